What follows belongs to an exercise in optimizing a design on an open flow for small area, a short achievable clock period and few clock cycles; a production flow would make more cautious choices.
At most, simulation tests tie the RTL to the original design; equivalence was not proved.
Order is by start time. A run may have started before the one above it ended, and the first run may already hold edits.
The series may have gaps, and a smaller design here may also do less where the tests do not look.
No functional check of the RTL was part of runs 4, 5, 12, 13, 17, 24, 25, 30 to 32, 35, 37 and 39 to 42.
Power figures rest on the tool's default switching activity, not on a simulated workload.

## design/flow/constraint.sdc

```tcl
create_clock -name core_clock -period 12.0 [get_ports {clk}]
set_input_delay 2.4000 -clock core_clock [delete_from_list [all_inputs] [get_ports {clk}]]
set_output_delay 2.4000 -clock core_clock [all_outputs]
set_load 0.01 [all_outputs]
```

## design/flow/run.sh

```bash
#!/bin/bash
# synth_recipe.tcl (not shown) runs the flow's synth.tcl, then flattens the netlist and writes it again
# the make line also repeats each setting of config.mk as NAME=value (left out here)
make -C /OpenROAD-flow-scripts/flow DESIGN_CONFIG=/design/flow/config.mk WORK_HOME=/design/flow/orfs CLKGATE_MAP_FILE= SYNTH_SCRIPT=/design/flow/synth_recipe.tcl finish
```

## design/flow/design.v

```verilog
module LCD_CTRL (
  input              clk,
  input              reset,
  input        [3:0] cmd,
  input              cmd_valid,
  input        [7:0] IROM_Q,
  output logic       IROM_rd,
  output logic [5:0] IROM_A,
  output logic       IRAM_valid,
  output logic [7:0] IRAM_D,
  output logic [5:0] IRAM_A,
  output logic       busy,
  output             done
);
  typedef enum logic [3:0] {
    IDLE,
    ROM_RD,
    CMD_SU,
    CMD_SD,
    CMD_SL,
    CMD_SR,
    CMD_MAX,
    CMD_MIN,
    CMD_AVG,
    CMD_CCW,
    CMD_CW,
    CMD_MX,
    CMD_MY,
    CMD_WR,
    DONE
  } state_t;
  state_t cs, ns;
  parameter int BIT_WIDTH = 8;
  logic [BIT_WIDTH-1:0] map[8][8];
  logic [6:0] rom_rd_cnt, rom_rd_cnt_r;
  logic [6:0] cmd_cnt;
  logic [3:0] op_x, op_y;   
  logic [2*BIT_WIDTH-1:0] calc_res, calc_res_tmp1, calc_res_tmp2;
  logic [2:0] rom_rd_x, rom_rd_y, ram_wr_x, ram_wr_y;
  always_ff @(posedge clk or posedge reset) begin
    if (reset) rom_rd_cnt <= '0;
    else if (cs == ROM_RD) rom_rd_cnt <= rom_rd_cnt + 1'b1;
    else if (cs == CMD_WR) rom_rd_cnt <= rom_rd_cnt + 1'b1;
    else rom_rd_cnt <= '0;
  end
  always_ff @(posedge clk or posedge reset) begin
    if (reset) rom_rd_cnt_r <= '0;
    else rom_rd_cnt_r <= rom_rd_cnt;
  end
  assign rom_rd_x = rom_rd_cnt_r[2:0];
  assign rom_rd_y = rom_rd_cnt_r[5:3];
  assign ram_wr_x = rom_rd_cnt[2:0];
  assign ram_wr_y = rom_rd_cnt[5:3];
  always_ff @(posedge clk or posedge reset) begin
    if (reset) IROM_A <= '0;
    else if (cs == ROM_RD) IROM_A <= rom_rd_cnt;
  end
  always_ff @(posedge clk or posedge reset) begin
    if (reset) IROM_rd <= 1'b0;
    else if (cs == ROM_RD) IROM_rd <= 1'b1;
    else IROM_rd <= 1'b0;
  end
  always_ff @(posedge clk) begin
    if (IROM_rd == 1'b1) map[rom_rd_y][rom_rd_x] <= IROM_Q;   
    else if (cs == CMD_MAX || cs == CMD_MIN || cs == CMD_AVG) begin   
      map[op_y][op_x]      <= calc_res;
      map[op_y-1'b1][op_x] <= calc_res;
      map[op_y][op_x-1'b1] <= calc_res;
      map[op_y-1][op_x-1]  <= calc_res;
    end else if (cs == CMD_CCW) begin   
      map[op_y-1][op_x-1] <= map[op_y-1][op_x];
      map[op_y][op_x-1]   <= map[op_y-1][op_x-1];
      map[op_y][op_x]     <= map[op_y][op_x-1];
      map[op_y-1][op_x]   <= map[op_y][op_x];
    end else if (cs == CMD_CW) begin   
      map[op_y-1][op_x-1] <= map[op_y][op_x-1];
      map[op_y-1][op_x]   <= map[op_y-1][op_x-1];
      map[op_y][op_x]     <= map[op_y-1][op_x];
      map[op_y][op_x-1]   <= map[op_y][op_x];
    end else if (cs == CMD_MX) begin   
      map[op_y-1][op_x-1] <= map[op_y][op_x-1];
      map[op_y-1][op_x]   <= map[op_y][op_x];
      map[op_y][op_x]     <= map[op_y-1][op_x];
      map[op_y][op_x-1]   <= map[op_y-1][op_x-1];
    end else if (cs == CMD_MY) begin   
      map[op_y-1][op_x-1] <= map[op_y-1][op_x];
      map[op_y-1][op_x]   <= map[op_y-1][op_x-1];
      map[op_y][op_x]     <= map[op_y][op_x-1];
      map[op_y][op_x-1]   <= map[op_y][op_x];
    end
  end
  always_ff @(posedge clk or posedge reset) begin
    if (reset) IRAM_valid <= 1'b0;
    else if (cs == CMD_WR) IRAM_valid <= 1'b1;
    else IRAM_valid <= 1'b0;
  end
  assign IRAM_A = rom_rd_cnt_r;
  always_ff @(posedge clk or posedge reset) begin
    if (reset) IRAM_D <= '0;
    else if (cs == CMD_WR) IRAM_D <= map[ram_wr_y][ram_wr_x];
  end
  always_ff @(posedge clk or posedge reset) begin
    if (reset) begin
      op_x <= 4'd4;
      op_y <= 4'd4;
    end else begin
      case (cs)
        CMD_SU: begin
          op_x <= op_x;
          op_y <= (op_y != 4'd1) ? op_y - 1'd1 : op_y;
        end
        CMD_SD: begin
          op_x <= op_x;
          op_y <= (op_y != 4'd7) ? op_y + 1'd1 : op_y;
        end
        CMD_SL: begin
          op_x <= (op_x != 4'd1) ? op_x - 1'd1 : op_x;
          op_y <= op_y;
        end
        CMD_SR: begin
          op_x <= (op_x != 4'd7) ? op_x + 1'd1 : op_x;
          op_y <= op_y;
        end
        default: begin
          op_x <= op_x;
          op_y <= op_y;
        end
      endcase
    end
  end
  always_comb begin
    calc_res_tmp1 = '0;
    calc_res_tmp2 = '0;
    case (cs)
      CMD_MAX: begin
        if (map[op_y][op_x] > map[op_y][op_x-1]) calc_res_tmp1 = map[op_y][op_x];
        else calc_res_tmp1 = map[op_y][op_x-1];
        if (map[op_y-1][op_x] > map[op_y-1][op_x-1]) calc_res_tmp2 = map[op_y-1][op_x];
        else calc_res_tmp2 = map[op_y-1][op_x-1];
        if (calc_res_tmp1 > calc_res_tmp2) calc_res = calc_res_tmp1;
        else calc_res = calc_res_tmp2;
      end
      CMD_MIN: begin
        if (map[op_y][op_x] < map[op_y][op_x-1]) calc_res_tmp1 = map[op_y][op_x];
        else calc_res_tmp1 = map[op_y][op_x-1];
        if (map[op_y-1][op_x] < map[op_y-1][op_x-1]) calc_res_tmp2 = map[op_y-1][op_x];
        else calc_res_tmp2 = map[op_y-1][op_x-1];
        if (calc_res_tmp1 < calc_res_tmp2) calc_res = calc_res_tmp1;
        else calc_res = calc_res_tmp2;
      end
      CMD_AVG: begin
        calc_res_tmp1 = map[op_y][op_x] + map[op_y][op_x-1] + map[op_y-1][op_x] + map[op_y-1][op_x-1];
        calc_res_tmp2 = calc_res_tmp1 >> 2;
        calc_res = calc_res_tmp2;
      end
      default: calc_res = '0;
    endcase
  end
  always_ff @(posedge clk or posedge reset) begin
    if (reset) cs <= ROM_RD;
    else cs <= ns;
  end
  always_comb begin
    case (cs)
      IDLE: begin
        case (cmd)
          4'b0000: ns = (cmd_valid == 1) ? CMD_WR : IDLE;   
          4'b0001: ns = (cmd_valid == 1) ? CMD_SU : IDLE;   
          4'b0010: ns = (cmd_valid == 1) ? CMD_SD : IDLE;   
          4'b0011: ns = (cmd_valid == 1) ? CMD_SL : IDLE;   
          4'b0100: ns = (cmd_valid == 1) ? CMD_SR : IDLE;   
          4'b0101: ns = (cmd_valid == 1) ? CMD_MAX : IDLE;   
          4'b0110: ns = (cmd_valid == 1) ? CMD_MIN : IDLE;   
          4'b0111: ns = (cmd_valid == 1) ? CMD_AVG : IDLE;   
          4'b1000: ns = (cmd_valid == 1) ? CMD_CCW : IDLE;   
          4'b1001: ns = (cmd_valid == 1) ? CMD_CW : IDLE;   
          4'b1010: ns = (cmd_valid == 1) ? CMD_MX : IDLE;   
          4'b1011: ns = (cmd_valid == 1) ? CMD_MY : IDLE;   
          default: ns = (cmd_valid == 1) ? CMD_WR : IDLE;   
        endcase
      end
      ROM_RD:  ns = (rom_rd_cnt_r == 63) ? IDLE : ROM_RD;
      CMD_SU:  ns = IDLE;
      CMD_SD:  ns = IDLE;
      CMD_SL:  ns = IDLE;
      CMD_SR:  ns = IDLE;
      CMD_MAX: ns = IDLE;
      CMD_MIN: ns = IDLE;
      CMD_AVG: ns = IDLE;
      CMD_CW:  ns = IDLE;
      CMD_CCW: ns = IDLE;
      CMD_MX:  ns = IDLE;
      CMD_MY:  ns = IDLE;
      CMD_WR:  ns = (rom_rd_cnt_r == 63) ? DONE : CMD_WR;
      DONE:    ns = IDLE;
      default: ns = cs;   
    endcase
  end
  assign done = (cs == DONE);
  assign busy = (cs != IDLE);
endmodule
```

## design/flow/config.mk

```make
export PLATFORM = sky130hd
export DESIGN_NAME = LCD_CTRL
export DESIGN_NICKNAME = LCD_CTRL
export VERILOG_FILES = /design/flow/design.v
export SDC_FILE = /design/flow/constraint.sdc
export NUM_CORES = 8
export LEC_CHECK = 0
export CAP_MARGIN = 20
export CORE_MARGIN = 2
export CORE_UTILIZATION = 25
export SLEW_MARGIN = 20
```

==> impl_metrics.py, run 1 <==
metrics = {
    "run_status": {
        "status": "finished clean",
    },
    "timing": {
        "fin_crit_sh_pct": 91.0,
        "slew_headroom_pct": 6.62,
        "min_period_ns": 10.92,
        "setup_tns_ns": 0,
        "hold_viol": 0,
        "fmax_ghz": 0.0916,
        "rsz0062_at_grt": "no",
        "drv_slew": 0,
        "worst_pin_slew_ns": 1.40,
        "setup_viol": 0,
        "finClkSkew_ns": 0.0515,
    },
    "logic_synthesis": {
        "synth_fa_ha_area_share_pct": 2.38,
        "async_flop_share_pct": 7.58,
        "avgSynthCellArea_sq_um": 9.75,
        "ys_types": 106,
        "synth_flop_cell": "edfxtp_1",
        "synth_compound_area_share_pct": 25.6,
        "synthXorXnorAreaFrac_pct": 0.709,
        "syn-num-nets": 5130,
        "synth.area.mux_share_pct": 18.8,
        "synth_seq_cells": 554,
        "synth-edff-count": 512,
        "yosys.area_share.simple_pct": 13.8,
        "ys_seq_area_share_pct": 33.5,
        "synth_top_family_by_area": "compound AO/OA/AOI/OAI gates",
        "syn_inst": 5033,
        "yosys_warnings": 1,
        "syn_area_sq_um": 49100,
    },
    "setup_path": {
        "critical_path_depth": 29,
        "cp.arrival_ns": 11.26,
        "critical_path_class": "reg2reg",
        "r2r-start": "op_x[2]",
        "cp_top_family": "compound AO/OA/AOI/OAI gates",
        "start_kind": "flip-flop",
        "critPathSlowestCell": "a2111oi_0",
        "cp_max_fo": 24,
        "reg2reg_to": "map[11][7]",
        "rrSetupSlack_ns": 1.08,
        "cpMostUsedCell": "buf_4",
        "cp_num_buf_inv": 4,
        "critPathMaxStageDelay_ns": 1.09,
        "critPathCaptureType": "flip-flop",
        "cp_data_required_time_ns": 12.35,
        "reg2reg_depth": 29,
    },
    "min_path": {
        "whs_path_depth": 0,
        "hold_end": "rom_rd_cnt_r[6]",
        "hp-start": "rom_rd_cnt[6]",
        "hp-class": "reg2reg",
    },
    "cells_and_area": {
        "area_growth_pct": 14.2,
        "drive_gt1_share_pct": 17.5,
        "nFillCells": 20500,
        "layout.nets": 5033,
        "multi_input_comb_area_sq_um": 30700,
        "regArea_sq_um": 16500,
    },
    "grt": {
        "grt_pass1_vias": 49300,
        "grt_antenna_before_repair": 38,
        "grt_max_degree": 78,
        "grt_overflow_total": 0,
        "grt_pass1_wl_mm": 440,
        "grt_use_total_pct": 31.9,
    },
    "floorplanning": {
        "die_area_sq_um": 200000,
        "die_x_microns": 447,
        "die_h_microns": 447,
        "start_util_pct": 25.2,
        "num_rows": 162,
        "fp.coreArea_sq_um": 195000,
        "ioPinCount": 39,
    },
    "drt": {
        "wl_met2_mm": 129,
        "drtIter0Drc": 12000,
        "viasPerCell": 7.24,
        "highest_layer": "met5",
        "wl_per_cell_microns": 43.1,
        "drtPass1Iterations": 13,
        "wl_met1_mm": 112,
        "routed_wirelength_mm": 331,
        "vias": 55600,
        "drcViolationCount": 0,
        "met3_length_mm": 56.1,
        "drtAntennaViolNets": 0,
    },
    "place": {
        "place_hpwl_mm": 227,
        "portBuffers": 38,
        "gp_congestion": 1.13,
    },
    "clock_tree": {
        "cts_buffer_depth": 3,
        "clock_sinks": 554,
        "cts_tree": "yes",
        "cts.hold.buffers_added": 0,
        "cts-root-buf": "clkbuf_16",
        "numCtsBuffers": 71,
        "htreeDepth": 3,
        "clk_pin_slew_ns": 0.06,
        "cts_setup_buffers": 0,
        "insertion_delay_ns": 0.75,
        "cts.repair.resized": 0,
    },
    "run": {
        "maxCapViolations": 0,
    },
}
==> cell usage after synthesis (all sizes together), types with 10 or more instances <==
master / n / area share (%)
nand2b: 58 / 0.74
nor4: 20 / 0.29
o22ai: 84 / 1.1
o21ai: 187 / 1.9
a22o: 16 / 0.29
and2: 13 / 0.17
and3: 16 / 0.20
buf: 216 / 2.6
a31oi: 26 / 0.36
edfxtp: 512 / 31
xor2: 16 / 0.30
mux2i: 177 / 3.6
nor2: 499 / 3.8
o221ai: 307 / 5.5
o22a: 12 / 0.21
a222oi: 19 / 0.39
a221oi: 151 / 2.8
a22oi: 431 / 6.7
o21bai: 10 / 0.15
o21a: 16 / 0.24
dfrtp: 39 / 2.0
ha: 63 / 1.6
xnor2: 15 / 0.27
a21oi: 262 / 2.7
clkbuf: 257 / 2.0
nor2b: 22 / 0.28
a21o: 19 / 0.29
a221o: 14 / 0.29
o211ai: 53 / 0.82
nand2: 578 / 4.4
mux4: 285 / 13
inv: 69 / 0.53
nand3b: 14 / 0.21
mux2: 93 / 2.1
or3: 15 / 0.19
nand4: 10 / 0.13
fa: 19 / 0.78
nor3: 122 / 1.2
nand3: 160 / 1.7
a211oi: 14 / 0.22
==> cell type report <==
cell class	instances	area share [%]
Multi-Input combinational cell	3936	54.7
Sequential cell	554	29.4
Tap cell	2624	5.86
Timing Repair Buffer	303	5.30
Clock buffer	88	3.45
Clock inverter	40	0.529
Inverter	70	0.478
Antenna cell	62	0.277
==> cells in the final DEF (no fill, tap or decap), types with 52 or more instances in the layout <==
cell type	instances
nand2b_1	54
nand2_1	571
ha_1	62
diode_2	62
buf_4	215
o22ai_1	84
o21ai_0	140
a221oi_1	146
o221ai_1	304
edfxtp_1	512
mux2i_1	177
nand3_1	147
mux4_2	285
o211ai_1	52
a21oi_1	254
a22oi_1	427
inv_1	65
clkbuf_16	74
mux2_2	91
nor3_1	114
nor2_1	486
==> routing by layer <==
| metal | global-route usage, % | up-vias |
|---|---|---|
| li1 | - | 20300 |
| met1 | 37.9 | 26900 |
| met2 | 43.5 | 6497 |
| met3 | 15.9 | 1870 |
| met4 | 24.2 | 32 |
| met5 | 0.635 | - |
==> worst max-delay path by stage <==
stage	from	end	slack, ns
6_report	op_x[2]	map[11][7]	1.08
3_3_place_gp	op_x[2]	map[11][7]	1.34
2_1_floorplan	op_x[0]	map[38][1]	2.55
3_5_place_dp	op_x[2]	map[11][7]	1.51
5_1_grt	op_x[2]	map[63][1]	1.06
4_1_cts	op_x[2]	map[11][7]	1.47
==> per-stage QoR <==
step | util [%] | setup WS, ns | instance area, sq um | std cells | hold slack (ns)
floorplan | - | 2.55 | 49100 | 5033 | 0.352
finish | 28.7 | 1.08 | 56000 | 7677 | 0.395
detailed placement | 27.5 | 1.51 | 53500 | 7483 | 0.384
global placement | 27.4 | 1.34 | 53500 | 7476 | 0.385
global route | 28.7 | 1.06 | 55900 | 7620 | 0.406
CTS | 28.6 | 1.47 | 55800 | 7611 | 0.398
==> flip-flops by register name (all words and copies together), names as in the netlist <==
signal and cells:
IRAM_D 8, IROM_rd 1, rom_rd_cnt_r 7, op_y 4, IROM_A 6, map 512
cs 4, rom_rd_cnt 7, IRAM_valid 1, op_x 4
==> cells by family (layout without fill, tap and decap cells) <==
| kind of cell | Yosys count | count (layout) |
|---|---|---|
| other | 0 | 62 |
| AO/OA/AOI/OAI | 1709 | 1709 |
| XOR/XNOR | 34 | 34 |
| multiplexers | 555 | 555 |
| adder cells (fa/ha/maj) | 82 | 82 |
| buffers and inverters | 543 | 501 |
| flip-flops | 554 | 554 |
| AND/OR/NAND/NOR | 1556 | 1556 |
Testbench counts, summed over its fixed seeds: cycles 10,176.
Power of run 1 is not shown: the default activity estimate is doubtful for this run.
==> run 2: changes to the inputs <==
==> design/flow/design.v (replaced) <==
module LCD_CTRL (
  input              clk,
  input              reset,
  input        [3:0] cmd,
  input              cmd_valid,
  input        [7:0] IROM_Q,
  output logic       IROM_rd,
  output logic [5:0] IROM_A,
  output logic       IRAM_valid,
  output logic [7:0] IRAM_D,
  output logic [5:0] IRAM_A,
  output logic       busy,
  output logic       done
);
  logic [7:0] img [64];
  logic [63:0] vld;
  logic [2:0] x, y;           
  logic       pend;           
  logic [2:0] op;             
  logic       wr_act;         
  logic [5:0] wptr;
  logic [1:0] ya, yb, xa, xb;
  assign ya = y[2:1];
  assign yb = 2'(3'(y - 3'd1) >> 1);
  assign xa = x[2:1];
  assign xb = 2'(3'(x - 3'd1) >> 1);
  logic [1:0] sr [4], sc [4];   
  logic [7:0] K  [4];
  logic [3:0] vk;
  always_comb
    for (int k = 0; k < 4; k++) begin
      if (wr_act) begin
        sr[k] = wptr[5:4];
        sc[k] = wptr[2:1];
      end else begin
        sr[k] = k[1] ? yb : ya;
        sc[k] = k[0] ? xb : xa;
      end
      K[k]  = img[{sr[k], k[1], sc[k], k[0]}];
      vk[k] = vld[{sr[k], k[1], sc[k], k[0]}];
    end
  logic ready, exec;
  assign ready = &vk;
  assign exec  = pend & ready;
  logic [7:0] mx01, mx23, mn01, mn23, vmax, vmin, vavg, alu;
  logic [9:0] sum;
  assign mx01 = (K[0] > K[1]) ? K[0] : K[1];
  assign mx23 = (K[2] > K[3]) ? K[2] : K[3];
  assign vmax = (mx01 > mx23) ? mx01 : mx23;
  assign mn01 = (K[0] < K[1]) ? K[0] : K[1];
  assign mn23 = (K[2] < K[3]) ? K[2] : K[3];
  assign vmin = (mn01 < mn23) ? mn01 : mn23;
  assign sum  = 10'(K[0]) + 10'(K[1]) + 10'(K[2]) + 10'(K[3]);
  assign vavg = sum[9:2];
  always_comb
    case (op)
      3'd0:    alu = vmax;
      3'd1:    alu = vmin;
      default: alu = vavg;
    endcase
  logic       cw_cls;
  logic [3:0] from1;        
  assign cw_cls = (op == 3'd4) ^ x[0] ^ y[0];
  always_comb
    for (int k = 0; k < 4; k++)
      from1[k] = (op == 3'd6) | ((op == 3'd3 || op == 3'd4) & ((k[1] == k[0]) ^ cw_cls));
  logic [7:0] wb [4];
  always_comb
    for (int k = 0; k < 4; k++)
      if (IROM_rd & !wr_act) wb[k] = IROM_Q;
      else if (op <= 3'd2)   wb[k] = alu;
      else if (from1[k])     wb[k] = K[k ^ 1];
      else                   wb[k] = K[k ^ 2];
  logic ldst;
  assign ldst = IROM_rd & !wr_act;
  for (genvar p = 0; p < 64; p++) begin : g_pix
    localparam int R = p / 8, C = p % 8, KC = (R % 2) * 2 + (C % 2);
    logic inwin, ld;
    assign inwin = (R / 2 == sr[KC]) && (C / 2 == sc[KC]);
    assign ld    = ldst && (IROM_A == 6'(p)) && !vld[p];
    always_ff @(posedge clk)
      if ((exec && inwin) || ld) img[p] <= wb[KC];
    always_ff @(posedge clk or posedge reset)
      if (reset) vld[p] <= 1'b0;
      else if (ld) vld[p] <= 1'b1;
  end
  logic       acc, is_wr, is_data;
  logic [2:0] nx, ny;
  assign acc     = cmd_valid & !busy;
  assign is_wr   = (cmd == 4'd0) || (cmd >= 4'd12);
  assign is_data = (cmd >= 4'd5) && (cmd <= 4'd11);
  always_comb begin
    nx = x;
    ny = y;
    if (acc)
      case (cmd)
        4'd1: if (y != 3'd1) ny = y - 3'd1;
        4'd2: if (y != 3'd7) ny = y + 3'd1;
        4'd3: if (x != 3'd1) nx = x - 3'd1;
        4'd4: if (x != 3'd7) nx = x + 3'd1;
        default: ;
      endcase
  end
  always_ff @(posedge clk or posedge reset)
    if (reset) begin
      x    <= 3'd4;
      y    <= 3'd4;
      pend <= 1'b0;
      op   <= 3'd0;
    end else begin
      x <= nx;
      y <= ny;
      if (acc) begin
        pend <= is_data;
        op   <= 3'(cmd - 4'd5);
      end else if (exec) pend <= 1'b0;
    end
  logic [1:0] nya, nyb, nxa, nxb;
  assign nya = ny[2:1];
  assign nyb = 2'(3'(ny - 3'd1) >> 1);
  assign nxa = nx[2:1];
  assign nxb = 2'(3'(nx - 3'd1) >> 1);
  logic [5:0] na [4];
  logic [3:0] need;
  always_comb
    for (int k = 0; k < 4; k++) begin
      na[k]   = {k[1] ? nyb : nya, k[1], k[0] ? nxb : nxa, k[0]};
      need[k] = !vld[na[k]] && !(ldst && IROM_A == na[k]);
    end
  logic       wr_start;
  assign wr_start = acc & is_wr;
  always_ff @(posedge clk or posedge reset)
    if (reset) begin
      IROM_rd <= 1'b0;
      IROM_A  <= 6'd0;
    end else if (wr_start) begin
      IROM_rd <= 1'b1;
      IROM_A  <= 6'd0;
    end else if (wr_act) begin
      IROM_rd <= (wptr != 6'd63);
      IROM_A  <= wptr + 6'd1;
    end else begin
      IROM_rd <= |need;
      if (need[0])      IROM_A <= na[0];
      else if (need[1]) IROM_A <= na[1];
      else if (need[2]) IROM_A <= na[2];
      else              IROM_A <= na[3];
    end
  logic [1:0] wk;
  assign wk = {wptr[3], wptr[0]};
  always_ff @(posedge clk or posedge reset)
    if (reset) begin
      wr_act     <= 1'b0;
      wptr       <= 6'd0;
      IRAM_valid <= 1'b0;
      done       <= 1'b0;
    end else begin
      IRAM_valid <= wr_act;
      done       <= IRAM_valid && !wr_act;
      if (wr_start) begin
        wr_act <= 1'b1;
        wptr   <= 6'd0;
      end else if (wr_act) begin
        wptr <= wptr + 6'd1;
        if (wptr == 6'd63) wr_act <= 1'b0;
      end
    end
  always_ff @(posedge clk)
    if (wr_act) begin
      IRAM_A <= wptr;
      IRAM_D <= vk[wk] ? K[wk] : IROM_Q;
    end
  assign busy = wr_act | IRAM_valid | done | (pend & !ready);
endmodule
==> impl_metrics.py, run 2 <==
metrics = {
    "run_status": {
        "status": "finished clean",
    },
    "floorplanning": {
        "die_area_sq_um": 118000,
        "start_util_pct": 25.2,
        "ioPinCount": 39,
        "die_h_microns": 343,
        "die_x_microns": 343,
        "num_rows": 124,
        "fp.coreArea_sq_um": 114000,
    },
    "cells_and_area": {
        "multi_input_comb_area_sq_um": 10100,
        "largest_register": "img",
        "drive_gt1_share_pct": 14.7,
        "largestRegisters": "img (512), vld (64), IRAM_D (8)",
        "antenna_cells": 0,
        "layout.nets": 2421,
        "area_growth_pct": 17.1,
        "regArea_sq_um": 18100,
        "largest_reg_flops": 512,
        "instances_no_fill": 3897,
        "final_common_cell": "edfxtp_1",
        "final_cell_mix": "edfxtp_1 (526), nor2_1 (165), nand2_1 (160)",
        "nFillCells": 11600,
    },
    "logic_synthesis": {
        "syn_inst": 2214,
        "ys_seq_area_share_pct": 62.8,
        "ys_types": 96,
        "synth_flop_cell": "edfxtp_1",
        "synth-edff-count": 526,
        "async_flop_share_pct": 14.6,
        "post-synth-top-count-cell": "edfxtp_1",
        "synth_common_cells": "edfxtp_1 (526), nor2_1 (167), nand2_1 (160)",
        "avgSynthCellArea_sq_um": 13.0,
        "syn_area_sq_um": 28700,
        "syn-num-nets": 2303,
        "synth_top_area_share_pct": 55.0,
        "synth_area_leaders": "edfxtp_1 (55%), dfrtp_1 (7.7%), ha_1 (2.6%), a22oi_1 (2.4%), a21oi_1 (2.3%)",
        "yosys_warnings": 7,
        "synth_top_cell_by_area": "edfxtp_1",
        "synth_seq_cells": 616,
    },
    "timing": {
        "fin_crit_sh_pct": 81.5,
        "finClkSkew_ns": 0.0460,
        "slew_headroom_pct": 22.0,
        "setup_viol": 0,
        "worst_pin_slew_ns": 1.16,
        "setup_tns_ns": 0,
        "rsz0062_at_grt": "no",
        "drv_slew": 0,
        "min_period_ns": 9.78,
        "fmax_ghz": 0.102,
        "holdWs_ns": 0.522,
        "hold_viol": 0,
    },
    "setup_path": {
        "cp.arrival_ns": 10.06,
        "cp_data_required_time_ns": 12.28,
        "critPathCaptureType": "flip-flop",
        "rrSetupSlack_ns": 2.22,
        "critical_path_class": "reg2reg",
        "critPathMaxStageDelay_ns": 0.90,
        "critPathSlowestCell": "o21ai_0",
        "cp_max_fo": 29,
        "cpMostUsedCell": "o21ai_0",
        "start_kind": "flip-flop",
    },
    "grt": {
        "grt_antenna_before_repair": 0,
        "grt_pass1_vias": 19800,
        "grt_overflow_total": 0,
        "grt_max_degree": 53,
        "grt_use_total_pct": 15.9,
        "grt_pass1_wl_mm": 139,
    },
    "clock_tree": {
        "numCtsBuffers": 61,
        "cts.hold.buffers_added": 0,
        "cts_setup_buffers": 0,
        "cts.repair.resized": 0,
        "htreeDepth": 2,
        "insertion_delay_ns": 0.66,
        "cts-root-buf": "clkbuf_16",
        "clock_sinks": 616,
        "cts_tree": "yes",
        "cts_buffer_depth": 3,
        "clk_pin_slew_ns": 0.07,
    },
    "drt": {
        "drtAntennaViolNets": 0,
        "drcViolationCount": 0,
        "routed_wirelength_mm": 95.9,
        "viasPerCell": 5.33,
        "wl_per_cell_microns": 24.6,
        "vias": 20800,
        "drtPass1Iterations": 7,
        "drtIter0Drc": 2915,
    },
    "place": {
        "portBuffers": 38,
        "dpl.cell_count": 3781,
        "place_hpwl_mm": 64.1,
        "gp_congestion": 0.961,
    },
    "min_path": {
        "hp-class": "reg2reg",
    },
    "run": {
        "maxCapViolations": 0,
    },
}
-- run 2: cell count changes after synthesis, moves of 130 or more --
cell,previous run,this run
clkbuf_1,257,92
a22oi_1,427,93
a221oi_1,148,18
nor2_1,499,167
nand2_1,575,160
o221ai_1,306,6
mux4_2,285,21
-- run 2: path summary, 6_finish.rpt --
kind,start,endpoint,cells after the start
min reg2reg,vld[41],vld[41],1
max in group asynchronous,reset,vld[57],3
min,vld[41],vld[41],1
min in group asynchronous,reset,IROM_A[4],2
max,wr_act,img[22][7],28
max reg2reg,wr_act,img[22][7],28
-- run 2: worst max-delay path, delay by kind of cell, from the launching register on --
| family | cells | cell delay (ns) |
|---|---|---|
| compound gates | 15 | 3.96 |
| fa+ha+maj | 2 | 0.63 |
| buf+inv | 3 | 1.01 |
| flops | 1 | 0.73 |
| mux | 1 | 0.45 |
| simple gates | 7 | 2.60 |
-- run 2: cell type report --
class,instances,share of cell area (%)
Multi-Input combinational cell,1409,29.9
Sequential cell,616,53.6
Clock inverter,40,1.18
Inverter,71,0.799
Timing Repair Buffer,173,4.14
Tap cell,1512,5.62
Clock buffer,76,4.77
-- run 2: per-layer routing --
metal  vias up  GRT usage [%]  part of all wire (%)
met3       185           2.96                    10
met2      1217           24.9                    45
li1       8912              -                     -
met1     10500           21.9                    41
met5         -              0                     0
met4         0           5.73                   3.6
-- run 2: cells by family (layout without fill, tap and decap cells) --
logic type                 after synthesis  count (layout)  share of synthesized area [%]
AOI/OAI and AO/OA                      636             636                           15.6
muxes                                  110             110                           4.93
DFF                                    616             616                           62.8
and+or+nand+nor                        559             559                           9.29
buffers and inverters                  189             360                           2.70
xor gates and xnor gates                30              30                           1.08
adders and majority gates               74              74                           3.61
-- run 2: per-stage QoR --
| stage | area, sq um | util [%] | setup slack (ns) |
|---|---|---|---|
| after floorplan | 28700 | - | 4.01 |
| after global placement | 31600 | 27.7 | 2.63 |
| after detailed placement | 31600 | 27.7 | 2.55 |
| after CTS | 33600 | 29.4 | 2.51 |
| after global routing | 33700 | 29.5 | 1.89 |
| final | 33700 | 29.5 | 2.22 |
Testbench counts for the RTL of run 2, summed over its fixed seeds: cycles 5,556.
Power of run 2 is not shown: default switching activity piles up to over one toggle a cycle in this logic, so the estimate is an artifact.
==> run 3: changes to the inputs <==
==> design/flow/design.v (replaced) <==
module LCD_CTRL (
  input              clk,
  input              reset,
  input        [3:0] cmd,
  input              cmd_valid,
  input        [7:0] IROM_Q,
  output logic       IROM_rd,
  output logic [5:0] IROM_A,
  output logic       IRAM_valid,
  output logic [7:0] IRAM_D,
  output logic [5:0] IRAM_A,
  output logic       busy,
  output logic       done
);
  logic [7:0]  img [64];
  logic [63:0] vld;
  logic [2:0] x, y;           
  logic [1:0] ra, rb, ca, cb;
  logic [7:0] W [4];          
  logic [3:0] Wv;             
  logic       pend;           
  logic       is_alu;         
  logic [1:0] alu_op;         
  logic [3:0] from1;          
  logic       wr_act;         
  logic [5:0] wptr;
  logic [5:0] la [4];
  logic [7:0] L  [4];
  logic [3:0] LV;
  always_comb
    for (int k = 0; k < 4; k++) begin
      la[k] = {k[1] ? rb : ra, k[1], k[0] ? cb : ca, k[0]};
      L[k]  = img[la[k]];
      LV[k] = vld[la[k]];
    end
  logic ready, exec, ldst;
  assign ready = &Wv;
  assign exec  = pend & ready;
  assign ldst  = IROM_rd & !wr_act;
  logic [3:0] ldhit;
  always_comb
    for (int k = 0; k < 4; k++) ldhit[k] = ldst && (IROM_A == la[k]);
  logic c01, c02, c03, c12, c13, c23;   
  assign c01 = W[0] >= W[1];
  assign c02 = W[0] >= W[2];
  assign c03 = W[0] >= W[3];
  assign c12 = W[1] >= W[2];
  assign c13 = W[1] >= W[3];
  assign c23 = W[2] >= W[3];
  logic [3:0] mx, mn, s;
  assign mx[0] =  c01 &  c02 &  c03;
  assign mx[1] = !c01 &  c12 &  c13;
  assign mx[2] = !c02 & !c12 &  c23;
  assign mx[3] = !c03 & !c13 & !c23;
  assign mn[0] = !c01 & !c02 & !c03;
  assign mn[1] =  c01 & !c12 & !c13;
  assign mn[2] =  c02 &  c12 & !c23;
  assign mn[3] =  c03 &  c13 &  c23;
  always_comb
    for (int i = 0; i < 4; i++)
      s[i] = (alu_op == 2'd0) ? mx[i] : (alu_op == 2'd1) ? mn[i] : 1'b0;
  logic [9:0] sum;
  logic [7:0] avg;
  assign sum = 10'(W[0]) + 10'(W[1]) + 10'(W[2]) + 10'(W[3]);
  assign avg = sum[9:2];
  logic [7:0] wb [4];
  always_comb
    for (int k = 0; k < 4; k++) begin
      wb[k] = (is_alu && alu_op == 2'd2) ? avg : 8'd0;
      for (int i = 0; i < 4; i++)
        if ((is_alu && s[i]) ||
            (!is_alu && i == (k ^ 1) && from1[k]) ||
            (!is_alu && i == (k ^ 2) && !from1[k]))
          wb[k] = wb[k] | W[i];
    end
  logic [7:0] bus [4];
  always_comb
    for (int k = 0; k < 4; k++) bus[k] = ldst ? IROM_Q : wb[k];
  for (genvar p = 0; p < 64; p++) begin : g_pix
    localparam int R = p / 8, C = p % 8, KC = (R % 2) * 2 + (C % 2);
    logic inwin, ld;
    assign inwin = (6'(p) == la[KC]);
    assign ld    = ldst && (IROM_A == 6'(p)) && !vld[p];
    always_ff @(posedge clk)
      if ((exec && inwin) || ld) img[p] <= bus[KC];
    always_ff @(posedge clk or posedge reset)
      if (reset) vld[p] <= 1'b0;
      else if (ld) vld[p] <= 1'b1;
  end
  always_ff @(posedge clk)
    for (int k = 0; k < 4; k++)
      W[k] <= (exec || ldhit[k]) ? bus[k] : L[k];
  always_ff @(posedge clk or posedge reset)
    if (reset) Wv <= 4'd0;
    else Wv <= LV | ldhit;
  logic       acc, is_wr, is_data, wr_start;
  logic [2:0] nx, ny;
  assign acc      = cmd_valid & !busy;
  assign is_wr    = (cmd == 4'd0) || (cmd >= 4'd12);
  assign is_data  = (cmd >= 4'd5) && (cmd <= 4'd11);
  assign wr_start = acc & is_wr;
  always_comb begin
    nx = x;
    ny = y;
    if (acc)
      case (cmd)
        4'd1: if (y != 3'd1) ny = y - 3'd1;
        4'd2: if (y != 3'd7) ny = y + 3'd1;
        4'd3: if (x != 3'd1) nx = x - 3'd1;
        4'd4: if (x != 3'd7) nx = x + 3'd1;
        default: ;
      endcase
  end
  logic       cw_cls;
  logic [3:0] nfrom1;
  assign cw_cls = (cmd == 4'd9) ^ x[0] ^ y[0];
  always_comb
    for (int k = 0; k < 4; k++)
      nfrom1[k] = (cmd == 4'd11) | ((cmd == 4'd8 || cmd == 4'd9) & ((k[1] == k[0]) ^ cw_cls));
  logic [5:0] nwptr;
  logic       nwr;
  always_comb begin
    nwr   = wr_act;
    nwptr = wptr;
    if (wr_start) begin
      nwr   = 1'b1;
      nwptr = 6'd0;
    end else if (wr_act) begin
      nwptr = wptr + 6'd1;
      if (wptr == 6'd63) nwr = 1'b0;
    end
  end
  always_ff @(posedge clk or posedge reset)
    if (reset) begin
      x      <= 3'd4;
      y      <= 3'd4;
      ra     <= 2'd2;
      rb     <= 2'd1;
      ca     <= 2'd2;
      cb     <= 2'd1;
      pend   <= 1'b0;
      is_alu <= 1'b0;
      alu_op <= 2'd0;
      from1  <= 4'd0;
      wr_act <= 1'b0;
      wptr   <= 6'd0;
    end else begin
      x      <= nx;
      y      <= ny;
      wr_act <= nwr;
      wptr   <= nwptr;
      if (nwr) begin
        ra <= nwptr[5:4];
        rb <= nwptr[5:4];
        ca <= nwptr[2:1];
        cb <= nwptr[2:1];
      end else begin
        ra <= ny[2:1];
        rb <= 2'(3'(ny - 3'd1) >> 1);
        ca <= nx[2:1];
        cb <= 2'(3'(nx - 3'd1) >> 1);
      end
      if (acc) begin
        pend   <= is_data;
        is_alu <= cmd <= 4'd7;
        alu_op <= 2'(cmd - 4'd5);
        from1  <= nfrom1;
      end else if (exec) pend <= 1'b0;
    end
  logic [3:0] need;
  assign need = ~(LV | ldhit);
  always_ff @(posedge clk or posedge reset)
    if (reset) begin
      IROM_rd <= 1'b0;
      IROM_A  <= 6'd27;
    end else if (wr_start) begin
      IROM_rd <= 1'b1;
      IROM_A  <= 6'd0;
    end else if (wr_act) begin
      IROM_rd <= (wptr != 6'd63);
      IROM_A  <= nwptr;
    end else begin
      IROM_rd <= |need;
      if (need[0])      IROM_A <= la[0];
      else if (need[1]) IROM_A <= la[1];
      else if (need[2]) IROM_A <= la[2];
      else              IROM_A <= la[3];
    end
  logic [1:0] wk;
  assign wk = {wptr[3], wptr[0]};
  always_ff @(posedge clk or posedge reset)
    if (reset) begin
      IRAM_valid <= 1'b0;
      done       <= 1'b0;
      busy       <= 1'b0;
    end else begin
      IRAM_valid <= wr_act;
      done       <= IRAM_valid && !wr_act;
      busy       <= nwr | IRAM_valid |
                    (((acc & is_data) | (pend & !exec)) & !(&(LV | ldhit)));
    end
  always_ff @(posedge clk)
    if (wr_act) begin
      IRAM_A <= wptr;
      IRAM_D <= LV[wk] ? L[wk] : IROM_Q;
    end
endmodule
==> impl_metrics.py, run 3 <==
metrics = {
    "clock_tree": {
        "cts_setup_buffers": 0,
        "cts.repair.resized": 0,
        "numCtsBuffers": 69,
        "clk_pin_slew_ns": 0.06,
        "htreeDepth": 3,
        "cts-root-buf": "clkbuf_16",
        "clock_sinks": 663,
        "cts.hold.buffers_added": 0,
        "insertion_delay_ns": 0.65,
        "cts_buffer_depth": 3,
        "cts_tree": "yes",
    },
    "drt": {
        "viasPerCell": 5.12,
        "drtPass1Iterations": 6,
        "drtAntennaViolNets": 0,
        "drcViolationCount": 0,
        "vias": 21300,
        "routed_wirelength_mm": 96.1,
        "drtIter0Drc": 2542,
        "wl_per_cell_microns": 23.1,
    },
    "logic_synthesis": {
        "post-synth-top-count-cell": "edfxtp_1",
        "syn_inst": 2393,
        "synth_common_cells": "edfxtp_1 (526), nand2_1 (200), nor2_1 (167)",
        "synth_top_cell_by_area": "edfxtp_1",
        "synth_top_area_share_pct": 51.6,
        "avgSynthCellArea_sq_um": 12.8,
        "synth-edff-count": 526,
        "syn-num-nets": 2492,
        "syn_area_sq_um": 30600,
        "async_flop_share_pct": 15.8,
        "ys_seq_area_share_pct": 62.3,
        "ys_types": 84,
        "synth_area_leaders": "edfxtp_1 (52%), dfrtp_1 (7.8%), ha_1 (2.8%), mux2i_1 (2.6%), nand2_1 (2.5%)",
        "yosys_warnings": 7,
        "synth_flop_cell": "edfxtp_1",
        "synth_seq_cells": 663,
    },
    "run": {
        "maxCapViolations": 0,
    },
    "setup_path": {
        "cp_max_fo": 16,
        "start_kind": "flip-flop",
        "cp_num_buf_inv": 2,
        "critPathSlowestCell": "nor3_2",
        "critPathCaptureType": "flip-flop",
        "cp_top_family": "compound AO/OA/AOI/OAI gates",
        "critPathMaxStageDelay_ns": 0.65,
        "cp_data_required_time_ns": 12.26,
        "path_cells": "inv_1 -> fa_1 -> inv_1 -> fa_1 -> nand2_1 -> nor2_1 -> fa_1 -> a21o_1 -> a21oi_1 -> o21ai_0 -> a21o_1 -> a21oi_1 -> o21ai_0 -> nor3_2 -> a21oi_1",
        "cp.arrival_ns": 5.07,
        "critical_path_class": "reg2reg",
    },
    "floorplanning": {
        "die_h_microns": 354,
        "start_util_pct": 25.2,
        "die_area_sq_um": 125000,
        "fp.coreArea_sq_um": 122000,
        "ioPinCount": 39,
        "die_x_microns": 354,
        "num_rows": 128,
    },
    "timing": {
        "rsz0062_at_grt": "no",
        "fin_crit_sh_pct": 40.1,
        "fmax_ghz": 0.208,
        "slew_headroom_pct": 28.6,
        "hold_viol": 0,
        "finClkSkew_ns": 0.0412,
        "finalWorstSetupSlack_ns": 7.19,
        "setup_viol": 0,
        "worst_pin_slew_ns": 1.07,
        "drv_slew": 0,
        "min_period_ns": 4.81,
        "setup_tns_ns": 0,
    },
    "place": {
        "portBuffers": 38,
        "gp_congestion": 0.936,
        "place_ws_ns": 6.87,
        "place_hpwl_mm": 64.6,
        "place_area_sq_um": 33400,
    },
    "cells_and_area": {
        "nFillCells": 12400,
        "multi_input_comb_area_sq_um": 10800,
        "final_cell_mix": "edfxtp_1 (526), nand2_1 (200), nor2_1 (160)",
        "layout.nets": 2582,
        "drive_gt1_share_pct": 14.1,
        "largest_register": "img",
        "final_common_cell": "edfxtp_1",
        "final_area_sq_um": 35700,
        "regArea_sq_um": 19100,
        "largest_reg_flops": 512,
        "area_growth_pct": 16.7,
        "antenna_cells": 0,
        "largestRegisters": "img (512), vld (64), W (32)",
    },
    "min_path": {
        "hp-class": "reg2reg",
    },
    "grt": {
        "grt_overflow_total": 0,
        "grt_pass1_wl_mm": 141,
        "grt_use_total_pct": 15.0,
        "grt_max_degree": 64,
        "grt_pass1_vias": 20900,
        "grt_antenna_before_repair": 2,
    },
    "run_status": {
        "status": "finished clean",
    },
}
-- run 3: cell count changes after synthesis, moves of 25 or more --
cell / before / now
a222oi_1: 48 / 5
a22oi_1: 93 / 37
buf_2: 9 / 44
dfxtp_1: 0 / 32
mux2i_1: 56 / 81
nand2_1: 160 / 200
o21ai_0: 75 / 110
-- run 3: stage by stage --
step	instances	util [%]	hold slack (ns)
after floorplan	2393	-	0.452
after global placement	4034	27.4	0.469
after detailed placement	4036	27.4	0.475
after CTS	4163	29.3	0.492
after global routing	4164	29.4	0.511
final	4164	29.4	0.492
-- run 3: final timing paths --
check / slack [ns] / start / cells after the start / to
max in group asynchronous: 8.49 / reset / 3 / vld[63]
min in group asynchronous: 2.19 / reset / 2 / vld[8]
min reg2reg: 0.49 / vld[13] / 1 / vld[13]
max reg2reg: 7.19 / W[0][1] / 15 / img[16][7]
max: 7.19 / W[0][1] / 15 / img[16][7]
min: 0.49 / vld[13] / 1 / vld[13]
-- run 3: routing by layer --
metal / vias up / global-route usage, % / share of wire (%)
li1: 9362 / - / -
met1: 10800 / 20.0 / 42
met2: 952 / 24.1 / 47
met3: 168 / 2.64 / 7.8
met4: 0 / 5.75 / 3.7
met5: - / 0 / 0
-- run 3: cell type report --
type                            instances  area share [%]
Timing Repair Buffer                  153            3.48
Tap cell                             1625            5.69
Sequential cell                       663            53.4
Multi-Input combinational cell       1520            30.1
Clock inverter                         30            1.13
Clock buffer                           97            5.35
Inverter                               76           0.809
-- run 3: cell families (layout without fill, tap and decap cells) --
kind of cell	count (synthesis)	after routing	synth area share (%)
fa+ha+maj	84	84	3.82
compound gates	606	606	13.4
flops	663	663	62.3
buf+inv	210	356	2.89
mux	155	155	6.59
simple gates	655	655	10.4
xor+xnor	20	20	0.572
Testbench counts for the RTL of run 3, summed over its fixed seeds: cycles 5,820.
Power of run 3 is not shown: the default activity estimate is doubtful for this run.
==> run 4: changes to the inputs <==
==> design/flow/design.v (replaced) <==
module LCD_CTRL (
  input              clk,
  input              reset,
  input        [3:0] cmd,
  input              cmd_valid,
  input        [7:0] IROM_Q,
  output logic       IROM_rd,
  output logic [5:0] IROM_A,
  output logic       IRAM_valid,
  output logic [7:0] IRAM_D,
  output logic [5:0] IRAM_A,
  output logic       busy,
  output logic       done
);
  logic [7:0]  img [64];
  logic [63:0] vld;
  logic [2:0] x, y;           
  logic [1:0] ra, rb, ca, cb;
  logic [1:0] dra, drb, dca, dcb;   
  logic       dirty;                
  logic [7:0] W [4];          
  logic [3:0] Wv;             
  logic [3:0] rl;             
  logic       pend;           
  logic       is_alu;         
  logic [1:0] alu_op;         
  logic [3:0] from1;          
  logic       wr_act;         
  logic [5:0] wptr;
  logic [5:0] wa [4];
  always_comb
    for (int k = 0; k < 4; k++)
      wa[k] = {k[1] ? rb : ra, k[1], k[0] ? cb : ca, k[0]};
  logic [5:0] la [4];
  logic [7:0] L  [4];
  logic [3:0] LV;
  always_comb
    for (int k = 0; k < 4; k++) begin
      la[k] = wr_act ? {wptr[5:4], k[1], wptr[2:1], k[0]} : wa[k];
      L[k]  = img[la[k]];
      LV[k] = vld[la[k]];
    end
  logic ready, exec, ldst, hit;
  assign ready = &Wv;
  assign exec  = pend & ready;
  assign ldst  = IROM_rd & !wr_act;
  assign hit   = ldst && (IROM_A[5:4] == (IROM_A[3] ? rb : ra)) &&
                         (IROM_A[2:1] == (IROM_A[0] ? cb : ca));
  logic [3:0] ldhit;
  always_comb
    for (int k = 0; k < 4; k++) ldhit[k] = hit && ({IROM_A[3], IROM_A[0]} == 2'(k));
  function automatic logic ge8(input logic [7:0] a, input logic [7:0] b);
    logic [7:0] g, p;
    logic [3:0] g2, p2;
    logic [1:0] g4, p4;
    for (int i = 0; i < 8; i++) begin
      g[i] = a[i] & ~b[i];
      p[i] = a[i] | ~b[i];
    end
    for (int i = 0; i < 4; i++) begin
      g2[i] = g[2*i+1] | (p[2*i+1] & g[2*i]);
      p2[i] = p[2*i+1] & p[2*i];
    end
    for (int i = 0; i < 2; i++) begin
      g4[i] = g2[2*i+1] | (p2[2*i+1] & g2[2*i]);
      p4[i] = p2[2*i+1] & p2[2*i];
    end
    ge8 = g4[1] | (p4[1] & (g4[0] | p4[0]));
  endfunction
  logic c01, c02, c03, c12, c13, c23;   
  assign c01 = ge8(W[0], W[1]);
  assign c02 = ge8(W[0], W[2]);
  assign c03 = ge8(W[0], W[3]);
  assign c12 = ge8(W[1], W[2]);
  assign c13 = ge8(W[1], W[3]);
  assign c23 = ge8(W[2], W[3]);
  logic [3:0] mx, mn, s;
  assign mx[0] =  c01 &  c02 &  c03;
  assign mx[1] = !c01 &  c12 &  c13;
  assign mx[2] = !c02 & !c12 &  c23;
  assign mx[3] = !c03 & !c13 & !c23;
  assign mn[0] = !c01 & !c02 & !c03;
  assign mn[1] =  c01 & !c12 & !c13;
  assign mn[2] =  c02 &  c12 & !c23;
  assign mn[3] =  c03 &  c13 &  c23;
  always_comb
    for (int i = 0; i < 4; i++)
      s[i] = (alu_op == 2'd0) ? mx[i] : (alu_op == 2'd1) ? mn[i] : 1'b0;
  logic [9:0] sum;
  logic [7:0] avg;
  assign sum = 10'(W[0]) + 10'(W[1]) + 10'(W[2]) + 10'(W[3]);
  assign avg = sum[9:2];
  logic [7:0] wb [4];
  always_comb
    for (int k = 0; k < 4; k++) begin
      wb[k] = (is_alu && alu_op == 2'd2) ? avg : 8'd0;
      for (int i = 0; i < 4; i++)
        if ((is_alu && s[i]) ||
            (!is_alu && i == (k ^ 1) && from1[k]) ||
            (!is_alu && i == (k ^ 2) && !from1[k]))
          wb[k] = wb[k] | W[i];
    end
  always_ff @(posedge clk)
    for (int k = 0; k < 4; k++)
      if (exec)          W[k] <= wb[k];
      else if (ldhit[k]) W[k] <= IROM_Q;
      else if (rl[k])    W[k] <= L[k];
  logic [3:0] nWv;
  always_comb
    for (int k = 0; k < 4; k++)
      nWv[k] = ldhit[k] | (rl[k] ? LV[k] : Wv[k]);
  always_ff @(posedge clk or posedge reset)
    if (reset) Wv <= 4'd0;
    else Wv <= nWv;
  for (genvar p = 0; p < 64; p++) begin : g_pix
    localparam int R = p / 8, C = p % 8, KC = (R % 2) * 2 + (C % 2);
    logic wen;
    assign wen = dirty && ((R % 2) ? (R / 2 == drb) : (R / 2 == dra)) &&
                          ((C % 2) ? (C / 2 == dcb) : (C / 2 == dca));
    always_ff @(posedge clk)
      if (wen) img[p] <= W[KC];
    always_ff @(posedge clk or posedge reset)
      if (reset) vld[p] <= 1'b0;
      else if (hit && IROM_A == 6'(p)) vld[p] <= 1'b1;
  end
  logic       acc, is_wr, is_data, wr_start;
  logic [2:0] nx, ny;
  logic [3:0] nrl;
  assign acc      = cmd_valid & !busy;
  assign is_wr    = (cmd == 4'd0) || (cmd >= 4'd12);
  assign is_data  = (cmd >= 4'd5) && (cmd <= 4'd11);
  assign wr_start = acc & is_wr;
  always_comb begin
    nx  = x;
    ny  = y;
    nrl = 4'd0;
    if (acc)
      case (cmd)
        4'd1: if (y != 3'd1) begin ny = y - 3'd1; nrl = y[0] ? 4'b1100 : 4'b0011; end
        4'd2: if (y != 3'd7) begin ny = y + 3'd1; nrl = y[0] ? 4'b0011 : 4'b1100; end
        4'd3: if (x != 3'd1) begin nx = x - 3'd1; nrl = x[0] ? 4'b1010 : 4'b0101; end
        4'd4: if (x != 3'd7) begin nx = x + 3'd1; nrl = x[0] ? 4'b0101 : 4'b1010; end
        default: ;
      endcase
  end
  logic       cw_cls;
  logic [3:0] nfrom1;
  assign cw_cls = (cmd == 4'd9) ^ x[0] ^ y[0];
  always_comb
    for (int k = 0; k < 4; k++)
      nfrom1[k] = (cmd == 4'd11) | ((cmd == 4'd8 || cmd == 4'd9) & ((k[1] == k[0]) ^ cw_cls));
  logic [5:0] nwptr;
  logic       nwr;
  always_comb begin
    nwr   = wr_act;
    nwptr = wptr;
    if (wr_start) begin
      nwr   = 1'b1;
      nwptr = 6'd0;
    end else if (wr_act) begin
      nwptr = wptr + 6'd1;
      if (wptr == 6'd63) nwr = 1'b0;
    end
  end
  logic npend;
  assign npend = acc ? is_data : (pend & !exec);
  always_ff @(posedge clk or posedge reset)
    if (reset) begin
      x      <= 3'd4;
      y      <= 3'd4;
      ra     <= 2'd2;
      rb     <= 2'd1;
      ca     <= 2'd2;
      cb     <= 2'd1;
      dra    <= 2'd2;
      drb    <= 2'd1;
      dca    <= 2'd2;
      dcb    <= 2'd1;
      dirty  <= 1'b0;
      rl     <= 4'd0;
      pend   <= 1'b0;
      is_alu <= 1'b0;
      alu_op <= 2'd0;
      from1  <= 4'd0;
      wr_act <= 1'b0;
      wptr   <= 6'd0;
    end else begin
      x      <= nx;
      y      <= ny;
      ra     <= ny[2:1];
      rb     <= 2'(3'(ny - 3'd1) >> 1);
      ca     <= nx[2:1];
      cb     <= 2'(3'(nx - 3'd1) >> 1);
      dra    <= ra;
      drb    <= rb;
      dca    <= ca;
      dcb    <= cb;
      dirty  <= exec | hit;
      rl     <= nrl;
      wr_act <= nwr;
      wptr   <= nwptr;
      pend   <= npend;
      if (acc) begin
        is_alu <= cmd <= 4'd7;
        alu_op <= 2'(cmd - 4'd5);
        from1  <= nfrom1;
      end
    end
  logic [3:0] need;
  assign need = ~nWv;
  always_ff @(posedge clk or posedge reset)
    if (reset) begin
      IROM_rd <= 1'b0;
      IROM_A  <= 6'd27;
    end else if (wr_start) begin
      IROM_rd <= 1'b1;
      IROM_A  <= 6'd0;
    end else if (wr_act) begin
      IROM_rd <= (wptr != 6'd63);
      IROM_A  <= nwptr;
    end else begin
      IROM_rd <= |need;
      if (need[0])      IROM_A <= wa[0];
      else if (need[1]) IROM_A <= wa[1];
      else if (need[2]) IROM_A <= wa[2];
      else              IROM_A <= wa[3];
    end
  logic [1:0] wk;
  logic       inwin, pv;
  logic [7:0] pd;
  assign wk    = {wptr[3], wptr[0]};
  assign inwin = (wptr == wa[wk]);
  assign pv    = inwin ? Wv[wk] : LV[wk];
  assign pd    = inwin ? W[wk] : L[wk];
  always_ff @(posedge clk or posedge reset)
    if (reset) begin
      IRAM_valid <= 1'b0;
      done       <= 1'b0;
      busy       <= 1'b0;
    end else begin
      IRAM_valid <= wr_act;
      done       <= IRAM_valid && !wr_act;
      busy       <= nwr | IRAM_valid | (npend & !(&nWv));
    end
  always_ff @(posedge clk)
    if (wr_act) begin
      IRAM_A <= wptr;
      IRAM_D <= pv ? pd : IROM_Q;
    end
endmodule
--- a/design/flow/config.mk
+++ b/design/flow/config.mk
@@ -7,5 +7,5 @@
 export LEC_CHECK = 0
 export CAP_MARGIN = 20
 export CORE_MARGIN = 2
-export CORE_UTILIZATION = 25
+export CORE_UTILIZATION = 60
 export SLEW_MARGIN = 20
==> impl_metrics.py, run 4 <==
metrics = {
    "logic_synthesis": {
        "syn_area_sq_um": 30200,
        "syn_inst": 2216,
        "synth_flop_cell": "edfxtp_1",
        "synth_top_area_share_pct": 55.5,
        "synth_top_cell_by_area": "edfxtp_1",
        "syn-num-nets": 2291,
        "synth_seq_cells": 672,
        "synth-edff-count": 558,
        "synth_area_leaders": "edfxtp_1 (56%), dfrtp_1 (8.5%), a22oi_1 (3.9%), mux2i_1 (3.0%), nor2_1 (2.0%)",
        "ys_seq_area_share_pct": 65.0,
        "avgSynthCellArea_sq_um": 13.6,
        "synth_common_cells": "edfxtp_1 (558), nor2_1 (163), a22oi_1 (157)",
        "ys_types": 86,
        "yosys_warnings": 7,
        "post-synth-top-count-cell": "edfxtp_1",
        "async_flop_share_pct": 17.0,
    },
    "cells_and_area": {
        "area_growth_pct": 10.9,
        "drive_gt1_share_pct": 11.3,
        "layout.nets": 2301,
        "final_common_cell": "edfxtp_1",
        "largest_reg_flops": 512,
        "largest_register": "img",
        "largestRegisters": "img (512), vld (64), W (32)",
        "final_cell_mix": "edfxtp_1 (558), a22oi_1 (157), nor2_1 (151)",
    },
    "pwr": {
        "power_leakage_nw": 11.9,
        "finalPower_mw": 8.70,
        "ir_drop_mv": 0.159,
        "power_density_nw_per_um2": 260,
    },
    "timing": {
        "worst_pin_slew_ns": 1.18,
        "setup_tns_ns": 0,
        "drv_slew": 0,
        "finClkSkew_ns": 0.0158,
        "min_period_ns": 4.87,
        "hold_viol": 0,
        "finalWorstSetupSlack_ns": 7.13,
        "setup_viol": 0,
        "rsz0062_at_grt": "no",
        "fin_crit_sh_pct": 40.6,
        "slew_headroom_pct": 21.4,
        "fmax_ghz": 0.205,
    },
    "grt": {
        "grt_pass1_vias": 19900,
        "grt_use_total_pct": 34.8,
        "grt_antenna_before_repair": 1,
        "grt_overflow_total": 0,
        "grt_pass1_wl_mm": 133,
        "grt_max_degree": 80,
    },
    "run": {
        "maxCapViolations": 0,
    },
    "drt": {
        "wl_per_cell_microns": 30.6,
        "routed_wirelength_mm": 90.5,
        "drtIter0Drc": 2978,
        "drcViolationCount": 0,
        "viasPerCell": 6.94,
        "vias": 20500,
        "drtAntennaViolNets": 0,
        "drtPass1Iterations": 8,
    },
    "setup_path": {
        "start_kind": "flip-flop",
        "cp.arrival_ns": 5.20,
        "cp_data_required_time_ns": 12.33,
        "critPathMaxStageDelay_ns": 0.83,
        "critical_path_class": "reg2reg",
        "cp_max_fo": 24,
        "path_cells": "inv_1 -> fa_1 -> inv_1 -> fa_1 -> nand2_1 -> nor2_1 -> fa_1 -> a21o_1 -> a21oi_1 -> o21bai_1 -> a21oi_1 -> o21bai_1 -> a21oi_1 -> o21ai_0 -> a211oi_1 -> a32oi_1",
        "cp_num_buf_inv": 2,
        "critPathCaptureType": "flip-flop",
        "critPathSlowestCell": "edfxtp_1",
        "cp_top_family": "compound AO/OA/AOI/OAI gates",
    },
    "clock_tree": {
        "cts_tree": "yes",
        "insertion_delay_ns": 0.62,
        "cts_setup_buffers": 0,
        "cts_buffer_depth": 3,
        "numCtsBuffers": 70,
        "clk_pin_slew_ns": 0.06,
        "cts.hold.buffers_added": 0,
        "clock_sinks": 672,
        "cts.repair.resized": 0,
        "cts-root-buf": "clkbuf_16",
        "htreeDepth": 3,
    },
    "floorplanning": {
        "die_x_microns": 228,
        "fp.coreArea_sq_um": 49900,
        "ioPinCount": 39,
        "start_util_pct": 60.5,
        "die_h_microns": 228,
        "num_rows": 82,
        "die_area_sq_um": 52100,
    },
    "place": {
        "place_hpwl_mm": 59.2,
        "gp_congestion": 0.952,
        "portBuffers": 38,
        "place_ws_ns": 7.24,
    },
    "min_path": {
        "hp-class": "reg2reg",
    },
    "run_status": {
        "status": "finished clean",
    },
}
[run 4: kinds of logic (layout without fill, tap and decap cells)]
group | after synthesis | in the layout | share of synthesized area [%]
DFF | 672 | 672 | 65.0
AOI/OAI and AO/OA | 624 | 624 | 15.1
buffers and inverters | 225 | 290 | 3.13
other | 0 | 1 | 0
muxes | 119 | 119 | 5.02
and+or+nand+nor | 488 | 488 | 8.02
xor gates and xnor gates | 22 | 22 | 0.638
adders and majority gates | 66 | 66 | 3.08
[run 4: layer usage]
metal | track usage, % | vias up | wire [microns]
met5 | 0 | - | 0
met4 | 11.7 | 0 | 3130
met3 | 7.24 | 187 | 9490
met2 | 55.1 | 1208 | 42300
met1 | 48.7 | 10400 | 35700
li1 | - | 8689 | -
[run 4: cell type report]
type,count,area [sq um]
diodes,1,2.50
clock buffers,89,1850
clock inverters,38,437
fillers,3638,16400
inverters,76,288
multi-input cells,1319,9670
flip-flops and latches,672,19600
well taps,672,841
repair buffers,87,752
[run 4: power by group]
group          internal [mW]  switching (mW)
Clock                   1.29           0.898
Combinational           1.18            2.13
Sequential              2.85           0.350
[run 4: worst reg2reg max path, cell delays in order, from the launching register on]
cell and delay (ns):
edfxtp_1 0.83, inv_1 0.23, fa_1 0.59, inv_1 0.05, fa_1 0.45, nand2_1 0.11, nor2_1 0.08, fa_1 0.45
a21o_1 0.18, a21oi_1 0.23, o21bai_1 0.11, a21oi_1 0.24, o21bai_1 0.09, a21oi_1 0.14, o21ai_0 0.09, a211oi_1 0.55
a32oi_1 0.18
[run 4: final timing paths]
check	start	end	slack (ns)	cells past startpoint
worst max-delay path	W[0][1]	W[1][7]	7.13	16
worst min-delay path	vld[11]	vld[11]	0.45	1
worst max register to register	W[0][1]	W[1][7]	7.13	16
worst min register to register	vld[11]	vld[11]	0.45	1
max in group asynchronous	reset	wptr[0]	8.40	3
min in group asynchronous	reset	vld[44]	2.15	2
[run 4: through the flow]
stage          cells  util, %  hold WS, ns  area (sq um)
2_1_floorplan   2216        -        0.349         30200
3_3_place_gp    2823     62.4        0.431         31100
3_5_place_dp    2823     62.4        0.442         31100
4_1_cts         2950     67.0        0.455         33400
5_1_grt         2953     67.1        0.469         33500
6_report        2954     67.1        0.450         33500
==> run 5: changes to the inputs <==
--- a/design/flow/config.mk
+++ b/design/flow/config.mk
@@ -7,5 +7,5 @@
 export LEC_CHECK = 0
 export CAP_MARGIN = 20
 export CORE_MARGIN = 2
-export CORE_UTILIZATION = 60
+export CORE_UTILIZATION = 25
 export SLEW_MARGIN = 20
==> impl_metrics.py, run 5 <==
metrics = {
    "run_status": {
        "status": "finished clean",
    },
    "clock_tree": {
        "cts_tree": "yes",
        "clock_sinks": 672,
        "cts_setup_buffers": 0,
        "cts-root-buf": "clkbuf_16",
        "htreeDepth": 3,
        "cts_buffer_depth": 3,
        "cts.hold.buffers_added": 0,
        "clk_pin_slew_ns": 0.06,
        "numCtsBuffers": 71,
        "cts.repair.resized": 0,
        "insertion_delay_ns": 0.62,
    },
    "timing": {
        "min_period_ns": 4.99,
        "fin_crit_sh_pct": 41.5,
        "finalWorstSetupSlack_ns": 7.01,
        "hold_viol": 0,
        "fmax_ghz": 0.201,
        "worst_pin_slew_ns": 1.19,
        "rsz0062_at_grt": "no",
        "drv_slew": 0,
        "setup_viol": 0,
        "slew_headroom_pct": 20.1,
        "setup_tns_ns": 0,
        "finClkSkew_ns": 0.0416,
    },
    "logic_synthesis": {
        "synth_common_cells": "edfxtp_1 (558), nor2_1 (163), a22oi_1 (157)",
        "async_flop_share_pct": 17.0,
        "syn_area_sq_um": 30200,
        "syn-num-nets": 2291,
        "synth_seq_cells": 672,
        "yosys_warnings": 7,
        "avgSynthCellArea_sq_um": 13.6,
        "synth_top_cell_by_area": "edfxtp_1",
        "synth_area_leaders": "edfxtp_1 (56%), dfrtp_1 (8.5%), a22oi_1 (3.9%), mux2i_1 (3.0%), nor2_1 (2.0%)",
        "ys_types": 86,
        "synth-edff-count": 558,
        "post-synth-top-count-cell": "edfxtp_1",
        "syn_inst": 2216,
        "synth_flop_cell": "edfxtp_1",
        "synth_top_area_share_pct": 55.5,
        "ys_seq_area_share_pct": 65.0,
    },
    "pwr": {
        "p_clk_share_pct": 24.8,
        "power_density_nw_per_um2": 252,
        "finalPower_mw": 8.72,
        "switchingPower_mw": 3.43,
        "power_leakage_nw": 11.9,
        "pwr-share-seq_pct": 36.2,
        "ir_drop_mv": 0.202,
        "internal-power_mw": 5.29,
        "comb_power_share_pct": 39.0,
        "sw_frac_of_total_pct": 39.3,
    },
    "setup_path": {
        "rrSetupSlack_ns": 7.01,
        "cp_max_fo": 24,
        "cp.arrival_ns": 5.30,
        "start_kind": "flip-flop",
        "cp_data_required_time_ns": 12.31,
        "critPathCaptureType": "flip-flop",
        "critical_path_class": "reg2reg",
    },
    "cells_and_area": {
        "drive_gt1_share_pct": 11.4,
        "largest_register": "img",
        "nFillCells": 12100,
        "final_common_cell": "edfxtp_1",
        "final_cell_mix": "edfxtp_1 (558), nor2_1 (157), a22oi_1 (157)",
        "area_growth_pct": 14.8,
        "multi_input_comb_area_sq_um": 9650,
        "regArea_sq_um": 19600,
        "largestRegisters": "img (512), vld (64), W (32)",
        "layout.nets": 2310,
        "fin_util_pct": 28.9,
        "largest_reg_flops": 512,
    },
    "drt": {
        "viasPerCell": 5.23,
        "drcViolationCount": 0,
        "drtIter0Drc": 2710,
        "routed_wirelength_mm": 94.0,
        "wl_per_cell_microns": 24.1,
        "vias": 20400,
        "drtPass1Iterations": 6,
        "drtAntennaViolNets": 0,
    },
    "floorplanning": {
        "ioPinCount": 39,
        "num_rows": 127,
        "die_area_sq_um": 124000,
        "die_h_microns": 352,
        "die_x_microns": 352,
        "fp.coreArea_sq_um": 120000,
        "start_util_pct": 25.2,
    },
    "grt": {
        "grt_pass1_vias": 19900,
        "grt_overflow_total": 0,
        "grt_max_degree": 69,
        "grt_use_total_pct": 15.0,
        "grt_pass1_wl_mm": 137,
        "grt_antenna_before_repair": 6,
    },
    "min_path": {
        "hp-class": "reg2reg",
    },
    "run": {
        "maxCapViolations": 0,
    },
    "place": {
        "gp_congestion": 0.903,
        "place_hpwl_mm": 61.4,
        "place_ws_ns": 7.03,
        "portBuffers": 38,
    },
}
==> run 5: worst max-delay path: stages (launching register included) <==
cell and delay, ns:
edfxtp_1 0.89, inv_1 0.20, fa_1 0.55, inv_1 0.05, fa_1 0.43, nand2_1 0.10, nor2_1 0.07, fa_1 0.45
a21o_1 0.18, a21oi_1 0.22, o21bai_1 0.10, a21oi_1 0.22, o21bai_1 0.09, a21oi_1 0.14, o21ai_0 0.08, a211oi_1 0.70
a32oi_1 0.23
==> run 5: power groups by stage <==
| stage | Clock [mW] | Sequential, mW | Combinational [mW] |
|---|---|---|---|
| global placement | 0 | 3.20 | 3.29 |
| global route | 2.28 | 3.19 | 3.61 |
| floorplan | 0 | 3.04 | 2.16 |
| finish | 2.16 | 3.16 | 3.40 |
| CTS | 2.18 | 3.16 | 3.33 |
| detailed placement | 0 | 3.20 | 3.31 |
==> run 5: per-stage QoR <==
stage                     hold slack (ns)  std cells  instance area [sq um]
after floorplan                     0.349       2216                  30200
after global placement              0.429       3771                  32400
after detailed placement            0.431       3772                  32400
after CTS                           0.428       3898                  34600
after global routing                0.438       3900                  34600
final                               0.423       3901                  34600
==> run 5: cell families (layout without fill, tap and decap cells) <==
| kind of cell | after synthesis | in the layout | synth area share (%) |
|---|---|---|---|
| adder cells (fa/ha/maj) | 66 | 66 | 3.08 |
| AO/OA/AOI/OAI | 624 | 624 | 15.1 |
| multiplexers | 119 | 119 | 5.02 |
| other | 0 | 1 | 0 |
| flip-flops | 672 | 672 | 65.0 |
| XOR/XNOR | 22 | 22 | 0.638 |
| buffers and inverters | 225 | 297 | 3.13 |
| AND/OR/NAND/NOR | 488 | 488 | 8.02 |
==> run 5: worst paths after layout <==
check                              from       to  cells after the start
min in group asynchronous         reset     y[0]                      2
worst min register to register    rb[0]   drb[0]                      0
max in group asynchronous         reset  vld[48]                      3
worst max-delay path            W[1][1]  W[1][7]                     16
worst max register to register  W[1][1]  W[1][7]                     16
worst min-delay path              rb[0]   drb[0]                      0
==> run 5: per-layer routing <==
metal,part of all wire [%],routed length [microns],track usage [%],vias up
li1,-,-,-,8706
met1,42,39200,20.6,10300
met2,45,42400,23.3,1178
met3,9.6,9000,3.03,211
met4,3.6,3360,5.71,8
met5,0.053,50,0,-
==> run 5: area by class of cell <==
| type | count | area share, % |
|---|---|---|
| multi-input cells | 1319 | 27.8 |
| inverters | 76 | 0.831 |
| well taps | 1612 | 5.82 |
| flip-flops and latches | 672 | 56.6 |
| clock inverters | 30 | 0.943 |
| repair buffers | 95 | 2.37 |
| diodes | 1 | 0.00722 |
| clock buffers | 96 | 5.55 |
==> run 6: changes to the inputs <==
--- a/design/flow/design.v
+++ b/design/flow/design.v
@@ -40,15 +40,19 @@
       L[k]  = img[la[k]];
       LV[k] = vld[la[k]];
     end
-  logic ready, exec, ldst, hit;
-  assign ready = &Wv;
+  logic ready, exec, ldst, hit, is_avg;
+  assign is_avg = is_alu && alu_op == 2'd2;
+  assign ready = &Wv && (!is_avg || uni || avgok);
   assign exec  = pend & ready;
   assign ldst  = IROM_rd & !wr_act;
-  assign hit   = ldst && (IROM_A[5:4] == (IROM_A[3] ? rb : ra)) &&
-                         (IROM_A[2:1] == (IROM_A[0] ? cb : ca));
+  logic [1:0] ik;
+  assign ik  = {IROM_A[3], IROM_A[0]};
+  assign hit = ldst && (IROM_A[5:4] == (IROM_A[3] ? rb : ra)) &&
+                       (IROM_A[2:1] == (IROM_A[0] ? cb : ca)) &&
+                       !(rl[ik] && LV[ik]);
   logic [3:0] ldhit;
   always_comb
-    for (int k = 0; k < 4; k++) ldhit[k] = hit && ({IROM_A[3], IROM_A[0]} == 2'(k));
+    for (int k = 0; k < 4; k++) ldhit[k] = hit && (ik == 2'(k));
   function automatic logic ge8(input logic [7:0] a, input logic [7:0] b);
     logic [7:0] g, p;
     logic [3:0] g2, p2;
@@ -87,13 +91,15 @@
     for (int i = 0; i < 4; i++)
       s[i] = (alu_op == 2'd0) ? mx[i] : (alu_op == 2'd1) ? mn[i] : 1'b0;
   logic [9:0] sum;
-  logic [7:0] avg;
+  logic [7:0] AVGR, avg;
+  logic       avgok, uni;
   assign sum = 10'(W[0]) + 10'(W[1]) + 10'(W[2]) + 10'(W[3]);
-  assign avg = sum[9:2];
+  assign avg = uni ? W[0] : AVGR;
+  always_ff @(posedge clk) AVGR <= sum[9:2];
   logic [7:0] wb [4];
   always_comb
     for (int k = 0; k < 4; k++) begin
-      wb[k] = (is_alu && alu_op == 2'd2) ? avg : 8'd0;
+      wb[k] = is_avg ? avg : 8'd0;
       for (int i = 0; i < 4; i++)
         if ((is_alu && s[i]) ||
             (!is_alu && i == (k ^ 1) && from1[k]) ||
@@ -124,24 +130,63 @@
       else if (hit && IROM_A == 6'(p)) vld[p] <= 1'b1;
   end
   logic       acc, is_wr, is_data, wr_start;
-  logic [2:0] nx, ny;
-  logic [3:0] nrl;
   assign acc      = cmd_valid & !busy;
   assign is_wr    = (cmd == 4'd0) || (cmd >= 4'd12);
   assign is_data  = (cmd >= 4'd5) && (cmd <= 4'd11);
   assign wr_start = acc & is_wr;
+  logic       mu, md, ml, mr;       
+  assign mu = acc && cmd == 4'd1 && y != 3'd1;
+  assign md = acc && cmd == 4'd2 && y != 3'd7;
+  assign ml = acc && cmd == 4'd3 && x != 3'd1;
+  assign mr = acc && cmd == 4'd4 && x != 3'd7;
+  logic [2:0] ym1, yp1, xm1, xp1, ym2, xm2;
+  assign ym1 = y - 3'd1;
+  assign yp1 = y + 3'd1;
+  assign ym2 = y - 3'd2;
+  assign xm1 = x - 3'd1;
+  assign xp1 = x + 3'd1;
+  assign xm2 = x - 3'd2;
+  logic [2:0] nx, ny;
+  logic [1:0] nra, nrb, nca, ncb;
+  logic [3:0] nrl;
+  logic [5:0] na;
   always_comb begin
     nx  = x;
     ny  = y;
+    nra = ra;
+    nrb = rb;
+    nca = ca;
+    ncb = cb;
     nrl = 4'd0;
-    if (acc)
-      case (cmd)
-        4'd1: if (y != 3'd1) begin ny = y - 3'd1; nrl = y[0] ? 4'b1100 : 4'b0011; end
-        4'd2: if (y != 3'd7) begin ny = y + 3'd1; nrl = y[0] ? 4'b0011 : 4'b1100; end
-        4'd3: if (x != 3'd1) begin nx = x - 3'd1; nrl = x[0] ? 4'b1010 : 4'b0101; end
-        4'd4: if (x != 3'd7) begin nx = x + 3'd1; nrl = x[0] ? 4'b0101 : 4'b1010; end
-        default: ;
-      endcase
+    na  = 6'd0;
+    if (mu) begin
+      ny  = ym1;
+      nra = ym1[2:1];
+      nrb = ym2[2:1];
+      nrl = y[0] ? 4'b1100 : 4'b0011;
+      na  = {ym2, ca, 1'b0};
+    end
+    if (md) begin
+      ny  = yp1;
+      nra = yp1[2:1];
+      nrb = y[2:1];
+      nrl = y[0] ? 4'b0011 : 4'b1100;
+      na  = {yp1, ca, 1'b0};
+    end
+    if (ml) begin
+      nx  = xm1;
+      nca = xm1[2:1];
+      ncb = xm2[2:1];
+      nrl = x[0] ? 4'b1010 : 4'b0101;
+      na  = {ra, 1'b0, xm2};
+    end
+    if (mr) begin
+      nx  = xp1;
+      nca = xp1[2:1];
+      ncb = x[2:1];
+      nrl = x[0] ? 4'b0101 : 4'b1010;
+      na  = {ra, 1'b0, xp1};
+    end
   end
   logic       cw_cls;
   logic [3:0] nfrom1;
@@ -162,8 +207,11 @@
       if (wptr == 6'd63) nwr = 1'b0;
     end
   end
-  logic npend;
-  assign npend = acc ? is_data : (pend & !exec);
+  logic npend, nis_avg, navgok, nuni;
+  assign npend   = acc ? is_data : (pend & !exec);
+  assign nis_avg = acc ? (cmd == 4'd7) : is_avg;
+  assign navgok  = !(hit | (|rl));
+  assign nuni    = (exec & is_alu) | (uni & !(hit | (|rl)));
   always_ff @(posedge clk or posedge reset)
     if (reset) begin
       x      <= 3'd4;
@@ -178,6 +226,8 @@
       dcb    <= 2'd1;
       dirty  <= 1'b0;
       rl     <= 4'd0;
+      avgok  <= 1'b0;
+      uni    <= 1'b0;
       pend   <= 1'b0;
       is_alu <= 1'b0;
       alu_op <= 2'd0;
@@ -187,16 +237,18 @@
     end else begin
       x      <= nx;
       y      <= ny;
-      ra     <= ny[2:1];
-      rb     <= 2'(3'(ny - 3'd1) >> 1);
-      ca     <= nx[2:1];
-      cb     <= 2'(3'(nx - 3'd1) >> 1);
+      ra     <= nra;
+      rb     <= nrb;
+      ca     <= nca;
+      cb     <= ncb;
       dra    <= ra;
       drb    <= rb;
       dca    <= ca;
       dcb    <= cb;
       dirty  <= exec | hit;
       rl     <= nrl;
+      avgok  <= navgok;
+      uni    <= nuni;
       wr_act <= nwr;
       wptr   <= nwptr;
       pend   <= npend;
@@ -218,6 +270,9 @@
     end else if (wr_act) begin
       IROM_rd <= (wptr != 6'd63);
       IROM_A  <= nwptr;
+    end else if (mu | md | ml | mr) begin
+      IROM_rd <= 1'b1;
+      IROM_A  <= na;
     end else begin
       IROM_rd <= |need;
       if (need[0])      IROM_A <= wa[0];
@@ -240,7 +295,7 @@
     end else begin
       IRAM_valid <= wr_act;
       done       <= IRAM_valid && !wr_act;
-      busy       <= nwr | IRAM_valid | (npend & !(&nWv));
+      busy       <= nwr | IRAM_valid | (npend & !(&nWv && (!nis_avg || nuni || navgok)));
     end
   always_ff @(posedge clk)
     if (wr_act) begin
==> impl_metrics.py, run 6 <==
metrics = {
    "drt": {
        "met3_length_mm": 11.3,
        "wl_met2_mm": 43.3,
        "drtAntennaViolNets": 0,
        "drtPass1Iterations": 6,
        "drcViolationCount": 0,
        "vias": 21700,
        "wl_met1_mm": 42.9,
        "highest_layer": "met4",
        "routed_wirelength_mm": 100,
        "viasPerCell": 5.35,
        "drtIter0Drc": 2846,
        "wl_per_cell_microns": 24.7,
    },
    "cells_and_area": {
        "largest_reg_flops": 512,
        "layout.nets": 2426,
        "final_common_cell": "edfxtp_1",
        "largestRegisters": "img (512), vld (64), W (32)",
        "final_cell_mix": "edfxtp_1 (558), nor2_1 (164), nand2_1 (124)",
        "largest_register": "img",
        "instances_no_fill": 4050,
        "area_growth_pct": 15.6,
        "final_area_sq_um": 35900,
        "drive_gt1_share_pct": 12.1,
        "antenna_cells": 0,
    },
    "logic_synthesis": {
        "synth_seq_cells": 682,
        "synth_common_cells": "edfxtp_1 (558), nor2_1 (167), clkbuf_1 (130)",
        "post-synth-top-count-cell": "edfxtp_1",
        "avgSynthCellArea_sq_um": 13.3,
        "synth_top_area_share_pct": 54.0,
        "yosys_warnings": 7,
        "syn_area_sq_um": 31100,
        "syn-num-nets": 2398,
        "syn_inst": 2331,
        "synth-edff-count": 558,
        "async_flop_share_pct": 17.0,
        "ys_types": 78,
        "synth_top_cell_by_area": "edfxtp_1",
        "synth_flop_cell": "edfxtp_1",
        "ys_seq_area_share_pct": 63.9,
        "synth_area_leaders": "edfxtp_1 (54%), dfrtp_1 (8.4%), mux2i_1 (4.0%), a22oi_1 (2.7%), nor2_1 (2.0%)",
    },
    "clock_tree": {
        "cts_buffer_depth": 3,
        "clk_pin_slew_ns": 0.07,
        "insertion_delay_ns": 0.64,
        "htreeDepth": 3,
        "cts_setup_buffers": 0,
        "cts_tree": "yes",
        "numCtsBuffers": 71,
        "cts.repair.resized": 0,
        "cts-root-buf": "clkbuf_16",
        "cts.hold.buffers_added": 0,
        "clock_sinks": 682,
    },
    "place": {
        "place_area_sq_um": 33500,
        "place_hpwl_mm": 65.7,
        "portBuffers": 38,
        "gp_congestion": 0.862,
        "dpl.cell_count": 3922,
    },
    "setup_path": {
        "critPathMaxStageDelay_ns": 0.98,
        "cpMostUsedCell": "o21ai_0",
        "critPathCaptureType": "flip-flop",
        "r2r-start": "wr_act",
        "critPathSlowestCell": "dfrtp_2",
        "cp-startpoint": "wr_act",
        "cp.arrival_ns": 5.15,
        "path_cells": "or3b_2 -> nand2_1 -> buf_4 -> a222oi_1 -> o22ai_1 -> nor3_1 -> o21ai_0 -> mux4_2 -> mux2i_1 -> o21ai_0",
        "cp_top_family": "simple AND/OR/NAND/NOR gates",
        "reg2reg_depth": 10,
        "cp_max_fo": 47,
        "rrSetupSlack_ns": 7.24,
        "cp_data_required_time_ns": 12.39,
        "critical_path_class": "reg2reg",
        "start_kind": "flip-flop",
        "reg2reg_to": "IRAM_D[6]",
        "cp_num_buf_inv": 1,
    },
    "timing": {
        "worst_pin_slew_ns": 1.18,
        "min_period_ns": 4.76,
        "fin_crit_sh_pct": 39.7,
        "drv_slew": 0,
        "rsz0062_at_grt": "no",
        "slew_headroom_pct": 21.0,
        "setup_viol": 0,
        "finClkSkew_ns": 0.0348,
        "fmax_ghz": 0.210,
        "hold_viol": 0,
        "setup_tns_ns": 0,
    },
    "floorplanning": {
        "fp.coreArea_sq_um": 123000,
        "die_h_microns": 356,
        "die_x_microns": 356,
        "ioPinCount": 39,
        "num_rows": 129,
        "die_area_sq_um": 127000,
        "start_util_pct": 25.1,
    },
    "pwr": {
        "power_density_nw_per_um2": 276,
        "sw_frac_of_total_pct": 40.7,
        "p_clk_share_pct": 23.5,
        "switchingPower_mw": 4.03,
        "pwr-share-seq_pct": 34.3,
        "comb_power_share_pct": 42.3,
        "internal-power_mw": 5.88,
        "ir_drop_mv": 0.181,
        "power_leakage_nw": 12.6,
    },
    "min_path": {
        "hp-start": "vld[13]",
        "whs_path_depth": 1,
        "hp-class": "reg2reg",
        "hold_end": "vld[13]",
    },
    "grt": {
        "grt_overflow_total": 0,
        "grt_max_degree": 64,
        "grt_pass1_wl_mm": 146,
        "grt_antenna_before_repair": 0,
        "grt_use_total_pct": 15.4,
        "grt_pass1_vias": 20600,
    },
    "run_status": {
        "status": "finished clean",
    },
    "run": {
        "maxCapViolations": 0,
    },
}
## run 6: metrics by stage
step           power [mW]  hold WS (ns)  utilization [%]  setup WS (ns)
3_3_place_gp         7.52         0.434             27.1           7.02
6_report             9.91         0.456             29.1           7.24
3_5_place_dp         7.54         0.441             27.1           6.99
2_1_floorplan        5.89         0.358                -           6.55
5_1_grt              10.4         0.462             29.1           7.18
4_1_cts              9.88         0.458             29.1           7.38
## run 6: logic make-up after synthesis
family,Yosys count,share of synthesized area (%)
simple gates,575,9.30
buf+inv,208,2.60
flops,682,63.9
mux,155,5.88
fa+ha+maj,62,2.80
xor+xnor,22,0.621
compound gates,627,14.9
## run 6: how the worst max path moves through the flow
stage	to	cells after the start
final	IRAM_D[6]	10
after global routing	IRAM_D[6]	10
after CTS	IROM_A[5]	1
after detailed placement	IROM_A[2]	9
after global placement	IROM_A[2]	9
after floorplan	IRAM_valid	1
## run 6: cell type report
class / instances / area [sq um]
fill: 12500 / 87600
sequential: 682 / 19800
multi-input combinational: 1441 / 10400
tap: 1637 / 2050
clock buffer: 84 / 1860
timing repair buffer: 117 / 975
clock inverter: 43 / 577
inverter: 46 / 175
## run 6: worst register-to-register path: cells and delay by family, from the launching register on
kind / cells / cell delay, ns
compound gates: 4 / 1.02
buf+inv: 1 / 0.50
flops: 1 / 0.98
mux: 2 / 0.69
simple gates: 3 / 1.35
## run 6: per-layer routing
layer	track usage, %	vias to the layer above
met2	22.6	1276
met4	4.36	0
met5	0	-
met3	3.77	151
li1	-	9229
met1	22.3	11000
## run 6: power groups by stage
| stage | combinational, mW | sequential (mW) | clock [mW] |
|---|---|---|---|
| after floorplan | 2.64 | 3.25 | 0 |
| after global placement | 4.09 | 3.43 | 0 |
| after detailed placement | 4.12 | 3.42 | 0 |
| after CTS | 4.15 | 3.38 | 2.36 |
| after global routing | 4.48 | 3.42 | 2.46 |
| final | 4.19 | 3.40 | 2.33 |
Testbench counts for the RTL of run 6, summed over its fixed seeds: cycles 5,676.
==> run 7: changes to the inputs <==
==> design/flow/flow/run.sh (new file) <==
#!/bin/bash
# Standard layout, with timing repair aiming past the clock period.
set -euo pipefail
bash standard.sh SETUP_SLACK_MARGIN=8.5 finish > make.log 2>&1
==> design/flow/standard.sh (new file) <==
#!/bin/bash
# synth_recipe.tcl (not shown) runs the flow's synth.tcl, then flattens the netlist and writes it again
# the make line also repeats each setting of config.mk as NAME=value (left out here)
make -C /OpenROAD-flow-scripts/flow DESIGN_CONFIG=/design/flow/config.mk WORK_HOME=/design/flow/orfs CLKGATE_MAP_FILE= SYNTH_SCRIPT=/design/flow/synth_recipe.tcl "${@:-finish}"
--- a/design/flow/config.mk
+++ b/design/flow/config.mk
@@ -7,5 +7,5 @@
 export LEC_CHECK = 0
 export CAP_MARGIN = 20
 export CORE_MARGIN = 2
-export CORE_UTILIZATION = 25
+export CORE_UTILIZATION = 50
 export SLEW_MARGIN = 20
removed: design/flow/run.sh
==> impl_metrics.py, run 7 <==
metrics = {
    "floorplanning": {
        "die_area_sq_um": 64100,
        "ioPinCount": 39,
        "start_util_pct": 50.4,
        "num_rows": 91,
        "die_x_microns": 253,
        "die_h_microns": 253,
        "fp.coreArea_sq_um": 61600,
    },
    "place": {
        "portBuffers": 38,
        "place_area_sq_um": 32500,
        "place_ws_ns": 7.50,
        "gp_congestion": 0.940,
        "place_hpwl_mm": 65.5,
    },
    "setup_path": {
        "path_cells": "buf_6",
        "cp_top_family": "flip-flops",
        "cp_data_required_time_ns": 9.60,
        "start_kind": "flip-flop",
        "critical_path_class": "reg2out",
        "critPathSlowestCell": "dfstp_4",
        "cp_max_fo": 2,
        "cp.arrival_ns": 1.36,
        "critPathMaxStageDelay_ns": 0.63,
        "cp_num_buf_inv": 1,
        "critPathCaptureType": "output port",
    },
    "logic_synthesis": {
        "synth_top_cell_by_area": "edfxtp_1",
        "yosys_warnings": 7,
        "syn_area_sq_um": 31100,
        "async_flop_share_pct": 17.0,
        "synth-edff-count": 558,
        "ys_types": 78,
        "synth_seq_cells": 682,
        "post-synth-top-count-cell": "edfxtp_1",
        "synth_common_cells": "edfxtp_1 (558), nor2_1 (167), clkbuf_1 (130)",
        "syn-num-nets": 2398,
        "ys_seq_area_share_pct": 63.9,
        "syn_inst": 2331,
        "synth_flop_cell": "edfxtp_1",
        "synth_area_leaders": "edfxtp_1 (54%), dfrtp_1 (8.4%), mux2i_1 (4.0%), a22oi_1 (2.7%), nor2_1 (2.0%)",
        "synth_top_area_share_pct": 54.0,
        "avgSynthCellArea_sq_um": 13.3,
    },
    "grt": {
        "grt_max_degree": 75,
        "grt_overflow_total": 0,
        "grt_pass1_vias": 21800,
        "grt_pass1_wl_mm": 155,
        "grt_use_total_pct": 33.8,
        "grt_antenna_before_repair": 1,
    },
    "drt": {
        "drcViolationCount": 0,
        "wl_met2_mm": 47.1,
        "highest_layer": "met4",
        "viasPerCell": 6.77,
        "drtAntennaViolNets": 0,
        "routed_wirelength_mm": 110,
        "vias": 23000,
        "met3_length_mm": 13.6,
        "wl_met1_mm": 44.0,
        "drtPass1Iterations": 9,
        "drtIter0Drc": 3575,
        "wl_per_cell_microns": 32.3,
    },
    "timing": {
        "hold_viol": 0,
        "setup_viol": 0,
        "fin_crit_sh_pct": 31.3,
        "finalWorstSetupSlack_ns": 8.24,
        "slew_headroom_pct": 22.4,
        "rsz0062_at_grt": "yes",
        "min_period_ns": 3.76,
        "drv_slew": 0,
        "fmax_ghz": 0.266,
        "worst_pin_slew_ns": 1.16,
        "setup_tns_ns": 0,
        "finClkSkew_ns": 0.0264,
    },
    "run": {
        "maxCapViolations": 0,
    },
    "cells_and_area": {
        "final_cell_mix": "edfxtp_1 (558), buf_4 (161), nor2_1 (152)",
        "drive_gt1_share_pct": 23.9,
        "nFillCells": 4679,
        "largestRegisters": "img (512), vld (64), W (32)",
        "final_common_cell": "edfxtp_1",
        "final_area_sq_um": 37500,
        "largest_register": "img",
        "layout.nets": 2572,
        "area_growth_pct": 20.6,
        "largest_reg_flops": 512,
    },
    "min_path": {
        "hp-class": "reg2reg",
    },
    "clock_tree": {
        "clk_pin_slew_ns": 0.06,
        "htreeDepth": 3,
        "insertion_delay_ns": 0.64,
        "cts_tree": "yes",
        "clock_sinks": 682,
        "cts.hold.buffers_added": 0,
        "numCtsBuffers": 73,
        "cts-root-buf": "clkbuf_16",
        "cts_buffer_depth": 3,
    },
    "pwr": {
        "power_density_nw_per_um2": 296,
        "ir_drop_mv": 0.150,
        "finalPower_mw": 11.1,
        "power_leakage_nw": 13.7,
    },
    "run_status": {
        "status": "finished clean",
    },
}
==> run 7: changes by cell type in the layout (fill, tap and decap cells not counted), sizes merged, moves of 2 or more <==
cell / previous run / this run
buf: 79 / 236
clkinv: 28 / 33
dlygate4sd2: 0 / 2
clkbuf: 84 / 90
clkdlybuf4s50: 38 / 9
clkinvlp: 0 / 6
bufbuf: 0 / 4
bufinv: 12 / 9
==> run 7: final cells by class <==
cell class,count,area (sq um),share of cell area [%]
clock inverters,51,523,1.40
multi-input cells,1443,11300,30.1
repair buffers,259,2660,7.10
clock buffers,82,1900,5.08
inverters,46,176,0.471
flip-flops and latches,682,19900,53.1
well taps,837,1050,2.80
diodes,1,2.50,0.00668
==> run 7: final timing paths <==
kind | startpoint | to | slack, ns | depth (start not counted)
min | vld[12] | vld[12] | 0.46 | 1
max | IROM_A[4] | IROM_A[4] | 8.24 | 1
max in group asynchronous | reset | vld[43] | 8.85 | 4
max reg2reg | wr_act | IRAM_D[7] | 8.33 | 12
min in group asynchronous | reset | alu_op[0] | 2.31 | 3
min reg2reg | vld[12] | vld[12] | 0.46 | 1
==> run 7: timing repair <==
item | 4_1_cts | 5_1_grt
gates resized for setup | 273 | 116
endpoints found under the hold margin | 0 | 0
gates cloned | 12 | 6
buffers inserted | 81 | 55
setup endpoints to repair | 256 | 138
pin swaps | 40 | 62
==> run 7: cell families after synthesis <==
logic type               synth area share [%]
adder cells (fa/ha/maj)                  2.80
AO/OA/AOI/OAI                            14.9
XOR/XNOR                                0.621
AND/OR/NAND/NOR                          9.30
buffers and inverters                    2.60
flip-flops                               63.9
multiplexers                             5.88
==> run 7: metal layers <==
metal	up-vias	GRT usage, %
met1	11600	49.0
li1	9543	-
met4	0	14.4
met2	1645	48.7
met5	-	0
met3	251	8.13
==> run 7: metrics by stage <==
step,cells,hold slack (ns),utilization [%]
5_1_grt,3400,0.474,60.8
2_1_floorplan,2331,0.358,-
3_3_place_gp,3111,0.435,52.7
4_1_cts,3337,0.458,59.2
6_report,3401,0.463,60.8
3_5_place_dp,3111,0.444,52.7
==> run 7: power breakdown <==
part / switching (mW) / internal, mW / leakage (nW)
combinational: 3.26 / 2.19 / 5.90
clock: 0.962 / 1.34 / 1.18
sequential: 0.335 / 3.01 / 6.61
total: 4.55 / 6.54 / 13.7
==> run 8: changes to the inputs <==
==> design/flow/flow/run.sh (replaced) <==
#!/bin/bash
# Standard layout, with plain port buffers and timing repair aiming past the clock period.
set -euo pipefail
bash standard.sh SETUP_SLACK_MARGIN=8.7 "BUFFER_PORTS_ARGS=-buffer_cell sky130_fd_sc_hd__buf_4" finish > make.log 2>&1
--- a/design/flow/config.mk
+++ b/design/flow/config.mk
@@ -8,4 +8,5 @@
 export CAP_MARGIN = 20
 export CORE_MARGIN = 2
 export CORE_UTILIZATION = 50
+export CTS_CLUSTER_SIZE = 30
 export SLEW_MARGIN = 20
==> impl_metrics.py, run 8 <==
metrics = {
    "clock_tree": {
        "cts.hold.buffers_added": 0,
        "numCtsBuffers": 75,
        "clock_sinks": 682,
        "clk_pin_slew_ns": 0.06,
        "htreeDepth": 3,
        "insertion_delay_ns": 0.63,
        "cts-root-buf": "clkbuf_16",
        "cts_tree": "yes",
        "cts_buffer_depth": 3,
    },
    "logic_synthesis": {
        "synth_seq_cells": 682,
        "avgSynthCellArea_sq_um": 13.3,
        "synth-edff-count": 558,
        "synth_area_leaders": "edfxtp_1 (54%), dfrtp_1 (8.4%), mux2i_1 (4.0%), a22oi_1 (2.7%), nor2_1 (2.0%)",
        "synth_top_area_share_pct": 54.0,
        "syn_area_sq_um": 31100,
        "yosys_warnings": 7,
        "ys_seq_area_share_pct": 63.9,
        "syn_inst": 2331,
        "synth_common_cells": "edfxtp_1 (558), nor2_1 (167), clkbuf_1 (130)",
        "syn-num-nets": 2398,
        "post-synth-top-count-cell": "edfxtp_1",
        "synth_top_cell_by_area": "edfxtp_1",
        "ys_types": 78,
        "async_flop_share_pct": 17.0,
        "synth_flop_cell": "edfxtp_1",
    },
    "setup_path": {
        "cp.arrival_ns": 1.35,
        "cp_top_family": "flip-flops",
        "critPathCaptureType": "output port",
        "start_kind": "flip-flop",
        "critPathSlowestCell": "dfstp_4",
        "cp_num_buf_inv": 1,
        "reg2reg_to": "IRAM_D[7]",
        "critical_path_class": "reg2out",
        "path_cells": "buf_6",
        "critPathMaxStageDelay_ns": 0.63,
        "cp_max_fo": 2,
        "r2r-start": "wr_act",
        "cp_data_required_time_ns": 9.60,
        "critical_path_depth": 1,
        "rrSetupSlack_ns": 8.31,
        "cp-startpoint": "IROM_A[0]",
        "reg2reg_depth": 11,
    },
    "cells_and_area": {
        "drive_gt1_share_pct": 27.4,
        "final_common_cell": "edfxtp_1",
        "largestRegisters": "img (512), vld (64), W (32)",
        "area_growth_pct": 24.1,
        "final_area_sq_um": 38500,
        "final_cell_mix": "edfxtp_1 (558), buf_4 (203), nor2_1 (142)",
        "layout.nets": 2626,
        "largest_reg_flops": 512,
        "largest_register": "img",
    },
    "grt": {
        "grt_pass1_wl_mm": 157,
        "grt_use_total_pct": 34.2,
        "grt_antenna_before_repair": 1,
        "grt_overflow_total": 0,
        "grt_pass1_vias": 22300,
        "grt_max_degree": 83,
    },
    "timing": {
        "hold_viol": 0,
        "worst_pin_slew_ns": 1.24,
        "setup_tns_ns": 0,
        "setup_viol": 0,
        "min_period_ns": 3.75,
        "rsz0062_at_grt": "yes",
        "drv_slew": 0,
        "fin_crit_sh_pct": 31.3,
        "finClkSkew_ns": 0.0176,
        "finalWorstSetupSlack_ns": 8.25,
        "slew_headroom_pct": 17.2,
        "fmax_ghz": 0.267,
    },
    "place": {
        "place_ws_ns": 7.19,
        "place_area_sq_um": 32500,
        "portBuffers": 38,
        "place_hpwl_mm": 66.2,
        "gp_congestion": 0.951,
    },
    "drt": {
        "routed_wirelength_mm": 112,
        "drcViolationCount": 0,
        "vias": 23500,
        "drtPass1Iterations": 8,
        "drtIter0Drc": 3445,
        "drtAntennaViolNets": 0,
        "wl_per_cell_microns": 32.6,
        "viasPerCell": 6.80,
    },
    "run_status": {
        "status": "finished clean",
    },
    "run": {
        "maxCapViolations": 0,
    },
    "floorplanning": {
        "start_util_pct": 50.4,
        "die_x_microns": 253,
        "fp.coreArea_sq_um": 61600,
        "num_rows": 91,
        "die_h_microns": 253,
        "die_area_sq_um": 64100,
        "ioPinCount": 39,
    },
    "pwr": {
        "power_density_nw_per_um2": 299,
        "power_leakage_nw": 14.2,
        "ir_drop_mv": 0.169,
    },
    "min_path": {
        "hp-class": "reg2reg",
        "hold_end": "vld[12]",
        "hp-start": "vld[12]",
        "whs_path_depth": 1,
    },
}
## run 8: kinds of logic (layout without fill, tap and decap cells)
| kind of cell | count (synthesis) | count (layout) | share of synthesized area, % |
|---|---|---|---|
| multiplexers | 155 | 155 | 5.88 |
| adder cells (fa/ha/maj) | 62 | 62 | 2.80 |
| buffers and inverters | 208 | 490 | 2.60 |
| flip-flops | 682 | 682 | 63.9 |
| AND/OR/NAND/NOR | 575 | 578 | 9.30 |
| XOR/XNOR | 22 | 22 | 0.621 |
| other | 0 | 1 | 0 |
| AO/OA/AOI/OAI | 627 | 627 | 14.9 |
## run 8: worst max-delay path by stage
stage / to / slack [ns]
after floorplan: IRAM_valid / 8.20
after global placement: IRAM_D[2] / 7.03
after detailed placement: IRAM_D[3] / 7.19
after CTS: IROM_A[0] / 8.23
after global routing: IRAM_D[7] / 8.20
final: IROM_A[0] / 8.25
## run 8: layer usage
layer / track usage [%] / vias up / share of wire [%]
met5: 0 / - / 0
met4: 13.5 / 0 / 4.2
met3: 8.42 / 308 / 13
li1: - / 9653 / -
met2: 51.0 / 1713 / 44
met1: 48.4 / 11800 / 39
## run 8: report_power, final
group          total (mW)  switching [mW]  internal (mW)
logic                5.76            3.35           2.40
registers            3.35           0.341           3.01
clock network        2.40           0.965           1.43
total                11.5            4.66           6.85
## run 8: cell type report
cell class                      instances  area [sq um]
Timing Repair Buffer                  310          3310
Inverter                               46           194
Fill cell                            4597         23100
Antenna cell                            1          2.50
Multi-Input combinational cell       1444         11600
Sequential cell                       682         19900
Tap cell                              837          1050
Clock buffer                          100          2070
Clock inverter                         34           468
## run 8: timing repair
| action | 4_1_cts | 5_1_grt |
|---|---|---|
| buffers inserted | 111 | 76 |
| gates cloned | 15 | 7 |
| pin swaps | 58 | 53 |
| gates resized for setup | 223 | 131 |
| setup endpoints to repair | 254 | 217 |
| endpoints found under the hold margin | 0 | 0 |
## run 8: through the flow
step                hold slack (ns)  instances  utilization [%]  power [mW]
finish                        0.455       3454             62.6        11.5
global route                  0.470       3454             62.6        11.9
CTS                           0.456       3369             60.4        10.8
detailed placement            0.442       3109             52.7        7.52
global placement              0.434       3107             52.7        7.44
floorplan                     0.358       2331                -        5.90
==> run 9: changes to the inputs <==
==> design/flow/flow/run.sh (replaced) <==
#!/bin/bash
# Standard layout, with plain port buffers and timing repair aiming past the clock period.
set -euo pipefail
bash standard.sh SETUP_SLACK_MARGIN=8.2 "BUFFER_PORTS_ARGS=-buffer_cell sky130_fd_sc_hd__buf_4" finish > make.log 2>&1
--- a/design/flow/config.mk
+++ b/design/flow/config.mk
@@ -8,5 +8,4 @@
 export CAP_MARGIN = 20
 export CORE_MARGIN = 2
 export CORE_UTILIZATION = 50
-export CTS_CLUSTER_SIZE = 30
 export SLEW_MARGIN = 20
==> impl_metrics.py, run 9 <==
metrics = {
    "run_status": {
        "status": "finished clean",
    },
    "floorplanning": {
        "fp.coreArea_sq_um": 61600,
        "die_area_sq_um": 64100,
        "num_rows": 91,
        "start_util_pct": 50.4,
        "die_x_microns": 253,
        "ioPinCount": 39,
        "die_h_microns": 253,
    },
    "timing": {
        "fin_crit_sh_pct": 31.5,
        "hold_viol": 0,
        "rsz0062_at_grt": "no",
        "finClkSkew_ns": 0.0302,
        "drv_slew": 0,
        "setup_tns_ns": 0,
        "min_period_ns": 3.78,
        "finalWorstSetupSlack_ns": 8.22,
        "slew_headroom_pct": 22.5,
        "worst_pin_slew_ns": 1.16,
        "setup_viol": 0,
        "fmax_ghz": 0.265,
    },
    "pwr": {
        "ir_drop_mv": 0.163,
        "p_clk_share_pct": 22.7,
        "finalPower_mw": 10.0,
        "power_leakage_nw": 12.8,
        "comb_power_share_pct": 44.2,
        "power_density_nw_per_um2": 284,
        "internal-power_mw": 5.92,
        "sw_frac_of_total_pct": 41.1,
        "switchingPower_mw": 4.13,
        "pwr-share-seq_pct": 33.1,
    },
    "grt": {
        "grt_pass1_vias": 21100,
        "grt_overflow_total": 0,
        "grt_pass1_wl_mm": 148,
        "grt_use_total_pct": 31.8,
        "grt_max_degree": 80,
        "grt_antenna_before_repair": 0,
    },
    "cells_and_area": {
        "antenna_cells": 0,
        "largest_register": "img",
        "final_cell_mix": "edfxtp_1 (558), nor2_1 (154), buf_4 (128)",
        "final_area_sq_um": 35400,
        "drive_gt1_share_pct": 16.5,
        "final_common_cell": "edfxtp_1",
        "largest_reg_flops": 512,
        "area_growth_pct": 14.0,
        "layout.nets": 2454,
        "largestRegisters": "img (512), vld (64), W (32)",
        "instances_no_fill": 3282,
    },
    "min_path": {
        "hold_end": "vld[11]",
        "hp-start": "vld[11]",
        "hp-class": "reg2reg",
        "whs_path_depth": 1,
    },
    "place": {
        "place_area_sq_um": 32300,
        "place_hpwl_mm": 66.3,
        "place_ws_ns": 7.35,
        "dpl.cell_count": 3114,
        "gp_congestion": 0.914,
        "portBuffers": 38,
    },
    "clock_tree": {
        "numCtsBuffers": 75,
        "cts_buffer_depth": 3,
        "cts-root-buf": "clkbuf_16",
        "cts_tree": "yes",
        "insertion_delay_ns": 0.64,
        "clock_sinks": 682,
        "clk_pin_slew_ns": 0.06,
        "htreeDepth": 3,
    },
    "drt": {
        "wl_per_cell_microns": 31.0,
        "drcViolationCount": 0,
        "routed_wirelength_mm": 102,
        "drtPass1Iterations": 8,
        "drtAntennaViolNets": 0,
        "vias": 22100,
        "drtIter0Drc": 2812,
        "viasPerCell": 6.72,
    },
    "logic_synthesis": {
        "async_flop_share_pct": 17.0,
        "ys_types": 78,
        "synth_common_cells": "edfxtp_1 (558), nor2_1 (167), clkbuf_1 (130)",
        "syn-num-nets": 2398,
        "synth-edff-count": 558,
        "synth_flop_cell": "edfxtp_1",
        "synth_area_leaders": "edfxtp_1 (54%), dfrtp_1 (8.4%), mux2i_1 (4.0%), a22oi_1 (2.7%), nor2_1 (2.0%)",
        "yosys_warnings": 7,
        "synth_seq_cells": 682,
        "syn_area_sq_um": 31100,
        "synth_top_cell_by_area": "edfxtp_1",
        "post-synth-top-count-cell": "edfxtp_1",
        "synth_top_area_share_pct": 54.0,
        "avgSynthCellArea_sq_um": 13.3,
        "syn_inst": 2331,
        "ys_seq_area_share_pct": 63.9,
    },
    "setup_path": {
        "critical_path_class": "reg2out",
        "cp.arrival_ns": 1.38,
        "path_cells": "buf_4",
        "cp_num_buf_inv": 1,
        "start_kind": "flip-flop",
        "reg2reg_depth": 10,
        "critPathCaptureType": "output port",
        "cp_data_required_time_ns": 9.60,
        "critPathSlowestCell": "dfrtp_4",
        "r2r-start": "rb[0]",
        "cp_top_family": "flip-flops",
        "reg2reg_to": "IRAM_D[1]",
        "rrSetupSlack_ns": 8.30,
        "critPathMaxStageDelay_ns": 0.57,
        "cp_max_fo": 12,
    },
    "run": {
        "maxCapViolations": 0,
    },
}
==> run 9: layout make-up <==
type | instances | area [sq um]
well taps | 837 | 1050
clock inverters | 45 | 447
flip-flops and latches | 682 | 19900
inverters | 46 | 176
clock buffers | 90 | 1960
multi-input cells | 1441 | 10700
fillers | 4966 | 26200
repair buffers | 141 | 1170
==> run 9: how the worst max path moves through the flow <==
stage / slack (ns) / start / to / cells after the start
2_1_floorplan: 8.20 / reset / IRAM_valid / 1
3_3_place_gp: 7.26 / wr_act / IRAM_D[2] / 8
4_1_cts: 8.20 / W[3][0] / W[0][4] / 8
3_5_place_dp: 7.35 / wr_act / IRAM_D[3] / 8
6_report: 8.22 / IROM_A[5] / IROM_A[5] / 1
5_1_grt: 8.18 / wr_act / IRAM_D[0] / 11
==> run 9: kinds of logic after synthesis <==
family                   count (synthesis)  synth area share, %
AO/OA/AOI/OAI                          627                 14.9
XOR/XNOR                                22                0.621
adder cells (fa/ha/maj)                 62                 2.80
buffers and inverters                  208                 2.60
flip-flops                             682                 63.9
multiplexers                           155                 5.88
AND/OR/NAND/NOR                        575                 9.30
==> run 9: per-stage QoR <==
stage / hold slack (ns) / utilization, %
3_5_place_dp: 0.447 / 52.5
2_1_floorplan: 0.358 / -
5_1_grt: 0.466 / 57.5
6_report: 0.456 / 57.5
3_3_place_gp: 0.441 / 52.4
4_1_cts: 0.462 / 56.8
==> run 9: routing by layer <==
metal / global-route usage, % / routed length [microns] / up-vias
li1: - / - / 9310
met1: 46.2 / 42100 / 11200
met2: 48.6 / 45900 / 1379
met3: 6.09 / 10700 / 178
met4: 9.97 / 3100 / 0
met5: 0 / 0 / -
==> run 9: what timing repair did <==
action	4_1_cts	5_1_grt
pin swaps	3	10
endpoints found under the setup margin	145	115
cloned	1	0
setup buffers	12	19
endpoints found under the hold margin	0	0
gates resized for setup	31	39
hold buffers	0	0
==> run 9: power groups by stage <==
stage          clock [mW]  sequential (mW)  combinational, mW
2_1_floorplan           0             3.25               2.64
3_3_place_gp            0             3.39               4.05
3_5_place_dp            0             3.40               4.10
4_1_cts              2.30             3.32               4.28
5_1_grt              2.40             3.35               4.71
6_report             2.28             3.33               4.44
==> run 10: changes to the inputs <==
--- a/design/flow/config.mk
+++ b/design/flow/config.mk
@@ -8,4 +8,5 @@
 export CAP_MARGIN = 20
 export CORE_MARGIN = 2
 export CORE_UTILIZATION = 50
+export CTS_BUF_LIST = sky130_fd_sc_hd__clkbuf_8
 export SLEW_MARGIN = 20
==> impl_metrics.py, run 10 <==
metrics = {
    "run_status": {
        "status": "finished clean",
    },
    "grt": {
        "grt_use_total_pct": 31.8,
        "grt_pass1_vias": 21300,
        "grt_pass1_wl_mm": 147,
        "grt_max_degree": 80,
        "grt_overflow_total": 0,
        "grt_antenna_before_repair": 2,
    },
    "cells_and_area": {
        "final_common_cell": "edfxtp_1",
        "multi_input_comb_area_sq_um": 10700,
        "largest_register": "img",
        "instances_no_fill": 3345,
        "layout.nets": 2487,
        "largest_reg_flops": 512,
        "final_area_sq_um": 35100,
        "nFillCells": 5042,
        "area_growth_pct": 13.1,
        "final_cell_mix": "edfxtp_1 (558), nor2_1 (154), nand2_1 (121), mux2i_1 (121), clkbuf_8 (115)",
        "largestRegisters": "img (512), vld (64), W (32)",
        "drive_gt1_share_pct": 17.5,
        "fin_util_pct": 57.0,
        "regArea_sq_um": 19900,
    },
    "drt": {
        "wl_per_cell_microns": 30.5,
        "drtIter0Drc": 3157,
        "drtPass1Iterations": 10,
        "viasPerCell": 6.63,
        "drtAntennaViolNets": 0,
        "routed_wirelength_mm": 102,
        "vias": 22200,
        "drcViolationCount": 0,
    },
    "logic_synthesis": {
        "synth_flop_cell": "edfxtp_1",
        "ys_seq_area_share_pct": 63.9,
        "synth_top_area_share_pct": 54.0,
        "synth_top_cell_by_area": "edfxtp_1",
        "synth-edff-count": 558,
        "yosys_warnings": 7,
        "synth_seq_cells": 682,
        "syn-num-nets": 2398,
        "syn_area_sq_um": 31100,
        "syn_inst": 2331,
        "async_flop_share_pct": 17.0,
        "ys_types": 78,
        "synth_area_leaders": "edfxtp_1 (54%), dfrtp_1 (8.4%), mux2i_1 (4.0%), a22oi_1 (2.7%), nor2_1 (2.0%)",
        "synth_common_cells": "edfxtp_1 (558), nor2_1 (167), clkbuf_1 (130)",
        "avgSynthCellArea_sq_um": 13.3,
        "post-synth-top-count-cell": "edfxtp_1",
    },
    "setup_path": {
        "critPathMaxStageDelay_ns": 0.63,
        "reg2reg_depth": 8,
        "rrSetupSlack_ns": 8.29,
        "cp_max_fo": 2,
        "critical_path_class": "reg2out",
        "cp.arrival_ns": 1.43,
        "path_cells": "buf_6",
        "cp_num_buf_inv": 1,
        "start_kind": "flip-flop",
        "cp_top_family": "flip-flops",
        "r2r-start": "ca[0]",
        "reg2reg_to": "W[2][6]",
        "critPathCaptureType": "output port",
        "critPathSlowestCell": "dfstp_4",
        "cp_data_required_time_ns": 9.60,
    },
    "clock_tree": {
        "cts.hold.buffers_added": 0,
        "cts_tree": "yes",
        "cts_buffer_depth": 3,
        "numCtsBuffers": 110,
        "cts-root-buf": "clkbuf_8",
        "htreeDepth": 3,
        "clock_sinks": 682,
        "insertion_delay_ns": 0.73,
        "clk_pin_slew_ns": 0.06,
    },
    "pwr": {
        "finalPower_mw": 9.77,
        "power_density_nw_per_um2": 278,
        "ir_drop_mv": 0.173,
        "power_leakage_nw": 12.8,
    },
    "run": {
        "maxCapViolations": 0,
    },
    "place": {
        "dpl.cell_count": 3114,
        "place_hpwl_mm": 66.3,
        "place_area_sq_um": 32300,
        "gp_congestion": 0.914,
        "portBuffers": 38,
        "place_ws_ns": 7.35,
    },
    "min_path": {
        "hp-class": "reg2reg",
        "hold_end": "vld[11]",
        "hp-start": "vld[11]",
        "whs_path_depth": 1,
    },
    "timing": {
        "holdWs_ns": 0.459,
        "setup_tns_ns": 0,
        "worst_pin_slew_ns": 1.24,
        "rsz0062_at_grt": "yes",
        "finClkSkew_ns": 0.0511,
        "finalWorstSetupSlack_ns": 8.17,
        "setup_viol": 0,
        "fin_crit_sh_pct": 31.9,
        "fmax_ghz": 0.261,
        "drv_slew": 0,
        "hold_viol": 0,
        "min_period_ns": 3.83,
        "slew_headroom_pct": 17.6,
    },
    "floorplanning": {
        "start_util_pct": 50.4,
        "ioPinCount": 39,
        "die_h_microns": 253,
        "fp.coreArea_sq_um": 61600,
        "die_x_microns": 253,
        "num_rows": 91,
        "die_area_sq_um": 64100,
    },
}
[run 10: cell type report]
cell class | instances | share of cell area, %
diodes | 2 | 0.0142
clock buffers | 114 | 4.47
clock inverters | 84 | 1.62
multi-input cells | 1441 | 30.5
inverters | 46 | 0.502
flip-flops and latches | 682 | 56.5
well taps | 837 | 2.98
repair buffers | 139 | 3.40
[run 10: what timing repair did]
| action | CTS | global route |
|---|---|---|
| setup endpoints to repair | 152 | 123 |
| pin swaps | 3 | 6 |
| gates resized for setup | 39 | 36 |
| buffers inserted | 17 | 12 |
| gates cloned | 1 | 0 |
[run 10: how the worst max path moves through the flow]
| stage | from | slack [ns] | cells after the start | end |
|---|---|---|---|---|
| finish | IROM_A[0] | 8.17 | 1 | IROM_A[0] |
| global route | IROM_A[0] | 8.11 | 1 | IROM_A[0] |
| CTS | IROM_A[0] | 8.12 | 1 | IROM_A[0] |
| detailed placement | wr_act | 7.35 | 8 | IRAM_D[3] |
| global placement | wr_act | 7.26 | 8 | IRAM_D[2] |
| floorplan | reset | 8.20 | 1 | IRAM_valid |
[run 10: cells by family (layout without fill, tap and decap cells)]
| group | after synthesis | in the layout | synth area share (%) |
|---|---|---|---|
| AO/OA/AOI/OAI | 627 | 627 | 14.9 |
| XOR/XNOR | 22 | 22 | 0.621 |
| adder cells (fa/ha/maj) | 62 | 62 | 2.80 |
| buffers and inverters | 208 | 383 | 2.60 |
| flip-flops | 682 | 682 | 63.9 |
| multiplexers | 155 | 155 | 5.88 |
| other | 0 | 2 | 0 |
| AND/OR/NAND/NOR | 575 | 575 | 9.30 |
[run 10: layer usage]
metal / part of all wire, % / track usage (%)
met5: 0.013 / 0
met4: 3.3 / 10.4
met3: 10 / 6.81
met2: 45 / 48.0
met1: 42 / 45.9
[run 10: power by group]
| group | internal [mW] | leakage, nW | switching, mW |
|---|---|---|---|
| clock network | 1.04 | 1.21 | 0.944 |
| registers | 3.00 | 6.61 | 0.315 |
| logic | 1.60 | 5.01 | 2.87 |
| total | 5.65 | 12.8 | 4.13 |
==> run 11: changes to the inputs <==
==> design/flow/flow/run.sh (replaced) <==
#!/bin/bash
# Standard layout, with plain port buffers and timing repair aiming past the clock period.
set -euo pipefail
bash standard.sh SETUP_SLACK_MARGIN=7.9 "BUFFER_PORTS_ARGS=-buffer_cell sky130_fd_sc_hd__buf_4" finish > make.log 2>&1
--- a/design/flow/config.mk
+++ b/design/flow/config.mk
@@ -8,5 +8,4 @@
 export CAP_MARGIN = 20
 export CORE_MARGIN = 2
 export CORE_UTILIZATION = 50
-export CTS_BUF_LIST = sky130_fd_sc_hd__clkbuf_8
 export SLEW_MARGIN = 20
==> impl_metrics.py, run 11 <==
metrics = {
    "cells_and_area": {
        "final_common_cell": "edfxtp_1",
        "area_growth_pct": 12.7,
        "layout.nets": 2431,
        "largestRegisters": "img (512), vld (64), W (32)",
        "largest_reg_flops": 512,
        "largest_register": "img",
        "drive_gt1_share_pct": 15.0,
        "final_cell_mix": "edfxtp_1 (558), nor2_1 (155), nand2_1 (123)",
        "antenna_cells": 0,
    },
    "clock_tree": {
        "cts_tree": "yes",
        "cts-root-buf": "clkbuf_16",
        "cts_buffer_depth": 3,
        "htreeDepth": 3,
        "numCtsBuffers": 75,
        "insertion_delay_ns": 0.63,
        "clock_sinks": 682,
        "clk_pin_slew_ns": 0.06,
    },
    "logic_synthesis": {
        "synth_common_cells": "edfxtp_1 (558), nor2_1 (167), clkbuf_1 (130)",
        "yosys.area_share.simple_pct": 9.30,
        "synth_seq_cells": 682,
        "synth-edff-count": 558,
        "syn_inst": 2331,
        "ys_types": 78,
        "synth.area.mux_share_pct": 5.88,
        "avgSynthCellArea_sq_um": 13.3,
        "ys_seq_area_share_pct": 63.9,
        "synth_flop_cell": "edfxtp_1",
        "synth_top_family_by_area": "compound AO/OA/AOI/OAI gates",
        "post-synth-top-count-cell": "edfxtp_1",
        "synth_area_leaders": "edfxtp_1 (54%), dfrtp_1 (8.4%), mux2i_1 (4.0%), a22oi_1 (2.7%), nor2_1 (2.0%)",
        "synth_fa_ha_area_share_pct": 2.80,
        "synth_top_area_share_pct": 54.0,
        "synthXorXnorAreaFrac_pct": 0.621,
        "syn_area_sq_um": 31100,
        "yosys_warnings": 7,
        "synth_compound_area_share_pct": 14.9,
        "synth_top_cell_by_area": "edfxtp_1",
        "async_flop_share_pct": 17.0,
        "syn-num-nets": 2398,
    },
    "timing": {
        "drv_slew": 0,
        "setup_viol": 0,
        "finClkSkew_ns": 0.0272,
        "min_period_ns": 4.09,
        "fin_crit_sh_pct": 34.1,
        "rsz0062_at_grt": "yes",
        "fmax_ghz": 0.245,
        "hold_viol": 0,
        "slew_headroom_pct": 18.5,
        "worst_pin_slew_ns": 1.22,
        "setup_tns_ns": 0,
    },
    "pwr": {
        "pwr-share-seq_pct": 33.8,
        "power_density_nw_per_um2": 285,
        "sw_frac_of_total_pct": 41.1,
        "finalPower_mw": 9.99,
        "power_leakage_nw": 12.6,
        "comb_power_share_pct": 42.9,
        "p_clk_share_pct": 23.3,
        "internal-power_mw": 5.88,
        "ir_drop_mv": 0.181,
        "switchingPower_mw": 4.11,
    },
    "setup_path": {
        "cp.arrival_ns": 4.45,
        "start_kind": "flip-flop",
        "cp_max_fo": 55,
        "cp-startpoint": "wr_act",
        "critPathCaptureType": "flip-flop",
        "r2r-start": "wr_act",
        "cp_data_required_time_ns": 12.36,
        "critical_path_class": "reg2reg",
    },
    "floorplanning": {
        "die_h_microns": 253,
        "die_x_microns": 253,
        "start_util_pct": 50.4,
        "ioPinCount": 39,
        "num_rows": 91,
        "fp.coreArea_sq_um": 61600,
        "die_area_sq_um": 64100,
    },
    "min_path": {
        "hp-class": "reg2reg",
        "hp-start": "vld[12]",
    },
    "drt": {
        "drcViolationCount": 0,
        "wl_met1_mm": 41.9,
        "vias": 21900,
        "drtAntennaViolNets": 0,
        "highest_layer": "met5",
        "routed_wirelength_mm": 102,
        "viasPerCell": 6.72,
        "wl_met2_mm": 45.6,
        "drtPass1Iterations": 9,
        "drtIter0Drc": 3152,
        "wl_per_cell_microns": 31.3,
        "met3_length_mm": 10.9,
    },
    "grt": {
        "grt_antenna_before_repair": 1,
        "grt_use_total_pct": 31.9,
        "grt_pass1_wl_mm": 147,
        "grt_overflow_total": 0,
        "grt_pass1_vias": 20900,
        "grt_max_degree": 78,
    },
    "run": {
        "maxCapViolations": 0,
    },
    "place": {
        "gp_congestion": 0.911,
        "portBuffers": 38,
        "place_hpwl_mm": 66.7,
    },
    "run_status": {
        "status": "finished clean",
    },
}
## run 11: cell count changes in the layout (fill, tap and decap cells not counted), sizes merged
| cell | delta |
|---|---|
| inv | -27 |
| clkinv | -26 |
| buf | -21 |
| clkbuf | -17 |
| clkinvlp | +5 |
| diode | -2 |
| bufbuf | -1 |
| bufinv | +1 |
## run 11: metal layers
layer / global-route usage [%] / vias up
met5: 0 / -
met3: 5.98 / 199
met2: 48.3 / 1356
li1: - / 9236
met4: 11.0 / 2
met1: 46.3 / 11100
## run 11: power by group through the flow
stage          registers [mW]  clock network (mW)  logic (mW)
6_report                 3.38                2.33        4.29
5_1_grt                  3.40                2.44        4.54
4_1_cts                  3.37                2.35        4.18
3_5_place_dp             3.40                   0        4.13
3_3_place_gp             3.40                   0        4.08
2_1_floorplan            3.25                   0        2.64
## run 11: cell families (layout without fill, tap and decap cells)
logic type                 count (synthesis)  after routing
DFF                                      682            682
AOI/OAI and AO/OA                        627            627
and+or+nand+nor                          575            575
buffers and inverters                    208            297
muxes                                    155            155
adders and majority gates                 62             62
xor gates and xnor gates                  22             22
## run 11: worst max-delay path, stage by stage (launching register included)
cell	delay (ns)
dfrtp_4	0.57
buf_12	0.22
and3b_1	0.34
or2_1	0.41
buf_4	0.34
a222oi_1	0.53
nor2_1	0.14
nor4_2	0.37
a21oi_1	0.29
mux2i_1	0.20
o221ai_1	0.13
mux2_2	0.27
## run 11: what timing repair did
action                                  4_1_cts  5_1_grt
pin swaps                                     1        0
resized for setup                            14       15
endpoints found under the setup margin      106       74
buffers inserted                              1        2
endpoints found under the hold margin         0        0
hold buffers                                  0        0
## run 11: stage by stage
stage / util [%] / hold slack, ns / instances / setup slack (ns) / cell area, sq um
2_1_floorplan: - / 0.358 / 2331 / 8.08 / 31100
3_3_place_gp: 52.5 / 0.434 / 3116 / 6.92 / 32300
4_1_cts: 56.6 / 0.455 / 3252 / 7.82 / 34900
6_report: 56.8 / 0.460 / 3257 / 7.91 / 35000
5_1_grt: 56.8 / 0.475 / 3257 / 7.90 / 35000
3_5_place_dp: 52.5 / 0.443 / 3118 / 7.22 / 32400
## run 11: final cells by class
cell class / instances / area (sq um)
fillers: 5019 / 26600
flip-flops and latches: 682 / 19800
multi-input cells: 1441 / 10600
clock buffers: 96 / 2020
well taps: 837 / 1050
repair buffers: 118 / 907
clock inverters: 37 / 434
inverters: 46 / 176
## run 11: path summary, 6_finish.rpt
check / slack (ns) / cells past startpoint / to
worst min register to register: 0.46 / 1 / vld[12]
worst max-delay path: 7.91 / 11 / IRAM_D[2]
worst min-delay path: 0.46 / 1 / vld[12]
min in group asynchronous: 1.96 / 2 / x[0]
max in group asynchronous: 8.48 / 3 / wr_act
worst max register to register: 7.91 / 11 / IRAM_D[2]
==> run 12: changes to the inputs <==
--- a/design/flow/design.v
+++ b/design/flow/design.v
@@ -26,19 +26,23 @@
   logic [1:0] alu_op;         
   logic [3:0] from1;          
   logic       wr_act;         
-  logic [5:0] wptr;
+  logic       avgok, uni;     
+  logic [3:0] rs [2], cs [2];
   logic [5:0] wa [4];
   always_comb
     for (int k = 0; k < 4; k++)
       wa[k] = {k[1] ? rb : ra, k[1], k[0] ? cb : ca, k[0]};
-  logic [5:0] la [4];
   logic [7:0] L  [4];
   logic [3:0] LV;
   always_comb
     for (int k = 0; k < 4; k++) begin
-      la[k] = wr_act ? {wptr[5:4], k[1], wptr[2:1], k[0]} : wa[k];
-      L[k]  = img[la[k]];
-      LV[k] = vld[la[k]];
+      L[k]  = 8'd0;
+      LV[k] = 1'b0;
+      for (int q = 0; q < 16; q++)
+        if (rs[k / 2][q / 4] && cs[k % 2][q % 4]) begin
+          L[k]  = L[k]  | img[(q / 4) * 16 + (k / 2) * 8 + (q % 4) * 2 + k % 2];
+          LV[k] = LV[k] | vld[(q / 4) * 16 + (k / 2) * 8 + (q % 4) * 2 + k % 2];
+        end
     end
   logic ready, exec, ldst, hit, is_avg;
   assign is_avg = is_alu && alu_op == 2'd2;
@@ -71,41 +75,29 @@
     end
     ge8 = g4[1] | (p4[1] & (g4[0] | p4[0]));
   endfunction
-  logic c01, c02, c03, c12, c13, c23;   
-  assign c01 = ge8(W[0], W[1]);
-  assign c02 = ge8(W[0], W[2]);
-  assign c03 = ge8(W[0], W[3]);
-  assign c12 = ge8(W[1], W[2]);
-  assign c13 = ge8(W[1], W[3]);
-  assign c23 = ge8(W[2], W[3]);
-  logic [3:0] mx, mn, s;
-  assign mx[0] =  c01 &  c02 &  c03;
-  assign mx[1] = !c01 &  c12 &  c13;
-  assign mx[2] = !c02 & !c12 &  c23;
-  assign mx[3] = !c03 & !c13 & !c23;
-  assign mn[0] = !c01 & !c02 & !c03;
-  assign mn[1] =  c01 & !c12 & !c13;
-  assign mn[2] =  c02 &  c12 & !c23;
-  assign mn[3] =  c03 &  c13 &  c23;
-  always_comb
-    for (int i = 0; i < 4; i++)
-      s[i] = (alu_op == 2'd0) ? mx[i] : (alu_op == 2'd1) ? mn[i] : 1'b0;
+  logic       g01, g23, gmx, gmn;
+  logic [7:0] hi01, lo01, hi23, lo23, vmax, vmin;
+  assign g01  = ge8(W[0], W[1]);
+  assign g23  = ge8(W[2], W[3]);
+  assign hi01 = g01 ? W[0] : W[1];
+  assign lo01 = g01 ? W[1] : W[0];
+  assign hi23 = g23 ? W[2] : W[3];
+  assign lo23 = g23 ? W[3] : W[2];
+  assign gmx  = ge8(hi01, hi23);
+  assign gmn  = ge8(lo23, lo01);
+  assign vmax = gmx ? hi01 : hi23;
+  assign vmin = gmn ? lo01 : lo23;
   logic [9:0] sum;
   logic [7:0] AVGR, avg;
-  logic       avgok, uni;
   assign sum = 10'(W[0]) + 10'(W[1]) + 10'(W[2]) + 10'(W[3]);
   assign avg = uni ? W[0] : AVGR;
   always_ff @(posedge clk) AVGR <= sum[9:2];
+  logic [7:0] alu;
+  assign alu = (alu_op == 2'd0) ? vmax : (alu_op == 2'd1) ? vmin : avg;
   logic [7:0] wb [4];
   always_comb
-    for (int k = 0; k < 4; k++) begin
-      wb[k] = is_avg ? avg : 8'd0;
-      for (int i = 0; i < 4; i++)
-        if ((is_alu && s[i]) ||
-            (!is_alu && i == (k ^ 1) && from1[k]) ||
-            (!is_alu && i == (k ^ 2) && !from1[k]))
-          wb[k] = wb[k] | W[i];
-    end
+    for (int k = 0; k < 4; k++)
+      wb[k] = is_alu ? alu : from1[k] ? W[k ^ 1] : W[k ^ 2];
   always_ff @(posedge clk)
     for (int k = 0; k < 4; k++)
       if (exec)          W[k] <= wb[k];
@@ -194,18 +186,28 @@
   always_comb
     for (int k = 0; k < 4; k++)
       nfrom1[k] = (cmd == 4'd11) | ((cmd == 4'd8 || cmd == 4'd9) & ((k[1] == k[0]) ^ cw_cls));
-  logic [5:0] nwptr;
-  logic       nwr;
-  always_comb begin
-    nwr   = wr_act;
-    nwptr = wptr;
-    if (wr_start) begin
-      nwr   = 1'b1;
-      nwptr = 6'd0;
-    end else if (wr_act) begin
-      nwptr = wptr + 6'd1;
-      if (wptr == 6'd63) nwr = 1'b0;
-    end
+  logic nwr;
+  assign nwr = wr_start | (wr_act & (IROM_A != 6'd63));
+  logic [5:0] nrd;
+  logic [1:0] nr0, nr1, nc0, nc1;
+  assign nrd = wr_start ? 6'd0 : IROM_A + 6'd1;
+  always_comb
+    if (nwr) begin
+      nr0 = nrd[5:4];
+      nr1 = nrd[5:4];
+      nc0 = nrd[2:1];
+      nc1 = nrd[2:1];
+    end else begin
+      nr0 = nra;
+      nr1 = nrb;
+      nc0 = nca;
+      nc1 = ncb;
+    end
+  always_ff @(posedge clk) begin
+    rs[0] <= 4'b1 << nr0;
+    rs[1] <= 4'b1 << nr1;
+    cs[0] <= 4'b1 << nc0;
+    cs[1] <= 4'b1 << nc1;
   end
   logic npend, nis_avg, navgok, nuni;
   assign npend   = acc ? is_data : (pend & !exec);
@@ -220,20 +222,11 @@
       rb     <= 2'd1;
       ca     <= 2'd2;
       cb     <= 2'd1;
-      dra    <= 2'd2;
-      drb    <= 2'd1;
-      dca    <= 2'd2;
-      dcb    <= 2'd1;
       dirty  <= 1'b0;
       rl     <= 4'd0;
-      avgok  <= 1'b0;
       uni    <= 1'b0;
       pend   <= 1'b0;
-      is_alu <= 1'b0;
-      alu_op <= 2'd0;
-      from1  <= 4'd0;
       wr_act <= 1'b0;
-      wptr   <= 6'd0;
     end else begin
       x      <= nx;
       y      <= ny;
@@ -241,23 +234,24 @@
       rb     <= nrb;
       ca     <= nca;
       cb     <= ncb;
-      dra    <= ra;
-      drb    <= rb;
-      dca    <= ca;
-      dcb    <= cb;
       dirty  <= exec | hit;
       rl     <= nrl;
-      avgok  <= navgok;
       uni    <= nuni;
       wr_act <= nwr;
-      wptr   <= nwptr;
       pend   <= npend;
-      if (acc) begin
-        is_alu <= cmd <= 4'd7;
-        alu_op <= 2'(cmd - 4'd5);
-        from1  <= nfrom1;
-      end
     end
+  always_ff @(posedge clk) begin
+    dra   <= ra;
+    drb   <= rb;
+    dca   <= ca;
+    dcb   <= cb;
+    avgok <= navgok;
+    if (acc) begin
+      is_alu <= cmd <= 4'd7;
+      alu_op <= 2'(cmd - 4'd5);
+      from1  <= nfrom1;
+    end
+  end
   logic [3:0] need;
   assign need = ~nWv;
   always_ff @(posedge clk or posedge reset)
@@ -268,8 +262,8 @@
       IROM_rd <= 1'b1;
       IROM_A  <= 6'd0;
     end else if (wr_act) begin
-      IROM_rd <= (wptr != 6'd63);
-      IROM_A  <= nwptr;
+      IROM_rd <= (IROM_A != 6'd63);
+      IROM_A  <= nrd;
     end else if (mu | md | ml | mr) begin
       IROM_rd <= 1'b1;
       IROM_A  <= na;
@@ -283,8 +277,8 @@
   logic [1:0] wk;
   logic       inwin, pv;
   logic [7:0] pd;
-  assign wk    = {wptr[3], wptr[0]};
-  assign inwin = (wptr == wa[wk]);
+  assign wk    = {IROM_A[3], IROM_A[0]};
+  assign inwin = (IROM_A == wa[wk]);
   assign pv    = inwin ? Wv[wk] : LV[wk];
   assign pd    = inwin ? W[wk] : L[wk];
   always_ff @(posedge clk or posedge reset)
@@ -297,9 +291,8 @@
       done       <= IRAM_valid && !wr_act;
       busy       <= nwr | IRAM_valid | (npend & !(&nWv && (!nis_avg || nuni || navgok)));
     end
-  always_ff @(posedge clk)
-    if (wr_act) begin
-      IRAM_A <= wptr;
-      IRAM_D <= pv ? pd : IROM_Q;
-    end
+  always_ff @(posedge clk) begin
+    IRAM_A <= IROM_A;
+    IRAM_D <= pv ? pd : IROM_Q;
+  end
 endmodule
==> design/flow/flow/run.sh (replaced) <==
#!/bin/bash
# Standard layout, with plain port buffers and timing repair aiming past the clock period.
set -euo pipefail
bash standard.sh SETUP_SLACK_MARGIN=8.2 "BUFFER_PORTS_ARGS=-buffer_cell sky130_fd_sc_hd__buf_4" finish > make.log 2>&1
==> impl_metrics.py, run 12 <==
metrics = {
    "run_status": {
        "status": "finished clean",
    },
    "drt": {
        "wl_met2_mm": 45.1,
        "routed_wirelength_mm": 99.2,
        "drtAntennaViolNets": 0,
        "drcViolationCount": 0,
        "wl_met1_mm": 39.8,
        "met3_length_mm": 9.82,
        "highest_layer": "met4",
        "drtPass1Iterations": 6,
        "drtIter0Drc": 2835,
        "viasPerCell": 6.67,
        "wl_per_cell_microns": 31.1,
        "vias": 21300,
    },
    "clock_tree": {
        "clk_pin_slew_ns": 0.06,
        "cts-root-buf": "clkbuf_16",
        "clock_sinks": 696,
        "numCtsBuffers": 73,
        "cts.hold.buffers_added": 0,
        "htreeDepth": 3,
        "cts_tree": "yes",
        "cts_buffer_depth": 3,
        "insertion_delay_ns": 0.62,
    },
    "pwr": {
        "ir_drop_mv": 0.148,
        "power_leakage_nw": 12.7,
        "power_density_nw_per_um2": 216,
    },
    "setup_path": {
        "cp_max_fo": 2,
        "critPathSlowestCell": "dfstp_4",
        "cp_num_buf_inv": 1,
        "cp_top_family": "flip-flops",
        "cp.arrival_ns": 1.35,
        "reg2reg_depth": 15,
        "critPathCaptureType": "output port",
        "path_cells": "buf_4",
        "r2r-start": "W[1][5]",
        "start_kind": "flip-flop",
        "reg2reg_to": "W[0][4]",
        "critPathMaxStageDelay_ns": 0.62,
        "cp_data_required_time_ns": 9.60,
        "critical_path_class": "reg2out",
        "rrSetupSlack_ns": 8.26,
        "cp-startpoint": "IROM_A[0]",
    },
    "logic_synthesis": {
        "synth_seq_cells": 696,
        "avgSynthCellArea_sq_um": 13.6,
        "synth.area.mux_share_pct": 4.97,
        "async_flop_share_pct": 14.4,
        "synth_top_area_share_pct": 54.4,
        "yosys_warnings": 8,
        "synth_fa_ha_area_share_pct": 2.73,
        "ys_types": 84,
        "synth_compound_area_share_pct": 16.1,
        "synth-edff-count": 549,
        "synth_top_cell_by_area": "edfxtp_1",
        "synth_flop_cell": "edfxtp_1",
        "synth_top_family_by_area": "compound AO/OA/AOI/OAI gates",
        "syn_area_sq_um": 30300,
        "synth_common_cells": "edfxtp_1 (549), nor2_1 (170), nand2_1 (127)",
        "ys_seq_area_share_pct": 65.8,
        "yosys.area_share.simple_pct": 7.24,
        "synthXorXnorAreaFrac_pct": 0.636,
        "post-synth-top-count-cell": "edfxtp_1",
        "synth_area_leaders": "edfxtp_1 (54%), dfrtp_1 (7.4%), dfxtp_1 (3.1%), a222oi_1 (3.0%), mux2i_1 (2.7%)",
        "syn-num-nets": 2299,
        "syn_inst": 2229,
    },
    "cells_and_area": {
        "final_common_cell": "edfxtp_1",
        "final_area_sq_um": 35200,
        "final_cell_mix": "edfxtp_1 (549), nor2_1 (165), buf_4 (154)",
        "area_growth_pct": 16.1,
        "largest_register": "img",
        "instances_no_fill": 3188,
        "fin_util_pct": 58.5,
        "layout.nets": 2416,
        "largest_reg_flops": 512,
        "drive_gt1_share_pct": 19.0,
        "largestRegisters": "img (512), vld (64), W (32)",
    },
    "floorplanning": {
        "num_rows": 90,
        "ioPinCount": 39,
        "fp.coreArea_sq_um": 60100,
        "die_area_sq_um": 62600,
        "die_x_microns": 250,
        "die_h_microns": 250,
        "start_util_pct": 50.4,
    },
    "timing": {
        "fmax_ghz": 0.266,
        "drv_slew": 0,
        "hold_viol": 0,
        "holdWs_ns": 0.467,
        "rsz0062_at_grt": "yes",
        "setup_tns_ns": 0,
        "worst_pin_slew_ns": 1.16,
        "finClkSkew_ns": 0.0225,
        "slew_headroom_pct": 22.7,
        "min_period_ns": 3.75,
        "setup_viol": 0,
        "fin_crit_sh_pct": 31.3,
    },
    "min_path": {
        "whs_path_depth": 1,
        "hp-class": "reg2reg",
        "hold_end": "vld[31]",
        "hp-start": "vld[31]",
    },
    "grt": {
        "grt_use_total_pct": 31.3,
        "grt_pass1_wl_mm": 142,
        "grt_overflow_total": 0,
        "grt_pass1_vias": 20500,
        "grt_antenna_before_repair": 0,
        "grt_max_degree": 85,
    },
    "place": {
        "place_hpwl_mm": 61.9,
        "gp_congestion": 0.936,
        "place_area_sq_um": 31500,
        "dpl.cell_count": 2959,
        "portBuffers": 38,
    },
    "run": {
        "maxCapViolations": 0,
    },
}
## run 12: cell count changes after synthesis, moves of 16 or more
cell,previous run,this run
a21o_1,54,12
a21oi_1,105,70
mux2i_1,124,83
a22o_1,8,41
a222oi_1,55,91
or2_2,36,7
dfxtp_1,8,47
buf_2,20,2
o22ai_1,38,54
o21bai_1,8,63
a32oi_1,41,3
mux2_2,10,28
inv_1,46,65
clkbuf_1,130,112
## run 12: cell type report
cell class / instances / area, sq um
well taps: 782 / 978
multi-input cells: 1328 / 10100
flip-flops and latches: 696 / 20000
diodes: 1 / 2.50
inverters: 71 / 295
repair buffers: 176 / 1510
clock buffers: 94 / 2010
fillers: 4793 / 25000
clock inverters: 40 / 359
## run 12: worst max path at each step
stage	endpoint	cells past startpoint	slack (ns)
2_1_floorplan	IROM_A[5]	8	8.21
3_3_place_gp	W[0][0]	13	7.22
3_5_place_dp	W[3][4]	13	7.15
4_1_cts	W[3][5]	12	8.12
5_1_grt	W[0][4]	16	8.10
6_report	IROM_A[0]	1	8.25
## run 12: through the flow
stage	total power, mW	setup slack (ns)
global placement	5.17	7.22
detailed placement	5.19	7.15
CTS	7.51	8.12
floorplan	4.29	8.21
finish	7.59	8.25
global route	7.84	8.10
## run 12: kinds of logic (layout without fill, tap and decap cells)
| kind of cell | count (synthesis) | in the layout |
|---|---|---|
| XOR/XNOR | 22 | 22 |
| AO/OA/AOI/OAI | 643 | 643 |
| adder cells (fa/ha/maj) | 57 | 57 |
| buffers and inverters | 206 | 381 |
| multiplexers | 127 | 127 |
| flip-flops | 696 | 696 |
| other | 0 | 1 |
| AND/OR/NAND/NOR | 478 | 479 |
## run 12: what timing repair did
item / 4_1_cts / 5_1_grt
endpoints found under the setup margin: 146 / 84
buffers inserted: 51 / 35
resized for setup: 49 / 75
cloned: 1 / 4
pin swaps: 8 / 23
## run 12: routing by layer
metal	global-route usage, %	up-vias
met2	48.1	1229
met3	6.98	209
met4	13.4	0
met1	43.0	10800
li1	-	9031
met5	0	-
## run 12: where the power goes
part	internal (mW)	switching (mW)
sequential	2.79	0.115
combinational	0.835	1.58
clock	1.30	0.962
total	4.93	2.66
==> run 13: changes to the inputs <==
--- a/design/flow/design.v
+++ b/design/flow/design.v
@@ -27,7 +27,7 @@
   logic [3:0] from1;          
   logic       wr_act;         
   logic       avgok, uni;     
-  logic [3:0] rs [2], cs [2];
+  logic [1:0] rs [2], cs [2];
   logic [5:0] wa [4];
   always_comb
     for (int k = 0; k < 4; k++)
@@ -36,13 +36,8 @@
   logic [3:0] LV;
   always_comb
     for (int k = 0; k < 4; k++) begin
-      L[k]  = 8'd0;
-      LV[k] = 1'b0;
-      for (int q = 0; q < 16; q++)
-        if (rs[k / 2][q / 4] && cs[k % 2][q % 4]) begin
-          L[k]  = L[k]  | img[(q / 4) * 16 + (k / 2) * 8 + (q % 4) * 2 + k % 2];
-          LV[k] = LV[k] | vld[(q / 4) * 16 + (k / 2) * 8 + (q % 4) * 2 + k % 2];
-        end
+      L[k]  = img[{rs[k / 2], 1'(k / 2), cs[k % 2], 1'(k % 2)}];
+      LV[k] = vld[{rs[k / 2], 1'(k / 2), cs[k % 2], 1'(k % 2)}];
     end
   logic ready, exec, ldst, hit, is_avg;
   assign is_avg = is_alu && alu_op == 2'd2;
@@ -53,7 +48,7 @@
   assign ik  = {IROM_A[3], IROM_A[0]};
   assign hit = ldst && (IROM_A[5:4] == (IROM_A[3] ? rb : ra)) &&
                        (IROM_A[2:1] == (IROM_A[0] ? cb : ca)) &&
-                       !(rl[ik] && LV[ik]);
+                       !(rl[ik] ? LV[ik] : Wv[ik]);
   logic [3:0] ldhit;
   always_comb
     for (int k = 0; k < 4; k++) ldhit[k] = hit && (ik == 2'(k));
@@ -186,11 +181,12 @@
   always_comb
     for (int k = 0; k < 4; k++)
       nfrom1[k] = (cmd == 4'd11) | ((cmd == 4'd8 || cmd == 4'd9) & ((k[1] == k[0]) ^ cw_cls));
-  logic nwr;
-  assign nwr = wr_start | (wr_act & (IROM_A != 6'd63));
+  logic spec, fast, nwr;
+  assign fast = wr_start & spec & !vld[0];
+  assign nwr  = wr_start | (wr_act & (IROM_A != 6'd63));
   logic [5:0] nrd;
   logic [1:0] nr0, nr1, nc0, nc1;
-  assign nrd = wr_start ? 6'd0 : IROM_A + 6'd1;
+  assign nrd = (wr_start & !fast) ? 6'd0 : IROM_A + 6'd1;
   always_comb
     if (nwr) begin
       nr0 = nrd[5:4];
@@ -204,10 +200,10 @@
       nc1 = ncb;
     end
   always_ff @(posedge clk) begin
-    rs[0] <= 4'b1 << nr0;
-    rs[1] <= 4'b1 << nr1;
-    cs[0] <= 4'b1 << nc0;
-    cs[1] <= 4'b1 << nc1;
+    rs[0] <= nr0;
+    rs[1] <= nr1;
+    cs[0] <= nc0;
+    cs[1] <= nc1;
   end
   logic npend, nis_avg, navgok, nuni;
   assign npend   = acc ? is_data : (pend & !exec);
@@ -258,21 +254,26 @@
     if (reset) begin
       IROM_rd <= 1'b0;
       IROM_A  <= 6'd27;
-    end else if (wr_start) begin
-      IROM_rd <= 1'b1;
-      IROM_A  <= 6'd0;
-    end else if (wr_act) begin
-      IROM_rd <= (IROM_A != 6'd63);
-      IROM_A  <= nrd;
-    end else if (mu | md | ml | mr) begin
-      IROM_rd <= 1'b1;
-      IROM_A  <= na;
-    end else begin
-      IROM_rd <= |need;
-      if (need[0])      IROM_A <= wa[0];
-      else if (need[1]) IROM_A <= wa[1];
-      else if (need[2]) IROM_A <= wa[2];
-      else              IROM_A <= wa[3];
+      spec    <= 1'b0;
+    end else begin
+      spec <= 1'b0;
+      if (wr_start | wr_act) begin
+        IROM_rd <= nwr;
+        IROM_A  <= nrd;
+      end else if (mu | md | ml | mr) begin
+        IROM_rd <= 1'b1;
+        IROM_A  <= na;
+      end else begin
+        IROM_rd <= 1'b1;
+        if (need[0])      IROM_A <= wa[0];
+        else if (need[1]) IROM_A <= wa[1];
+        else if (need[2]) IROM_A <= wa[2];
+        else if (need[3]) IROM_A <= wa[3];
+        else begin
+          IROM_A <= 6'd0;
+          spec   <= 1'b1;
+        end
+      end
     end
   logic [1:0] wk;
   logic       inwin, pv;
@@ -287,12 +288,12 @@
       done       <= 1'b0;
       busy       <= 1'b0;
     end else begin
-      IRAM_valid <= wr_act;
+      IRAM_valid <= wr_act | fast;
       done       <= IRAM_valid && !wr_act;
       busy       <= nwr | IRAM_valid | (npend & !(&nWv && (!nis_avg || nuni || navgok)));
     end
   always_ff @(posedge clk) begin
     IRAM_A <= IROM_A;
-    IRAM_D <= pv ? pd : IROM_Q;
+    IRAM_D <= (pv & !fast) ? pd : IROM_Q;
   end
 endmodule
==> impl_metrics.py, run 13 <==
metrics = {
    "run_status": {
        "status": "finished clean",
    },
    "drt": {
        "vias": 22300,
        "drtAntennaViolNets": 0,
        "wl_per_cell_microns": 30.0,
        "drtIter0Drc": 2782,
        "viasPerCell": 6.49,
        "routed_wirelength_mm": 103,
        "drtPass1Iterations": 6,
        "drcViolationCount": 0,
    },
    "run": {
        "maxCapViolations": 0,
    },
    "clock_tree": {
        "cts_tree": "yes",
        "clock_sinks": 689,
        "numCtsBuffers": 74,
        "clk_pin_slew_ns": 0.06,
        "htreeDepth": 3,
        "insertion_delay_ns": 0.64,
        "cts-root-buf": "clkbuf_16",
        "cts_buffer_depth": 3,
    },
    "logic_synthesis": {
        "avgSynthCellArea_sq_um": 13.1,
        "yosys_warnings": 8,
        "synth_top_cell_by_area": "edfxtp_1",
        "async_flop_share_pct": 14.7,
        "synth_flop_cell": "edfxtp_1",
        "synth_seq_cells": 689,
        "syn-num-nets": 2482,
        "post-synth-top-count-cell": "edfxtp_1",
        "synth_common_cells": "edfxtp_1 (549), nor2_1 (229), nand2_1 (159)",
        "synth_top_area_share_pct": 52.1,
        "ys_seq_area_share_pct": 62.5,
        "syn_inst": 2412,
        "ys_types": 90,
        "synth_area_leaders": "edfxtp_1 (52%), dfrtp_1 (7.2%), mux2i_1 (4.0%), mux4_2 (3.8%), nor2_1 (2.7%)",
        "synth-edff-count": 549,
        "syn_area_sq_um": 31700,
    },
    "timing": {
        "drv_slew": 0,
        "min_period_ns": 3.77,
        "worst_pin_slew_ns": 1.18,
        "setup_tns_ns": 0,
        "hold_viol": 0,
        "rsz0062_at_grt": "yes",
        "fmax_ghz": 0.265,
        "fin_crit_sh_pct": 31.5,
        "setup_viol": 0,
        "holdWs_ns": 0.449,
        "finClkSkew_ns": 0.0346,
        "slew_headroom_pct": 21.0,
    },
    "pwr": {
        "internal-power_mw": 5.43,
        "power_density_nw_per_um2": 240,
        "ir_drop_mv": 0.256,
        "sw_frac_of_total_pct": 38.0,
        "switchingPower_mw": 3.33,
        "power_leakage_nw": 13.2,
        "p_clk_share_pct": 25.1,
        "pwr-share-seq_pct": 35.1,
        "comb_power_share_pct": 39.8,
    },
    "floorplanning": {
        "die_h_microns": 256,
        "ioPinCount": 39,
        "die_x_microns": 256,
        "num_rows": 92,
        "die_area_sq_um": 65400,
        "fp.coreArea_sq_um": 62900,
        "start_util_pct": 50.4,
    },
    "place": {
        "dpl.cell_count": 3213,
        "portBuffers": 38,
        "place_hpwl_mm": 66.0,
        "place_area_sq_um": 33000,
        "gp_congestion": 0.966,
    },
    "cells_and_area": {
        "antenna_cells": 0,
        "instances_no_fill": 3437,
        "drive_gt1_share_pct": 20.2,
        "final_cell_mix": "edfxtp_1 (549), nor2_1 (215), buf_4 (159)",
        "layout.nets": 2604,
        "largest_register": "img",
        "largest_reg_flops": 512,
        "final_common_cell": "edfxtp_1",
        "area_growth_pct": 15.4,
        "final_area_sq_um": 36500,
        "largestRegisters": "img (512), vld (64), W (32)",
    },
    "grt": {
        "grt_use_total_pct": 31.2,
        "grt_pass1_wl_mm": 149,
        "grt_antenna_before_repair": 1,
        "grt_overflow_total": 0,
        "grt_max_degree": 70,
        "grt_pass1_vias": 21500,
    },
    "setup_path": {
        "rrSetupSlack_ns": 8.23,
        "critical_path_class": "reg2reg",
        "cp.arrival_ns": 4.20,
        "cp_data_required_time_ns": 12.43,
        "r2r-start": "W[0][1]",
        "critPathCaptureType": "flip-flop",
        "reg2reg_depth": 12,
        "start_kind": "flip-flop",
        "reg2reg_to": "W[3][1]",
        "cp_max_fo": 6,
    },
    "min_path": {
        "hold_end": "dcb[0]",
        "whs_path_depth": 0,
        "hp-class": "reg2reg",
        "hp-start": "cb[0]",
    },
}
[run 13: kinds of logic after synthesis]
family	synth area share, %
multiplexers	9.21
flip-flops	62.5
AO/OA/AOI/OAI	14.0
AND/OR/NAND/NOR	8.31
adder cells (fa/ha/maj)	2.65
XOR/XNOR	0.608
buffers and inverters	2.73
[run 13: worst max-delay path by stage]
stage | startpoint | endpoint | slack (ns) | cells past startpoint
2_1_floorplan | cmd[0] | IROM_A[5] | 8.21 | 8
3_3_place_gp | W[0][1] | W[2][3] | 6.92 | 12
3_5_place_dp | W[0][1] | W[1][3] | 6.81 | 12
4_1_cts | cmd[0] | rs[1][1] | 8.19 | 10
5_1_grt | W[2][1] | W[0][3] | 8.13 | 12
6_report | W[0][1] | W[3][1] | 8.23 | 12
[run 13: through the flow]
| stage | setup WS [ns] | util (%) | power, mW |
|---|---|---|---|
| floorplan | 8.21 | - | 5.05 |
| global placement | 6.92 | 52.5 | 6.19 |
| detailed placement | 6.81 | 52.6 | 6.22 |
| CTS | 8.19 | 57.5 | 8.59 |
| global route | 8.13 | 58.2 | 9.08 |
| finish | 8.23 | 58.2 | 8.76 |
[run 13: final cells by class]
type / instances / area (sq um)
fill: 5121 / 26300
sequential: 689 / 19800
multi-input combinational: 1506 / 11400
clock buffer: 90 / 1970
timing repair buffer: 190 / 1640
tap: 846 / 1060
clock inverter: 43 / 357
inverter: 73 / 285
[run 13: routing by layer]
metal	vias up	wire (microns)	track usage, %
li1	9533	-	-
met1	11300	42100	44.8
met2	1312	46100	46.9
met3	222	10800	6.10
met4	0	4210	12.5
met5	-	0	0
[run 13: critical path, stage by stage (launching register included)]
cell	delay, ns
edfxtp_1	0.44
ha_2	0.22
or3b_4	0.40
a311oi_4	0.38
o31ai_4	0.13
buf_6	0.17
mux2_2	0.29
o211a_1	0.20
a211o_1	0.34
o211ai_4	0.27
a211o_1	0.23
o221ai_2	0.18
o31ai_1	0.32
[run 13: repair_timing]
item / CTS / global route
setup endpoints to repair: 129 / 80
buffers inserted: 63 / 23
pin swaps: 12 / 16
hold buffers: 0 / 0
gates cloned: 2 / 3
gates resized for setup: 57 / 44
[run 13: power by group through the flow]
| stage | registers, mW | clock network (mW) | logic (mW) |
|---|---|---|---|
| 2_1_floorplan | 3.03 | 0 | 2.03 |
| 3_3_place_gp | 3.16 | 0 | 3.02 |
| 3_5_place_dp | 3.17 | 0 | 3.05 |
| 4_1_cts | 3.08 | 2.23 | 3.27 |
| 5_1_grt | 3.09 | 2.33 | 3.66 |
| 6_report | 3.07 | 2.20 | 3.48 |
==> run 14: changes to the inputs <==
--- a/design/flow/design.v
+++ b/design/flow/design.v
@@ -27,7 +27,7 @@
   logic [3:0] from1;          
   logic       wr_act;         
   logic       avgok, uni;     
-  logic [1:0] rs [2], cs [2];
+  logic [3:0] rs [2], cs [2];
   logic [5:0] wa [4];
   always_comb
     for (int k = 0; k < 4; k++)
@@ -36,8 +36,13 @@
   logic [3:0] LV;
   always_comb
     for (int k = 0; k < 4; k++) begin
-      L[k]  = img[{rs[k / 2], 1'(k / 2), cs[k % 2], 1'(k % 2)}];
-      LV[k] = vld[{rs[k / 2], 1'(k / 2), cs[k % 2], 1'(k % 2)}];
+      L[k]  = 8'd0;
+      LV[k] = 1'b0;
+      for (int q = 0; q < 16; q++)
+        if (rs[k / 2][q / 4] && cs[k % 2][q % 4]) begin
+          L[k]  = L[k]  | img[(q / 4) * 16 + (k / 2) * 8 + (q % 4) * 2 + k % 2];
+          LV[k] = LV[k] | vld[(q / 4) * 16 + (k / 2) * 8 + (q % 4) * 2 + k % 2];
+        end
     end
   logic ready, exec, ldst, hit, is_avg;
   assign is_avg = is_alu && alu_op == 2'd2;
@@ -200,10 +205,10 @@
       nc1 = ncb;
     end
   always_ff @(posedge clk) begin
-    rs[0] <= nr0;
-    rs[1] <= nr1;
-    cs[0] <= nc0;
-    cs[1] <= nc1;
+    rs[0] <= 4'b1 << nr0;
+    rs[1] <= 4'b1 << nr1;
+    cs[0] <= 4'b1 << nc0;
+    cs[1] <= 4'b1 << nc1;
   end
   logic npend, nis_avg, navgok, nuni;
   assign npend   = acc ? is_data : (pend & !exec);
==> impl_metrics.py, run 14 <==
metrics = {
    "setup_path": {
        "cp_data_required_time_ns": 9.60,
        "critical_path_class": "reg2out",
        "critPathCaptureType": "output port",
        "rrSetupSlack_ns": 8.24,
        "cp_max_fo": 2,
        "cp.arrival_ns": 1.38,
        "start_kind": "flip-flop",
    },
    "logic_synthesis": {
        "synth_common_cells": "edfxtp_1 (549), nor2_1 (154), a22oi_1 (132)",
        "synth_top_area_share_pct": 54.7,
        "post-synth-top-count-cell": "edfxtp_1",
        "synth.area.mux_share_pct": 5.51,
        "yosys.area_share.simple_pct": 6.68,
        "ys_types": 73,
        "ys_seq_area_share_pct": 66.2,
        "yosys_warnings": 8,
        "avgSynthCellArea_sq_um": 13.7,
        "synth_top_cell_by_area": "edfxtp_1",
        "synthXorXnorAreaFrac_pct": 0.639,
        "syn_area_sq_um": 30100,
        "synth_flop_cell": "edfxtp_1",
        "synth_seq_cells": 697,
        "async_flop_share_pct": 14.5,
        "synth_compound_area_share_pct": 15.6,
        "synth_area_leaders": "edfxtp_1 (55%), dfrtp_1 (7.6%), a22oi_1 (3.3%), dfxtp_1 (3.1%), a222oi_1 (2.8%)",
        "synth_top_family_by_area": "compound AO/OA/AOI/OAI gates",
        "syn_inst": 2207,
        "synth_fa_ha_area_share_pct": 2.68,
        "synth-edff-count": 549,
        "syn-num-nets": 2277,
    },
    "cells_and_area": {
        "largestRegisters": "img (512), vld (64), W (32)",
        "largest_reg_flops": 512,
        "largest_register": "img",
        "fin_util_pct": 57.9,
        "drive_gt1_share_pct": 18.6,
        "layout.nets": 2384,
        "area_growth_pct": 15.3,
        "nFillCells": 4785,
        "final_cell_mix": "edfxtp_1 (549), buf_4 (145), nor2_1 (144)",
        "final_common_cell": "edfxtp_1",
        "antenna_cells": 0,
    },
    "timing": {
        "setup_viol": 0,
        "finClkSkew_ns": 0.0196,
        "fin_crit_sh_pct": 31.5,
        "drv_slew": 0,
        "finalWorstSetupSlack_ns": 8.22,
        "hold_viol": 0,
        "rsz0062_at_grt": "yes",
        "worst_pin_slew_ns": 1.17,
        "setup_tns_ns": 0,
        "slew_headroom_pct": 21.8,
        "fmax_ghz": 0.265,
        "min_period_ns": 3.78,
    },
    "run": {
        "maxCapViolations": 0,
    },
    "pwr": {
        "ir_drop_mv": 0.174,
        "power_leakage_nw": 12.3,
        "power_density_nw_per_um2": 227,
    },
    "grt": {
        "grt_max_degree": 72,
        "grt_overflow_total": 0,
        "grt_use_total_pct": 31.8,
        "met1_usage_pct": 45.5,
        "use_met2_pct": 47.5,
        "grt_pass1_vias": 20400,
        "grtUsageMet3_pct": 6.72,
        "grt_pass1_wl_mm": 143,
        "grt_antenna_before_repair": 5,
        "top_usage_layer": "met2",
    },
    "clock_tree": {
        "cts.hold.buffers_added": 0,
        "cts_tree": "yes",
        "cts-root-buf": "clkbuf_16",
        "htreeDepth": 3,
        "cts_buffer_depth": 3,
        "clk_pin_slew_ns": 0.06,
        "insertion_delay_ns": 0.63,
        "clock_sinks": 697,
        "numCtsBuffers": 75,
    },
    "drt": {
        "drtPass1Iterations": 7,
        "wl_per_cell_microns": 31.5,
        "routed_wirelength_mm": 99.4,
        "vias": 21100,
        "drtAntennaViolNets": 0,
        "viasPerCell": 6.68,
        "drcViolationCount": 0,
        "drtIter0Drc": 3010,
    },
    "floorplanning": {
        "num_rows": 90,
        "start_util_pct": 50.2,
        "fp.coreArea_sq_um": 60000,
        "die_x_microns": 250,
        "ioPinCount": 39,
        "die_area_sq_um": 62300,
        "die_h_microns": 250,
    },
    "run_status": {
        "status": "finished clean",
    },
    "place": {
        "portBuffers": 38,
        "gp_congestion": 0.983,
        "place_ws_ns": 7.31,
        "place_hpwl_mm": 61.7,
    },
    "min_path": {
        "hp-class": "reg2reg",
    },
}
==> run 14: cell count changes after synthesis, sizes merged, moves of 36 or more <==
| cell | before | now |
|---|---|---|
| a22oi | 37 | 132 |
| a222oi | 4 | 85 |
| nor2 | 229 | 154 |
| nand2 | 159 | 100 |
| mux2i | 125 | 76 |
| a31oi | 49 | 13 |
| mux4 | 53 | 17 |
==> run 14: where the power goes <==
part / switching, mW / internal (mW) / leakage (nW)
logic: 1.65 / 0.976 / 4.54
clock network: 0.946 / 1.24 / 1.12
registers: 0.200 / 2.87 / 6.66
==> run 14: layout make-up <==
type	count	area (sq um)	area share [%]
clock buffers	93	1970	5.68
clock inverters	40	322	0.925
inverters	71	288	0.828
multi-input cells	1304	9790	28.2
flip-flops and latches	697	20000	57.5
well taps	782	978	2.82
repair buffers	165	1410	4.06
==> run 14: logic make-up after synthesis <==
logic type | Yosys count
DFF | 697
AOI/OAI and AO/OA | 662
and+or+nand+nor | 425
buffers and inverters | 207
muxes | 139
adders and majority gates | 55
xor gates and xnor gates | 22
==> run 14: per-layer routing <==
layer | part of all wire [%] | vias up
met3 | 10 | 237
met2 | 45 | 1233
met1 | 41 | 10700
li1 | - | 8863
met4 | 4.2 | 4
met5 | 0.029 | -
==> run 14: repair_timing <==
action / CTS / global route
endpoints found under the setup margin: 102 / 65
gates resized for setup: 31 / 62
pin swaps: 7 / 7
buffers inserted: 54 / 15
gates cloned: 2 / 0
==> run 14: final timing paths <==
path,cells after the start,start,end
hold reg to reg,0,cb[0],dcb[0]
min in group asynchronous,2,reset,vld[7]
hold / removal,0,cb[0],dcb[0]
max in group asynchronous,3,reset,IROM_A[2]
setup / recovery,2,IROM_A[0],IROM_A[0]
setup reg to reg,10,rs[0][1],W[1][5]
==> run 14: stage by stage <==
| step | hold WS [ns] | instance area (sq um) | instances | power [mW] |
|---|---|---|---|---|
| after global placement | 0.441 | 31400 | 2944 | 5.46 |
| after CTS | 0.449 | 34300 | 3136 | 7.78 |
| final | 0.450 | 34700 | 3152 | 7.88 |
| after detailed placement | 0.439 | 31400 | 2947 | 5.49 |
| after global routing | 0.457 | 34700 | 3152 | 8.15 |
| after floorplan | 0.381 | 30200 | 2207 | 4.54 |
==> run 14: worst max-delay path: stages, from the launching register on <==
cell	delay, ns
dfstp_2	0.56
buf_12	0.11
buf_6	0.09
Testbench counts for the RTL of run 14, summed over its fixed seeds: cycles 5,646.
==> run 15: changes to the inputs <==
--- a/design/flow/config.mk
+++ b/design/flow/config.mk
@@ -8,4 +8,6 @@
 export CAP_MARGIN = 20
 export CORE_MARGIN = 2
 export CORE_UTILIZATION = 50
+export CTS_CLUSTER_DIAMETER = 120
+export CTS_CLUSTER_SIZE = 25
 export SLEW_MARGIN = 20
==> impl_metrics.py, run 15 <==
metrics = {
    "run_status": {
        "status": "finished clean",
    },
    "drt": {
        "drtPass1Iterations": 9,
        "vias": 20900,
        "drtIter0Drc": 2701,
        "routed_wirelength_mm": 98.0,
        "drcViolationCount": 0,
        "drtAntennaViolNets": 0,
        "wl_per_cell_microns": 31.8,
        "viasPerCell": 6.77,
    },
    "logic_synthesis": {
        "synth_compound_area_share_pct": 15.6,
        "synth_top_area_share_pct": 54.7,
        "synth.area.mux_share_pct": 5.51,
        "avgSynthCellArea_sq_um": 13.7,
        "synth_common_cells": "edfxtp_1 (549), nor2_1 (154), a22oi_1 (132)",
        "yosys.area_share.simple_pct": 6.68,
        "synth_seq_cells": 697,
        "synth_top_cell_by_area": "edfxtp_1",
        "yosys_warnings": 8,
        "synth-edff-count": 549,
        "synth_top_family_by_area": "compound AO/OA/AOI/OAI gates",
        "ys_types": 73,
        "syn-num-nets": 2277,
        "post-synth-top-count-cell": "edfxtp_1",
        "synth_area_leaders": "edfxtp_1 (55%), dfrtp_1 (7.6%), a22oi_1 (3.3%), dfxtp_1 (3.1%), a222oi_1 (2.8%)",
        "async_flop_share_pct": 14.5,
        "synth_flop_cell": "edfxtp_1",
        "synthXorXnorAreaFrac_pct": 0.639,
        "syn_area_sq_um": 30100,
        "syn_inst": 2207,
        "synth_fa_ha_area_share_pct": 2.68,
        "ys_seq_area_share_pct": 66.2,
    },
    "clock_tree": {
        "cts_tree": "yes",
        "insertion_delay_ns": 0.64,
        "clk_pin_slew_ns": 0.11,
        "numCtsBuffers": 31,
        "cts_buffer_depth": 3,
        "cts-root-buf": "clkbuf_16",
        "clock_sinks": 697,
        "htreeDepth": 1,
    },
    "setup_path": {
        "cp_data_required_time_ns": 12.37,
        "critical_path_depth": 16,
        "path_cells": "ha_1 -> nand2b_1 -> a21oi_2 -> o31ai_2 -> a211oi_4 -> buf_6 -> mux2i_4 -> o211ai_1 -> buf_4 -> a41oi_2 -> o41ai_4 -> buf_4 -> o21bai_4 -> buf_12 -> mux2i_4 -> nand3_1",
        "cp_max_fo": 7,
        "cp-startpoint": "W[0][0]",
        "reg2reg_depth": 16,
        "start_kind": "flip-flop",
        "cp.arrival_ns": 4.20,
        "cp_top_family": "compound AO/OA/AOI/OAI gates",
        "critical_path_class": "reg2reg",
        "cp_num_buf_inv": 4,
        "r2r-start": "W[0][0]",
        "critPathMaxStageDelay_ns": 0.52,
        "critPathSlowestCell": "edfxtp_1",
        "critPathCaptureType": "flip-flop",
    },
    "pwr": {
        "power_leakage_nw": 11.7,
        "ir_drop_mv": 0.159,
        "power_density_nw_per_um2": 207,
        "finalPower_mw": 6.91,
    },
    "min_path": {
        "hp-class": "reg2reg",
        "hp-start": "ca[1]",
        "whs_path_depth": 0,
    },
    "timing": {
        "hold_viol": 0,
        "finClkSkew_ns": 0.0218,
        "fin_crit_sh_pct": 31.9,
        "setup_tns_ns": 0,
        "holdWs_ns": 0.446,
        "rsz0062_at_grt": "yes",
        "setup_viol": 0,
        "min_period_ns": 3.83,
        "worst_pin_slew_ns": 1.17,
        "slew_headroom_pct": 21.9,
        "fmax_ghz": 0.261,
        "finalWorstSetupSlack_ns": 8.17,
        "drv_slew": 0,
    },
    "place": {
        "gp_congestion": 0.983,
        "place_hpwl_mm": 61.7,
        "dpl.cell_count": 2947,
        "place_area_sq_um": 31400,
        "place_ws_ns": 7.31,
        "portBuffers": 38,
    },
    "cells_and_area": {
        "largestRegisters": "img (512), vld (64), W (32)",
        "final_cell_mix": "edfxtp_1 (549), buf_4 (150), nor2_1 (143)",
        "area_growth_pct": 11.0,
        "fin_util_pct": 55.8,
        "instances_no_fill": 3086,
        "layout.nets": 2350,
        "regArea_sq_um": 20000,
        "largest_register": "img",
        "nFillCells": 4912,
        "largest_reg_flops": 512,
        "multi_input_comb_area_sq_um": 9810,
        "drive_gt1_share_pct": 16.3,
        "final_area_sq_um": 33500,
        "final_common_cell": "edfxtp_1",
    },
    "floorplanning": {
        "ioPinCount": 39,
        "die_x_microns": 250,
        "start_util_pct": 50.2,
        "die_h_microns": 250,
        "die_area_sq_um": 62300,
        "fp.coreArea_sq_um": 60000,
        "num_rows": 90,
    },
    "grt": {
        "grt_antenna_before_repair": 3,
        "grt_max_degree": 72,
        "grt_use_total_pct": 31.0,
        "grt_pass1_vias": 19900,
        "grt_overflow_total": 0,
        "grt_pass1_wl_mm": 141,
    },
    "run": {
        "maxCapViolations": 0,
    },
}
run 15: cell counts after synthesis:
Identical to the previous run, type by type.
run 15: layout make-up:
| cell class | instances | area share, % |
|---|---|---|
| multi-input combinational | 1304 | 29.3 |
| clock inverter | 1 | 0.0150 |
| timing repair buffer | 175 | 4.58 |
| sequential | 697 | 59.7 |
| clock buffer | 55 | 2.59 |
| antenna | 1 | 0.00748 |
| tap | 782 | 2.92 |
| inverter | 71 | 0.860 |
run 15: path summary, 6_finish.rpt:
path / to / slack, ns
max: W[0][3] / 8.17
min: dca[1] / 0.45
max reg2reg: W[0][3] / 8.17
min reg2reg: dca[1] / 0.45
max in group asynchronous: IROM_A[2] / 8.72
min in group asynchronous: vld[7] / 1.86
run 15: what timing repair did:
| item | CTS | global route |
|---|---|---|
| endpoints found under the setup margin | 91 | 61 |
| pin swaps | 6 | 11 |
| hold buffers | 0 | 0 |
| resized for setup | 34 | 64 |
| cloned | 2 | 2 |
| buffers inserted | 54 | 23 |
run 15: cell families after synthesis:
family	Yosys count
AO/OA/AOI/OAI	662
XOR/XNOR	22
adder cells (fa/ha/maj)	55
buffers and inverters	207
flip-flops	697
multiplexers	139
AND/OR/NAND/NOR	425
run 15: metal layers:
layer,vias up,GRT usage [%],part of all wire [%]
li1,8777,-,-
met4,2,11.1,4.3
met3,229,5.36,10
met1,10700,45.3,41
met2,1214,46.9,44
met5,-,0,0.013
run 15: report_power, final:
group	internal (mW)	total, mW	switching (mW)
Combinational	0.986	2.63	1.65
Sequential	2.86	3.06	0.199
Clock	0.492	1.22	0.727
==> run 16: changes to the inputs <==
--- a/design/flow/config.mk
+++ b/design/flow/config.mk
@@ -7,7 +7,7 @@
 export LEC_CHECK = 0
 export CAP_MARGIN = 20
 export CORE_MARGIN = 2
-export CORE_UTILIZATION = 50
+export CORE_UTILIZATION = 65
 export CTS_CLUSTER_DIAMETER = 120
 export CTS_CLUSTER_SIZE = 25
 export SLEW_MARGIN = 20
==> impl_metrics.py, run 16 <==
metrics = {
    "run_status": {
        "status": "finished clean",
    },
    "setup_path": {
        "critical_path_class": "reg2reg",
        "cp_top_family": "compound AO/OA/AOI/OAI gates",
        "cp_num_buf_inv": 4,
        "critPathSlowestCell": "edfxtp_1",
        "start_kind": "flip-flop",
        "critPathMaxStageDelay_ns": 0.57,
        "cp_data_required_time_ns": 12.41,
        "path_cells": "inv_2 -> ha_4 -> inv_2 -> a211oi_4 -> o31ai_4 -> a211oi_4 -> buf_6 -> mux2i_4 -> o211ai_1 -> buf_4 -> a41oi_2 -> o41ai_4 -> o21bai_4 -> mux2i_4 -> nand3_1",
        "cp.arrival_ns": 4.39,
        "cp_max_fo": 5,
        "critPathCaptureType": "flip-flop",
    },
    "timing": {
        "hold_viol": 0,
        "setup_viol": 0,
        "fmax_ghz": 0.251,
        "worst_pin_slew_ns": 1.25,
        "slew_headroom_pct": 16.9,
        "fin_crit_sh_pct": 33.2,
        "finClkSkew_ns": 0.0329,
        "rsz0062_at_grt": "yes",
        "min_period_ns": 3.98,
        "setup_tns_ns": 0,
        "drv_slew": 0,
    },
    "floorplanning": {
        "start_util_pct": 66.1,
        "die_h_microns": 219,
        "die_area_sq_um": 48100,
        "num_rows": 78,
        "die_x_microns": 219,
        "ioPinCount": 39,
        "fp.coreArea_sq_um": 45600,
    },
    "pwr": {
        "power_density_nw_per_um2": 209,
        "ir_drop_mv": 0.194,
        "power_leakage_nw": 11.7,
    },
    "cells_and_area": {
        "area_growth_pct": 10.5,
        "drive_gt1_share_pct": 17.0,
        "nFillCells": 2905,
        "final_cell_mix": "edfxtp_1 (549), buf_4 (149), nor2_1 (143)",
        "fin_util_pct": 73.1,
        "instances_no_fill": 2910,
        "layout.nets": 2351,
        "final_common_cell": "edfxtp_1",
        "largest_register": "img",
        "largest_reg_flops": 512,
        "largestRegisters": "img (512), vld (64), W (32)",
    },
    "drt": {
        "vias": 21400,
        "viasPerCell": 7.35,
        "drtPass1Iterations": 9,
        "drcViolationCount": 0,
        "drtIter0Drc": 3992,
        "drtAntennaViolNets": 0,
        "wl_per_cell_microns": 32.4,
        "routed_wirelength_mm": 94.4,
    },
    "place": {
        "portBuffers": 38,
        "dpl.cell_count": 2757,
        "gp_congestion": 0.989,
        "place_hpwl_mm": 59.0,
    },
    "clock_tree": {
        "cts-root-buf": "clkbuf_16",
        "numCtsBuffers": 31,
        "clk_pin_slew_ns": 0.12,
        "cts_tree": "yes",
        "htreeDepth": 1,
        "insertion_delay_ns": 0.67,
        "cts.hold.buffers_added": 0,
        "clock_sinks": 697,
        "cts_buffer_depth": 3,
    },
    "logic_synthesis": {
        "synth_top_area_share_pct": 54.7,
        "ys_types": 73,
        "synth_seq_cells": 697,
        "synth_flop_cell": "edfxtp_1",
        "post-synth-top-count-cell": "edfxtp_1",
        "ys_seq_area_share_pct": 66.2,
        "synth_common_cells": "edfxtp_1 (549), nor2_1 (154), a22oi_1 (132)",
        "async_flop_share_pct": 14.5,
        "yosys_warnings": 8,
        "syn_area_sq_um": 30100,
        "syn-num-nets": 2277,
        "synth_top_cell_by_area": "edfxtp_1",
        "synth-edff-count": 549,
        "avgSynthCellArea_sq_um": 13.7,
        "syn_inst": 2207,
        "synth_area_leaders": "edfxtp_1 (55%), dfrtp_1 (7.6%), a22oi_1 (3.3%), dfxtp_1 (3.1%), a222oi_1 (2.8%)",
    },
    "grt": {
        "grt_pass1_wl_mm": 136,
        "grt_antenna_before_repair": 3,
        "grt_overflow_total": 0,
        "grt_pass1_vias": 20100,
        "grt_max_degree": 73,
        "grt_use_total_pct": 39.6,
    },
    "run": {
        "maxCapViolations": 0,
    },
    "min_path": {
        "hp-class": "reg2reg",
    },
}
## run 16: cell counts after synthesis
Identical to the previous run, type by type.
## run 16: report_power, final
| group | internal, mW | switching, mW |
|---|---|---|
| clock | 0.497 | 0.734 |
| sequential | 2.86 | 0.187 |
| combinational | 1.01 | 1.67 |
## run 16: final timing paths
path                          from        end  slack (ns)  cells past startpoint
setup / recovery           W[0][3]    W[1][3]        8.02                     15
hold / removal               ra[1]     dra[1]        0.46                      0
setup reg to reg           W[0][3]    W[1][3]        8.02                     15
hold reg to reg              ra[1]     dra[1]        0.46                      0
max in group asynchronous    reset  IROM_A[5]        8.73                      3
min in group asynchronous    reset    vld[14]        1.81                      2
## run 16: cell families after synthesis
logic type | after synthesis | synth area share, %
AOI/OAI and AO/OA | 662 | 15.6
xor gates and xnor gates | 22 | 0.639
adders and majority gates | 55 | 2.68
buffers and inverters | 207 | 2.64
DFF | 697 | 66.2
muxes | 139 | 5.51
and+or+nand+nor | 425 | 6.68
## run 16: layer usage
metal	vias up	part of all wire [%]	global-route usage [%]
met2	1844	43	56.7
li1	8771	-	-
met5	-	0	0
met1	10500	37	58.1
met3	281	15	11.2
met4	0	4.6	14.8
## run 16: final cells by class
class	count	area [sq um]	share of cell area, %
clock buffer	56	870	2.61
antenna	4	10.0	0.0301
sequential	697	20000	60.0
inverter	71	302	0.905
timing repair buffer	176	1510	4.55
tap	600	751	2.25
multi-input combinational	1304	9860	29.6
clock inverter	2	25.0	0.0751
## run 16: timing repair
action,CTS,global route
hold endpoints to repair,0,0
pin swaps,4,20
gates resized for setup,45,77
gates cloned,3,0
endpoints found under the setup margin,99,92
setup buffers,47,39
## run 16: stage by stage
stage          hold WS [ns]  instance area, sq um  power, mW  setup WS [ns]
2_1_floorplan         0.381                 30200       4.54           8.17
3_3_place_gp          0.433                 31100       5.40           7.32
3_5_place_dp          0.434                 31100       5.44           7.21
4_1_cts               0.452                 32600       6.75           8.03
5_1_grt               0.455                 33300       7.15           7.91
6_report              0.455                 33300       6.96           8.02
==> run 17: changes to the inputs <==
--- a/design/flow/design.v
+++ b/design/flow/design.v
@@ -122,15 +122,18 @@
       else if (hit && IROM_A == 6'(p)) vld[p] <= 1'b1;
   end
   logic       acc, is_wr, is_data, wr_start;
+  logic [15:0] c;            
+  always_comb
+    for (int i = 0; i < 16; i++) c[i] = (cmd == 4'(i));
   assign acc      = cmd_valid & !busy;
-  assign is_wr    = (cmd == 4'd0) || (cmd >= 4'd12);
-  assign is_data  = (cmd >= 4'd5) && (cmd <= 4'd11);
+  assign is_wr    = c[0] | c[12] | c[13] | c[14] | c[15];
+  assign is_data  = |c[11:5];
   assign wr_start = acc & is_wr;
   logic       mu, md, ml, mr;       
-  assign mu = acc && cmd == 4'd1 && y != 3'd1;
-  assign md = acc && cmd == 4'd2 && y != 3'd7;
-  assign ml = acc && cmd == 4'd3 && x != 3'd1;
-  assign mr = acc && cmd == 4'd4 && x != 3'd7;
+  assign mu = acc && c[1] && y != 3'd1;
+  assign md = acc && c[2] && y != 3'd7;
+  assign ml = acc && c[3] && x != 3'd1;
+  assign mr = acc && c[4] && x != 3'd7;
   logic [2:0] ym1, yp1, xm1, xp1, ym2, xm2;
   assign ym1 = y - 3'd1;
   assign yp1 = y + 3'd1;
@@ -182,37 +185,28 @@
   end
   logic       cw_cls;
   logic [3:0] nfrom1;
-  assign cw_cls = (cmd == 4'd9) ^ x[0] ^ y[0];
+  assign cw_cls = c[9] ^ x[0] ^ y[0];
   always_comb
     for (int k = 0; k < 4; k++)
-      nfrom1[k] = (cmd == 4'd11) | ((cmd == 4'd8 || cmd == 4'd9) & ((k[1] == k[0]) ^ cw_cls));
+      nfrom1[k] = c[11] | ((c[8] | c[9]) & ((k[1] == k[0]) ^ cw_cls));
   logic spec, fast, nwr;
   assign fast = wr_start & spec & !vld[0];
   assign nwr  = wr_start | (wr_act & (IROM_A != 6'd63));
-  logic [5:0] nrd;
-  logic [1:0] nr0, nr1, nc0, nc1;
-  assign nrd = (wr_start & !fast) ? 6'd0 : IROM_A + 6'd1;
-  always_comb
-    if (nwr) begin
-      nr0 = nrd[5:4];
-      nr1 = nrd[5:4];
-      nc0 = nrd[2:1];
-      nc1 = nrd[2:1];
-    end else begin
-      nr0 = nra;
-      nr1 = nrb;
-      nc0 = nca;
-      nc1 = ncb;
-    end
+  logic [5:0] nrd, wpix;
+  assign nrd  = (wr_start & !fast) ? 6'd0 : IROM_A + 6'd1;
+  assign wpix = wr_act ? IROM_A + 6'd1 : {5'd0, spec & !vld[0]};
+  function automatic logic [3:0] oh(input logic [1:0] v);
+    oh = 4'b1 << v;
+  endfunction
   always_ff @(posedge clk) begin
-    rs[0] <= 4'b1 << nr0;
-    rs[1] <= 4'b1 << nr1;
-    cs[0] <= 4'b1 << nc0;
-    cs[1] <= 4'b1 << nc1;
+    rs[0] <= mu ? oh(ym1[2:1]) : md ? oh(yp1[2:1]) : (ml | mr) ? oh(ra) : oh(wpix[5:4]);
+    rs[1] <= mu ? oh(ym2[2:1]) : md ? oh(y[2:1])   : (ml | mr) ? oh(rb) : oh(wpix[5:4]);
+    cs[0] <= ml ? oh(xm1[2:1]) : mr ? oh(xp1[2:1]) : (mu | md) ? oh(ca) : oh(wpix[2:1]);
+    cs[1] <= ml ? oh(xm2[2:1]) : mr ? oh(x[2:1])   : (mu | md) ? oh(cb) : oh(wpix[2:1]);
   end
   logic npend, nis_avg, navgok, nuni;
   assign npend   = acc ? is_data : (pend & !exec);
-  assign nis_avg = acc ? (cmd == 4'd7) : is_avg;
+  assign nis_avg = acc ? c[7] : is_avg;
   assign navgok  = !(hit | (|rl));
   assign nuni    = (exec & is_alu) | (uni & !(hit | (|rl)));
   always_ff @(posedge clk or posedge reset)
@@ -248,8 +242,8 @@
     dcb   <= cb;
     avgok <= navgok;
     if (acc) begin
-      is_alu <= cmd <= 4'd7;
-      alu_op <= 2'(cmd - 4'd5);
+      is_alu <= c[5] | c[6] | c[7];
+      alu_op <= {c[7], c[6]};
       from1  <= nfrom1;
     end
   end
--- a/design/flow/config.mk
+++ b/design/flow/config.mk
@@ -7,7 +7,7 @@
 export LEC_CHECK = 0
 export CAP_MARGIN = 20
 export CORE_MARGIN = 2
-export CORE_UTILIZATION = 65
+export CORE_UTILIZATION = 50
 export CTS_CLUSTER_DIAMETER = 120
 export CTS_CLUSTER_SIZE = 25
 export SLEW_MARGIN = 20
==> impl_metrics.py, run 17 <==
metrics = {
    "run_status": {
        "status": "finished clean",
    },
    "place": {
        "portBuffers": 38,
        "place_hpwl_mm": 61.0,
        "gp_congestion": 0.984,
    },
    "logic_synthesis": {
        "syn-num-nets": 2301,
        "synth_top_cell_by_area": "edfxtp_1",
        "synth_common_cells": "edfxtp_1 (549), nor2_1 (157), a22oi_1 (120)",
        "synth_flop_cell": "edfxtp_1",
        "yosys_warnings": 8,
        "ys_seq_area_share_pct": 65.2,
        "avgSynthCellArea_sq_um": 13.7,
        "synth-edff-count": 549,
        "syn_inst": 2227,
        "syn_area_sq_um": 30400,
        "ys_types": 94,
        "synth_area_leaders": "edfxtp_1 (54%), dfrtp_1 (7.3%), dfxtp_1 (3.1%), a22oi_1 (3.0%), a222oi_1 (2.9%)",
        "synth_seq_cells": 693,
        "post-synth-top-count-cell": "edfxtp_1",
        "async_flop_share_pct": 14.0,
        "synth_top_area_share_pct": 54.1,
    },
    "drt": {
        "viasPerCell": 6.83,
        "routed_wirelength_mm": 99.4,
        "drtIter0Drc": 3222,
        "wl_per_cell_microns": 32.0,
        "drtAntennaViolNets": 0,
        "vias": 21200,
        "drcViolationCount": 0,
        "drtPass1Iterations": 9,
    },
    "pwr": {
        "power_leakage_nw": 11.7,
        "ir_drop_mv": 0.146,
        "power_density_nw_per_um2": 188,
    },
    "grt": {
        "grt_pass1_vias": 20400,
        "grt_pass1_wl_mm": 143,
        "grt_antenna_before_repair": 5,
        "grt_use_total_pct": 31.2,
        "grt_max_degree": 81,
        "grt_overflow_total": 0,
    },
    "floorplanning": {
        "fp.coreArea_sq_um": 60200,
        "die_area_sq_um": 62900,
        "ioPinCount": 39,
        "die_h_microns": 251,
        "die_x_microns": 251,
        "start_util_pct": 50.5,
        "num_rows": 90,
    },
    "timing": {
        "finClkSkew_ns": 0.0434,
        "hold_viol": 0,
        "rsz0062_at_grt": "yes",
        "fmax_ghz": 0.253,
        "slew_headroom_pct": 20.1,
        "setup_viol": 0,
        "worst_pin_slew_ns": 1.19,
        "min_period_ns": 3.96,
        "fin_crit_sh_pct": 33.0,
        "setup_tns_ns": 0,
        "drv_slew": 0,
    },
    "setup_path": {
        "endpoint": "W[1][3]",
        "cp-startpoint": "W[0][1]",
        "rrSetupSlack_ns": 8.04,
        "critPathMaxStageDelay_ns": 0.50,
        "start_kind": "flip-flop",
        "reg2reg_to": "W[1][3]",
        "reg2reg_depth": 15,
        "critPathCaptureType": "flip-flop",
        "path_cells": "ha_2 -> or3b_4 -> a311oi_4 -> o31ai_4 -> buf_6 -> buf_12 -> mux2i_1 -> a21boi_2 -> a311oi_2 -> a2bb2oi_4 -> a221oi_4 -> buf_6 -> o21ai_2 -> a31oi_4 -> a211oi_2",
        "cp_max_fo": 8,
        "cp_data_required_time_ns": 12.37,
        "cpMostUsedCell": "buf_6",
        "cp.arrival_ns": 4.33,
        "r2r-start": "W[0][1]",
        "critPathSlowestCell": "edfxtp_1",
        "critical_path_class": "reg2reg",
    },
    "clock_tree": {
        "cts_tree": "yes",
        "insertion_delay_ns": 0.66,
        "clk_pin_slew_ns": 0.11,
        "numCtsBuffers": 31,
        "clock_sinks": 693,
        "htreeDepth": 1,
        "cts-root-buf": "clkbuf_16",
        "cts_buffer_depth": 3,
    },
    "cells_and_area": {
        "final_cell_mix": "edfxtp_1 (549), buf_4 (172), nor2_1 (145)",
        "largest_reg_flops": 512,
        "fin_util_pct": 56.3,
        "layout.nets": 2372,
        "final_common_cell": "edfxtp_1",
        "largest_register": "img",
        "largestRegisters": "img (512), vld (64), W (32)",
        "area_growth_pct": 11.4,
        "drive_gt1_share_pct": 18.7,
    },
    "min_path": {
        "hp-class": "reg2reg",
    },
    "run": {
        "maxCapViolations": 0,
    },
}
-- run 17: worst min path at each step --
stage / from / endpoint / slack [ns] / cells past startpoint
CTS: vld[63] / vld[63] / 0.48 / 1
global route: vld[31] / vld[31] / 0.50 / 1
detailed placement: vld[63] / vld[63] / 0.45 / 1
global placement: vld[63] / vld[63] / 0.44 / 1
floorplan: ra[1] / dra[1] / 0.42 / 0
finish: vld[6] / vld[6] / 0.48 / 1
-- run 17: timing repair --
action                                  in CTS  in global routing
setup buffers                               84                 19
endpoints found under the setup margin     159                 76
endpoints found under the hold margin        0                  0
resized for setup                           70                 35
gates cloned                                 5                  0
pin swaps                                   26                 18
hold buffers                                 0                  0
-- run 17: layout make-up --
cell class,instances,area [sq um]
fill,4827,26300
sequential,693,19900
multi-input combinational,1315,10300
timing repair buffer,194,1660
tap,782,978
clock buffer,56,870
inverter,63,251
clock inverter,1,8.76
antenna,3,7.51
-- run 17: report_power, final --
group          switching (mW)  total, mW  internal [mW]  leakage (nW)
registers               0.118       2.89           2.77          6.62
logic                    1.40       2.26          0.856          4.65
clock network           0.736       1.23          0.494         0.416
-- run 17: critical path: cells and delay by family, from the launching register on --
kind | cells | cell delay, ns
AO/OA/AOI/OAI | 9 | 1.93
multiplexers | 1 | 0.15
buffers and inverters | 3 | 0.45
adder cells (fa/ha/maj) | 1 | 0.23
AND/OR/NAND/NOR | 1 | 0.41
flip-flops | 1 | 0.50
-- run 17: cells by family (layout without fill, tap and decap cells) --
family / count (synthesis) / in the layout / share of synthesized area (%)
buffers and inverters: 220 / 314 / 2.84
other: 0 / 3 / 0
DFF: 693 / 693 / 65.2
AOI/OAI and AO/OA: 685 / 686 / 17.2
xor gates and xnor gates: 21 / 21 / 0.604
and+or+nand+nor: 443 / 443 / 6.89
muxes: 104 / 104 / 4.33
adders and majority gates: 61 / 61 / 2.89
-- run 17: layer usage --
metal / vias up / wire, microns / share of wire [%] / global-route usage, %
li1: 8974 / - / - / -
met1: 10800 / 40000 / 40 / 45.2
met2: 1285 / 44900 / 45 / 48.0
met3: 165 / 10700 / 11 / 5.67
met4: 2 / 3820 / 3.8 / 10.0
met5: - / 13 / 0.013 / 0
-- run 17: through the flow --
stage               setup WS [ns]  std cells  cell area [sq um]  power [mW]  hold slack [ns]
floorplan                    8.03       2227              30700        4.17            0.423
global placement             7.14       2935              31600        4.93            0.442
detailed placement           7.08       2937              31600        4.95            0.449
CTS                          8.14       3083              33600        6.29            0.476
global route                 7.94       3105              33900        6.58            0.499
finish                       8.04       3107              33900        6.38            0.476
==> run 18: changes to the inputs <==
--- a/design/flow/design.v
+++ b/design/flow/design.v
@@ -75,29 +75,41 @@
     end
     ge8 = g4[1] | (p4[1] & (g4[0] | p4[0]));
   endfunction
-  logic       g01, g23, gmx, gmn;
-  logic [7:0] hi01, lo01, hi23, lo23, vmax, vmin;
-  assign g01  = ge8(W[0], W[1]);
-  assign g23  = ge8(W[2], W[3]);
-  assign hi01 = g01 ? W[0] : W[1];
-  assign lo01 = g01 ? W[1] : W[0];
-  assign hi23 = g23 ? W[2] : W[3];
-  assign lo23 = g23 ? W[3] : W[2];
-  assign gmx  = ge8(hi01, hi23);
-  assign gmn  = ge8(lo23, lo01);
-  assign vmax = gmx ? hi01 : hi23;
-  assign vmin = gmn ? lo01 : lo23;
+  logic c01, c02, c03, c12, c13, c23;   
+  assign c01 = ge8(W[0], W[1]);
+  assign c02 = ge8(W[0], W[2]);
+  assign c03 = ge8(W[0], W[3]);
+  assign c12 = ge8(W[1], W[2]);
+  assign c13 = ge8(W[1], W[3]);
+  assign c23 = ge8(W[2], W[3]);
+  logic [3:0] mx, mn;
+  assign mx[0] =  c01 &  c02 &  c03;
+  assign mx[1] = !c01 &  c12 &  c13;
+  assign mx[2] = !c02 & !c12 &  c23;
+  assign mx[3] = !c03 & !c13 & !c23;
+  assign mn[0] = !c01 & !c02 & !c03;
+  assign mn[1] =  c01 & !c12 & !c13;
+  assign mn[2] =  c02 &  c12 & !c23;
+  assign mn[3] =  c03 &  c13 &  c23;
   logic [9:0] sum;
   logic [7:0] AVGR, avg;
   assign sum = 10'(W[0]) + 10'(W[1]) + 10'(W[2]) + 10'(W[3]);
   assign avg = uni ? W[0] : AVGR;
   always_ff @(posedge clk) AVGR <= sum[9:2];
-  logic [7:0] alu;
-  assign alu = (alu_op == 2'd0) ? vmax : (alu_op == 2'd1) ? vmin : avg;
+  logic [3:0] s;
+  always_comb
+    for (int i = 0; i < 4; i++)
+      s[i] = (alu_op == 2'd0) ? mx[i] : (alu_op == 2'd1) ? mn[i] : 1'b0;
   logic [7:0] wb [4];
   always_comb
-    for (int k = 0; k < 4; k++)
-      wb[k] = is_alu ? alu : from1[k] ? W[k ^ 1] : W[k ^ 2];
+    for (int k = 0; k < 4; k++) begin
+      wb[k] = is_avg ? avg : 8'd0;
+      for (int i = 0; i < 4; i++)
+        if ((is_alu && s[i]) ||
+            (!is_alu && i == (k ^ 1) && from1[k]) ||
+            (!is_alu && i == (k ^ 2) && !from1[k]))
+          wb[k] = wb[k] | W[i];
+    end
   always_ff @(posedge clk)
     for (int k = 0; k < 4; k++)
       if (exec)          W[k] <= wb[k];
@@ -249,31 +261,24 @@
   end
   logic [3:0] need;
   assign need = ~nWv;
+  logic mv;
+  assign mv = mu | md | ml | mr;
   always_ff @(posedge clk or posedge reset)
     if (reset) begin
       IROM_rd <= 1'b0;
-      IROM_A  <= 6'd27;
       spec    <= 1'b0;
     end else begin
-      spec <= 1'b0;
-      if (wr_start | wr_act) begin
-        IROM_rd <= nwr;
-        IROM_A  <= nrd;
-      end else if (mu | md | ml | mr) begin
-        IROM_rd <= 1'b1;
-        IROM_A  <= na;
-      end else begin
-        IROM_rd <= 1'b1;
-        if (need[0])      IROM_A <= wa[0];
-        else if (need[1]) IROM_A <= wa[1];
-        else if (need[2]) IROM_A <= wa[2];
-        else if (need[3]) IROM_A <= wa[3];
-        else begin
-          IROM_A <= 6'd0;
-          spec   <= 1'b1;
-        end
-      end
+      IROM_rd <= (wr_start | wr_act) ? nwr : 1'b1;
+      spec    <= !(wr_start | wr_act | mv) & !(|need);
     end
+  always_ff @(posedge clk)
+    if (wr_start | wr_act) IROM_A <= nrd;
+    else if (mv)           IROM_A <= na;
+    else if (need[0])      IROM_A <= wa[0];
+    else if (need[1])      IROM_A <= wa[1];
+    else if (need[2])      IROM_A <= wa[2];
+    else if (need[3])      IROM_A <= wa[3];
+    else                   IROM_A <= 6'd0;
   logic [1:0] wk;
   logic       inwin, pv;
   logic [7:0] pd;
==> impl_metrics.py, run 18 <==
metrics = {
    "setup_path": {
        "r2r-start": "W[0][0]",
        "cpMostUsedCell": "buf_4",
        "critical_path_class": "in2reg",
        "cp_max_fo": 10,
        "cp-startpoint": "cmd[3]",
        "critPathSlowestCell": "o21ai_1",
        "critPathMaxStageDelay_ns": 0.41,
        "path_cells": "buf_4 -> nor2_4 -> nand3_2 -> nor3_4 -> nor2_1 -> buf_4 -> o311ai_0 -> o21ai_0 -> o21ai_1",
        "cp.arrival_ns": 4.33,
        "critPathCaptureType": "flip-flop",
        "start_kind": "primary input",
        "cp_data_required_time_ns": 12.50,
    },
    "clock_tree": {
        "clk_pin_slew_ns": 0.10,
        "insertion_delay_ns": 0.65,
        "clock_sinks": 693,
        "numCtsBuffers": 31,
        "cts_buffer_depth": 3,
        "cts_tree": "yes",
        "htreeDepth": 1,
        "cts-root-buf": "clkbuf_16",
    },
    "pwr": {
        "p_clk_share_pct": 20.0,
        "switchingPower_mw": 2.23,
        "power_density_nw_per_um2": 187,
        "power_leakage_nw": 11.6,
        "comb_power_share_pct": 33.9,
        "sw_frac_of_total_pct": 36.2,
        "internal-power_mw": 3.93,
        "ir_drop_mv": 0.131,
        "pwr-share-seq_pct": 46.0,
    },
    "timing": {
        "drv_slew": 0,
        "holdWs_ns": 0.399,
        "slew_headroom_pct": 25.7,
        "rsz0062_at_grt": "yes",
        "finClkSkew_ns": 0.0316,
        "min_period_ns": 3.83,
        "fin_crit_sh_pct": 32.0,
        "setup_tns_ns": 0,
        "fmax_ghz": 0.261,
        "worst_pin_slew_ns": 1.11,
        "hold_viol": 0,
        "setup_viol": 0,
    },
    "grt": {
        "grt_pass1_wl_mm": 137,
        "grt_use_total_pct": 29.1,
        "grt_pass1_vias": 20000,
        "grt_antenna_before_repair": 2,
        "grt_max_degree": 67,
        "grt_overflow_total": 0,
    },
    "place": {
        "place_hpwl_mm": 60.2,
        "portBuffers": 38,
        "gp_congestion": 0.898,
    },
    "cells_and_area": {
        "antenna_cells": 0,
        "largest_register": "img",
        "drive_gt1_share_pct": 11.6,
        "largest_reg_flops": 512,
        "layout.nets": 2319,
        "area_growth_pct": 7.46,
        "nFillCells": 4971,
        "final_common_cell": "edfxtp_1",
        "largestRegisters": "img (512), vld (64), W (32)",
        "final_cell_mix": "edfxtp_1 (549), nor2_1 (159), a22oi_1 (116)",
    },
    "logic_synthesis": {
        "synth-edff-count": 549,
        "synth_area_leaders": "edfxtp_1 (54%), dfrtp_1 (7.1%), dfxtp_1 (3.5%), a22oi_1 (2.8%), a222oi_1 (2.8%)",
        "synth_top_area_share_pct": 53.8,
        "yosys_warnings": 8,
        "synth_top_cell_by_area": "edfxtp_1",
        "avgSynthCellArea_sq_um": 13.5,
        "syn-num-nets": 2340,
        "post-synth-top-count-cell": "edfxtp_1",
        "synth_flop_cell": "edfxtp_1",
        "synth_common_cells": "edfxtp_1 (549), nor2_1 (163), clkbuf_1 (137)",
        "syn_inst": 2266,
        "ys_seq_area_share_pct": 64.7,
        "syn_area_sq_um": 30600,
        "async_flop_share_pct": 13.1,
        "ys_types": 80,
        "synth_seq_cells": 693,
    },
    "drt": {
        "drtPass1Iterations": 7,
        "routed_wirelength_mm": 93.1,
        "wl_per_cell_microns": 30.5,
        "drcViolationCount": 0,
        "drtAntennaViolNets": 0,
        "drtIter0Drc": 2722,
        "viasPerCell": 6.78,
        "vias": 20700,
    },
    "run_status": {
        "status": "finished clean",
    },
    "floorplanning": {
        "ioPinCount": 39,
        "die_x_microns": 252,
        "die_h_microns": 252,
        "start_util_pct": 50.7,
        "num_rows": 90,
        "fp.coreArea_sq_um": 60500,
        "die_area_sq_um": 63300,
    },
    "min_path": {
        "hp-start": "IROM_A[3]",
        "hp-class": "reg2reg",
    },
    "run": {
        "maxCapViolations": 0,
    },
}
## run 18: cell count changes in the layout (fill, tap and decap cells not counted), moves of 16 or more
cell,before,now
a2111oi_0,19,1
a22o_1,39,62
a2bb2oi_1,0,34
buf_4,172,110
inv_1,47,63
mux2i_1,55,71
nand3_1,38,58
o211ai_1,27,5
o21bai_1,50,34
## run 18: what timing repair did
action	CTS	global route
pin swaps	1	4
hold buffers	0	0
gates resized for setup	10	10
buffers inserted	9	13
endpoints found under the setup margin	95	76
cloned	0	0
## run 18: stage by stage
| step | cell area, sq um | power [mW] | std cells | setup slack, ns | utilization [%] |
|---|---|---|---|---|---|
| 6_report | 32900 | 6.16 | 3051 | 8.17 | 54.5 |
| 4_1_cts | 32800 | 6.13 | 3034 | 8.02 | 54.2 |
| 2_1_floorplan | 30700 | 4.10 | 2266 | 8.20 | - |
| 3_3_place_gp | 31700 | 4.89 | 2968 | 7.33 | 52.5 |
| 3_5_place_dp | 31700 | 4.90 | 2968 | 7.30 | 52.5 |
| 5_1_grt | 32900 | 6.38 | 3051 | 8.08 | 54.5 |
## run 18: cells by family after synthesis
logic type / after synthesis / synth area share (%)
flops: 693 / 64.7
xor+xnor: 21 / 0.600
simple gates: 500 / 8.21
fa+ha+maj: 69 / 3.13
mux: 105 / 4.27
compound gates: 633 / 16.0
buf+inv: 245 / 3.04
## run 18: path summary, 6_finish.rpt
| kind | endpoint | slack (ns) | cells past startpoint |
|---|---|---|---|
| min in group asynchronous | rb[1] | 1.84 | 2 |
| max reg2reg | W[3][4] | 8.30 | 10 |
| max | cs[1][0] | 8.17 | 9 |
| min | IRAM_A[3] | 0.40 | 0 |
| max in group asynchronous | vld[37] | 8.85 | 3 |
| min reg2reg | IRAM_A[3] | 0.40 | 0 |
## run 18: final cells by class
type	count	area, sq um	share of cell area [%]
repair buffers	118	945	2.87
clock inverters	1	8.76	0.0266
inverters	73	294	0.893
clock buffers	56	870	2.64
flip-flops and latches	693	19800	60.3
well taps	782	978	2.97
multi-input cells	1328	9990	30.3
## run 18: layer usage
| layer | routed length [microns] | GRT usage [%] |
|---|---|---|
| met4 | 3020 | 8.52 |
| met1 | 39400 | 43.2 |
| met5 | 0 | 0 |
| met2 | 42200 | 44.7 |
| met3 | 8460 | 4.46 |
## run 18: worst max-delay path: cells and delay by family
kind	cells	cell delay, ns
simple gates	4	0.79
compound gates	3	0.81
buf+inv	2	0.34
## run 18: power by group through the flow
stage / Combinational, mW / Sequential [mW] / Clock [mW]
4_1_cts: 2.05 / 2.83 / 1.25
5_1_grt: 2.21 / 2.85 / 1.33
3_5_place_dp: 1.99 / 2.91 / 0
3_3_place_gp: 1.99 / 2.91 / 0
2_1_floorplan: 1.25 / 2.85 / 0
6_report: 2.09 / 2.84 / 1.23
Testbench counts for the RTL of run 18, summed over its fixed seeds: cycles 5,646.
==> run 19: changes to the inputs <==
==> design/flow/flow/run.sh (replaced) <==
#!/bin/bash
# Standard layout, with plain port buffers and timing repair aiming past the clock period.
set -euo pipefail
bash standard.sh SETUP_SLACK_MARGIN=8.8 "BUFFER_PORTS_ARGS=-buffer_cell sky130_fd_sc_hd__buf_4" finish > make.log 2>&1
==> impl_metrics.py, run 19 <==
metrics = {
    "run_status": {
        "status": "finished clean",
    },
    "setup_path": {
        "cp.arrival_ns": 1.22,
        "critPathCaptureType": "output port",
        "cp-startpoint": "IROM_A[3]",
        "start_kind": "flip-flop",
        "rrSetupSlack_ns": 8.66,
        "cp_data_required_time_ns": 9.60,
        "critPathSlowestCell": "dfxtp_4",
        "critical_path_class": "reg2out",
        "critical_path_depth": 2,
        "reg2reg_to": "W[1][6]",
        "cp_top_family": "flip-flops",
        "critPathMaxStageDelay_ns": 0.36,
        "r2r-start": "rs[0][0]",
        "cp_max_fo": 2,
        "path_cells": "buf_12 -> buf_6",
        "reg2reg_depth": 10,
        "endpoint": "IROM_A[3]",
        "cp_num_buf_inv": 2,
    },
    "logic_synthesis": {
        "avgSynthCellArea_sq_um": 13.5,
        "synth_common_cells": "edfxtp_1 (549), nor2_1 (163), clkbuf_1 (137)",
        "synth_top_cell_by_area": "edfxtp_1",
        "ys_types": 80,
        "yosys_warnings": 8,
        "syn-num-nets": 2340,
        "synth-edff-count": 549,
        "syn_area_sq_um": 30600,
        "synth_seq_cells": 693,
        "synth_top_area_share_pct": 53.8,
        "synth_area_leaders": "edfxtp_1 (54%), dfrtp_1 (7.1%), dfxtp_1 (3.5%), a22oi_1 (2.8%), a222oi_1 (2.8%)",
        "syn_inst": 2266,
        "synth_flop_cell": "edfxtp_1",
        "ys_seq_area_share_pct": 64.7,
        "async_flop_share_pct": 13.1,
        "post-synth-top-count-cell": "edfxtp_1",
    },
    "drt": {
        "drtIter0Drc": 2827,
        "viasPerCell": 6.82,
        "drtPass1Iterations": 6,
        "drtAntennaViolNets": 0,
        "routed_wirelength_mm": 103,
        "wl_per_cell_microns": 31.9,
        "vias": 22000,
        "drcViolationCount": 0,
    },
    "cells_and_area": {
        "final_common_cell": "edfxtp_1",
        "largest_register": "img",
        "layout.nets": 2492,
        "area_growth_pct": 18.1,
        "nFillCells": 4702,
        "final_area_sq_um": 36200,
        "final_cell_mix": "edfxtp_1 (549), buf_4 (171), nor2_1 (148)",
        "regArea_sq_um": 19900,
        "drive_gt1_share_pct": 24.5,
        "largest_reg_flops": 512,
        "multi_input_comb_area_sq_um": 10800,
        "largestRegisters": "img (512), vld (64), W (32)",
    },
    "grt": {
        "grt_overflow_total": 0,
        "grt_use_total_pct": 31.4,
        "grt_max_degree": 68,
        "grt_antenna_before_repair": 3,
        "grt_pass1_wl_mm": 146,
        "grt_pass1_vias": 20900,
    },
    "clock_tree": {
        "cts_buffer_depth": 3,
        "numCtsBuffers": 31,
        "clk_pin_slew_ns": 0.11,
        "cts-root-buf": "clkbuf_16",
        "cts.hold.buffers_added": 0,
        "cts_tree": "yes",
        "htreeDepth": 1,
        "clock_sinks": 693,
        "insertion_delay_ns": 0.64,
    },
    "pwr": {
        "finalPower_mw": 6.63,
        "ir_drop_mv": 0.124,
        "power_leakage_nw": 13.0,
        "power_density_nw_per_um2": 183,
    },
    "floorplanning": {
        "start_util_pct": 50.7,
        "die_area_sq_um": 63300,
        "fp.coreArea_sq_um": 60500,
        "die_x_microns": 252,
        "ioPinCount": 39,
        "die_h_microns": 252,
        "num_rows": 90,
    },
    "timing": {
        "hold_viol": 0,
        "setup_viol": 0,
        "finClkSkew_ns": 0.0297,
        "drv_slew": 0,
        "fmax_ghz": 0.276,
        "worst_pin_slew_ns": 1.17,
        "fin_crit_sh_pct": 30.2,
        "rsz0062_at_grt": "yes",
        "slew_headroom_pct": 21.7,
        "min_period_ns": 3.62,
        "finalWorstSetupSlack_ns": 8.38,
        "setup_tns_ns": 0,
    },
    "place": {
        "gp_congestion": 0.926,
        "place_area_sq_um": 31800,
        "portBuffers": 38,
        "place_hpwl_mm": 60.2,
        "place_ws_ns": 7.44,
    },
    "min_path": {
        "hp-class": "reg2reg",
        "hp-start": "vld[63]",
    },
    "run": {
        "maxCapViolations": 0,
    },
}
run 19: cell counts after synthesis:
Identical to the previous run, type by type.
run 19: cells by family after synthesis:
kind of cell             Yosys count  share of synthesized area [%]
AO/OA/AOI/OAI                    633                           16.0
XOR/XNOR                          21                          0.600
adder cells (fa/ha/maj)           69                           3.13
buffers and inverters            245                           3.04
flip-flops                       693                           64.7
multiplexers                     105                           4.27
AND/OR/NAND/NOR                  500                           8.21
run 19: layer usage:
metal,track usage (%),vias to the layer above,wire (microns)
met5,0,-,27
li1,-,9257,-
met1,45.0,11200,41700
met3,5.79,198,10500
met2,48.3,1318,46200
met4,11.0,4,4480
run 19: layout make-up:
class	count	area share, %
Clock buffer	56	2.40
Timing Repair Buffer	290	8.97
Sequential cell	693	55.0
Antenna cell	2	0.0138
Multi-Input combinational cell	1329	30.0
Inverter	73	0.920
Tap cell	782	2.70
Clock inverter	1	0.0242
run 19: worst min path at each step:
stage	end	slack (ns)	cells past startpoint
finish	vld[63]	0.47	1
global route	vld[31]	0.49	1
CTS	vld[63]	0.47	1
detailed placement	IRAM_A[1]	0.44	0
global placement	vld[63]	0.44	1
floorplan	IRAM_A[2]	0.39	0
run 19: worst register-to-register path: cells and delay by family, from the launching register on:
kind            cells  cell delay, ns
buf+inv             4            0.80
flops               1            0.33
simple gates        1            0.58
compound gates      3            0.60
mux                 2            0.78
run 19: power by group:
group	leakage, nW	internal [mW]	total (mW)	switching [mW]
clock network	0.416	0.495	1.23	0.731
logic	5.99	0.995	2.55	1.56
registers	6.61	2.73	2.85	0.113
run 19: stage by stage:
stage | util, % | std cells | hold WS, ns
global route | 59.8 | 3224 | 0.488
global placement | 52.7 | 2970 | 0.439
CTS | 57.8 | 3159 | 0.468
detailed placement | 52.7 | 2970 | 0.440
floorplan | - | 2266 | 0.392
finish | 59.8 | 3226 | 0.475
run 19: timing repair:
item | in CTS | in global routing
pin swaps | 64 | 91
setup buffers | 115 | 59
endpoints found under the setup margin | 191 | 188
cloned | 17 | 6
resized for setup | 230 | 139
==> run 20: changes to the inputs <==
==> design/flow/flow/run.sh (replaced) <==
#!/bin/bash
# Standard layout, with plain port buffers and timing repair aiming past the clock period.
set -euo pipefail
bash standard.sh SETUP_SLACK_MARGIN=8.6 "BUFFER_PORTS_ARGS=-buffer_cell sky130_fd_sc_hd__buf_4" finish > make.log 2>&1
==> impl_metrics.py, run 20 <==
metrics = {
    "min_path": {
        "hp-start": "vld[31]",
        "hp-class": "reg2reg",
        "whs_path_depth": 1,
        "hold_end": "vld[31]",
    },
    "timing": {
        "min_period_ns": 3.59,
        "rsz0062_at_grt": "yes",
        "fin_crit_sh_pct": 29.9,
        "drv_slew": 0,
        "worst_pin_slew_ns": 1.17,
        "holdWs_ns": 0.477,
        "setup_tns_ns": 0,
        "hold_viol": 0,
        "finClkSkew_ns": 0.0326,
        "setup_viol": 0,
        "slew_headroom_pct": 22.0,
        "fmax_ghz": 0.279,
    },
    "run": {
        "maxCapViolations": 0,
    },
    "logic_synthesis": {
        "post-synth-top-count-cell": "edfxtp_1",
        "synth_top_family_by_area": "compound AO/OA/AOI/OAI gates",
        "synth_top_area_share_pct": 53.8,
        "synth.area.mux_share_pct": 4.27,
        "yosys.area_share.simple_pct": 8.21,
        "async_flop_share_pct": 13.1,
        "synth_area_leaders": "edfxtp_1 (54%), dfrtp_1 (7.1%), dfxtp_1 (3.5%), a22oi_1 (2.8%), a222oi_1 (2.8%)",
        "yosys_warnings": 8,
        "syn_inst": 2266,
        "syn-num-nets": 2340,
        "synth_flop_cell": "edfxtp_1",
        "synth_fa_ha_area_share_pct": 3.13,
        "synth_compound_area_share_pct": 16.0,
        "ys_seq_area_share_pct": 64.7,
        "synth_seq_cells": 693,
        "ys_types": 80,
        "synth-edff-count": 549,
        "synth_common_cells": "edfxtp_1 (549), nor2_1 (163), clkbuf_1 (137)",
        "synth_top_cell_by_area": "edfxtp_1",
        "synthXorXnorAreaFrac_pct": 0.600,
        "syn_area_sq_um": 30600,
        "avgSynthCellArea_sq_um": 13.5,
    },
    "setup_path": {
        "reg2reg_depth": 9,
        "path_cells": "buf_6",
        "cp_num_buf_inv": 1,
        "cp.arrival_ns": 1.19,
        "reg2reg_to": "W[1][7]",
        "critical_path_class": "reg2out",
        "r2r-start": "rs[0][3]",
        "cp_max_fo": 2,
        "critPathCaptureType": "output port",
        "cp_top_family": "flip-flops",
        "critPathMaxStageDelay_ns": 0.44,
        "start_kind": "flip-flop",
        "critPathSlowestCell": "dfrtp_2",
        "cp_data_required_time_ns": 9.60,
        "rrSetupSlack_ns": 8.55,
    },
    "floorplanning": {
        "die_h_microns": 252,
        "start_util_pct": 50.7,
        "fp.coreArea_sq_um": 60500,
        "num_rows": 90,
        "die_area_sq_um": 63300,
        "die_x_microns": 252,
        "ioPinCount": 39,
    },
    "place": {
        "place_area_sq_um": 31800,
        "portBuffers": 38,
        "gp_congestion": 0.919,
        "place_hpwl_mm": 60.2,
    },
    "cells_and_area": {
        "fin_util_pct": 56.6,
        "layout.nets": 2392,
        "largest_register": "img",
        "area_growth_pct": 11.8,
        "largest_reg_flops": 512,
        "antenna_cells": 0,
        "final_common_cell": "edfxtp_1",
        "nFillCells": 4880,
        "largestRegisters": "img (512), vld (64), W (32)",
        "final_area_sq_um": 34300,
        "final_cell_mix": "edfxtp_1 (549), nor2_1 (152), buf_4 (126)",
        "drive_gt1_share_pct": 17.2,
    },
    "grt": {
        "grt_use_total_pct": 29.4,
        "grt_antenna_before_repair": 2,
        "grt_max_degree": 68,
        "grt_pass1_wl_mm": 138,
        "use_met2_pct": 45.5,
        "grt_pass1_vias": 20200,
        "grt_overflow_total": 0,
        "grtUsageMet3_pct": 4.52,
        "met1_usage_pct": 43.4,
        "top_usage_layer": "met2",
    },
    "pwr": {
        "ir_drop_mv": 0.130,
        "finalPower_mw": 6.43,
        "power_density_nw_per_um2": 188,
        "power_leakage_nw": 12.1,
    },
    "drt": {
        "drcViolationCount": 0,
        "drtAntennaViolNets": 0,
        "drtIter0Drc": 2881,
        "viasPerCell": 6.82,
        "routed_wirelength_mm": 97.5,
        "vias": 21300,
        "drtPass1Iterations": 8,
        "wl_per_cell_microns": 31.2,
    },
    "clock_tree": {
        "htreeDepth": 1,
        "cts_tree": "yes",
        "cts-root-buf": "clkbuf_16",
        "cts_buffer_depth": 3,
        "insertion_delay_ns": 0.64,
        "numCtsBuffers": 31,
        "clock_sinks": 693,
        "cts.hold.buffers_added": 0,
        "clk_pin_slew_ns": 0.10,
    },
    "run_status": {
        "status": "finished clean",
    },
}
-- run 20: changes by cell type in the layout (fill, tap and decap cells not counted), moves of 8 or more --
cell | previous run | this run
o21ai_0 | 18 | 29
a21oi_1 | 69 | 79
buf_4 | 171 | 126
buf_6 | 63 | 40
a2bb2oi_1 | 22 | 33
a2bb2oi_2 | 12 | 1
buf_12 | 27 | 13
o21ai_1 | 17 | 9
bufbuf_16 | 14 | 0
ha_1 | 35 | 43
a21oi_2 | 16 | 6
nand2_1 | 79 | 88
-- run 20: layer usage --
layer  share of wire (%)  vias up  wire length [microns]
met5                   0        -                      0
met2                  45     1278                  44000
li1                    -     9020                      -
met3                  10      170                   9810
met4                 3.3        0                   3250
met1                  42    10800                  40500
-- run 20: repair_timing --
| action | CTS | global route |
|---|---|---|
| endpoints found under the hold margin | 0 | 0 |
| gates resized for setup | 101 | 74 |
| setup endpoints to repair | 184 | 80 |
| gates cloned | 0 | 7 |
| setup buffers | 46 | 46 |
| pin swaps | 23 | 31 |
-- run 20: cell families after synthesis --
logic type | count (synthesis)
flip-flops | 693
multiplexers | 105
XOR/XNOR | 21
AO/OA/AOI/OAI | 633
buffers and inverters | 245
adder cells (fa/ha/maj) | 69
AND/OR/NAND/NOR | 500
-- run 20: how the worst max path moves through the flow --
| stage | from | depth (start not counted) | slack [ns] | endpoint |
|---|---|---|---|---|
| 2_1_floorplan | cmd_valid | 9 | 8.23 | IROM_A[1] |
| 3_3_place_gp | cmd_valid | 8 | 7.55 | IROM_A[4] |
| 3_5_place_dp | cmd_valid | 8 | 7.49 | IROM_A[4] |
| 4_1_cts | IROM_A[3] | 1 | 8.16 | IROM_A[3] |
| 5_1_grt | IRAM_valid | 1 | 8.38 | IRAM_valid |
| 6_report | IRAM_valid | 1 | 8.41 | IRAM_valid |
-- run 20: layout make-up --
type                    instances  area (sq um)  share of cell area (%)
well taps                     782           978                    2.86
repair buffers                191          1920                    5.60
inverters                      73           312                   0.910
flip-flops and latches        693         19900                    58.1
multi-input cells            1328         10300                    30.0
clock buffers                  56           870                    2.54
clock inverters                 1          8.76                  0.0256
-- run 20: through the flow --
stage	worst slack (ns)	cells
final	8.41	3124
after global routing	8.38	3124
after CTS	8.16	3071
after detailed placement	7.49	2968
after global placement	7.55	2968
after floorplan	8.23	2266
-- run 20: worst reg2reg max path, stage by stage, from the launching register on --
cell,delay [ns]
dfxtp_2,0.35
buf_6,0.20
clkinv_2,0.42
a21oi_1,0.10
or4_4,0.55
mux4_2,0.53
a2111oi_4,0.50
buf_4,0.25
mux2i_1,0.20
a2bb2oi_1,0.09
-- run 20: report_power, final --
group          total (mW)  switching, mW  internal [mW]
registers            2.84          0.104           2.73
clock network        1.24          0.741          0.495
logic                2.36           1.50          0.862
==> run 21: changes to the inputs <==
==> design/flow/flow/run.sh (replaced) <==
#!/bin/bash
# Standard layout, with plain port buffers and timing repair aiming past the clock period.
set -euo pipefail
bash standard.sh SETUP_SLACK_MARGIN=8.4 "BUFFER_PORTS_ARGS=-buffer_cell sky130_fd_sc_hd__buf_4" finish > make.log 2>&1
==> impl_metrics.py, run 21 <==
metrics = {
    "clock_tree": {
        "cts.hold.buffers_added": 0,
        "clock_sinks": 693,
        "htreeDepth": 1,
        "numCtsBuffers": 31,
        "cts_buffer_depth": 3,
        "insertion_delay_ns": 0.66,
        "cts-root-buf": "clkbuf_16",
        "cts_tree": "yes",
        "clk_pin_slew_ns": 0.11,
    },
    "cells_and_area": {
        "final_common_cell": "edfxtp_1",
        "largestRegisters": "img (512), vld (64), W (32)",
        "final_area_sq_um": 33500,
        "largest_register": "img",
        "final_cell_mix": "edfxtp_1 (549), nor2_1 (155), buf_4 (136)",
        "layout.nets": 2359,
        "area_growth_pct": 9.19,
        "drive_gt1_share_pct": 13.9,
        "largest_reg_flops": 512,
    },
    "pwr": {
        "comb_power_share_pct": 34.8,
        "power_leakage_nw": 11.8,
        "pwr-share-seq_pct": 45.3,
        "ir_drop_mv": 0.160,
        "sw_frac_of_total_pct": 36.0,
        "p_clk_share_pct": 20.0,
        "internal-power_mw": 3.98,
        "switchingPower_mw": 2.25,
        "finalPower_mw": 6.23,
        "power_density_nw_per_um2": 186,
    },
    "logic_synthesis": {
        "ys_types": 80,
        "synth_seq_cells": 693,
        "syn-num-nets": 2340,
        "synth-edff-count": 549,
        "avgSynthCellArea_sq_um": 13.5,
        "syn_area_sq_um": 30600,
        "post-synth-top-count-cell": "edfxtp_1",
        "ys_seq_area_share_pct": 64.7,
        "yosys_warnings": 8,
        "async_flop_share_pct": 13.1,
        "syn_inst": 2266,
        "synth_area_leaders": "edfxtp_1 (54%), dfrtp_1 (7.1%), dfxtp_1 (3.5%), a22oi_1 (2.8%), a222oi_1 (2.8%)",
        "synth_top_cell_by_area": "edfxtp_1",
        "synth_common_cells": "edfxtp_1 (549), nor2_1 (163), clkbuf_1 (137)",
        "synth_top_area_share_pct": 53.8,
        "synth_flop_cell": "edfxtp_1",
    },
    "drt": {
        "drtAntennaViolNets": 0,
        "met3_length_mm": 8.69,
        "routed_wirelength_mm": 93.7,
        "wl_per_cell_microns": 30.3,
        "wl_met2_mm": 42.6,
        "drcViolationCount": 0,
        "highest_layer": "met4",
        "vias": 21000,
        "wl_met1_mm": 39.0,
        "viasPerCell": 6.78,
        "drtIter0Drc": 3024,
        "drtPass1Iterations": 7,
    },
    "timing": {
        "rsz0062_at_grt": "yes",
        "finClkSkew_ns": 0.0252,
        "hold_viol": 0,
        "setup_tns_ns": 0,
        "slew_headroom_pct": 19.6,
        "worst_pin_slew_ns": 1.20,
        "drv_slew": 0,
        "setup_viol": 0,
        "min_period_ns": 3.63,
        "fmax_ghz": 0.275,
        "fin_crit_sh_pct": 30.3,
    },
    "grt": {
        "grt_use_total_pct": 29.1,
        "grt_overflow_total": 0,
        "grt_max_degree": 73,
        "grt_antenna_before_repair": 0,
        "grt_pass1_wl_mm": 136,
        "grt_pass1_vias": 19900,
    },
    "place": {
        "gp_congestion": 0.923,
        "place_hpwl_mm": 59.3,
        "portBuffers": 38,
        "place_area_sq_um": 31800,
    },
    "setup_path": {
        "path_cells": "buf_6",
        "rrSetupSlack_ns": 8.49,
        "critPathSlowestCell": "dfrtp_1",
        "cp_max_fo": 2,
        "cp_num_buf_inv": 1,
        "cp_top_family": "flip-flops",
        "r2r-start": "W[1][0]",
        "cp.arrival_ns": 1.23,
        "critPathCaptureType": "output port",
        "reg2reg_depth": 12,
        "start_kind": "flip-flop",
        "cp_data_required_time_ns": 9.60,
        "critical_path_class": "reg2out",
        "critPathMaxStageDelay_ns": 0.43,
        "reg2reg_to": "W[3][6]",
    },
    "run_status": {
        "status": "finished clean",
    },
    "floorplanning": {
        "die_x_microns": 252,
        "die_h_microns": 252,
        "num_rows": 90,
        "ioPinCount": 39,
        "start_util_pct": 50.7,
        "fp.coreArea_sq_um": 60500,
        "die_area_sq_um": 63300,
    },
    "min_path": {
        "hp-class": "reg2reg",
        "hp-start": "vld[63]",
        "hold_end": "vld[63]",
        "whs_path_depth": 1,
    },
    "run": {
        "maxCapViolations": 0,
    },
}
==> run 21: metrics by stage <==
stage          util [%]  instances  hold slack [ns]  setup WS (ns)
6_report           55.3       3093            0.466           8.37
5_1_grt            55.3       3092            0.491           8.34
4_1_cts            54.8       3067            0.468           7.97
3_5_place_dp       52.6       2964            0.448           7.63
3_3_place_gp       52.6       2964            0.439           7.64
2_1_floorplan         -       2266            0.392           8.25
==> run 21: area by class of cell <==
type                    instances  area, sq um
diodes                          1         2.50
clock buffers                  56          870
clock inverters                 2         28.8
fillers                      4970        27000
inverters                      73          305
multi-input cells            1328        10100
flip-flops and latches        693        19900
well taps                     782          978
repair buffers                158         1320
==> run 21: how the worst max path moves through the flow <==
stage	cells after the start	start	slack, ns	endpoint
2_1_floorplan	8	cmd[3]	8.25	IROM_A[1]
3_3_place_gp	8	cmd[3]	7.64	IROM_A[1]
3_5_place_dp	8	cmd[3]	7.63	IROM_A[1]
4_1_cts	1	IROM_A[3]	7.97	IROM_A[3]
5_1_grt	1	IRAM_valid	8.34	IRAM_valid
6_report	1	IRAM_valid	8.37	IRAM_valid
==> run 21: cells by family after synthesis <==
kind of cell | share of synthesized area (%)
flip-flops | 64.7
AO/OA/AOI/OAI | 16.0
AND/OR/NAND/NOR | 8.21
buffers and inverters | 3.04
multiplexers | 4.27
adder cells (fa/ha/maj) | 3.13
XOR/XNOR | 0.600
==> run 21: per-layer routing <==
layer / vias up / global-route usage, %
met4: 0 / 8.08
met2: 1184 / 44.9
met5: - / 0
met1: 10700 / 42.8
met3: 172 / 4.89
li1: 8962 / -
==> run 21: power groups by stage <==
stage	Clock, mW	Combinational, mW	Sequential (mW)
2_1_floorplan	0	1.26	2.85
3_3_place_gp	0	1.97	2.92
3_5_place_dp	0	1.98	2.92
4_1_cts	1.26	2.07	2.84
5_1_grt	1.33	2.29	2.83
6_report	1.24	2.17	2.82
==> run 21: timing repair <==
item                                    4_1_cts  5_1_grt
buffers inserted                             45       25
gates resized for setup                      23       17
gates cloned                                  0        0
pin swaps                                     8        6
endpoints found under the setup margin      119       93
==> run 22: changes to the inputs <==
--- a/design/flow/config.mk
+++ b/design/flow/config.mk
@@ -10,4 +10,5 @@
 export CORE_UTILIZATION = 50
 export CTS_CLUSTER_DIAMETER = 120
 export CTS_CLUSTER_SIZE = 25
+export PLACE_DENSITY = 0.75
 export SLEW_MARGIN = 20
==> impl_metrics.py, run 22 <==
metrics = {
    "drt": {
        "drtPass1Iterations": 10,
        "vias": 21600,
        "viasPerCell": 7.00,
        "drtAntennaViolNets": 0,
        "wl_per_cell_microns": 29.3,
        "drcViolationCount": 0,
        "drtIter0Drc": 3548,
        "routed_wirelength_mm": 90.5,
    },
    "grt": {
        "grt_pass1_vias": 20500,
        "grt_use_total_pct": 28.0,
        "grt_pass1_wl_mm": 133,
        "grt_antenna_before_repair": 1,
        "grt_max_degree": 69,
        "grt_overflow_total": 0,
    },
    "setup_path": {
        "cp.arrival_ns": 1.27,
        "critical_path_class": "reg2out",
        "path_cells": "buf_6",
        "critPathSlowestCell": "dfrtp_1",
        "cp_data_required_time_ns": 9.60,
        "start_kind": "flip-flop",
        "cp_num_buf_inv": 1,
        "cp_top_family": "flip-flops",
        "cp_max_fo": 3,
        "critPathCaptureType": "output port",
        "cp-startpoint": "IRAM_valid",
        "critPathMaxStageDelay_ns": 0.46,
        "r2r-start": "W[0][1]",
    },
    "cells_and_area": {
        "final_common_cell": "edfxtp_1",
        "final_area_sq_um": 33400,
        "nFillCells": 4698,
        "area_growth_pct": 8.94,
        "final_cell_mix": "edfxtp_1 (549), nor2_1 (154), buf_4 (128)",
        "largest_register": "img",
        "layout.nets": 2347,
        "drive_gt1_share_pct": 13.6,
        "largest_reg_flops": 512,
        "largestRegisters": "img (512), vld (64), W (32)",
    },
    "logic_synthesis": {
        "async_flop_share_pct": 13.1,
        "ys_types": 80,
        "synth_area_leaders": "edfxtp_1 (54%), dfrtp_1 (7.1%), dfxtp_1 (3.5%), a22oi_1 (2.8%), a222oi_1 (2.8%)",
        "syn_inst": 2266,
        "synth_top_cell_by_area": "edfxtp_1",
        "avgSynthCellArea_sq_um": 13.5,
        "synth-edff-count": 549,
        "syn-num-nets": 2340,
        "yosys_warnings": 8,
        "ys_seq_area_share_pct": 64.7,
        "synth_common_cells": "edfxtp_1 (549), nor2_1 (163), clkbuf_1 (137)",
        "synth_top_area_share_pct": 53.8,
        "synth_seq_cells": 693,
        "syn_area_sq_um": 30600,
        "synth_flop_cell": "edfxtp_1",
        "post-synth-top-count-cell": "edfxtp_1",
    },
    "pwr": {
        "pwr-share-seq_pct": 45.8,
        "ir_drop_mv": 0.151,
        "comb_power_share_pct": 34.3,
        "sw_frac_of_total_pct": 35.2,
        "switchingPower_mw": 2.17,
        "power_leakage_nw": 11.8,
        "power_density_nw_per_um2": 184,
        "p_clk_share_pct": 19.9,
        "internal-power_mw": 3.98,
    },
    "clock_tree": {
        "cts_buffer_depth": 3,
        "clk_pin_slew_ns": 0.11,
        "htreeDepth": 1,
        "cts-root-buf": "clkbuf_16",
        "cts.hold.buffers_added": 0,
        "cts_tree": "yes",
        "insertion_delay_ns": 0.66,
        "numCtsBuffers": 31,
        "clock_sinks": 693,
    },
    "timing": {
        "slew_headroom_pct": 20.9,
        "finClkSkew_ns": 0.0293,
        "fin_crit_sh_pct": 30.6,
        "setup_viol": 0,
        "min_period_ns": 3.67,
        "fmax_ghz": 0.272,
        "hold_viol": 0,
        "drv_slew": 0,
        "rsz0062_at_grt": "yes",
        "worst_pin_slew_ns": 1.19,
        "setup_tns_ns": 0,
    },
    "floorplanning": {
        "start_util_pct": 50.7,
        "die_area_sq_um": 63300,
        "die_h_microns": 252,
        "num_rows": 90,
        "fp.coreArea_sq_um": 60500,
        "die_x_microns": 252,
        "ioPinCount": 39,
    },
    "place": {
        "gp_congestion": 0.942,
        "portBuffers": 38,
        "place_area_sq_um": 31800,
        "place_hpwl_mm": 55.3,
    },
    "run": {
        "maxCapViolations": 0,
    },
    "min_path": {
        "hp-start": "IROM_A[1]",
        "hp-class": "reg2reg",
    },
    "run_status": {
        "status": "finished clean",
    },
}
## run 22: cell types whose count changed in the layout (fill, tap and decap cells not counted), sizes merged
cell      change
diode         +1
clkinv        +2
clkinvlp      -1
inv           -1
buf          -14
bufbuf        +2
## run 22: final cells by class
type | instances | area, sq um | share of cell area [%]
flip-flops and latches | 693 | 19900 | 59.5
multi-input cells | 1328 | 10100 | 30.3
repair buffers | 146 | 1240 | 3.71
well taps | 782 | 978 | 2.93
clock buffers | 56 | 870 | 2.60
inverters | 73 | 302 | 0.903
clock inverters | 2 | 17.5 | 0.0525
diodes | 2 | 5.00 | 0.0150
## run 22: worst reg2reg max path: stages, from the launching register on
cell,delay (ns)
edfxtp_1,0.50
buf_4,0.21
or3b_1,0.37
a41oi_1,0.21
maj3_1,0.26
o2111ai_1,0.11
o2111ai_1,0.34
o41a_1,0.40
a21oi_1,0.14
a2111o_1,0.53
a2bb2oi_1,0.18
## run 22: path summary, 6_finish.rpt
path,to,cells past startpoint,slack [ns]
max,IRAM_valid,1,8.33
min,IRAM_A[1],0,0.44
max reg2reg,W[0][2],10,8.46
min reg2reg,IRAM_A[1],0,0.44
max in group asynchronous,vld[4],3,8.94
min in group asynchronous,IRAM_valid,2,1.82
## run 22: per-layer routing
layer / vias to the layer above / share of wire (%) / routed length [microns] / track usage [%]
li1: 8932 / - / - / -
met1: 10700 / 37 / 33700 / 39.5
met2: 1701 / 45 / 40600 / 42.2
met3: 258 / 13 / 12000 / 5.51
met4: 0 / 4.6 / 4170 / 12.5
met5: - / 0 / 0 / 0
## run 22: stage by stage
step / setup slack, ns / hold slack [ns] / total power [mW] / instances / utilization, %
finish: 8.33 / 0.440 / 6.15 / 3082 / 55.2
detailed placement: 7.56 / 0.456 / 4.79 / 2961 / 52.5
global route: 8.33 / 0.449 / 6.33 / 3081 / 55.2
CTS: 8.14 / 0.437 / 6.06 / 3054 / 54.7
global placement: 7.54 / 0.443 / 4.76 / 2961 / 52.5
floorplan: 8.25 / 0.392 / 4.11 / 2266 / -
## run 22: logic make-up after synthesis
| kind of cell | count (synthesis) | synth area share [%] |
|---|---|---|
| flops | 693 | 64.7 |
| compound gates | 633 | 16.0 |
| simple gates | 500 | 8.21 |
| buf+inv | 245 | 3.04 |
| mux | 105 | 4.27 |
| fa+ha+maj | 69 | 3.13 |
| xor+xnor | 21 | 0.600 |
## run 22: what timing repair did
item	CTS	global route
endpoints found under the setup margin	142	114
buffers inserted	33	26
cloned	2	0
gates resized for setup	31	20
pin swaps	4	10
## run 22: power by group through the flow
stage	clock network, mW	registers, mW	logic (mW)
final	1.22	2.82	2.11
after global routing	1.29	2.83	2.21
after CTS	1.22	2.81	2.03
after detailed placement	0	2.90	1.89
after global placement	0	2.90	1.86
after floorplan	0	2.85	1.26
==> run 23: changes to the inputs <==
--- a/design/flow/config.mk
+++ b/design/flow/config.mk
@@ -7,8 +7,7 @@
 export LEC_CHECK = 0
 export CAP_MARGIN = 20
 export CORE_MARGIN = 2
-export CORE_UTILIZATION = 50
+export CORE_UTILIZATION = 40
 export CTS_CLUSTER_DIAMETER = 120
 export CTS_CLUSTER_SIZE = 25
-export PLACE_DENSITY = 0.75
 export SLEW_MARGIN = 20
==> impl_metrics.py, run 23 <==
metrics = {
    "timing": {
        "setup_viol": 0,
        "fmax_ghz": 0.276,
        "rsz0062_at_grt": "yes",
        "min_period_ns": 3.63,
        "finalWorstSetupSlack_ns": 8.37,
        "setup_tns_ns": 0,
        "fin_crit_sh_pct": 30.2,
        "finClkSkew_ns": 0.0242,
        "slew_headroom_pct": 21.7,
        "hold_viol": 0,
        "worst_pin_slew_ns": 1.16,
        "holdWs_ns": 0.432,
        "drv_slew": 0,
    },
    "grt": {
        "grt_overflow_total": 0,
        "grt_antenna_before_repair": 1,
        "grt_pass1_wl_mm": 139,
        "grt_max_degree": 66,
        "grt_use_total_pct": 23.7,
        "grt_pass1_vias": 20300,
    },
    "clock_tree": {
        "clk_pin_slew_ns": 0.12,
        "cts.hold.buffers_added": 0,
        "cts-root-buf": "clkbuf_16",
        "cts_tree": "yes",
        "htreeDepth": 1,
        "clock_sinks": 693,
        "numCtsBuffers": 31,
        "cts_buffer_depth": 3,
        "insertion_delay_ns": 0.64,
    },
    "cells_and_area": {
        "fin_util_pct": 44.5,
        "largest_register": "img",
        "largestRegisters": "img (512), vld (64), W (32)",
        "antenna_cells": 0,
        "final_area_sq_um": 33800,
        "instances_no_fill": 3329,
        "final_cell_mix": "edfxtp_1 (549), nor2_1 (151), buf_4 (120)",
        "drive_gt1_share_pct": 13.9,
        "layout.nets": 2349,
        "area_growth_pct": 10.2,
        "final_common_cell": "edfxtp_1",
        "largest_reg_flops": 512,
    },
    "floorplanning": {
        "num_rows": 101,
        "start_util_pct": 40.4,
        "fp.coreArea_sq_um": 75900,
        "die_area_sq_um": 78800,
        "die_h_microns": 281,
        "ioPinCount": 39,
        "die_x_microns": 281,
    },
    "drt": {
        "vias": 21100,
        "drcViolationCount": 0,
        "viasPerCell": 6.35,
        "drtPass1Iterations": 9,
        "routed_wirelength_mm": 95.0,
        "drtIter0Drc": 3070,
        "drtAntennaViolNets": 0,
        "wl_per_cell_microns": 28.5,
    },
    "setup_path": {
        "cp-startpoint": "IROM_rd",
        "cp_num_buf_inv": 1,
        "cp_data_required_time_ns": 9.60,
        "cp_max_fo": 2,
        "path_cells": "buf_6",
        "start_kind": "flip-flop",
        "reg2reg_to": "W[3][2]",
        "cp.arrival_ns": 1.23,
        "critPathMaxStageDelay_ns": 0.47,
        "endpoint": "IROM_rd",
        "critical_path_depth": 1,
        "critPathCaptureType": "output port",
        "critPathSlowestCell": "dfrtp_2",
        "reg2reg_depth": 12,
        "r2r-start": "W[1][0]",
        "critical_path_class": "reg2out",
        "cp_top_family": "flip-flops",
        "rrSetupSlack_ns": 8.43,
    },
    "logic_synthesis": {
        "ys_seq_area_share_pct": 64.7,
        "synth_top_cell_by_area": "edfxtp_1",
        "syn_inst": 2266,
        "syn_area_sq_um": 30600,
        "post-synth-top-count-cell": "edfxtp_1",
        "avgSynthCellArea_sq_um": 13.5,
        "async_flop_share_pct": 13.1,
        "synth_area_leaders": "edfxtp_1 (54%), dfrtp_1 (7.1%), dfxtp_1 (3.5%), a22oi_1 (2.8%), a222oi_1 (2.8%)",
        "yosys_warnings": 8,
        "synth_seq_cells": 693,
        "synth_common_cells": "edfxtp_1 (549), nor2_1 (163), clkbuf_1 (137)",
        "synth_flop_cell": "edfxtp_1",
        "ys_types": 80,
        "synth_top_area_share_pct": 53.8,
        "syn-num-nets": 2340,
        "synth-edff-count": 549,
    },
    "run": {
        "maxCapViolations": 0,
    },
    "place": {
        "portBuffers": 38,
        "place_ws_ns": 7.57,
        "dpl.cell_count": 3217,
        "gp_congestion": 0.939,
        "place_area_sq_um": 32100,
        "place_hpwl_mm": 60.4,
    },
    "pwr": {
        "finalPower_mw": 6.25,
        "power_leakage_nw": 11.8,
        "ir_drop_mv": 0.109,
        "power_density_nw_per_um2": 185,
    },
    "run_status": {
        "status": "finished clean",
    },
    "min_path": {
        "hp-class": "reg2reg",
    },
}
[run 23: final cells by class]
cell class              count  area [sq um]
inverters                  73           302
repair buffers            148          1280
well taps                1030          1290
clock inverters             1          8.76
clock buffers              56           870
flip-flops and latches    693         19900
fillers                  6803         42200
multi-input cells        1328         10200
[run 23: worst min-delay path by stage]
stage	from	endpoint	slack, ns	cells after the start
floorplan	IROM_A[2]	IRAM_A[2]	0.39	0
global placement	vld[63]	vld[63]	0.44	1
CTS	IROM_A[1]	IRAM_A[1]	0.45	0
global route	IROM_A[1]	IRAM_A[1]	0.45	0
detailed placement	vld[63]	vld[63]	0.45	1
finish	IROM_A[1]	IRAM_A[1]	0.43	0
[run 23: power breakdown]
part | internal, mW | switching [mW] | total (mW)
registers | 2.73 | 0.116 | 2.84
logic | 0.772 | 1.40 | 2.17
clock network | 0.495 | 0.740 | 1.23
total | 3.99 | 2.26 | 6.25
[run 23: timing repair]
action | in CTS | in global routing
endpoints found under the setup margin | 153 | 71
setup buffers | 41 | 13
gates resized for setup | 36 | 32
pin swaps | 10 | 15
gates cloned | 0 | 0
[run 23: kinds of logic (layout without fill, tap and decap cells)]
| family | Yosys count | in the layout | synth area share, % |
|---|---|---|---|
| AOI/OAI and AO/OA | 633 | 633 | 16.0 |
| xor gates and xnor gates | 21 | 21 | 0.600 |
| adders and majority gates | 69 | 69 | 3.13 |
| buffers and inverters | 245 | 278 | 3.04 |
| DFF | 693 | 693 | 64.7 |
| muxes | 105 | 105 | 4.27 |
| and+or+nand+nor | 500 | 500 | 8.21 |
[run 23: routing by layer]
layer  up-vias  GRT usage [%]  wire length (microns)
met5         -              0                      0
met4         0           6.64                   2910
met3       171           3.33                   9010
met2      1195           37.1                  43400
met1     10800           34.4                  39700
li1       8956              -                      -
==> run 24: changes to the inputs <==
--- a/design/flow/design.v
+++ b/design/flow/design.v
@@ -20,13 +20,18 @@
   logic       dirty;                
   logic [7:0] W [4];          
   logic [3:0] Wv;             
+  logic [1:0] src [4];        
   logic [3:0] rl;             
   logic       pend;           
   logic       is_alu;         
   logic [1:0] alu_op;         
   logic [3:0] from1;          
+  logic       psh, pwr;       
+  logic [1:0] pdir;           
   logic       wr_act;         
   logic       avgok, uni;     
+  logic       spec;           
+  logic       last;           
   logic [3:0] rs [2], cs [2];
   logic [5:0] wa [4];
   always_comb
@@ -44,19 +49,23 @@
           LV[k] = LV[k] | vld[(q / 4) * 16 + (k / 2) * 8 + (q % 4) * 2 + k % 2];
         end
     end
-  logic ready, exec, ldst, hit, is_avg;
-  assign is_avg = is_alu && alu_op == 2'd2;
-  assign ready = &Wv && (!is_avg || uni || avgok);
-  assign exec  = pend & ready;
-  assign ldst  = IROM_rd & !wr_act;
+  logic       ldst, inw;
   logic [1:0] ik;
-  assign ik  = {IROM_A[3], IROM_A[0]};
-  assign hit = ldst && (IROM_A[5:4] == (IROM_A[3] ? rb : ra)) &&
-                       (IROM_A[2:1] == (IROM_A[0] ? cb : ca)) &&
-                       !(rl[ik] ? LV[ik] : Wv[ik]);
-  logic [3:0] ldhit;
+  logic [3:0] hit;
+  assign ldst = IROM_rd & !wr_act;
+  assign ik   = {IROM_A[3], IROM_A[0]};
+  assign inw  = ldst && (IROM_A[5:4] == (IROM_A[3] ? rb : ra)) &&
+                        (IROM_A[2:1] == (IROM_A[0] ? cb : ca));
+  always_comb
+    for (int k = 0; k < 4; k++)
+      hit[k] = inw && (rl[k] ? (ik == 2'(k) && !LV[k]) : (!Wv[k] && src[k] == ik));
+  logic [7:0] Wh [4];
+  logic [3:0] Wvh;
   always_comb
-    for (int k = 0; k < 4; k++) ldhit[k] = hit && (ik == 2'(k));
+    for (int k = 0; k < 4; k++) begin
+      Wh[k]  = hit[k] ? IROM_Q : W[k];
+      Wvh[k] = Wv[k] | hit[k];
+    end
   function automatic logic ge8(input logic [7:0] a, input logic [7:0] b);
     logic [7:0] g, p;
     logic [3:0] g2, p2;
@@ -96,32 +105,58 @@
   assign sum = 10'(W[0]) + 10'(W[1]) + 10'(W[2]) + 10'(W[3]);
   assign avg = uni ? W[0] : AVGR;
   always_ff @(posedge clk) AVGR <= sum[9:2];
+  logic is_avg, ready, exec;
+  assign is_avg = is_alu && alu_op == 2'd2;
+  assign ready  = !is_alu || (&Wv && (!is_avg || uni || avgok));
+  assign exec   = pend & ready;
   logic [3:0] s;
   always_comb
     for (int i = 0; i < 4; i++)
       s[i] = (alu_op == 2'd0) ? mx[i] : (alu_op == 2'd1) ? mn[i] : 1'b0;
-  logic [7:0] wb [4];
-  always_comb
-    for (int k = 0; k < 4; k++) begin
-      wb[k] = is_avg ? avg : 8'd0;
-      for (int i = 0; i < 4; i++)
-        if ((is_alu && s[i]) ||
-            (!is_alu && i == (k ^ 1) && from1[k]) ||
-            (!is_alu && i == (k ^ 2) && !from1[k]))
-          wb[k] = wb[k] | W[i];
-    end
-  always_ff @(posedge clk)
-    for (int k = 0; k < 4; k++)
-      if (exec)          W[k] <= wb[k];
-      else if (ldhit[k]) W[k] <= IROM_Q;
-      else if (rl[k])    W[k] <= L[k];
+  logic [7:0] va;             
+  always_comb begin
+    va = is_avg ? avg : 8'd0;
+    for (int i = 0; i < 4; i++)
+      if (s[i]) va = va | W[i];
+  end
+  logic [7:0] nW [4];
   logic [3:0] nWv;
+  logic [1:0] nsrc [4];
   always_comb
     for (int k = 0; k < 4; k++)
-      nWv[k] = ldhit[k] | (rl[k] ? LV[k] : Wv[k]);
+      if (exec && is_alu) begin
+        nW[k]   = va;
+        nWv[k]  = 1'b1;
+        nsrc[k] = src[k];
+      end else if (exec) begin    
+        nW[k]   = from1[k] ? Wh[k ^ 1]  : Wh[k ^ 2];
+        nWv[k]  = from1[k] ? Wvh[k ^ 1] : Wvh[k ^ 2];
+        nsrc[k] = from1[k] ? src[k ^ 1] : src[k ^ 2];
+      end else if (rl[k]) begin
+        nW[k]   = hit[k] ? IROM_Q : L[k];
+        nWv[k]  = hit[k] | LV[k];
+        nsrc[k] = 2'(k);
+      end else begin
+        nW[k]   = Wh[k];
+        nWv[k]  = Wvh[k];
+        nsrc[k] = src[k];
+      end
+  logic ppn;
+  always_comb begin
+    ppn = 1'b0;
+    for (int k = 0; k < 4; k++)
+      if (!nWv[k] && nsrc[k] != 2'(k)) ppn = 1'b1;
+  end
+  always_ff @(posedge clk)
+    for (int k = 0; k < 4; k++) W[k] <= nW[k];
   always_ff @(posedge clk or posedge reset)
-    if (reset) Wv <= 4'd0;
-    else Wv <= nWv;
+    if (reset) begin
+      Wv <= 4'd0;
+      for (int k = 0; k < 4; k++) src[k] <= 2'(k);
+    end else begin
+      Wv <= nWv;
+      for (int k = 0; k < 4; k++) src[k] <= nsrc[k];
+    end
   for (genvar p = 0; p < 64; p++) begin : g_pix
     localparam int R = p / 8, C = p % 8, KC = (R % 2) * 2 + (C % 2);
     logic wen;
@@ -131,21 +166,26 @@
       if (wen) img[p] <= W[KC];
     always_ff @(posedge clk or posedge reset)
       if (reset) vld[p] <= 1'b0;
-      else if (hit && IROM_A == 6'(p)) vld[p] <= 1'b1;
+      else if (wen) vld[p] <= Wv[KC];
   end
-  logic       acc, is_wr, is_data, wr_start;
-  logic [15:0] c;            
+  logic [15:0] c;             
   always_comb
     for (int i = 0; i < 16; i++) c[i] = (cmd == 4'(i));
-  assign acc      = cmd_valid & !busy;
-  assign is_wr    = c[0] | c[12] | c[13] | c[14] | c[15];
-  assign is_data  = |c[11:5];
-  assign wr_start = acc & is_wr;
+  logic acc, is_wr, is_sh, is_data;
+  assign acc     = cmd_valid & !busy;
+  assign is_wr   = c[0] | c[12] | c[13] | c[14] | c[15];
+  assign is_sh   = |c[4:1];
+  assign is_data = |c[11:5];
+  logic       go_sh, wr_start;
+  logic [1:0] dir;
+  assign go_sh    = !ppn & ((acc & is_sh) | psh);
+  assign dir      = psh ? pdir : {c[3] | c[4], c[2] | c[4]};
+  assign wr_start = !ppn & ((acc & is_wr) | pwr);
   logic       mu, md, ml, mr;       
-  assign mu = acc && c[1] && y != 3'd1;
-  assign md = acc && c[2] && y != 3'd7;
-  assign ml = acc && c[3] && x != 3'd1;
-  assign mr = acc && c[4] && x != 3'd7;
+  assign mu = go_sh && dir == 2'd0 && y != 3'd1;
+  assign md = go_sh && dir == 2'd1 && y != 3'd7;
+  assign ml = go_sh && dir == 2'd2 && x != 3'd1;
+  assign mr = go_sh && dir == 2'd3 && x != 3'd7;
   logic [2:0] ym1, yp1, xm1, xp1, ym2, xm2;
   assign ym1 = y - 3'd1;
   assign yp1 = y + 3'd1;
@@ -201,8 +241,8 @@
   always_comb
     for (int k = 0; k < 4; k++)
       nfrom1[k] = c[11] | ((c[8] | c[9]) & ((k[1] == k[0]) ^ cw_cls));
-  logic spec, fast, nwr;
-  assign fast = wr_start & spec & !vld[0];
+  logic fast, nwr;
+  assign fast = wr_start & spec & !vld[0] & !(ra == 2'd0 && ca == 2'd0);
   assign nwr  = wr_start | (wr_act & (IROM_A != 6'd63));
   logic [5:0] nrd, wpix;
   assign nrd  = (wr_start & !fast) ? 6'd0 : IROM_A + 6'd1;
@@ -216,11 +256,14 @@
     cs[0] <= ml ? oh(xm1[2:1]) : mr ? oh(xp1[2:1]) : (mu | md) ? oh(ca) : oh(wpix[2:1]);
     cs[1] <= ml ? oh(xm2[2:1]) : mr ? oh(x[2:1])   : (mu | md) ? oh(cb) : oh(wpix[2:1]);
   end
-  logic npend, nis_avg, navgok, nuni;
-  assign npend   = acc ? is_data : (pend & !exec);
+  logic npend, nis_alu, nis_avg, navgok, nuni, npsh, npwr;
+  assign npend   = (acc & is_data) | (pend & !exec);
+  assign nis_alu = acc ? (c[5] | c[6] | c[7]) : is_alu;
   assign nis_avg = acc ? c[7] : is_avg;
-  assign navgok  = !(hit | (|rl));
-  assign nuni    = (exec & is_alu) | (uni & !(hit | (|rl)));
+  assign navgok  = !((|hit) | (|rl));
+  assign nuni    = (exec & is_alu) | (uni & !((|hit) | (|rl)));
+  assign npsh    = ppn & ((acc & is_sh) | psh);
+  assign npwr    = ppn & ((acc & is_wr) | pwr);
   always_ff @(posedge clk or posedge reset)
     if (reset) begin
       x      <= 3'd4;
@@ -233,6 +276,8 @@
       rl     <= 4'd0;
       uni    <= 1'b0;
       pend   <= 1'b0;
+      psh    <= 1'b0;
+      pwr    <= 1'b0;
       wr_act <= 1'b0;
     end else begin
       x      <= nx;
@@ -241,11 +286,13 @@
       rb     <= nrb;
       ca     <= nca;
       cb     <= ncb;
-      dirty  <= exec | hit;
+      dirty  <= exec | (|hit);
       rl     <= nrl;
       uni    <= nuni;
-      wr_act <= nwr;
       pend   <= npend;
+      psh    <= npsh;
+      pwr    <= npwr;
+      wr_act <= nwr;
     end
   always_ff @(posedge clk) begin
     dra   <= ra;
@@ -257,12 +304,20 @@
       is_alu <= c[5] | c[6] | c[7];
       alu_op <= {c[7], c[6]};
       from1  <= nfrom1;
+      pdir   <= dir;
     end
   end
   logic [3:0] need;
   assign need = ~nWv;
   logic mv;
   assign mv = mu | md | ml | mr;
+  logic [5:0] dem;            
+  always_comb
+    if (need[0])      dem = wa[nsrc[0]];
+    else if (need[1]) dem = wa[nsrc[1]];
+    else if (need[2]) dem = wa[nsrc[2]];
+    else if (need[3]) dem = wa[nsrc[3]];
+    else              dem = 6'd0;
   always_ff @(posedge clk or posedge reset)
     if (reset) begin
       IROM_rd <= 1'b0;
@@ -274,11 +329,7 @@
   always_ff @(posedge clk)
     if (wr_start | wr_act) IROM_A <= nrd;
     else if (mv)           IROM_A <= na;
-    else if (need[0])      IROM_A <= wa[0];
-    else if (need[1])      IROM_A <= wa[1];
-    else if (need[2])      IROM_A <= wa[2];
-    else if (need[3])      IROM_A <= wa[3];
-    else                   IROM_A <= 6'd0;
+    else                   IROM_A <= dem;
   logic [1:0] wk;
   logic       inwin, pv;
   logic [7:0] pd;
@@ -289,12 +340,15 @@
   always_ff @(posedge clk or posedge reset)
     if (reset) begin
       IRAM_valid <= 1'b0;
+      last       <= 1'b0;
       done       <= 1'b0;
       busy       <= 1'b0;
     end else begin
       IRAM_valid <= wr_act | fast;
-      done       <= IRAM_valid && !wr_act;
-      busy       <= nwr | IRAM_valid | (npend & !(&nWv && (!nis_avg || nuni || navgok)));
+      last       <= wr_act && IROM_A == 6'd63;
+      done       <= last;
+      busy       <= nwr | wr_act | last | npsh | npwr |
+                    (npend & nis_alu & !(&nWv && (!nis_avg || nuni || navgok)));
     end
   always_ff @(posedge clk) begin
     IRAM_A <= IROM_A;
--- a/design/flow/config.mk
+++ b/design/flow/config.mk
@@ -7,7 +7,7 @@
 export LEC_CHECK = 0
 export CAP_MARGIN = 20
 export CORE_MARGIN = 2
-export CORE_UTILIZATION = 40
+export CORE_UTILIZATION = 50
 export CTS_CLUSTER_DIAMETER = 120
 export CTS_CLUSTER_SIZE = 25
 export SLEW_MARGIN = 20
==> impl_metrics.py, run 24 <==
metrics = {
    "timing": {
        "rsz0062_at_grt": "yes",
        "drv_slew": 0,
        "worst_pin_slew_ns": 1.21,
        "slew_headroom_pct": 18.8,
        "setup_tns_ns": 0,
        "setup_viol": 0,
        "fin_crit_sh_pct": 33.0,
        "hold_viol": 0,
        "fmax_ghz": 0.253,
        "min_period_ns": 3.95,
        "finClkSkew_ns": 0.0336,
    },
    "logic_synthesis": {
        "synth_top_area_share_pct": 48.1,
        "synth_top_cell_by_area": "edfxtp_1",
        "avgSynthCellArea_sq_um": 12.7,
        "synth_common_cells": "edfxtp_1 (518), nor2_1 (202), a21oi_1 (154)",
        "syn_area_sq_um": 32400,
        "ys_seq_area_share_pct": 61.3,
        "synth_seq_cells": 706,
        "post-synth-top-count-cell": "edfxtp_1",
        "ys_types": 94,
        "yosys_warnings": 11,
        "syn-num-nets": 2627,
        "async_flop_share_pct": 14.4,
        "synth-edff-count": 518,
        "syn_inst": 2556,
        "synth_area_leaders": "edfxtp_1 (48%), dfrtp_1 (7.3%), dfxtp_1 (5.3%), a22oi_1 (3.3%), mux2_2 (3.1%)",
        "synth_flop_cell": "edfxtp_1",
    },
    "cells_and_area": {
        "multi_input_comb_area_sq_um": 12300,
        "nFillCells": 5379,
        "drive_gt1_share_pct": 22.0,
        "regArea_sq_um": 19900,
        "final_area_sq_um": 36800,
        "final_cell_mix": "edfxtp_1 (518), buf_4 (179), nor2_1 (178)",
        "largest_register": "img",
        "final_common_cell": "edfxtp_1",
        "layout.nets": 2706,
        "largestRegisters": "img (512), vld (64), W (32)",
        "area_growth_pct": 13.6,
        "largest_reg_flops": 512,
    },
    "clock_tree": {
        "insertion_delay_ns": 0.60,
        "clock_sinks": 706,
        "clk_pin_slew_ns": 0.12,
        "numCtsBuffers": 34,
        "htreeDepth": 2,
        "cts_buffer_depth": 3,
        "cts-root-buf": "clkbuf_16",
        "cts_tree": "yes",
        "cts.hold.buffers_added": 0,
    },
    "setup_path": {
        "rrSetupSlack_ns": 8.33,
        "critical_path_class": "in2reg",
        "critPathSlowestCell": "o41a_1",
        "path_cells": "buf_4 -> o41a_1 -> inv_2 -> a21oi_4 -> o21ai_4 -> nor3_4 -> buf_6 -> a22o_1 -> o31ai_4",
        "cp.arrival_ns": 4.40,
        "reg2reg_to": "y[2]",
        "r2r-start": "rs[1][3]",
        "start_kind": "primary input",
        "cp_data_required_time_ns": 12.45,
        "cp_top_family": "compound AO/OA/AOI/OAI gates",
        "cp_max_fo": 7,
        "reg2reg_depth": 17,
        "critPathCaptureType": "flip-flop",
        "critPathMaxStageDelay_ns": 0.55,
        "cp_num_buf_inv": 3,
    },
    "pwr": {
        "ir_drop_mv": 0.294,
        "power_leakage_nw": 12.9,
        "power_density_nw_per_um2": 274,
        "finalPower_mw": 10.1,
    },
    "place": {
        "portBuffers": 38,
        "place_area_sq_um": 33600,
        "gp_congestion": 0.917,
        "place_hpwl_mm": 70.6,
    },
    "floorplanning": {
        "die_x_microns": 258,
        "die_area_sq_um": 66800,
        "ioPinCount": 39,
        "num_rows": 93,
        "die_h_microns": 258,
        "fp.coreArea_sq_um": 64200,
        "start_util_pct": 50.4,
    },
    "grt": {
        "grt_pass1_vias": 22400,
        "grt_overflow_total": 0,
        "grt_antenna_before_repair": 5,
        "grt_pass1_wl_mm": 156,
        "grt_use_total_pct": 31.6,
        "grt_max_degree": 70,
    },
    "drt": {
        "drtAntennaViolNets": 0,
        "drtIter0Drc": 3251,
        "viasPerCell": 6.73,
        "drtPass1Iterations": 8,
        "drcViolationCount": 0,
        "vias": 23700,
        "wl_per_cell_microns": 30.7,
        "routed_wirelength_mm": 108,
    },
    "run": {
        "maxCapViolations": 0,
    },
    "run_status": {
        "status": "finished clean",
    },
    "min_path": {
        "hold_end": "IRAM_A[0]",
        "whs_path_depth": 0,
        "hp-class": "reg2reg",
        "hp-start": "IROM_A[0]",
    },
}
run 24: changes by cell type in the layout (fill, tap and decap cells not counted), moves of 27 or more:
cell,previous run,this run
buf_4,120,179
o21bai_1,34,3
a21oi_1,85,143
a2bb2oi_1,34,0
nor2_1,151,178
edfxtp_1,549,518
mux2_2,15,81
dfxtp_1,35,65
a22o_1,62,31
nand2_1,87,141
run 24: per-layer routing:
layer | wire length (microns) | share of wire, % | track usage (%)
met5 | 21 | 0.019 | 0
met1 | 44200 | 41 | 45.6
met4 | 3710 | 3.4 | 8.85
met2 | 49100 | 45 | 49.2
met3 | 10900 | 10 | 5.92
run 24: cell families (layout without fill, tap and decap cells):
group	Yosys count	after routing	synth area share, %
xor gates and xnor gates	33	33	0.893
DFF	706	706	61.3
buffers and inverters	275	376	3.50
adders and majority gates	64	64	2.78
muxes	175	175	6.49
other	0	2	0
AOI/OAI and AO/OA	729	730	16.4
and+or+nand+nor	574	576	8.63
run 24: through the flow:
stage	hold slack (ns)	util, %	setup slack, ns	instances
after floorplan	0.345	-	7.62	2556
after global placement	0.380	52.2	6.60	3322
after detailed placement	0.373	52.3	6.68	3323
after CTS	0.403	56.0	8.01	3462
after global routing	0.419	57.2	8.01	3516
final	0.409	57.2	8.05	3517
run 24: area by class of cell:
cell class              instances  area share [%]
multi-input cells            1578            33.5
flip-flops and latches        706            54.2
clock buffers                  57            2.61
well taps                     855            2.91
diodes                          2          0.0136
clock inverters                 4          0.0953
inverters                      90            1.03
repair buffers                225            5.66
run 24: how the worst max path moves through the flow:
stage | from | to | slack, ns | depth (start not counted)
after floorplan | cmd[2] | IROM_A[1] | 7.62 | 10
after global placement | Wv[0] | cs[1][3] | 6.60 | 10
after detailed placement | cs[1][1] | cs[1][3] | 6.68 | 12
after CTS | cmd[2] | cs[1][3] | 8.01 | 10
after global routing | cmd[1] | rs[0][2] | 8.01 | 10
final | cmd[3] | cs[1][3] | 8.05 | 9
run 24: power breakdown:
part | switching, mW | leakage, nW | internal, mW
combinational | 3.20 | 5.71 | 1.91
clock | 0.775 | 0.477 | 0.560
sequential | 0.412 | 6.74 | 3.22
total | 4.39 | 12.9 | 5.69
run 24: what timing repair did:
action                     CTS  global route
gates resized for setup    161            69
pin swaps                   44            34
setup endpoints to repair   94           131
setup buffers               74            43
cloned                       4             3
run 24: worst reg2reg max path, stage by stage, from the launching register on:
cell      delay, ns
dfxtp_1        0.33
buf_12         0.17
a22o_1         0.33
a222oi_1       0.34
buf_4          0.19
a41oi_2        0.14
nor4_4         0.27
buf_12         0.21
nor3_2         0.10
o21ai_4        0.20
buf_4          0.16
nand2_8        0.10
buf_4          0.17
nor3_4         0.28
buf_4          0.17
buf_6          0.12
a211oi_1       0.08
a211oi_2       0.22
==> run 25: changes to the inputs <==
--- a/design/flow/design.v
+++ b/design/flow/design.v
@@ -22,6 +22,7 @@
   logic [3:0] Wv;             
   logic [1:0] src [4];        
   logic [3:0] rl;             
+  logic [3:0] pvld;           
   logic       pend;           
   logic       is_alu;         
   logic [1:0] alu_op;         
@@ -141,20 +142,26 @@
         nWv[k]  = Wvh[k];
         nsrc[k] = src[k];
       end
+  logic [3:0] npvld;
+  always_comb
+    for (int k = 0; k < 4; k++)
+      npvld[k] = rl[k] ? (LV[k] | hit[k]) : (pvld[k] | nWv[k]);
   logic ppn;
   always_comb begin
     ppn = 1'b0;
     for (int k = 0; k < 4; k++)
-      if (!nWv[k] && nsrc[k] != 2'(k)) ppn = 1'b1;
+      if (!nWv[k] && (nsrc[k] != 2'(k) || npvld[k])) ppn = 1'b1;
   end
   always_ff @(posedge clk)
     for (int k = 0; k < 4; k++) W[k] <= nW[k];
   always_ff @(posedge clk or posedge reset)
     if (reset) begin
-      Wv <= 4'd0;
+      Wv   <= 4'd0;
+      pvld <= 4'd0;
       for (int k = 0; k < 4; k++) src[k] <= 2'(k);
     end else begin
-      Wv <= nWv;
+      Wv   <= nWv;
+      pvld <= npvld;
       for (int k = 0; k < 4; k++) src[k] <= nsrc[k];
     end
   for (genvar p = 0; p < 64; p++) begin : g_pix
@@ -166,7 +173,7 @@
       if (wen) img[p] <= W[KC];
     always_ff @(posedge clk or posedge reset)
       if (reset) vld[p] <= 1'b0;
-      else if (wen) vld[p] <= Wv[KC];
+      else if (wen && Wv[KC]) vld[p] <= 1'b1;
   end
   logic [15:0] c;             
   always_comb
@@ -311,13 +318,15 @@
   assign need = ~nWv;
   logic mv;
   assign mv = mu | md | ml | mr;
+  logic [1:0] dc;             
   logic [5:0] dem;            
-  always_comb
-    if (need[0])      dem = wa[nsrc[0]];
-    else if (need[1]) dem = wa[nsrc[1]];
-    else if (need[2]) dem = wa[nsrc[2]];
-    else if (need[3]) dem = wa[nsrc[3]];
-    else              dem = 6'd0;
+  always_comb begin
+    if (need[0])      dc = nsrc[0];
+    else if (need[1]) dc = nsrc[1];
+    else if (need[2]) dc = nsrc[2];
+    else              dc = nsrc[3];
+    dem = (|need) ? {dc[1] ? rb : ra, dc[1], dc[0] ? cb : ca, dc[0]} : 6'd0;
+  end
   always_ff @(posedge clk or posedge reset)
     if (reset) begin
       IROM_rd <= 1'b0;
==> impl_metrics.py, run 25 <==
metrics = {
    "run_status": {
        "status": "finished clean",
    },
    "setup_path": {
        "critPathMaxStageDelay_ns": 0.41,
        "path_cells": "buf_12 -> xnor2_4 -> nor4_4 -> a21oi_2 -> buf_6 -> or3_4 -> nand2_4 -> nand3_4 -> buf_6 -> o31a_1 -> a22oi_1",
        "cp.arrival_ns": 4.25,
        "cp_max_fo": 7,
        "cp_data_required_time_ns": 12.52,
        "cpMostUsedCell": "buf_6",
        "cp_num_buf_inv": 3,
        "start_kind": "primary input",
        "cp_top_family": "simple AND/OR/NAND/NOR gates",
        "critPathCaptureType": "flip-flop",
        "critical_path_class": "in2reg",
        "critPathSlowestCell": "or3_4",
    },
    "timing": {
        "slew_headroom_pct": 15.7,
        "worst_pin_slew_ns": 1.25,
        "finClkSkew_ns": 0.0353,
        "min_period_ns": 3.73,
        "fin_crit_sh_pct": 31.1,
        "rsz0062_at_grt": "yes",
        "setup_tns_ns": 0,
        "hold_viol": 0,
        "drv_slew": 0,
        "finalWorstSetupSlack_ns": 8.27,
        "setup_viol": 0,
        "fmax_ghz": 0.268,
    },
    "logic_synthesis": {
        "syn-num-nets": 2619,
        "ys_seq_area_share_pct": 63.0,
        "synth_top_cell_by_area": "edfxtp_1",
        "ys_types": 93,
        "yosys_warnings": 11,
        "avgSynthCellArea_sq_um": 12.4,
        "synth_top_area_share_pct": 49.1,
        "synth_common_cells": "edfxtp_1 (518), nand2_1 (190), nor2_1 (189)",
        "post-synth-top-count-cell": "edfxtp_1",
        "syn_inst": 2548,
        "syn_area_sq_um": 31700,
        "synth_area_leaders": "edfxtp_1 (49%), dfrtp_1 (7.7%), dfxtp_1 (5.4%), a22oi_1 (4.4%), nand2_1 (2.3%)",
        "async_flop_share_pct": 14.9,
        "synth_seq_cells": 710,
        "synth-edff-count": 518,
        "synth_flop_cell": "edfxtp_1",
    },
    "place": {
        "portBuffers": 38,
        "place_area_sq_um": 32800,
        "place_ws_ns": 6.74,
        "dpl.cell_count": 3299,
        "gp_congestion": 0.969,
        "place_hpwl_mm": 66.4,
    },
    "clock_tree": {
        "cts_buffer_depth": 3,
        "htreeDepth": 2,
        "numCtsBuffers": 34,
        "insertion_delay_ns": 0.61,
        "clock_sinks": 710,
        "cts-root-buf": "clkbuf_16",
        "cts_tree": "yes",
        "clk_pin_slew_ns": 0.11,
        "cts.hold.buffers_added": 0,
    },
    "drt": {
        "drcViolationCount": 0,
        "drtAntennaViolNets": 0,
        "wl_per_cell_microns": 30.7,
        "drtPass1Iterations": 7,
        "viasPerCell": 6.72,
        "drtIter0Drc": 3696,
        "routed_wirelength_mm": 108,
        "vias": 23600,
    },
    "cells_and_area": {
        "drive_gt1_share_pct": 19.0,
        "largest_reg_flops": 512,
        "largestRegisters": "img (512), vld (64), W (32)",
        "largest_register": "img",
        "nFillCells": 5195,
        "final_cell_mix": "edfxtp_1 (518), nand2_1 (184), nor2_1 (182)",
        "layout.nets": 2716,
        "final_common_cell": "edfxtp_1",
        "instances_no_fill": 3512,
        "area_growth_pct": 16.0,
        "final_area_sq_um": 36700,
    },
    "floorplanning": {
        "die_area_sq_um": 65400,
        "ioPinCount": 39,
        "num_rows": 92,
        "die_x_microns": 256,
        "die_h_microns": 256,
        "start_util_pct": 50.4,
        "fp.coreArea_sq_um": 62900,
    },
    "pwr": {
        "ir_drop_mv": 0.420,
        "power_density_nw_per_um2": 267,
        "finalPower_mw": 9.79,
        "power_leakage_nw": 12.7,
    },
    "grt": {
        "grt_antenna_before_repair": 2,
        "grt_overflow_total": 0,
        "grt_pass1_wl_mm": 153,
        "grt_use_total_pct": 31.7,
        "grt_max_degree": 76,
        "grt_pass1_vias": 22100,
    },
    "run": {
        "maxCapViolations": 0,
    },
    "min_path": {
        "hp-class": "reg2reg",
    },
}
run 25: where the power goes:
| part | leakage [nW] | internal, mW | switching [mW] |
|---|---|---|---|
| combinational | 5.43 | 1.94 | 2.91 |
| sequential | 6.77 | 3.19 | 0.410 |
| clock | 0.473 | 0.558 | 0.790 |
| total | 12.7 | 5.68 | 4.11 |
run 25: path summary, 6_finish.rpt:
check / depth (start not counted) / slack, ns / from / end
max in group asynchronous: 3 / 8.92 / reset / rb[1]
worst min register to register: 0 / 0.44 / IROM_A[1] / IRAM_A[1]
min in group asynchronous: 2 / 1.90 / reset / x[1]
worst max register to register: 13 / 8.29 / is_alu / rs[1][1]
worst min-delay path: 0 / 0.44 / IROM_A[1] / IRAM_A[1]
worst max-delay path: 11 / 8.27 / cmd[1] / rs[1][1]
run 25: cells by family (layout without fill, tap and decap cells):
kind of cell,Yosys count,after routing,share of synthesized area [%]
AO/OA/AOI/OAI,831,831,18.8
flip-flops,710,710,63.0
AND/OR/NAND/NOR,577,578,8.38
buffers and inverters,263,378,3.20
adder cells (fa/ha/maj),67,67,2.94
multiplexers,65,65,2.79
XOR/XNOR,35,35,0.968
other,0,2,0
run 25: cell type report:
class / instances / area, sq um / area share, %
timing repair buffer: 245 / 2640 / 7.18
antenna: 2 / 5.00 / 0.0136
multi-input combinational: 1576 / 11700 / 31.8
clock inverter: 3 / 45.0 / 0.123
sequential: 710 / 20100 / 54.6
tap: 846 / 1060 / 2.88
clock buffer: 52 / 940 / 2.56
inverter: 78 / 337 / 0.916
run 25: per-layer routing:
metal	up-vias	routed length, microns	share of wire (%)	track usage (%)
met5	-	8	0.0074	0
met4	2	4650	4.3	11.1
met3	229	11500	11	5.35
met2	1506	48000	45	47.8
met1	11800	43500	40	46.6
li1	10000	-	-	-
run 25: timing repair:
item | 4_1_cts | 5_1_grt
resized for setup | 215 | 70
endpoints found under the setup margin | 96 | 87
gates cloned | 13 | 5
setup buffers | 97 | 41
pin swaps | 48 | 40
run 25: per-stage QoR:
step | util, % | hold slack [ns]
finish | 58.5 | 0.441
floorplan | - | 0.355
global placement | 52.2 | 0.427
detailed placement | 52.2 | 0.431
CTS | 57.3 | 0.438
global route | 58.5 | 0.441
==> run 26: changes to the inputs <==
==> design/flow/design.v (replaced) <==
module LCD_CTRL (
  input              clk,
  input              reset,
  input        [3:0] cmd,
  input              cmd_valid,
  input        [7:0] IROM_Q,
  output logic       IROM_rd,
  output logic [5:0] IROM_A,
  output logic       IRAM_valid,
  output logic [7:0] IRAM_D,
  output logic [5:0] IRAM_A,
  output logic       busy,
  output logic       done
);
  logic [7:0]  img [64];
  logic [63:0] vld;
  logic [2:0] x, y;           
  logic [1:0] ra, rb, ca, cb;
  logic [1:0] dra, drb, dca, dcb;   
  logic       dirty;                
  logic [7:0] W [4];          
  logic [3:0] Wv;             
  logic [3:0] rl;             
  logic       pend;           
  logic       is_alu;         
  logic [1:0] alu_op;         
  logic [3:0] from1;          
  logic       wr_act;         
  logic [3:0] rs [2], cs [2];
  logic [5:0] wa [4];
  always_comb
    for (int k = 0; k < 4; k++)
      wa[k] = {k[1] ? rb : ra, k[1], k[0] ? cb : ca, k[0]};
  logic [7:0] L  [4];
  logic [3:0] LV;
  always_comb
    for (int k = 0; k < 4; k++) begin
      L[k]  = 8'd0;
      LV[k] = 1'b0;
      for (int q = 0; q < 16; q++)
        if (rs[k / 2][q / 4] && cs[k % 2][q % 4]) begin
          L[k]  = L[k]  | img[(q / 4) * 16 + (k / 2) * 8 + (q % 4) * 2 + k % 2];
          LV[k] = LV[k] | vld[(q / 4) * 16 + (k / 2) * 8 + (q % 4) * 2 + k % 2];
        end
    end
  logic ready, exec, ldst, hit, is_avg;
  assign is_avg = is_alu && alu_op == 2'd2;
  assign ready = &Wv;
  assign exec  = pend & ready;
  assign ldst  = IROM_rd & !wr_act;
  logic [1:0] ik;
  assign ik  = {IROM_A[3], IROM_A[0]};
  assign hit = ldst && (IROM_A[5:4] == (IROM_A[3] ? rb : ra)) &&
                       (IROM_A[2:1] == (IROM_A[0] ? cb : ca)) &&
                       !(rl[ik] ? LV[ik] : Wv[ik]);
  logic [3:0] ldhit;
  always_comb
    for (int k = 0; k < 4; k++) ldhit[k] = hit && (ik == 2'(k));
  function automatic logic ge8(input logic [7:0] a, input logic [7:0] b);
    logic [7:0] g, p;
    logic [3:0] g2, p2;
    logic [1:0] g4, p4;
    for (int i = 0; i < 8; i++) begin
      g[i] = a[i] & ~b[i];
      p[i] = a[i] | ~b[i];
    end
    for (int i = 0; i < 4; i++) begin
      g2[i] = g[2*i+1] | (p[2*i+1] & g[2*i]);
      p2[i] = p[2*i+1] & p[2*i];
    end
    for (int i = 0; i < 2; i++) begin
      g4[i] = g2[2*i+1] | (p2[2*i+1] & g2[2*i]);
      p4[i] = p2[2*i+1] & p2[2*i];
    end
    ge8 = g4[1] | (p4[1] & (g4[0] | p4[0]));
  endfunction
  logic c01, c02, c03, c12, c13, c23;   
  assign c01 = ge8(W[0], W[1]);
  assign c02 = ge8(W[0], W[2]);
  assign c03 = ge8(W[0], W[3]);
  assign c12 = ge8(W[1], W[2]);
  assign c13 = ge8(W[1], W[3]);
  assign c23 = ge8(W[2], W[3]);
  logic [3:0] mx, mn;
  assign mx[0] =  c01 &  c02 &  c03;
  assign mx[1] = !c01 &  c12 &  c13;
  assign mx[2] = !c02 & !c12 &  c23;
  assign mx[3] = !c03 & !c13 & !c23;
  assign mn[0] = !c01 & !c02 & !c03;
  assign mn[1] =  c01 & !c12 & !c13;
  assign mn[2] =  c02 &  c12 & !c23;
  assign mn[3] =  c03 &  c13 &  c23;
  logic [9:0] sum;
  logic [7:0] avg;
  assign sum = 10'(W[0]) + 10'(W[1]) + 10'(W[2]) + 10'(W[3]);
  assign avg = sum[9:2];
  logic [3:0] s;
  always_comb
    for (int i = 0; i < 4; i++)
      s[i] = (alu_op == 2'd0) ? mx[i] : (alu_op == 2'd1) ? mn[i] : 1'b0;
  logic [7:0] wb [4];
  always_comb
    for (int k = 0; k < 4; k++) begin
      wb[k] = is_avg ? avg : 8'd0;
      for (int i = 0; i < 4; i++)
        if ((is_alu && s[i]) ||
            (!is_alu && i == (k ^ 1) && from1[k]) ||
            (!is_alu && i == (k ^ 2) && !from1[k]))
          wb[k] = wb[k] | W[i];
    end
  always_ff @(posedge clk)
    for (int k = 0; k < 4; k++)
      if (exec)          W[k] <= wb[k];
      else if (ldhit[k]) W[k] <= IROM_Q;
      else if (rl[k])    W[k] <= L[k];
  logic [3:0] nWv;
  always_comb
    for (int k = 0; k < 4; k++)
      nWv[k] = ldhit[k] | (rl[k] ? LV[k] : Wv[k]);
  always_ff @(posedge clk or posedge reset)
    if (reset) Wv <= 4'd0;
    else Wv <= nWv;
  for (genvar p = 0; p < 64; p++) begin : g_pix
    localparam int R = p / 8, C = p % 8, KC = (R % 2) * 2 + (C % 2);
    logic wen;
    assign wen = dirty && ((R % 2) ? (R / 2 == drb) : (R / 2 == dra)) &&
                          ((C % 2) ? (C / 2 == dcb) : (C / 2 == dca));
    always_ff @(posedge clk)
      if (wen) img[p] <= W[KC];
    always_ff @(posedge clk or posedge reset)
      if (reset) vld[p] <= 1'b0;
      else if (hit && IROM_A == 6'(p)) vld[p] <= 1'b1;
  end
  logic       acc, is_wr, is_data, wr_start;
  logic [15:0] c;            
  always_comb
    for (int i = 0; i < 16; i++) c[i] = (cmd == 4'(i));
  assign acc      = cmd_valid & !busy;
  assign is_wr    = c[0] | c[12] | c[13] | c[14] | c[15];
  assign is_data  = |c[11:5];
  assign wr_start = acc & is_wr;
  logic       mu, md, ml, mr;       
  assign mu = acc && c[1] && y != 3'd1;
  assign md = acc && c[2] && y != 3'd7;
  assign ml = acc && c[3] && x != 3'd1;
  assign mr = acc && c[4] && x != 3'd7;
  logic [2:0] ym1, yp1, xm1, xp1, ym2, xm2;
  assign ym1 = y - 3'd1;
  assign yp1 = y + 3'd1;
  assign ym2 = y - 3'd2;
  assign xm1 = x - 3'd1;
  assign xp1 = x + 3'd1;
  assign xm2 = x - 3'd2;
  logic [2:0] nx, ny;
  logic [1:0] nra, nrb, nca, ncb;
  logic [3:0] nrl;
  logic [5:0] na;
  always_comb begin
    nx  = x;
    ny  = y;
    nra = ra;
    nrb = rb;
    nca = ca;
    ncb = cb;
    nrl = 4'd0;
    na  = 6'd0;
    if (mu) begin
      ny  = ym1;
      nra = ym1[2:1];
      nrb = ym2[2:1];
      nrl = y[0] ? 4'b1100 : 4'b0011;
      na  = {ym2, ca, 1'b0};
    end
    if (md) begin
      ny  = yp1;
      nra = yp1[2:1];
      nrb = y[2:1];
      nrl = y[0] ? 4'b0011 : 4'b1100;
      na  = {yp1, ca, 1'b0};
    end
    if (ml) begin
      nx  = xm1;
      nca = xm1[2:1];
      ncb = xm2[2:1];
      nrl = x[0] ? 4'b1010 : 4'b0101;
      na  = {ra, 1'b0, xm2};
    end
    if (mr) begin
      nx  = xp1;
      nca = xp1[2:1];
      ncb = x[2:1];
      nrl = x[0] ? 4'b0101 : 4'b1010;
      na  = {ra, 1'b0, xp1};
    end
  end
  logic       cw_cls;
  logic [3:0] nfrom1;
  assign cw_cls = c[9] ^ x[0] ^ y[0];
  always_comb
    for (int k = 0; k < 4; k++)
      nfrom1[k] = c[11] | ((c[8] | c[9]) & ((k[1] == k[0]) ^ cw_cls));
  logic spec, fast, nwr;
  assign fast = wr_start & spec & !vld[0];
  assign nwr  = wr_start | (wr_act & (IROM_A != 6'd63));
  logic [5:0] nrd, wpix;
  assign nrd  = (wr_start & !fast) ? 6'd0 : IROM_A + 6'd1;
  assign wpix = wr_act ? IROM_A + 6'd1 : {5'd0, spec & !vld[0]};
  function automatic logic [3:0] oh(input logic [1:0] v);
    oh = 4'b1 << v;
  endfunction
  always_ff @(posedge clk) begin
    rs[0] <= mu ? oh(ym1[2:1]) : md ? oh(yp1[2:1]) : (ml | mr) ? oh(ra) : oh(wpix[5:4]);
    rs[1] <= mu ? oh(ym2[2:1]) : md ? oh(y[2:1])   : (ml | mr) ? oh(rb) : oh(wpix[5:4]);
    cs[0] <= ml ? oh(xm1[2:1]) : mr ? oh(xp1[2:1]) : (mu | md) ? oh(ca) : oh(wpix[2:1]);
    cs[1] <= ml ? oh(xm2[2:1]) : mr ? oh(x[2:1])   : (mu | md) ? oh(cb) : oh(wpix[2:1]);
  end
  logic npend;
  assign npend   = acc ? is_data : (pend & !exec);
  always_ff @(posedge clk or posedge reset)
    if (reset) begin
      x      <= 3'd4;
      y      <= 3'd4;
      ra     <= 2'd2;
      rb     <= 2'd1;
      ca     <= 2'd2;
      cb     <= 2'd1;
      dirty  <= 1'b0;
      rl     <= 4'd0;
      pend   <= 1'b0;
      wr_act <= 1'b0;
    end else begin
      x      <= nx;
      y      <= ny;
      ra     <= nra;
      rb     <= nrb;
      ca     <= nca;
      cb     <= ncb;
      dirty  <= exec | hit;
      rl     <= nrl;
      wr_act <= nwr;
      pend   <= npend;
    end
  always_ff @(posedge clk) begin
    dra   <= ra;
    drb   <= rb;
    dca   <= ca;
    dcb   <= cb;
    if (acc) begin
      is_alu <= c[5] | c[6] | c[7];
      alu_op <= {c[7], c[6]};
      from1  <= nfrom1;
    end
  end
  logic [3:0] need;
  assign need = ~nWv;
  logic mv;
  assign mv = mu | md | ml | mr;
  always_ff @(posedge clk or posedge reset)
    if (reset) begin
      IROM_rd <= 1'b0;
      spec    <= 1'b0;
    end else begin
      IROM_rd <= (wr_start | wr_act) ? nwr : 1'b1;
      spec    <= !(wr_start | wr_act | mv) & !(|need);
    end
  always_ff @(posedge clk)
    if (wr_start | wr_act) IROM_A <= nrd;
    else if (mv)           IROM_A <= na;
    else if (need[0])      IROM_A <= wa[0];
    else if (need[1])      IROM_A <= wa[1];
    else if (need[2])      IROM_A <= wa[2];
    else if (need[3])      IROM_A <= wa[3];
    else                   IROM_A <= 6'd0;
  logic [1:0] wk;
  logic       inwin, pv;
  logic [7:0] pd;
  assign wk    = {IROM_A[3], IROM_A[0]};
  assign inwin = (IROM_A == wa[wk]);
  assign pv    = inwin ? Wv[wk] : LV[wk];
  assign pd    = inwin ? W[wk] : L[wk];
  always_ff @(posedge clk or posedge reset)
    if (reset) begin
      IRAM_valid <= 1'b0;
      done       <= 1'b0;
      busy       <= 1'b0;
    end else begin
      IRAM_valid <= wr_act | fast;
      done       <= IRAM_valid && !wr_act;
      busy       <= nwr | IRAM_valid | (npend & !(&nWv));
    end
  always_ff @(posedge clk) begin
    IRAM_A <= IROM_A;
    IRAM_D <= (pv & !fast) ? pd : IROM_Q;
  end
endmodule
==> impl_metrics.py, run 26 <==
metrics = {
    "run_status": {
        "status": "finished clean",
    },
    "setup_path": {
        "cp_top_family": "flip-flops",
        "cp_num_buf_inv": 2,
        "rrSetupSlack_ns": 8.41,
        "path_cells": "buf_12 -> buf_6",
        "cp_data_required_time_ns": 9.60,
        "critPathCaptureType": "output port",
        "cp.arrival_ns": 1.24,
        "cp-startpoint": "IROM_A[4]",
        "reg2reg_depth": 14,
        "critical_path_depth": 2,
        "critical_path_class": "reg2out",
        "critPathMaxStageDelay_ns": 0.37,
        "reg2reg_to": "W[3][7]",
        "start_kind": "flip-flop",
        "critPathSlowestCell": "dfxtp_4",
        "r2r-start": "W[1][1]",
        "cp_max_fo": 2,
    },
    "drt": {
        "routed_wirelength_mm": 93.1,
        "vias": 20700,
        "wl_per_cell_microns": 30.6,
        "viasPerCell": 6.81,
        "drtAntennaViolNets": 0,
        "drtPass1Iterations": 8,
        "drtIter0Drc": 2969,
        "drcViolationCount": 0,
    },
    "cells_and_area": {
        "final_common_cell": "edfxtp_1",
        "area_growth_pct": 9.98,
        "largest_reg_flops": 512,
        "largest_register": "img",
        "largestRegisters": "img (512), vld (64), W (32)",
        "final_cell_mix": "edfxtp_1 (549), nor2_1 (189), buf_4 (127)",
        "layout.nets": 2317,
        "antenna_cells": 0,
        "nFillCells": 4763,
        "fin_util_pct": 55.8,
        "drive_gt1_share_pct": 16.6,
    },
    "timing": {
        "fmax_ghz": 0.275,
        "finClkSkew_ns": 0.0500,
        "holdWs_ns": 0.469,
        "hold_viol": 0,
        "slew_headroom_pct": 19.9,
        "min_period_ns": 3.64,
        "setup_tns_ns": 0,
        "setup_viol": 0,
        "worst_pin_slew_ns": 1.19,
        "rsz0062_at_grt": "yes",
        "fin_crit_sh_pct": 30.3,
        "drv_slew": 0,
    },
    "floorplanning": {
        "die_x_microns": 249,
        "die_area_sq_um": 62100,
        "fp.coreArea_sq_um": 59200,
        "ioPinCount": 39,
        "num_rows": 89,
        "start_util_pct": 50.7,
        "die_h_microns": 249,
    },
    "grt": {
        "grt_overflow_total": 0,
        "grt_use_total_pct": 29.3,
        "grt_pass1_vias": 20000,
        "grt_max_degree": 71,
        "grt_antenna_before_repair": 2,
        "grt_pass1_wl_mm": 136,
    },
    "logic_synthesis": {
        "syn_area_sq_um": 30100,
        "async_flop_share_pct": 13.2,
        "synth_flop_cell": "edfxtp_1",
        "ys_seq_area_share_pct": 65.3,
        "synth_top_cell_by_area": "edfxtp_1",
        "synth-edff-count": 549,
        "syn_inst": 2207,
        "yosys_warnings": 8,
        "syn-num-nets": 2281,
        "post-synth-top-count-cell": "edfxtp_1",
        "synth_common_cells": "edfxtp_1 (549), nor2_1 (196), a22oi_1 (117)",
        "synth_area_leaders": "edfxtp_1 (55%), dfrtp_1 (7.2%), a222oi_1 (2.9%), dfxtp_1 (2.9%), a22oi_1 (2.9%)",
        "synth_top_area_share_pct": 54.8,
        "ys_types": 83,
        "synth_seq_cells": 683,
        "avgSynthCellArea_sq_um": 13.6,
    },
    "pwr": {
        "comb_power_share_pct": 40.9,
        "power_leakage_nw": 11.8,
        "pwr-share-seq_pct": 42.2,
        "ir_drop_mv": 0.153,
        "sw_frac_of_total_pct": 38.5,
        "p_clk_share_pct": 16.9,
        "power_density_nw_per_um2": 222,
        "internal-power_mw": 4.51,
        "switchingPower_mw": 2.83,
    },
    "min_path": {
        "hp-start": "vld[30]",
        "hold_end": "vld[30]",
        "whs_path_depth": 1,
        "hp-class": "reg2reg",
    },
    "clock_tree": {
        "cts-root-buf": "clkbuf_16",
        "cts_buffer_depth": 3,
        "insertion_delay_ns": 0.67,
        "cts.hold.buffers_added": 0,
        "htreeDepth": 1,
        "numCtsBuffers": 31,
        "cts_tree": "yes",
        "clock_sinks": 683,
        "clk_pin_slew_ns": 0.11,
    },
    "place": {
        "gp_congestion": 0.930,
        "place_hpwl_mm": 57.7,
        "portBuffers": 38,
    },
    "run": {
        "maxCapViolations": 0,
    },
}
[run 26: changes by cell type after synthesis, moves of 28 or more]
cell,before,now
dfxtp_1,86,44
a21oi_1,133,71
o21ai_0,116,53
edfxtp_1,518,549
a31o_2,0,33
clkbuf_1,143,115
a22oi_1,184,117
nand2_1,190,105
a41o_1,2,32
o21bai_1,65,4
[run 26: through the flow]
stage / cell area, sq um / total power, mW / setup slack (ns) / cells
2_1_floorplan: 30200 / 4.83 / 8.21 / 2207
3_3_place_gp: 31200 / 5.82 / 7.43 / 2908
3_5_place_dp: 31200 / 5.84 / 7.41 / 2908
4_1_cts: 32800 / 7.25 / 8.34 / 3022
5_1_grt: 33100 / 7.63 / 8.29 / 3041
6_report: 33100 / 7.33 / 8.36 / 3041
[run 26: worst max path at each step]
stage	end	slack [ns]
after CTS	W[1][4]	8.34
after global routing	W[3][7]	8.29
after detailed placement	IROM_A[2]	7.41
after floorplan	IROM_A[2]	8.21
after global placement	IROM_A[2]	7.43
final	IROM_A[4]	8.36
[run 26: kinds of logic after synthesis]
family / Yosys count / share of synthesized area (%)
xor gates and xnor gates: 20 / 0.583
DFF: 683 / 65.3
and+or+nand+nor: 468 / 7.23
muxes: 98 / 4.20
buffers and inverters: 229 / 2.95
AOI/OAI and AO/OA: 646 / 16.8
adders and majority gates: 63 / 3.00
[run 26: layout make-up]
cell class                 instances  area [sq um]  area share, %
clock buffer                      56           870           2.63
clock inverter                     2          36.3          0.110
inverter                          75           290          0.878
multi-input combinational       1295          9760           29.5
sequential                       683         19700           59.5
tap                              773           967           2.93
timing repair buffer             157          1470           4.45
[run 26: timing repair]
item / CTS / global route
buffers inserted: 50 / 16
endpoints found under the setup margin: 164 / 60
resized for setup: 53 / 19
cloned: 6 / 0
pin swaps: 10 / 18
[run 26: power groups by stage]
stage	Sequential [mW]	Clock, mW	Combinational, mW
global placement	3.19	0	2.63
global route	3.11	1.34	3.18
CTS	3.10	1.25	2.90
detailed placement	3.20	0	2.64
finish	3.10	1.24	3.00
floorplan	3.07	0	1.76
[run 26: metal layers]
metal  vias up  track usage, %  share of wire, %
met5         -               0             0.020
met4         2            10.4               4.1
met3       182            4.36               9.4
met2      1174            46.8                46
met1     10500            41.3                40
li1       8815               -                 -
Testbench counts for the RTL of run 26, summed over its fixed seeds: cycles 5,572.
==> run 27: changes to the inputs <==
==> design/flow/flow/run.sh (replaced) <==
#!/bin/bash
# Standard layout, with plain port buffers and timing repair aiming past the clock period.
set -euo pipefail
bash standard.sh SETUP_SLACK_MARGIN=8.4 "BUFFER_PORTS_ARGS=-buffer_cell sky130_fd_sc_hd__buf_2" finish > make.log 2>&1
==> impl_metrics.py, run 27 <==
metrics = {
    "cells_and_area": {
        "final_cell_mix": "edfxtp_1 (549), nor2_1 (188), a22oi_1 (117)",
        "instances_no_fill": 3034,
        "final_area_sq_um": 32900,
        "largest_reg_flops": 512,
        "layout.nets": 2309,
        "largest_register": "img",
        "regArea_sq_um": 19700,
        "nFillCells": 4849,
        "final_common_cell": "edfxtp_1",
        "area_growth_pct": 9.49,
        "largestRegisters": "img (512), vld (64), W (32)",
        "multi_input_comb_area_sq_um": 9780,
        "drive_gt1_share_pct": 16.4,
    },
    "setup_path": {
        "reg2reg_to": "W[0][3]",
        "critical_path_class": "reg2out",
        "cp_max_fo": 2,
        "critPathCaptureType": "output port",
        "cp.arrival_ns": 1.25,
        "reg2reg_depth": 12,
        "start_kind": "flip-flop",
        "cp_data_required_time_ns": 9.60,
        "rrSetupSlack_ns": 8.37,
        "r2r-start": "W[1][1]",
    },
    "clock_tree": {
        "numCtsBuffers": 31,
        "htreeDepth": 1,
        "insertion_delay_ns": 0.65,
        "clk_pin_slew_ns": 0.11,
        "cts_tree": "yes",
        "cts.hold.buffers_added": 0,
        "cts-root-buf": "clkbuf_16",
        "cts_buffer_depth": 3,
        "clock_sinks": 683,
    },
    "timing": {
        "hold_viol": 0,
        "worst_pin_slew_ns": 1.22,
        "min_period_ns": 3.65,
        "fin_crit_sh_pct": 30.4,
        "setup_viol": 0,
        "holdWs_ns": 0.419,
        "slew_headroom_pct": 18.7,
        "setup_tns_ns": 0,
        "drv_slew": 0,
        "rsz0062_at_grt": "yes",
        "finClkSkew_ns": 0.0340,
        "fmax_ghz": 0.274,
    },
    "drt": {
        "vias": 20700,
        "drtPass1Iterations": 10,
        "drcViolationCount": 0,
        "wl_per_cell_microns": 30.7,
        "drtIter0Drc": 2792,
        "drtAntennaViolNets": 0,
        "viasPerCell": 6.83,
        "routed_wirelength_mm": 93.2,
    },
    "pwr": {
        "finalPower_mw": 7.29,
        "ir_drop_mv": 0.147,
        "power_density_nw_per_um2": 221,
        "power_leakage_nw": 11.7,
    },
    "floorplanning": {
        "ioPinCount": 39,
        "die_area_sq_um": 62100,
        "fp.coreArea_sq_um": 59200,
        "die_x_microns": 249,
        "num_rows": 89,
        "die_h_microns": 249,
        "start_util_pct": 50.7,
    },
    "logic_synthesis": {
        "synth_area_leaders": "edfxtp_1 (55%), dfrtp_1 (7.2%), a222oi_1 (2.9%), dfxtp_1 (2.9%), a22oi_1 (2.9%)",
        "post-synth-top-count-cell": "edfxtp_1",
        "synth_fa_ha_area_share_pct": 3.00,
        "yosys_warnings": 8,
        "synth_top_area_share_pct": 54.8,
        "synth_top_family_by_area": "compound AO/OA/AOI/OAI gates",
        "synth_flop_cell": "edfxtp_1",
        "synth_common_cells": "edfxtp_1 (549), nor2_1 (196), a22oi_1 (117)",
        "async_flop_share_pct": 13.2,
        "ys_seq_area_share_pct": 65.3,
        "syn_area_sq_um": 30100,
        "syn-num-nets": 2281,
        "avgSynthCellArea_sq_um": 13.6,
        "synth-edff-count": 549,
        "synthXorXnorAreaFrac_pct": 0.583,
        "synth_seq_cells": 683,
        "synth_top_cell_by_area": "edfxtp_1",
        "synth_compound_area_share_pct": 16.8,
        "syn_inst": 2207,
        "ys_types": 83,
        "synth.area.mux_share_pct": 4.20,
        "yosys.area_share.simple_pct": 7.23,
    },
    "min_path": {
        "hold_end": "IRAM_A[1]",
        "hp-class": "reg2reg",
        "hp-start": "IROM_A[1]",
        "whs_path_depth": 0,
    },
    "run_status": {
        "status": "finished clean",
    },
    "place": {
        "portBuffers": 38,
        "place_hpwl_mm": 58.1,
        "place_area_sq_um": 31100,
        "dpl.cell_count": 2910,
        "gp_congestion": 0.937,
    },
    "grt": {
        "grt_use_total_pct": 29.3,
        "grt_overflow_total": 0,
        "grt_pass1_wl_mm": 135,
        "grt_pass1_vias": 19700,
        "grt_max_degree": 66,
        "grt_antenna_before_repair": 3,
    },
    "run": {
        "maxCapViolations": 0,
    },
}
[run 27: cell counts after synthesis]
No cell type changed its count.
[run 27: report_power, final]
part	total (mW)	switching (mW)	leakage [nW]	internal (mW)
Sequential	3.12	0.251	6.51	2.87
Clock	1.24	0.738	0.431	0.502
Combinational	2.93	1.83	4.79	1.10
Total	7.29	2.82	11.7	4.47
[run 27: final cells by class]
type	instances	area share [%]
Sequential cell	683	59.8
Multi-Input combinational cell	1295	29.7
Timing Repair Buffer	149	3.96
Tap cell	773	2.94
Clock buffer	56	2.64
Inverter	75	0.874
Clock inverter	2	0.122
Antenna cell	1	0.00760
[run 27: cells by family after synthesis]
group,Yosys count
xor gates and xnor gates,20
and+or+nand+nor,468
adders and majority gates,63
AOI/OAI and AO/OA,646
DFF,683
buffers and inverters,229
muxes,98
[run 27: per-layer routing]
metal | track usage [%] | vias up | part of all wire (%)
met1 | 41.3 | 10500 | 40
met5 | 0 | - | 0
met4 | 10.7 | 0 | 4.3
met2 | 46.7 | 1197 | 47
li1 | - | 8806 | -
met3 | 3.87 | 186 | 8.8
[run 27: through the flow]
| stage | util (%) | worst slack, ns |
|---|---|---|
| 5_1_grt | 55.6 | 8.19 |
| 4_1_cts | 55.2 | 8.34 |
| 2_1_floorplan | - | 8.21 |
| 3_5_place_dp | 52.5 | 7.35 |
| 6_report | 55.6 | 8.35 |
| 3_3_place_gp | 52.5 | 7.39 |
[run 27: how the worst max path moves through the flow]
| stage | from | endpoint | slack [ns] | depth (start not counted) |
|---|---|---|---|---|
| final | IROM_A[4] | IROM_A[4] | 8.35 | 2 |
| after global routing | W[1][1] | W[3][7] | 8.19 | 14 |
| after CTS | IROM_A[4] | IROM_A[4] | 8.34 | 2 |
| after detailed placement | cmd_valid | IROM_A[2] | 7.35 | 9 |
| after global placement | cmd_valid | IROM_A[2] | 7.39 | 9 |
| after floorplan | cmd_valid | IROM_A[2] | 8.21 | 8 |
[run 27: what timing repair did]
action / in CTS / in global routing
setup endpoints to repair: 165 / 71
endpoints found under the hold margin: 0 / 0
cloned: 6 / 0
setup buffers: 44 / 14
pin swaps: 19 / 21
resized for setup: 55 / 16
[run 27: worst max-delay path: stages, from the launching register on]
cell     delay (ns)
dfxtp_4        0.37
buf_12         0.13
buf_6          0.11
==> run 28: changes to the inputs <==
==> design/flow/flow/run.sh (replaced) <==
#!/bin/bash
# Standard layout, with plain port buffers and timing repair aiming past the clock period.
set -euo pipefail
bash standard.sh SETUP_SLACK_MARGIN=8.4 "BUFFER_PORTS_ARGS=-buffer_cell sky130_fd_sc_hd__buf_4" finish > make.log 2>&1
--- a/design/flow/config.mk
+++ b/design/flow/config.mk
@@ -11,3 +11,4 @@
 export CTS_CLUSTER_DIAMETER = 120
 export CTS_CLUSTER_SIZE = 25
 export SLEW_MARGIN = 20
+export TNS_END_PERCENT = 50
==> impl_metrics.py, run 28 <==
metrics = {
    "cells_and_area": {
        "largestRegisters": "img (512), vld (64), W (32)",
        "nFillCells": 4793,
        "final_cell_mix": "edfxtp_1 (549), nor2_1 (188), buf_4 (142)",
        "fin_util_pct": 55.9,
        "layout.nets": 2327,
        "largest_reg_flops": 512,
        "drive_gt1_share_pct": 16.5,
        "area_growth_pct": 10.1,
        "final_common_cell": "edfxtp_1",
        "instances_no_fill": 3052,
        "largest_register": "img",
        "final_area_sq_um": 33100,
    },
    "logic_synthesis": {
        "avgSynthCellArea_sq_um": 13.6,
        "ys_types": 83,
        "syn_area_sq_um": 30100,
        "async_flop_share_pct": 13.2,
        "synth_area_leaders": "edfxtp_1 (55%), dfrtp_1 (7.2%), a222oi_1 (2.9%), dfxtp_1 (2.9%), a22oi_1 (2.9%)",
        "syn_inst": 2207,
        "synth_top_cell_by_area": "edfxtp_1",
        "synth-edff-count": 549,
        "ys_seq_area_share_pct": 65.3,
        "post-synth-top-count-cell": "edfxtp_1",
        "synth_top_area_share_pct": 54.8,
        "yosys_warnings": 8,
        "syn-num-nets": 2281,
        "synth_seq_cells": 683,
        "synth_flop_cell": "edfxtp_1",
        "synth_common_cells": "edfxtp_1 (549), nor2_1 (196), a22oi_1 (117)",
    },
    "floorplanning": {
        "num_rows": 89,
        "die_h_microns": 249,
        "die_x_microns": 249,
        "fp.coreArea_sq_um": 59200,
        "start_util_pct": 50.7,
        "ioPinCount": 39,
        "die_area_sq_um": 62100,
    },
    "pwr": {
        "ir_drop_mv": 0.146,
        "internal-power_mw": 4.50,
        "power_leakage_nw": 11.8,
        "comb_power_share_pct": 40.5,
        "sw_frac_of_total_pct": 38.4,
        "switchingPower_mw": 2.81,
        "finalPower_mw": 7.31,
        "power_density_nw_per_um2": 221,
        "pwr-share-seq_pct": 42.7,
        "p_clk_share_pct": 16.8,
    },
    "setup_path": {
        "critPathCaptureType": "flip-flop",
        "critPathMaxStageDelay_ns": 0.52,
        "critPathSlowestCell": "fa_1",
        "critical_path_class": "reg2reg",
        "cp_max_fo": 4,
        "path_cells": "buf_12 -> fa_1 -> fa_2 -> nor3b_4 -> fa_2 -> a21o_1 -> a21oi_2 -> o21bai_1 -> a21oi_2 -> buf_4 -> xnor2_2 -> o21ai_2 -> nor2_1 -> a41oi_1",
        "cp.arrival_ns": 4.03,
        "start_kind": "flip-flop",
        "cp_data_required_time_ns": 12.37,
        "rrSetupSlack_ns": 8.35,
    },
    "timing": {
        "hold_viol": 0,
        "fin_crit_sh_pct": 30.5,
        "finalWorstSetupSlack_ns": 8.35,
        "holdWs_ns": 0.468,
        "min_period_ns": 3.65,
        "drv_slew": 0,
        "setup_tns_ns": 0,
        "fmax_ghz": 0.274,
        "setup_viol": 0,
        "rsz0062_at_grt": "yes",
        "finClkSkew_ns": 0.0286,
        "slew_headroom_pct": 19.9,
        "worst_pin_slew_ns": 1.20,
    },
    "grt": {
        "grt_overflow_total": 0,
        "grt_antenna_before_repair": 1,
        "grt_use_total_pct": 29.1,
        "grt_max_degree": 75,
        "grt_pass1_wl_mm": 134,
        "grt_pass1_vias": 19800,
    },
    "place": {
        "place_hpwl_mm": 57.0,
        "gp_congestion": 0.919,
        "place_ws_ns": 6.86,
        "portBuffers": 38,
        "place_area_sq_um": 31100,
        "dpl.cell_count": 2908,
    },
    "min_path": {
        "hp-class": "reg2reg",
    },
    "drt": {
        "vias": 20700,
        "drtPass1Iterations": 8,
        "wl_per_cell_microns": 30.5,
        "wl_met2_mm": 42.9,
        "routed_wirelength_mm": 93.1,
        "drcViolationCount": 0,
        "drtIter0Drc": 2915,
        "highest_layer": "met4",
        "met3_length_mm": 8.78,
        "viasPerCell": 6.77,
        "drtAntennaViolNets": 0,
        "wl_met1_mm": 37.1,
    },
    "clock_tree": {
        "htreeDepth": 1,
        "clk_pin_slew_ns": 0.11,
        "cts_buffer_depth": 3,
        "numCtsBuffers": 31,
        "insertion_delay_ns": 0.64,
        "cts_tree": "yes",
        "clock_sinks": 683,
        "cts-root-buf": "clkbuf_16",
    },
    "run": {
        "maxCapViolations": 0,
    },
    "run_status": {
        "status": "finished clean",
    },
}
## run 28: logic make-up (layout without fill, tap and decap cells)
family                   Yosys count  after routing  synth area share [%]
buffers and inverters            229            299                  2.95
multiplexers                      98             98                  4.20
adder cells (fa/ha/maj)           63             63                  3.00
AO/OA/AOI/OAI                    646            646                  16.8
XOR/XNOR                          20             20                 0.583
flip-flops                       683            683                  65.3
other                              0              2                     0
AND/OR/NAND/NOR                  468            468                  7.23
## run 28: per-layer routing
metal | track usage [%] | vias up
met3 | 4.85 | 172
met1 | 40.9 | 10500
met5 | 0 | -
li1 | - | 8839
met4 | 11.5 | 0
met2 | 45.4 | 1134
## run 28: critical path, delay by kind of cell (launching register included)
| family | cells | cell delay (ns) |
|---|---|---|
| adder cells (fa/ha/maj) | 3 | 1.34 |
| AND/OR/NAND/NOR | 2 | 0.34 |
| flip-flops | 1 | 0.45 |
| AO/OA/AOI/OAI | 6 | 0.84 |
| buffers and inverters | 2 | 0.30 |
| XOR/XNOR | 1 | 0.11 |
## run 28: path summary, 6_finish.rpt
kind                       cells past startpoint       from         to
min in group asynchronous                      2      reset    vld[24]
max in group asynchronous                      3      reset    vld[15]
min                                            0  IROM_A[1]  IRAM_A[1]
max reg2reg                                   14    W[1][1]    W[0][5]
min reg2reg                                    0  IROM_A[1]  IRAM_A[1]
max                                           14    W[1][1]    W[0][5]
## run 28: layout make-up
cell class | instances | area (sq um) | area share (%)
Clock buffer | 55 | 866 | 2.62
Multi-Input combinational cell | 1295 | 9740 | 29.4
Antenna cell | 2 | 5.00 | 0.0151
Sequential cell | 683 | 19700 | 59.4
Tap cell | 773 | 967 | 2.92
Timing Repair Buffer | 167 | 1520 | 4.61
Inverter | 75 | 298 | 0.900
Clock inverter | 2 | 28.8 | 0.0870
## run 28: what timing repair did
action / in CTS / in global routing
pin swaps: 14 / 13
resized for setup: 61 / 18
hold buffers: 0 / 0
cloned: 6 / 0
buffers inserted: 44 / 33
setup endpoints to repair: 178 / 117
## run 28: power by group through the flow
stage	Combinational (mW)	Sequential (mW)	Clock (mW)
floorplan	1.74	3.07	0
global placement	2.57	3.21	0
detailed placement	2.59	3.22	0
CTS	2.85	3.13	1.24
global route	3.15	3.14	1.32
finish	2.96	3.12	1.23
==> run 29: changes to the inputs <==
==> design/flow/flow/run.sh (replaced) <==
#!/bin/bash
# Standard layout, with plain port buffers and timing repair aiming past the clock period.
set -euo pipefail
bash standard.sh SETUP_SLACK_MARGIN=8.5 "BUFFER_PORTS_ARGS=-buffer_cell sky130_fd_sc_hd__buf_4" finish > make.log 2>&1
--- a/design/flow/config.mk
+++ b/design/flow/config.mk
@@ -11,4 +11,3 @@
 export CTS_CLUSTER_DIAMETER = 120
 export CTS_CLUSTER_SIZE = 25
 export SLEW_MARGIN = 20
-export TNS_END_PERCENT = 50
==> impl_metrics.py, run 29 <==
metrics = {
    "logic_synthesis": {
        "synth_top_area_share_pct": 54.8,
        "synth_flop_cell": "edfxtp_1",
        "synth_area_leaders": "edfxtp_1 (55%), dfrtp_1 (7.2%), a222oi_1 (2.9%), dfxtp_1 (2.9%), a22oi_1 (2.9%)",
        "synth_common_cells": "edfxtp_1 (549), nor2_1 (196), a22oi_1 (117)",
        "syn-num-nets": 2281,
        "post-synth-top-count-cell": "edfxtp_1",
        "async_flop_share_pct": 13.2,
        "syn_area_sq_um": 30100,
        "synth-edff-count": 549,
        "avgSynthCellArea_sq_um": 13.6,
        "syn_inst": 2207,
        "ys_seq_area_share_pct": 65.3,
        "synth_seq_cells": 683,
        "yosys_warnings": 8,
        "ys_types": 83,
        "synth_top_cell_by_area": "edfxtp_1",
    },
    "cells_and_area": {
        "largest_reg_flops": 512,
        "nFillCells": 4835,
        "largestRegisters": "img (512), vld (64), W (32)",
        "fin_util_pct": 56.3,
        "layout.nets": 2336,
        "area_growth_pct": 10.9,
        "drive_gt1_share_pct": 18.1,
        "largest_register": "img",
        "final_common_cell": "edfxtp_1",
        "final_cell_mix": "edfxtp_1 (549), nor2_1 (186), buf_4 (128)",
    },
    "timing": {
        "worst_pin_slew_ns": 1.19,
        "drv_slew": 0,
        "setup_viol": 0,
        "fmax_ghz": 0.275,
        "min_period_ns": 3.63,
        "hold_viol": 0,
        "fin_crit_sh_pct": 30.3,
        "slew_headroom_pct": 20.8,
        "finalWorstSetupSlack_ns": 8.37,
        "rsz0062_at_grt": "yes",
        "setup_tns_ns": 0,
        "finClkSkew_ns": 0.0300,
    },
    "place": {
        "gp_congestion": 0.957,
        "portBuffers": 38,
        "place_hpwl_mm": 58.4,
        "place_ws_ns": 7.34,
    },
    "setup_path": {
        "cp.arrival_ns": 1.23,
        "reg2reg_depth": 14,
        "critical_path_class": "reg2out",
        "reg2reg_to": "W[0][7]",
        "rrSetupSlack_ns": 8.39,
        "cp_max_fo": 2,
        "endpoint": "IROM_A[5]",
        "critPathCaptureType": "output port",
        "cp-startpoint": "IROM_A[5]",
        "start_kind": "flip-flop",
        "cp_data_required_time_ns": 9.60,
        "r2r-start": "W[1][1]",
    },
    "grt": {
        "grt_pass1_vias": 19700,
        "grt_max_degree": 66,
        "grt_pass1_wl_mm": 136,
        "grt_antenna_before_repair": 1,
        "grt_use_total_pct": 29.6,
        "grt_overflow_total": 0,
    },
    "floorplanning": {
        "die_area_sq_um": 62100,
        "start_util_pct": 50.7,
        "fp.coreArea_sq_um": 59200,
        "die_x_microns": 249,
        "ioPinCount": 39,
        "die_h_microns": 249,
        "num_rows": 89,
    },
    "clock_tree": {
        "clk_pin_slew_ns": 0.11,
        "cts-root-buf": "clkbuf_16",
        "cts_buffer_depth": 3,
        "insertion_delay_ns": 0.65,
        "numCtsBuffers": 31,
        "cts_tree": "yes",
        "clock_sinks": 683,
        "htreeDepth": 1,
    },
    "drt": {
        "viasPerCell": 6.76,
        "drtIter0Drc": 2806,
        "vias": 20700,
        "drtPass1Iterations": 9,
        "drcViolationCount": 0,
        "routed_wirelength_mm": 94.4,
        "wl_per_cell_microns": 30.8,
        "drtAntennaViolNets": 0,
    },
    "pwr": {
        "power_leakage_nw": 11.9,
        "ir_drop_mv": 0.134,
        "power_density_nw_per_um2": 221,
    },
    "min_path": {
        "hp-class": "reg2reg",
        "whs_path_depth": 1,
    },
    "run_status": {
        "status": "finished clean",
    },
    "run": {
        "maxCapViolations": 0,
    },
}
==> run 29: cell counts after synthesis <==
Identical to the previous run, type by type.
==> run 29: final cells by class <==
class                   count  area [sq um]  share of cell area [%]
well taps                 773           967                    2.90
clock inverters             2          40.0                   0.120
repair buffers            175          1630                    4.90
inverters                  75           290                   0.871
clock buffers              56           870                    2.61
diodes                      1          2.50                 0.00750
flip-flops and latches    683         19700                    59.0
multi-input cells        1296          9860                    29.6
==> run 29: worst max-delay path, cell delays in order (launching register included) <==
cell and delay, ns:
dfxtp_4 0.37, buf_12 0.12, buf_6 0.11
==> run 29: report_power, final <==
group	leakage (nW)	switching, mW	internal [mW]
clock	0.431	0.735	0.502
combinational	4.94	1.87	1.15
sequential	6.51	0.234	2.87
==> run 29: worst min path at each step <==
stage               slack (ns)      start   endpoint
global route              0.49    vld[47]    vld[47]
CTS                       0.48     vld[4]     vld[4]
detailed placement        0.40  IROM_A[0]  IRAM_A[0]
floorplan                 0.39  IROM_A[2]  IRAM_A[2]
global placement          0.40  IROM_A[0]  IRAM_A[0]
finish                    0.47     vld[4]     vld[4]
==> run 29: metrics by stage <==
step	total power, mW	area (sq um)	instances	hold WS (ns)
floorplan	4.84	30300	2207	0.392
global placement	5.83	31200	2908	0.399
detailed placement	5.85	31200	2908	0.398
CTS	7.28	33000	3031	0.478
global route	7.66	33300	3060	0.492
finish	7.36	33300	3061	0.473
==> run 29: kinds of logic after synthesis <==
kind of cell    after synthesis  share of synthesized area [%]
compound gates              646                           16.8
mux                          98                           4.20
simple gates                468                           7.23
fa+ha+maj                    63                           3.00
xor+xnor                     20                          0.583
flops                       683                           65.3
buf+inv                     229                           2.95
==> run 29: timing repair <==
item                       in CTS  in global routing
pin swaps                      24                 15
setup buffers                  61                 27
cloned                          4                  1
setup endpoints to repair     187                155
hold buffers                    0                  0
gates resized for setup        80                 24
==> run 29: layer usage <==
metal  global-route usage (%)  part of all wire, %  vias to the layer above
met1                     41.8                   40                    10500
li1                         -                    -                     8853
met4                     8.78                  3.5                        2
met3                     4.33                  9.4                      171
met5                        0                0.017                        -
met2                     47.8                   47                     1204
==> run 30: changes to the inputs <==
--- a/design/flow/design.v
+++ b/design/flow/design.v
@@ -44,8 +44,9 @@
         end
     end
   logic ready, exec, ldst, hit, is_avg;
+  logic [3:0] ldhit;
   assign is_avg = is_alu && alu_op == 2'd2;
-  assign ready = &Wv;
+  assign ready = is_alu ? &Wv : &(Wv | ldhit);
   assign exec  = pend & ready;
   assign ldst  = IROM_rd & !wr_act;
   logic [1:0] ik;
@@ -53,7 +54,6 @@
   assign hit = ldst && (IROM_A[5:4] == (IROM_A[3] ? rb : ra)) &&
                        (IROM_A[2:1] == (IROM_A[0] ? cb : ca)) &&
                        !(rl[ik] ? LV[ik] : Wv[ik]);
-  logic [3:0] ldhit;
   always_comb
     for (int k = 0; k < 4; k++) ldhit[k] = hit && (ik == 2'(k));
   function automatic logic ge8(input logic [7:0] a, input logic [7:0] b);
@@ -98,15 +98,19 @@
   always_comb
     for (int i = 0; i < 4; i++)
       s[i] = (alu_op == 2'd0) ? mx[i] : (alu_op == 2'd1) ? mn[i] : 1'b0;
+  logic [7:0] Wh [4];
+  always_comb
+    for (int k = 0; k < 4; k++) Wh[k] = ldhit[k] ? IROM_Q : W[k];
   logic [7:0] wb [4];
   always_comb
     for (int k = 0; k < 4; k++) begin
       wb[k] = is_avg ? avg : 8'd0;
-      for (int i = 0; i < 4; i++)
-        if ((is_alu && s[i]) ||
-            (!is_alu && i == (k ^ 1) && from1[k]) ||
+      for (int i = 0; i < 4; i++) begin
+        if (is_alu && s[i]) wb[k] = wb[k] | W[i];
+        if ((!is_alu && i == (k ^ 1) && from1[k]) ||
             (!is_alu && i == (k ^ 2) && !from1[k]))
-          wb[k] = wb[k] | W[i];
+          wb[k] = wb[k] | Wh[i];
+      end
     end
   always_ff @(posedge clk)
     for (int k = 0; k < 4; k++)
@@ -116,7 +120,7 @@
   logic [3:0] nWv;
   always_comb
     for (int k = 0; k < 4; k++)
-      nWv[k] = ldhit[k] | (rl[k] ? LV[k] : Wv[k]);
+      nWv[k] = exec | ldhit[k] | (rl[k] ? LV[k] : Wv[k]);
   always_ff @(posedge clk or posedge reset)
     if (reset) Wv <= 4'd0;
     else Wv <= nWv;
@@ -214,8 +218,10 @@
     cs[0] <= ml ? oh(xm1[2:1]) : mr ? oh(xp1[2:1]) : (mu | md) ? oh(ca) : oh(wpix[2:1]);
     cs[1] <= ml ? oh(xm2[2:1]) : mr ? oh(x[2:1])   : (mu | md) ? oh(cb) : oh(wpix[2:1]);
   end
-  logic npend;
+  logic npend, nperm, one;
   assign npend   = acc ? is_data : (pend & !exec);
+  assign nperm   = acc ? (c[8] | c[9] | c[10] | c[11]) : !is_alu;
+  assign one     = (need == 4'b0001) | (need == 4'b0010) | (need == 4'b0100) | (need == 4'b1000);
   always_ff @(posedge clk or posedge reset)
     if (reset) begin
       x      <= 3'd4;
@@ -286,7 +292,7 @@
     end else begin
       IRAM_valid <= wr_act | fast;
       done       <= IRAM_valid && !wr_act;
-      busy       <= nwr | IRAM_valid | (npend & !(&nWv));
+      busy       <= nwr | IRAM_valid | (npend & !(&nWv) & !(nperm & one));
     end
   always_ff @(posedge clk) begin
     IRAM_A <= IROM_A;
==> design/flow/flow/run.sh (replaced) <==
#!/bin/bash
# Standard layout, with plain port buffers and timing repair aiming past the clock period.
set -euo pipefail
bash standard.sh SETUP_SLACK_MARGIN=8.4 "BUFFER_PORTS_ARGS=-buffer_cell sky130_fd_sc_hd__buf_4" finish > make.log 2>&1
==> impl_metrics.py, run 30 <==
metrics = {
    "run_status": {
        "status": "finished clean",
    },
    "drt": {
        "drtIter0Drc": 3209,
        "met3_length_mm": 9.84,
        "drcViolationCount": 0,
        "vias": 21700,
        "wl_met1_mm": 41.0,
        "wl_met2_mm": 44.2,
        "highest_layer": "met5",
        "drtPass1Iterations": 7,
        "drtAntennaViolNets": 0,
        "routed_wirelength_mm": 99.1,
        "wl_per_cell_microns": 31.6,
        "viasPerCell": 6.91,
    },
    "timing": {
        "worst_pin_slew_ns": 1.14,
        "finClkSkew_ns": 0.0322,
        "setup_tns_ns": 0,
        "fin_crit_sh_pct": 31.4,
        "hold_viol": 0,
        "slew_headroom_pct": 23.1,
        "holdWs_ns": 0.420,
        "rsz0062_at_grt": "yes",
        "setup_viol": 0,
        "min_period_ns": 3.77,
        "fmax_ghz": 0.266,
        "drv_slew": 0,
    },
    "logic_synthesis": {
        "syn_area_sq_um": 30200,
        "syn_inst": 2258,
        "post-synth-top-count-cell": "edfxtp_1",
        "synth_top_cell_by_area": "edfxtp_1",
        "syn-num-nets": 2332,
        "yosys_warnings": 9,
        "async_flop_share_pct": 13.2,
        "ys_seq_area_share_pct": 64.9,
        "synth_common_cells": "edfxtp_1 (549), nor2_1 (177), clkbuf_1 (129)",
        "synth_area_leaders": "edfxtp_1 (55%), dfrtp_1 (7.1%), a222oi_1 (2.9%), a22oi_1 (2.9%), dfxtp_1 (2.9%)",
        "avgSynthCellArea_sq_um": 13.4,
        "synth_top_area_share_pct": 54.5,
        "synth_seq_cells": 683,
        "ys_types": 85,
        "synth_flop_cell": "edfxtp_1",
        "synth-edff-count": 549,
    },
    "floorplanning": {
        "num_rows": 90,
        "fp.coreArea_sq_um": 60100,
        "die_h_microns": 250,
        "ioPinCount": 39,
        "die_area_sq_um": 62500,
        "die_x_microns": 250,
        "start_util_pct": 50.3,
    },
    "clock_tree": {
        "numCtsBuffers": 31,
        "cts_buffer_depth": 3,
        "htreeDepth": 1,
        "clk_pin_slew_ns": 0.11,
        "clock_sinks": 683,
        "cts-root-buf": "clkbuf_16",
        "insertion_delay_ns": 0.64,
        "cts.hold.buffers_added": 0,
        "cts_tree": "yes",
    },
    "place": {
        "place_hpwl_mm": 60.9,
        "portBuffers": 38,
        "gp_congestion": 0.937,
        "dpl.cell_count": 2965,
    },
    "pwr": {
        "power_density_nw_per_um2": 208,
        "comb_power_share_pct": 41.0,
        "switchingPower_mw": 2.75,
        "power_leakage_nw": 12.3,
        "internal-power_mw": 4.40,
        "finalPower_mw": 7.16,
        "sw_frac_of_total_pct": 38.5,
        "pwr-share-seq_pct": 41.8,
        "p_clk_share_pct": 17.2,
        "ir_drop_mv": 0.278,
    },
    "setup_path": {
        "cp_data_required_time_ns": 12.36,
        "cp_max_fo": 8,
        "critical_path_class": "reg2reg",
        "critPathSlowestCell": "mux4_2",
        "cp_num_buf_inv": 3,
        "start_kind": "flip-flop",
        "path_cells": "buf_12 -> mux4_2 -> nor2b_4 -> or4_4 -> o41a_1 -> a211o_1 -> nor4_4 -> buf_4 -> buf_12 -> nand2_2 -> a221oi_4 -> a41oi_1",
        "cp.arrival_ns": 4.12,
        "cpMostUsedCell": "buf_12",
        "critPathCaptureType": "flip-flop",
        "critPathMaxStageDelay_ns": 0.49,
        "cp_top_family": "compound AO/OA/AOI/OAI gates",
    },
    "cells_and_area": {
        "nFillCells": 4825,
        "drive_gt1_share_pct": 19.9,
        "instances_no_fill": 3138,
        "fin_util_pct": 57.3,
        "antenna_cells": 0,
        "largest_reg_flops": 512,
        "final_cell_mix": "edfxtp_1 (549), nor2_1 (167), buf_4 (151)",
        "final_common_cell": "edfxtp_1",
        "largestRegisters": "img (512), vld (64), W (32)",
        "largest_register": "img",
        "layout.nets": 2406,
        "area_growth_pct": 14.0,
    },
    "run": {
        "maxCapViolations": 0,
    },
    "grt": {
        "grt_pass1_wl_mm": 142,
        "grt_pass1_vias": 20500,
        "grt_antenna_before_repair": 2,
        "grt_max_degree": 60,
        "grt_overflow_total": 0,
        "grt_use_total_pct": 30.9,
    },
    "min_path": {
        "hp-class": "reg2reg",
    },
}
run 30: through the flow:
step                worst slack, ns  instance area, sq um
global route                   8.14                 34500
floorplan                      7.75                 30400
CTS                            8.21                 33700
finish                         8.23                 34500
global placement               6.38                 31400
detailed placement             6.28                 31400
run 30: area by class of cell:
class                   count  area, sq um  share of cell area, %
multi-input cells        1340        10800                   31.2
clock inverters             1         20.0                 0.0581
flip-flops and latches    683        19700                   57.0
well taps                 782          978                   2.84
inverters                  75          302                  0.875
repair buffers            201         1900                   5.50
clock buffers              56          870                   2.52
run 30: worst paths after layout:
check | from | to | slack (ns) | cells after the start
max | IROM_A[0] | W[1][3] | 8.23 | 12
min | IROM_A[2] | IRAM_A[2] | 0.42 | 0
max reg2reg | IROM_A[0] | W[1][3] | 8.23 | 12
min reg2reg | IROM_A[2] | IRAM_A[2] | 0.42 | 0
max in group asynchronous | reset | vld[5] | 8.89 | 3
min in group asynchronous | reset | y[0] | 1.94 | 2
run 30: logic make-up after synthesis:
family	synth area share [%]
compound gates	17.0
flops	64.9
simple gates	7.60
buf+inv	3.02
mux	3.77
fa+ha+maj	3.10
xor+xnor	0.579
run 30: routing by layer:
metal | vias up | GRT usage, %
li1 | 9062 | -
met1 | 11100 | 45.5
met5 | - | 0
met3 | 215 | 5.09
met4 | 2 | 10.1
met2 | 1310 | 47.0
run 30: worst reg2reg max path: stages (launching register included):
cell and delay [ns]:
dfxtp_4 0.39, buf_12 0.10, mux4_2 0.49, nor2b_4 0.16, or4_4 0.42, o41a_1 0.43, a211o_1 0.33, nor4_4 0.30
buf_4 0.17, buf_12 0.15, nand2_2 0.08, a221oi_4 0.30, a41oi_1 0.17
run 30: power groups by stage:
| stage | Combinational (mW) | Clock, mW | Sequential (mW) |
|---|---|---|---|
| 3_3_place_gp | 2.40 | 0 | 3.07 |
| 4_1_cts | 2.72 | 1.24 | 2.98 |
| 5_1_grt | 3.08 | 1.32 | 3.01 |
| 2_1_floorplan | 1.57 | 0 | 2.98 |
| 3_5_place_dp | 2.42 | 0 | 3.08 |
| 6_report | 2.93 | 1.23 | 2.99 |
run 30: what timing repair did:
action / CTS / global route
buffers inserted: 81 / 30
setup endpoints to repair: 177 / 140
cloned: 4 / 0
pin swaps: 56 / 57
resized for setup: 128 / 107
==> run 31: changes to the inputs <==
--- a/design/flow/design.v
+++ b/design/flow/design.v
@@ -46,7 +46,8 @@
   logic ready, exec, ldst, hit, is_avg;
   logic [3:0] ldhit;
   assign is_avg = is_alu && alu_op == 2'd2;
-  assign ready = is_alu ? &Wv : &(Wv | ldhit);
+  logic [3:0] land;
+  assign ready = is_alu ? &Wv : &(Wv | land);
   assign exec  = pend & ready;
   assign ldst  = IROM_rd & !wr_act;
   logic [1:0] ik;
@@ -54,8 +55,14 @@
   assign hit = ldst && (IROM_A[5:4] == (IROM_A[3] ? rb : ra)) &&
                        (IROM_A[2:1] == (IROM_A[0] ? cb : ca)) &&
                        !(rl[ik] ? LV[ik] : Wv[ik]);
+  logic inw;
+  assign inw = ldst && (IROM_A[5:4] == (IROM_A[3] ? rb : ra)) &&
+                       (IROM_A[2:1] == (IROM_A[0] ? cb : ca));
   always_comb
-    for (int k = 0; k < 4; k++) ldhit[k] = hit && (ik == 2'(k));
+    for (int k = 0; k < 4; k++) begin
+      ldhit[k] = hit && (ik == 2'(k));
+      land[k]  = inw && (ik == 2'(k)) && !Wv[k];
+    end
   function automatic logic ge8(input logic [7:0] a, input logic [7:0] b);
     logic [7:0] g, p;
     logic [3:0] g2, p2;
@@ -100,7 +107,7 @@
       s[i] = (alu_op == 2'd0) ? mx[i] : (alu_op == 2'd1) ? mn[i] : 1'b0;
   logic [7:0] Wh [4];
   always_comb
-    for (int k = 0; k < 4; k++) Wh[k] = ldhit[k] ? IROM_Q : W[k];
+    for (int k = 0; k < 4; k++) Wh[k] = land[k] ? IROM_Q : W[k];
   logic [7:0] wb [4];
   always_comb
     for (int k = 0; k < 4; k++) begin
==> impl_metrics.py, run 31 <==
metrics = {
    "run_status": {
        "status": "finished clean",
    },
    "run": {
        "maxCapViolations": 0,
    },
    "floorplanning": {
        "die_area_sq_um": 63100,
        "num_rows": 90,
        "ioPinCount": 39,
        "start_util_pct": 50.6,
        "die_h_microns": 251,
        "fp.coreArea_sq_um": 60400,
        "die_x_microns": 251,
    },
    "cells_and_area": {
        "largest_reg_flops": 512,
        "final_common_cell": "edfxtp_1",
        "area_growth_pct": 12.5,
        "layout.nets": 2431,
        "fin_util_pct": 57.0,
        "drive_gt1_share_pct": 19.2,
        "largest_register": "img",
        "regArea_sq_um": 19700,
        "nFillCells": 4912,
        "largestRegisters": "img (512), vld (64), W (32)",
        "final_cell_mix": "edfxtp_1 (549), buf_4 (172), nor2_1 (157), a22oi_1 (157), dfrtp_1 (84)",
        "multi_input_comb_area_sq_um": 10700,
    },
    "grt": {
        "grt_pass1_wl_mm": 147,
        "grt_overflow_total": 0,
        "grt_use_total_pct": 32.0,
        "grt_max_degree": 59,
        "grt_antenna_before_repair": 2,
        "grt_pass1_vias": 20900,
    },
    "timing": {
        "slew_headroom_pct": 26.2,
        "finClkSkew_ns": 0.0350,
        "setup_tns_ns": 0,
        "worst_pin_slew_ns": 1.10,
        "min_period_ns": 3.85,
        "rsz0062_at_grt": "yes",
        "fmax_ghz": 0.260,
        "holdWs_ns": 0.465,
        "hold_viol": 0,
        "finalWorstSetupSlack_ns": 8.15,
        "setup_viol": 0,
        "fin_crit_sh_pct": 32.1,
        "drv_slew": 0,
    },
    "pwr": {
        "finalPower_mw": 6.84,
        "power_density_nw_per_um2": 199,
        "power_leakage_nw": 12.2,
        "ir_drop_mv": 0.150,
    },
    "setup_path": {
        "critical_path_class": "reg2reg",
        "cp_max_fo": 4,
        "cp.arrival_ns": 4.24,
        "cp_data_required_time_ns": 12.39,
        "critPathCaptureType": "flip-flop",
        "start_kind": "flip-flop",
    },
    "drt": {
        "drtAntennaViolNets": 0,
        "vias": 22000,
        "viasPerCell": 6.94,
        "drtPass1Iterations": 7,
        "wl_per_cell_microns": 32.3,
        "drcViolationCount": 0,
        "drtIter0Drc": 3150,
        "routed_wirelength_mm": 102,
    },
    "logic_synthesis": {
        "async_flop_share_pct": 13.2,
        "synth_flop_cell": "edfxtp_1",
        "ys_seq_area_share_pct": 64.2,
        "syn-num-nets": 2345,
        "yosys_warnings": 9,
        "synth_seq_cells": 683,
        "ys_types": 93,
        "synth_top_cell_by_area": "edfxtp_1",
        "syn_area_sq_um": 30600,
        "syn_inst": 2271,
        "post-synth-top-count-cell": "edfxtp_1",
        "synth_common_cells": "edfxtp_1 (549), nor2_1 (168), a22oi_1 (158)",
        "synth_area_leaders": "edfxtp_1 (54%), dfrtp_1 (7.0%), a22oi_1 (3.9%), dfxtp_1 (2.9%), a222oi_1 (2.5%)",
        "synth-edff-count": 549,
        "synth_top_area_share_pct": 53.9,
        "avgSynthCellArea_sq_um": 13.5,
    },
    "clock_tree": {
        "insertion_delay_ns": 0.64,
        "htreeDepth": 1,
        "numCtsBuffers": 31,
        "cts.hold.buffers_added": 0,
        "cts_buffer_depth": 3,
        "cts-root-buf": "clkbuf_16",
        "clk_pin_slew_ns": 0.11,
        "clock_sinks": 683,
        "cts_tree": "yes",
    },
    "place": {
        "portBuffers": 38,
        "gp_congestion": 0.914,
        "place_hpwl_mm": 64.7,
        "place_ws_ns": 7.18,
    },
    "min_path": {
        "hp-class": "reg2reg",
    },
}
-- run 31: cells by family after synthesis --
family	Yosys count	share of synthesized area, %
AO/OA/AOI/OAI	695	17.4
flip-flops	683	64.2
AND/OR/NAND/NOR	479	7.86
buffers and inverters	236	3.00
multiplexers	92	3.97
adder cells (fa/ha/maj)	65	3.01
XOR/XNOR	21	0.602
-- run 31: worst paths after layout --
kind	end	slack (ns)	from	cells past startpoint
worst max-delay path	W[3][5]	8.15	W[1][1]	12
worst min-delay path	vld[55]	0.47	vld[55]	1
worst min register to register	vld[55]	0.47	vld[55]	1
worst max register to register	W[3][5]	8.15	W[1][1]	12
min in group asynchronous	ra[0]	1.89	reset	2
max in group asynchronous	IRAM_valid	8.84	reset	3
-- run 31: final cells by class --
type	count	area share [%]
antenna	1	0.00728
clock buffer	56	2.53
clock inverter	2	0.0837
inverter	72	0.920
multi-input combinational	1354	31.0
sequential	683	57.1
tap	782	2.84
timing repair buffer	215	5.43
-- run 31: power by group --
group          leakage (nW)  total [mW]  internal [mW]  switching, mW
clock                 0.426        1.23          0.499          0.732
combinational          5.27        2.67          0.962           1.70
sequential             6.51        2.94           2.76          0.185
total                  12.2        6.84           4.22           2.62
-- run 31: worst max-delay path, cell delays in order (launching register included) --
cell	delay [ns]
edfxtp_1	0.46
fa_1	0.55
fa_1	0.40
and3b_1	0.23
fa_2	0.36
a21o_1	0.20
a21oi_2	0.15
o21bai_1	0.10
a21oi_2	0.20
xnor2_1	0.10
a221o_1	0.33
a2111oi_4	0.37
a22oi_1	0.16
-- run 31: timing repair --
action | 4_1_cts | 5_1_grt
resized for setup | 78 | 82
setup buffers | 62 | 60
pin swaps | 33 | 51
setup endpoints to repair | 182 | 126
hold endpoints to repair | 0 | 0
cloned | 2 | 2
-- run 31: per-layer routing --
| layer | wire [microns] | global-route usage (%) | vias to the layer above |
|---|---|---|---|
| li1 | - | - | 9167 |
| met1 | 40000 | 45.0 | 11200 |
| met2 | 46500 | 49.4 | 1393 |
| met3 | 10600 | 5.10 | 238 |
| met4 | 5260 | 13.9 | 2 |
| met5 | 13 | 0 | - |
-- run 31: metrics by stage --
step | area, sq um | instances
2_1_floorplan | 30800 | 2271
3_3_place_gp | 31800 | 2980
3_5_place_dp | 31800 | 2980
4_1_cts | 33500 | 3102
5_1_grt | 34400 | 3164
6_report | 34400 | 3165
==> run 32: changes to the inputs <==
==> design/flow/flow/run.sh (replaced) <==
#!/bin/bash
# Standard layout, with plain port buffers and timing repair aiming past the clock period.
set -euo pipefail
bash standard.sh SETUP_SLACK_MARGIN=8.3 "BUFFER_PORTS_ARGS=-buffer_cell sky130_fd_sc_hd__buf_4" finish > make.log 2>&1
==> impl_metrics.py, run 32 <==
metrics = {
    "setup_path": {
        "cp_data_required_time_ns": 12.39,
        "critPathMaxStageDelay_ns": 0.55,
        "cp.arrival_ns": 4.29,
        "cp_max_fo": 4,
        "critPathSlowestCell": "fa_1",
        "critical_path_class": "reg2reg",
        "critPathCaptureType": "flip-flop",
        "rrSetupSlack_ns": 8.10,
        "start_kind": "flip-flop",
        "path_cells": "buf_6 -> fa_1 -> fa_1 -> and3b_2 -> fa_2 -> a21o_1 -> a21oi_2 -> o21bai_1 -> a21oi_2 -> xnor2_1 -> a221o_1 -> a2111oi_4 -> a22oi_1",
    },
    "timing": {
        "worst_pin_slew_ns": 1.12,
        "fin_crit_sh_pct": 32.5,
        "min_period_ns": 3.90,
        "hold_viol": 0,
        "finClkSkew_ns": 0.0268,
        "drv_slew": 0,
        "setup_tns_ns": 0,
        "rsz0062_at_grt": "yes",
        "setup_viol": 0,
        "fmax_ghz": 0.256,
        "slew_headroom_pct": 25.2,
    },
    "cells_and_area": {
        "largestRegisters": "img (512), vld (64), W (32)",
        "largest_register": "img",
        "final_common_cell": "edfxtp_1",
        "antenna_cells": 0,
        "final_area_sq_um": 34100,
        "drive_gt1_share_pct": 17.7,
        "final_cell_mix": "edfxtp_1 (549), buf_4 (174), nor2_1 (159)",
        "area_growth_pct": 11.6,
        "largest_reg_flops": 512,
        "layout.nets": 2416,
        "nFillCells": 4935,
    },
    "floorplanning": {
        "die_h_microns": 251,
        "die_area_sq_um": 63100,
        "num_rows": 90,
        "die_x_microns": 251,
        "start_util_pct": 50.6,
        "fp.coreArea_sq_um": 60400,
        "ioPinCount": 39,
    },
    "place": {
        "portBuffers": 38,
        "place_area_sq_um": 31800,
        "place_hpwl_mm": 64.4,
        "gp_congestion": 0.970,
    },
    "clock_tree": {
        "insertion_delay_ns": 0.65,
        "cts-root-buf": "clkbuf_16",
        "cts.hold.buffers_added": 0,
        "cts_tree": "yes",
        "cts_buffer_depth": 3,
        "clk_pin_slew_ns": 0.11,
        "htreeDepth": 1,
        "numCtsBuffers": 31,
        "clock_sinks": 683,
    },
    "logic_synthesis": {
        "ys_types": 93,
        "syn_inst": 2271,
        "yosys_warnings": 9,
        "synth.area.mux_share_pct": 3.97,
        "async_flop_share_pct": 13.2,
        "synth_top_cell_by_area": "edfxtp_1",
        "synth-edff-count": 549,
        "synth_area_leaders": "edfxtp_1 (54%), dfrtp_1 (7.0%), a22oi_1 (3.9%), dfxtp_1 (2.9%), a222oi_1 (2.5%)",
        "synth_common_cells": "edfxtp_1 (549), nor2_1 (168), a22oi_1 (158)",
        "yosys.area_share.simple_pct": 7.86,
        "avgSynthCellArea_sq_um": 13.5,
        "post-synth-top-count-cell": "edfxtp_1",
        "synthXorXnorAreaFrac_pct": 0.602,
        "synth_flop_cell": "edfxtp_1",
        "synth_fa_ha_area_share_pct": 3.01,
        "synth_seq_cells": 683,
        "syn-num-nets": 2345,
        "syn_area_sq_um": 30600,
        "synth_top_area_share_pct": 53.9,
        "synth_top_family_by_area": "compound AO/OA/AOI/OAI gates",
        "ys_seq_area_share_pct": 64.2,
        "synth_compound_area_share_pct": 17.4,
    },
    "pwr": {
        "power_leakage_nw": 12.1,
        "power_density_nw_per_um2": 199,
        "finalPower_mw": 6.77,
        "ir_drop_mv": 0.141,
    },
    "drt": {
        "drtIter0Drc": 2979,
        "routed_wirelength_mm": 102,
        "drtAntennaViolNets": 0,
        "vias": 21800,
        "drtPass1Iterations": 7,
        "wl_per_cell_microns": 32.3,
        "drcViolationCount": 0,
        "viasPerCell": 6.93,
    },
    "grt": {
        "grt_antenna_before_repair": 2,
        "grt_overflow_total": 0,
        "grt_use_total_pct": 31.7,
        "grt_max_degree": 52,
        "grt_pass1_vias": 20800,
        "grt_pass1_wl_mm": 146,
    },
    "run": {
        "maxCapViolations": 0,
    },
    "run_status": {
        "status": "finished clean",
    },
    "min_path": {
        "hp-class": "reg2reg",
    },
}
==> run 32: timing repair <==
item                                    4_1_cts  5_1_grt
setup buffers                                43       59
endpoints found under the setup margin      157      137
gates cloned                                  2        3
resized for setup                            60       63
pin swaps                                    26       39
==> run 32: cell families after synthesis <==
logic type | count (synthesis)
AO/OA/AOI/OAI | 695
XOR/XNOR | 21
adder cells (fa/ha/maj) | 65
buffers and inverters | 236
flip-flops | 683
multiplexers | 92
AND/OR/NAND/NOR | 479
==> run 32: final timing paths <==
check,start,end,cells past startpoint
worst max-delay path,W[0][1],W[3][5],13
worst min-delay path,IROM_A[4],IRAM_A[4],0
worst min register to register,IROM_A[4],IRAM_A[4],0
min in group asynchronous,reset,vld[61],2
max in group asynchronous,reset,IRAM_valid,3
worst max register to register,W[0][1],W[3][5],13
==> run 32: through the flow <==
| step | hold WS [ns] | setup slack, ns | utilization (%) | std cells |
|---|---|---|---|---|
| 2_1_floorplan | 0.392 | 7.77 | - | 2271 |
| 3_3_place_gp | 0.437 | 7.22 | 52.6 | 2984 |
| 3_5_place_dp | 0.439 | 7.19 | 52.6 | 2984 |
| 4_1_cts | 0.447 | 8.12 | 55.2 | 3087 |
| 5_1_grt | 0.445 | 7.93 | 56.5 | 3149 |
| 6_report | 0.436 | 8.10 | 56.5 | 3149 |
==> run 32: cell type report <==
cell class	count	area [sq um]	area share [%]
Sequential cell	683	19700	57.6
Multi-Input combinational cell	1353	10500	30.8
Timing Repair Buffer	201	1760	5.16
Tap cell	782	978	2.87
Clock buffer	56	870	2.55
Inverter	72	304	0.891
Clock inverter	2	28.8	0.0844
==> run 32: worst max-delay path, delay by kind of cell (launching register included) <==
family                   cells  cell delay (ns)
adder cells (fa/ha/maj)      3             1.29
XOR/XNOR                     1             0.09
AO/OA/AOI/OAI                7             1.43
flip-flops                   1             0.44
AND/OR/NAND/NOR              1             0.24
buffers and inverters        1             0.16
==> run 32: per-layer routing <==
metal,vias to the layer above,routed length [microns],GRT usage [%]
met4,0,4580,11.9
li1,9128,-,-
met5,-,0,0
met3,222,9970,5.77
met2,1300,46300,49.2
met1,11200,41000,45.0
==> run 32: report_power, final <==
part           switching (mW)  internal (mW)  leakage, nW  total [mW]
combinational            1.65          0.939         5.19        2.59
sequential              0.187           2.76         6.50        2.94
clock                   0.743          0.499        0.426        1.24
==> run 33: changes to the inputs <==
==> design/flow/design.v: back to that of run 26 <==
==> design/flow/flow/run.sh (replaced) <==
#!/bin/bash
# Standard layout, with plain port buffers and timing repair aiming past the clock period.
set -euo pipefail
bash standard.sh SETUP_SLACK_MARGIN=8.4 "BUFFER_PORTS_ARGS=-buffer_cell sky130_fd_sc_hd__buf_4" finish > make.log 2>&1
--- a/design/flow/config.mk
+++ b/design/flow/config.mk
@@ -10,4 +10,5 @@
 export CORE_UTILIZATION = 50
 export CTS_CLUSTER_DIAMETER = 120
 export CTS_CLUSTER_SIZE = 25
+export GPL_TIMING_DRIVEN = 0
 export SLEW_MARGIN = 20
==> impl_metrics.py, run 33 <==
metrics = {
    "run_status": {
        "status": "finished clean",
    },
    "logic_synthesis": {
        "ys_types": 83,
        "synth_seq_cells": 683,
        "syn_inst": 2207,
        "synth_flop_cell": "edfxtp_1",
        "syn_area_sq_um": 30100,
        "avgSynthCellArea_sq_um": 13.6,
        "yosys_warnings": 8,
        "synth_common_cells": "edfxtp_1 (549), nor2_1 (196), a22oi_1 (117)",
        "ys_seq_area_share_pct": 65.3,
        "async_flop_share_pct": 13.2,
        "post-synth-top-count-cell": "edfxtp_1",
        "synth-edff-count": 549,
        "synth_area_leaders": "edfxtp_1 (55%), dfrtp_1 (7.2%), a222oi_1 (2.9%), dfxtp_1 (2.9%), a22oi_1 (2.9%)",
        "synth_top_cell_by_area": "edfxtp_1",
        "syn-num-nets": 2281,
        "synth_top_area_share_pct": 54.8,
    },
    "cells_and_area": {
        "area_growth_pct": 11.8,
        "final_cell_mix": "edfxtp_1 (549), nor2_1 (181), buf_4 (129)",
        "drive_gt1_share_pct": 18.0,
        "largestRegisters": "img (512), vld (64), W (32)",
        "final_common_cell": "edfxtp_1",
        "layout.nets": 2460,
        "largest_reg_flops": 512,
        "largest_register": "img",
    },
    "timing": {
        "setup_viol": 0,
        "setup_tns_ns": 0,
        "slew_headroom_pct": 21.1,
        "fin_crit_sh_pct": 30.4,
        "hold_viol": 0,
        "finClkSkew_ns": 0.0231,
        "fmax_ghz": 0.274,
        "rsz0062_at_grt": "yes",
        "worst_pin_slew_ns": 1.18,
        "min_period_ns": 3.64,
        "finalWorstSetupSlack_ns": 8.36,
        "drv_slew": 0,
    },
    "drt": {
        "drtAntennaViolNets": 0,
        "drtPass1Iterations": 8,
        "viasPerCell": 6.87,
        "drtIter0Drc": 3997,
        "vias": 21900,
        "wl_per_cell_microns": 32.8,
        "drcViolationCount": 0,
        "routed_wirelength_mm": 105,
    },
    "setup_path": {
        "cp_num_buf_inv": 4,
        "cp_top_family": "compound AO/OA/AOI/OAI gates",
        "critPathSlowestCell": "a21boi_4",
        "cp.arrival_ns": 4.15,
        "critPathCaptureType": "flip-flop",
        "cp_data_required_time_ns": 12.51,
        "cpMostUsedCell": "buf_4",
        "path_cells": "buf_4 -> nor2b_4 -> clkbuf_8 -> a21boi_4 -> and3b_2 -> inv_1 -> o211ai_1 -> buf_4 -> nand2_1 -> o21ai_1",
        "cp_max_fo": 14,
        "critical_path_class": "in2reg",
        "critPathMaxStageDelay_ns": 0.27,
        "start_kind": "primary input",
    },
    "pwr": {
        "power_leakage_nw": 12.1,
        "power_density_nw_per_um2": 229,
        "ir_drop_mv": 0.158,
    },
    "place": {
        "gp_congestion": 0.920,
        "place_hpwl_mm": 70.1,
        "portBuffers": 37,
        "place_ws_ns": 7.18,
    },
    "clock_tree": {
        "numCtsBuffers": 31,
        "cts_buffer_depth": 3,
        "clock_sinks": 683,
        "cts-root-buf": "clkbuf_16",
        "htreeDepth": 1,
        "cts_tree": "yes",
        "clk_pin_slew_ns": 0.10,
        "cts.hold.buffers_added": 0,
        "insertion_delay_ns": 0.65,
    },
    "run": {
        "maxCapViolations": 0,
    },
    "floorplanning": {
        "ioPinCount": 39,
        "die_h_microns": 249,
        "num_rows": 89,
        "fp.coreArea_sq_um": 59200,
        "die_x_microns": 249,
        "die_area_sq_um": 62100,
        "start_util_pct": 50.7,
    },
    "min_path": {
        "hp-class": "reg2reg",
    },
    "grt": {
        "grt_overflow_total": 0,
        "grt_use_total_pct": 33.0,
        "grt_pass1_wl_mm": 148,
        "grt_pass1_vias": 20700,
        "grt_max_degree": 34,
        "grt_antenna_before_repair": 10,
    },
}
==> run 33: cell count changes after synthesis, moves of 29 or more <==
cell     change
a21o_1      -59
a22o_1      +30
a22oi_1     -41
a31o_2      +32
a41o_1      +29
nand2_1     +31
o22ai_1     -40
==> run 33: kinds of logic after synthesis <==
logic type | count (synthesis) | share of synthesized area, %
flops | 683 | 65.3
compound gates | 646 | 16.8
simple gates | 468 | 7.23
buf+inv | 229 | 2.95
mux | 98 | 4.20
fa+ha+maj | 63 | 3.00
xor+xnor | 20 | 0.583
==> run 33: final cells by class <==
type,instances,area (sq um)
Tap cell,773,967
Clock buffer,56,880
Timing Repair Buffer,146,1190
Antenna cell,3,7.51
Clock inverter,2,36.3
Multi-Input combinational cell,1295,9850
Buffer,154,731
Sequential cell,683,19600
Fill cell,4818,25600
Inverter,75,287
==> run 33: worst register-to-register path, cell delays in order (launching register included) <==
cell      delay [ns]
edfxtp_1        0.49
fa_1            0.58
fa_1            0.42
nor3b_2         0.17
fa_2            0.34
a21o_1          0.18
a21oi_2         0.16
o21bai_1        0.11
a21oi_2         0.20
o21ai_2         0.09
a21oi_2         0.18
o21ai_2         0.10
nor2_2          0.17
a41oi_2         0.13
==> run 33: metal layers <==
metal  global-route usage, %  share of wire, %
met1                    45.7                39
met2                    49.8                44
met3                    9.53                13
met4                    11.5               4.3
met5                       0             0.044
==> run 33: worst paths after layout <==
check,cells past startpoint,start,slack [ns],end
hold reg to reg,0,IROM_A[3],0.39,IRAM_A[3]
setup / recovery,10,cmd_valid,8.36,IRAM_D[3]
max in group asynchronous,4,reset,9.27,vld[17]
min in group asynchronous,2,reset,1.90,done
setup reg to reg,13,W[1][1],8.40,W[0][7]
hold / removal,0,IROM_A[3],0.39,IRAM_A[3]
==> run 33: through the flow <==
stage	util, %	total power, mW	instances	cell area (sq um)	hold WS, ns
6_report	56.7	7.69	3187	33600	0.394
4_1_cts	55.9	7.48	3142	33100	0.401
3_5_place_dp	53.3	6.09	3021	31600	0.396
2_1_floorplan	-	4.83	2207	30200	0.392
5_1_grt	56.7	7.94	3184	33600	0.414
3_3_place_gp	53.1	6.06	3017	31500	0.391
==> run 33: power breakdown <==
group,total [mW],internal (mW),switching [mW],leakage [nW]
clock,1.24,0.506,0.735,0.435
combinational,3.39,1.15,2.24,5.13
sequential,3.06,2.86,0.198,6.50
==> run 33: repair_timing <==
action                     in CTS  in global routing
gates cloned                    0                  1
setup buffers                  63                 41
gates resized for setup        66                 51
setup endpoints to repair      71                118
pin swaps                      19                 28
Testbench counts for the RTL of run 33, summed over its fixed seeds: cycles 5,572.
==> run 34: changes to the inputs <==
--- a/design/flow/config.mk
+++ b/design/flow/config.mk
@@ -10,5 +10,5 @@
 export CORE_UTILIZATION = 50
 export CTS_CLUSTER_DIAMETER = 120
 export CTS_CLUSTER_SIZE = 25
-export GPL_TIMING_DRIVEN = 0
+export GPL_ROUTABILITY_DRIVEN = 0
 export SLEW_MARGIN = 20
==> impl_metrics.py, run 34 <==
metrics = {
    "min_path": {
        "whs_path_depth": 1,
        "hp-class": "reg2reg",
    },
    "logic_synthesis": {
        "syn-num-nets": 2281,
        "syn_inst": 2207,
        "synth_flop_cell": "edfxtp_1",
        "synth_area_leaders": "edfxtp_1 (55%), dfrtp_1 (7.2%), a222oi_1 (2.9%), dfxtp_1 (2.9%), a22oi_1 (2.9%)",
        "post-synth-top-count-cell": "edfxtp_1",
        "synth_common_cells": "edfxtp_1 (549), nor2_1 (196), a22oi_1 (117)",
        "synth_seq_cells": 683,
        "avgSynthCellArea_sq_um": 13.6,
        "synth_top_area_share_pct": 54.8,
        "synth_top_cell_by_area": "edfxtp_1",
        "ys_seq_area_share_pct": 65.3,
        "ys_types": 83,
        "synth-edff-count": 549,
        "async_flop_share_pct": 13.2,
        "syn_area_sq_um": 30100,
        "yosys_warnings": 8,
    },
    "clock_tree": {
        "cts_tree": "yes",
        "clock_sinks": 683,
        "cts-root-buf": "clkbuf_16",
        "numCtsBuffers": 31,
        "htreeDepth": 1,
        "clk_pin_slew_ns": 0.11,
        "insertion_delay_ns": 0.66,
        "cts_buffer_depth": 3,
    },
    "cells_and_area": {
        "regArea_sq_um": 19700,
        "final_cell_mix": "edfxtp_1 (549), nor2_1 (185), buf_4 (142)",
        "largestRegisters": "img (512), vld (64), W (32)",
        "layout.nets": 2331,
        "largest_register": "img",
        "nFillCells": 4777,
        "area_growth_pct": 10.4,
        "drive_gt1_share_pct": 17.2,
        "final_common_cell": "edfxtp_1",
        "multi_input_comb_area_sq_um": 9810,
        "largest_reg_flops": 512,
    },
    "setup_path": {
        "cp_max_fo": 4,
        "reg2reg_to": "W[2][5]",
        "reg2reg_depth": 14,
        "rrSetupSlack_ns": 8.33,
        "endpoint": "W[2][5]",
        "r2r-start": "W[1][1]",
        "cp.arrival_ns": 4.04,
        "path_cells": "buf_12 -> fa_2 -> fa_2 -> nor3b_4 -> fa_2 -> a21o_1 -> a21oi_2 -> o21bai_1 -> a21oi_2 -> buf_4 -> xnor2_4 -> o21ai_4 -> nor2_1 -> a41oi_1",
        "start_kind": "flip-flop",
        "cp-startpoint": "W[1][1]",
        "critical_path_class": "reg2reg",
        "critPathMaxStageDelay_ns": 0.56,
        "critPathCaptureType": "flip-flop",
        "cp_data_required_time_ns": 12.37,
        "critPathSlowestCell": "fa_2",
        "cpMostUsedCell": "fa_2",
    },
    "place": {
        "place_hpwl_mm": 57.7,
        "portBuffers": 38,
    },
    "timing": {
        "finClkSkew_ns": 0.0342,
        "worst_pin_slew_ns": 1.15,
        "fin_crit_sh_pct": 30.6,
        "setup_tns_ns": 0,
        "fmax_ghz": 0.273,
        "hold_viol": 0,
        "min_period_ns": 3.67,
        "drv_slew": 0,
        "rsz0062_at_grt": "yes",
        "setup_viol": 0,
        "slew_headroom_pct": 22.8,
    },
    "drt": {
        "drtPass1Iterations": 9,
        "wl_per_cell_microns": 30.7,
        "drtAntennaViolNets": 0,
        "drcViolationCount": 0,
        "vias": 20700,
        "viasPerCell": 6.77,
        "routed_wirelength_mm": 93.8,
        "drtIter0Drc": 2976,
    },
    "grt": {
        "grt_pass1_vias": 19700,
        "grt_pass1_wl_mm": 136,
        "grt_use_total_pct": 29.4,
        "grt_overflow_total": 0,
        "grt_max_degree": 66,
        "grt_antenna_before_repair": 4,
    },
    "floorplanning": {
        "die_x_microns": 249,
        "ioPinCount": 39,
        "die_h_microns": 249,
        "die_area_sq_um": 62100,
        "fp.coreArea_sq_um": 59200,
        "num_rows": 89,
        "start_util_pct": 50.7,
    },
    "pwr": {
        "power_leakage_nw": 11.9,
        "power_density_nw_per_um2": 222,
        "ir_drop_mv": 0.148,
        "finalPower_mw": 7.36,
    },
    "run": {
        "maxCapViolations": 0,
    },
    "run_status": {
        "status": "finished clean",
    },
}
-- run 34: cell counts after synthesis --
Identical to the previous run, type by type.
-- run 34: logic make-up after synthesis --
| group | count (synthesis) | synth area share (%) |
|---|---|---|
| AND/OR/NAND/NOR | 468 | 7.23 |
| XOR/XNOR | 20 | 0.583 |
| multiplexers | 98 | 4.20 |
| adder cells (fa/ha/maj) | 63 | 3.00 |
| flip-flops | 683 | 65.3 |
| AO/OA/AOI/OAI | 646 | 16.8 |
| buffers and inverters | 229 | 2.95 |
-- run 34: worst max-delay path, delay by kind of cell, from the launching register on --
kind | cells | cell delay (ns)
adder cells (fa/ha/maj) | 3 | 1.36
AO/OA/AOI/OAI | 6 | 0.87
flip-flops | 1 | 0.44
buffers and inverters | 2 | 0.31
AND/OR/NAND/NOR | 2 | 0.30
XOR/XNOR | 1 | 0.12
-- run 34: metrics by stage --
stage          instance area, sq um  hold WS [ns]  util, %  setup WS [ns]  cells
4_1_cts                       32800         0.424     55.4           8.25   3021
6_report                      33200         0.469     56.0           8.33   3055
3_5_place_dp                  31200         0.454     52.6           7.48   2908
3_3_place_gp                  31100         0.448     52.6           7.52   2906
5_1_grt                       33200         0.486     56.0           8.21   3055
2_1_floorplan                 30200         0.392        -           8.21   2207
-- run 34: what timing repair did --
action | 4_1_cts | 5_1_grt
cloned | 5 | 0
pin swaps | 16 | 20
gates resized for setup | 47 | 24
hold buffers | 0 | 0
setup endpoints to repair | 160 | 129
setup buffers | 51 | 32
-- run 34: how the worst min path moves through the flow --
| stage | start | endpoint | slack, ns |
|---|---|---|---|
| after detailed placement | vld[11] | vld[11] | 0.45 |
| after CTS | IROM_A[1] | IRAM_A[1] | 0.42 |
| after global placement | vld[15] | vld[15] | 0.45 |
| final | vld[44] | vld[44] | 0.47 |
| after global routing | vld[11] | vld[11] | 0.49 |
| after floorplan | IROM_A[2] | IRAM_A[2] | 0.39 |
-- run 34: routing by layer --
| layer | up-vias | GRT usage, % | wire length [microns] |
|---|---|---|---|
| li1 | 8849 | - | - |
| met1 | 10500 | 40.9 | 37200 |
| met2 | 1135 | 47.1 | 43700 |
| met3 | 215 | 4.73 | 8590 |
| met4 | 4 | 10.8 | 4320 |
| met5 | - | 0 | 23 |
-- run 34: area by class of cell --
type                       count  share of cell area [%]
antenna                        1                 0.00754
clock buffer                  54                    2.60
clock inverter                 3                   0.166
inverter                      75                   0.874
multi-input combinational   1295                    29.5
sequential                   683                    59.2
tap                          773                    2.91
timing repair buffer         171                    4.68
-- run 34: power by group --
group	leakage (nW)	switching (mW)	internal (mW)	total, mW
clock	0.435	0.731	0.516	1.25
combinational	4.92	1.88	1.15	3.02
sequential	6.51	0.223	2.87	3.09
total	11.9	2.83	4.53	7.36
==> run 35: changes to the inputs <==
--- a/design/flow/design.v
+++ b/design/flow/design.v
@@ -16,8 +16,6 @@
   logic [63:0] vld;
   logic [2:0] x, y;           
   logic [1:0] ra, rb, ca, cb;
-  logic [1:0] dra, drb, dca, dcb;   
-  logic       dirty;                
   logic [7:0] W [4];          
   logic [3:0] Wv;             
   logic [3:0] rl;             
@@ -110,9 +108,8 @@
     end
   always_ff @(posedge clk)
     for (int k = 0; k < 4; k++)
-      if (exec)          W[k] <= wb[k];
-      else if (ldhit[k]) W[k] <= IROM_Q;
-      else if (rl[k])    W[k] <= L[k];
+      if (exec || ldhit[k]) W[k] <= wd[k];
+      else if (rl[k])       W[k] <= L[k];
   logic [3:0] nWv;
   always_comb
     for (int k = 0; k < 4; k++)
@@ -120,13 +117,17 @@
   always_ff @(posedge clk or posedge reset)
     if (reset) Wv <= 4'd0;
     else Wv <= nWv;
+  logic [7:0] wd [4];
+  always_comb
+    for (int k = 0; k < 4; k++) wd[k] = exec ? wb[k] : IROM_Q;
   for (genvar p = 0; p < 64; p++) begin : g_pix
     localparam int R = p / 8, C = p % 8, KC = (R % 2) * 2 + (C % 2);
     logic wen;
-    assign wen = dirty && ((R % 2) ? (R / 2 == drb) : (R / 2 == dra)) &&
-                          ((C % 2) ? (C / 2 == dcb) : (C / 2 == dca));
+    assign wen = (exec || ldhit[KC]) &&
+                 ((R % 2) ? (R / 2 == rb) : (R / 2 == ra)) &&
+                 ((C % 2) ? (C / 2 == cb) : (C / 2 == ca));
     always_ff @(posedge clk)
-      if (wen) img[p] <= W[KC];
+      if (wen) img[p] <= wd[KC];
     always_ff @(posedge clk or posedge reset)
       if (reset) vld[p] <= 1'b0;
       else if (hit && IROM_A == 6'(p)) vld[p] <= 1'b1;
@@ -224,7 +225,6 @@
       rb     <= 2'd1;
       ca     <= 2'd2;
       cb     <= 2'd1;
-      dirty  <= 1'b0;
       rl     <= 4'd0;
       pend   <= 1'b0;
       wr_act <= 1'b0;
@@ -235,16 +235,11 @@
       rb     <= nrb;
       ca     <= nca;
       cb     <= ncb;
-      dirty  <= exec | hit;
       rl     <= nrl;
       wr_act <= nwr;
       pend   <= npend;
     end
   always_ff @(posedge clk) begin
-    dra   <= ra;
-    drb   <= rb;
-    dca   <= ca;
-    dcb   <= cb;
     if (acc) begin
       is_alu <= c[5] | c[6] | c[7];
       alu_op <= {c[7], c[6]};
--- a/design/flow/config.mk
+++ b/design/flow/config.mk
@@ -10,5 +10,4 @@
 export CORE_UTILIZATION = 50
 export CTS_CLUSTER_DIAMETER = 120
 export CTS_CLUSTER_SIZE = 25
-export GPL_ROUTABILITY_DRIVEN = 0
 export SLEW_MARGIN = 20
==> impl_metrics.py, run 35 <==
metrics = {
    "pwr": {
        "ir_drop_mv": 0.149,
        "pwr-share-seq_pct": 43.1,
        "power_leakage_nw": 12.0,
        "internal-power_mw": 4.05,
        "sw_frac_of_total_pct": 37.7,
        "finalPower_mw": 6.50,
        "switchingPower_mw": 2.45,
        "p_clk_share_pct": 18.8,
        "power_density_nw_per_um2": 186,
        "comb_power_share_pct": 38.1,
    },
    "setup_path": {
        "cp_max_fo": 16,
        "cp_data_required_time_ns": 12.28,
        "critPathSlowestCell": "fa_1",
        "critPathCaptureType": "flip-flop",
        "critical_path_class": "reg2reg",
        "path_cells": "fa_1 -> fa_1 -> and3b_1 -> fa_2 -> a21o_1 -> a21oi_2 -> buf_4 -> buf_4 -> xnor2_1 -> o21ai_0 -> a221o_1 -> a2111oi_4 -> buf_12 -> a21oi_4",
        "cp.arrival_ns": 4.65,
        "start_kind": "flip-flop",
        "critPathMaxStageDelay_ns": 0.59,
        "reg2reg_depth": 14,
    },
    "timing": {
        "finClkSkew_ns": 0.0481,
        "worst_pin_slew_ns": 1.27,
        "slew_headroom_pct": 15.0,
        "finalWorstSetupSlack_ns": 7.63,
        "drv_slew": 0,
        "fmax_ghz": 0.229,
        "fin_crit_sh_pct": 36.4,
        "setup_tns_ns": 0,
        "hold_viol": 0,
        "setup_viol": 0,
        "holdWs_ns": 0.478,
        "min_period_ns": 4.37,
        "rsz0062_at_grt": "yes",
    },
    "drt": {
        "viasPerCell": 6.99,
        "drcViolationCount": 0,
        "wl_per_cell_microns": 33.0,
        "drtPass1Iterations": 10,
        "drtAntennaViolNets": 0,
        "routed_wirelength_mm": 103,
        "vias": 21800,
        "drtIter0Drc": 3605,
    },
    "clock_tree": {
        "cts-root-buf": "clkbuf_16",
        "clock_sinks": 674,
        "cts_tree": "yes",
        "numCtsBuffers": 30,
        "insertion_delay_ns": 0.66,
        "htreeDepth": 1,
        "clk_pin_slew_ns": 0.11,
        "cts.hold.buffers_added": 0,
        "cts_buffer_depth": 3,
    },
    "floorplanning": {
        "die_x_microns": 249,
        "start_util_pct": 50.7,
        "fp.coreArea_sq_um": 59200,
        "die_h_microns": 249,
        "num_rows": 89,
        "die_area_sq_um": 62000,
        "ioPinCount": 39,
    },
    "grt": {
        "grtUsageMet3_pct": 5.54,
        "top_usage_layer": "met2",
        "grt_max_degree": 57,
        "grt_use_total_pct": 31.9,
        "met1_usage_pct": 47.2,
        "grt_pass1_vias": 20500,
        "grt_antenna_before_repair": 0,
        "grt_overflow_total": 0,
        "grt_pass1_wl_mm": 146,
        "use_met2_pct": 47.8,
    },
    "place": {
        "gp_congestion": 0.907,
        "place_hpwl_mm": 64.3,
        "portBuffers": 38,
        "place_ws_ns": 6.84,
    },
    "logic_synthesis": {
        "yosys_warnings": 9,
        "synth_top_area_share_pct": 54.9,
        "synth_seq_cells": 674,
        "async_flop_share_pct": 13.2,
        "synth-edff-count": 549,
        "post-synth-top-count-cell": "edfxtp_1",
        "syn_inst": 2208,
        "ys_seq_area_share_pct": 64.7,
        "ys_types": 87,
        "synth_area_leaders": "edfxtp_1 (55%), dfrtp_1 (7.1%), a22oi_1 (3.3%), a222oi_1 (2.9%), dfxtp_1 (2.4%)",
        "synth_flop_cell": "edfxtp_1",
        "syn-num-nets": 2282,
        "synth_common_cells": "edfxtp_1 (549), nor2_1 (146), a22oi_1 (133)",
        "avgSynthCellArea_sq_um": 13.6,
        "synth_top_cell_by_area": "edfxtp_1",
        "syn_area_sq_um": 30000,
    },
    "cells_and_area": {
        "multi_input_comb_area_sq_um": 11100,
        "final_common_cell": "edfxtp_1",
        "final_cell_mix": "edfxtp_1 (549), buf_4 (158), a22oi_1 (128)",
        "regArea_sq_um": 19500,
        "largest_register": "img",
        "drive_gt1_share_pct": 25.7,
        "largestRegisters": "img (512), vld (64), W (32)",
        "nFillCells": 4631,
        "layout.nets": 2390,
        "largest_reg_flops": 512,
        "fin_util_pct": 59.0,
        "area_growth_pct": 16.4,
    },
    "run": {
        "maxCapViolations": 0,
    },
    "min_path": {
        "hp-class": "reg2reg",
        "whs_path_depth": 1,
    },
    "run_status": {
        "status": "finished clean",
    },
}
[run 35: cell types whose count changed in the layout (fill, tap and decap cells not counted), moves of 26 or more]
cell      change
a41o_1       -26
a41oi_1      -26
nor2_1      -102
o21bai_1     +30
nor2_4       +52
nand2_1      -31
a21oi_4      +34
[run 35: metal layers]
| layer | share of wire, % | vias up |
|---|---|---|
| li1 | - | 8997 |
| met1 | 40 | 11000 |
| met2 | 44 | 1517 |
| met3 | 12 | 237 |
| met4 | 4.5 | 0 |
| met5 | 0 | - |
[run 35: final timing paths]
kind                                    to  startpoint  slack (ns)
worst max register to register  img[11][3]     W[2][1]        7.63
worst min-delay path               vld[24]     vld[24]        0.48
worst max-delay path            img[11][3]     W[2][1]        7.63
min in group asynchronous           vld[8]       reset        1.86
max in group asynchronous             busy       reset        8.92
worst min register to register     vld[24]     vld[24]        0.48
[run 35: what timing repair did]
item / in CTS / in global routing
cloned: 10 / 9
setup endpoints to repair: 1194 / 1137
endpoints found under the hold margin: 0 / 0
resized for setup: 209 / 88
pin swaps: 44 / 56
buffers inserted: 68 / 72
[run 35: cells by family (layout without fill, tap and decap cells)]
kind of cell,count (synthesis),count (layout),synth area share (%)
multiplexers,89,89,3.82
buffers and inverters,226,347,2.92
AO/OA/AOI/OAI,684,692,17.4
flip-flops,674,674,64.7
adder cells (fa/ha/maj),64,64,3.03
AND/OR/NAND/NOR,451,454,7.50
other,0,1,0
XOR/XNOR,20,20,0.583
[run 35: layout make-up]
| cell class | instances | share of cell area, % |
|---|---|---|
| Inverter | 66 | 0.773 |
| Clock buffer | 55 | 2.48 |
| Clock inverter | 1 | 0.0501 |
| Sequential cell | 674 | 55.7 |
| Tap cell | 773 | 2.77 |
| Multi-Input combinational cell | 1319 | 31.8 |
| Antenna cell | 1 | 0.00716 |
| Timing Repair Buffer | 225 | 6.38 |
[run 35: power by group through the flow]
stage / clock network, mW / logic (mW) / registers, mW
after global routing: 1.31 / 2.58 / 2.81
after global placement: 0 / 2.12 / 2.90
after floorplan: 0 / 1.35 / 2.80
final: 1.22 / 2.48 / 2.80
after detailed placement: 0 / 2.12 / 2.90
after CTS: 1.23 / 2.33 / 2.81
[run 35: stage by stage]
step | instances | instance area [sq um]
floorplan | 2208 | 30500
global placement | 2897 | 31400
detailed placement | 2897 | 31400
CTS | 3031 | 33800
global route | 3113 | 34900
finish | 3114 | 35000
[run 35: worst max-delay path: cells and delay by family (launching register included)]
kind	cells	cell delay, ns
compound gates	6	1.36
xor+xnor	1	0.09
fa+ha+maj	3	1.35
buf+inv	3	0.46
flops	1	0.49
simple gates	1	0.21
==> run 36: changes to the inputs <==
--- a/design/flow/design.v
+++ b/design/flow/design.v
@@ -16,6 +16,8 @@
   logic [63:0] vld;
   logic [2:0] x, y;           
   logic [1:0] ra, rb, ca, cb;
+  logic [1:0] dra, drb, dca, dcb;   
+  logic       dirty;                
   logic [7:0] W [4];          
   logic [3:0] Wv;             
   logic [3:0] rl;             
@@ -108,8 +110,9 @@
     end
   always_ff @(posedge clk)
     for (int k = 0; k < 4; k++)
-      if (exec || ldhit[k]) W[k] <= wd[k];
-      else if (rl[k])       W[k] <= L[k];
+      if (exec)          W[k] <= wb[k];
+      else if (ldhit[k]) W[k] <= IROM_Q;
+      else if (rl[k])    W[k] <= L[k];
   logic [3:0] nWv;
   always_comb
     for (int k = 0; k < 4; k++)
@@ -117,17 +120,13 @@
   always_ff @(posedge clk or posedge reset)
     if (reset) Wv <= 4'd0;
     else Wv <= nWv;
-  logic [7:0] wd [4];
-  always_comb
-    for (int k = 0; k < 4; k++) wd[k] = exec ? wb[k] : IROM_Q;
   for (genvar p = 0; p < 64; p++) begin : g_pix
     localparam int R = p / 8, C = p % 8, KC = (R % 2) * 2 + (C % 2);
     logic wen;
-    assign wen = (exec || ldhit[KC]) &&
-                 ((R % 2) ? (R / 2 == rb) : (R / 2 == ra)) &&
-                 ((C % 2) ? (C / 2 == cb) : (C / 2 == ca));
+    assign wen = dirty && ((R % 2) ? (R / 2 == drb) : (R / 2 == dra)) &&
+                          ((C % 2) ? (C / 2 == dcb) : (C / 2 == dca));
     always_ff @(posedge clk)
-      if (wen) img[p] <= wd[KC];
+      if (wen) img[p] <= W[KC];
     always_ff @(posedge clk or posedge reset)
       if (reset) vld[p] <= 1'b0;
       else if (hit && IROM_A == 6'(p)) vld[p] <= 1'b1;
@@ -225,6 +224,7 @@
       rb     <= 2'd1;
       ca     <= 2'd2;
       cb     <= 2'd1;
+      dirty  <= 1'b0;
       rl     <= 4'd0;
       pend   <= 1'b0;
       wr_act <= 1'b0;
@@ -235,11 +235,16 @@
       rb     <= nrb;
       ca     <= nca;
       cb     <= ncb;
+      dirty  <= exec | hit;
       rl     <= nrl;
       wr_act <= nwr;
       pend   <= npend;
     end
   always_ff @(posedge clk) begin
+    dra   <= ra;
+    drb   <= rb;
+    dca   <= ca;
+    dcb   <= cb;
     if (acc) begin
       is_alu <= c[5] | c[6] | c[7];
       alu_op <= {c[7], c[6]};
--- a/design/flow/config.mk
+++ b/design/flow/config.mk
@@ -8,6 +8,7 @@
 export CAP_MARGIN = 20
 export CORE_MARGIN = 2
 export CORE_UTILIZATION = 50
+export CTS_BUF_LIST = sky130_fd_sc_hd__clkbuf_8 sky130_fd_sc_hd__clkbuf_16
 export CTS_CLUSTER_DIAMETER = 120
 export CTS_CLUSTER_SIZE = 25
 export SLEW_MARGIN = 20
==> impl_metrics.py, run 36 <==
metrics = {
    "run_status": {
        "status": "finished clean",
    },
    "drt": {
        "vias": 20700,
        "drtAntennaViolNets": 0,
        "drtIter0Drc": 2779,
        "drcViolationCount": 0,
        "wl_per_cell_microns": 30.6,
        "routed_wirelength_mm": 93.1,
        "drtPass1Iterations": 8,
        "viasPerCell": 6.82,
    },
    "floorplanning": {
        "die_h_microns": 249,
        "die_x_microns": 249,
        "die_area_sq_um": 62100,
        "num_rows": 89,
        "start_util_pct": 50.7,
        "fp.coreArea_sq_um": 59200,
        "ioPinCount": 39,
    },
    "cells_and_area": {
        "drive_gt1_share_pct": 16.6,
        "regArea_sq_um": 19700,
        "final_common_cell": "edfxtp_1",
        "final_cell_mix": "edfxtp_1 (549), nor2_1 (189), buf_4 (127)",
        "largestRegisters": "img (512), vld (64), W (32)",
        "instances_no_fill": 3041,
        "antenna_cells": 0,
        "area_growth_pct": 9.98,
        "multi_input_comb_area_sq_um": 9760,
        "final_area_sq_um": 33100,
        "largest_reg_flops": 512,
        "fin_util_pct": 55.8,
        "nFillCells": 4764,
        "layout.nets": 2317,
        "largest_register": "img",
    },
    "timing": {
        "hold_viol": 0,
        "finClkSkew_ns": 0.0444,
        "setup_viol": 0,
        "min_period_ns": 3.64,
        "fmax_ghz": 0.275,
        "setup_tns_ns": 0,
        "fin_crit_sh_pct": 30.3,
        "rsz0062_at_grt": "yes",
        "worst_pin_slew_ns": 1.14,
        "drv_slew": 0,
        "slew_headroom_pct": 23.0,
    },
    "clock_tree": {
        "clk_pin_slew_ns": 0.11,
        "cts-root-buf": "clkbuf_16",
        "cts_tree": "yes",
        "htreeDepth": 1,
        "insertion_delay_ns": 0.67,
        "numCtsBuffers": 31,
        "clock_sinks": 683,
        "cts_buffer_depth": 3,
    },
    "run": {
        "maxCapViolations": 0,
    },
    "pwr": {
        "comb_power_share_pct": 41.0,
        "pwr-share-seq_pct": 42.4,
        "ir_drop_mv": 0.153,
        "p_clk_share_pct": 16.6,
        "sw_frac_of_total_pct": 38.6,
        "finalPower_mw": 7.31,
        "switchingPower_mw": 2.82,
        "internal-power_mw": 4.49,
        "power_leakage_nw": 11.9,
        "power_density_nw_per_um2": 221,
    },
    "setup_path": {
        "cp_max_fo": 2,
        "cp.arrival_ns": 1.24,
        "critPathCaptureType": "output port",
        "cp_data_required_time_ns": 9.60,
        "critical_path_class": "reg2out",
        "start_kind": "flip-flop",
    },
    "place": {
        "place_area_sq_um": 31200,
        "gp_congestion": 0.930,
        "portBuffers": 38,
        "place_hpwl_mm": 57.7,
        "dpl.cell_count": 2908,
    },
    "logic_synthesis": {
        "ys_types": 83,
        "synth_top_cell_by_area": "edfxtp_1",
        "async_flop_share_pct": 13.2,
        "avgSynthCellArea_sq_um": 13.6,
        "synth_seq_cells": 683,
        "synth_area_leaders": "edfxtp_1 (55%), dfrtp_1 (7.2%), a222oi_1 (2.9%), dfxtp_1 (2.9%), a22oi_1 (2.9%)",
        "synth-edff-count": 549,
        "yosys_warnings": 8,
        "synth_top_area_share_pct": 54.8,
        "syn_area_sq_um": 30100,
        "synth_common_cells": "edfxtp_1 (549), nor2_1 (196), a22oi_1 (117)",
        "ys_seq_area_share_pct": 65.3,
        "post-synth-top-count-cell": "edfxtp_1",
        "syn_inst": 2207,
        "synth_flop_cell": "edfxtp_1",
        "syn-num-nets": 2281,
    },
    "grt": {
        "grt_use_total_pct": 29.3,
        "grt_pass1_wl_mm": 136,
        "grt_overflow_total": 0,
        "grt_max_degree": 71,
        "grt_pass1_vias": 20000,
        "grt_antenna_before_repair": 2,
    },
    "min_path": {
        "hp-class": "reg2reg",
    },
}
[run 36: cell types whose count changed in the layout (fill, tap and decap cells not counted), moves of 20 or more]
cell	before	now
nor2_4	55	3
a22o_1	33	57
buf_4	158	127
inv_1	54	91
a41oi_1	1	26
mux2_2	12	32
nand2_1	71	102
a41o_1	6	32
or2_2	38	17
o21bai_1	34	4
nor2_1	83	189
clkbuf_1	24	0
a21oi_4	36	1
[run 36: power by group through the flow]
stage | logic, mW | clock network [mW] | registers, mW
2_1_floorplan | 1.76 | 0 | 3.07
3_3_place_gp | 2.63 | 0 | 3.19
3_5_place_dp | 2.64 | 0 | 3.20
4_1_cts | 2.89 | 1.23 | 3.10
5_1_grt | 3.17 | 1.32 | 3.11
6_report | 3.00 | 1.22 | 3.10
[run 36: critical path, cell delays in order (launching register included)]
cell and delay [ns]:
dfxtp_4 0.37, buf_12 0.12, buf_6 0.11
[run 36: per-stage QoR]
| stage | hold WS, ns | setup WS, ns |
|---|---|---|
| final | 0.468 | 8.36 |
| after floorplan | 0.392 | 8.21 |
| after global placement | 0.447 | 7.43 |
| after CTS | 0.420 | 8.34 |
| after global routing | 0.484 | 8.29 |
| after detailed placement | 0.455 | 7.41 |
[run 36: final cells by class]
cell class,instances,area share [%]
sequential,683,59.5
multi-input combinational,1295,29.5
timing repair buffer,157,4.45
tap,773,2.93
clock buffer,31,2.35
inverter,75,0.878
clock inverter,27,0.394
[run 36: cells by family (layout without fill, tap and decap cells)]
| logic type | count (synthesis) | in the layout | share of synthesized area (%) |
|---|---|---|---|
| DFF | 683 | 683 | 65.3 |
| xor gates and xnor gates | 20 | 20 | 0.583 |
| muxes | 98 | 98 | 4.20 |
| adders and majority gates | 63 | 63 | 3.00 |
| and+or+nand+nor | 468 | 468 | 7.23 |
| AOI/OAI and AO/OA | 646 | 646 | 16.8 |
| buffers and inverters | 229 | 290 | 2.95 |
[run 36: what timing repair did]
action                     4_1_cts  5_1_grt
gates cloned                     6        0
resized for setup               52       20
setup endpoints to repair      164       61
pin swaps                       10       19
buffers inserted                49       17
hold buffers                     0        0
[run 36: final timing paths]
| kind | depth (start not counted) | slack, ns | to | from |
|---|---|---|---|---|
| min | 1 | 0.47 | vld[30] | vld[30] |
| max | 2 | 8.36 | IROM_A[4] | IROM_A[4] |
| min reg2reg | 1 | 0.47 | vld[30] | vld[30] |
| max in group asynchronous | 3 | 8.97 | ra[0] | reset |
| max reg2reg | 14 | 8.42 | W[3][7] | W[1][1] |
| min in group asynchronous | 2 | 1.74 | vld[26] | reset |
[run 36: routing by layer]
layer	vias to the layer above	wire (microns)	global-route usage [%]
li1	8814	-	-
met1	10500	37500	41.4
met2	1192	43200	46.7
met3	186	8490	4.12
met4	2	3880	10.5
met5	-	19	0
Testbench counts for the RTL of run 36, summed over its fixed seeds: cycles 5,572.
==> run 37: changes to the inputs <==
--- a/design/flow/design.v
+++ b/design/flow/design.v
@@ -44,8 +44,9 @@
         end
     end
   logic ready, exec, ldst, hit, is_avg;
+  logic [3:0] ldhit, land;
   assign is_avg = is_alu && alu_op == 2'd2;
-  assign ready = &Wv;
+  assign ready = is_alu ? &Wv : &(Wv | land);
   assign exec  = pend & ready;
   assign ldst  = IROM_rd & !wr_act;
   logic [1:0] ik;
@@ -53,9 +54,14 @@
   assign hit = ldst && (IROM_A[5:4] == (IROM_A[3] ? rb : ra)) &&
                        (IROM_A[2:1] == (IROM_A[0] ? cb : ca)) &&
                        !(rl[ik] ? LV[ik] : Wv[ik]);
-  logic [3:0] ldhit;
+  logic inw;
+  assign inw = ldst && (IROM_A[5:4] == (IROM_A[3] ? rb : ra)) &&
+                       (IROM_A[2:1] == (IROM_A[0] ? cb : ca));
   always_comb
-    for (int k = 0; k < 4; k++) ldhit[k] = hit && (ik == 2'(k));
+    for (int k = 0; k < 4; k++) begin
+      ldhit[k] = hit && (ik == 2'(k));
+      land[k]  = inw && (ik == 2'(k)) && !Wv[k];
+    end
   function automatic logic ge8(input logic [7:0] a, input logic [7:0] b);
     logic [7:0] g, p;
     logic [3:0] g2, p2;
@@ -108,15 +114,18 @@
             (!is_alu && i == (k ^ 2) && !from1[k]))
           wb[k] = wb[k] | W[i];
     end
+  logic [3:0] lt;
+  always_comb
+    for (int k = 0; k < 4; k++) lt[k] = !is_alu && (from1[k] ? land[k ^ 1] : land[k ^ 2]);
   always_ff @(posedge clk)
     for (int k = 0; k < 4; k++)
-      if (exec)          W[k] <= wb[k];
-      else if (ldhit[k]) W[k] <= IROM_Q;
-      else if (rl[k])    W[k] <= L[k];
+      if (exec && !lt[k])            W[k] <= wb[k];
+      else if (exec ? lt[k] : ldhit[k]) W[k] <= IROM_Q;
+      else if (rl[k])                W[k] <= L[k];
   logic [3:0] nWv;
   always_comb
     for (int k = 0; k < 4; k++)
-      nWv[k] = ldhit[k] | (rl[k] ? LV[k] : Wv[k]);
+      nWv[k] = exec | ldhit[k] | (rl[k] ? LV[k] : Wv[k]);
   always_ff @(posedge clk or posedge reset)
     if (reset) Wv <= 4'd0;
     else Wv <= nWv;
@@ -214,8 +223,10 @@
     cs[0] <= ml ? oh(xm1[2:1]) : mr ? oh(xp1[2:1]) : (mu | md) ? oh(ca) : oh(wpix[2:1]);
     cs[1] <= ml ? oh(xm2[2:1]) : mr ? oh(x[2:1])   : (mu | md) ? oh(cb) : oh(wpix[2:1]);
   end
-  logic npend;
+  logic npend, nperm, one;
   assign npend   = acc ? is_data : (pend & !exec);
+  assign nperm   = acc ? (c[8] | c[9] | c[10] | c[11]) : !is_alu;
+  assign one     = (need == 4'b0001) | (need == 4'b0010) | (need == 4'b0100) | (need == 4'b1000);
   always_ff @(posedge clk or posedge reset)
     if (reset) begin
       x      <= 3'd4;
@@ -286,7 +297,7 @@
     end else begin
       IRAM_valid <= wr_act | fast;
       done       <= IRAM_valid && !wr_act;
-      busy       <= nwr | IRAM_valid | (npend & !(&nWv));
+      busy       <= nwr | IRAM_valid | (npend & !(&nWv) & !(nperm & one));
     end
   always_ff @(posedge clk) begin
     IRAM_A <= IROM_A;
--- a/design/flow/config.mk
+++ b/design/flow/config.mk
@@ -8,7 +8,6 @@
 export CAP_MARGIN = 20
 export CORE_MARGIN = 2
 export CORE_UTILIZATION = 50
-export CTS_BUF_LIST = sky130_fd_sc_hd__clkbuf_8 sky130_fd_sc_hd__clkbuf_16
 export CTS_CLUSTER_DIAMETER = 120
 export CTS_CLUSTER_SIZE = 25
 export SLEW_MARGIN = 20
==> impl_metrics.py, run 37 <==
metrics = {
    "run_status": {
        "status": "finished clean",
    },
    "setup_path": {
        "endpoint": "W[3][7]",
        "start_kind": "flip-flop",
        "cp_data_required_time_ns": 12.39,
        "cp_top_family": "compound AO/OA/AOI/OAI gates",
        "cp_num_buf_inv": 0,
        "r2r-start": "W[2][1]",
        "rrSetupSlack_ns": 8.21,
        "cp_max_fo": 4,
        "cp-startpoint": "W[2][1]",
        "critical_path_depth": 13,
        "critPathMaxStageDelay_ns": 0.59,
        "cp.arrival_ns": 4.18,
        "critPathSlowestCell": "fa_1",
        "reg2reg_depth": 13,
        "critPathCaptureType": "flip-flop",
        "critical_path_class": "reg2reg",
        "cpMostUsedCell": "a21oi_2",
        "reg2reg_to": "W[3][7]",
        "path_cells": "fa_1 -> fa_1 -> and3b_2 -> fa_2 -> a21o_1 -> a21oi_2 -> o21bai_1 -> a21oi_2 -> o21bai_1 -> a21oi_2 -> o22ai_2 -> a2111oi_4 -> a22oi_1",
    },
    "floorplanning": {
        "fp.coreArea_sq_um": 60400,
        "die_h_microns": 251,
        "die_x_microns": 251,
        "num_rows": 90,
        "start_util_pct": 50.6,
        "ioPinCount": 39,
        "die_area_sq_um": 63100,
    },
    "drt": {
        "drtAntennaViolNets": 0,
        "wl_per_cell_microns": 30.7,
        "vias": 21200,
        "drtPass1Iterations": 9,
        "drcViolationCount": 0,
        "drtIter0Drc": 3176,
        "viasPerCell": 6.71,
        "routed_wirelength_mm": 97.1,
    },
    "pwr": {
        "comb_power_share_pct": 42.8,
        "switchingPower_mw": 3.07,
        "pwr-share-seq_pct": 41.2,
        "finalPower_mw": 7.73,
        "p_clk_share_pct": 15.9,
        "sw_frac_of_total_pct": 39.8,
        "internal-power_mw": 4.66,
        "power_leakage_nw": 12.7,
        "power_density_nw_per_um2": 228,
        "ir_drop_mv": 0.171,
    },
    "cells_and_area": {
        "final_common_cell": "edfxtp_1",
        "multi_input_comb_area_sq_um": 10400,
        "largest_reg_flops": 512,
        "area_growth_pct": 10.9,
        "final_cell_mix": "edfxtp_1 (549), buf_4 (153), nand2_1 (145)",
        "nFillCells": 4879,
        "largest_register": "img",
        "antenna_cells": 0,
        "drive_gt1_share_pct": 15.4,
        "layout.nets": 2436,
        "largestRegisters": "img (512), vld (64), W (32)",
        "regArea_sq_um": 19700,
    },
    "logic_synthesis": {
        "synth_top_area_share_pct": 53.9,
        "ys_seq_area_share_pct": 64.2,
        "syn_area_sq_um": 30600,
        "yosys_warnings": 8,
        "synth-edff-count": 549,
        "yosys.area_share.simple_pct": 8.47,
        "avgSynthCellArea_sq_um": 13.3,
        "async_flop_share_pct": 13.2,
        "syn-num-nets": 2375,
        "synth_fa_ha_area_share_pct": 3.04,
        "synth_flop_cell": "edfxtp_1",
        "synthXorXnorAreaFrac_pct": 0.631,
        "synth_compound_area_share_pct": 17.3,
        "synth.area.mux_share_pct": 3.17,
        "post-synth-top-count-cell": "edfxtp_1",
        "synth_area_leaders": "edfxtp_1 (54%), dfrtp_1 (7.0%), a222oi_1 (3.6%), a22oi_1 (3.3%), dfxtp_1 (2.9%)",
        "synth_top_cell_by_area": "edfxtp_1",
        "synth_common_cells": "edfxtp_1 (549), nand2_1 (152), a22oi_1 (134)",
        "synth_top_family_by_area": "compound AO/OA/AOI/OAI gates",
        "ys_types": 94,
        "synth_seq_cells": 683,
        "syn_inst": 2301,
    },
    "grt": {
        "grt_overflow_total": 0,
        "grt_pass1_vias": 20400,
        "grt_antenna_before_repair": 2,
        "grt_use_total_pct": 30.1,
        "grt_max_degree": 65,
        "grt_pass1_wl_mm": 140,
    },
    "clock_tree": {
        "insertion_delay_ns": 0.66,
        "cts.hold.buffers_added": 0,
        "clk_pin_slew_ns": 0.10,
        "clock_sinks": 683,
        "numCtsBuffers": 31,
        "cts_tree": "yes",
        "cts-root-buf": "clkbuf_16",
        "htreeDepth": 1,
        "cts_buffer_depth": 3,
    },
    "run": {
        "maxCapViolations": 0,
    },
    "timing": {
        "worst_pin_slew_ns": 1.17,
        "fmax_ghz": 0.264,
        "fin_crit_sh_pct": 31.6,
        "min_period_ns": 3.79,
        "setup_tns_ns": 0,
        "slew_headroom_pct": 21.9,
        "finClkSkew_ns": 0.0444,
        "rsz0062_at_grt": "yes",
        "drv_slew": 0,
        "setup_viol": 0,
        "hold_viol": 0,
    },
    "place": {
        "gp_congestion": 0.955,
        "place_hpwl_mm": 58.9,
        "portBuffers": 38,
    },
    "min_path": {
        "hp-class": "reg2reg",
    },
}
run 37: cell count changes after synthesis, sizes merged, moves of 32 or more:
cell   change
nor2      -81
nand2     +49
a22o      +33
nand3     +32
a21o      +60
run 37: area by class of cell:
| class | instances | share of cell area, % |
|---|---|---|
| Timing Repair Buffer | 183 | 4.76 |
| Sequential cell | 683 | 58.0 |
| Clock buffer | 56 | 2.56 |
| Multi-Input combinational cell | 1364 | 30.6 |
| Tap cell | 782 | 2.89 |
| Clock inverter | 1 | 0.0590 |
| Inverter | 99 | 1.11 |
run 37: power groups by stage:
stage	clock, mW	sequential, mW	combinational, mW
after floorplan	0	3.15	1.94
after global placement	0	3.34	2.74
after detailed placement	0	3.36	2.78
after CTS	1.25	3.20	3.12
after global routing	1.33	3.21	3.52
final	1.23	3.19	3.31
run 37: per-layer routing:
metal | up-vias | GRT usage (%) | routed length (microns)
met5 | - | 0 | 50
met4 | 2 | 10.6 | 3800
met3 | 199 | 5.78 | 9250
met2 | 1178 | 47.4 | 45000
met1 | 10700 | 42.0 | 39000
li1 | 9135 | - | -
run 37: worst min path at each step:
stage,from,end,slack (ns),cells past startpoint
after global placement,vld[2],vld[2],0.44,1
after floorplan,IROM_A[3],IRAM_A[3],0.39,0
final,vld[20],vld[20],0.46,1
after detailed placement,vld[20],vld[20],0.44,1
after global routing,vld[50],vld[50],0.48,1
after CTS,vld[20],vld[20],0.46,1
run 37: what timing repair did:
action	4_1_cts	5_1_grt
setup endpoints to repair	144	81
pin swaps	11	25
cloned	4	2
buffers inserted	65	34
resized for setup	43	34
run 37: stage by stage:
stage                     setup WS (ns)  area, sq um  hold WS, ns  util (%)  instances
after floorplan                    8.00        30800        0.390         -       2301
after global placement             7.33        31700        0.437      52.6       3006
after detailed placement           7.38        31800        0.436      52.6       3006
after CTS                          8.23        33500        0.460      55.4       3132
after global routing               8.06        33900        0.475      56.2       3168
final                              8.21        33900        0.460      56.2       3168
run 37: cell families (layout without fill, tap and decap cells):
| kind of cell | after synthesis | count (layout) |
|---|---|---|
| AOI/OAI and AO/OA | 686 | 686 |
| DFF | 683 | 683 |
| and+or+nand+nor | 517 | 518 |
| buffers and inverters | 255 | 339 |
| muxes | 72 | 72 |
| adders and majority gates | 66 | 66 |
| xor gates and xnor gates | 22 | 22 |
==> run 38: changes to the inputs <==
==> design/flow/design.v: back to that of run 26 <==
==> design/flow/flow/run.sh (replaced) <==
#!/bin/bash
# Standard layout with plain port buffers, timing repair aiming past the
# clock period, and adders left to ABC instead of full-adder cells.
set -euo pipefail
bash standard.sh SETUP_SLACK_MARGIN=8.4 "BUFFER_PORTS_ARGS=-buffer_cell sky130_fd_sc_hd__buf_4" ADDER_MAP_FILE= finish > make.log 2>&1
==> impl_metrics.py, run 38 <==
metrics = {
    "cells_and_area": {
        "largest_reg_flops": 512,
        "layout.nets": 2397,
        "largest_register": "img",
        "final_common_cell": "edfxtp_1",
        "drive_gt1_share_pct": 17.5,
        "largestRegisters": "img (512), vld (64), W (32)",
        "area_growth_pct": 11.7,
        "antenna_cells": 0,
        "final_cell_mix": "edfxtp_1 (549), nor2_1 (195), buf_4 (158)",
    },
    "timing": {
        "rsz0062_at_grt": "yes",
        "setup_tns_ns": 0,
        "hold_viol": 0,
        "setup_viol": 0,
        "finClkSkew_ns": 0.0233,
        "holdWs_ns": 0.447,
        "slew_headroom_pct": 24.9,
        "drv_slew": 0,
        "fmax_ghz": 0.253,
        "fin_crit_sh_pct": 32.9,
        "worst_pin_slew_ns": 1.12,
        "min_period_ns": 3.95,
    },
    "logic_synthesis": {
        "synth_top_area_share_pct": 54.1,
        "synth-edff-count": 549,
        "syn_area_sq_um": 30500,
        "avgSynthCellArea_sq_um": 13.1,
        "post-synth-top-count-cell": "edfxtp_1",
        "ys_types": 97,
        "synth_flop_cell": "edfxtp_1",
        "synth_common_cells": "edfxtp_1 (549), nor2_1 (207), clkbuf_1 (126)",
        "yosys_warnings": 8,
        "synth_area_leaders": "edfxtp_1 (54%), dfrtp_1 (7.1%), a222oi_1 (3.3%), a22oi_1 (3.1%), dfxtp_1 (2.9%)",
        "ys_seq_area_share_pct": 64.4,
        "syn_inst": 2332,
        "synth_seq_cells": 683,
        "synth_top_cell_by_area": "edfxtp_1",
        "syn-num-nets": 2347,
        "async_flop_share_pct": 13.2,
    },
    "floorplanning": {
        "num_rows": 90,
        "fp.coreArea_sq_um": 60400,
        "die_x_microns": 251,
        "start_util_pct": 50.5,
        "die_h_microns": 251,
        "die_area_sq_um": 63000,
        "ioPinCount": 39,
    },
    "clock_tree": {
        "cts_tree": "yes",
        "insertion_delay_ns": 0.66,
        "cts-root-buf": "clkbuf_16",
        "htreeDepth": 1,
        "numCtsBuffers": 31,
        "cts.hold.buffers_added": 0,
        "clk_pin_slew_ns": 0.11,
        "cts_buffer_depth": 3,
        "clock_sinks": 683,
    },
    "run_status": {
        "status": "finished clean",
    },
    "min_path": {
        "whs_path_depth": 0,
        "hp-class": "reg2reg",
    },
    "setup_path": {
        "rrSetupSlack_ns": 8.49,
        "path_cells": "buf_8 -> or4b_4 -> or3_4 -> o21ai_4 -> buf_6 -> nor3_4 -> a21o_1 -> o211ai_1 -> o21ai_1 -> a221o_1",
        "cp_data_required_time_ns": 12.56,
        "cp_max_fo": 5,
        "start_kind": "primary input",
        "critPathSlowestCell": "or4b_4",
        "cp.arrival_ns": 4.51,
        "critPathMaxStageDelay_ns": 0.52,
        "critPathCaptureType": "flip-flop",
        "critical_path_class": "in2reg",
        "reg2reg_depth": 9,
    },
    "drt": {
        "wl_per_cell_microns": 30.6,
        "viasPerCell": 6.78,
        "routed_wirelength_mm": 97.7,
        "drtIter0Drc": 2867,
        "drcViolationCount": 0,
        "drtAntennaViolNets": 0,
        "vias": 21600,
        "drtPass1Iterations": 6,
    },
    "place": {
        "place_hpwl_mm": 62.8,
        "portBuffers": 38,
        "gp_congestion": 0.905,
    },
    "grt": {
        "grt_overflow_total": 0,
        "grt_use_total_pct": 30.4,
        "grt_antenna_before_repair": 2,
        "grt_pass1_wl_mm": 142,
        "grt_pass1_vias": 20400,
        "grt_max_degree": 78,
    },
    "pwr": {
        "finalPower_mw": 6.75,
        "power_density_nw_per_um2": 198,
        "power_leakage_nw": 12.0,
        "ir_drop_mv": 0.147,
    },
    "run": {
        "maxCapViolations": 0,
    },
}
run 38: metrics by stage:
stage | cells | setup WS, ns | cell area [sq um] | util, %
floorplan | 2332 | 7.40 | 30700 | -
global placement | 3034 | 6.93 | 31700 | 52.5
detailed placement | 3034 | 6.90 | 31700 | 52.5
CTS | 3151 | 8.01 | 33400 | 55.4
global route | 3189 | 7.95 | 34000 | 56.4
finish | 3189 | 8.05 | 34000 | 56.4
run 38: area by class of cell:
type,count,area (sq um)
Timing Repair Buffer,192,1700
Inverter,72,302
Clock buffer,55,866
Clock inverter,3,40.0
Fill cell,4936,26300
Tap cell,782,978
Sequential cell,683,19700
Multi-Input combinational cell,1402,10500
run 38: critical path, delay by kind of cell:
family / cells / cell delay (ns)
and+or+nand+nor: 3 / 0.91
AOI/OAI and AO/OA: 5 / 0.96
buffers and inverters: 2 / 0.24
run 38: layer usage:
layer	GRT usage [%]	wire [microns]	part of all wire, %
met4	8.61	3610	3.7
met5	0	29	0.030
met1	44.2	40400	41
met3	5.14	9290	9.5
met2	47.3	44300	45
run 38: power breakdown:
part,total [mW],switching (mW),internal [mW]
Combinational,2.57,1.62,0.947
Sequential,2.94,0.206,2.73
Clock,1.25,0.748,0.500
Total,6.75,2.57,4.18
run 38: final timing paths:
path	start	end
worst max register to register	cs[1][0]	IRAM_D[6]
worst min register to register	IROM_A[5]	IRAM_A[5]
min in group asynchronous	reset	busy
worst min-delay path	IROM_A[5]	IRAM_A[5]
worst max-delay path	cmd[2]	rs[0][2]
max in group asynchronous	reset	vld[55]
run 38: kinds of logic (layout without fill, tap and decap cells):
kind of cell | Yosys count | in the layout | synth area share (%)
AO/OA/AOI/OAI | 683 | 683 | 17.1
flip-flops | 683 | 683 | 64.4
AND/OR/NAND/NOR | 532 | 532 | 8.37
buffers and inverters | 247 | 322 | 3.16
multiplexers | 111 | 111 | 4.45
XOR/XNOR | 45 | 45 | 1.48
adder cells (fa/ha/maj) | 31 | 31 | 1.03
run 38: repair_timing:
item	CTS	global route
setup endpoints to repair	179	101
setup buffers	58	36
resized for setup	76	62
cloned	1	2
endpoints found under the hold margin	0	0
pin swaps	25	29
Testbench counts for the RTL of run 38, summed over its fixed seeds: cycles 5,572.
==> run 39: changes to the inputs <==
==> design/flow/design.v: back to that of run 37 <==
==> design/flow/flow/run.sh (replaced) <==
#!/bin/bash
# Standard layout, with plain port buffers and timing repair aiming past the clock period.
set -euo pipefail
bash standard.sh SETUP_SLACK_MARGIN=8.5 "BUFFER_PORTS_ARGS=-buffer_cell sky130_fd_sc_hd__buf_4" finish > make.log 2>&1
==> impl_metrics.py, run 39 <==
metrics = {
    "setup_path": {
        "cp_data_required_time_ns": 12.36,
        "critPathMaxStageDelay_ns": 0.59,
        "critical_path_class": "reg2reg",
        "critPathSlowestCell": "fa_1",
        "r2r-start": "W[2][1]",
        "cpMostUsedCell": "a21oi_2",
        "reg2reg_depth": 13,
        "cp-startpoint": "W[2][1]",
        "rrSetupSlack_ns": 8.20,
        "critPathCaptureType": "flip-flop",
        "cp.arrival_ns": 4.16,
        "start_kind": "flip-flop",
        "reg2reg_to": "W[2][7]",
        "path_cells": "fa_1 -> fa_1 -> and3b_2 -> fa_2 -> a21o_1 -> a21oi_2 -> o21bai_1 -> a21oi_2 -> o21bai_1 -> a21oi_2 -> o22ai_2 -> a2111oi_4 -> a22oi_1",
        "endpoint": "W[2][7]",
        "cp_max_fo": 4,
    },
    "logic_synthesis": {
        "async_flop_share_pct": 13.2,
        "synth_area_leaders": "edfxtp_1 (54%), dfrtp_1 (7.0%), a222oi_1 (3.6%), a22oi_1 (3.3%), dfxtp_1 (2.9%)",
        "ys_types": 94,
        "synth_seq_cells": 683,
        "synth-edff-count": 549,
        "syn-num-nets": 2375,
        "syn_area_sq_um": 30600,
        "synth_top_cell_by_area": "edfxtp_1",
        "yosys_warnings": 8,
        "avgSynthCellArea_sq_um": 13.3,
        "post-synth-top-count-cell": "edfxtp_1",
        "synth_common_cells": "edfxtp_1 (549), nand2_1 (152), a22oi_1 (134)",
        "synth_flop_cell": "edfxtp_1",
        "synth_top_area_share_pct": 53.9,
        "syn_inst": 2301,
        "ys_seq_area_share_pct": 64.2,
    },
    "clock_tree": {
        "cts_tree": "yes",
        "numCtsBuffers": 31,
        "insertion_delay_ns": 0.64,
        "cts_buffer_depth": 3,
        "clk_pin_slew_ns": 0.10,
        "clock_sinks": 683,
        "htreeDepth": 1,
        "cts-root-buf": "clkbuf_16",
    },
    "grt": {
        "top_usage_layer": "met2",
        "grt_overflow_total": 0,
        "grt_antenna_before_repair": 4,
        "grt_pass1_vias": 20600,
        "use_met2_pct": 48.7,
        "met1_usage_pct": 42.5,
        "grtUsageMet3_pct": 5.22,
        "grt_use_total_pct": 30.3,
        "grt_max_degree": 71,
        "grt_pass1_wl_mm": 141,
    },
    "drt": {
        "vias": 21700,
        "drtIter0Drc": 3343,
        "routed_wirelength_mm": 97.5,
        "drtAntennaViolNets": 0,
        "drcViolationCount": 0,
        "viasPerCell": 6.77,
        "drtPass1Iterations": 8,
        "wl_per_cell_microns": 30.4,
    },
    "floorplanning": {
        "fp.coreArea_sq_um": 60400,
        "die_h_microns": 251,
        "num_rows": 90,
        "start_util_pct": 50.6,
        "die_x_microns": 251,
        "ioPinCount": 39,
        "die_area_sq_um": 63100,
    },
    "cells_and_area": {
        "largest_register": "img",
        "multi_input_comb_area_sq_um": 10600,
        "final_cell_mix": "edfxtp_1 (549), buf_4 (177), nand2_1 (145)",
        "nFillCells": 4898,
        "largestRegisters": "img (512), vld (64), W (32)",
        "fin_util_pct": 56.9,
        "drive_gt1_share_pct": 17.8,
        "largest_reg_flops": 512,
        "final_area_sq_um": 34400,
        "regArea_sq_um": 19700,
        "area_growth_pct": 12.5,
        "layout.nets": 2474,
        "final_common_cell": "edfxtp_1",
    },
    "pwr": {
        "ir_drop_mv": 0.182,
        "comb_power_share_pct": 44.4,
        "p_clk_share_pct": 15.4,
        "sw_frac_of_total_pct": 39.5,
        "finalPower_mw": 7.95,
        "power_density_nw_per_um2": 231,
        "internal-power_mw": 4.81,
        "pwr-share-seq_pct": 40.2,
        "switchingPower_mw": 3.14,
        "power_leakage_nw": 12.9,
    },
    "timing": {
        "finClkSkew_ns": 0.0448,
        "fin_crit_sh_pct": 31.7,
        "fmax_ghz": 0.263,
        "min_period_ns": 3.80,
        "rsz0062_at_grt": "yes",
        "setup_tns_ns": 0,
        "setup_viol": 0,
        "worst_pin_slew_ns": 1.19,
        "hold_viol": 0,
        "slew_headroom_pct": 20.4,
        "finalWorstSetupSlack_ns": 8.20,
        "drv_slew": 0,
    },
    "min_path": {
        "hp-class": "reg2reg",
    },
    "place": {
        "place_area_sq_um": 31700,
        "gp_congestion": 0.946,
        "place_hpwl_mm": 58.5,
        "portBuffers": 38,
        "place_ws_ns": 7.14,
    },
    "run_status": {
        "status": "finished clean",
    },
    "run": {
        "maxCapViolations": 0,
    },
}
## run 39: cell count changes after synthesis, sizes merged, moves of 27 or more
cell   before  now
ha          0   43
nand2     112  154
nor2      207  115
o22ai      57   23
mux2i      76   49
inv        65   98
a22o       16   90
## run 39: through the flow
stage / cells / hold slack (ns)
after detailed placement: 3003 / 0.444
final: 3207 / 0.467
after global placement: 3003 / 0.434
after floorplan: 2301 / 0.390
after CTS: 3173 / 0.464
after global routing: 3206 / 0.478
## run 39: worst max-delay path, delay by kind of cell, from the launching register on
kind	cells	cell delay [ns]
AOI/OAI and AO/OA	9	1.42
adders and majority gates	3	1.35
DFF	1	0.49
and+or+nand+nor	1	0.25
## run 39: cells by family (layout without fill, tap and decap cells)
logic type	after synthesis	in the layout	synth area share [%]
buf+inv	255	376	3.18
mux	72	72	3.17
xor+xnor	22	22	0.631
fa+ha+maj	66	66	3.04
other cells	0	1	0
compound gates	686	686	17.3
simple gates	517	519	8.47
flops	683	683	64.2
## run 39: routing by layer
layer  wire, microns  part of all wire, %
met1           39100                   40
met2           45300                   46
met3            9570                  9.8
met4            3550                  3.6
met5              16                0.016
## run 39: how the worst min path moves through the flow
stage                    from  cells past startpoint   endpoint
floorplan           IROM_A[3]                      0  IRAM_A[3]
global placement      vld[20]                      1    vld[20]
detailed placement    vld[20]                      1    vld[20]
CTS                   vld[20]                      1    vld[20]
global route          vld[11]                      1    vld[11]
finish                vld[19]                      1    vld[19]
## run 39: cell type report
cell class | instances | area share, %
Tap cell | 782 | 2.85
Multi-Input combinational cell | 1365 | 30.7
Clock buffer | 56 | 2.53
Clock inverter | 1 | 0.0583
Antenna cell | 1 | 0.00728
Sequential cell | 683 | 57.2
Timing Repair Buffer | 220 | 5.51
Inverter | 99 | 1.09
## run 39: power by group through the flow
stage	clock network [mW]	registers [mW]	logic (mW)
5_1_grt	1.32	3.21	3.73
6_report	1.23	3.19	3.53
3_3_place_gp	0	3.35	2.74
2_1_floorplan	0	3.15	1.95
3_5_place_dp	0	3.36	2.76
4_1_cts	1.24	3.20	3.29
## run 39: timing repair
item	in CTS	in global routing
hold buffers	0	0
setup endpoints to repair	176	114
gates cloned	4	1
pin swaps	28	20
buffers inserted	109	31
resized for setup	74	59
==> run 40: changes to the inputs <==
==> design/flow/flow/run.sh (replaced) <==
#!/bin/bash
# Standard layout with plain port buffers, timing repair aiming past the
# clock period, and adders left to ABC instead of full-adder cells.
set -euo pipefail
bash standard.sh SETUP_SLACK_MARGIN=8.4 "BUFFER_PORTS_ARGS=-buffer_cell sky130_fd_sc_hd__buf_4" ADDER_MAP_FILE= finish > make.log 2>&1
==> impl_metrics.py, run 40 <==
metrics = {
    "timing": {
        "fmax_ghz": 0.249,
        "finalWorstSetupSlack_ns": 7.98,
        "setup_tns_ns": 0,
        "min_period_ns": 4.02,
        "drv_slew": 0,
        "rsz0062_at_grt": "yes",
        "hold_viol": 0,
        "slew_headroom_pct": 21.7,
        "finClkSkew_ns": 0.0196,
        "holdWs_ns": 0.475,
        "worst_pin_slew_ns": 1.17,
        "setup_viol": 0,
        "fin_crit_sh_pct": 33.5,
    },
    "cells_and_area": {
        "fin_util_pct": 55.8,
        "layout.nets": 2365,
        "largest_register": "img",
        "largest_reg_flops": 512,
        "instances_no_fill": 3159,
        "largestRegisters": "img (512), vld (64), W (32)",
        "final_area_sq_um": 33600,
        "final_common_cell": "edfxtp_1",
        "drive_gt1_share_pct": 16.8,
        "area_growth_pct": 10.9,
        "final_cell_mix": "edfxtp_1 (549), nor2_1 (178), a22oi_1 (154)",
    },
    "setup_path": {
        "cp_max_fo": 3,
        "critPathMaxStageDelay_ns": 0.31,
        "path_cells": "buf_8 -> nor4b_4 -> buf_4 -> nand2_4 -> or2_4 -> o2bb2ai_4 -> a21o_4 -> a41o_1 -> o21a_1 -> a21oi_2 -> a31oi_1 -> a221o_1",
        "cp.arrival_ns": 4.58,
        "critPathCaptureType": "flip-flop",
        "critPathSlowestCell": "a221o_1",
        "cp_data_required_time_ns": 12.56,
        "critical_path_class": "in2reg",
        "start_kind": "primary input",
    },
    "grt": {
        "grt_use_total_pct": 30.5,
        "grt_pass1_wl_mm": 141,
        "grt_overflow_total": 0,
        "grt_pass1_vias": 20700,
        "grt_max_degree": 68,
        "grt_antenna_before_repair": 5,
    },
    "clock_tree": {
        "clock_sinks": 683,
        "insertion_delay_ns": 0.66,
        "cts_tree": "yes",
        "htreeDepth": 1,
        "cts.hold.buffers_added": 0,
        "clk_pin_slew_ns": 0.10,
        "numCtsBuffers": 31,
        "cts_buffer_depth": 3,
        "cts-root-buf": "clkbuf_16",
    },
    "pwr": {
        "comb_power_share_pct": 38.4,
        "internal-power_mw": 4.19,
        "switchingPower_mw": 2.53,
        "power_density_nw_per_um2": 200,
        "ir_drop_mv": 0.169,
        "p_clk_share_pct": 18.5,
        "sw_frac_of_total_pct": 37.6,
        "pwr-share-seq_pct": 43.0,
        "finalPower_mw": 6.72,
        "power_leakage_nw": 11.4,
    },
    "logic_synthesis": {
        "synth_common_cells": "edfxtp_1 (549), nor2_1 (188), a22oi_1 (154)",
        "ys_types": 87,
        "synth_top_cell_by_area": "edfxtp_1",
        "synth_area_leaders": "edfxtp_1 (54%), dfrtp_1 (7.1%), a22oi_1 (3.8%), a222oi_1 (3.1%), dfxtp_1 (2.9%)",
        "synth_seq_cells": 683,
        "syn_inst": 2316,
        "synth_top_area_share_pct": 54.4,
        "ys_seq_area_share_pct": 64.8,
        "synth-edff-count": 549,
        "syn_area_sq_um": 30300,
        "synth_flop_cell": "edfxtp_1",
        "async_flop_share_pct": 13.2,
        "syn-num-nets": 2331,
        "avgSynthCellArea_sq_um": 13.1,
        "post-synth-top-count-cell": "edfxtp_1",
        "yosys_warnings": 8,
    },
    "floorplanning": {
        "die_x_microns": 250,
        "ioPinCount": 39,
        "die_h_microns": 250,
        "fp.coreArea_sq_um": 60100,
        "num_rows": 90,
        "start_util_pct": 50.4,
        "die_area_sq_um": 62500,
    },
    "drt": {
        "drtIter0Drc": 2956,
        "drtPass1Iterations": 8,
        "viasPerCell": 6.80,
        "wl_per_cell_microns": 30.7,
        "routed_wirelength_mm": 96.8,
        "drcViolationCount": 0,
        "drtAntennaViolNets": 0,
        "vias": 21500,
    },
    "place": {
        "place_hpwl_mm": 61.5,
        "gp_congestion": 0.923,
        "place_area_sq_um": 31500,
        "portBuffers": 38,
        "place_ws_ns": 6.49,
        "dpl.cell_count": 3015,
    },
    "min_path": {
        "hp-class": "reg2reg",
    },
    "run_status": {
        "status": "finished clean",
    },
    "run": {
        "maxCapViolations": 0,
    },
}
run 40: changes by cell type in the layout (fill, tap and decap cells not counted), moves of 50 or more:
cell and delta:
inv_1 -50, a21o_1 -63, nor2_1 +77, nand2_1 -54, a22o_1 -68
run 40: worst paths after layout:
path,end,slack (ns),startpoint,cells past startpoint
min in group asynchronous,rb[1],1.80,reset,2
max,cs[0][3],7.98,cmd[3],12
max reg2reg,W[1][0],8.42,W[3][1],11
min reg2reg,vld[3],0.48,vld[3],1
max in group asynchronous,vld[46],8.99,reset,3
min,vld[3],0.48,vld[3],1
run 40: cell type report:
type | count | area, sq um
Antenna cell | 2 | 5.00
Clock buffer | 55 | 866
Clock inverter | 3 | 40.0
Fill cell | 5022 | 26600
Inverter | 55 | 244
Multi-Input combinational cell | 1395 | 10200
Sequential cell | 683 | 19600
Tap cell | 782 | 978
Timing Repair Buffer | 184 | 1590
run 40: critical path, delay by kind of cell:
kind | cells | cell delay (ns)
compound gates | 7 | 1.34
simple gates | 3 | 0.55
buf+inv | 2 | 0.29
run 40: cells by family (layout without fill, tap and decap cells):
group,count (synthesis),in the layout,synth area share (%)
xor+xnor,48,48,1.44
mux,99,99,4.05
buf+inv,238,297,3.03
fa+ha+maj,28,28,0.938
flops,683,683,64.8
other cells,0,2,0
compound gates,704,704,17.4
simple gates,516,516,8.37
run 40: what timing repair did:
item | in CTS | in global routing
buffers inserted | 62 | 22
gates resized for setup | 87 | 40
endpoints found under the setup margin | 179 | 115
pin swaps | 19 | 21
run 40: power groups by stage:
| stage | Clock, mW | Combinational, mW | Sequential (mW) |
|---|---|---|---|
| floorplan | 0 | 1.54 | 2.87 |
| global placement | 0 | 2.35 | 2.96 |
| detailed placement | 0 | 2.36 | 2.97 |
| CTS | 1.26 | 2.50 | 2.89 |
| global route | 1.34 | 2.72 | 2.91 |
| finish | 1.24 | 2.58 | 2.89 |
run 40: per-layer routing:
| metal | GRT usage [%] | routed length [microns] | part of all wire (%) | up-vias |
|---|---|---|---|---|
| li1 | - | - | - | 9214 |
| met3 | 4.73 | 9170 | 9.5 | 183 |
| met4 | 9.22 | 2930 | 3.0 | 4 |
| met2 | 49.1 | 45900 | 47 | 1163 |
| met5 | 0 | 28 | 0.029 | - |
| met1 | 43.0 | 38800 | 40 | 10900 |
==> run 41: changes to the inputs <==
--- a/design/flow/design.v
+++ b/design/flow/design.v
@@ -26,6 +26,7 @@
   logic [1:0] alu_op;         
   logic [3:0] from1;          
   logic       wr_act;         
+  logic       wfirst;         
   logic [3:0] rs [2], cs [2];
   logic [5:0] wa [4];
   always_comb
@@ -119,9 +120,9 @@
     for (int k = 0; k < 4; k++) lt[k] = !is_alu && (from1[k] ? land[k ^ 1] : land[k ^ 2]);
   always_ff @(posedge clk)
     for (int k = 0; k < 4; k++)
-      if (exec && !lt[k])            W[k] <= wb[k];
+      if (exec && !lt[k])               W[k] <= wb[k];
       else if (exec ? lt[k] : ldhit[k]) W[k] <= IROM_Q;
-      else if (rl[k])                W[k] <= L[k];
+      else if (rl[k])                   W[k] <= L[k];
   logic [3:0] nWv;
   always_comb
     for (int k = 0; k < 4; k++)
@@ -213,15 +214,15 @@
   assign nwr  = wr_start | (wr_act & (IROM_A != 6'd63));
   logic [5:0] nrd, wpix;
   assign nrd  = (wr_start & !fast) ? 6'd0 : IROM_A + 6'd1;
-  assign wpix = wr_act ? IROM_A + 6'd1 : {5'd0, spec & !vld[0]};
+  assign wpix = IROM_A + 6'd1;
   function automatic logic [3:0] oh(input logic [1:0] v);
     oh = 4'b1 << v;
   endfunction
   always_ff @(posedge clk) begin
-    rs[0] <= mu ? oh(ym1[2:1]) : md ? oh(yp1[2:1]) : (ml | mr) ? oh(ra) : oh(wpix[5:4]);
-    rs[1] <= mu ? oh(ym2[2:1]) : md ? oh(y[2:1])   : (ml | mr) ? oh(rb) : oh(wpix[5:4]);
-    cs[0] <= ml ? oh(xm1[2:1]) : mr ? oh(xp1[2:1]) : (mu | md) ? oh(ca) : oh(wpix[2:1]);
-    cs[1] <= ml ? oh(xm2[2:1]) : mr ? oh(x[2:1])   : (mu | md) ? oh(cb) : oh(wpix[2:1]);
+    rs[0] <= mu ? oh(ym1[2:1]) : md ? oh(yp1[2:1]) : wr_act ? oh(wpix[5:4]) : oh(ra);
+    rs[1] <= mu ? oh(ym2[2:1]) : md ? oh(y[2:1])   : wr_act ? oh(wpix[5:4]) : oh(rb);
+    cs[0] <= ml ? oh(xm1[2:1]) : mr ? oh(xp1[2:1]) : wr_act ? oh(wpix[2:1]) : oh(ca);
+    cs[1] <= ml ? oh(xm2[2:1]) : mr ? oh(x[2:1])   : wr_act ? oh(wpix[2:1]) : oh(cb);
   end
   logic npend, nperm, one;
   assign npend   = acc ? is_data : (pend & !exec);
@@ -287,15 +288,17 @@
   logic [7:0] pd;
   assign wk    = {IROM_A[3], IROM_A[0]};
   assign inwin = (IROM_A == wa[wk]);
-  assign pv    = inwin ? Wv[wk] : LV[wk];
-  assign pd    = inwin ? W[wk] : L[wk];
+  assign pv    = inwin ? Wv[wk] : wfirst ? vld[IROM_A[0]] : LV[wk];
+  assign pd    = inwin ? W[wk]  : wfirst ? img[IROM_A[0]] : L[wk];
   always_ff @(posedge clk or posedge reset)
     if (reset) begin
       IRAM_valid <= 1'b0;
+      wfirst     <= 1'b0;
       done       <= 1'b0;
       busy       <= 1'b0;
     end else begin
       IRAM_valid <= wr_act | fast;
+      wfirst     <= wr_start;
       done       <= IRAM_valid && !wr_act;
       busy       <= nwr | IRAM_valid | (npend & !(&nWv) & !(nperm & one));
     end
==> design/flow/flow/run.sh (replaced) <==
#!/bin/bash
# Standard layout, with plain port buffers and timing repair aiming past the clock period.
set -euo pipefail
bash standard.sh SETUP_SLACK_MARGIN=8.4 "BUFFER_PORTS_ARGS=-buffer_cell sky130_fd_sc_hd__buf_4" finish > make.log 2>&1
==> impl_metrics.py, run 41 <==
metrics = {
    "setup_path": {
        "cp.arrival_ns": 4.08,
        "cp_data_required_time_ns": 12.40,
        "critical_path_class": "reg2reg",
        "cp_max_fo": 4,
        "critPathMaxStageDelay_ns": 0.58,
        "critical_path_depth": 13,
        "cp_top_family": "adder cells",
        "critPathSlowestCell": "fa_1",
        "reg2reg_depth": 13,
        "critPathCaptureType": "flip-flop",
        "endpoint": "W[3][5]",
        "cp_num_buf_inv": 2,
        "cp-startpoint": "W[0][1]",
        "path_cells": "fa_1 -> fa_1 -> and3b_2 -> fa_2 -> a21o_1 -> a21oi_2 -> o21bai_1 -> a21oi_2 -> buf_4 -> xnor2_2 -> a222oi_1 -> buf_4 -> a41oi_2",
        "start_kind": "flip-flop",
        "rrSetupSlack_ns": 8.32,
        "reg2reg_to": "W[3][5]",
        "r2r-start": "W[0][1]",
    },
    "grt": {
        "grt_use_total_pct": 32.3,
        "grt_overflow_total": 0,
        "grt_antenna_before_repair": 1,
        "grt_max_degree": 69,
        "grt_pass1_wl_mm": 147,
        "grt_pass1_vias": 20800,
    },
    "pwr": {
        "power_density_nw_per_um2": 243,
        "ir_drop_mv": 0.242,
        "finalPower_mw": 8.25,
        "power_leakage_nw": 11.6,
    },
    "drt": {
        "drtPass1Iterations": 6,
        "viasPerCell": 6.87,
        "drtIter0Drc": 2944,
        "wl_per_cell_microns": 32.6,
        "vias": 21800,
        "routed_wirelength_mm": 104,
        "drtAntennaViolNets": 0,
        "drcViolationCount": 0,
    },
    "floorplanning": {
        "die_area_sq_um": 62800,
        "fp.coreArea_sq_um": 60200,
        "start_util_pct": 50.5,
        "ioPinCount": 39,
        "die_x_microns": 251,
        "die_h_microns": 251,
        "num_rows": 90,
    },
    "clock_tree": {
        "cts_tree": "yes",
        "htreeDepth": 1,
        "insertion_delay_ns": 0.66,
        "numCtsBuffers": 31,
        "cts-root-buf": "clkbuf_16",
        "cts_buffer_depth": 3,
        "cts.hold.buffers_added": 0,
        "clock_sinks": 684,
        "clk_pin_slew_ns": 0.12,
    },
    "logic_synthesis": {
        "synth_area_leaders": "edfxtp_1 (54%), dfrtp_1 (7.2%), a22oi_1 (3.3%), a222oi_1 (2.9%), dfxtp_1 (2.9%)",
        "synth-edff-count": 549,
        "avgSynthCellArea_sq_um": 13.3,
        "syn_inst": 2290,
        "synth_top_cell_by_area": "edfxtp_1",
        "ys_seq_area_share_pct": 64.6,
        "ys_types": 90,
        "async_flop_share_pct": 13.3,
        "synth_seq_cells": 684,
        "syn_area_sq_um": 30400,
        "synth_common_cells": "edfxtp_1 (549), nor2_1 (215), a22oi_1 (134)",
        "synth_top_area_share_pct": 54.2,
        "yosys_warnings": 8,
        "post-synth-top-count-cell": "edfxtp_1",
        "syn-num-nets": 2364,
        "synth_flop_cell": "edfxtp_1",
    },
    "timing": {
        "finalWorstSetupSlack_ns": 8.32,
        "drv_slew": 0,
        "hold_viol": 0,
        "slew_headroom_pct": 20.9,
        "fin_crit_sh_pct": 30.7,
        "setup_tns_ns": 0,
        "fmax_ghz": 0.272,
        "min_period_ns": 3.68,
        "setup_viol": 0,
        "worst_pin_slew_ns": 1.18,
        "rsz0062_at_grt": "yes",
        "finClkSkew_ns": 0.0445,
    },
    "cells_and_area": {
        "largest_reg_flops": 512,
        "final_common_cell": "edfxtp_1",
        "largest_register": "img",
        "final_cell_mix": "edfxtp_1 (549), nor2_1 (207), buf_4 (170)",
        "area_growth_pct": 11.5,
        "antenna_cells": 0,
        "layout.nets": 2447,
        "drive_gt1_share_pct": 16.3,
        "largestRegisters": "img (512), vld (64), W (32)",
    },
    "place": {
        "place_ws_ns": 7.55,
        "place_hpwl_mm": 65.2,
        "portBuffers": 38,
        "gp_congestion": 0.955,
    },
    "run": {
        "maxCapViolations": 0,
    },
    "run_status": {
        "status": "finished clean",
    },
    "min_path": {
        "whs_path_depth": 0,
        "hp-class": "reg2reg",
    },
}
[run 41: power breakdown]
part	internal (mW)	switching (mW)	total [mW]
Clock	0.496	0.736	1.23
Combinational	1.41	2.44	3.85
Sequential	2.94	0.240	3.18
Total	4.84	3.41	8.25
[run 41: final cells by class]
type,instances,area (sq um)
fillers,4887,26300
flip-flops and latches,684,19700
multi-input cells,1389,10400
repair buffers,198,1680
well taps,782,978
clock buffers,56,870
inverters,69,285
clock inverters,1,16.3
[run 41: worst min path at each step]
stage	slack, ns	start	endpoint
2_1_floorplan	0.39	IROM_A[4]	IRAM_A[4]
3_3_place_gp	0.43	IROM_A[0]	IRAM_A[0]
3_5_place_dp	0.43	IROM_A[0]	IRAM_A[0]
4_1_cts	0.42	IROM_A[0]	IRAM_A[0]
5_1_grt	0.42	IROM_A[0]	IRAM_A[0]
6_report	0.42	IROM_A[0]	IRAM_A[0]
[run 41: per-stage QoR]
stage	hold slack (ns)	cell area, sq um	instances	util [%]
floorplan	0.392	30600	2290	-
global placement	0.434	31600	3006	52.4
detailed placement	0.433	31600	3010	52.5
CTS	0.422	33400	3151	55.5
global route	0.419	33900	3179	56.3
finish	0.422	33900	3179	56.3
[run 41: metal layers]
| layer | vias to the layer above | track usage [%] | share of wire, % |
|---|---|---|---|
| met5 | - | 0 | 0 |
| met3 | 218 | 6.59 | 11 |
| li1 | 9153 | - | - |
| met2 | 1380 | 49.9 | 45 |
| met4 | 0 | 9.53 | 3.6 |
| met1 | 11100 | 46.4 | 40 |
[run 41: kinds of logic after synthesis]
kind of cell,count (synthesis),synth area share (%)
flip-flops,684,64.6
AO/OA/AOI/OAI,660,16.3
buffers and inverters,217,2.81
AND/OR/NAND/NOR,540,8.37
multiplexers,103,4.26
adder cells (fa/ha/maj),65,3.02
XOR/XNOR,21,0.605
[run 41: what timing repair did]
item	4_1_cts	5_1_grt
buffers inserted	82	27
cloned	2	0
pin swaps	23	41
setup endpoints to repair	154	64
gates resized for setup	47	50
==> run 42: changes to the inputs <==
--- a/design/flow/design.v
+++ b/design/flow/design.v
@@ -45,9 +45,8 @@
         end
     end
   logic ready, exec, ldst, hit, is_avg;
-  logic [3:0] ldhit, land;
   assign is_avg = is_alu && alu_op == 2'd2;
-  assign ready = is_alu ? &Wv : &(Wv | land);
+  assign ready = &Wv;
   assign exec  = pend & ready;
   assign ldst  = IROM_rd & !wr_act;
   logic [1:0] ik;
@@ -55,14 +54,9 @@
   assign hit = ldst && (IROM_A[5:4] == (IROM_A[3] ? rb : ra)) &&
                        (IROM_A[2:1] == (IROM_A[0] ? cb : ca)) &&
                        !(rl[ik] ? LV[ik] : Wv[ik]);
-  logic inw;
-  assign inw = ldst && (IROM_A[5:4] == (IROM_A[3] ? rb : ra)) &&
-                       (IROM_A[2:1] == (IROM_A[0] ? cb : ca));
+  logic [3:0] ldhit;
   always_comb
-    for (int k = 0; k < 4; k++) begin
-      ldhit[k] = hit && (ik == 2'(k));
-      land[k]  = inw && (ik == 2'(k)) && !Wv[k];
-    end
+    for (int k = 0; k < 4; k++) ldhit[k] = hit && (ik == 2'(k));
   function automatic logic ge8(input logic [7:0] a, input logic [7:0] b);
     logic [7:0] g, p;
     logic [3:0] g2, p2;
@@ -115,18 +109,15 @@
             (!is_alu && i == (k ^ 2) && !from1[k]))
           wb[k] = wb[k] | W[i];
     end
-  logic [3:0] lt;
-  always_comb
-    for (int k = 0; k < 4; k++) lt[k] = !is_alu && (from1[k] ? land[k ^ 1] : land[k ^ 2]);
   always_ff @(posedge clk)
     for (int k = 0; k < 4; k++)
-      if (exec && !lt[k])               W[k] <= wb[k];
-      else if (exec ? lt[k] : ldhit[k]) W[k] <= IROM_Q;
-      else if (rl[k])                   W[k] <= L[k];
+      if (exec)          W[k] <= wb[k];
+      else if (ldhit[k]) W[k] <= IROM_Q;
+      else if (rl[k])    W[k] <= L[k];
   logic [3:0] nWv;
   always_comb
     for (int k = 0; k < 4; k++)
-      nWv[k] = exec | ldhit[k] | (rl[k] ? LV[k] : Wv[k]);
+      nWv[k] = ldhit[k] | (rl[k] ? LV[k] : Wv[k]);
   always_ff @(posedge clk or posedge reset)
     if (reset) Wv <= 4'd0;
     else Wv <= nWv;
@@ -224,10 +215,8 @@
     cs[0] <= ml ? oh(xm1[2:1]) : mr ? oh(xp1[2:1]) : wr_act ? oh(wpix[2:1]) : oh(ca);
     cs[1] <= ml ? oh(xm2[2:1]) : mr ? oh(x[2:1])   : wr_act ? oh(wpix[2:1]) : oh(cb);
   end
-  logic npend, nperm, one;
+  logic npend;
   assign npend   = acc ? is_data : (pend & !exec);
-  assign nperm   = acc ? (c[8] | c[9] | c[10] | c[11]) : !is_alu;
-  assign one     = (need == 4'b0001) | (need == 4'b0010) | (need == 4'b0100) | (need == 4'b1000);
   always_ff @(posedge clk or posedge reset)
     if (reset) begin
       x      <= 3'd4;
@@ -300,7 +289,7 @@
       IRAM_valid <= wr_act | fast;
       wfirst     <= wr_start;
       done       <= IRAM_valid && !wr_act;
-      busy       <= nwr | IRAM_valid | (npend & !(&nWv) & !(nperm & one));
+      busy       <= nwr | IRAM_valid | (npend & !(&nWv));
     end
   always_ff @(posedge clk) begin
     IRAM_A <= IROM_A;
==> impl_metrics.py, run 42 <==
metrics = {
    "floorplanning": {
        "die_h_microns": 251,
        "die_x_microns": 251,
        "num_rows": 90,
        "start_util_pct": 50.4,
        "die_area_sq_um": 62800,
        "ioPinCount": 39,
        "fp.coreArea_sq_um": 60200,
    },
    "logic_synthesis": {
        "async_flop_share_pct": 13.3,
        "synth_common_cells": "edfxtp_1 (549), nor2_1 (171), a22oi_1 (154)",
        "ys_seq_area_share_pct": 64.7,
        "yosys_warnings": 8,
        "syn_inst": 2267,
        "post-synth-top-count-cell": "edfxtp_1",
        "syn_area_sq_um": 30400,
        "ys_types": 85,
        "synth-edff-count": 549,
        "synth_top_cell_by_area": "edfxtp_1",
        "synth_top_area_share_pct": 54.3,
        "avgSynthCellArea_sq_um": 13.4,
        "synth_area_leaders": "edfxtp_1 (54%), dfrtp_1 (7.2%), a22oi_1 (3.8%), dfxtp_1 (2.9%), a222oi_1 (2.5%)",
        "syn-num-nets": 2341,
        "synth_seq_cells": 684,
        "synth_flop_cell": "edfxtp_1",
    },
    "cells_and_area": {
        "largestRegisters": "img (512), vld (64), W (32)",
        "layout.nets": 2392,
        "area_growth_pct": 10.6,
        "fin_util_pct": 55.8,
        "largest_register": "img",
        "final_common_cell": "edfxtp_1",
        "final_cell_mix": "edfxtp_1 (549), nor2_1 (162), buf_4 (161)",
        "largest_reg_flops": 512,
        "final_area_sq_um": 33600,
        "drive_gt1_share_pct": 17.0,
    },
    "drt": {
        "drtAntennaViolNets": 0,
        "drcViolationCount": 0,
        "drtIter0Drc": 2991,
        "vias": 21400,
        "routed_wirelength_mm": 98.4,
        "viasPerCell": 6.83,
        "drtPass1Iterations": 9,
        "wl_per_cell_microns": 31.5,
    },
    "place": {
        "gp_congestion": 0.912,
        "place_area_sq_um": 31500,
        "portBuffers": 38,
        "place_ws_ns": 7.24,
        "place_hpwl_mm": 62.0,
    },
    "timing": {
        "slew_headroom_pct": 19.3,
        "fin_crit_sh_pct": 30.2,
        "min_period_ns": 3.62,
        "rsz0062_at_grt": "yes",
        "setup_tns_ns": 0,
        "drv_slew": 0,
        "hold_viol": 0,
        "finalWorstSetupSlack_ns": 8.38,
        "worst_pin_slew_ns": 1.21,
        "fmax_ghz": 0.276,
        "setup_viol": 0,
        "finClkSkew_ns": 0.0340,
    },
    "grt": {
        "grt_pass1_wl_mm": 142,
        "grt_max_degree": 81,
        "grt_antenna_before_repair": 4,
        "grt_overflow_total": 0,
        "grt_use_total_pct": 30.9,
        "grt_pass1_vias": 20100,
    },
    "clock_tree": {
        "insertion_delay_ns": 0.63,
        "cts.hold.buffers_added": 0,
        "htreeDepth": 1,
        "cts_tree": "yes",
        "numCtsBuffers": 31,
        "clock_sinks": 684,
        "cts-root-buf": "clkbuf_16",
        "cts_buffer_depth": 3,
        "clk_pin_slew_ns": 0.10,
    },
    "setup_path": {
        "critPathCaptureType": "output port",
        "cp_data_required_time_ns": 9.60,
        "critical_path_class": "reg2out",
        "start_kind": "flip-flop",
        "cp_max_fo": 2,
        "cp.arrival_ns": 1.22,
    },
    "pwr": {
        "finalPower_mw": 6.17,
        "ir_drop_mv": 0.128,
        "power_leakage_nw": 11.5,
        "power_density_nw_per_um2": 184,
    },
    "run_status": {
        "status": "finished clean",
    },
    "run": {
        "maxCapViolations": 0,
    },
    "min_path": {
        "hp-class": "reg2reg",
    },
}
-- run 42: changes by cell type in the layout (fill, tap and decap cells not counted), moves of 12 or more --
cell | before | now
nor2_1 | 207 | 162
a21oi_1 | 68 | 99
a31oi_1 | 15 | 41
o21bai_1 | 66 | 40
mux2i_1 | 74 | 50
mux2_2 | 7 | 30
a22oi_1 | 134 | 150
o21ai_0 | 34 | 50
and2_1 | 19 | 4
o22ai_1 | 63 | 48
a222oi_1 | 89 | 76
nand2_1 | 110 | 97
o21a_1 | 4 | 16
-- run 42: through the flow --
| stage | std cells | hold WS, ns |
|---|---|---|
| 5_1_grt | 3125 | 0.481 |
| 2_1_floorplan | 2267 | 0.392 |
| 3_5_place_dp | 2970 | 0.451 |
| 4_1_cts | 3102 | 0.471 |
| 6_report | 3125 | 0.471 |
| 3_3_place_gp | 2969 | 0.449 |
-- run 42: cell type report --
cell class                      instances  area (sq um)
Antenna cell                            1          2.50
Clock buffer                           56           870
Clock inverter                          1          16.3
Fill cell                            4944         26700
Inverter                               66           263
Multi-Input combinational cell       1352         10200
Sequential cell                       684         19700
Tap cell                              782           978
Timing Repair Buffer                  183          1520
-- run 42: final timing paths --
kind,start,to,slack [ns],cells past startpoint
worst min register to register,vld[63],vld[63],0.47,1
worst max-delay path,IROM_A[0],IROM_A[0],8.38,2
worst min-delay path,vld[63],vld[63],0.47,1
max in group asynchronous,reset,vld[32],9.25,3
worst max register to register,cs[1][2],vld[4],8.44,9
min in group asynchronous,reset,busy,1.72,2
-- run 42: critical path, stage by stage, from the launching register on --
cell and delay [ns]:
dfxtp_4 0.37, buf_12 0.12, buf_6 0.11
-- run 42: kinds of logic after synthesis --
logic type,Yosys count,share of synthesized area (%)
AO/OA/AOI/OAI,697,17.0
XOR/XNOR,21,0.605
adder cells (fa/ha/maj),66,3.06
buffers and inverters,232,3.04
flip-flops,684,64.7
multiplexers,100,4.20
AND/OR/NAND/NOR,467,7.45
-- run 42: where the power goes --
group / total [mW] / switching, mW / internal, mW
registers: 2.80 / 0.119 / 2.68
logic: 2.14 / 1.38 / 0.760
clock network: 1.23 / 0.732 / 0.497
total: 6.17 / 2.23 / 3.94
-- run 42: per-layer routing --
layer,track usage [%],wire [microns]
met4,10.1,3540
met5,0,0
met1,45.8,40700
met3,5.79,10700
met2,46.1,43500
-- run 42: repair_timing --
action	in CTS	in global routing
pin swaps	5	17
resized for setup	48	44
endpoints found under the setup margin	125	86
gates cloned	2	0
buffers inserted	73	20
endpoints found under the hold margin	0	0

[separate check: timing with driven ports]
How much do the figures lean on ideal ports? The routed layouts below were timed once more, with nothing changed but the port constraints.
Step 1 (the two cells are an assumption about what drives the block):
set clk [get_ports {clk}]
set_driving_cell -lib_cell sky130_fd_sc_hd__clkbuf_16 $clk
set_driving_cell -lib_cell sky130_fd_sc_hd__buf_2 [delete_from_list [all_inputs] $clk]
Step 2 times the ports against the registers' clock, not the clock port: input delays grow and output delays shrink by t, the midpoint of the rising clock arrivals with the driver on.
Three values: ideal, step 1, step 2; two values: the first two.
run	t, ns	slack for setup (ns)	hold slack, ns	pins driven straight from the clock port
run 1	0.808	1.085 / 1.085 / 1.085	0.395 / 0.395 / 0.395	1
run 2	0.702	2.220 / 2.220 / 2.220	0.522 / 0.522 / 0.522	1
run 3	0.702	7.192 / 7.192 / 6.693	0.492 / 0.492 / 0.492	1
run 4	0.675	7.132 / 7.132 / 7.132	0.450 / 0.450 / 0.450	1
run 5	0.668	7.014 / 7.014 / 7.014	0.423 / 0.423 / 0.423	1
run 6	0.689	7.240 / 7.240 / 6.946	0.456 / 0.456 / 0.456	1
run 7	0.687	8.241 / 8.178 / 7.947	0.463 / 0.463 / 0.463	1
run 8	0.681	8.248 / 8.188 / 8.045	0.455 / 0.455 / 0.455	1
run 9	0.686	8.223 / 8.161 / 7.721	0.456 / 0.456 / 0.456	1
run 10	0.764	8.166 / 8.104 / 7.590	0.459 / 0.459 / 0.459	1
run 11	0.678	7.912 / 7.912 / 7.437	0.460 / 0.460 / 0.460	1
run 12	0.677	8.246 / 8.182 / 7.683	0.467 / 0.467 / 0.467	1
run 13	0.692	8.225 / 8.159 / 7.677	0.449 / 0.449 / 0.449	1
run 14	0.683	8.219 / 8.156 / 7.612	0.450 / 0.450 / 0.450	1
run 15	0.692	8.169 / 8.150 / 7.592	0.446 / 0.446 / 0.446	1
run 16	0.714	8.022 / 8.022 / 7.614	0.455 / 0.455 / 0.455	1
run 17	0.696	8.041 / 8.041 / 7.657	0.476 / 0.476 / 0.476	1
run 18	0.702	8.165 / 8.192 / 7.507	0.399 / 0.399 / 0.399	1
run 19	0.691	8.379 / 8.312 / 7.949	0.475 / 0.475 / 0.475	1
run 20	0.690	8.411 / 8.345 / 7.965	0.477 / 0.477 / 0.477	1
run 21	0.714	8.370 / 8.306 / 7.807	0.466 / 0.466 / 0.466	1
run 22	0.704	8.330 / 8.268 / 7.841	0.440 / 0.440 / 0.440	1
run 23	0.695	8.372 / 8.305 / 7.798	0.432 / 0.432 / 0.432	1
run 24	0.657	8.046 / 8.070 / 7.413	0.409 / 0.409 / 0.409	1
run 25	0.659	8.270 / 8.288 / 7.631	0.441 / 0.441 / 0.441	1
run 26	0.707	8.363 / 8.301 / 7.808	0.469 / 0.469 / 0.469	1
run 27	0.697	8.354 / 8.294 / 7.832	0.419 / 0.419 / 0.419	1
run 28	0.698	8.346 / 8.280 / 7.826	0.468 / 0.468 / 0.468	1
run 29	0.702	8.368 / 8.306 / 7.871	0.473 / 0.473 / 0.473	1
run 30	0.691	8.234 / 8.205 / 7.584	0.420 / 0.420 / 0.420	1
run 31	0.694	8.149 / 8.149 / 7.587	0.465 / 0.465 / 0.465	1
run 32	0.703	8.097 / 8.097 / 7.524	0.436 / 0.436 / 0.436	1
run 33	0.704	8.355 / 8.294 / 7.673	0.394 / 0.394 / 0.394	1
run 34	0.700	8.331 / 8.296 / 7.875	0.469 / 0.469 / 0.469	1
run 35	0.695	7.634 / 7.634 / 7.634	0.478 / 0.478 / 0.478	1
run 36	0.707	8.361 / 8.299 / 7.813	0.468 / 0.468 / 0.468	1
run 37	0.698	8.208 / 8.208 / 7.720	0.460 / 0.460 / 0.460	1
run 38	0.711	8.052 / 8.076 / 7.365	0.447 / 0.447 / 0.447	1
run 39	0.681	8.196 / 8.196 / 7.864	0.467 / 0.467 / 0.467	1
run 40	0.717	7.979 / 8.004 / 7.287	0.475 / 0.475 / 0.475	1
run 41	0.698	8.321 / 8.294 / 7.845	0.422 / 0.422 / 0.422	1
run 42	0.678	8.378 / 8.318 / 7.880	0.471 / 0.471 / 0.471	1
After both steps setup and hold are still met in every run listed. The setup slack of run 40, which loses most, moves by +0.025 ns with the drivers and by -0.692 ns with both steps.
